This is an optimization exercise on Yosys and OpenROAD, whose aim is small area, not a production implementation.
At most, simulation tests tie the RTL to the original design; equivalence was not proved.
Runs are listed by start time; runs that overlapped did not see each other's results, and the first one shown may already differ from the original design.
Not every run is shown, and edits may drop behaviour that the tests do not exercise.
For runs 10 to 13, 20 to 23, 25 and 30 to 35, only the layout was checked, not whether the RTL still works.

==> flow/design.v <==
`timescale 1ns / 1ps
module FPGA_ScoreBoard_TOP( 
				input CLK_50MHZ,  
				input BTN_WEST,  
				input RS232_DCE_RXD,  
				output RS232_DCE_TXD,  
				output [21:0] NF_A,
				input [7:0] NF_D_I,  
				output [7:0] NF_D_O,  
				output NF_D_OE,  
				output NF_CE, NF_BYTE, NF_OE, NF_RP, NF_WE, NF_WP
    );
wire RS_TRG_WRITE, RS_DONE;
wire [7:0] RS_DATAIN, RS_DATAOUT;
wire FL_FLOW, FL_STATUS, FL_TRG;
wire [7:0] fl_data_in, fl_data_out, FL_ADDR;
assign NF_A[21:8] = 0;
UART uart( 	.RST(BTN_WEST), .CLK_50MHZ(CLK_50MHZ), .TX(RS232_DCE_TXD), .RX(RS232_DCE_RXD),
				.DATA_IN(RS_DATAIN), .DATA_OUT(RS_DATAOUT),
				.TRG_WRITE(RS_TRG_WRITE), .DONE(RS_DONE)
	);
Flash fl( 	.CLK_50MHZ(CLK_50MHZ), .RST(BTN_WEST),
				.addr(FL_ADDR), .data_in(fl_data_out), .data_out(fl_data_in),
				.fb_start(FL_TRG),.fb_done(FL_STATUS), .direction_rw(FL_FLOW),
				.NF_A(NF_A[7:0]), .NF_D_I(NF_D_I), .NF_D_O(NF_D_O), .NF_D_OE(NF_D_OE),
				.NF_CE(NF_CE), .NF_BYTE(NF_BYTE), .NF_OE(NF_OE), .NF_RP(NF_RP), .NF_WE(NF_WE), .NF_WP(NF_WP)
			);
MANAGER mgr( 	.CLK_50MHZ(CLK_50MHZ), .RST(BTN_WEST), .RS_DATAIN(RS_DATAIN),
					.RS_DATAOUT(RS_DATAOUT), .RS_TRG_WRITE(RS_TRG_WRITE),
					.RS_DONE(RS_DONE),
					.fl_data_in(fl_data_in), .fl_data_out(fl_data_out),
					.FL_TRG(FL_TRG), .FL_STATUS(FL_STATUS),
					.FL_FLOW(FL_FLOW), .FL_ADDR(FL_ADDR)
				);
endmodule
`timescale 1ns / 1ps
module UART(
				input RST,
				input CLK_50MHZ,
				output TX,
				input RX,
				input [7:0] DATA_IN,
				output [7:0] DATA_OUT,
				input TRG_WRITE,
				output DONE
				);
wire MOD_RST;				 
wire TICK_RX, TICK_TX;		 
UART_CLOCK #(.K(2416),.N(16)) clk(.CLK(CLK_50MHZ),.RST(RST),.TICK_RX(TICK_RX),.TICK_TX(TICK_TX));
SERIAL_RX_FIFO #(.DEPTH(2))
					mod_rx( 	.CLK(CLK_50MHZ),
							.TICK_RX(TICK_RX),
							.RST(~MOD_RST),
							.RD_EN(DONE),
							.RX(RX),
							.DATA_RDY(DONE),
							.DATA(DATA_OUT)
						);
SERIAL_TX_FIFO #(.DEPTH(2))
					mod_tx( 	.CLK(CLK_50MHZ),
							.TICK_TX(TICK_TX),
							.RST(~MOD_RST),
							.WR_EN(TRG_WRITE),							
							.TX(TX),
							.DATA(DATA_IN)
						);
uart_rst_fsm fsm(	.MOD_RST(MOD_RST),
						.RST(RST),
						.CLK(CLK_50MHZ)
						);
endmodule
`timescale 1ns / 1ps
module UART_CLOCK #(parameter K=1, N=1)
	(
   input CLK,
   input RST,
   output reg TICK_RX,	 
   output reg TICK_TX	 
   );
reg [N-1:0] acc;
reg [3:0] cnt;
reg clk_1_16;
wire [N-1:0] acc_next = acc + K;
always @(posedge CLK)  
 if(RST) begin acc<=0; TICK_RX<=0; end
 else begin acc<=acc_next; TICK_RX<=~acc[N-1] & acc_next[N-1]; end
always @(posedge CLK)  
 if(RST) begin cnt<=0; clk_1_16<=0; TICK_TX<=0; end
 else
 begin
  TICK_TX<=0;
  if(TICK_RX)
   if(cnt<4'd7) cnt<=cnt+1;
   else
   begin cnt<=0; clk_1_16<=~clk_1_16; TICK_TX<=~clk_1_16; end
 end
endmodule
module SERIAL_RX_FIFO
       #(parameter DEPTH=5)
       (input CLK,TICK_RX,RST,RX,RD_EN,
        output reg DATA_RDY,
        output  [7:0] DATA);
localparam N=2**DEPTH;
reg [7:0] FIFO [0:N-1];
reg [DEPTH-1:0] rd_cnt, wr_cnt,wr_cnt_sync,wr_cnt_sync1;						  
wire [7:0] rx_data;
reg rd_ack;
wire rx_rdy;
reg [1:0] st;
reg WR_EN;
SERIAL_RX uart_rx
         (.CLK(CLK),.TICK(TICK_RX),.RX(RX),.RD_ACK(rd_ack),
          .RST(RST),.DATA(rx_data),.RDY(rx_rdy));
always @(posedge CLK)
if(~RST) wr_cnt<=0;
else
 if(TICK_RX & WR_EN) wr_cnt<=wr_cnt+1;
always @(posedge CLK)
 if (TICK_RX & WR_EN) FIFO[wr_cnt]<=rx_data;
assign DATA=FIFO[rd_cnt];
always @(posedge CLK)  
if(~RST) begin rd_cnt<=0;DATA_RDY<=0; end
else
if (RD_EN) 
begin
  rd_cnt<=rd_cnt+1; DATA_RDY<=0;
end
else
begin
 if(wr_cnt_sync!=rd_cnt) DATA_RDY<=1;
  else DATA_RDY<=0;
end
always @(posedge CLK) 
begin
 wr_cnt_sync1<=wr_cnt;
 wr_cnt_sync<=wr_cnt_sync1;
end
always @(posedge CLK)  
 if(~RST) begin st<=0; WR_EN<=0; rd_ack<=0; end
 else if(TICK_RX)
   case (st)
    0: begin WR_EN<=0; rd_ack<=0; if(rx_rdy) st<=1; end
    1: begin WR_EN<=1; rd_ack<=1; st<=2; end
    2: begin WR_EN<=0; if(~rx_rdy) st<=0; end
   endcase
endmodule
module SERIAL_RX(input CLK,TICK,RST,RX,RD_ACK,
                 output [7:0] DATA,
		  output RDY);
reg [7:0] rxdata;
reg [3:0] cnt;
reg r1,r2,r3,start,rxbit,rxdone;
reg rx_sync1,rx_sync2,rx_m,rd_ack_sync1,rd_ack_sync2;
reg [3:0] bcnt;
assign DATA=rxdata;
assign RDY=rxdone;
always @(*)  
 case ({r1,r2,r3})
  3'b000: rxbit=0;
  3'b001: rxbit=0;
  3'b010: rxbit=0;
  3'b011: rxbit=1;
  3'b100: rxbit=0;
  3'b101: rxbit=1;
  3'b110: rxbit=1;
  3'b111: rxbit=1;
 endcase 
always @(posedge CLK)  
if(TICK)
begin 
 rx_sync1<=RX;
 rx_sync2<=rx_sync1;
 rx_m<=rx_sync2;
 rd_ack_sync1<=RD_ACK;
 rd_ack_sync2<=rd_ack_sync1;
end
always @(posedge CLK)
begin
  if(~RST)
  begin
   start<=1'b0; rxdone<=1'b0; rxdata<=8'd0;
  end
  else if(TICK)
  begin
    if(rxdone)
     if (rd_ack_sync2) rxdone<=1'b0;
     if(rx_m&~rx_sync2&~start)  
     begin start<=1'b1; cnt<=4'd15; bcnt<=4'd0; end
     if(start)
     begin
      if(cnt==5'd11)  r3<=rx_sync2;  
      if(cnt==5'd8)   r2<=rx_sync2;  
      if(cnt==5'd4)   r1<=rx_sync2;  
      if(cnt) cnt<=cnt-1; else
	 begin
	   cnt<=4'd15;
	   rxdata<={rxbit,rxdata[7:1]};  
	   if (bcnt<8) bcnt<=bcnt+1;
	   else begin start<=1'b0; rxdone<=1'b1; end
	 end
     end
  end
end
endmodule
module SERIAL_TX_FIFO
       #(parameter DEPTH=5)
       (input CLK,TICK_TX,RST,WR_EN,
        output TX,
        input [7:0] DATA);
localparam N=2**DEPTH;
reg [7:0] FIFO [0:N-1];
reg [DEPTH-1:0] rd_cnt, wr_cnt;
wire [7:0] DATA_OUT;
reg [3:0] st;
reg tx_send;
wire tx_done;
rs232_tx uart_tx( .CLK(CLK),.TICK(TICK_TX),.RST(RST),.WR_EN(tx_send), .TX(TX),.DONE(tx_done),.DATA(DATA_OUT));
always @(posedge CLK)
if(~RST) wr_cnt<=0;
else
 if(WR_EN) wr_cnt<=wr_cnt+1;
always @(posedge CLK)
 if (WR_EN) FIFO[wr_cnt]<=DATA;
assign DATA_OUT=FIFO[rd_cnt];								
always @(posedge CLK)  
 if(~RST) st<=0;
 else
   case (st)
    0: begin tx_send<=0; rd_cnt<=0; st<=1; end
    1: if(wr_cnt!=rd_cnt) st<=2;else st<=1;
    2: begin tx_send<=1; if(~tx_done) st<=3; end
    3: begin tx_send<=0; if(tx_done) st<=4; end
    4: begin rd_cnt<=rd_cnt+1; st<=1; end
   endcase
endmodule
`timescale 1ns / 1ps
module rs232_tx( CLK, TICK, RST, TX, DATA, WR_EN, DONE
    );
input CLK;
input TICK;
input RST;
output TX;
input [7:0]DATA;
input WR_EN;
output reg DONE;
reg tx_;
assign TX = tx_;
reg [7:0] data_buf;
reg [3:0] data_left;
localparam [2:0]	IDLE = 0,
						WAITING_TRG = 1,
						SEND_START = 2,
						WAITING_WRITE = 3,
						DONE_WRITING = 4;
reg [2:0] state, next;
always @(posedge CLK) begin
	if( ~RST ) state <= IDLE;
	else if( TICK ) state <= next;
end
always @* begin
	if( ~RST )
		next = IDLE;
	else begin
		next = IDLE;
		case( state )
			IDLE: begin 
								next = WAITING_TRG;
			end
			WAITING_TRG: begin 
				if( WR_EN )	next = SEND_START;
				else			next = WAITING_TRG;
			end
			SEND_START: begin
								next = WAITING_WRITE;
			end
			WAITING_WRITE: begin 
				if( data_left > 0 )
								next = WAITING_WRITE;
				else			next = DONE_WRITING;
			end
			DONE_WRITING: begin 
								next = IDLE;
			end
		endcase
	end
end
always @(posedge CLK) begin
	if( ~RST ) begin
		DONE <= 1;
		tx_ <= 1;
	end else if( TICK ) begin
		case( state )
			IDLE: begin end
			WAITING_TRG: begin 
				data_left <= 7;
				data_buf <= DATA;
				tx_ <= 1;
			end
			SEND_START: begin
				tx_ <= 0;
				DONE <= 0;
			end
			WAITING_WRITE: begin 
				data_left <= data_left - 1;
				tx_ <= ~data_buf[0];
				data_buf[7:0] <= {1'b0, data_buf[7:1]};
			end
			DONE_WRITING: begin 			
				DONE <= 1;
			end
		endcase
	end
end
endmodule
`timescale 1ns / 1ps
module uart_rst_fsm( MOD_RST, RST, CLK);
output reg MOD_RST;
input RST, CLK;
parameter [2:0]  
						IDLE = 3'd0,
				        S1 = 3'd1,
						  S2 = 3'd2,
						STOP = 3'd3,
					  ERROR = 3'd4;
reg [2:0]  
				state, next;
reg [7:0] mod_cnt;
always @(posedge CLK) begin
	if( RST ) state <= IDLE;
	else begin 
		state <= next;
		if ( state == S1 ) mod_cnt <= 255;
		else if( mod_cnt ) 	mod_cnt <= mod_cnt - 1;
	end
end
always @* begin
	next = IDLE;
	MOD_RST = 0;
	case( state ) 
		IDLE: begin  
							next = S1;
			MOD_RST = 1;
		end
		S1: begin  
							next = S2;
			MOD_RST = 1;
		end
		S2: begin  
			if( mod_cnt > 3'd0 ) next = S2;
			else 			next = STOP;
			MOD_RST = 1;
		end
		STOP: begin  
							next = STOP;
		end
		ERROR: begin
							next = ERROR;
		end		
	endcase
end
endmodule
`timescale 1ns / 1ps
module MANAGER( CLK_50MHZ, RST, RS_DATAIN, RS_DATAOUT, RS_TRG_WRITE,
						RS_DONE, fl_data_in, fl_data_out, FL_ADDR, FL_TRG, FL_STATUS, FL_FLOW );
input CLK_50MHZ;
input RST;
output [7:0] RS_DATAIN;
input [7:0] RS_DATAOUT;
output RS_TRG_WRITE;
input RS_DONE;
input [7:0] fl_data_in;
output [7:0] fl_data_out;
output [7:0] FL_ADDR; 
output FL_TRG;
input FL_STATUS;
output FL_FLOW;
wire cmd_rx;
wire [7:0] addr_rx;
wire [7:0] data_rx, data_tx;
wire fl_rx_trg, tx_trig;
Manager_RX_FSM m_rx_fsm(
	CLK_50MHZ,
	RST,
	RS_DATAOUT,
	RS_DONE,
	fl_rx_trg,
	cmd_rx,
	addr_rx,
	data_rx
);
Manager_Flash_FSM m_flash_fsm(
	.CLK_50MHZ(CLK_50MHZ),
	.RST(RST),
	.cmd_rx(cmd_rx),
	.FL_FLOW(FL_FLOW),
	.FL_ADDR(FL_ADDR),
	.fl_data_in(fl_data_in),
	.fl_data_out(fl_data_out),
	.addr_rx(addr_rx),
	.data_rx(data_rx),
	.data_tx(data_tx),
	.fb_start(FL_TRG),
	.fb_done(FL_STATUS),
	.fl_trg(fl_rx_trg),
	.tx_trig(tx_trig)
);
Manager_TX_FSM m_tx_fsm(
	.CLK_50MHZ(CLK_50MHZ),
	.RST(RST),
	.tx_trig(tx_trig),
	.data_tx(data_tx),
	.RS_DATAIN(RS_DATAIN),
	.RS_TRG_WRITE(RS_TRG_WRITE)
);
endmodule
`timescale 1ns / 1ps
module Manager_RX_FSM(
	input CLK_50MHZ,
	input RST,
	input [7:0] RS_DATAOUT,
	input RS_DONE,
	output reg fl_trg,
	output reg cmd_rx,
	output reg [7:0] addr_rx,
	output reg [7:0] data_rx
   );
	reg cmd_rx_buf;
	reg [2:0] state_rx;
	localparam [2:0]	IDLE = 3'd0,
							RX_WAITING_CMD = 3'd1,
							RX_READING_CMD = 3'd2,
							RX_WAITING_ADDR = 3'd3,
							RX_READING_ADDR = 3'd4,
							RX_WAITING_DATA = 3'd5,
							RX_READING_DATA = 3'd6,
							RX_DONE = 3'd7;
	always @(posedge CLK_50MHZ) begin
		if(RST) state_rx <= IDLE;
		else begin
			case (state_rx)
				IDLE: begin
					state_rx <= RX_WAITING_CMD;
				end
				RX_WAITING_CMD: begin
					if( RS_DONE ) begin
						state_rx <= RX_READING_CMD;
					end
				end
				RX_READING_CMD: begin
					state_rx <= RX_WAITING_ADDR;
				end
				RX_WAITING_ADDR: begin
					if( RS_DONE ) begin
						state_rx <= RX_READING_ADDR;
					end
				end
				RX_READING_ADDR: begin
					state_rx <= RX_WAITING_DATA;
				end
				RX_WAITING_DATA: begin
					if( RS_DONE ) begin
						state_rx <= RX_READING_DATA;
					end
				end
				RX_READING_DATA: begin
					state_rx <= RX_DONE;
				end
				RX_DONE: begin
					state_rx <= RX_WAITING_CMD;
				end
			endcase
		end
	end
	always @(posedge CLK_50MHZ) begin
		fl_trg <= 1'b0;
		case( state_rx )
			RX_WAITING_CMD: begin
				cmd_rx_buf <= RS_DATAOUT;
			end
			RX_WAITING_ADDR: begin
				cmd_rx <= cmd_rx_buf;
				addr_rx <= RS_DATAOUT;
			end
			RX_WAITING_DATA: begin
				data_rx <= RS_DATAOUT;
			end
			RX_DONE:
				fl_trg <= 1'b1;				
		endcase
	end
endmodule
`timescale 1ns / 1ps
module Manager_Flash_FSM(
	input CLK_50MHZ,
	input RST,
	input cmd_rx,
	output reg FL_FLOW,
	output reg [7:0] FL_ADDR,
	input [7:0] fl_data_in,
	output reg [7:0] fl_data_out,
	input [7:0] addr_rx,
	input [7:0] data_rx,
	output reg [7:0] data_tx,
	output reg fb_start,
	input fb_done,
	input fl_trg,
	output reg tx_trig
   );
	reg [7:0] data_tx_buf;
	reg [2:0] state_fl;  
	localparam [2:0]	IDLE = 3'd0,
							FL_WAITING_TRIG = 3'd1,
							FL_RW = 3'd2,
							FL_WAITING_RW = 3'd3,
							TX_TRG = 3'd4,
							TX_TRG_DONE = 3'd5;							
	always @(posedge CLK_50MHZ) begin
		if(RST) state_fl <= IDLE;
		else begin
			case (state_fl)
				IDLE:
					state_fl <= FL_WAITING_TRIG;
				FL_WAITING_TRIG:
					if(fl_trg) state_fl <= FL_RW;
				FL_RW:
					state_fl <= FL_WAITING_RW;
				FL_WAITING_RW:
					if(fb_done) state_fl <= TX_TRG_DONE;
				TX_TRG_DONE:
					state_fl <= FL_WAITING_TRIG;
			endcase
		end
	end
	always @(posedge CLK_50MHZ) begin	
		FL_FLOW <= 1'b0;
		fb_start <= 0;
		tx_trig <= 0;
		data_tx <= data_tx_buf;
		case( state_fl )
			IDLE: begin
			end
			FL_RW: begin
				FL_FLOW <= cmd_rx;
				FL_ADDR <= addr_rx;
				fl_data_out <= data_rx;
				fb_start <= 1;
			end
			FL_WAITING_RW: begin
				FL_FLOW <= cmd_rx;
				FL_ADDR <= addr_rx;	
			end
			TX_TRG_DONE: begin
				tx_trig <= 1'b1;				
			end
		endcase
	end
always @(posedge CLK_50MHZ) begin
	if(state_fl == TX_TRG_DONE) data_tx_buf <= fl_data_in;
end
endmodule
`timescale 1ns / 1ps
module Manager_TX_FSM(
	input CLK_50MHZ,
	input RST,
	input tx_trig,
	input [7:0] data_tx,
	output reg [7:0] RS_DATAIN,
	output reg RS_TRG_WRITE
   );
	reg [2:0] state_tx;  
	localparam [2:0]	IDLE = 3'd0,
							TX_WAITING_TRIG = 3'd1,
							TX_WRITING_DATA = 3'd2;
	always @(posedge CLK_50MHZ) begin
		if(RST) state_tx <= IDLE;  
		else begin
			case (state_tx)
				IDLE: begin
					state_tx <= TX_WAITING_TRIG;
				end
				TX_WAITING_TRIG:
					if( tx_trig )
						state_tx <= TX_WRITING_DATA;
				TX_WRITING_DATA:
					state_tx <= IDLE;
			endcase
		end
	end
	always @* begin
		RS_DATAIN = data_tx;
		RS_TRG_WRITE = 1'b0;
		case( state_tx )
			IDLE:
				RS_TRG_WRITE = 1'b0;
			TX_WRITING_DATA: begin
				RS_TRG_WRITE = 1'b1;
			end
		endcase
	end
endmodule
`timescale 1ns / 1ps
module Flash(  
	input RST,  
	input CLK_50MHZ,
	output reg NF_CE, NF_BYTE, NF_OE, NF_RP, NF_WE, NF_WP,
	output [7:0] NF_A,
	input [7:0] NF_D_I,	 
	output [7:0] NF_D_O,	 
	output NF_D_OE,	 
	input [7:0] addr,  
	input [7:0] data_in,  
	output reg [7:0] data_out,
	input direction_rw,  
	input fb_start,  
	output reg fb_done
	);
		assign NF_A[7:0] = addr[7:0];
		reg [7:0] flash_data_buf;
		reg czy_czytamy_flash;
		assign NF_D_O = flash_data_buf;
		assign NF_D_OE = ~czy_czytamy_flash;
	reg ft_start;
	wire ft_done;
	FlashTimer fl_timer(.CLK_50MHZ(CLK_50MHZ), .RST(RST), .start(ft_start), .done(ft_done));
	localparam 	IDLE = 3'd0,
			RW = 3'd1,
			WAITING = 3'd2,
			DONE = 3'd3;
	reg [2:0] state;
	always @(posedge CLK_50MHZ)
	begin
		if(RST) begin
			NF_BYTE<=1'b0;  
			NF_WP<=1'b0;  
			NF_RP<=1;
		end
		else
			NF_RP<=0;
	end
	always @(posedge CLK_50MHZ)
		begin
			if(RST) 
				state <= IDLE;
			else begin			
				case(state)
					IDLE:
						if(fb_start == 1'b1)  
							state <= RW;
						else
							state <= IDLE;
					RW: 			
						state <= WAITING;
					WAITING:
						if(ft_done)
							state <= DONE;
						else
							state <= WAITING;
					DONE:
						state <= IDLE;
				endcase
			end
	end
	always @(posedge CLK_50MHZ)
	begin
		NF_CE <= 1'b1;  
		NF_WE <= 1'b1;  
		NF_OE <= 1'b1;  
		ft_start <= 1'b0;
		fb_done <= 1'b0;
		czy_czytamy_flash <= 1;
		data_out <= flash_data_buf;
		case(state)
			IDLE: begin
			end
			RW: begin
				NF_CE <= 1'b0;
				if(direction_rw) begin
					NF_OE <= 1'b0;
				end else begin
					NF_WE <= 1'b0;
					flash_data_buf <= data_in;
					czy_czytamy_flash <= 0;
				end
				ft_start <= 1'b1;
			end
			WAITING: begin
				NF_CE <= 1'b0;
				if(direction_rw) begin
					NF_OE <= 1'b0;
				end else begin
					NF_WE <= 1'b0;
					czy_czytamy_flash <= 0;
				end
			end
			DONE: begin			
				if(direction_rw) 
					flash_data_buf <= NF_D_I;
				fb_done <= 1;
			end
		endcase
	end
endmodule
`timescale 1ns / 1ps
module FlashTimer  
	(input CLK_50MHZ,
	 input RST,
	 input start,
	 output reg done
	);
localparam [1:0]  IDLE = 3'd0,
						COUNTING = 3'd1,
						STOP = 3'd2;
reg [1:0] state, next;	
	reg [2:0] cnt, next_cnt;  
	always @(posedge CLK_50MHZ) begin
		if(RST) begin
			state <= IDLE;
		end else begin
			state <= next;
			cnt <= next_cnt;
		end
	end
	always @* begin	
		done = 0;
		next_cnt = 0;
		next = IDLE;
		case(state) 
			IDLE: begin
				done = 0;
				if(start)	next = COUNTING;
				else 			next = IDLE;			
			end
			COUNTING: begin
				if(cnt > 4'd5) next = STOP;
				else begin				
						next = COUNTING;
						next_cnt = cnt + 1;
				end
			end
			STOP: begin
								next = IDLE;
				done = 1;
			end
		endcase
	end
endmodule
==> flow/run.sh <==
#!/bin/bash
# synth_recipe.tcl (not shown) runs the flow's synth.tcl, then flattens the netlist and writes it again
# the make line also repeats each setting of config.mk as NAME=value (left out here)
make -C /OpenROAD-flow-scripts/flow DESIGN_CONFIG=/design/flow/config.mk WORK_HOME=/design/flow/orfs CLKGATE_MAP_FILE= SYNTH_SCRIPT=/design/flow/synth_recipe.tcl finish
==> flow/config.mk <==
export PLATFORM = sky130hd
export DESIGN_NAME = FPGA_ScoreBoard_TOP
export DESIGN_NICKNAME = FPGA_ScoreBoard_TOP
export VERILOG_FILES = /design/flow/design.v
export SDC_FILE = /design/flow/constraint.sdc
export NUM_CORES = 4
export LEC_CHECK = 0
export CAP_MARGIN = 20
export CORE_MARGIN = 2
export CORE_UTILIZATION = 40
export SLEW_MARGIN = 20
==> flow/constraint.sdc <==
create_clock -name core_clock -period 20.0 [get_ports {CLK_50MHZ}]
set_input_delay 4.0000 -clock core_clock [delete_from_list [all_inputs] [get_ports {CLK_50MHZ}]]
set_output_delay 4.0000 -clock core_clock [all_outputs]
set_load 0.01 [all_outputs]
==> results of run 1 <==
cell families after synthesis:
| family | after synthesis | share of synthesized area [%] |
|---|---|---|
| other | 1 | 0.0387 |
| multiplexers | 42 | 6.54 |
| buffers and inverters | 67 | 3.29 |
| flip-flops | 253 | 68.3 |
| AND/OR/NAND/NOR | 212 | 11.2 |
| XOR/XNOR | 21 | 1.90 |
| adder cells (fa/ha/maj) | 34 | 4.39 |
| AO/OA/AOI/OAI | 67 | 4.31 |
how the worst max path moves through the flow:
stage / startpoint / to / depth (start not counted)
floorplan: BTN_WEST / uart.fsm.mod_cnt[0]$_SDFFCE_PN1P_ / 3
global placement: BTN_WEST / uart.fsm.mod_cnt[2]$_SDFFCE_PN1P_ / 3
detailed placement: BTN_WEST / uart.fsm.mod_cnt[4]$_SDFFCE_PN1P_ / 3
CTS: fl.flash_data_buf[0]$_DFFE_PP_ / NF_D_O[0] / 1
global route: fl.flash_data_buf[0]$_DFFE_PP_ / NF_D_O[0] / 1
finish: fl.flash_data_buf[0]$_DFFE_PP_ / NF_D_O[0] / 1
layout by cell type (no fill, tap or decap), types with 8 or more instances in the layout:
master and n:
a21oi_1 28, and2_1 9, and3_1 11, clkbuf_16 25, clkdlybuf4s50_1 32, conb_1 16
dfxtp_1 97, edfxtp_1 156, ha_1 34, inv_1 32, mux2_2 11, mux2i_1 15
mux4_2 16, nand2_1 67, nand2b_1 8, nor2_1 50, nor2b_1 14, nor3_1 14
o21ai_0 12, xnor2_1 17
area by class of cell:
class	count	share of cell area, %
Clock buffer	36	6.50
Clock inverter	9	1.28
Inverter	32	1.07
Multi-Input combinational cell	392	25.2
Sequential cell	253	59.3
Tap cell	319	3.57
Timing Repair Buffer	36	3.13
per-layer routing:
metal	share of wire (%)	global-route usage [%]	vias to the layer above
li1	-	-	2553
met1	42	13.5	2548
met2	53	22.5	65
met3	2.8	2.08	27
met4	2.1	2.77	0
met5	0	0	-
through the flow:
stage                     instances  util (%)  setup slack, ns  hold WS, ns
after CTS                      1077      47.3            14.54        0.328
after detailed placement       1032      43.7            14.33        0.313
after floorplan                 712         -            14.79        0.310
final                          1077      47.4            14.56        0.328
after global routing           1077      47.4            14.52        0.331
after global placement         1032      43.7            14.40        0.314
flip-flops by register name, summed over array words and instances, names as in the netlist, 4 cells and up, named ones only:
register	count
uart.mod_tx.FIFO	32
mgr.m_flash_fsm.data_tx	8
uart.mod_rx.FIFO	32
fl.flash_data_buf	8
uart.mod_tx.uart_tx.data_buf	8
uart.mod_rx.uart_rx.rxdata	8
fl.data_out	8
uart.fsm.mod_cnt	8
mgr.m_rx_fsm.data_rx	8
uart.mod_rx.uart_rx.cnt	4
mgr.m_flash_fsm.fl_data_out	8
mgr.m_flash_fsm.data_tx_buf	8
uart.mod_rx.uart_rx.bcnt	4
uart.clk.cnt	4
mgr.m_rx_fsm.addr_rx	8
mgr.m_flash_fsm.FL_ADDR	8
uart.clk.acc	12
uart.mod_tx.uart_tx.data_left	4
==> notes.md, run 1 <==
outcome timing/DRC/antenna clean; first-pass GRT wire length 25,000 microns; Least-Margin Pin Slew 0.746 ns; final hold viol count 0; row cnt 56; Post-CTS Hold Buffers 0; reg2reg end uart.mod_rx.uart_rx.rxdata[3]$_SDFFE_PP0P_; DP Area 10,300 sq um; Skew-Pair Late Insertion Delay 0.50 ns; asr flop ratio synth 0%; flops & latches, synth 253; EDFF count, synth 156; final worst path period share 27.2%; P&R area growth vs syn 15.3%; GRT Util Overall 11.7%; Pins Over Slew Limit 0; GR Overflow Total 0; CTS sink cnt 253; drt pass-1 iters 4; via count 5,193; Worst Hold Class flop to flop; Fillers 2,059; area of the multi-input gates 2820 sq um; area share of the largest cell type after synthesis 48.3%; max frequency 0.184 GHz; post-route setup TNS 0 ns; post-synthesis sequential area ratio 68.3%; synthesized area 9700 sq um; Mean Syn Cell Area 13.9 sq um; CORE AREA 23,600 sq um; DP HPWL 10,300 microns; initial antenna violation count 0; worst path arrival time 1.44 ns; slowest cell on the critical path clkdlybuf4s50_1; layout cells sized above 1 10.7%; worst rel slew slack 50.1%; Crit. End Element primary output; crit-path leading delay family buffers and inverters; Final nets 785; worst r2r src uart.mod_rx.uart_rx.cnt[0]$_SDFFCE_PN1P_; Boundary Pins 49; YS warnings 11; post-route ant nets 0; average wire per cell in the routed design 13.9 microns; WP data required 16.00 ns; Crit Path Category flop to primary output; maximum root-to-sink buffer count 3; vias in the first global route 5,343; most numerous cell in the Yosys netlist edfxtp_1; hold endpoint uart.mod_rx.wr_cnt_sync[0]$_DFF_P_; routability-driven placement congestion ratio 0.749; Initial Utilization 41.1%; final instance area 11,200 sq um; Final Critical Period 5.44 ns; clock-pin slew on the worst setup and hold paths 0.06 ns; crit-path max cell delay 0.61 ns; skew final 0.0173 ns; largest net degree at the start of global routing 37; I/O Buffers 32; TritonCTS clock tree yes; Synth area leaders edfxtp_1 (48%), dfxtp_1 (20%), ha_1 (4.4%); Max FO, Critical Path 2; die area 25,500 sq um; post-CTS setup repair buffer count 0; RSZ-0062 raised after global routing false; CTS resizes 0; post-synthesis cell count 697; DR iter-0 viols 258; # DRC 0; most common library cells after synthesis edfxtp_1 (156), dfxtp_1 (97), nand2_1 (67); hold path startpoint uart.mod_rx.wr_cnt_sync1[0]$_DFF_P_; crit-path cells clkdlybuf4s50_1; final setup fails 0; DRT Wirelength 15,000 microns; crit start category flop; die width 160 microns; Seq. cell area 6630 sq um; Max Cap Viol 0; reg-to-reg slack, setup 17.80 ns; area leader, netlist edfxtp_1; Yosys cell types 57; die height 160 microns; Clock H-tree levels 1; via density per instance 4.82; Worst Path Buf+Inv 1; n_diodes 0; r2r worst-path depth 6; hold depth 0; Clk Tree Root Cell clkbuf_16; Top FF cell, synth edfxtp_1; CTS Buf Count 25
Power of run 1 is not shown: the default activity estimate is doubtful for this run.
==> inputs of run 2 (changes only) <==
==> flow/design.v (replaced) <==
module FPGA_ScoreBoard_TOP(
	input CLK_50MHZ,
	input BTN_WEST,
	input RS232_DCE_RXD,
	output RS232_DCE_TXD,
	output [21:0] NF_A,
	input [7:0] NF_D_I,
	output [7:0] NF_D_O,
	output NF_D_OE,
	output reg NF_CE, NF_BYTE, NF_OE, NF_RP, NF_WE, NF_WP
);
wire clk = CLK_50MHZ;
wire rst = BTN_WEST;
reg [11:0] acc;
reg tick_rx, tick_tx;
reg [3:0] tdiv;                
wire [12:0] acc_sum = {1'b0, acc} + 13'd151;
always @(posedge clk)
	if (rst) begin acc <= 0; tick_rx <= 0; end
	else begin acc <= acc_sum[11:0]; tick_rx <= ~acc[11] & acc_sum[11]; end
always @(posedge clk)
	if (rst) begin tdiv <= 0; tick_tx <= 0; end
	else begin
		tick_tx <= tick_rx & (tdiv == 4'd7);
		if (tick_rx) tdiv <= tdiv + 1'b1;
	end
reg mdone;
wire mrst = ~mdone;
always @(posedge clk)
	if (rst) mdone <= 0;
	else if (acc == 12'd1943) mdone <= 1;
reg rx_s1, rx_s2, rx_m, ack_s1, ack_s2;
reg start, rxdone, r2, r3;
reg [3:0] cnt, bcnt;
reg [7:0] rxdata;
wire maj = (r3 & r2) | (r3 & rx_s2) | (r2 & rx_s2);
reg [1:0] st;
reg wr_en, rd_ack;
reg wr_t, wr_t1, wr_t2, rd_t, data_rdy;
always @(posedge clk)
	if (tick_rx) begin
		rx_s1 <= RS232_DCE_RXD; rx_s2 <= rx_s1; rx_m <= rx_s2;
		ack_s1 <= rd_ack; ack_s2 <= ack_s1;
	end
always @(posedge clk)
	if (mrst) begin start <= 0; rxdone <= 0; end
	else if (tick_rx) begin
		if (rxdone & ack_s2) rxdone <= 0;
		if (rx_m & ~rx_s2 & ~start) begin start <= 1; cnt <= 15; bcnt <= 0; end
		if (start) begin
			if (cnt == 4'd11) r3 <= rx_s2;
			if (cnt == 4'd8) r2 <= rx_s2;
			if (cnt == 4'd4) rxdata <= {maj, rxdata[7:1]};
			if (cnt != 0) cnt <= cnt - 1'b1;
			else begin
				cnt <= 15;
				if (bcnt < 8) bcnt <= bcnt + 1'b1;
				else begin start <= 0; rxdone <= 1; end
			end
		end
	end
always @(posedge clk)
	if (mrst) begin st <= 0; wr_en <= 0; rd_ack <= 0; end
	else if (tick_rx)
		case (st)
		0: begin wr_en <= 0; rd_ack <= 0; if (rxdone) st <= 1; end
		1: begin wr_en <= 1; rd_ack <= 1; st <= 2; end
		2: begin wr_en <= 0; if (~rxdone) st <= 0; end
		default: ;
		endcase
always @(posedge clk)
	if (mrst) wr_t <= 0;
	else if (tick_rx & wr_en) wr_t <= ~wr_t;
always @(posedge clk) begin wr_t1 <= wr_t; wr_t2 <= wr_t1; end
always @(posedge clk)
	if (mrst) begin rd_t <= 0; data_rdy <= 0; end
	else if (data_rdy) begin rd_t <= ~rd_t; data_rdy <= 0; end
	else data_rdy <= wr_t2 ^ rd_t;
localparam RX_IDLE = 3'd0, RX_WCMD = 3'd1, RX_RCMD = 3'd2, RX_WADDR = 3'd3,
           RX_RADDR = 3'd4, RX_WDATA = 3'd5, RX_RDATA = 3'd6, RX_DONE = 3'd7;
reg [2:0] state_rx;
reg fl_trg, cmd_q;
always @(posedge clk)
	if (rst) state_rx <= RX_IDLE;
	else case (state_rx)
		RX_IDLE: state_rx <= RX_WCMD;
		RX_WCMD: if (data_rdy) state_rx <= RX_RCMD;
		RX_RCMD: state_rx <= RX_WADDR;
		RX_WADDR: if (data_rdy) state_rx <= RX_RADDR;
		RX_RADDR: state_rx <= RX_WDATA;
		RX_WDATA: if (data_rdy) state_rx <= RX_RDATA;
		RX_RDATA: state_rx <= RX_DONE;
		RX_DONE: state_rx <= RX_WCMD;
	endcase
always @(posedge clk) begin
	fl_trg <= (state_rx == RX_DONE);
	if (state_rx == RX_WCMD & data_rdy) cmd_q <= rxdata[0];
end
localparam FS_IDLE = 3'd0, FS_WTRIG = 3'd1, FS_RW = 3'd2, FS_WRW = 3'd3, FS_TXD = 3'd5;
reg [2:0] state_fl;
reg fl_flow, fb_start, tx_trig;
always @(posedge clk)
	if (rst) state_fl <= FS_IDLE;
	else case (state_fl)
		FS_IDLE: state_fl <= FS_WTRIG;
		FS_WTRIG: if (fl_trg) state_fl <= FS_RW;
		FS_RW: state_fl <= FS_WRW;
		FS_WRW: if (fb_done) state_fl <= FS_TXD;
		FS_TXD: state_fl <= FS_WTRIG;
		default: ;
	endcase
always @(posedge clk) begin
	fl_flow <= (state_fl == FS_RW | state_fl == FS_WRW) & cmd_q;
	fb_start <= (state_fl == FS_RW);
	tx_trig <= (state_fl == FS_TXD);
end
reg [1:0] state_tx;
always @(posedge clk)
	if (rst) state_tx <= 0;
	else case (state_tx)
		0: state_tx <= 1;
		1: if (tx_trig) state_tx <= 2;
		2: state_tx <= 0;
		default: ;
	endcase
wire trg_write = (state_tx == 2);
localparam F_IDLE = 2'd0, F_RW = 2'd1, F_WAIT = 2'd2, F_DONE = 2'd3;
reg [1:0] fstate;
reg ft_start, fb_done, czy;
reg [1:0] ftstate;
reg [2:0] ftcnt;
wire ft_done = (ftstate == 2'd2);
always @(posedge clk) begin
	if (rst) begin NF_BYTE <= 0; NF_WP <= 0; NF_RP <= 1; end
	else NF_RP <= 0;
end
always @(posedge clk)
	if (rst) fstate <= F_IDLE;
	else case (fstate)
		F_IDLE: if (fb_start) fstate <= F_RW;
		F_RW: fstate <= F_WAIT;
		F_WAIT: if (ft_done) fstate <= F_DONE;
		F_DONE: fstate <= F_IDLE;
	endcase
wire active = (fstate == F_RW) | (fstate == F_WAIT);
always @(posedge clk) begin
	NF_CE <= ~active;
	NF_OE <= ~(active & fl_flow);
	NF_WE <= ~(active & ~fl_flow);
	czy <= ~(active & ~fl_flow);
	ft_start <= (fstate == F_RW);
	fb_done <= (fstate == F_DONE);
end
always @(posedge clk)
	if (rst) ftstate <= 0;
	else case (ftstate)
		2'd0: begin ftcnt <= 0; if (ft_start) ftstate <= 2'd1; end
		2'd1: if (ftcnt > 3'd5) begin ftstate <= 2'd2; ftcnt <= 0; end else ftcnt <= ftcnt + 1'b1;
		default: begin ftstate <= 2'd0; ftcnt <= 0; end
	endcase
reg [7:0] R;
reg tw_t, tr_t;         
reg [2:0] tst;
reg tx_send;
reg [2:0] txs;
reg [3:0] data_left;
reg tx_, tdone;
assign RS232_DCE_TXD = tx_;
always @(posedge clk)
	if (mrst) tw_t <= 0;
	else if (trg_write) tw_t <= ~tw_t;
always @(posedge clk)
	if (mrst) tst <= 0;
	else case (tst)
		0: begin tx_send <= 0; tr_t <= 0; tst <= 1; end
		1: if (tw_t != tr_t) tst <= 2;
		2: begin tx_send <= 1; if (~tdone) tst <= 3; end
		3: begin tx_send <= 0; if (tdone) tst <= 4; end
		4: begin tr_t <= ~tr_t; tst <= 1; end
		default: ;
	endcase
localparam T_IDLE = 3'd0, T_WAIT = 3'd1, T_START = 3'd2, T_WRITE = 3'd3, T_DONE = 3'd4;
always @(posedge clk)
	if (mrst) txs <= T_IDLE;
	else if (tick_tx) case (txs)
		T_IDLE: txs <= T_WAIT;
		T_WAIT: if (tx_send) txs <= T_START;
		T_START: txs <= T_WRITE;
		T_WRITE: if (data_left == 0) txs <= T_DONE;
		default: txs <= T_IDLE;
	endcase
always @(posedge clk)
	if (mrst) begin tdone <= 1; tx_ <= 1; end
	else if (tick_tx) case (txs)
		T_WAIT: begin data_left <= 7; tx_ <= 1; end
		T_START: begin tx_ <= 0; tdone <= 0; end
		T_WRITE: begin data_left <= data_left - 1'b1; tx_ <= ~R[0]; end
		T_DONE: tdone <= 1;
		default: ;
	endcase
always @(posedge clk)
	if (state_rx == RX_WADDR & data_rdy) R <= rxdata;
	else if (fstate == F_DONE) R <= fl_flow ? NF_D_I : rxdata;
	else if (~mrst & tick_tx & txs == T_WRITE) R <= {1'b0, R[7:1]};
assign NF_A[21:8] = 14'd0;
assign NF_A[7:0] = R;
assign NF_D_O = rxdata;
assign NF_D_OE = ~czy;
endmodule
==> run 2 against run 1 <==
Compared with the run above:
- die area decreased by 52%
- critical path depth stayed put
- fmax up 3.0%
- final cell count is 43% lower
- utilization shrank 0.58 points
- area after synthesis shrank 53%
- sequential share of layout area down 13 points
- setup slack better by 0.16 ns
- non-clock buffer count decreased by 2
- clock skew fell by 0.012 ns
- design area decreased by 53%
- still clean on timing, DRC and antenna
==> notes.md, run 2 <==
EDFF count, synth 41 (-74%); via count 3,014 (-42%); CTS resizes 0 (unchanged); Top Metal Used met4; layout cells sized above 1 6.41% (-4.3 points); hold depth 0 (unchanged); routed wl met3 285 microns (-32%); P&R area growth vs syn 15.5%; vias in the first global route 2,891 (-46%); crit-path max cell delay 0.57 ns (-0.04 ns); initial antenna violation count 0 (unchanged); most common cell after layout, fill and taps aside dfxtp_1; post-route ant nets 0 (unchanged); Clock H-tree levels 3 (+2); post-synthesis sequential area ratio 53.7% (-15 points); crit-path leading delay family buffers and inverters; post-synthesis cell count 431 (-38%); Mean Syn Cell Area 10.6 sq um (-24%); Final nets 498 (-37%); maximum root-to-sink buffer count 2 (-1); most frequent cells in the layout dfxtp_1 (61), nand2_1 (43), edfxtp_1 (41); Skew-Pair Late Insertion Delay 0.34 ns (-0.16 ns); first-pass GRT wire length 13,200 microns (-47%); I/O Buffers 32 (unchanged); WP data required 16.00 ns (about the same); GRT Util Overall 13.0% (+1.3 points); r2r worst-path depth 3 (-3); final setup fails 0 (unchanged); Biggest register acc; Crit Path Category flop to primary output; biggest regs acc (12), R (8), rxdata (8); clock-pin slew on the worst setup and hold paths 0.07 ns (about the same); flops & latches, synth 102 (-60%); reg2reg end rxdata[3]$_DFFE_PP_; CTS sink cnt 102 (-60%); Final Critical Period 5.28 ns (-0.157 ns); hold endpoint wr_t2$_DFF_P_; worst path arrival time 1.28 ns (-0.16 ns); area leader, netlist edfxtp_1; area share of the largest cell type after synthesis 27.0% (-21 points); worst r2r src tick_rx$_SDFF_PP0_; synthesized area 4570 sq um (-53%); final worst path period share 26.4% (-0.78 points); DR iter-0 viols 156 (-40%); skew final 0.00481 ns (-0.0125 ns); post-CTS setup repair buffer count 0 (unchanged); reg-to-reg slack, setup 18.06 ns (+0.26 ns); drt pass-1 iters 4 (unchanged); crit-path cells clkdlybuf4s50_1; RSZ-0062 raised after global routing false; largest net degree at the start of global routing 35 (-5.4%); GR Overflow Total 0 (unchanged); M1 WL 3650 microns (-42%); routability-driven placement congestion ratio 0.748 (-0.16%); outcome timing/DRC/antenna clean; row cnt 39 (-30%); n_diodes 0 (unchanged); Synth area leaders edfxtp_1 (27%), dfxtp_1 (27%), ha_1 (6.6%); final hold viol count 0 (unchanged); # DRC 0 (unchanged); Clk Tree Root Cell clkbuf_16; Post-CTS Hold Buffers 0 (unchanged); max reg flops 12; CORE AREA 11,300 sq um (-52%); Fillers 1,049 (-49%); wire length on met2 3350 microns (-58%); CTS Buf Count 9 (-64%); DRT Wirelength 7440 microns (-50%); DP HPWL 5260 microns (-49%); crit start category flop; Pins Over Slew Limit 0 (unchanged); Max FO, Critical Path 3 (+1); Worst Hold Class flop to flop; average wire per cell in the routed design 12.2 microns (-13%); slowest cell on the critical path clkdlybuf4s50_1; hold path startpoint wr_t1$_DFF_P_; die height 111 microns (-31%); worst rel slew slack 44.9% (-5.2 points); most common library cells after synthesis dfxtp_1 (61), nand2_1 (43), edfxtp_1 (41); Crit. End Element primary output; die area 12,300 sq um (-52%); max frequency 0.189 GHz (+3.0%); Yosys cell types 57 (unchanged); post-route setup TNS 0 ns (unchanged); asr flop ratio synth 0% (unchanged); Top FF cell, synth dfxtp_1; Max Cap Viol 0 (unchanged); die width 111 microns (-31%); most numerous cell in the Yosys netlist dfxtp_1; Least-Margin Pin Slew 0.825 ns (+0.0786 ns); TritonCTS clock tree yes; Worst Path Buf+Inv 1 (unchanged); YS warnings 1 (-10); Boundary Pins 49 (unchanged); via density per instance 4.93 (+2.3%); Initial Utilization 40.5% (-0.57 points)
==> run 2: cell types whose count changed after synthesis, moves of 4 or more <==
cell / before / now
edfxtp_1: 156 / 41
dfxtp_1: 97 / 61
nand2_1: 67 / 43
nor2_1: 51 / 32
mux4_2: 16 / 0
mux2_2: 11 / 0
ha_1: 34 / 24
clkbuf_1: 13 / 4
xnor2_1: 17 / 8
inv_1: 32 / 25
and3_1: 11 / 5
and2_1: 9 / 4
a21oi_1: 29 / 25
==> run 2: cell type report <==
class | instances | area (sq um) | share of cell area (%)
clock buffers | 14 | 305 | 5.79
clock inverters | 2 | 10.0 | 0.190
inverters | 25 | 93.8 | 1.78
multi-input cells | 291 | 1900 | 36.0
flip-flops and latches | 102 | 2450 | 46.5
well taps | 143 | 179 | 3.39
repair buffers | 34 | 335 | 6.36
==> run 2: layer usage <==
metal  GRT usage [%]  vias to the layer above
met5               0                        -
met4            5.50                        0
met3            3.39                        9
met2            20.7                       47
met1            16.8                     1425
li1                -                     1533
==> run 2: cell families after synthesis <==
logic type | after synthesis | share of synthesized area (%)
muxes | 18 | 4.06
AOI/OAI and AO/OA | 63 | 8.47
xor gates and xnor gates | 13 | 2.49
DFF | 102 | 53.7
buffers and inverters | 53 | 5.97
adders and majority gates | 25 | 6.80
and+or+nand+nor | 156 | 18.4
other | 1 | 0.0821
==> run 2: worst max path at each step <==
stage | endpoint | start | cells past startpoint | slack, ns
after global routing | NF_D_O[5] | rxdata[5]$_DFFE_PP_ | 1 | 14.64
after detailed placement | acc[6]$_SDFF_PP0_ | BTN_WEST | 6 | 14.59
after floorplan | acc[9]$_SDFF_PP0_ | BTN_WEST | 3 | 15.37
after global placement | acc[6]$_SDFF_PP0_ | BTN_WEST | 6 | 14.61
after CTS | NF_D_O[5] | rxdata[5]$_DFFE_PP_ | 1 | 14.68
final | NF_D_O[7] | rxdata[7]$_DFFE_PP_ | 1 | 14.72
==> run 2: stage by stage <==
| step | instances | utilization, % | worst slack [ns] | hold slack, ns | area [sq um] |
|---|---|---|---|---|---|
| final | 611 | 46.8 | 14.72 | 0.322 | 5270 |
| after global routing | 611 | 46.8 | 14.64 | 0.338 | 5270 |
| after CTS | 611 | 46.8 | 14.68 | 0.323 | 5270 |
| after detailed placement | 595 | 44.0 | 14.59 | 0.314 | 4960 |
| after global placement | 595 | 44.0 | 14.61 | 0.311 | 4960 |
| after floorplan | 446 | - | 15.37 | 0.310 | 4620 |
Power of run 2 is not shown: the default activity estimate is doubtful for this run.
==> inputs of run 3 (changes only) <==
==> flow/design.v (replaced) <==
module FPGA_ScoreBoard_TOP(
	input CLK_50MHZ,
	input BTN_WEST,
	input RS232_DCE_RXD,
	output RS232_DCE_TXD,
	output [21:0] NF_A,
	input [7:0] NF_D_I,
	output [7:0] NF_D_O,
	output NF_D_OE,
	output NF_CE, NF_BYTE, NF_OE,
	output reg NF_RP,
	output NF_WE, NF_WP
);
wire clk = CLK_50MHZ;
wire rst = BTN_WEST;
reg [11:0] acc;
reg tick_rx, tick_tx;
reg [3:0] tdiv;                
wire [12:0] acc_sum = {1'b0, acc} + 13'd151;
always @(posedge clk)
	if (rst) begin acc <= 0; tick_rx <= 0; end
	else begin acc <= acc_sum[11:0]; tick_rx <= ~acc[11] & acc_sum[11]; end
always @(posedge clk)
	if (rst) begin tdiv <= 0; tick_tx <= 0; end
	else begin
		tick_tx <= tick_rx & (tdiv == 4'd7);
		if (tick_rx) tdiv <= tdiv + 1'b1;
	end
reg mdone;
wire mrst = ~mdone;
always @(posedge clk)
	if (rst) mdone <= 0;
	else if (acc == 12'd1943) mdone <= 1;
always @(posedge clk) NF_RP <= rst;
reg rx_s1, rx_s2, rx_m;
reg start, r2, r3;
reg [3:0] cnt, bcnt;
reg [7:0] rxdata;
wire maj = (r3 & r2) | (r3 & rx_s2) | (r2 & rx_s2);
wire bytedone = ~mrst & tick_rx & start & (cnt == 0) & (bcnt == 4'd8);
always @(posedge clk)
	if (tick_rx) begin rx_s1 <= RS232_DCE_RXD; rx_s2 <= rx_s1; rx_m <= rx_s2; end
always @(posedge clk)
	if (mrst) start <= 0;
	else if (tick_rx) begin
		if (rx_m & ~rx_s2 & ~start) begin start <= 1; cnt <= 15; bcnt <= 0; end
		if (start) begin
			if (cnt == 4'd11) r3 <= rx_s2;
			if (cnt == 4'd8) r2 <= rx_s2;
			if (cnt == 4'd4) rxdata <= {maj, rxdata[7:1]};
			if (cnt != 0) cnt <= cnt - 1'b1;
			else begin
				cnt <= 15;
				if (bcnt != 4'd8) bcnt <= bcnt + 1'b1;
				else start <= 0;
			end
		end
	end
reg [4:0] ps;
reg [1:0] bc;
reg cmd_q, act_q;
reg [7:0] R;
reg [3:0] ts;
wire tx_wait = (ts == 4'd12) | (ts == 4'd13);
wire pickup = tick_tx & tx_wait;
always @(posedge clk)
	if (rst) ps <= (ps == 5'd11) ? 5'd12 : 5'd0;
	else if (bytedone) ps <= 5'd1;
	else if (ps == 5'd0) ps <= 5'd0;
	else if (ps <= 5'd3) begin if (tick_rx) ps <= ps + 1'b1; end
	else if (ps == 5'd7 & bc != 2'd2) ps <= 5'd0;
	else if (ps == 5'd29) ps <= 5'd30;
	else if (ps == 5'd30) begin if (mrst | pickup) ps <= 5'd0; end
	else ps <= ps + 1'b1;
always @(posedge clk)
	if (rst) bc <= 0;
	else if (ps == 5'd7) bc <= (bc == 2'd2) ? 2'd0 : bc + 1'b1;
always @(posedge clk)
	if (rst) begin if (ps == 5'd11) cmd_q <= 0; end
	else if (ps == 5'd7 & bc == 2'd0) cmd_q <= rxdata[0];
always @(posedge clk) act_q <= (ps >= 5'd13) & (ps <= 5'd22);
always @(posedge clk)
	if (mrst) ts <= 4'd11;
	else if (tick_tx) begin
		if (tx_wait) ts <= (ps == 5'd30) ? 4'd15 : 4'd12;
		else if (ts == 4'd15) ts <= 4'd0;
		else if (ts == 4'd9) ts <= 4'd13;
		else if (ts == 4'd11) ts <= 4'd12;
		else ts <= ts + 1'b1;
	end
assign RS232_DCE_TXD = (ts == 4'd0) ? 1'b0 : (ts == 4'd11 | ts == 4'd12 | ts == 4'd15) ? 1'b1 : ~R[0];
always @(posedge clk)
	if (ps == 5'd7 & bc == 2'd1) R <= rxdata;
	else if (ps == 5'd23) R <= cmd_q ? NF_D_I : rxdata;
	else if (~mrst & tick_tx & ts >= 4'd1 & ts <= 4'd7) R <= {1'b0, R[7:1]};
assign NF_A[21:8] = 14'd0;
assign NF_A[7:0] = R;
assign NF_D_O = rxdata;
assign NF_CE = ~act_q;
assign NF_OE = ~(act_q & cmd_q);
assign NF_WE = ~(act_q & ~cmd_q);
assign NF_D_OE = act_q & ~cmd_q;
assign NF_BYTE = 1'b0;
assign NF_WP = 1'b0;
endmodule
==> run 3 against run 2 <==
Compared with the run above:
- synthesized cell count down 23%
- clock-buffer cell count fell by 4
- non-clock buffer count stayed put
- critical path depth rose by 5
- fmax decreased by 13%
- still clean
- final cell count is 23% lower
- highest routed layer unchanged
- worst hold slack better by 0.10 ns
- utilization grew 0.78 points
- global-route usage is 1.6 points higher
==> notes.md, run 3 <==
Least-Margin Pin Slew 0.527 ns (-0.298 ns); synthesized area 3370 sq um (-26%); final setup fails 0 (unchanged); P&R area growth vs syn 15.5% (about the same); Skew-Pair Late Insertion Delay 0.33 ns (about the same); die width 95.7 microns (-14%); drt pass-1 iters 4 (unchanged); post-synthesis sequential area ratio 47.9% (-5.9 points); largest family of logic cells by synthesized area compound AO/OA/AOI/OAI gates; Fillers 790 (-25%); Post-CTS Hold Buffers 0 (unchanged); Crit. End Element primary output; Post-Synth Adder-Cell Area 6.61% (-0.18 points); Pins Over Slew Limit 0 (unchanged); most frequent cells in the layout edfxtp_1 (35), clkdlybuf4s50_1 (32), dfxtp_1 (28); WP data required 16.00 ns (about the same); Max FO, Critical Path 8 (+5); Top FF cell, synth edfxtp_1; post-route setup TNS 0 ns (unchanged); I/O Buffers 32 (unchanged); asr flop ratio synth 0% (unchanged); worst path arrival time 2.08 ns (+0.80 ns); layout cells sized above 1 6.27% (-0.14 points); GRT Util Overall 14.5% (+1.6 points); Biggest register acc; post-CTS setup repair buffer count 0 (unchanged); die height 95.7 microns (-14%); routability-driven placement congestion ratio 0.845 (+13%); GR Overflow Total 0 (unchanged); via density per instance 5.23 (+6.1%); CORE AREA 8180 sq um (-27%); biggest regs acc (12), R (8), rxdata (8); Clk Tree Root Cell clkbuf_8; area of the multi-input gates 1530 sq um (-19%); area share of the largest cell type after synthesis 31.2% (+4.2 points); Initial Utilization 41.2% (+0.68 points); CTS Buf Count 9 (unchanged); TritonCTS clock tree yes; crit start category flop; r2r worst-path depth 5 (+2); initial antenna violation count 0 (unchanged); largest net degree at the start of global routing 24 (-31%); Final nets 390 (-22%); post-synthesis cell count 333 (-23%); Post-Synth Simple-Gate Area 17.1% (-1.3 points); vias in the first global route 2,248 (-22%); outcome timing/DRC/antenna clean; RSZ-0062 raised after global routing false; CTS resizes 0 (unchanged); flops & latches, synth 63 (-38%); Final Critical Period 6.08 ns (+0.795 ns); DRT Wirelength 6280 microns (-16%); clock-pin slew on the worst setup and hold paths 0.07 ns (about the same); maximum root-to-sink buffer count 2 (unchanged); DR iter-0 viols 83 (-47%); skew final 0.0106 ns (+0.00581 ns); Crit Path Category flop to primary output; area leader, netlist edfxtp_1; Synth Area in XOR/XNOR 1.56% (-0.93 points); max frequency 0.165 GHz (-13%); via count 2,470 (-18%); worst rel slew slack 64.8% (+20 points); hold depth 0 (unchanged); most common library cells after synthesis edfxtp_1 (35), dfxtp_1 (28), nor2_1 (24); YS warnings 1 (unchanged); complex-gate fraction of the synthesized area 17.9% (+9.4 points); final worst path period share 30.4% (+4.0 points); most common cell after layout, fill and taps aside edfxtp_1; Clock H-tree levels 3 (unchanged); Max Cap Viol 0 (unchanged); average wire per cell in the routed design 13.3 microns (+9.3%); post-route ant nets 0 (unchanged); first-pass GRT wire length 10,400 microns (-21%); n_diodes 0 (unchanged); Synth area leaders edfxtp_1 (31%), dfxtp_1 (17%), ha_1 (6.3%); final hold viol count 0 (unchanged); most numerous cell in the Yosys netlist edfxtp_1; Worst Hold Class flop to flop; Mean Syn Cell Area 10.1 sq um (-4.6%); EDFF count, synth 35 (-15%); mux share of post-synthesis cell area 0.632% (-3.4 points); DP HPWL 4520 microns (-14%); Yosys cell types 62 (+8.8%); # DRC 0 (unchanged); Boundary Pins 49 (unchanged); CTS sink cnt 63 (-38%); max reg flops 12 (unchanged); row cnt 33 (-15%); die area 9170 sq um (-25%); Seq. cell area 1610 sq um (-34%)
[run 3: cell families (layout without fill, tap and decap cells)]
kind of cell               count (synthesis)  after routing
xor gates and xnor gates                   6              6
other                                      1             16
DFF                                       63             63
muxes                                      2              2
adders and majority gates                 18             18
and+or+nand+nor                          103            103
buffers and inverters                     54             73
AOI/OAI and AO/OA                         86             86
[run 3: area by class of cell]
type / instances / area share (%)
clock buffers: 10 / 3.28
flip-flops and latches: 63 / 41.5
repair buffers: 34 / 8.63
well taps: 105 / 3.38
inverters: 23 / 2.22
multi-input cells: 231 / 39.5
clock inverters: 6 / 1.58
[run 3: layer usage]
metal / vias to the layer above / global-route usage (%) / share of wire [%]
met1: 1155 / 20.1 / 49
li1: 1261 / - / -
met5: - / 0 / 0
met2: 48 / 22.3 / 46
met3: 6 / 3.76 / 3.8
met4: 0 / 4.88 / 1.1
[run 3: metrics by stage]
step           instances  util (%)  area (sq um)  setup slack [ns]  hold WS, ns
2_1_floorplan        348         -          3420             14.81        0.400
3_3_place_gp         456      45.2          3700             14.34        0.406
3_5_place_dp         456      45.2          3700             14.27        0.408
4_1_cts              472      47.6          3890             13.90        0.425
5_1_grt              472      47.6          3890             13.76        0.447
6_report             472      47.6          3890             13.92        0.424
[run 3: worst max-delay path, cell delays in order, from the launching register on]
cell and delay [ns]:
dfxtp_1 0.46, inv_1 0.08, ha_1 0.28, inv_1 0.10, o22ai_1 0.08, a22oi_1 0.20
clkdlybuf4s50_1 0.56
[run 3: final timing paths]
kind                                     startpoint              end  slack (ns)
worst min register to register      rx_s1$_DFFE_PP_  rx_s2$_DFFE_PP_        0.42
worst max register to register  ps[1]$_SDFFCE_PP0P_   R[6]$_DFFE_PP_       17.90
worst min-delay path                rx_s1$_DFFE_PP_  rx_s2$_DFFE_PP_        0.42
worst max-delay path             ts[0]$_SDFFE_PN1P_    RS232_DCE_TXD       13.92
Power of run 3 is not shown: the default activity estimate is doubtful for this run.
==> inputs of run 4 (changes only) <==
==> flow/design.v (replaced) <==
module FPGA_ScoreBoard_TOP(
	input CLK_50MHZ,
	input BTN_WEST,
	input RS232_DCE_RXD,
	output RS232_DCE_TXD,
	output [21:0] NF_A,
	input [7:0] NF_D_I,
	output [7:0] NF_D_O,
	output NF_D_OE,
	output NF_CE, NF_BYTE, NF_OE,
	output reg NF_RP,
	output NF_WE, NF_WP
);
wire clk = CLK_50MHZ;
wire rst = BTN_WEST;
reg [1:0] bc;                  
reg [11:0] acc;
reg tick_rx, tick_tx;
reg [3:0] tdiv;                
wire [12:0] acc_sum = {1'b0, acc} + 13'd151;
always @(posedge clk)
	if (rst) begin acc <= 0; tick_rx <= 0; end
	else begin acc <= acc_sum[11:0]; tick_rx <= ~acc[11] & acc_sum[11]; end
always @(posedge clk)
	if (rst) begin tdiv <= 0; tick_tx <= 0; end
	else begin
		tick_tx <= tick_rx & (tdiv == 4'd7);
		if (tick_rx) tdiv <= tdiv + 1'b1;
	end
reg mdone;
wire mrst = ~mdone;
always @(posedge clk)
	if (rst) mdone <= 0;
	else if (acc == 12'd1943) mdone <= 1;
always @(posedge clk) NF_RP <= rst;
reg rx_s1, rx_s2, rx_m;
reg r2, r3;
reg [7:0] rc;
reg [7:0] rxdata;              
wire maj = (r3 & r2) | (r3 & rx_s2) | (r2 & rx_s2);
wire rx_idle = (rc == 8'd255);
wire bytedone = ~mrst & tick_rx & (rc == 8'd0);
wire rx_shift = ~mrst & tick_rx & ~rx_idle & (rc[3:0] == 4'd4);
always @(posedge clk)
	if (tick_rx) begin rx_s1 <= RS232_DCE_RXD; rx_s2 <= rx_s1; rx_m <= rx_s2; end
always @(posedge clk)
	if (mrst) rc <= 8'd255;
	else if (tick_rx) begin
		if (rx_idle) begin if (rx_m & ~rx_s2) rc <= 8'd143; end
		else begin
			rc <= rc - 1'b1;
			if (rc[3:0] == 4'd11) r3 <= rx_s2;
			if (rc[3:0] == 4'd8) r2 <= rx_s2;
		end
	end
always @(posedge clk)
	if (rx_shift & bc != 2'd2) rxdata <= {maj, rxdata[7:1]};
reg [4:0] ps;
reg cmd_q;
reg [7:0] R;                   
reg [3:0] ts;
wire tx_wait = (ts == 4'd12) | (ts == 4'd13);
wire pickup = tick_tx & tx_wait;
always @(posedge clk)
	if (rst) ps <= (ps == 5'd11) ? 5'd12 : (ps >= 5'd13 & ps <= 5'd22) ? 5'd31 : 5'd0;
	else if (bytedone) ps <= 5'd1;
	else if (ps == 5'd0) ps <= 5'd0;
	else if (ps <= 5'd3) begin if (tick_rx) ps <= ps + 1'b1; end
	else if (ps == 5'd7 & bc != 2'd2) ps <= 5'd0;
	else if (ps == 5'd29) ps <= 5'd30;
	else if (ps == 5'd30) begin if (mrst | pickup) ps <= 5'd0; end
	else if (ps == 5'd31) ps <= 5'd0;
	else ps <= ps + 1'b1;
always @(posedge clk)
	if (rst) bc <= 0;
	else if (ps == 5'd7) bc <= (bc == 2'd2) ? 2'd0 : bc + 1'b1;
always @(posedge clk)
	if (rst) begin if (ps == 5'd11) cmd_q <= 0; end
	else if (ps == 5'd7 & bc == 2'd0) cmd_q <= rxdata[0];
wire act = (ps >= 5'd14 & ps <= 5'd23) | (ps == 5'd31);
always @(posedge clk)
	if (mrst) ts <= 4'd11;
	else if (tick_tx) begin
		if (tx_wait) ts <= (ps == 5'd30) ? 4'd15 : 4'd12;
		else if (ts == 4'd15) ts <= 4'd0;
		else if (ts == 4'd9) ts <= 4'd13;
		else if (ts == 4'd11) ts <= 4'd12;
		else ts <= ts + 1'b1;
	end
assign RS232_DCE_TXD = (ts == 4'd0) ? 1'b0 : (ts == 4'd11 | ts == 4'd12 | ts == 4'd15) ? 1'b1 : ~R[0];
always @(posedge clk)
	if (ps == 5'd23 & cmd_q) R <= NF_D_I;
	else if ((rx_shift & bc == 2'd2) | (~mrst & tick_tx & ts >= 4'd1 & ts <= 4'd7)) R <= {maj, R[7:1]};
assign NF_A[21:8] = 14'd0;
assign NF_A[7:0] = rxdata;
assign NF_D_O = R;
assign NF_CE = ~act;
assign NF_OE = ~(act & cmd_q);
assign NF_WE = ~(act & ~cmd_q);
assign NF_D_OE = act & ~cmd_q;
assign NF_BYTE = 1'b0;
assign NF_WP = 1'b0;
endmodule
==> run 4 against run 3 <==
Compared with the run above:
- non-clock buffer count is 1 higher
- setup slack worse by 0.53 ns
- final cell count is 1.9% lower
- via count fell by 1.8%
- worst hold slack barely moved
- global-route usage barely moved
==> notes.md, run 4 <==
die area 8740 sq um (-4.6%); Pins Over Slew Limit 0 (unchanged); slowest cell on the critical path clkdlybuf4s50_1; Top Metal Used met4; hold path startpoint rx_s1$_DFFE_PP_; Max FO, Critical Path 8 (unchanged); Post-CTS Hold Buffers 0 (unchanged); CTS sink cnt 61 (-3.2%); drt pass-1 iters 4 (unchanged); Least-Margin Pin Slew 0.740 ns (+0.213 ns); outcome timing/DRC/antenna clean; post-route setup TNS 0 ns (unchanged); skew final 0.00900 ns (-0.00162 ns); final setup fails 0 (unchanged); average wire per cell in the routed design 13.1 microns (-1.6%); n_diodes 0 (unchanged); max reg flops 12 (unchanged); CTS resizes 0 (unchanged); die width 93.5 microns (-2.3%); wire length on met2 2780 microns (-3.6%); flops & latches, synth 61 (-3.2%); worst path arrival time 2.61 ns (+0.53 ns); mux share of post-synthesis cell area 3.48% (+2.8 points); Yosys cell types 60 (-3.2%); Initial Utilization 41.5% (+0.28 points); Final nets 382 (-2.1%); WP data required 16.00 ns (about the same); largest family of logic cells by synthesized area simple AND/OR/NAND/NOR gates; I/O Buffers 32 (unchanged); post-CTS setup repair buffer count 0 (unchanged); Post-Synth Adder-Cell Area 6.17% (-0.45 points); final worst path period share 33.0% (+2.6 points); # DRC 0 (unchanged); complex-gate fraction of the synthesized area 13.7% (-4.2 points); asr flop ratio synth 0% (unchanged); most common cell after layout, fill and taps aside dfxtp_1; DR iter-0 viols 89 (+7.2%); Synth Area in XOR/XNOR 2.46% (+0.90 points); Max Cap Viol 0 (unchanged); TritonCTS clock tree yes; M1 WL 2870 microns (-6.9%); hold depth 0 (unchanged); most frequent cells in the layout dfxtp_1 (34), nor2_1 (32), clkdlybuf4s50_1 (32); max frequency 0.151 GHz (-8.0%); area share of the largest cell type after synthesis 25.3% (-5.9 points); post-route ant nets 0 (unchanged); Biggest register acc; Boundary Pins 49 (unchanged); cell mode on critical path ha_1; routability-driven placement congestion ratio 0.844 (-0.13%); reg-to-reg slack, setup 17.55 ns (-0.35 ns); Clock H-tree levels 3 (unchanged); reg2reg end ps[4]$_DFFE_PP_; P&R area growth vs syn 17.1%; crit-path max cell delay 0.52 ns (-0.04 ns); Worst Hold Class flop to flop; initial antenna violation count 0 (unchanged); first-pass GRT wire length 9980 microns (-4.4%); DP HPWL 4360 microns (-3.6%); Crit Path Category flop to primary output; layout cells sized above 1 9.70% (+3.4 points); via density per instance 5.24 (+0.13%); r2r worst-path depth 5 (unchanged); Clk Tree Root Cell clkbuf_8; crit-path cells ha_1 > and3_1 > ha_1 > a211oi_1 > or2_2 > clkdlybuf4s50_1; EDFF count, synth 27 (-23%); vias in the first global route 2,079 (-7.5%); CTS Buf Count 9 (unchanged); CORE AREA 7730 sq um (-5.5%); GRT Util Overall 14.5% (-0.027 points); area leader, netlist edfxtp_1; GR Overflow Total 0 (unchanged); worst r2r src ps[0]$_DFFE_PP_; clock-pin slew on the worst setup and hold paths 0.07 ns (about the same); maximum root-to-sink buffer count 2 (unchanged); Final Critical Period 6.61 ns (+0.528 ns); via count 2,426 (-1.8%); row cnt 32 (-3.0%); synthesized area 3200 sq um (-4.8%); Mean Syn Cell Area 9.89 sq um (-2.2%); die height 93.5 microns (-2.3%); RSZ-0062 raised after global routing false; Crit. End Element primary output; post-synthesis cell count 324 (-2.7%); largest net degree at the start of global routing 32 (+33%); Synth area leaders edfxtp_1 (25%), dfxtp_1 (21%), ha_1 (5.9%); Skew-Pair Late Insertion Delay 0.34 ns (about the same); DRT Wirelength 6060 microns (-3.5%); final hold viol count 0 (unchanged); YS warnings 1 (unchanged); most common library cells after synthesis dfxtp_1 (34), nor2_1 (32), edfxtp_1 (27); most numerous cell in the Yosys netlist dfxtp_1; hold endpoint rx_s2$_DFFE_PP_; post-synthesis sequential area ratio 46.5% (-1.3 points); Top FF cell, synth dfxtp_1; crit start category flop; Post-Synth Simple-Gate Area 20.0% (+2.9 points); routed wl met3 321 microns (+33%); worst rel slew slack 50.2% (-15 points)
-- run 4: changes by cell type after synthesis, moves of 6 or more --
cell | previous run | this run
mux2_2 | 0 | 9
nor2_1 | 24 | 32
o211ai_1 | 2 | 9
nand2_1 | 20 | 14
edfxtp_1 | 35 | 27
o22ai_1 | 11 | 1
o21ai_1 | 9 | 1
dfxtp_1 | 28 | 34
o21ai_0 | 3 | 15
a2bb2oi_1 | 7 | 1
-- run 4: worst max-delay path: cells and delay by family (launching register included) --
| family | cells | cell delay [ns] |
|---|---|---|
| buf+inv | 1 | 0.52 |
| fa+ha+maj | 2 | 0.54 |
| simple gates | 2 | 0.38 |
| flops | 1 | 0.50 |
| compound gates | 1 | 0.32 |
-- run 4: worst max path at each step --
stage	startpoint	endpoint	slack, ns	cells past startpoint
after global placement	ps[0]$_DFFE_PP_	NF_WE	13.77	6
after CTS	ps[0]$_DFFE_PP_	NF_WE	13.37	6
after detailed placement	ps[0]$_DFFE_PP_	NF_WE	13.75	6
after floorplan	ps[0]$_DFFE_PP_	NF_WE	14.19	5
final	ps[0]$_DFFE_PP_	NF_WE	13.39	6
after global routing	ps[0]$_DFFE_PP_	NF_WE	13.18	6
-- run 4: cell families (layout without fill, tap and decap cells) --
family	after synthesis	in the layout
xor+xnor	9	9
compound gates	66	66
fa+ha+maj	16	16
buf+inv	47	69
other cells	1	16
simple gates	114	114
flops	61	61
mux	10	10
-- run 4: final cells by class --
type | count | area, sq um
Inverter | 18 | 67.6
Timing Repair Buffer | 35 | 343
Clock inverter | 7 | 72.6
Tap cell | 102 | 128
Clock buffer | 9 | 124
Fill cell | 725 | 3970
Multi-Input combinational cell | 231 | 1530
Sequential cell | 61 | 1490
-- run 4: routing by layer --
metal | track usage (%) | up-vias
met5 | 0 | -
met4 | 5.76 | 0
met3 | 4.83 | 7
met2 | 20.3 | 62
met1 | 20.5 | 1142
li1 | - | 1215
-- run 4: through the flow --
stage | std cells | setup WS [ns] | hold WS, ns | area [sq um] | util, %
floorplan | 339 | 14.19 | 0.400 | 3260 | -
global placement | 447 | 13.77 | 0.404 | 3560 | 46.0
detailed placement | 447 | 13.75 | 0.406 | 3560 | 46.0
CTS | 463 | 13.37 | 0.424 | 3750 | 48.6
global route | 463 | 13.18 | 0.432 | 3750 | 48.6
finish | 463 | 13.39 | 0.424 | 3750 | 48.6
Power of run 4 is not shown: the default activity estimate is doubtful for this run.
==> inputs of run 5 (changes only) <==
--- a/flow/config.mk
+++ b/flow/config.mk
@@ -8,4 +8,6 @@
 export CAP_MARGIN = 20
 export CORE_MARGIN = 2
 export CORE_UTILIZATION = 40
+export CTS_BUF_LIST = sky130_fd_sc_hd__clkbuf_4
+export CTS_CLUSTER_SIZE = 30
 export SLEW_MARGIN = 20
==> run 5 against run 4 <==
Compared with the run above:
- setup slack lost 0.063 ns
- flip-flop and latch count is the same
- via count shrank 0.45%
- clock-buffer cell count unchanged
- sequential share of layout area grew 0.61 points
- global-route usage grew 0.051 points
- non-clock buffer count is the same
- utilization shrank 0.73 points
- critical path depth did not move
- design area shrank 1.5%
- clock skew grew 0.0067 ns
==> notes.md, run 5 <==
maximum root-to-sink buffer count 2 (unchanged); vias in the first global route 2,084 (+0.24%); WP data required 16.00 ns (about the same); CTS sink cnt 61 (unchanged); n_diodes 0 (unchanged); synthesized area 3200 sq um (unchanged); area share of the largest cell type after synthesis 25.3% (unchanged); most common cell after layout, fill and taps aside dfxtp_1; first-pass GRT wire length 9990 microns (about the same); Crit Path Category flop to primary output; CP startpoint ps[0]$_DFFE_PP_; Worst Hold Class flop to flop; layout cells sized above 1 9.70% (unchanged); YS warnings 1 (unchanged); Final nets 382 (unchanged); max frequency 0.150 GHz (-0.95%); most frequent cells in the layout dfxtp_1 (34), nor2_1 (32), clkdlybuf4s50_1 (32); Crit. End Element primary output; DP HPWL 4360 microns (unchanged); Post-CTS Hold Buffers 0 (unchanged); TritonCTS clock tree yes; GR Overflow Total 0 (unchanged); max reg flops 12 (unchanged); worst rel slew slack 50.5% (+0.30 points); Max Cap Viol 0 (unchanged); final setup fails 0 (unchanged); post-synthesis cell count 324 (unchanged); CTS resizes 0 (unchanged); drt pass-1 iters 4 (unchanged); asr flop ratio synth 0% (unchanged); CP Capture Point NF_WE; via density per instance 5.22 (-0.45%); CTS Buf Count 9 (unchanged); final hold viol count 0 (unchanged); post-route ant nets 0 (unchanged); Initial Utilization 41.5% (unchanged); die width 93.5 microns (unchanged); clock-pin slew on the worst setup and hold paths 0.11 ns (+0.04 ns); area leader, netlist edfxtp_1; skew final 0.0157 ns (+0.00670 ns); EDFF count, synth 27 (unchanged); Least-Margin Pin Slew 0.735 ns (-0.00451 ns); DR iter-0 viols 89 (unchanged); post-route setup TNS 0 ns (unchanged); Pins Over Slew Limit 0 (unchanged); Final Critical Period 6.67 ns (+0.0633 ns); Clock H-tree levels 3 (unchanged); CORE AREA 7730 sq um (unchanged); flops & latches, synth 61 (unchanged); die height 93.5 microns (unchanged); via count 2,415 (-0.45%); Yosys cell types 60 (unchanged); initial antenna violation count 0 (unchanged); routability-driven placement congestion ratio 0.844 (unchanged); post-CTS setup repair buffer count 0 (unchanged); Skew-Pair Late Insertion Delay 0.40 ns (+0.06 ns); # DRC 0 (unchanged); Boundary Pins 49 (unchanged); die area 8740 sq um (unchanged); reg2reg end ps[3]$_DFFE_PP_; reg-to-reg slack, setup 17.53 ns (-0.02 ns); final worst path period share 33.3% (+0.32 points); largest net degree at the start of global routing 32 (unchanged); I/O Buffers 32 (unchanged); most common library cells after synthesis dfxtp_1 (34), nor2_1 (32), edfxtp_1 (27); Max FO, Critical Path 8 (unchanged); Biggest register acc; GRT Util Overall 14.6% (+0.051 points); row cnt 32 (unchanged); crit start category flop; Clk Tree Root Cell clkbuf_4; average wire per cell in the routed design 13.1 microns (+0.35%); P&R area growth vs syn 15.4%; Synth area leaders edfxtp_1 (25%), dfxtp_1 (21%), ha_1 (5.9%); post-synthesis sequential area ratio 46.5% (unchanged); Top FF cell, synth dfxtp_1; Mean Syn Cell Area 9.89 sq um (unchanged); r2r worst-path depth 5 (unchanged); RSZ-0062 raised after global routing false; worst path arrival time 2.67 ns (+0.06 ns); outcome timing/DRC/antenna clean; DRT Wirelength 6080 microns (+0.35%); worst r2r src ps[1]$_DFFE_PP_; most numerous cell in the Yosys netlist dfxtp_1
==> run 5: worst min path at each step <==
stage / startpoint / end / slack (ns) / depth (start not counted)
floorplan: rx_s1$_DFFE_PP_ / rx_s2$_DFFE_PP_ / 0.40 / 0
global placement: rx_s1$_DFFE_PP_ / rx_s2$_DFFE_PP_ / 0.40 / 0
detailed placement: rx_s1$_DFFE_PP_ / rx_s2$_DFFE_PP_ / 0.41 / 0
CTS: rx_s1$_DFFE_PP_ / rx_s2$_DFFE_PP_ / 0.43 / 0
global route: rx_s1$_DFFE_PP_ / rx_s2$_DFFE_PP_ / 0.44 / 0
finish: rx_s1$_DFFE_PP_ / rx_s2$_DFFE_PP_ / 0.43 / 0
==> run 5: cell families after synthesis <==
logic type      Yosys count  synth area share, %
mux                      10                 3.48
other cells               1                0.117
buf+inv                  47                 7.54
compound gates           66                 13.7
fa+ha+maj                16                 6.17
xor+xnor                  9                 2.46
simple gates            114                 20.0
flops                    61                 46.5
==> run 5: metrics by stage <==
step                util (%)  area [sq um]  std cells  setup slack [ns]  hold slack [ns]
floorplan                  -          3260        339             14.19            0.400
global placement        46.0          3560        447             13.77            0.404
detailed placement      46.0          3560        447             13.75            0.406
CTS                     47.8          3700        463             13.28            0.434
global route            47.8          3700        463             13.09            0.443
finish                  47.8          3700        463             13.33            0.433
==> run 5: worst max-delay path, cell delays in order, from the launching register on <==
cell and delay, ns:
edfxtp_1 0.51, ha_1 0.33, and3_1 0.21, ha_1 0.21, a211oi_1 0.32, or2_2 0.17
clkdlybuf4s50_1 0.52
==> run 5: cell type report <==
class | count | area (sq um)
clock buffers | 9 | 67.6
clock inverters | 7 | 72.6
fillers | 739 | 4030
inverters | 18 | 67.6
multi-input cells | 231 | 1530
flip-flops and latches | 61 | 1490
well taps | 102 | 128
repair buffers | 35 | 343
==> run 5: layer usage <==
metal	share of wire, %	global-route usage [%]	wire length [microns]
met5	0	0	0
met4	0.63	6.50	38
met3	4.7	4.11	288
met2	46	20.7	2770
met1	49	20.5	2980
Power of run 5 is not shown: the default activity estimate is doubtful for this run.
==> inputs of run 6 (changes only) <==
--- a/flow/config.mk
+++ b/flow/config.mk
@@ -5,9 +5,8 @@
 export SDC_FILE = /design/flow/constraint.sdc
 export NUM_CORES = 4
 export LEC_CHECK = 0
+export ABC_AREA = 1
 export CAP_MARGIN = 20
 export CORE_MARGIN = 2
 export CORE_UTILIZATION = 40
-export CTS_BUF_LIST = sky130_fd_sc_hd__clkbuf_4
-export CTS_CLUSTER_SIZE = 30
 export SLEW_MARGIN = 20
==> run 6 against run 5 <==
Compared with the run above:
- critical path depth grew 2
- highest routed layer unchanged
- global-route usage grew 0.74 points
- critical path type unchanged
- flip-flop and latch count is the same
- fmax grew 7.1%
- design area grew 2.9%
==> notes.md, run 6 <==
CTS sink cnt 61 (unchanged); maximum root-to-sink buffer count 2 (unchanged); WP data required 16.00 ns (about the same); first-pass GRT wire length 10,700 microns (+6.8%); Least-Margin Pin Slew 0.722 ns (-0.0136 ns); flops & latches, synth 61 (unchanged); CTS resizes 0 (unchanged); most numerous cell in the Yosys netlist nand2_1; row cnt 32 (unchanged); skew final 0.00907 ns (-0.00663 ns); Max FO, Critical Path 5 (-3); average wire per cell in the routed design 11.7 microns (-11%); initial antenna violation count 0 (unchanged); EDFF count, synth 27 (unchanged); max reg flops 12 (unchanged); I/O Buffers 32 (unchanged); Fillers 761 (+3.0%); cell mode on critical path nor2_1; die width 93.6 microns (+0.14%); most common cell after layout, fill and taps aside nand2_1; Max Cap Viol 0 (unchanged); Top FF cell, synth dfxtp_1; P&R area growth vs syn 18.3%; CTS Buf Count 9 (unchanged); worst rel slew slack 51.7% (+1.2 points); die area 8770 sq um (+0.29%); Final nets 449 (+18%); Synth Area in XOR/XNOR 1.91% (-0.55 points); Clk Tree Root Cell clkbuf_8; largest net degree at the start of global routing 17 (-47%); Boundary Pins 49 (unchanged); Skew-Pair Late Insertion Delay 0.33 ns (-0.07 ns); DRT Wirelength 6230 microns (+2.4%); Crit Path Category flop to primary output; complex-gate fraction of the synthesized area 8.95% (-4.7 points); final worst path period share 31.1% (-2.2 points); post-synthesis cell count 387 (+19%); GR Overflow Total 0 (unchanged); post-synthesis sequential area ratio 46.4% (-0.14 points); Worst Hold Class flop to flop; synthesized area 3210 sq um (+0.31%); clock-pin slew on the worst setup and hold paths 0.06 ns (-0.05 ns); hold depth 0 (unchanged); most frequent cells in the layout nand2_1 (75), inv_1 (53), dfxtp_1 (34), nand3_1 (34), clkdlybuf4s50_1 (32); outcome timing/DRC/antenna clean; CORE AREA 7770 sq um (+0.52%); post-route setup TNS 0 ns (unchanged); # DRC 0 (unchanged); Synth area leaders edfxtp_1 (25%), dfxtp_1 (21%), nand2_1 (8.8%); die height 93.6 microns (+0.14%); area leader, netlist edfxtp_1; crit-path max cell delay 0.52 ns (about the same); DP HPWL 4680 microns (+7.3%); post-CTS setup repair buffer count 0 (unchanged); reg-to-reg slack, setup 17.85 ns (+0.32 ns); Pins Over Slew Limit 0 (unchanged); Crit. End Element primary output; most common library cells after synthesis nand2_1 (75), inv_1 (53), dfxtp_1 (34), nand3_1 (34), nor2_1 (31); crit start category flop; routability-driven placement congestion ratio 0.910 (+7.9%); DR iter-0 viols 98 (+10%); RSZ-0062 raised after global routing false; vias in the first global route 2,399 (+15%); final hold viol count 0 (unchanged); slowest cell on the critical path clkdlybuf4s50_1; GRT Util Overall 15.3% (+0.74 points); final setup fails 0 (unchanged); TritonCTS clock tree yes; Post-CTS Hold Buffers 0 (unchanged); post-route ant nets 0 (unchanged); Post-Synth Simple-Gate Area 22.7% (+2.7 points); YS warnings 1 (unchanged); largest family of logic cells by synthesized area simple AND/OR/NAND/NOR gates; asr flop ratio synth 0% (unchanged); crit-path cells ha_1 > inv_1 > nor2_1 > ha_1 > nor2_1 > nor2_1 > inv_1 > clkdlybuf4s50_1; n_diodes 0 (unchanged); Biggest register acc; max frequency 0.161 GHz (+7.1%); Clock H-tree levels 3 (unchanged); via density per instance 4.91 (-5.8%); Post-Synth Adder-Cell Area 6.15% (-0.019 points); Yosys cell types 37 (-38%); area share of the largest cell type after synthesis 25.2% (-0.079 points); worst path arrival time 2.22 ns (-0.45 ns); Mean Syn Cell Area 8.31 sq um (-16%); layout cells sized above 1 7.48% (-2.2 points); via count 2,604 (+7.8%); mux share of post-synthesis cell area 2.80% (-0.67 points); r2r worst-path depth 5 (unchanged); Final Critical Period 6.22 ns (-0.445 ns); drt pass-1 iters 5 (+1); Initial Utilization 41.4% (-0.085 points)
-- run 6: cell count changes after synthesis, moves of 6 or more --
cell	previous run	this run
nor2b_1	6	0
nand3_1	10	34
a21oi_1	14	20
nand2_1	14	75
o211ai_1	9	2
inv_1	18	53
-- run 6: critical path, delay by kind of cell, from the launching register on --
kind	cells	cell delay (ns)
AND/OR/NAND/NOR	3	0.26
adder cells (fa/ha/maj)	2	0.52
flip-flops	1	0.45
buffers and inverters	3	0.67
-- run 6: path summary, 6_finish.rpt --
kind / start / endpoint
hold reg to reg: rx_s1$_DFFE_PP_ / rx_s2$_DFFE_PP_
setup reg to reg: mdone$_SDFFE_PP0N_ / R[5]$_DFFE_PP_
hold / removal: rx_s1$_DFFE_PP_ / rx_s2$_DFFE_PP_
setup / recovery: ps[0]$_DFFE_PP_ / NF_WE
-- run 6: cell families after synthesis --
family          count (synthesis)
simple gates                  165
buf+inv                        77
flops                          61
compound gates                 52
fa+ha+maj                      16
mux                             8
xor+xnor                        7
other cells                     1
-- run 6: final cells by class --
cell class	instances	area, sq um	area share (%)
Clock buffer	11	131	3.45
Sequential cell	61	1490	39.2
Tap cell	102	128	3.36
Timing Repair Buffer	32	320	8.42
Inverter	55	206	5.43
Clock inverter	5	98.8	2.60
Multi-Input combinational cell	264	1430	37.5
-- run 6: through the flow --
| step | utilization [%] | cells | area [sq um] | hold WS, ns | setup WS (ns) |
|---|---|---|---|---|---|
| 2_1_floorplan | - | 402 | 3270 | 0.400 | 14.53 |
| 3_3_place_gp | 46.0 | 514 | 3570 | 0.404 | 14.15 |
| 3_5_place_dp | 46.0 | 514 | 3570 | 0.419 | 14.07 |
| 4_1_cts | 49.0 | 530 | 3800 | 0.438 | 13.77 |
| 5_1_grt | 49.0 | 530 | 3800 | 0.456 | 13.58 |
| 6_report | 49.0 | 530 | 3800 | 0.433 | 13.78 |
-- run 6: routing by layer --
| layer | vias up | global-route usage (%) | part of all wire, % |
|---|---|---|---|
| li1 | 1326 | - | - |
| met1 | 1177 | 20.4 | 48 |
| met2 | 87 | 23.2 | 43 |
| met3 | 14 | 4.03 | 6.3 |
| met4 | 0 | 7.13 | 2.5 |
| met5 | - | 0 | 0 |
Power of run 6 is not shown: the default activity estimate is doubtful for this run.
==> inputs of run 7 (changes only) <==
--- a/flow/config.mk
+++ b/flow/config.mk
@@ -9,4 +9,6 @@
 export CAP_MARGIN = 20
 export CORE_MARGIN = 2
 export CORE_UTILIZATION = 40
+export CTS_BUF_LIST = sky130_fd_sc_hd__clkbuf_4
+export CTS_CLUSTER_SIZE = 20
 export SLEW_MARGIN = 20
==> run 7 against run 6 <==
Compared with the run above:
- still clean
- global-route usage stayed put
- first-iteration DRC count is 1.0% higher
- wire length down 0.77%
- setup slack got worse by 0.054 ns
- register-to-register slack worse by 0.03 ns
- highest routed layer unchanged
==> notes.md, run 7 <==
post-route ant nets 0 (unchanged); Clock H-tree levels 3 (unchanged); Max FO, Critical Path 5 (unchanged); Skew-Pair Late Insertion Delay 0.39 ns (+0.06 ns); first-pass GRT wire length 10,600 microns (-0.26%); area leader, netlist edfxtp_1; final setup fails 0 (unchanged); worst r2r src mdone$_SDFFE_PP0N_; final worst path period share 31.4% (+0.27 points); GRT Util Overall 15.3% (unchanged); skew final 0.0145 ns (+0.00544 ns); Biggest register acc; final instance area 3750 sq um (-1.3%); die area 8770 sq um (unchanged); largest net degree at the start of global routing 17 (unchanged); P&R area growth vs syn 16.8%; GR Overflow Total 0 (unchanged); CTS Buf Count 9 (unchanged); post-route setup TNS 0 ns (unchanged); max frequency 0.159 GHz (-0.86%); Yosys cell types 37 (unchanged); reg2reg end R[5]$_DFFE_PP_; Max Cap Viol 0 (unchanged); WP data required 16.00 ns (about the same); die height 93.6 microns (unchanged); worst path arrival time 2.28 ns (+0.06 ns); I/O Buffers 32 (unchanged); post-synthesis cell count 387 (unchanged); area share of the largest cell type after synthesis 25.2% (unchanged); routability-driven placement congestion ratio 0.910 (unchanged); Boundary Pins 49 (unchanged); die width 93.6 microns (unchanged); Final nets 449 (unchanged); GR Layer Usage met3 4.51% (+0.48 points); Initial Utilization 41.4% (unchanged); Crit Path Category flop to primary output; flops & latches, synth 61 (unchanged); hold endpoint acc[0]$_SDFF_PP0_; maximum root-to-sink buffer count 2 (unchanged); post-CTS setup repair buffer count 0 (unchanged); initial antenna violation count 0 (unchanged); CORE AREA 7770 sq um (unchanged); layout cells sized above 1 7.94% (+0.47 points); Top FF cell, synth dfxtp_1; synthesized area 3210 sq um (unchanged); hold depth 1 (+1); Pins Over Slew Limit 0 (unchanged); CTS sink cnt 61 (unchanged); max reg flops 12 (unchanged); Least-Margin Pin Slew 0.735 ns (+0.0133 ns); DRT Wirelength 6180 microns (-0.77%); clock-pin slew on the worst setup and hold paths 0.09 ns (+0.03 ns); Seq. cell area 1490 sq um (unchanged); r2r worst-path depth 5 (unchanged); average wire per cell in the routed design 11.7 microns (-0.77%); DR iter-0 viols 99 (+1.0%); row cnt 32 (unchanged); most common cell after layout, fill and taps aside nand2_1; DP Area 3570 sq um (unchanged); most frequent cells in the layout nand2_1 (75), inv_1 (53), dfxtp_1 (34), nand3_1 (34), clkdlybuf4s50_1 (32); EDFF count, synth 27 (unchanged); M2 GR Usage 23.1% (-0.12 points); n_diodes 0 (unchanged); reg-to-reg slack, setup 17.82 ns (-0.03 ns); # DRC 0 (unchanged); CTS resizes 0 (unchanged); vias in the first global route 2,402 (+0.13%); area of the multi-input gates 1430 sq um (unchanged); RSZ-0062 raised after global routing false; via count 2,615 (+0.42%); asr flop ratio synth 0% (unchanged); post-synthesis sequential area ratio 46.4% (unchanged); TritonCTS clock tree yes; routing usage on met1 20.4% (-0.051 points); most numerous cell in the Yosys netlist nand2_1; Clk Tree Root Cell clkbuf_4; Fillers 766 (+0.66%); drt pass-1 iters 4 (-1); worst rel slew slack 50.8% (-0.89 points); most common library cells after synthesis nand2_1 (75), inv_1 (53), dfxtp_1 (34), nand3_1 (34), nor2_1 (31); DP HPWL 4680 microns (unchanged); Mean Syn Cell Area 8.31 sq um (unchanged); hold path startpoint acc[0]$_SDFF_PP0_; Worst Hold Class flop to flop; crit start category flop; YS warnings 1 (unchanged); Synth area leaders edfxtp_1 (25%), dfxtp_1 (21%), nand2_1 (8.8%); GR peak layer met2; Crit. End Element primary output; via density per instance 4.93 (+0.42%); Post-CTS Hold Buffers 0 (unchanged); outcome timing/DRC/antenna clean; Final Critical Period 6.28 ns (+0.0538 ns); final hold viol count 0 (unchanged)
## run 7: cell counts after synthesis
Identical to the previous run, type by type.
## run 7: stage by stage
stage	setup WS [ns]	hold slack, ns	cells	utilization (%)
5_1_grt	13.49	0.464	530	48.3
4_1_cts	13.69	0.446	530	48.3
2_1_floorplan	14.53	0.400	402	-
3_3_place_gp	14.15	0.404	514	46.0
6_report	13.72	0.442	530	48.3
3_5_place_dp	14.07	0.419	514	46.0
## run 7: area by class of cell
type                       count  share of cell area (%)
clock inverter                 5                    2.63
sequential                    61                    39.7
timing repair buffer          32                    8.53
clock buffer                  11                    2.20
tap                          102                    3.40
multi-input combinational    264                    38.0
inverter                      55                    5.50
## run 7: metal layers
metal / up-vias / wire length, microns
met5: - / 0
met4: 0 / 157
met3: 14 / 400
met2: 81 / 2630
met1: 1194 / 2990
li1: 1326 / -
## run 7: worst max path at each step
stage / start / end / slack (ns) / cells past startpoint
global route: ps[0]$_DFFE_PP_ / NF_D_OE / 13.49 / 7
floorplan: ps[0]$_DFFE_PP_ / NF_WE / 14.53 / 7
detailed placement: BTN_WEST / ps[2]$_DFFE_PP_ / 14.07 / 5
global placement: BTN_WEST / ps[2]$_DFFE_PP_ / 14.15 / 5
finish: ps[0]$_DFFE_PP_ / NF_WE / 13.72 / 8
CTS: ps[0]$_DFFE_PP_ / NF_WE / 13.69 / 8
## run 7: worst max-delay path, cell delays in order (launching register included)
cell and delay (ns):
edfxtp_1 0.46, ha_1 0.30, inv_1 0.09, nor2_1 0.05, ha_1 0.22, nor2_1 0.14, nor2_1 0.07, inv_1 0.05
clkdlybuf4s50_1 0.52
## run 7: logic make-up after synthesis
group | Yosys count | share of synthesized area (%)
and+or+nand+nor | 165 | 22.7
other | 1 | 0.117
adders and majority gates | 16 | 6.15
muxes | 8 | 2.80
AOI/OAI and AO/OA | 52 | 8.95
buffers and inverters | 77 | 10.9
xor gates and xnor gates | 7 | 1.91
DFF | 61 | 46.4
Power of run 7 is not shown: the default activity estimate is doubtful for this run.
==> inputs of run 8 (changes only) <==
==> flow/flow/run.sh (new file) <==
#!/bin/bash
# Layout flow: the standard flow (standard.sh) with three synthesis/placement settings changed:
#  - adders are left to ABC instead of being mapped to half/full-adder cells (ADDER_MAP_FILE empty),
#  - ABC maps with Yosys's default area-oriented script instead of ORFS's speed script,
#  - ports are buffered with sky130_fd_sc_hd__buf_1.
# The synthesis script is synth_recipe.tcl with only its source line pointed at the edited copy of
# ORFS's synth.tcl, so synth still runs with -nofsm -noshare and the netlist is flattened and
# renamed as synth_recipe.tcl does. Each tool's output goes to the logs ORFS writes under orfs/logs;
# make's own output goes to flow_make.log.
set -euo pipefail
W=$(pwd)
sed 's|log_cmd abc {\*}\$abc_args|abc {*}[lrange $abc_args 2 end-2]|' \
  "$FLOW_HOME/scripts/synth.tcl" > "$W/flow_synth.tcl"
grep -q 'abc {\*}\[lrange \$abc_args 2 end-2\]' "$W/flow_synth.tcl"
sed "s|source \$::env(SCRIPTS_DIR)/synth.tcl|source $W/flow_synth.tcl|" \
  "$W/synth_recipe.tcl" > "$W/flow_synth_recipe.tcl"
grep -q "source $W/flow_synth.tcl" "$W/flow_synth_recipe.tcl"
sed "s|SYNTH_SCRIPT=[^ ]*|SYNTH_SCRIPT=$W/flow_synth_recipe.tcl|" "$W/standard.sh" > "$W/flow_standard.sh"
grep -q "SYNTH_SCRIPT=$W/flow_synth_recipe.tcl" "$W/flow_standard.sh"
bash "$W/flow_standard.sh" ADDER_MAP_FILE= "BUFFER_PORTS_ARGS=-buffer_cell sky130_fd_sc_hd__buf_1" finish \
  > "$W/flow_make.log" 2>&1
==> flow/standard.sh (new file) <==
#!/bin/bash
# synth_recipe.tcl (not shown) runs the flow's synth.tcl, then flattens the netlist and writes it again
# the make line also repeats each setting of config.mk as NAME=value (left out here)
make -C /OpenROAD-flow-scripts/flow DESIGN_CONFIG=/design/flow/config.mk WORK_HOME=/design/flow/orfs CLKGATE_MAP_FILE= SYNTH_SCRIPT=/design/flow/synth_recipe.tcl "${@:-finish}"
==> flow/config.mk (replaced) <==
export PLATFORM = sky130hd
export DESIGN_NAME = FPGA_ScoreBoard_TOP
export DESIGN_NICKNAME = FPGA_ScoreBoard_TOP
export VERILOG_FILES = /design/flow/design.v
export SDC_FILE = /design/flow/constraint.sdc
export NUM_CORES = 4
export LEC_CHECK = 0
export CAP_MARGIN = 20
export CORE_MARGIN = 2
export CORE_UTILIZATION = 40
export SLEW_MARGIN = 20
removed: flow/run.sh
==> run 8 against run 7 <==
Compared with the run above:
- highest routed layer unchanged
- utilization is 3.0 points lower
- flip-flop and latch count stayed put
- clock skew is 0.0048 ns lower
- die area is 15% lower
- wire length is 27% lower
- fmax is 11% higher
- design area is 19% lower
- via count is 26% lower
==> notes.md, run 8 <==
TritonCTS clock tree yes; Clock H-tree levels 3 (unchanged); n_diodes 0 (unchanged); GR Overflow Total 0 (unchanged); worst path arrival time 1.64 ns (-0.64 ns); Worst Hold Class flop to flop; die area 7470 sq um (-15%); average wire per cell in the routed design 11.7 microns (+0.61%); largest net degree at the start of global routing 27 (+10); most frequent cells in the layout dfxtp_1 (34), buf_1 (32), edfxtp_1 (27); CTS sink cnt 61 (unchanged); first-pass GRT wire length 7490 microns (-30%); RSZ-0062 raised after global routing false; crit start category flop; row cnt 30 (-6.3%); Final Util 45.4% (-3.0 points); maximum root-to-sink buffer count 2 (unchanged); Crit Path Category flop to primary output; post-synthesis sequential area ratio 54.9% (+8.5 points); Biggest register acc; Pins Over Slew Limit 0 (unchanged); DR iter-0 viols 83 (-16%); DRT Wirelength 4530 microns (-27%); most common library cells after synthesis dfxtp_1 (34), edfxtp_1 (27), nand2_1 (24); max reg flops 12 (unchanged); initial antenna violation count 0 (unchanged); drt pass-1 iters 4 (unchanged); # DRC 0 (unchanged); Least-Margin Pin Slew 0.901 ns (+0.166 ns); YS warnings 1 (unchanged); max frequency 0.177 GHz (+11%); CTS Buf Count 9 (unchanged); final setup fails 0 (unchanged); post-route ant nets 0 (unchanged); Crit. End Element primary output; crit-path cells nand3_1 > a31oi_1 > nand2b_1 > inv_1 > buf_1; layout cells sized above 1 9.48% (+1.5 points); synthesized area 2720 sq um (-15%); EDFF count, synth 27 (unchanged); final worst path period share 28.2% (-3.2 points); Final Critical Period 5.64 ns (-0.640 ns); Max FO, Critical Path 11 (+6); slowest cell on the critical path edfxtp_1; Clk Tree Root Cell clkbuf_8; post-CTS setup repair buffer count 0 (unchanged); WP data required 16.00 ns (about the same); DP Cell Count 370 (-28%); Initial Utilization 40.7% (-0.73 points); asr flop ratio synth 0% (unchanged); Final nets 312 (-31%); DP HPWL 3250 microns (-30%); crit-path leading delay family flip-flops; post-synthesis cell count 268 (-31%); flops & latches, synth 61 (unchanged); clock-pin slew on the worst setup and hold paths 0.07 ns (-0.02 ns); Worst Path Buf+Inv 2 (-1); Max Cap Viol 0 (unchanged); I/O Buffers 32 (unchanged); via count 1,942 (-26%); P&R area growth vs syn 11.6%; CORE AREA 6680 sq um (-14%); crit-path max cell delay 0.53 ns (about the same); Synth area leaders edfxtp_1 (30%), dfxtp_1 (25%), buf_4 (4.4%); most numerous cell in the Yosys netlist dfxtp_1; CTS resizes 0 (unchanged); final hold viol count 0 (unchanged); GRT Util Overall 12.8% (-2.5 points); Top FF cell, synth dfxtp_1; routability-driven placement congestion ratio 0.803 (-12%); outcome timing/DRC/antenna clean; die width 86.4 microns (-7.7%); skew final 0.00966 ns (-0.00485 ns); Final Non-Filler Cells 386 (-27%); most common cell after layout, fill and taps aside dfxtp_1; Boundary Pins 49 (unchanged); Post-CTS Hold Buffers 0 (unchanged); area leader, netlist edfxtp_1; Mean Syn Cell Area 10.1 sq um (+22%); Skew-Pair Late Insertion Delay 0.33 ns (-0.06 ns); vias in the first global route 1,687 (-30%); area share of the largest cell type after synthesis 29.8% (+4.6 points); Yosys cell types 41 (+11%); worst rel slew slack 39.2% (-12 points); post-route setup TNS 0 ns (unchanged); via density per instance 5.03 (+2.0%); die height 86.4 microns (-7.7%)
-- run 8: cell types whose count changed after synthesis, moves of 5 or more --
cell	previous run	this run
inv_1	53	7
nand3_1	34	7
o211ai_1	2	7
ha_1	15	0
nor2_1	31	17
nand2_1	75	24
a21oi_1	20	14
nor3_1	6	11
or3_1	0	5
o21a_1	0	5
nor2b_1	0	8
-- run 8: worst register-to-register path, cell delays in order, from the launching register on --
cell and delay (ns):
dfxtp_1 0.66, nand2_1 0.21, nor4b_1 0.49, nor2b_1 0.62
-- run 8: final timing paths --
path	start	end	slack [ns]	depth (start not counted)
setup / recovery	ps[0]$_DFFE_PP_	NF_D_OE	14.36	5
hold / removal	rx_s1$_DFFE_PP_	rx_s2$_DFFE_PP_	0.42	0
setup reg to reg	mdone$_SDFFE_PP0N_	rxdata[3]$_DFFE_PP_	17.66	3
hold reg to reg	rx_s1$_DFFE_PP_	rx_s2$_DFFE_PP_	0.42	0
-- run 8: cell type report --
class | count | area [sq um]
repair buffers | 33 | 128
clock buffers | 10 | 128
inverters | 7 | 26.3
fillers | 636 | 3650
multi-input cells | 189 | 1090
well taps | 80 | 100
flip-flops and latches | 61 | 1490
clock inverters | 6 | 63.8
-- run 8: cells by family (layout without fill, tap and decap cells) --
logic type      count (synthesis)  in the layout  synth area share [%]
fa+ha+maj                       1              1                 0.369
buf+inv                        33             56                  7.09
mux                             8              8                  3.32
xor+xnor                        8              8                  2.58
compound gates                 55             55                  12.7
simple gates                  101            101                  18.9
other cells                     1             16                 0.138
flops                          61             61                  54.9
-- run 8: per-layer routing --
layer  wire length (microns)  GRT usage [%]
met1                    2230           16.3
met3                     196           4.95
met5                       0              0
met4                      31           6.53
met2                    2070           19.0
-- run 8: stage by stage --
step	cell area [sq um]	hold WS, ns	setup slack [ns]
floorplan	2770	0.400	14.76
global placement	2830	0.402	14.73
detailed placement	2840	0.405	14.71
CTS	3030	0.421	14.34
global route	3030	0.429	14.19
finish	3030	0.421	14.36
Power of run 8 is not shown: the default activity estimate is doubtful for this run.
==> inputs of run 9 (changes only) <==
--- a/flow/config.mk
+++ b/flow/config.mk
@@ -8,4 +8,6 @@
 export CAP_MARGIN = 20
 export CORE_MARGIN = 2
 export CORE_UTILIZATION = 40
+export CTS_BUF_LIST = sky130_fd_sc_hd__clkbuf_4
+export CTS_CLUSTER_SIZE = 20
 export SLEW_MARGIN = 20
==> run 9 against run 8 <==
Compared with the run above:
- still clean on timing, DRC and antenna
- critical endpoint unchanged
- via count increased by 0.31%
- worst hold slack improved by 0.0090 ns
- non-clock buffer count unchanged
- register-to-register slack improved by 0.02 ns
- critical path depth unchanged
- wire length increased by 0.44%
==> notes.md, run 9 <==
die height 86.4 microns (unchanged); largest net degree at the start of global routing 27 (unchanged); average wire per cell in the routed design 11.8 microns (+0.44%); post-synthesis sequential area ratio 54.9% (unchanged); CTS resizes 0 (unchanged); P&R area growth vs syn 9.63%; Skew-Pair Late Insertion Delay 0.39 ns (+0.06 ns); Initial Utilization 40.7% (unchanged); die area 7470 sq um (unchanged); WP data required 16.00 ns (about the same); maximum root-to-sink buffer count 2 (unchanged); Top FF cell, synth dfxtp_1; # DRC 0 (unchanged); CTS Buf Count 9 (unchanged); final hold viol count 0 (unchanged); Max Cap Viol 0 (unchanged); Max FO, Critical Path 11 (unchanged); most common cell after layout, fill and taps aside dfxtp_1; drt pass-1 iters 4 (unchanged); post-synthesis cell count 268 (unchanged); most numerous cell in the Yosys netlist dfxtp_1; asr flop ratio synth 0% (unchanged); CORE AREA 6680 sq um (unchanged); outcome timing/DRC/antenna clean; clock-pin slew on the worst setup and hold paths 0.10 ns (+0.03 ns); max frequency 0.175 GHz (-1.2%); via density per instance 5.05 (+0.31%); layout cells sized above 1 9.80% (+0.33 points); synthesized area 2720 sq um (unchanged); initial antenna violation count 0 (unchanged); worst r2r src mdone$_SDFFE_PP0N_; DRT Wirelength 4550 microns (+0.44%); Mean Syn Cell Area 10.1 sq um (unchanged); area leader, netlist edfxtp_1; worst rel slew slack 38.9% (-0.26 points); Clock H-tree levels 3 (unchanged); most frequent cells in the layout dfxtp_1 (34), buf_1 (32), edfxtp_1 (27); post-CTS setup repair buffer count 0 (unchanged); max reg flops 12 (unchanged); hold path startpoint rx_s1$_DFFE_PP_; final setup fails 0 (unchanged); DP Area 2840 sq um (unchanged); crit start category flop; Boundary Pins 49 (unchanged); area share of the largest cell type after synthesis 29.8% (unchanged); DP HPWL 3250 microns (unchanged); RSZ-0062 raised after global routing false; Biggest register acc; EDFF count, synth 27 (unchanged); GR Overflow Total 0 (unchanged); GRT Util Overall 12.9% (+0.060 points); Final Critical Period 5.71 ns (+0.0663 ns); final instance area 2980 sq um (-1.7%); post-route setup TNS 0 ns (unchanged); DR iter-0 viols 91 (+9.6%); DP Worst Slack 14.71 ns (unchanged); Pins Over Slew Limit 0 (unchanged); flops & latches, synth 61 (unchanged); Crit Path Category flop to primary output; Yosys cell types 41 (unchanged); Final nets 312 (unchanged); first-pass GRT wire length 7510 microns (+0.19%); worst path arrival time 1.71 ns (+0.07 ns); TritonCTS clock tree yes; post-route ant nets 0 (unchanged); Least-Margin Pin Slew 0.905 ns (+0.00388 ns); Post-CTS Hold Buffers 0 (unchanged); skew final 0.00814 ns (-0.00152 ns); Synth area leaders edfxtp_1 (30%), dfxtp_1 (25%), buf_4 (4.4%); I/O Buffers 32 (unchanged); YS warnings 1 (unchanged); Worst Hold Class flop to flop; final worst slack 14.29 ns (-0.0663 ns); routability-driven placement congestion ratio 0.803 (unchanged); Clk Tree Root Cell clkbuf_4; CP startpoint ps[0]$_DFFE_PP_; CTS sink cnt 61 (unchanged); n_diodes 0 (unchanged); most common library cells after synthesis dfxtp_1 (34), edfxtp_1 (27), nand2_1 (24); final worst path period share 28.5% (+0.33 points); row cnt 30 (unchanged); Crit. End Element primary output; vias in the first global route 1,697 (+0.59%); die width 86.4 microns (unchanged); via count 1,948 (+0.31%)
==> run 9: cell count changes in the layout (fill, tap and decap cells not counted) <==
cell / delta
clkbuf_1: -1
clkbuf_8: -9
clkbuf_4: +10
==> run 9: layer usage <==
metal / global-route usage (%) / vias up / share of wire (%)
met1: 16.5 / 882 / 49
li1: - / 1016 / -
met5: 0 / - / 0
met2: 19.0 / 46 / 45
met4: 8.24 / 0 / 1.1
met3: 3.81 / 4 / 4.4
==> run 9: final cells by class <==
class,count,area [sq um]
Fill cell,646,3700
Sequential cell,61,1490
Multi-Input combinational cell,189,1090
Timing Repair Buffer,33,128
Tap cell,80,100
Clock buffer,10,75.1
Clock inverter,6,63.8
Inverter,7,26.3
==> run 9: cells by family (layout without fill, tap and decap cells) <==
logic type	count (synthesis)	in the layout	share of synthesized area, %
adder cells (fa/ha/maj)	1	1	0.369
XOR/XNOR	8	8	2.58
multiplexers	8	8	3.32
buffers and inverters	33	56	7.09
flip-flops	61	61	54.9
AND/OR/NAND/NOR	101	101	18.9
other	1	16	0.138
AO/OA/AOI/OAI	55	55	12.7
==> run 9: through the flow <==
step | cells | util [%] | hold slack (ns)
final | 386 | 44.6 | 0.430
after global routing | 386 | 44.6 | 0.440
after CTS | 386 | 44.6 | 0.429
after detailed placement | 370 | 42.5 | 0.405
after global placement | 370 | 42.4 | 0.402
after floorplan | 283 | - | 0.400
==> run 9: worst paths after layout <==
path,to,slack (ns),cells past startpoint
setup / recovery,NF_D_OE,14.29,5
hold / removal,rx_s2$_DFFE_PP_,0.43,0
setup reg to reg,rxdata[3]$_DFFE_PP_,17.68,3
hold reg to reg,rx_s2$_DFFE_PP_,0.43,0
==> run 9: worst max-delay path: stages, from the launching register on <==
cell and delay, ns:
edfxtp_1 0.54, nand3_1 0.19, a31oi_1 0.28, nand2b_1 0.11
inv_1 0.06, buf_1 0.14
Power of run 9 is not shown: the default activity estimate is doubtful for this run.
==> inputs of run 10 (changes only) <==
--- a/flow/design.v
+++ b/flow/design.v
@@ -14,24 +14,21 @@
 wire clk = CLK_50MHZ;
 wire rst = BTN_WEST;
 reg [1:0] bc;                  
-reg [11:0] acc;
+reg [15:0] acc;
 reg tick_rx, tick_tx;
-reg [3:0] tdiv;                
-wire [12:0] acc_sum = {1'b0, acc} + 13'd151;
+wire [15:0] acc_next = acc + 16'd151;
 always @(posedge clk)
-	if (rst) begin acc <= 0; tick_rx <= 0; end
-	else begin acc <= acc_sum[11:0]; tick_rx <= ~acc[11] & acc_sum[11]; end
-always @(posedge clk)
-	if (rst) begin tdiv <= 0; tick_tx <= 0; end
+	if (rst) begin acc <= 16'h0800; tick_rx <= 0; tick_tx <= 0; end
 	else begin
-		tick_tx <= tick_rx & (tdiv == 4'd7);
-		if (tick_rx) tdiv <= tdiv + 1'b1;
+		acc <= acc_next;
+		tick_rx <= acc[11] & ~acc_next[11];
+		tick_tx <= tick_rx & (acc[15:12] == 4'd8);
 	end
 reg mdone;
 wire mrst = ~mdone;
 always @(posedge clk)
 	if (rst) mdone <= 0;
-	else if (acc == 12'd1943) mdone <= 1;
+	else if (acc[11:0] == 12'd3991) mdone <= 1;
 always @(posedge clk) NF_RP <= rst;
 reg rx_s1, rx_s2, rx_m;
 reg r2, r3;
@@ -59,7 +56,7 @@
 reg cmd_q;
 reg [7:0] R;                   
 reg [3:0] ts;
-wire tx_wait = (ts == 4'd12) | (ts == 4'd13);
+wire tx_wait = (ts == 4'd0) | (ts == 4'd15);
 wire pickup = tick_tx & tx_wait;
 always @(posedge clk)
 	if (rst) ps <= (ps == 5'd11) ? 5'd12 : (ps >= 5'd13 & ps <= 5'd22) ? 5'd31 : 5'd0;
@@ -79,18 +76,16 @@
 	else if (ps == 5'd7 & bc == 2'd0) cmd_q <= rxdata[0];
 wire act = (ps >= 5'd14 & ps <= 5'd23) | (ps == 5'd31);
 always @(posedge clk)
-	if (mrst) ts <= 4'd11;
+	if (mrst) ts <= 4'd1;
 	else if (tick_tx) begin
-		if (tx_wait) ts <= (ps == 5'd30) ? 4'd15 : 4'd12;
-		else if (ts == 4'd15) ts <= 4'd0;
-		else if (ts == 4'd9) ts <= 4'd13;
-		else if (ts == 4'd11) ts <= 4'd12;
+		if (tx_wait) ts <= (ps == 5'd30) ? 4'd4 : 4'd0;
+		else if (ts[3:2] == 2'b00) ts <= 4'd0;
 		else ts <= ts + 1'b1;
 	end
-assign RS232_DCE_TXD = (ts == 4'd0) ? 1'b0 : (ts == 4'd11 | ts == 4'd12 | ts == 4'd15) ? 1'b1 : ~R[0];
+assign RS232_DCE_TXD = (ts <= 4'd4) | ((ts >= 4'd6) & ~R[0]);
 always @(posedge clk)
 	if (ps == 5'd23 & cmd_q) R <= NF_D_I;
-	else if ((rx_shift & bc == 2'd2) | (~mrst & tick_tx & ts >= 4'd1 & ts <= 4'd7)) R <= {maj, R[7:1]};
+	else if ((rx_shift & bc == 2'd2) | (~mrst & tick_tx & ts >= 4'd6 & ts <= 4'd12)) R <= {maj, R[7:1]};
 assign NF_A[21:8] = 14'd0;
 assign NF_A[7:0] = rxdata;
 assign NF_D_O = R;
--- a/flow/config.mk
+++ b/flow/config.mk
@@ -8,6 +8,4 @@
 export CAP_MARGIN = 20
 export CORE_MARGIN = 2
 export CORE_UTILIZATION = 40
-export CTS_BUF_LIST = sky130_fd_sc_hd__clkbuf_4
-export CTS_CLUSTER_SIZE = 20
 export SLEW_MARGIN = 20
==> run 10 against run 9 <==
Compared with the run above:
- design area rose by 2.6%
- worst hold slack got worse by 0.0057 ns
- via count rose by 0.46%
- still clean
==> notes.md, run 10 <==
outcome timing/DRC/antenna clean; DR iter-0 viols 82 (-9.9%); worst path arrival time 1.69 ns (-0.02 ns); CORE AREA 6680 sq um (unchanged); crit start category flop; drt pass-1 iters 4 (unchanged); Crit. End Element primary output; post-synthesis cell count 264 (-1.5%); most frequent cells in the layout dfxtp_1 (34), buf_1 (32), edfxtp_1 (27), nor2_1 (27), nand2_1 (22); Clk Tree Root Cell clkbuf_8; GRT Util Overall 13.4% (+0.48 points); flops & latches, synth 61 (unchanged); Biggest register acc; Final nets 313 (+0.32%); most numerous cell in the Yosys netlist dfxtp_1; hold endpoint rx_s2$_DFFE_PP_; r2r worst-path depth 5 (+2); area leader, netlist edfxtp_1; average wire per cell in the routed design 12.2 microns (+3.4%); GR Overflow Total 0 (unchanged); layout cells sized above 1 10.7% (+0.95 points); post-route setup TNS 0 ns (unchanged); die area 7480 sq um (+0.17%); DRT Wirelength 4710 microns (+3.7%); Top FF cell, synth dfxtp_1; Least-Margin Pin Slew 0.746 ns (-0.159 ns); Worst Hold Class flop to flop; via count 1,957 (+0.46%); Skew-Pair Late Insertion Delay 0.34 ns (-0.05 ns); YS warnings 1 (unchanged); post-CTS setup repair buffer count 0 (unchanged); skew final 0.0104 ns (+0.00228 ns); Max FO, Critical Path 6 (-5); Boundary Pins 49 (unchanged); EDFF count, synth 27 (unchanged); first-pass GRT wire length 7690 microns (+2.5%); vias in the first global route 1,670 (-1.6%); die height 86.5 microns (about the same); most common cell after layout, fill and taps aside dfxtp_1; Yosys cell types 50 (+22%); Crit Path Category flop to primary output; Max Cap Viol 0 (unchanged); via density per instance 5.06 (+0.20%); largest net degree at the start of global routing 29 (+7.4%); Final Critical Period 5.69 ns (-0.0154 ns); final setup fails 0 (unchanged); die width 86.5 microns (about the same); Pins Over Slew Limit 0 (unchanged); most common library cells after synthesis dfxtp_1 (34), edfxtp_1 (27), nor2_1 (27); reg2reg end R[7]$_DFFE_PP_; CTS Buf Count 9 (unchanged); final hold viol count 0 (unchanged); maximum root-to-sink buffer count 2 (unchanged); WP data required 16.00 ns (about the same); I/O Buffers 32 (unchanged); post-route ant nets 0 (unchanged); hold path startpoint rx_s1$_DFFE_PP_; asr flop ratio synth 0% (unchanged); Mean Syn Cell Area 10.3 sq um (+1.7%); Initial Utilization 40.7% (+0.075 points); worst rel slew slack 50.0% (+11 points); # DRC 0 (unchanged); Fillers 648 (+0.31%); final worst path period share 28.4% (-0.077 points); reg-to-reg slack, setup 17.78 ns (+0.10 ns); area share of the largest cell type after synthesis 29.8% (-0.055 points); initial antenna violation count 0 (unchanged); RSZ-0062 raised after global routing false; DP HPWL 3230 microns (-0.73%); CTS resizes 0 (unchanged); Clock H-tree levels 3 (unchanged); hold depth 0 (unchanged); n_diodes 0 (unchanged); routability-driven placement congestion ratio 0.758 (-5.5%); TritonCTS clock tree yes; max reg flops 16 (+4); row cnt 30 (unchanged); synthesized area 2720 sq um (+0.18%); worst r2r src ps[0]$_DFFE_PP_; clock-pin slew on the worst setup and hold paths 0.07 ns (-0.03 ns); Post-CTS Hold Buffers 0 (unchanged); P&R area growth vs syn 12.3%; Synth area leaders edfxtp_1 (30%), dfxtp_1 (25%), buf_4 (4.4%); CTS sink cnt 61 (unchanged); post-synthesis sequential area ratio 54.8% (-0.10 points); max frequency 0.176 GHz (+0.27%)
==> run 10: final cells by class <==
class	count	area (sq um)	share of cell area (%)
well taps	80	100	3.27
clock inverters	7	66.3	2.17
inverters	5	18.8	0.614
multi-input cells	192	1130	36.9
repair buffers	33	128	4.18
flip-flops and latches	61	1490	48.8
clock buffers	9	124	4.05
==> run 10: worst max path at each step <==
stage	from	endpoint	cells after the start
floorplan	BTN_WEST	ps[0]$_DFFE_PP_	3
global placement	BTN_WEST	ps[2]$_DFFE_PP_	4
detailed placement	BTN_WEST	ps[3]$_DFFE_PP_	4
CTS	ps[0]$_DFFE_PP_	NF_D_OE	6
global route	ps[0]$_DFFE_PP_	NF_D_OE	6
finish	ps[0]$_DFFE_PP_	NF_D_OE	6
==> run 10: worst max-delay path, stage by stage, from the launching register on <==
cell	delay, ns
edfxtp_1	0.42
and2_1	0.23
nand2_1	0.12
a31oi_1	0.28
nand2b_1	0.10
inv_1	0.06
buf_1	0.14
==> run 10: through the flow <==
stage               worst slack, ns  hold WS (ns)  util [%]  instances  area, sq um
finish                        14.31         0.424      45.7        387         3060
CTS                           14.30         0.427      45.7        387         3060
global route                  14.10         0.430      45.7        387         3060
detailed placement            14.50         0.410      42.9        371         2870
global placement              14.53         0.404      42.9        371         2870
floorplan                     14.71         0.400         -        279         2780
==> run 10: routing by layer <==
metal / track usage (%) / routed length [microns]
met1: 17.3 / 2430
met2: 19.3 / 2020
met3: 4.67 / 180
met4: 7.67 / 79
met5: 0 / 0
==> run 10: kinds of logic (layout without fill, tap and decap cells) <==
group | count (synthesis) | after routing | synth area share (%)
buf+inv | 26 | 54 | 5.79
mux | 8 | 8 | 3.31
xor+xnor | 8 | 8 | 2.57
fa+ha+maj | 1 | 1 | 0.368
other cells | 1 | 16 | 0.138
flops | 61 | 61 | 54.8
simple gates | 111 | 111 | 21.2
compound gates | 48 | 48 | 11.8
Power of run 10 is not shown: the default activity estimate is doubtful for this run.
==> inputs of run 11 (changes only) <==
--- a/flow/config.mk
+++ b/flow/config.mk
@@ -8,4 +8,6 @@
 export CAP_MARGIN = 20
 export CORE_MARGIN = 2
 export CORE_UTILIZATION = 40
+export CTS_BUF_LIST = sky130_fd_sc_hd__clkbuf_4
+export CTS_CLUSTER_SIZE = 20
 export SLEW_MARGIN = 20
==> run 11 against run 10 <==
Compared with the run above:
- still clean
- critical path depth did not move
- fmax fell by 1.5%
- area after synthesis did not move
- critical path type unchanged
- largest cell class unchanged
==> notes.md, run 11 <==
outcome timing/DRC/antenna clean; TritonCTS clock tree yes; max frequency 0.173 GHz (-1.5%); maximum root-to-sink buffer count 2 (unchanged); CORE AREA 6680 sq um (unchanged); YS warnings 1 (unchanged); final worst path period share 28.9% (+0.44 points); Worst Hold Class flop to flop; die height 86.5 microns (unchanged); DP Area 2870 sq um (unchanged); Initial Utilization 40.7% (unchanged); Mean Syn Cell Area 10.3 sq um (unchanged); DRT Wirelength 4690 microns (-0.51%); CP Capture Point NF_D_OE; Max Cap Viol 0 (unchanged); vias in the first global route 1,678 (+0.48%); Final Util 44.9% (-0.84 points); r2r worst-path depth 5 (unchanged); die area 7480 sq um (unchanged); via density per instance 5.06 (about the same); Least-Margin Pin Slew 0.750 ns (+0.00380 ns); Max FO, Critical Path 6 (unchanged); I/O Buffers 32 (unchanged); Boundary Pins 49 (unchanged); post-CTS setup repair buffer count 0 (unchanged); Biggest register acc; row cnt 30 (unchanged); initial antenna violation count 0 (unchanged); slowest cell on the critical path edfxtp_1; synthesized area 2720 sq um (unchanged); Pins Over Slew Limit 0 (unchanged); post-route setup TNS 0 ns (unchanged); final setup fails 0 (unchanged); Top FF cell, synth dfxtp_1; CTS Buf Count 9 (unchanged); most common library cells after synthesis dfxtp_1 (34), edfxtp_1 (27), nor2_1 (27); max reg flops 16 (unchanged); routability-driven placement congestion ratio 0.758 (unchanged); Synth area leaders edfxtp_1 (30%), dfxtp_1 (25%), buf_4 (4.4%); GRT Util Overall 13.1% (-0.22 points); most frequent cells in the layout dfxtp_1 (34), buf_1 (32), edfxtp_1 (27), nor2_1 (27), nand2_1 (22); crit-path max cell delay 0.44 ns (+0.02 ns); via count 1,958 (+0.051%); CTS resizes 0 (unchanged); # DRC 0 (unchanged); Fillers 652 (+0.62%); flops & latches, synth 61 (unchanged); EDFF count, synth 27 (unchanged); layout cells sized above 1 10.7% (unchanged); reg2reg end R[7]$_DFFE_PP_; post-synthesis sequential area ratio 54.8% (unchanged); Crit Path Category flop to primary output; n_diodes 0 (unchanged); first-pass GRT wire length 7630 microns (-0.81%); DR iter-0 viols 147 (+79%); most numerous cell in the Yosys netlist dfxtp_1; crit start category flop; P&R area growth vs syn 10.3%; worst path arrival time 1.78 ns (+0.09 ns); Yosys cell types 50 (unchanged); GR Overflow Total 0 (unchanged); area leader, netlist edfxtp_1; clock-pin slew on the worst setup and hold paths 0.11 ns (+0.04 ns); CTS sink cnt 61 (unchanged); Post-CTS Hold Buffers 0 (unchanged); CP startpoint ps[0]$_DFFE_PP_; area share of the largest cell type after synthesis 29.8% (unchanged); die width 86.5 microns (unchanged); largest net degree at the start of global routing 29 (unchanged); post-synthesis cell count 264 (unchanged); asr flop ratio synth 0% (unchanged); Clock H-tree levels 3 (unchanged); DP HPWL 3230 microns (unchanged); post-route ant nets 0 (unchanged); final hold viol count 0 (unchanged); crit-path cells and2_1 > nand2_1 > a31oi_1 > nand2b_1 > inv_1 > buf_1; reg-to-reg slack, setup 17.78 ns (about the same); RSZ-0062 raised after global routing false; final instance area 3000 sq um (-1.8%); average wire per cell in the routed design 12.1 microns (-0.51%); most common cell after layout, fill and taps aside dfxtp_1; WP data required 16.00 ns (about the same); worst rel slew slack 49.7% (-0.25 points); Final nets 313 (unchanged); skew final 0.0215 ns (+0.0111 ns); drt pass-1 iters 4 (unchanged); Skew-Pair Late Insertion Delay 0.41 ns (+0.07 ns); area of the multi-input gates 1130 sq um (unchanged); Crit. End Element primary output; worst r2r src ps[0]$_DFFE_PP_; Final Critical Period 5.78 ns (+0.0879 ns); Clk Tree Root Cell clkbuf_4; Seq. cell area 1490 sq um (unchanged)
## run 11: cell counts after synthesis
Identical to the previous run, type by type.
## run 11: critical path, delay by kind of cell (launching register included)
family / cells / cell delay [ns]
and+or+nand+nor: 3 / 0.45
DFF: 1 / 0.44
buffers and inverters: 2 / 0.20
AOI/OAI and AO/OA: 1 / 0.28
## run 11: how the worst min path moves through the flow
stage / start / to / slack, ns / cells past startpoint
final: rx_s1$_DFFE_PP_ / rx_s2$_DFFE_PP_ / 0.44 / 0
after global routing: rx_s1$_DFFE_PP_ / rx_s2$_DFFE_PP_ / 0.44 / 0
after CTS: rx_s1$_DFFE_PP_ / rx_s2$_DFFE_PP_ / 0.44 / 0
after detailed placement: rx_s1$_DFFE_PP_ / rx_s2$_DFFE_PP_ / 0.41 / 0
after global placement: rx_s1$_DFFE_PP_ / rx_s2$_DFFE_PP_ / 0.40 / 0
after floorplan: rx_s1$_DFFE_PP_ / rx_s2$_DFFE_PP_ / 0.40 / 0
## run 11: final cells by class
cell class	count	share of cell area (%)
Sequential cell	61	49.7
Multi-Input combinational cell	192	37.6
Clock inverter	7	2.21
Clock buffer	9	2.25
Tap cell	80	3.34
Inverter	5	0.626
Timing Repair Buffer	33	4.25
## run 11: metal layers
metal	track usage [%]	vias up	wire (microns)
met5	0	-	0
met4	6.39	0	111
li1	-	1009	-
met3	4.95	9	183
met2	19.0	44	1940
met1	17.3	896	2450
## run 11: per-stage QoR
step	worst slack, ns	std cells	hold slack (ns)
5_1_grt	14.01	387	0.440
4_1_cts	14.22	387	0.436
3_3_place_gp	14.53	371	0.404
2_1_floorplan	14.71	279	0.400
3_5_place_dp	14.50	371	0.410
6_report	14.22	387	0.438
## run 11: kinds of logic after synthesis
family                     count (synthesis)  share of synthesized area [%]
other                                      1                          0.138
buffers and inverters                     26                           5.79
xor gates and xnor gates                   8                           2.57
adders and majority gates                  1                          0.368
muxes                                      8                           3.31
AOI/OAI and AO/OA                         48                           11.8
DFF                                       61                           54.8
and+or+nand+nor                          111                           21.2
Power of run 11 is not shown: the default activity estimate is doubtful for this run.
==> inputs of run 12 (changes only) <==
--- a/flow/config.mk
+++ b/flow/config.mk
@@ -8,6 +8,6 @@
 export CAP_MARGIN = 20
 export CORE_MARGIN = 2
 export CORE_UTILIZATION = 40
-export CTS_BUF_LIST = sky130_fd_sc_hd__clkbuf_4
-export CTS_CLUSTER_SIZE = 20
+export CTS_BUF_LIST = sky130_fd_sc_hd__clkbuf_8
+export CTS_CLUSTER_SIZE = 30
 export SLEW_MARGIN = 20
==> run 12 against run 11 <==
Compared with the run above:
- clock-buffer cell count did not move
- register-to-register slack is essentially flat
- non-clock buffer count did not move
- wire length up 0.51%
- worst hold slack got worse by 0.014 ns
- global-route usage up 0.22 points
- critical path type unchanged
==> notes.md, run 12 <==
synthesized area 2720 sq um (unchanged); via density per instance 5.06 (about the same); WP data required 16.00 ns (about the same); die height 86.5 microns (unchanged); TritonCTS clock tree yes; via count 1,957 (-0.051%); EDFF count, synth 27 (unchanged); Yosys cell types 50 (unchanged); Post-CTS Hold Buffers 0 (unchanged); Clock H-tree levels 3 (unchanged); Final Non-Filler Cells 387 (unchanged); post-CTS setup repair buffer count 0 (unchanged); Synth area leaders edfxtp_1 (30%), dfxtp_1 (25%), buf_4 (4.4%); Biggest register acc; I/O Buffers 32 (unchanged); Final Util 45.7% (+0.84 points); area share of the largest cell type after synthesis 29.8% (unchanged); most frequent cells in the layout dfxtp_1 (34), buf_1 (32), edfxtp_1 (27), nor2_1 (27), nand2_1 (22); die width 86.5 microns (unchanged); Top FF cell, synth dfxtp_1; average wire per cell in the routed design 12.2 microns (+0.51%); Clk Tree Root Cell clkbuf_8; DP Cell Count 371 (unchanged); Boundary Pins 49 (unchanged); max reg flops 16 (unchanged); CTS sink cnt 61 (unchanged); CTS Buf Count 9 (unchanged); Initial Utilization 40.7% (unchanged); Crit Path Category flop to primary output; routed wl met3 180 microns (-1.6%); most common library cells after synthesis dfxtp_1 (34), edfxtp_1 (27), nor2_1 (27); post-route setup TNS 0 ns (unchanged); Max Cap Viol 0 (unchanged); post-synthesis cell count 264 (unchanged); largest net degree at the start of global routing 29 (unchanged); asr flop ratio synth 0% (unchanged); area leader, netlist edfxtp_1; Skew-Pair Late Insertion Delay 0.34 ns (-0.07 ns); clock-pin slew on the worst setup and hold paths 0.07 ns (-0.04 ns); wire length on met2 2020 microns (+4.2%); drt pass-1 iters 4 (unchanged); Least-Margin Pin Slew 0.746 ns (-0.00380 ns); DRT Wirelength 4710 microns (+0.51%); GRT Util Overall 13.4% (+0.22 points); max frequency 0.176 GHz (+1.5%); final hold viol count 0 (unchanged); Mean Syn Cell Area 10.3 sq um (unchanged); final setup fails 0 (unchanged); DP HPWL 3230 microns (unchanged); Final Critical Period 5.69 ns (-0.0879 ns); worst rel slew slack 50.0% (+0.25 points); GR Overflow Total 0 (unchanged); crit start category flop; final worst path period share 28.4% (-0.44 points); first-pass GRT wire length 7690 microns (+0.81%); YS warnings 1 (unchanged); vias in the first global route 1,670 (-0.48%); post-synthesis sequential area ratio 54.8% (unchanged); Min Hold Slack 0.424 ns (-0.0139 ns); reg-to-reg slack, setup 17.78 ns (about the same); most common cell after layout, fill and taps aside dfxtp_1; worst path arrival time 1.69 ns (-0.09 ns); Worst Hold Class flop to flop; die area 7480 sq um (unchanged); Pins Over Slew Limit 0 (unchanged); CORE AREA 6680 sq um (unchanged); Max FO, Critical Path 6 (unchanged); Top Metal Used met4; routability-driven placement congestion ratio 0.758 (unchanged); flops & latches, synth 61 (unchanged); CTS resizes 0 (unchanged); RSZ-0062 raised after global routing false; # DRC 0 (unchanged); M1 WL 2430 microns (-0.94%); skew final 0.0104 ns (-0.0111 ns); Crit. End Element primary output; post-route ant nets 0 (unchanged); initial antenna violation count 0 (unchanged); Final nets 313 (unchanged); P&R area growth vs syn 12.3%; row cnt 30 (unchanged); outcome timing/DRC/antenna clean; DR iter-0 viols 82 (-44%); n_diodes 0 (unchanged); maximum root-to-sink buffer count 2 (unchanged); most numerous cell in the Yosys netlist dfxtp_1; layout cells sized above 1 10.7% (unchanged)
==> run 12: worst paths after layout <==
kind,from,depth (start not counted),to
max reg2reg,ps[0]$_DFFE_PP_,5,R[7]$_DFFE_PP_
max,ps[0]$_DFFE_PP_,6,NF_D_OE
min,rx_s1$_DFFE_PP_,0,rx_s2$_DFFE_PP_
min reg2reg,rx_s1$_DFFE_PP_,0,rx_s2$_DFFE_PP_
==> run 12: cell families (layout without fill, tap and decap cells) <==
logic type | count (synthesis) | count (layout) | share of synthesized area [%]
multiplexers | 8 | 8 | 3.31
AO/OA/AOI/OAI | 48 | 48 | 11.8
adder cells (fa/ha/maj) | 1 | 1 | 0.368
buffers and inverters | 26 | 54 | 5.79
flip-flops | 61 | 61 | 54.8
other | 1 | 16 | 0.138
AND/OR/NAND/NOR | 111 | 111 | 21.2
XOR/XNOR | 8 | 8 | 2.57
==> run 12: critical path: stages, from the launching register on <==
cell and delay, ns:
edfxtp_1 0.42, and2_1 0.23, nand2_1 0.12, a31oi_1 0.28, nand2b_1 0.10, inv_1 0.06
buf_1 0.14
==> run 12: layout make-up <==
| type | count | area [sq um] |
|---|---|---|
| fillers | 648 | 3620 |
| flip-flops and latches | 61 | 1490 |
| multi-input cells | 192 | 1130 |
| repair buffers | 33 | 128 |
| clock buffers | 9 | 124 |
| well taps | 80 | 100 |
| clock inverters | 7 | 66.3 |
| inverters | 5 | 18.8 |
==> run 12: per-layer routing <==
| layer | vias to the layer above | track usage [%] |
|---|---|---|
| met5 | - | 0 |
| met4 | 0 | 7.67 |
| met3 | 7 | 4.67 |
| met2 | 43 | 19.3 |
| met1 | 892 | 17.3 |
| li1 | 1015 | - |
==> run 12: metrics by stage <==
step	setup slack, ns	area (sq um)
final	14.31	3060
after global routing	14.10	3060
after CTS	14.30	3060
after detailed placement	14.50	2870
after global placement	14.53	2870
after floorplan	14.71	2780
Power of run 12 is not shown: the default activity estimate is doubtful for this run.
==> inputs of run 13 (changes only) <==
--- a/flow/config.mk
+++ b/flow/config.mk
@@ -7,7 +7,7 @@
 export LEC_CHECK = 0
 export CAP_MARGIN = 20
 export CORE_MARGIN = 2
-export CORE_UTILIZATION = 40
-export CTS_BUF_LIST = sky130_fd_sc_hd__clkbuf_8
-export CTS_CLUSTER_SIZE = 30
+export CORE_UTILIZATION = 70
+export CTS_BUF_LIST = sky130_fd_sc_hd__clkbuf_4
+export CTS_CLUSTER_SIZE = 20
 export SLEW_MARGIN = 20
==> run 13 against run 12 <==
Compared with the run above:
- still clean
- final cell count shrank 8.5%
- synthesized cell count is the same
- worst hold slack gained 0.025 ns
- utilization grew 35 points
- design area shrank 2.6%
- setup slack lost 0.11 ns
- flip-flop and latch count is the same
- area after synthesis is the same
- first-iteration DRC count grew to 2.5 times the previous value
- largest cell class unchanged
==> notes.md, run 13 <==
outcome timing/DRC/antenna clean; final worst path period share 29.0% (+0.54 points); max reg flops 16 (unchanged); n_diodes 0 (unchanged); Boundary Pins 49 (unchanged); Top FF cell, synth dfxtp_1; skew final 0.0138 ns (+0.00338 ns); YS warnings 1 (unchanged); most frequent cells in the layout dfxtp_1 (34), buf_1 (31), edfxtp_1 (27), nor2_1 (27), nand2_1 (22); die height 66.4 microns (-23%); Pins Over Slew Limit 0 (unchanged); area share of the largest cell type after synthesis 29.8% (unchanged); post-CTS setup repair buffer count 0 (unchanged); wire length on met2 2340 microns (+15%); most common library cells after synthesis dfxtp_1 (34), edfxtp_1 (27), nor2_1 (27); Biggest register acc; Skew-Pair Late Insertion Delay 0.40 ns (+0.06 ns); initial antenna violation count 0 (unchanged); Final Non-Filler Cells 354 (-8.5%); via density per instance 5.73 (+13%); row cnt 22 (-27%); TritonCTS clock tree yes; max frequency 0.172 GHz (-1.9%); flops & latches, synth 61 (unchanged); drt pass-1 iters 4 (unchanged); final instance area 2980 sq um (-2.6%); Final Critical Period 5.80 ns (+0.108 ns); die width 66.4 microns (-23%); crit start category flop; DR iter-0 viols 207 (+150%); Fillers 246 (-62%); M1 WL 2230 microns (-8.1%); DP Area 2820 sq um (-1.7%); Max Cap Viol 0 (unchanged); DP HPWL 3360 microns (+3.9%); CTS resizes 0 (unchanged); Top Metal Used met4; I/O Buffers 32 (unchanged); post-synthesis sequential area ratio 54.8% (unchanged); die area 4400 sq um (-41%); Worst Hold Class flop to flop; most common cell after layout, fill and taps aside dfxtp_1; EDFF count, synth 27 (unchanged); RSZ-0062 raised after global routing false; WP data required 16.00 ns (about the same); post-synthesis cell count 264 (unchanged); maximum root-to-sink buffer count 2 (unchanged); Final nets 312 (-0.32%); area leader, netlist edfxtp_1; post-route setup TNS 0 ns (unchanged); routability-driven placement congestion ratio 0.846 (+12%); Synth area leaders edfxtp_1 (30%), dfxtp_1 (25%), buf_4 (4.4%); final setup fails 0 (unchanged); Post-CTS Hold Buffers 0 (unchanged); post-route ant nets 0 (unchanged); largest net degree at the start of global routing 29 (unchanged); Mean Syn Cell Area 10.3 sq um (unchanged); P&R area growth vs syn 9.43%; synthesized area 2720 sq um (unchanged); GR Overflow Total 0 (unchanged); Crit. End Element primary output; Max FO, Critical Path 6 (unchanged); DRT Wirelength 4950 microns (+5.1%); DP Cell Count 338 (-8.9%); worst rel slew slack 54.5% (+4.5 points); clock-pin slew on the worst setup and hold paths 0.10 ns (+0.03 ns); Clock H-tree levels 3 (unchanged); CTS Buf Count 9 (unchanged); most numerous cell in the Yosys netlist dfxtp_1; Yosys cell types 50 (unchanged); worst path arrival time 1.80 ns (+0.11 ns); vias in the first global route 1,879 (+13%); routed wl met3 304 microns (+69%); Crit Path Category flop to primary output; Least-Margin Pin Slew 0.679 ns (-0.0673 ns); CORE AREA 3690 sq um (-45%); # DRC 0 (unchanged); Clk Tree Root Cell clkbuf_4; average wire per cell in the routed design 14.0 microns (+15%); via count 2,027 (+3.6%); layout cells sized above 1 11.4% (+0.69 points); asr flop ratio synth 0% (unchanged); Initial Utilization 73.8% (+33 points); first-pass GRT wire length 8490 microns (+10%); final hold viol count 0 (unchanged); GRT Util Overall 26.1% (+13 points); CTS sink cnt 61 (unchanged)
[run 13: stage by stage]
stage                     utilization, %  hold WS, ns  setup slack, ns
after floorplan                        -        0.400            14.71
after global routing                80.7        0.465            14.05
after detailed placement            76.4        0.427            14.25
final                               80.7        0.450            14.20
after CTS                           80.7        0.456            14.17
after global placement              76.4        0.400            14.26
[run 13: path summary, 6_finish.rpt]
path,from,end,slack (ns),cells after the start
max reg2reg,ps[0]$_DFFE_PP_,R[7]$_DFFE_PP_,17.79,5
min,acc[14]$_SDFF_PP0_,tick_tx$_SDFF_PP0_,0.45,1
min reg2reg,acc[14]$_SDFF_PP0_,tick_tx$_SDFF_PP0_,0.45,1
max,ps[0]$_DFFE_PP_,NF_D_OE,14.20,6
[run 13: metal layers]
layer / vias to the layer above / track usage [%]
li1: 1004 / -
met1: 941 / 33.3
met2: 74 / 41.5
met3: 8 / 7.50
met4: 0 / 11.0
met5: - / 0
[run 13: final cells by class]
cell class	instances	area, sq um	share of cell area [%]
flip-flops and latches	61	1490	50.1
multi-input cells	192	1130	37.9
repair buffers	32	121	4.08
clock buffers	11	82.6	2.77
clock inverters	5	75.1	2.52
well taps	48	60.1	2.02
inverters	5	18.8	0.630
[run 13: critical path, stage by stage (launching register included)]
cell and delay, ns:
edfxtp_1 0.44, and2_1 0.26, nand2_1 0.13, a31oi_1 0.27
nand2b_1 0.10, inv_1 0.06, buf_1 0.14
[run 13: kinds of logic after synthesis]
| family | share of synthesized area, % |
|---|---|
| xor gates and xnor gates | 2.57 |
| AOI/OAI and AO/OA | 11.8 |
| adders and majority gates | 0.368 |
| buffers and inverters | 5.79 |
| and+or+nand+nor | 21.2 |
| DFF | 54.8 |
| muxes | 3.31 |
| other | 0.138 |
Power of run 13 is not shown: the default activity estimate is doubtful for this run.
==> inputs of run 14 (changes only) <==
--- a/flow/design.v
+++ b/flow/design.v
@@ -14,21 +14,24 @@
 wire clk = CLK_50MHZ;
 wire rst = BTN_WEST;
 reg [1:0] bc;                  
-reg [15:0] acc;
+reg [11:0] acc;
 reg tick_rx, tick_tx;
-wire [15:0] acc_next = acc + 16'd151;
+reg [3:0] tdiv;                
+wire [12:0] acc_sum = {1'b0, acc} + 13'd151;
 always @(posedge clk)
-	if (rst) begin acc <= 16'h0800; tick_rx <= 0; tick_tx <= 0; end
+	if (rst) begin acc <= 0; tick_rx <= 0; end
+	else begin acc <= acc_sum[11:0]; tick_rx <= ~acc[11] & acc_sum[11]; end
+always @(posedge clk)
+	if (rst) begin tdiv <= 0; tick_tx <= 0; end
 	else begin
-		acc <= acc_next;
-		tick_rx <= acc[11] & ~acc_next[11];
-		tick_tx <= tick_rx & (acc[15:12] == 4'd8);
+		tick_tx <= tick_rx & (tdiv == 4'd7);
+		if (tick_rx) tdiv <= tdiv + 1'b1;
 	end
 reg mdone;
 wire mrst = ~mdone;
 always @(posedge clk)
 	if (rst) mdone <= 0;
-	else if (acc[11:0] == 12'd3991) mdone <= 1;
+	else if (acc == 12'd1943) mdone <= 1;
 always @(posedge clk) NF_RP <= rst;
 reg rx_s1, rx_s2, rx_m;
 reg r2, r3;
@@ -56,7 +59,7 @@
 reg cmd_q;
 reg [7:0] R;                   
 reg [3:0] ts;
-wire tx_wait = (ts == 4'd0) | (ts == 4'd15);
+wire tx_wait = (ts == 4'd12) | (ts == 4'd13);
 wire pickup = tick_tx & tx_wait;
 always @(posedge clk)
 	if (rst) ps <= (ps == 5'd11) ? 5'd12 : (ps >= 5'd13 & ps <= 5'd22) ? 5'd31 : 5'd0;
@@ -76,16 +79,18 @@
 	else if (ps == 5'd7 & bc == 2'd0) cmd_q <= rxdata[0];
 wire act = (ps >= 5'd14 & ps <= 5'd23) | (ps == 5'd31);
 always @(posedge clk)
-	if (mrst) ts <= 4'd1;
+	if (mrst) ts <= 4'd11;
 	else if (tick_tx) begin
-		if (tx_wait) ts <= (ps == 5'd30) ? 4'd4 : 4'd0;
-		else if (ts[3:2] == 2'b00) ts <= 4'd0;
+		if (tx_wait) ts <= (ps == 5'd30) ? 4'd15 : 4'd12;
+		else if (ts == 4'd15) ts <= 4'd0;
+		else if (ts == 4'd9) ts <= 4'd13;
+		else if (ts == 4'd11) ts <= 4'd12;
 		else ts <= ts + 1'b1;
 	end
-assign RS232_DCE_TXD = (ts <= 4'd4) | ((ts >= 4'd6) & ~R[0]);
+assign RS232_DCE_TXD = (ts == 4'd0) ? 1'b0 : (ts == 4'd11 | ts == 4'd12 | ts == 4'd15) ? 1'b1 : ~R[0];
 always @(posedge clk)
 	if (ps == 5'd23 & cmd_q) R <= NF_D_I;
-	else if ((rx_shift & bc == 2'd2) | (~mrst & tick_tx & ts >= 4'd6 & ts <= 4'd12)) R <= {maj, R[7:1]};
+	else if ((rx_shift & bc == 2'd2) | (~mrst & tick_tx & ts >= 4'd1 & ts <= 4'd7)) R <= {maj, R[7:1]};
 assign NF_A[21:8] = 14'd0;
 assign NF_A[7:0] = rxdata;
 assign NF_D_O = R;
--- a/flow/flow/run.sh
+++ b/flow/flow/run.sh
@@ -18,4 +18,4 @@
 sed "s|SYNTH_SCRIPT=[^ ]*|SYNTH_SCRIPT=$W/flow_synth_recipe.tcl|" "$W/standard.sh" > "$W/flow_standard.sh"
 grep -q "SYNTH_SCRIPT=$W/flow_synth_recipe.tcl" "$W/flow_standard.sh"
 bash "$W/flow_standard.sh" ADDER_MAP_FILE= "BUFFER_PORTS_ARGS=-buffer_cell sky130_fd_sc_hd__buf_1" finish \
-  > "$W/flow_make.log" 2>&1
+  "CTS_ARGS=-sink_clustering_enable -repair_clock_nets -dont_use_dummy_load -buf_list sky130_fd_sc_hd__clkbuf_4 -sink_clustering_size 20" > "$W/flow_make.log" 2>&1
--- a/flow/config.mk
+++ b/flow/config.mk
@@ -7,7 +7,5 @@
 export LEC_CHECK = 0
 export CAP_MARGIN = 20
 export CORE_MARGIN = 2
-export CORE_UTILIZATION = 70
-export CTS_BUF_LIST = sky130_fd_sc_hd__clkbuf_4
-export CTS_CLUSTER_SIZE = 20
+export CORE_UTILIZATION = 40
 export SLEW_MARGIN = 20
==> run 14 against run 13 <==
Compared with the run above:
- setup slack improved by 0.13 ns
- clock skew rose by 0.015 ns
- area after synthesis shrank 0.18%
- sequential share of layout area is 1.2 points higher
- still clean
- register-to-register slack got worse by 0.08 ns
- via count is 3.7% lower
- non-clock buffer count rose by 1
- die area grew 70%
- critical path depth decreased by 1
==> notes.md, run 14 <==
reg2reg end rxdata[3]$_DFFE_PP_; Clock H-tree levels 3 (unchanged); Clk Tree Root Cell clkbuf_4; layout cells sized above 1 7.69% (-3.7 points); clock-pin slew on the worst setup and hold paths 0.08 ns (-0.02 ns); crit start category flop; worst path arrival time 1.67 ns (-0.13 ns); CTS Buf Count 9 (unchanged); P&R area growth vs syn 7.00%; Worst Hold Class flop to flop; asr flop ratio synth 0% (unchanged); routability-driven placement congestion ratio 0.803 (-5.2%); vias in the first global route 1,674 (-11%); die height 86.4 microns (+30%); critical path depth 5 (-1); average wire per cell in the routed design 11.9 microns (-15%); synthesized area 2720 sq um (-0.18%); Mean Syn Cell Area 10.1 sq um (-1.7%); Max FO, Critical Path 11 (+5); CTS sink cnt 61 (unchanged); Final nets 312 (unchanged); max frequency 0.176 GHz (+2.2%); reg-to-reg slack, setup 17.71 ns (-0.08 ns); post-route setup TNS 0 ns (unchanged); initial antenna violation count 0 (unchanged); I/O Buffers 32 (unchanged); die width 86.4 microns (+30%); # DRC 0 (unchanged); RSZ-0062 raised after global routing false; most numerous cell in the Yosys netlist dfxtp_1; GRT Util Overall 13.1% (-13 points); Max Cap Viol 0 (unchanged); outcome timing/DRC/antenna clean; GR Overflow Total 0 (unchanged); max reg flops 12 (-4); DRT Wirelength 4530 microns (-8.6%); TritonCTS clock tree yes; Biggest register acc; CTS resizes 0 (unchanged); DP HPWL 3250 microns (-3.0%); r2r worst-path depth 3 (-2); post-route ant nets 0 (unchanged); via density per instance 5.15 (-10%); WP data required 16.00 ns (about the same); crit-path leading delay family flip-flops; final hold viol count 0 (unchanged); DR iter-0 viols 104 (-50%); die area 7470 sq um (+70%); via count 1,951 (-3.7%); first-pass GRT wire length 7480 microns (-12%); worst rel slew slack 36.2% (-18 points); Boundary Pins 49 (unchanged); most common library cells after synthesis dfxtp_1 (34), edfxtp_1 (27), nand2_1 (24); crit-path cells nand3_1 > a31oi_1 > nand2b_1 > inv_1 > buf_1; drt pass-1 iters 4 (unchanged); maximum root-to-sink buffer count 2 (unchanged); Synth area leaders edfxtp_1 (30%), dfxtp_1 (25%), buf_4 (4.4%); CORE AREA 6680 sq um (+81%); post-synthesis sequential area ratio 54.9% (+0.10 points); row cnt 30 (+36%); final setup fails 0 (unchanged); worst r2r src mdone$_SDFFE_PP0N_; Crit Path Category flop to primary output; Final Critical Period 5.67 ns (-0.125 ns); most frequent cells in the layout dfxtp_1 (34), buf_1 (32), edfxtp_1 (27); post-synthesis cell count 268 (+1.5%); area leader, netlist edfxtp_1; Crit. End Element primary output; Initial Utilization 40.7% (-33 points); crit-path max cell delay 0.53 ns (+0.09 ns); YS warnings 1 (unchanged); slowest cell on the critical path edfxtp_1; most common cell after layout, fill and taps aside dfxtp_1; Skew-Pair Late Insertion Delay 0.39 ns (about the same); n_diodes 0 (unchanged); Post-CTS Hold Buffers 0 (unchanged); Yosys cell types 41 (-18%); post-CTS setup repair buffer count 0 (unchanged); Top FF cell, synth dfxtp_1; area share of the largest cell type after synthesis 29.8% (+0.055 points); skew final 0.0286 ns (+0.0148 ns); CP startpoint ps[0]$_DFFE_PP_; EDFF count, synth 27 (unchanged); CP Capture Point NF_D_OE; final worst path period share 28.4% (-0.63 points); largest net degree at the start of global routing 27 (-6.9%); flops & latches, synth 61 (unchanged); Pins Over Slew Limit 0 (unchanged); Worst Path Buf+Inv 2 (unchanged); Least-Margin Pin Slew 0.946 ns (+0.267 ns)
==> run 14: cell families (layout without fill, tap and decap cells) <==
kind of cell / after synthesis / count (layout) / synth area share [%]
AND/OR/NAND/NOR: 101 / 101 / 18.9
flip-flops: 61 / 61 / 54.9
AO/OA/AOI/OAI: 55 / 55 / 12.7
buffers and inverters: 33 / 49 / 7.09
XOR/XNOR: 8 / 8 / 2.58
multiplexers: 8 / 8 / 3.32
adder cells (fa/ha/maj): 1 / 1 / 0.369
other: 1 / 16 / 0.138
==> run 14: routing by layer <==
layer | GRT usage [%] | part of all wire, %
met5 | 0 | 0
met4 | 6.53 | 0.84
met3 | 6.38 | 4.7
met2 | 18.5 | 46
met1 | 16.5 | 48
==> run 14: layout make-up <==
cell class | count | area, sq um
timing repair buffer | 33 | 128
sequential | 61 | 1490
multi-input combinational | 189 | 1090
fill | 652 | 3770
clock buffer | 9 | 67.6
inverter | 7 | 26.3
tap | 80 | 100
==> run 14: worst min-delay path by stage <==
stage | cells past startpoint | start | endpoint | slack, ns
4_1_cts | 0 | rx_s1$_DFFE_PP_ | rx_s2$_DFFE_PP_ | 0.43
3_5_place_dp | 0 | rx_s1$_DFFE_PP_ | rx_s2$_DFFE_PP_ | 0.40
2_1_floorplan | 0 | rx_s1$_DFFE_PP_ | rx_s2$_DFFE_PP_ | 0.40
6_report | 0 | rx_s1$_DFFE_PP_ | rx_s2$_DFFE_PP_ | 0.43
3_3_place_gp | 0 | rx_s1$_DFFE_PP_ | rx_s2$_DFFE_PP_ | 0.40
5_1_grt | 0 | rx_s1$_DFFE_PP_ | rx_s2$_DFFE_PP_ | 0.44
==> run 14: through the flow <==
stage                     hold slack [ns]  area, sq um  setup slack, ns  util [%]  std cells
after floorplan                     0.400         2770            14.76         -        283
after global placement              0.402         2830            14.73      42.4        370
after detailed placement            0.405         2840            14.71      42.5        370
after CTS                           0.426         2910            14.29      43.5        379
after global routing                0.436         2910            14.12      43.5        379
final                               0.427         2910            14.33      43.5        379
Power of run 14 is not shown: the default activity estimate is doubtful for this run.
==> inputs of run 15 (changes only) <==
--- a/flow/flow/run.sh
+++ b/flow/flow/run.sh
@@ -18,4 +18,4 @@
 sed "s|SYNTH_SCRIPT=[^ ]*|SYNTH_SCRIPT=$W/flow_synth_recipe.tcl|" "$W/standard.sh" > "$W/flow_standard.sh"
 grep -q "SYNTH_SCRIPT=$W/flow_synth_recipe.tcl" "$W/flow_standard.sh"
 bash "$W/flow_standard.sh" ADDER_MAP_FILE= "BUFFER_PORTS_ARGS=-buffer_cell sky130_fd_sc_hd__buf_1" finish \
-  "CTS_ARGS=-sink_clustering_enable -repair_clock_nets -dont_use_dummy_load -buf_list sky130_fd_sc_hd__clkbuf_4 -sink_clustering_size 20" > "$W/flow_make.log" 2>&1
+  "CTS_ARGS=-sink_clustering_enable -repair_clock_nets -dont_use_dummy_load -buf_list sky130_fd_sc_hd__clkbuf_8" > "$W/flow_make.log" 2>&1
==> run 15 against run 14 <==
Compared with the run above:
- critical path type unchanged
- still clean
- final cell count did not move
- die area is the same
- synthesized cell count unchanged
- critical endpoint unchanged
==> notes.md, run 15 <==
outcome timing/DRC/antenna clean; via count 1,921 (-1.5%); max frequency 0.178 GHz (+0.94%); WP data required 16.00 ns (about the same); crit-path cells nand3_1 > a31oi_1 > nand2b_1 > inv_1 > buf_1; row cnt 30 (unchanged); worst rel slew slack 37.4% (+1.2 points); YS warnings 1 (unchanged); area leader, netlist edfxtp_1; area share of the largest cell type after synthesis 29.8% (unchanged); Crit. End Element primary output; DRT Wirelength 4530 microns (about the same); clock-pin slew on the worst setup and hold paths 0.06 ns (-0.02 ns); first-pass GRT wire length 7470 microns (-0.19%); crit start category flop; TritonCTS clock tree yes; Final nets 312 (unchanged); DP Cell Count 370 (unchanged); final worst path period share 28.1% (-0.26 points); drt pass-1 iters 4 (unchanged); Synth area leaders edfxtp_1 (30%), dfxtp_1 (25%), buf_4 (4.4%); post-synthesis sequential area ratio 54.9% (unchanged); # DRC 0 (unchanged); die width 86.4 microns (unchanged); CORE AREA 6680 sq um (unchanged); max reg flops 12 (unchanged); asr flop ratio synth 0% (unchanged); post-route setup TNS 0 ns (unchanged); Yosys cell types 41 (unchanged); die height 86.4 microns (unchanged); Worst Path Buf+Inv 2 (unchanged); Final Non-Filler Cells 379 (unchanged); vias in the first global route 1,666 (-0.48%); slowest cell on the critical path edfxtp_1; Top FF cell, synth dfxtp_1; P&R area growth vs syn 9.07%; routability-driven placement congestion ratio 0.803 (unchanged); Least-Margin Pin Slew 0.927 ns (-0.0185 ns); Fillers 642 (-1.5%); maximum root-to-sink buffer count 2 (unchanged); most numerous cell in the Yosys netlist dfxtp_1; DP HPWL 3250 microns (unchanged); Boundary Pins 49 (unchanged); largest net degree at the start of global routing 27 (unchanged); die area 7470 sq um (unchanged); post-synthesis cell count 268 (unchanged); EDFF count, synth 27 (unchanged); Biggest register acc; final hold viol count 0 (unchanged); Skew-Pair Late Insertion Delay 0.33 ns (-0.06 ns); GRT Util Overall 13.0% (-0.060 points); CTS Buf Count 9 (unchanged); Clk Tree Root Cell clkbuf_8; average wire per cell in the routed design 12.0 microns (about the same); I/O Buffers 32 (unchanged); Final Util 44.3% (+0.84 points); RSZ-0062 raised after global routing false; CTS sink cnt 61 (unchanged); Clock H-tree levels 3 (unchanged); Max Cap Viol 0 (unchanged); Post-CTS Hold Buffers 0 (unchanged); DR iter-0 viols 101 (-2.9%); Mean Syn Cell Area 10.1 sq um (unchanged); GR Overflow Total 0 (unchanged); final setup fails 0 (unchanged); Crit Path Category flop to primary output; Worst Hold Class flop to flop; most common cell after layout, fill and taps aside dfxtp_1; initial antenna violation count 0 (unchanged); post-CTS setup repair buffer count 0 (unchanged); skew final 0.0190 ns (-0.00961 ns); most frequent cells in the layout dfxtp_1 (34), buf_1 (32), edfxtp_1 (27); crit-path max cell delay 0.52 ns (about the same); crit-path leading delay family flip-flops; Pins Over Slew Limit 0 (unchanged); flops & latches, synth 61 (unchanged); post-route ant nets 0 (unchanged); most common library cells after synthesis dfxtp_1 (34), edfxtp_1 (27), nand2_1 (24); layout cells sized above 1 7.69% (unchanged); Final Critical Period 5.62 ns (-0.0530 ns); n_diodes 0 (unchanged); Initial Utilization 40.7% (unchanged); CTS resizes 0 (unchanged); Max FO, Critical Path 11 (unchanged); synthesized area 2720 sq um (unchanged); worst path arrival time 1.62 ns (-0.05 ns); via density per instance 5.07 (-1.5%)
## run 15: worst paths after layout
path | slack [ns] | to | start | cells after the start
setup / recovery | 14.38 | NF_D_OE | ps[0]$_DFFE_PP_ | 5
hold / removal | 0.42 | rx_s2$_DFFE_PP_ | rx_s1$_DFFE_PP_ | 0
setup reg to reg | 17.71 | rxdata[3]$_DFFE_PP_ | mdone$_SDFFE_PP0N_ | 3
hold reg to reg | 0.42 | rx_s2$_DFFE_PP_ | rx_s1$_DFFE_PP_ | 0
## run 15: worst reg2reg max path, cell delays in order (launching register included)
cell     delay, ns
dfxtp_1       0.65
nand2_1       0.21
nor4b_1       0.46
nor2b_1       0.62
## run 15: cell families (layout without fill, tap and decap cells)
logic type / count (synthesis) / count (layout) / synth area share (%)
AOI/OAI and AO/OA: 55 / 55 / 12.7
buffers and inverters: 33 / 49 / 7.09
adders and majority gates: 1 / 1 / 0.369
other: 1 / 16 / 0.138
xor gates and xnor gates: 8 / 8 / 2.58
DFF: 61 / 61 / 54.9
muxes: 8 / 8 / 3.32
and+or+nand+nor: 101 / 101 / 18.9
## run 15: layout make-up
| class | count | area [sq um] | share of cell area, % |
|---|---|---|---|
| Timing Repair Buffer | 33 | 128 | 4.31 |
| Clock buffer | 9 | 124 | 4.18 |
| Inverter | 7 | 26.3 | 0.887 |
| Multi-Input combinational cell | 189 | 1090 | 36.9 |
| Tap cell | 80 | 100 | 3.38 |
| Sequential cell | 61 | 1490 | 50.3 |
## run 15: routing by layer
layer  global-route usage (%)  share of wire [%]
met1                     16.5                 49
met4                     6.53               0.68
met5                        0                  0
met2                     18.5                 46
met3                     6.10                4.4
## run 15: metrics by stage
stage,hold slack (ns),area (sq um),worst slack [ns]
5_1_grt,0.427,2960,14.20
3_5_place_dp,0.405,2840,14.71
3_3_place_gp,0.402,2830,14.73
2_1_floorplan,0.400,2770,14.76
4_1_cts,0.419,2960,14.35
6_report,0.420,2960,14.38
Power of run 15 is not shown: the default activity estimate is doubtful for this run.
==> inputs of run 16 (changes only) <==
--- a/flow/flow/run.sh
+++ b/flow/flow/run.sh
@@ -18,4 +18,4 @@
 sed "s|SYNTH_SCRIPT=[^ ]*|SYNTH_SCRIPT=$W/flow_synth_recipe.tcl|" "$W/standard.sh" > "$W/flow_standard.sh"
 grep -q "SYNTH_SCRIPT=$W/flow_synth_recipe.tcl" "$W/flow_standard.sh"
 bash "$W/flow_standard.sh" ADDER_MAP_FILE= "BUFFER_PORTS_ARGS=-buffer_cell sky130_fd_sc_hd__buf_1" finish \
-  "CTS_ARGS=-sink_clustering_enable -repair_clock_nets -dont_use_dummy_load -buf_list sky130_fd_sc_hd__clkbuf_8" > "$W/flow_make.log" 2>&1
+  "CTS_ARGS=-sink_clustering_enable -repair_clock_nets -dont_use_dummy_load -buf_list sky130_fd_sc_hd__clkbuf_8 -sink_clustering_size 30" > "$W/flow_make.log" 2>&1
==> run 16 against run 15 <==
Compared with the run above:
- still clean
- final cell count did not move
- wire length stayed put
- register-to-register slack about the same
- global-route usage unchanged
- clock skew did not move
- area after synthesis did not move
- flip-flop and latch count did not move
- first-iteration DRC count stayed put
- via count is the same
- design area is the same
- critical path depth unchanged
- fmax unchanged
==> notes.md, run 16 <==
outcome timing/DRC/antenna clean; worst path arrival time 1.62 ns (about the same); max reg flops 12 (unchanged); routability-driven placement congestion ratio 0.803 (unchanged); r2r worst-path depth 3 (unchanged); via density per instance 5.07 (unchanged); post-CTS setup repair buffer count 0 (unchanged); vias in the first global route 1,666 (unchanged); RSZ-0062 raised after global routing false; row cnt 30 (unchanged); I/O Buffers 32 (unchanged); initial antenna violation count 0 (unchanged); most numerous cell in the Yosys netlist dfxtp_1; Initial Utilization 40.7% (unchanged); average wire per cell in the routed design 12.0 microns (unchanged); maximum root-to-sink buffer count 2 (unchanged); EDFF count, synth 27 (unchanged); M2 GR Usage 18.5% (unchanged); most common library cells after synthesis dfxtp_1 (34), edfxtp_1 (27), nand2_1 (24); n_diodes 0 (unchanged); post-route setup TNS 0 ns (unchanged); routing usage on met1 16.5% (unchanged); synthesized area 2720 sq um (unchanged); crit start category flop; YS warnings 1 (unchanged); Synth area leaders edfxtp_1 (30%), dfxtp_1 (25%), buf_4 (4.4%); most frequent cells in the layout dfxtp_1 (34), buf_1 (32), edfxtp_1 (27); post-synthesis sequential area ratio 54.9% (unchanged); DP HPWL 3250 microns (unchanged); post-route ant nets 0 (unchanged); DP Cell Count 370 (unchanged); CTS resizes 0 (unchanged); Top FF cell, synth dfxtp_1; asr flop ratio synth 0% (unchanged); Boundary Pins 49 (unchanged); DP Area 2840 sq um (unchanged); die width 86.4 microns (unchanged); first-pass GRT wire length 7470 microns (unchanged); skew final 0.0190 ns (unchanged); die area 7470 sq um (unchanged); Yosys cell types 41 (unchanged); GR Overflow Total 0 (unchanged); area share of the largest cell type after synthesis 29.8% (unchanged); post-synthesis cell count 268 (unchanged); final setup fails 0 (unchanged); CORE AREA 6680 sq um (unchanged); Final Critical Period 5.62 ns (unchanged); via count 1,921 (unchanged); Skew-Pair Late Insertion Delay 0.33 ns (about the same); TritonCTS clock tree yes; Max FO, Critical Path 11 (unchanged); worst rel slew slack 37.4% (unchanged); Clock H-tree levels 3 (unchanged); GR peak layer met2; Final Util 44.3% (unchanged); Worst Hold Class flop to flop; DRT Wirelength 4530 microns (unchanged); flops & latches, synth 61 (unchanged); Max Cap Viol 0 (unchanged); Crit Path Category flop to primary output; final hold viol count 0 (unchanged); DR iter-0 viols 101 (unchanged); Least-Margin Pin Slew 0.927 ns (unchanged); P&R area growth vs syn 9.07% (unchanged); Final nets 312 (unchanged); CTS Buf Count 9 (unchanged); GRT Util Overall 13.0% (unchanged); Clk Tree Root Cell clkbuf_8; max frequency 0.178 GHz (unchanged); Pins Over Slew Limit 0 (unchanged); Crit. End Element primary output; die height 86.4 microns (unchanged); # DRC 0 (unchanged); final instance area 2960 sq um (unchanged); layout cells sized above 1 7.69% (unchanged); CTS sink cnt 61 (unchanged); clock-pin slew on the worst setup and hold paths 0.06 ns (about the same); drt pass-1 iters 4 (unchanged); area leader, netlist edfxtp_1; GR Layer Usage met3 6.10% (unchanged); Final Non-Filler Cells 379 (unchanged); Mean Syn Cell Area 10.1 sq um (unchanged); most common cell after layout, fill and taps aside dfxtp_1; Biggest register acc; Post-CTS Hold Buffers 0 (unchanged); hold depth 0 (unchanged); final worst path period share 28.1% (unchanged); largest net degree at the start of global routing 27 (unchanged); WP data required 16.00 ns (about the same)
## run 16: cell counts in the layout (fill, tap and decap cells not counted)
No cell type changed its count.
## run 16: logic make-up (layout without fill, tap and decap cells)
kind of cell	after synthesis	in the layout	share of synthesized area [%]
AOI/OAI and AO/OA	55	55	12.7
other	1	16	0.138
buffers and inverters	33	49	7.09
muxes	8	8	3.32
adders and majority gates	1	1	0.369
and+or+nand+nor	101	101	18.9
xor gates and xnor gates	8	8	2.58
DFF	61	61	54.9
## run 16: final cells by class
cell class | instances | area (sq um)
timing repair buffer | 33 | 128
clock buffer | 9 | 124
multi-input combinational | 189 | 1090
inverter | 7 | 26.3
tap | 80 | 100
sequential | 61 | 1490
fill | 642 | 3720
## run 16: layer usage
metal	routed length (microns)	up-vias	share of wire, %
met5	0	-	0
met1	2230	875	49
met3	200	2	4.4
met4	31	0	0.68
li1	-	1005	-
met2	2070	39	46
## run 16: stage by stage
stage          setup WS, ns  hold WS, ns
6_report              14.38        0.420
2_1_floorplan         14.76        0.400
5_1_grt               14.20        0.427
3_5_place_dp          14.71        0.405
3_3_place_gp          14.73        0.402
4_1_cts               14.35        0.419
## run 16: worst paths after layout
check                           slack, ns                  end               start
worst max register to register      17.71  rxdata[3]$_DFFE_PP_  mdone$_SDFFE_PP0N_
worst min-delay path                 0.42      rx_s2$_DFFE_PP_     rx_s1$_DFFE_PP_
worst max-delay path                14.38              NF_D_OE     ps[0]$_DFFE_PP_
worst min register to register       0.42      rx_s2$_DFFE_PP_     rx_s1$_DFFE_PP_
## run 16: critical path, cell delays in order, from the launching register on
cell	delay, ns
edfxtp_1	0.52
nand3_1	0.19
a31oi_1	0.28
nand2b_1	0.11
inv_1	0.06
buf_1	0.14
Power of run 16 is not shown: the default activity estimate is doubtful for this run.
==> inputs of run 17 (changes only) <==
--- a/flow/flow/run.sh
+++ b/flow/flow/run.sh
@@ -18,4 +18,4 @@
 sed "s|SYNTH_SCRIPT=[^ ]*|SYNTH_SCRIPT=$W/flow_synth_recipe.tcl|" "$W/standard.sh" > "$W/flow_standard.sh"
 grep -q "SYNTH_SCRIPT=$W/flow_synth_recipe.tcl" "$W/flow_standard.sh"
 bash "$W/flow_standard.sh" ADDER_MAP_FILE= "BUFFER_PORTS_ARGS=-buffer_cell sky130_fd_sc_hd__buf_1" finish \
-  "CTS_ARGS=-sink_clustering_enable -repair_clock_nets -dont_use_dummy_load -buf_list sky130_fd_sc_hd__clkbuf_8 -sink_clustering_size 30" > "$W/flow_make.log" 2>&1
+  "CTS_ARGS=-sink_clustering_enable -repair_clock_nets -dont_use_dummy_load -buf_list sky130_fd_sc_hd__clkbuf_16 -sink_clustering_size 64" > "$W/flow_make.log" 2>&1
==> run 17 against run 16 <==
Compared with the run above:
- highest routed layer unchanged
- largest cell class unchanged
- register-to-register slack barely moved
- critical endpoint unchanged
- area after synthesis unchanged
- still clean on timing, DRC and antenna
- final cell count is the same
- setup slack improved by 0.0058 ns
==> notes.md, run 17 <==
outcome timing/DRC/antenna clean; area share of the largest cell type after synthesis 29.8% (unchanged); crit-path max cell delay 0.52 ns (about the same); P&R area growth vs syn 12.8%; WP data required 16.00 ns (about the same); routability-driven placement congestion ratio 0.803 (unchanged); Fillers 630 (-1.9%); clock-pin slew on the worst setup and hold paths 0.05 ns (about the same); crit start category flop; DR iter-0 viols 99 (-2.0%); layout cells sized above 1 7.69% (unchanged); maximum root-to-sink buffer count 2 (unchanged); YS warnings 1 (unchanged); Final Critical Period 5.61 ns (-0.00580 ns); most numerous cell in the Yosys netlist dfxtp_1; most common library cells after synthesis dfxtp_1 (34), edfxtp_1 (27), nand2_1 (24); Worst Hold Class flop to flop; first-pass GRT wire length 7540 microns (+1.0%); Crit. End Element primary output; flops & latches, synth 61 (unchanged); CTS Buf Count 9 (unchanged); EDFF count, synth 27 (unchanged); final hold viol count 0 (unchanged); Max FO, Critical Path 11 (unchanged); area leader, netlist edfxtp_1; slowest cell on the critical path edfxtp_1; Initial Utilization 40.7% (unchanged); row cnt 30 (unchanged); Synth area leaders edfxtp_1 (30%), dfxtp_1 (25%), buf_4 (4.4%); die height 86.4 microns (unchanged); initial antenna violation count 0 (unchanged); GRT Util Overall 13.1% (+0.098 points); final setup fails 0 (unchanged); Yosys cell types 41 (unchanged); Final nets 312 (unchanged); most frequent cells in the layout dfxtp_1 (34), buf_1 (32), edfxtp_1 (27); Post-CTS Hold Buffers 0 (unchanged); Max Cap Viol 0 (unchanged); RSZ-0062 raised after global routing false; Mean Syn Cell Area 10.1 sq um (unchanged); asr flop ratio synth 0% (unchanged); n_diodes 0 (unchanged); Biggest register acc; Skew-Pair Late Insertion Delay 0.32 ns (about the same); die area 7470 sq um (unchanged); worst path arrival time 1.61 ns (about the same); skew final 0.0131 ns (-0.00591 ns); DRT Wirelength 4530 microns (about the same); worst rel slew slack 37.6% (+0.15 points); Pins Over Slew Limit 0 (unchanged); CORE AREA 6680 sq um (unchanged); Clk Tree Root Cell clkbuf_16; via density per instance 5.09 (+0.52%); # DRC 0 (unchanged); average wire per cell in the routed design 12.0 microns (about the same); Crit Path Category flop to primary output; final worst path period share 28.1% (-0.029 points); via count 1,931 (+0.52%); post-CTS setup repair buffer count 0 (unchanged); max frequency 0.178 GHz (+0.10%); die width 86.4 microns (unchanged); post-route ant nets 0 (unchanged); Clock H-tree levels 3 (unchanged); Boundary Pins 49 (unchanged); most common cell after layout, fill and taps aside dfxtp_1; synthesized area 2720 sq um (unchanged); TritonCTS clock tree yes; largest net degree at the start of global routing 27 (unchanged); max reg flops 12 (unchanged); I/O Buffers 32 (unchanged); area of the multi-input gates 1090 sq um (unchanged); CTS resizes 0 (unchanged); Top FF cell, synth dfxtp_1; post-synthesis cell count 268 (unchanged); GR Overflow Total 0 (unchanged); vias in the first global route 1,676 (+0.60%); Seq. cell area 1490 sq um (unchanged); DP HPWL 3250 microns (unchanged); Least-Margin Pin Slew 0.925 ns (-0.00229 ns); post-route setup TNS 0 ns (unchanged); crit-path cells nand3_1 > a31oi_1 > nand2b_1 > inv_1 > buf_1; drt pass-1 iters 4 (unchanged); CTS sink cnt 61 (unchanged); post-synthesis sequential area ratio 54.9% (unchanged)
-- run 17: cell counts after synthesis --
No cell type changed its count.
-- run 17: layer usage --
| layer | GRT usage [%] | wire [microns] |
|---|---|---|
| met1 | 16.7 | 2220 |
| met2 | 18.6 | 2030 |
| met3 | 6.38 | 216 |
| met4 | 6.11 | 65 |
| met5 | 0 | 0 |
-- run 17: worst paths after layout --
check	depth (start not counted)	endpoint	from	slack, ns
min	0	rx_s2$_DFFE_PP_	rx_s1$_DFFE_PP_	0.42
min reg2reg	0	rx_s2$_DFFE_PP_	rx_s1$_DFFE_PP_	0.42
max	5	NF_D_OE	ps[0]$_DFFE_PP_	14.39
max reg2reg	3	rxdata[3]$_DFFE_PP_	mdone$_SDFFE_PP0N_	17.72
-- run 17: layout make-up --
type                    count  area share, %
clock buffers               9           7.35
inverters                   7          0.857
multi-input cells         189           35.7
flip-flops and latches     61           48.7
well taps                  80           3.27
repair buffers             33           4.16
-- run 17: worst max-delay path, delay by kind of cell, from the launching register on --
family / cells / cell delay (ns)
flops: 1 / 0.52
simple gates: 2 / 0.30
compound gates: 1 / 0.28
buf+inv: 2 / 0.20
-- run 17: cell families after synthesis --
logic type | share of synthesized area (%)
fa+ha+maj | 0.369
xor+xnor | 2.58
buf+inv | 7.09
simple gates | 18.9
mux | 3.32
flops | 54.9
compound gates | 12.7
other cells | 0.138
-- run 17: metrics by stage --
stage                     std cells  setup slack, ns  utilization (%)  hold slack [ns]  cell area (sq um)
after floorplan                 283            14.76                -            0.400               2770
after global placement          370            14.73             42.4            0.402               2830
after detailed placement        370            14.71             42.5            0.405               2840
after CTS                       379            14.37             45.9            0.416               3060
after global routing            379            14.22             45.9            0.423               3060
final                           379            14.39             45.9            0.416               3060
Power of run 17 is not shown: the default activity estimate is doubtful for this run.
==> inputs of run 18 (changes only) <==
--- a/flow/flow/run.sh
+++ b/flow/flow/run.sh
@@ -18,4 +18,4 @@
 sed "s|SYNTH_SCRIPT=[^ ]*|SYNTH_SCRIPT=$W/flow_synth_recipe.tcl|" "$W/standard.sh" > "$W/flow_standard.sh"
 grep -q "SYNTH_SCRIPT=$W/flow_synth_recipe.tcl" "$W/flow_standard.sh"
 bash "$W/flow_standard.sh" ADDER_MAP_FILE= "BUFFER_PORTS_ARGS=-buffer_cell sky130_fd_sc_hd__buf_1" finish \
-  "CTS_ARGS=-sink_clustering_enable -repair_clock_nets -dont_use_dummy_load -buf_list sky130_fd_sc_hd__clkbuf_16 -sink_clustering_size 64" > "$W/flow_make.log" 2>&1
+  "CTS_ARGS=-sink_clustering_enable -repair_clock_nets -dont_use_dummy_load -buf_list sky130_fd_sc_hd__clkbuf_8 -sink_clustering_size 64 -sink_clustering_max_diameter 500 -sink_clustering_levels 1" > "$W/flow_make.log" 2>&1
==> run 18 against run 17 <==
Compared with the run above:
- still clean on timing, DRC and antenna
- design area shrank 3.3%
- synthesized cell count stayed put
- non-clock buffer count stayed put
- utilization down 1.5 points
- clock-buffer cell count is the same
- sequential share of layout area is 1.7 points higher
- final cell count unchanged
- clock skew up 0.0059 ns
- global-route usage fell by 0.098 points
- fmax down 0.10%
- area after synthesis unchanged
- largest cell class unchanged
==> notes.md, run 18 <==
final setup fails 0 (unchanged); Synth area leaders edfxtp_1 (30%), dfxtp_1 (25%), buf_4 (4.4%); crit-path cells nand3_1 > a31oi_1 > nand2b_1 > inv_1 > buf_1; P&R area growth vs syn 9.07%; Fillers 642 (+1.9%); average wire per cell in the routed design 12.0 microns (about the same); Post-CTS Hold Buffers 0 (unchanged); Worst Hold Class flop to flop; post-route ant nets 0 (unchanged); most frequent cells in the layout dfxtp_1 (34), buf_1 (32), edfxtp_1 (27); Yosys cell types 41 (unchanged); RSZ-0062 raised after global routing false; Least-Margin Pin Slew 0.927 ns (+0.00229 ns); via count 1,921 (-0.52%); hold depth 0 (unchanged); most common cell after layout, fill and taps aside dfxtp_1; DRT Wirelength 4530 microns (about the same); GR Overflow Total 0 (unchanged); max reg flops 12 (unchanged); drt pass-1 iters 4 (unchanged); Mean Syn Cell Area 10.1 sq um (unchanged); routability-driven placement congestion ratio 0.803 (unchanged); CTS sink cnt 61 (unchanged); die area 7470 sq um (unchanged); asr flop ratio synth 0% (unchanged); Pins Over Slew Limit 0 (unchanged); Biggest register acc; Boundary Pins 49 (unchanged); first-pass GRT wire length 7470 microns (-1.0%); area of the multi-input gates 1090 sq um (unchanged); layout cells sized above 1 7.69% (unchanged); WP data required 16.00 ns (about the same); post-synthesis cell count 268 (unchanged); Max Cap Viol 0 (unchanged); max frequency 0.178 GHz (-0.10%); final worst path period share 28.1% (+0.029 points); flops & latches, synth 61 (unchanged); Skew-Pair Late Insertion Delay 0.33 ns (about the same); YS warnings 1 (unchanged); via density per instance 5.07 (-0.52%); Crit Path Category flop to primary output; synthesized area 2720 sq um (unchanged); CTS Buf Count 9 (unchanged); Top FF cell, synth dfxtp_1; Final Critical Period 5.62 ns (+0.00580 ns); Seq. cell area 1490 sq um (unchanged); die width 86.4 microns (unchanged); n_diodes 0 (unchanged); area share of the largest cell type after synthesis 29.8% (unchanged); clock-pin slew on the worst setup and hold paths 0.06 ns (about the same); I/O Buffers 32 (unchanged); slowest cell on the critical path edfxtp_1; most numerous cell in the Yosys netlist dfxtp_1; DP HPWL 3250 microns (unchanged); crit-path max cell delay 0.52 ns (about the same); final hold viol count 0 (unchanged); EDFF count, synth 27 (unchanged); most common library cells after synthesis dfxtp_1 (34), edfxtp_1 (27), nand2_1 (24); post-route setup TNS 0 ns (unchanged); CORE AREA 6680 sq um (unchanged); Clk Tree Root Cell clkbuf_8; post-CTS setup repair buffer count 0 (unchanged); row cnt 30 (unchanged); crit start category flop; area leader, netlist edfxtp_1; skew final 0.0190 ns (+0.00591 ns); initial antenna violation count 0 (unchanged); Clock H-tree levels 3 (unchanged); largest net degree at the start of global routing 27 (unchanged); die height 86.4 microns (unchanged); Final nets 312 (unchanged); TritonCTS clock tree yes; DP Area 2840 sq um (unchanged); worst path arrival time 1.62 ns (about the same); Crit. End Element primary output; GRT Util Overall 13.0% (-0.098 points); maximum root-to-sink buffer count 2 (unchanged); r2r worst-path depth 3 (unchanged); reg-to-reg slack, setup 17.71 ns (about the same); worst rel slew slack 37.4% (-0.15 points); CTS resizes 0 (unchanged); DR iter-0 viols 101 (+2.0%); outcome timing/DRC/antenna clean; final instance area 2960 sq um (-3.3%); post-synthesis sequential area ratio 54.9% (unchanged); Initial Utilization 40.7% (unchanged); vias in the first global route 1,666 (-0.60%); Max FO, Critical Path 11 (unchanged); # DRC 0 (unchanged)
## run 18: cell counts after synthesis
No cell type changed its count.
## run 18: per-stage QoR
| stage | instances | setup slack, ns | hold slack, ns | util [%] |
|---|---|---|---|---|
| global route | 379 | 14.20 | 0.427 | 44.3 |
| floorplan | 283 | 14.76 | 0.400 | - |
| detailed placement | 370 | 14.71 | 0.405 | 42.5 |
| global placement | 370 | 14.73 | 0.402 | 42.4 |
| CTS | 379 | 14.35 | 0.419 | 44.3 |
| finish | 379 | 14.38 | 0.420 | 44.3 |
## run 18: kinds of logic (layout without fill, tap and decap cells)
| family | count (synthesis) | count (layout) | share of synthesized area (%) |
|---|---|---|---|
| multiplexers | 8 | 8 | 3.32 |
| XOR/XNOR | 8 | 8 | 2.58 |
| AND/OR/NAND/NOR | 101 | 101 | 18.9 |
| adder cells (fa/ha/maj) | 1 | 1 | 0.369 |
| AO/OA/AOI/OAI | 55 | 55 | 12.7 |
| buffers and inverters | 33 | 49 | 7.09 |
| flip-flops | 61 | 61 | 54.9 |
| other | 1 | 16 | 0.138 |
## run 18: final timing paths
check,from,to
hold / removal,rx_s1$_DFFE_PP_,rx_s2$_DFFE_PP_
setup / recovery,ps[0]$_DFFE_PP_,NF_D_OE
setup reg to reg,mdone$_SDFFE_PP0N_,rxdata[3]$_DFFE_PP_
hold reg to reg,rx_s1$_DFFE_PP_,rx_s2$_DFFE_PP_
## run 18: cell type report
cell class | instances | share of cell area, %
repair buffers | 33 | 4.31
well taps | 80 | 3.38
multi-input cells | 189 | 36.9
inverters | 7 | 0.887
clock buffers | 9 | 4.18
flip-flops and latches | 61 | 50.3
## run 18: routing by layer
| metal | up-vias | track usage, % | routed length, microns |
|---|---|---|---|
| met5 | - | 0 | 0 |
| met4 | 0 | 6.53 | 31 |
| met3 | 2 | 6.10 | 200 |
| met2 | 39 | 18.5 | 2070 |
| met1 | 875 | 16.5 | 2230 |
| li1 | 1005 | - | - |
## run 18: critical path: cells and delay by family, from the launching register on
kind / cells / cell delay [ns]
buffers and inverters: 2 / 0.20
flip-flops: 1 / 0.52
AO/OA/AOI/OAI: 1 / 0.28
AND/OR/NAND/NOR: 2 / 0.30
Power of run 18 is not shown: the default activity estimate is doubtful for this run.
==> inputs of run 19 (changes only) <==
--- a/flow/flow/run.sh
+++ b/flow/flow/run.sh
@@ -18,4 +18,4 @@
 sed "s|SYNTH_SCRIPT=[^ ]*|SYNTH_SCRIPT=$W/flow_synth_recipe.tcl|" "$W/standard.sh" > "$W/flow_standard.sh"
 grep -q "SYNTH_SCRIPT=$W/flow_synth_recipe.tcl" "$W/flow_standard.sh"
 bash "$W/flow_standard.sh" ADDER_MAP_FILE= "BUFFER_PORTS_ARGS=-buffer_cell sky130_fd_sc_hd__buf_1" finish \
-  "CTS_ARGS=-sink_clustering_enable -repair_clock_nets -dont_use_dummy_load -buf_list sky130_fd_sc_hd__clkbuf_8 -sink_clustering_size 64 -sink_clustering_max_diameter 500 -sink_clustering_levels 1" > "$W/flow_make.log" 2>&1
+  "CTS_ARGS=-repair_clock_nets -dont_use_dummy_load -buf_list sky130_fd_sc_hd__clkbuf_4" > "$W/flow_make.log" 2>&1
==> run 19 against run 18 <==
Compared with the run above:
- synthesized cell count unchanged
- non-clock buffer count unchanged
- worst hold slack better by 0.0066 ns
- design area down 1.9%
- utilization down 0.84 points
- sequential share of layout area up 0.98 points
- final cell count unchanged
- register-to-register slack about the same
- critical endpoint unchanged
==> notes.md, run 19 <==
max reg flops 12 (unchanged); initial antenna violation count 0 (unchanged); synthesized area 2720 sq um (unchanged); final hold viol count 0 (unchanged); Synth area leaders edfxtp_1 (30%), dfxtp_1 (25%), buf_4 (4.4%); Skew-Pair Late Insertion Delay 0.39 ns (+0.06 ns); DR iter-0 viols 104 (+3.0%); average wire per cell in the routed design 11.9 microns (about the same); crit start category flop; CTS sink cnt 61 (unchanged); DP HPWL 3250 microns (unchanged); post-synthesis sequential area ratio 54.9% (unchanged); die height 86.4 microns (unchanged); final worst path period share 28.4% (+0.26 points); area of the multi-input gates 1090 sq um (unchanged); Crit. End Element primary output; clock-pin slew on the worst setup and hold paths 0.08 ns (+0.02 ns); Worst Hold Class flop to flop; GR Overflow Total 0 (unchanged); flops & latches, synth 61 (unchanged); I/O Buffers 32 (unchanged); largest family of logic cells by synthesized area simple AND/OR/NAND/NOR gates; P&R area growth vs syn 7.00%; Pins Over Slew Limit 0 (unchanged); CP Capture Point NF_D_OE; most common cell after layout, fill and taps aside dfxtp_1; Fillers 652 (+1.6%); Post-Synth Adder-Cell Area 0.368% (unchanged); most frequent cells in the layout dfxtp_1 (34), buf_1 (32), edfxtp_1 (27); drt pass-1 iters 4 (unchanged); routability-driven placement congestion ratio 0.803 (unchanged); Synth Area in XOR/XNOR 2.58% (unchanged); n_diodes 0 (unchanged); post-CTS setup repair buffer count 0 (unchanged); RSZ-0062 raised after global routing false; outcome timing/DRC/antenna clean; CP startpoint ps[0]$_DFFE_PP_; Least-Margin Pin Slew 0.946 ns (+0.0185 ns); # DRC 0 (unchanged); Clock H-tree levels 3 (unchanged); Post-CTS Hold Buffers 0 (unchanged); CTS Buf Count 9 (unchanged); Boundary Pins 49 (unchanged); Mean Syn Cell Area 10.1 sq um (unchanged); reg2reg end rxdata[3]$_DFFE_PP_; Seq. cell area 1490 sq um (unchanged); mux share of post-synthesis cell area 3.32% (unchanged); worst rel slew slack 36.2% (-1.2 points); Clk Tree Root Cell clkbuf_4; TritonCTS clock tree yes; Max Cap Viol 0 (unchanged); die area 7470 sq um (unchanged); most numerous cell in the Yosys netlist dfxtp_1; Final nets 312 (unchanged); DRT Wirelength 4530 microns (about the same); final setup fails 0 (unchanged); Max FO, Critical Path 11 (unchanged); Biggest register acc; Final Critical Period 5.67 ns (+0.0530 ns); Initial Utilization 40.7% (unchanged); complex-gate fraction of the synthesized area 12.7% (unchanged); worst path arrival time 1.67 ns (+0.05 ns); GRT Util Overall 13.1% (+0.060 points); largest net degree at the start of global routing 27 (unchanged); YS warnings 1 (unchanged); max frequency 0.176 GHz (-0.94%); EDFF count, synth 27 (unchanged); Crit Path Category flop to primary output; post-route ant nets 0 (unchanged); Yosys cell types 41 (unchanged); first-pass GRT wire length 7480 microns (+0.19%); r2r worst-path depth 3 (unchanged); row cnt 30 (unchanged); area leader, netlist edfxtp_1; reg-to-reg slack, setup 17.71 ns (about the same); Post-Synth Simple-Gate Area 18.9% (unchanged); CORE AREA 6680 sq um (unchanged); area share of the largest cell type after synthesis 29.8% (unchanged); die width 86.4 microns (unchanged); worst r2r src mdone$_SDFFE_PP0N_; asr flop ratio synth 0% (unchanged); vias in the first global route 1,674 (+0.48%); CTS resizes 0 (unchanged); skew final 0.0286 ns (+0.00961 ns); layout cells sized above 1 7.69% (unchanged); post-synthesis cell count 268 (unchanged); via density per instance 5.15 (+1.6%); via count 1,951 (+1.6%); final instance area 2910 sq um (-1.9%); WP data required 16.00 ns (about the same); maximum root-to-sink buffer count 2 (unchanged); DP Area 2840 sq um (unchanged); post-route setup TNS 0 ns (unchanged); most common library cells after synthesis dfxtp_1 (34), edfxtp_1 (27), nand2_1 (24); Top FF cell, synth dfxtp_1
[run 19: cell counts after synthesis]
Identical to the previous run, type by type.
[run 19: through the flow]
stage / worst slack (ns) / utilization, % / cells / hold slack [ns]
after floorplan: 14.76 / - / 283 / 0.400
after CTS: 14.29 / 43.5 / 379 / 0.426
after global routing: 14.12 / 43.5 / 379 / 0.436
final: 14.33 / 43.5 / 379 / 0.427
after detailed placement: 14.71 / 42.5 / 370 / 0.405
after global placement: 14.73 / 42.4 / 370 / 0.402
[run 19: cell type report]
class,instances,share of cell area (%)
Timing Repair Buffer,33,4.39
Tap cell,80,3.44
Multi-Input combinational cell,189,37.6
Clock buffer,9,2.32
Inverter,7,0.904
Sequential cell,61,51.3
[run 19: cell families after synthesis]
group / count (synthesis)
simple gates: 101
flops: 61
compound gates: 55
buf+inv: 33
xor+xnor: 8
mux: 8
fa+ha+maj: 1
other cells: 1
[run 19: routing by layer]
metal,global-route usage (%),up-vias,share of wire [%]
met5,0,-,0
met1,16.5,887,48
li1,-,1011,-
met2,18.5,51,46
met3,6.38,2,4.7
met4,6.53,0,0.84
[run 19: critical path, cell delays in order, from the launching register on]
cell and delay [ns]:
edfxtp_1 0.53, nand3_1 0.19, a31oi_1 0.28, nand2b_1 0.11, inv_1 0.06, buf_1 0.14
[run 19: worst min path at each step]
stage / start / end / cells after the start
2_1_floorplan: rx_s1$_DFFE_PP_ / rx_s2$_DFFE_PP_ / 0
5_1_grt: rx_s1$_DFFE_PP_ / rx_s2$_DFFE_PP_ / 0
3_3_place_gp: rx_s1$_DFFE_PP_ / rx_s2$_DFFE_PP_ / 0
3_5_place_dp: rx_s1$_DFFE_PP_ / rx_s2$_DFFE_PP_ / 0
6_report: rx_s1$_DFFE_PP_ / rx_s2$_DFFE_PP_ / 0
4_1_cts: rx_s1$_DFFE_PP_ / rx_s2$_DFFE_PP_ / 0
Power of run 19 is not shown: the default activity estimate is doubtful for this run.
==> inputs of run 20 (changes only) <==
==> flow/design.v (replaced) <==
module FPGA_ScoreBoard_TOP(
	input CLK_50MHZ,
	input BTN_WEST,
	input RS232_DCE_RXD,
	output RS232_DCE_TXD,
	output [21:0] NF_A,
	input [7:0] NF_D_I,
	output [7:0] NF_D_O,
	output NF_D_OE,
	output NF_CE, NF_BYTE, NF_OE,
	output reg NF_RP,
	output NF_WE, NF_WP
);
wire clk = CLK_50MHZ;
wire rst = BTN_WEST;
reg [1:0] bc;                  
reg [15:0] acc;
reg tick_rx, tick_tx;
wire [15:0] acc_next = acc + 16'd151;
always @(posedge clk)
	if (rst) begin acc <= 16'h0800; tick_rx <= 0; tick_tx <= 0; end
	else begin
		acc <= acc_next;
		tick_rx <= acc[11] & ~acc_next[11];
		tick_tx <= tick_rx & (acc[15:12] == 4'd8);
	end
reg mdone;
wire mrst = ~mdone;
always @(posedge clk)
	if (rst) mdone <= 0;
	else if (acc[11:0] == 12'd3991) mdone <= 1;
always @(posedge clk) NF_RP <= rst;
reg rx_s1, rx_s2, m3, r2;
reg [7:0] rc;
reg [7:0] rxdata;              
wire maj = (m3 & r2) | (m3 & rx_s2) | (r2 & rx_s2);
wire rx_idle = (rc == 8'd255);
wire bytedone = ~mrst & tick_rx & (rc == 8'd0);
wire rx_shift = ~mrst & tick_rx & ~rx_idle & (rc[3:0] == 4'd4);
wire r3_hold = ~rx_idle & (rc[3:0] >= 4'd5) & (rc[3:0] <= 4'd10);
always @(posedge clk)
	if (tick_rx) begin
		rx_s1 <= RS232_DCE_RXD; rx_s2 <= rx_s1;
		if (~r3_hold) m3 <= rx_s2;
	end
always @(posedge clk)
	if (mrst) rc <= 8'd255;
	else if (tick_rx) begin
		if (rx_idle) begin if (m3 & ~rx_s2) rc <= 8'd143; end
		else begin
			rc <= rc - 1'b1;
			if (rc[3:0] == 4'd8) r2 <= rx_s2;
		end
	end
always @(posedge clk)
	if (rx_shift & bc != 2'd2) rxdata <= {maj, rxdata[7:1]};
reg [4:0] ps;
reg cmd_q;
reg [7:0] R;                   
reg [3:0] ts;
wire tx_wait = (ts == 4'd12) | (ts == 4'd13);
wire pickup = tick_tx & tx_wait;
always @(posedge clk)
	if (rst) ps <= (ps == 5'd11) ? 5'd12 : (ps >= 5'd13 & ps <= 5'd22) ? 5'd31 : 5'd0;
	else if (bytedone) ps <= 5'd1;
	else if (ps == 5'd0) ps <= 5'd0;
	else if (ps <= 5'd3) begin if (tick_rx) ps <= ps + 1'b1; end
	else if (ps == 5'd7 & bc != 2'd2) ps <= 5'd0;
	else if (ps == 5'd30) begin if (mrst | pickup) ps <= 5'd0; end
	else if (ps == 5'd31) ps <= 5'd0;
	else ps <= ps + 1'b1;
always @(posedge clk)
	if (rst) bc <= 0;
	else if (ps == 5'd7) bc <= (bc == 2'd2) ? 2'd0 : bc + 1'b1;
always @(posedge clk)
	if (rst) begin if (ps == 5'd11) cmd_q <= 0; end
	else if (ps == 5'd7 & bc == 2'd0) cmd_q <= rxdata[0];
wire act = (ps >= 5'd14 & ps <= 5'd23) | (ps == 5'd31);
always @(posedge clk)
	if (mrst) ts <= 4'd12;
	else if (tick_tx) begin
		if (tx_wait) ts <= (ps == 5'd30) ? 4'd15 : 4'd12;
		else if (ts == 4'd15) ts <= 4'd0;
		else if (ts == 4'd9) ts <= 4'd13;
		else ts <= ts + 1'b1;
	end
assign RS232_DCE_TXD = (ts == 4'd0) ? 1'b0 : (ts == 4'd12 | ts == 4'd15) ? 1'b1 : ~R[0];
always @(posedge clk)
	if (ps == 5'd23 & cmd_q) R <= NF_D_I;
	else if ((rx_shift & bc == 2'd2) | (tick_tx & ts >= 4'd1 & ts <= 4'd7)) R <= {maj, R[7:1]};
assign NF_A[21:8] = 14'd0;
assign NF_A[7:0] = rxdata;
assign NF_D_O = R;
assign NF_CE = ~act;
assign NF_OE = ~(act & cmd_q);
assign NF_WE = ~(act & ~cmd_q);
assign NF_D_OE = act & ~cmd_q;
assign NF_BYTE = 1'b0;
assign NF_WP = 1'b0;
endmodule
--- a/flow/flow/run.sh
+++ b/flow/flow/run.sh
@@ -18,4 +18,4 @@
 sed "s|SYNTH_SCRIPT=[^ ]*|SYNTH_SCRIPT=$W/flow_synth_recipe.tcl|" "$W/standard.sh" > "$W/flow_standard.sh"
 grep -q "SYNTH_SCRIPT=$W/flow_synth_recipe.tcl" "$W/flow_standard.sh"
 bash "$W/flow_standard.sh" ADDER_MAP_FILE= "BUFFER_PORTS_ARGS=-buffer_cell sky130_fd_sc_hd__buf_1" finish \
-  "CTS_ARGS=-repair_clock_nets -dont_use_dummy_load -buf_list sky130_fd_sc_hd__clkbuf_4" > "$W/flow_make.log" 2>&1
+  "CTS_ARGS=-sink_clustering_enable -repair_clock_nets -dont_use_dummy_load -buf_list sky130_fd_sc_hd__clkbuf_4 -sink_clustering_size 20" > "$W/flow_make.log" 2>&1
==> run 20 against run 19 <==
Compared with the run above:
- still clean on timing, DRC and antenna
- clock-buffer cell count unchanged
- wire length up 4.8%
- area after synthesis up 0.97%
- worst hold slack worse by 0.0016 ns
- final cell count up 1.1%
- utilization up 0.41 points
==> notes.md, run 20 <==
flops & latches, synth 60 (-1.6%); via count 2,028 (+3.9%); final instance area 2950 sq um (+1.5%); initial antenna violation count 0 (unchanged); row cnt 30 (unchanged); Initial Utilization 40.8% (+0.16 points); most frequent cells in the layout dfxtp_1 (34), buf_1 (32), edfxtp_1 (26), nand2_1 (26), nor2_1 (21); Clk Tree Root Cell clkbuf_4; area leader, netlist edfxtp_1; TritonCTS clock tree yes; RSZ-0062 raised after global routing false; skew final 0.0233 ns (-0.00533 ns); GR Overflow Total 0 (unchanged); area share of the largest cell type after synthesis 28.5% (-1.4 points); crit start category flop; DR iter-0 viols 76 (-27%); most numerous cell in the Yosys netlist dfxtp_1; # DRC 0 (unchanged); die height 86.8 microns (+0.46%); CTS resizes 0 (unchanged); die area 7540 sq um (+0.93%); Biggest register acc; post-synthesis cell count 269 (+0.37%); Max FO, Critical Path 9 (-2); Crit Path Category flop to primary output; drt pass-1 iters 4 (unchanged); Final nets 316 (+1.3%); DRT Wirelength 4750 microns (+4.8%); P&R area growth vs syn 7.57%; worst path arrival time 1.64 ns (-0.03 ns); routability-driven placement congestion ratio 0.796 (-0.76%); Mean Syn Cell Area 10.2 sq um (+0.59%); synthesized area 2740 sq um (+0.97%); Crit. End Element primary output; Least-Margin Pin Slew 0.734 ns (-0.211 ns); max frequency 0.177 GHz (+0.54%); Yosys cell types 50 (+22%); final setup fails 0 (unchanged); most common library cells after synthesis dfxtp_1 (34), edfxtp_1 (26), nand2_1 (26); post-synthesis sequential area ratio 53.3% (-1.6 points); Clock H-tree levels 3 (unchanged); Min Hold Slack 0.425 ns (-0.00162 ns); post-route setup TNS 0 ns (unchanged); Final Non-Filler Cells 383 (+1.1%); final worst path period share 28.2% (-0.15 points); n_diodes 0 (unchanged); CTS Buf Count 9 (unchanged); die width 86.8 microns (+0.46%); most common cell after layout, fill and taps aside dfxtp_1; Max Cap Viol 0 (unchanged); GRT Util Overall 13.5% (+0.40 points); EDFF count, synth 26 (-3.7%); I/O Buffers 32 (unchanged); via density per instance 5.30 (+2.9%); first-pass GRT wire length 7850 microns (+4.9%); post-route ant nets 0 (unchanged); worst rel slew slack 50.8% (+15 points); CTS sink cnt 60 (-1.6%); average wire per cell in the routed design 12.4 microns (+3.7%); Skew-Pair Late Insertion Delay 0.39 ns (about the same); DP Cell Count 374 (+1.1%); Final Critical Period 5.64 ns (-0.0305 ns); CORE AREA 6720 sq um (+0.56%); max reg flops 16 (+4); Boundary Pins 49 (unchanged); Post-CTS Hold Buffers 0 (unchanged); layout cells sized above 1 9.57% (+1.9 points); WP data required 16.00 ns (about the same); Worst Hold Class flop to flop; final hold viol count 0 (unchanged); largest net degree at the start of global routing 29 (+7.4%); asr flop ratio synth 0% (unchanged); Synth area leaders edfxtp_1 (28%), dfxtp_1 (25%), buf_4 (4.4%); YS warnings 1 (unchanged); post-CTS setup repair buffer count 0 (unchanged); outcome timing/DRC/antenna clean; DP Area 2880 sq um (+1.5%); Top FF cell, synth dfxtp_1; vias in the first global route 1,734 (+3.6%); clock-pin slew on the worst setup and hold paths 0.09 ns (about the same); Pins Over Slew Limit 0 (unchanged); maximum root-to-sink buffer count 2 (unchanged); DP HPWL 3320 microns (+2.1%)
==> run 20: metrics by stage <==
step | utilization [%] | worst slack [ns]
6_report | 43.9 | 14.36
2_1_floorplan | - | 14.78
3_5_place_dp | 42.9 | 14.76
3_3_place_gp | 42.8 | 14.81
5_1_grt | 43.9 | 14.22
4_1_cts | 43.9 | 14.33
==> run 20: path summary, 6_finish.rpt <==
| check | start | to | cells after the start | slack, ns |
|---|---|---|---|---|
| worst max-delay path | ps[0]$_DFFE_PP_ | NF_D_OE | 5 | 14.36 |
| worst min-delay path | rx_s1$_DFFE_PP_ | rx_s2$_DFFE_PP_ | 0 | 0.42 |
| worst max register to register | mdone$_SDFFE_PP0N_ | rxdata[0]$_DFFE_PP_ | 3 | 17.74 |
| worst min register to register | rx_s1$_DFFE_PP_ | rx_s2$_DFFE_PP_ | 0 | 0.42 |
==> run 20: cell type report <==
type	instances	area [sq um]
Fill cell	654	3770
Inverter	5	18.8
Sequential cell	60	1460
Multi-Input combinational cell	196	1170
Clock buffer	9	67.6
Timing Repair Buffer	33	128
Tap cell	80	100
==> run 20: worst max-delay path, cell delays in order (launching register included) <==
cell and delay (ns):
edfxtp_1 0.50, nand3_1 0.18, a31oi_1 0.28, nand2b_1 0.10
inv_1 0.06, buf_1 0.14
==> run 20: cells by family (layout without fill, tap and decap cells) <==
kind of cell | count (synthesis) | in the layout | share of synthesized area, %
compound gates | 58 | 58 | 15.1
xor+xnor | 7 | 7 | 2.24
fa+ha+maj | 1 | 1 | 0.365
buf+inv | 28 | 47 | 6.11
flops | 60 | 60 | 53.3
mux | 8 | 8 | 3.28
other cells | 1 | 16 | 0.137
simple gates | 106 | 106 | 19.5
==> run 20: per-layer routing <==
metal | vias up | part of all wire (%) | GRT usage, %
met5 | - | 0 | 0
met4 | 0 | 1.3 | 5.54
met3 | 5 | 4.8 | 5.14
met2 | 54 | 46 | 20.2
met1 | 939 | 48 | 17.4
li1 | 1030 | - | -
Power of run 20 is not shown: the default activity estimate is doubtful for this run.
==> inputs of run 21 (changes only) <==
--- a/flow/flow/run.sh
+++ b/flow/flow/run.sh
@@ -17,5 +17,5 @@
 grep -q "source $W/flow_synth.tcl" "$W/flow_synth_recipe.tcl"
 sed "s|SYNTH_SCRIPT=[^ ]*|SYNTH_SCRIPT=$W/flow_synth_recipe.tcl|" "$W/standard.sh" > "$W/flow_standard.sh"
 grep -q "SYNTH_SCRIPT=$W/flow_synth_recipe.tcl" "$W/flow_standard.sh"
-bash "$W/flow_standard.sh" ADDER_MAP_FILE= "BUFFER_PORTS_ARGS=-buffer_cell sky130_fd_sc_hd__buf_1" finish \
+bash "$W/flow_standard.sh" ADDER_MAP_FILE= SKIP_REPAIR_TIE_FANOUT=1 "BUFFER_PORTS_ARGS=-buffer_cell sky130_fd_sc_hd__buf_1" finish \
   "CTS_ARGS=-sink_clustering_enable -repair_clock_nets -dont_use_dummy_load -buf_list sky130_fd_sc_hd__clkbuf_4 -sink_clustering_size 20" > "$W/flow_make.log" 2>&1
==> run 21 against run 20 <==
Compared with the run above:
- still clean
- sequential share of layout area is 0.96 points higher
- setup slack worse by 0.019 ns
- non-clock buffer count stayed put
- critical path depth stayed put
- first-iteration DRC count is 14% higher
- global-route usage is 0.20 points higher
- wire length is 1.6% higher
- critical endpoint unchanged
==> notes.md, run 21 <==
worst rel slew slack 52.1% (+1.3 points); post-synthesis cell count 269 (unchanged); Yosys cell types 50 (unchanged); Pins Over Slew Limit 0 (unchanged); final setup fails 0 (unchanged); Final Critical Period 5.66 ns (+0.0192 ns); CTS Buf Count 9 (unchanged); crit-path leading delay family flip-flops; Crit Path Category flop to primary output; largest net degree at the start of global routing 29 (unchanged); post-route setup TNS 0 ns (unchanged); Max Cap Viol 0 (unchanged); area share of the largest cell type after synthesis 28.5% (unchanged); Final nets 301 (-4.7%); post-route ant nets 0 (unchanged); GRT Util Overall 13.7% (+0.20 points); complex-gate fraction of the synthesized area 15.1% (unchanged); I/O Buffers 32 (unchanged); skew final 0.0198 ns (-0.00344 ns); mux share of post-synthesis cell area 3.28% (unchanged); crit start category flop; crit-path cells a31oi_1 > a31oi_1 > nand2b_1 > inv_1 > buf_1; Worst Path Buf+Inv 2 (unchanged); TritonCTS clock tree yes; P&R area growth vs syn 5.52%; die width 86.8 microns (unchanged); first-pass GRT wire length 7980 microns (+1.8%); cell mode on critical path a31oi_1; post-CTS setup repair buffer count 0 (unchanged); Top FF cell, synth dfxtp_1; post-synthesis sequential area ratio 53.3% (unchanged); Skew-Pair Late Insertion Delay 0.39 ns (about the same); RSZ-0062 raised after global routing false; initial antenna violation count 0 (unchanged); YS warnings 1 (unchanged); CORE AREA 6720 sq um (unchanged); Clock H-tree levels 3 (unchanged); largest family of logic cells by synthesized area simple AND/OR/NAND/NOR gates; clock-pin slew on the worst setup and hold paths 0.08 ns (about the same); area leader, netlist edfxtp_1; Mean Syn Cell Area 10.2 sq um (unchanged); maximum root-to-sink buffer count 2 (unchanged); r2r worst-path depth 3 (unchanged); # DRC 0 (unchanged); worst path arrival time 1.66 ns (+0.02 ns); n_diodes 0 (unchanged); most frequent cells in the layout dfxtp_1 (34), buf_1 (32), edfxtp_1 (26), nand2_1 (26), nor2_1 (21); via density per instance 5.40 (+1.9%); Boundary Pins 49 (unchanged); Least-Margin Pin Slew 0.715 ns (-0.0196 ns); WP data required 16.00 ns (about the same); Post-Synth Simple-Gate Area 19.5% (unchanged); Clk Tree Root Cell clkbuf_4; Biggest register acc; critical path depth 5 (unchanged); CTS sink cnt 60 (unchanged); average wire per cell in the routed design 13.1 microns (+5.7%); vias in the first global route 1,759 (+1.4%); via count 1,986 (-2.1%); Crit. End Element primary output; layout cells sized above 1 10.1% (+0.50 points); slowest cell on the critical path edfxtp_1; Synth Area in XOR/XNOR 2.24% (unchanged); Max FO, Critical Path 12 (+3); Initial Utilization 40.8% (unchanged); DRT Wirelength 4820 microns (+1.6%); GR Overflow Total 0 (unchanged); flops & latches, synth 60 (unchanged); asr flop ratio synth 0% (unchanged); CTS resizes 0 (unchanged); row cnt 30 (unchanged); reg-to-reg slack, setup 17.76 ns (+0.02 ns); max reg flops 16 (unchanged); final hold viol count 0 (unchanged); most common library cells after synthesis dfxtp_1 (34), edfxtp_1 (26), nand2_1 (26); hold depth 0 (unchanged); most numerous cell in the Yosys netlist dfxtp_1; die height 86.8 microns (unchanged); Fillers 660 (+0.92%); die area 7540 sq um (unchanged); DR iter-0 viols 87 (+14%); routability-driven placement congestion ratio 0.760 (-4.6%); final worst path period share 28.3% (+0.096 points); drt pass-1 iters 4 (unchanged); Post-Synth Adder-Cell Area 0.365% (unchanged); Post-CTS Hold Buffers 0 (unchanged); Worst Hold Class flop to flop; crit-path max cell delay 0.55 ns (+0.05 ns); max frequency 0.177 GHz (-0.34%); synthesized area 2740 sq um (unchanged); EDFF count, synth 26 (unchanged); DP HPWL 3390 microns (+2.0%); outcome timing/DRC/antenna clean; Synth area leaders edfxtp_1 (28%), dfxtp_1 (25%), buf_4 (4.4%); most common cell after layout, fill and taps aside dfxtp_1
## run 21: cell count changes in the layout (fill, tap and decap cells not counted)
| cell | delta |
|---|---|
| conb_1 | -15 |
## run 21: path summary, 6_finish.rpt
kind,end,start
worst max-delay path,NF_D_OE,ps[3]$_DFFE_PP_
worst min-delay path,rx_s2$_DFFE_PP_,rx_s1$_DFFE_PP_
worst max register to register,rxdata[6]$_DFFE_PP_,mdone$_SDFFE_PP0N_
worst min register to register,rx_s2$_DFFE_PP_,rx_s1$_DFFE_PP_
## run 21: worst reg2reg max path, cell delays in order (launching register included)
cell and delay [ns]:
dfxtp_1 0.73, nand2_1 0.15, nor4_1 0.42, nor2b_1 0.60
## run 21: through the flow
stage               std cells  area, sq um  utilization, %  setup WS, ns  hold WS, ns
finish                    368         2890            43.1         14.34        0.426
global placement          359         2820            42.0         14.80        0.409
CTS                       368         2890            43.1         14.30        0.430
detailed placement        359         2830            42.1         14.73        0.408
floorplan                 269         2740               -         14.78        0.400
global route              368         2890            43.1         14.16        0.445
## run 21: layout make-up
type                       count  area, sq um  area share, %
sequential                    60         1460           50.5
inverter                       5         18.8          0.649
tap                           80          100           3.46
timing repair buffer          33          128           4.41
clock buffer                   9         67.6           2.33
multi-input combinational    181         1120           38.7
## run 21: kinds of logic (layout without fill, tap and decap cells)
logic type / Yosys count / in the layout
other: 1 / 1
muxes: 8 / 8
and+or+nand+nor: 106 / 106
DFF: 60 / 60
buffers and inverters: 28 / 47
AOI/OAI and AO/OA: 58 / 58
xor gates and xnor gates: 7 / 7
adders and majority gates: 1 / 1
## run 21: layer usage
layer  GRT usage (%)  share of wire [%]
met4            8.10                2.5
met2            20.5                 44
met1            17.7                 50
met5               0                  0
met3            3.43                3.2
Power of run 21 is not shown: the default activity estimate is doubtful for this run.
==> inputs of run 22 (changes only) <==
--- a/flow/design.v
+++ b/flow/design.v
@@ -14,21 +14,24 @@
 wire clk = CLK_50MHZ;
 wire rst = BTN_WEST;
 reg [1:0] bc;                  
-reg [15:0] acc;
+reg [11:0] acc;
 reg tick_rx, tick_tx;
-wire [15:0] acc_next = acc + 16'd151;
+reg [3:0] tdiv;                
+wire [12:0] acc_sum = {1'b0, acc} + 13'd151;
 always @(posedge clk)
-	if (rst) begin acc <= 16'h0800; tick_rx <= 0; tick_tx <= 0; end
+	if (rst) begin acc <= 0; tick_rx <= 0; end
+	else begin acc <= acc_sum[11:0]; tick_rx <= ~acc[11] & acc_sum[11]; end
+always @(posedge clk)
+	if (rst) begin tdiv <= 0; tick_tx <= 0; end
 	else begin
-		acc <= acc_next;
-		tick_rx <= acc[11] & ~acc_next[11];
-		tick_tx <= tick_rx & (acc[15:12] == 4'd8);
+		tick_tx <= tick_rx & (tdiv == 4'd7);
+		if (tick_rx) tdiv <= tdiv + 1'b1;
 	end
 reg mdone;
 wire mrst = ~mdone;
 always @(posedge clk)
 	if (rst) mdone <= 0;
-	else if (acc[11:0] == 12'd3991) mdone <= 1;
+	else if (acc == 12'd1943) mdone <= 1;
 always @(posedge clk) NF_RP <= rst;
 reg rx_s1, rx_s2, m3, r2;
 reg [7:0] rc;
@@ -66,6 +69,7 @@
 	else if (ps == 5'd0) ps <= 5'd0;
 	else if (ps <= 5'd3) begin if (tick_rx) ps <= ps + 1'b1; end
 	else if (ps == 5'd7 & bc != 2'd2) ps <= 5'd0;
+	else if (ps == 5'd29) ps <= 5'd30;
 	else if (ps == 5'd30) begin if (mrst | pickup) ps <= 5'd0; end
 	else if (ps == 5'd31) ps <= 5'd0;
 	else ps <= ps + 1'b1;
@@ -77,17 +81,18 @@
 	else if (ps == 5'd7 & bc == 2'd0) cmd_q <= rxdata[0];
 wire act = (ps >= 5'd14 & ps <= 5'd23) | (ps == 5'd31);
 always @(posedge clk)
-	if (mrst) ts <= 4'd12;
+	if (mrst) ts <= 4'd11;
 	else if (tick_tx) begin
 		if (tx_wait) ts <= (ps == 5'd30) ? 4'd15 : 4'd12;
 		else if (ts == 4'd15) ts <= 4'd0;
 		else if (ts == 4'd9) ts <= 4'd13;
+		else if (ts == 4'd11) ts <= 4'd12;
 		else ts <= ts + 1'b1;
 	end
-assign RS232_DCE_TXD = (ts == 4'd0) ? 1'b0 : (ts == 4'd12 | ts == 4'd15) ? 1'b1 : ~R[0];
+assign RS232_DCE_TXD = (ts == 4'd0) ? 1'b0 : (ts == 4'd11 | ts == 4'd12 | ts == 4'd15) ? 1'b1 : ~R[0];
 always @(posedge clk)
 	if (ps == 5'd23 & cmd_q) R <= NF_D_I;
-	else if ((rx_shift & bc == 2'd2) | (tick_tx & ts >= 4'd1 & ts <= 4'd7)) R <= {maj, R[7:1]};
+	else if ((rx_shift & bc == 2'd2) | (~mrst & tick_tx & ts >= 4'd1 & ts <= 4'd7)) R <= {maj, R[7:1]};
 assign NF_A[21:8] = 14'd0;
 assign NF_A[7:0] = rxdata;
 assign NF_D_O = R;
--- a/flow/flow/run.sh
+++ b/flow/flow/run.sh
@@ -17,5 +17,5 @@
 grep -q "source $W/flow_synth.tcl" "$W/flow_synth_recipe.tcl"
 sed "s|SYNTH_SCRIPT=[^ ]*|SYNTH_SCRIPT=$W/flow_synth_recipe.tcl|" "$W/standard.sh" > "$W/flow_standard.sh"
 grep -q "SYNTH_SCRIPT=$W/flow_synth_recipe.tcl" "$W/flow_standard.sh"
-bash "$W/flow_standard.sh" ADDER_MAP_FILE= SKIP_REPAIR_TIE_FANOUT=1 "BUFFER_PORTS_ARGS=-buffer_cell sky130_fd_sc_hd__buf_1" finish \
+bash "$W/flow_standard.sh" ADDER_MAP_FILE= "BUFFER_PORTS_ARGS=-buffer_cell sky130_fd_sc_hd__buf_1" finish \
   "CTS_ARGS=-sink_clustering_enable -repair_clock_nets -dont_use_dummy_load -buf_list sky130_fd_sc_hd__clkbuf_4 -sink_clustering_size 20" > "$W/flow_make.log" 2>&1
==> run 22 against run 21 <==
Compared with the run above:
- clock skew rose by 0.0096 ns
- worst hold slack got worse by 0.0029 ns
- final cell count rose by 1.4%
- clock-buffer cell count did not move
- utilization rose by 2.1 points
- die area fell by 1.5%
- synthesized cell count fell by 2.6%
- via count fell by 3.0%
- flip-flop and latch count did not move
- non-clock buffer count rose by 1
- critical endpoint unchanged
- highest routed layer unchanged
==> notes.md, run 22 <==
layout cells sized above 1 9.46% (-0.61 points); via count 1,927 (-3.0%); average wire per cell in the routed design 12.7 microns (-3.3%); worst path arrival time 1.69 ns (+0.03 ns); post-route setup TNS 0 ns (unchanged); Worst Path Buf+Inv 2 (unchanged); die width 86.2 microns (-0.74%); largest net degree at the start of global routing 29 (unchanged); flops & latches, synth 60 (unchanged); Yosys cell types 46 (-8.0%); final hold viol count 0 (unchanged); most common library cells after synthesis dfxtp_1 (34), nand2_1 (27), edfxtp_1 (26); skew final 0.0294 ns (+0.00960 ns); Worst Hold Class flop to flop; final worst path period share 28.4% (+0.13 points); max frequency 0.176 GHz (-0.47%); DP Cell Count 364 (+1.4%); Crit. End Element primary output; routability-driven placement congestion ratio 0.821 (+8.0%); post-synthesis sequential area ratio 54.1% (+0.84 points); slowest cell on the critical path edfxtp_1; n_diodes 0 (unchanged); die area 7420 sq um (-1.5%); initial antenna violation count 0 (unchanged); Initial Utilization 42.0% (+1.2 points); Clock H-tree levels 3 (unchanged); r2r worst-path depth 4 (+1); post-CTS setup repair buffer count 0 (unchanged); max reg flops 12 (-4); most common cell after layout, fill and taps aside dfxtp_1; final setup fails 0 (unchanged); TritonCTS clock tree yes; GR Overflow Total 0 (unchanged); Max Cap Viol 0 (unchanged); via density per instance 5.17 (-4.3%); Final Util 45.2% (+2.1 points); Pins Over Slew Limit 0 (unchanged); area leader, netlist edfxtp_1; Boundary Pins 49 (unchanged); post-synthesis cell count 262 (-2.6%); row cnt 29 (-3.3%); hold depth 0 (unchanged); synthesized area 2700 sq um (-1.6%); Top FF cell, synth dfxtp_1; crit-path max cell delay 0.48 ns (-0.07 ns); GRT Util Overall 14.0% (+0.34 points); clock-pin slew on the worst setup and hold paths 0.08 ns (about the same); EDFF count, synth 26 (unchanged); vias in the first global route 1,763 (+0.23%); maximum root-to-sink buffer count 2 (unchanged); RSZ-0062 raised after global routing false; YS warnings 1 (unchanged); critical path depth 5 (unchanged); worst rel slew slack 59.7% (+7.7 points); Max FO, Critical Path 8 (-4); first-pass GRT wire length 8080 microns (+1.2%); Least-Margin Pin Slew 0.603 ns (-0.112 ns); P&R area growth vs syn 7.55%; Synth area leaders edfxtp_1 (29%), dfxtp_1 (25%), buf_4 (4.4%); I/O Buffers 32 (unchanged); crit-path cells nand3_1 > a31oi_1 > nand2b_1 > inv_1 > buf_1; area share of the largest cell type after synthesis 28.9% (+0.45 points); CTS resizes 0 (unchanged); most numerous cell in the Yosys netlist dfxtp_1; DP HPWL 3310 microns (-2.4%); Mean Syn Cell Area 10.3 sq um (+1.1%); CTS Buf Count 9 (unchanged); outcome timing/DRC/antenna clean; Final Critical Period 5.69 ns (+0.0267 ns); Final nets 309 (+2.7%); drt pass-1 iters 4 (unchanged); WP data required 16.00 ns (about the same); CTS sink cnt 60 (unchanged); post-route ant nets 0 (unchanged); Post-CTS Hold Buffers 0 (unchanged); Final Non-Filler Cells 373 (+1.4%); Biggest register acc; asr flop ratio synth 0% (unchanged); Clk Tree Root Cell clkbuf_4; Skew-Pair Late Insertion Delay 0.39 ns (about the same); DRT Wirelength 4720 microns (-2.0%); # DRC 0 (unchanged); die height 86.2 microns (-0.74%); Crit Path Category flop to primary output; crit start category flop; CORE AREA 6420 sq um (-4.4%); most frequent cells in the layout dfxtp_1 (34), buf_1 (32), nand2_1 (27); DR iter-0 viols 105 (+21%); crit-path leading delay family flip-flops
## run 22: cell type report
class                           instances  area [sq um]
Multi-Input combinational cell        188          1120
Fill cell                             633          3520
Timing Repair Buffer                   34           135
Clock buffer                            9          67.6
Inverter                                5          18.8
Tap cell                               77          96.3
Sequential cell                        60          1460
## run 22: through the flow
stage | hold slack (ns) | cell area (sq um) | setup slack [ns]
after floorplan | 0.400 | 2760 | 14.84
after global routing | 0.439 | 2900 | 14.10
after global placement | 0.407 | 2840 | 14.79
after CTS | 0.426 | 2900 | 14.28
after detailed placement | 0.407 | 2840 | 14.73
final | 0.423 | 2900 | 14.31
## run 22: worst reg2reg max path, delay by kind of cell (launching register included)
| family | cells | cell delay [ns] |
|---|---|---|
| AOI/OAI and AO/OA | 1 | 0.36 |
| DFF | 1 | 0.48 |
| and+or+nand+nor | 3 | 0.82 |
## run 22: cell families (layout without fill, tap and decap cells)
logic type                 Yosys count  count (layout)  synth area share, %
and+or+nand+nor                     99              99                 19.2
DFF                                 60              60                 54.1
AOI/OAI and AO/OA                   58              58                 14.6
buffers and inverters               29              48                 6.30
adders and majority gates            1               1                0.371
muxes                                8               8                 3.34
other                                1              16                0.139
xor gates and xnor gates             6               6                 1.95
## run 22: per-layer routing
layer	vias to the layer above	GRT usage (%)	share of wire, %	wire length, microns
met5	-	0	0	0
met4	0	5.63	0.80	38
met3	2	5.49	5.0	236
met2	54	21.4	45	2150
met1	869	17.7	49	2310
li1	1002	-	-	-
## run 22: final timing paths
| path | start | to | slack (ns) |
|---|---|---|---|
| worst max register to register | ps[0]$_DFFE_PP_ | R[7]$_DFFE_PP_ | 18.01 |
| worst max-delay path | ps[0]$_DFFE_PP_ | NF_D_OE | 14.31 |
| worst min register to register | rx_s1$_DFFE_PP_ | rx_s2$_DFFE_PP_ | 0.42 |
| worst min-delay path | rx_s1$_DFFE_PP_ | rx_s2$_DFFE_PP_ | 0.42 |
Power of run 22 is not shown: the default activity estimate is doubtful for this run.
==> inputs of run 23 (changes only) <==
--- a/flow/design.v
+++ b/flow/design.v
@@ -33,25 +33,23 @@
 	if (rst) mdone <= 0;
 	else if (acc == 12'd1943) mdone <= 1;
 always @(posedge clk) NF_RP <= rst;
-reg rx_s1, rx_s2, m3, r2;
+reg rx_s1, rx_s2, rx_m;
+reg r2, r3;
 reg [7:0] rc;
 reg [7:0] rxdata;              
-wire maj = (m3 & r2) | (m3 & rx_s2) | (r2 & rx_s2);
+wire maj = (r3 & r2) | (r3 & rx_s2) | (r2 & rx_s2);
 wire rx_idle = (rc == 8'd255);
 wire bytedone = ~mrst & tick_rx & (rc == 8'd0);
 wire rx_shift = ~mrst & tick_rx & ~rx_idle & (rc[3:0] == 4'd4);
-wire r3_hold = ~rx_idle & (rc[3:0] >= 4'd5) & (rc[3:0] <= 4'd10);
 always @(posedge clk)
-	if (tick_rx) begin
-		rx_s1 <= RS232_DCE_RXD; rx_s2 <= rx_s1;
-		if (~r3_hold) m3 <= rx_s2;
-	end
+	if (tick_rx) begin rx_s1 <= RS232_DCE_RXD; rx_s2 <= rx_s1; rx_m <= rx_s2; end
 always @(posedge clk)
 	if (mrst) rc <= 8'd255;
 	else if (tick_rx) begin
-		if (rx_idle) begin if (m3 & ~rx_s2) rc <= 8'd143; end
+		if (rx_idle) begin if (rx_m & ~rx_s2) rc <= 8'd143; end
 		else begin
 			rc <= rc - 1'b1;
+			if (rc[3:0] == 4'd11) r3 <= rx_s2;
 			if (rc[3:0] == 4'd8) r2 <= rx_s2;
 		end
 	end
@@ -81,18 +79,17 @@
 	else if (ps == 5'd7 & bc == 2'd0) cmd_q <= rxdata[0];
 wire act = (ps >= 5'd14 & ps <= 5'd23) | (ps == 5'd31);
 always @(posedge clk)
-	if (mrst) ts <= 4'd11;
+	if (mrst) ts <= 4'd12;
 	else if (tick_tx) begin
 		if (tx_wait) ts <= (ps == 5'd30) ? 4'd15 : 4'd12;
 		else if (ts == 4'd15) ts <= 4'd0;
 		else if (ts == 4'd9) ts <= 4'd13;
-		else if (ts == 4'd11) ts <= 4'd12;
 		else ts <= ts + 1'b1;
 	end
-assign RS232_DCE_TXD = (ts == 4'd0) ? 1'b0 : (ts == 4'd11 | ts == 4'd12 | ts == 4'd15) ? 1'b1 : ~R[0];
+assign RS232_DCE_TXD = (ts == 4'd0) ? 1'b0 : (ts == 4'd12 | ts == 4'd15) ? 1'b1 : ~R[0];
 always @(posedge clk)
 	if (ps == 5'd23 & cmd_q) R <= NF_D_I;
-	else if ((rx_shift & bc == 2'd2) | (~mrst & tick_tx & ts >= 4'd1 & ts <= 4'd7)) R <= {maj, R[7:1]};
+	else if ((rx_shift & bc == 2'd2) | (tick_tx & ts >= 4'd1 & ts <= 4'd7)) R <= {maj, R[7:1]};
 assign NF_A[21:8] = 14'd0;
 assign NF_A[7:0] = rxdata;
 assign NF_D_O = R;
==> run 23 against run 22 <==
Compared with the run above:
- fmax down 1.2%
- die area increased by 0.30%
- setup slack got worse by 0.068 ns
- clock-buffer cell count stayed put
- critical path type unchanged
==> notes.md, run 23 <==
via density per instance 5.26 (+1.9%); post-CTS setup repair buffer count 0 (unchanged); Max FO, Critical Path 9 (+1); CORE AREA 6460 sq um (+0.56%); I/O Buffers 32 (unchanged); Max Cap Viol 0 (unchanged); Fillers 607 (-4.1%); r2r worst-path depth 4 (unchanged); routability-driven placement congestion ratio 0.831 (+1.2%); Initial Utilization 41.9% (-0.10 points); post-route ant nets 0 (unchanged); die height 86.3 microns (+0.15%); Top FF cell, synth dfxtp_1; Final nets 304 (-1.6%); most frequent cells in the layout dfxtp_1 (34), buf_1 (32), edfxtp_1 (27); Pins Over Slew Limit 0 (unchanged); final hold viol count 0 (unchanged); EDFF count, synth 27 (+3.8%); CTS Buf Count 9 (unchanged); via count 1,937 (+0.52%); die area 7450 sq um (+0.30%); worst path arrival time 1.76 ns (+0.07 ns); n_diodes 0 (unchanged); row cnt 29 (unchanged); Mean Syn Cell Area 10.5 sq um (+1.9%); vias in the first global route 1,726 (-2.1%); RSZ-0062 raised after global routing false; critical path depth 6 (+1); GRT Util Overall 14.1% (+0.082 points); flops & latches, synth 61 (+1.7%); post-synthesis sequential area ratio 55.1% (+0.93 points); drt pass-1 iters 4 (unchanged); most common cell after layout, fill and taps aside dfxtp_1; Yosys cell types 44 (-4.3%); GR Overflow Total 0 (unchanged); first-pass GRT wire length 8100 microns (+0.26%); DP HPWL 3480 microns (+5.0%); Clock H-tree levels 3 (unchanged); largest net degree at the start of global routing 27 (-6.9%); asr flop ratio synth 0% (unchanged); layout cells sized above 1 8.93% (-0.52 points); CP Capture Point NF_D_OE; P&R area growth vs syn 7.34%; post-route setup TNS 0 ns (unchanged); maximum root-to-sink buffer count 2 (unchanged); post-synthesis cell count 258 (-1.5%); Least-Margin Pin Slew 0.769 ns (+0.166 ns); # DRC 0 (unchanged); CTS resizes 0 (unchanged); die width 86.3 microns (+0.15%); final worst path period share 28.8% (+0.34 points); Worst Path Buf+Inv 2 (unchanged); initial antenna violation count 0 (unchanged); worst rel slew slack 48.4% (-11 points); most common library cells after synthesis dfxtp_1 (34), edfxtp_1 (27), nand2_1 (21); TritonCTS clock tree yes; max reg flops 12 (unchanged); Synth area leaders edfxtp_1 (30%), dfxtp_1 (25%), buf_4 (4.7%); average wire per cell in the routed design 13.1 microns (+3.6%); area leader, netlist edfxtp_1; outcome timing/DRC/antenna clean; slowest cell on the critical path edfxtp_1; area share of the largest cell type after synthesis 29.9% (+1.0 points); Crit Path Category flop to primary output; worst r2r src ps[0]$_DFFE_PP_; most numerous cell in the Yosys netlist dfxtp_1; Skew-Pair Late Insertion Delay 0.39 ns (about the same); max frequency 0.174 GHz (-1.2%); final setup fails 0 (unchanged); Final Critical Period 5.76 ns (+0.0683 ns); crit-path max cell delay 0.50 ns (+0.02 ns); WP data required 16.00 ns (about the same); Clk Tree Root Cell clkbuf_4; DR iter-0 viols 117 (+11%); YS warnings 1 (unchanged); CTS sink cnt 61 (+1.7%); synthesized area 2710 sq um (+0.32%); skew final 0.0209 ns (-0.00849 ns); Post-CTS Hold Buffers 0 (unchanged); Biggest register acc; Worst Hold Class flop to flop; reg2reg end R[4]$_DFFE_PP_; crit start category flop; Crit. End Element primary output; crit-path leading delay family flip-flops; CP startpoint ps[3]$_DFFE_PP_; Boundary Pins 49 (unchanged); crit-path cells and3_1 > nor2_1 > a31oi_1 > nand2b_1 > inv_1 > buf_1; reg-to-reg slack, setup 17.84 ns (-0.17 ns); clock-pin slew on the worst setup and hold paths 0.08 ns (about the same); DRT Wirelength 4830 microns (+2.2%)
==> run 23: worst min-delay path by stage <==
| stage | startpoint | end | slack [ns] | cells past startpoint |
|---|---|---|---|---|
| 2_1_floorplan | rx_s1$_DFFE_PP_ | rx_s2$_DFFE_PP_ | 0.40 | 0 |
| 3_3_place_gp | rx_s1$_DFFE_PP_ | rx_s2$_DFFE_PP_ | 0.41 | 0 |
| 3_5_place_dp | rx_s1$_DFFE_PP_ | rx_s2$_DFFE_PP_ | 0.41 | 0 |
| 4_1_cts | rx_s1$_DFFE_PP_ | rx_s2$_DFFE_PP_ | 0.42 | 0 |
| 5_1_grt | rx_s1$_DFFE_PP_ | rx_s2$_DFFE_PP_ | 0.44 | 0 |
| 6_report | rx_s1$_DFFE_PP_ | rx_s2$_DFFE_PP_ | 0.42 | 0 |
==> run 23: cell families after synthesis <==
logic type | share of synthesized area (%)
simple gates | 17.7
flops | 55.1
compound gates | 13.9
buf+inv | 6.51
xor+xnor | 2.91
mux | 3.33
fa+ha+maj | 0.370
other cells | 0.138
==> run 23: layer usage <==
metal	wire length [microns]	up-vias	GRT usage, %	part of all wire, %
met3	313	5	6.19	6.5
li1	-	992	-	-
met1	2410	896	19.5	50
met5	0	-	0	0
met4	63	0	4.97	1.3
met2	2040	44	19.5	42
==> run 23: worst register-to-register path, stage by stage, from the launching register on <==
cell,delay (ns)
edfxtp_1,0.54
nand3_1,0.19
nor3_2,0.65
a41oi_1,0.16
o31ai_2,0.26
==> run 23: stage by stage <==
| step | hold slack, ns | setup WS (ns) | instance area (sq um) | std cells | util [%] |
|---|---|---|---|---|---|
| final | 0.420 | 14.24 | 2910 | 368 | 45.0 |
| after global routing | 0.435 | 14.05 | 2910 | 368 | 45.0 |
| after CTS | 0.423 | 14.22 | 2910 | 368 | 45.0 |
| after detailed placement | 0.406 | 14.62 | 2840 | 359 | 44.0 |
| after global placement | 0.406 | 14.63 | 2840 | 359 | 43.9 |
| after floorplan | 0.400 | 14.70 | 2770 | 273 | - |
==> run 23: layout make-up <==
cell class	instances	area, sq um	share of cell area [%]
sequential	61	1490	51.3
timing repair buffer	33	128	4.39
inverter	6	22.5	0.775
clock buffer	9	67.6	2.32
tap	77	96.3	3.31
multi-input combinational	182	1100	37.9
Power of run 23 is not shown: the default activity estimate is doubtful for this run.
==> inputs of run 24 (changes only) <==
--- a/flow/design.v
+++ b/flow/design.v
@@ -33,23 +33,25 @@
 	if (rst) mdone <= 0;
 	else if (acc == 12'd1943) mdone <= 1;
 always @(posedge clk) NF_RP <= rst;
-reg rx_s1, rx_s2, rx_m;
-reg r2, r3;
+reg rx_s1, rx_s2, m3, r2;
 reg [7:0] rc;
 reg [7:0] rxdata;              
-wire maj = (r3 & r2) | (r3 & rx_s2) | (r2 & rx_s2);
+wire maj = (m3 & r2) | (m3 & rx_s2) | (r2 & rx_s2);
 wire rx_idle = (rc == 8'd255);
 wire bytedone = ~mrst & tick_rx & (rc == 8'd0);
 wire rx_shift = ~mrst & tick_rx & ~rx_idle & (rc[3:0] == 4'd4);
+wire r3_hold = ~rx_idle & (rc[3:0] >= 4'd5) & (rc[3:0] <= 4'd10);
 always @(posedge clk)
-	if (tick_rx) begin rx_s1 <= RS232_DCE_RXD; rx_s2 <= rx_s1; rx_m <= rx_s2; end
+	if (tick_rx) begin
+		rx_s1 <= RS232_DCE_RXD; rx_s2 <= rx_s1;
+		if (~r3_hold) m3 <= rx_s2;
+	end
 always @(posedge clk)
 	if (mrst) rc <= 8'd255;
 	else if (tick_rx) begin
-		if (rx_idle) begin if (rx_m & ~rx_s2) rc <= 8'd143; end
+		if (rx_idle) begin if (m3 & ~rx_s2) rc <= 8'd143; end
 		else begin
 			rc <= rc - 1'b1;
-			if (rc[3:0] == 4'd11) r3 <= rx_s2;
 			if (rc[3:0] == 4'd8) r2 <= rx_s2;
 		end
 	end
@@ -67,7 +69,6 @@
 	else if (ps == 5'd0) ps <= 5'd0;
 	else if (ps <= 5'd3) begin if (tick_rx) ps <= ps + 1'b1; end
 	else if (ps == 5'd7 & bc != 2'd2) ps <= 5'd0;
-	else if (ps == 5'd29) ps <= 5'd30;
 	else if (ps == 5'd30) begin if (mrst | pickup) ps <= 5'd0; end
 	else if (ps == 5'd31) ps <= 5'd0;
 	else ps <= ps + 1'b1;
--- a/flow/flow/run.sh
+++ b/flow/flow/run.sh
@@ -17,5 +17,5 @@
 grep -q "source $W/flow_synth.tcl" "$W/flow_synth_recipe.tcl"
 sed "s|SYNTH_SCRIPT=[^ ]*|SYNTH_SCRIPT=$W/flow_synth_recipe.tcl|" "$W/standard.sh" > "$W/flow_standard.sh"
 grep -q "SYNTH_SCRIPT=$W/flow_synth_recipe.tcl" "$W/flow_standard.sh"
-bash "$W/flow_standard.sh" ADDER_MAP_FILE= "BUFFER_PORTS_ARGS=-buffer_cell sky130_fd_sc_hd__buf_1" finish \
+bash "$W/flow_standard.sh" ADDER_MAP_FILE= SKIP_REPAIR_TIE_FANOUT=1 "BUFFER_PORTS_ARGS=-buffer_cell sky130_fd_sc_hd__buf_1" finish \
   "CTS_ARGS=-sink_clustering_enable -repair_clock_nets -dont_use_dummy_load -buf_list sky130_fd_sc_hd__clkbuf_4 -sink_clustering_size 20" > "$W/flow_make.log" 2>&1
==> run 24 against run 23 <==
Compared with the run above:
- still clean
- clock-buffer cell count is the same
- flip-flop and latch count shrank 1
- sequential share of layout area grew 0.34 points
- utilization down 0.95 points
- final cell count shrank 2.7%
- setup slack better by 0.078 ns
- first-iteration DRC count shrank 9.4%
- global-route usage fell by 0.46 points
- die area down 0.74%
==> notes.md, run 24 <==
row cnt 29 (unchanged); post-synthesis sequential area ratio 54.4% (-0.68 points); worst path arrival time 1.68 ns (-0.08 ns); Yosys cell types 47 (+6.8%); slowest cell on the critical path edfxtp_1; Clock H-tree levels 3 (unchanged); mux share of post-synthesis cell area 3.35% (+0.026 points); Post-Synth Simple-Gate Area 20.0% (+2.2 points); first-pass GRT wire length 7890 microns (-2.6%); area leader, netlist edfxtp_1; largest net degree at the start of global routing 28 (+3.7%); Final nets 294 (-3.3%); Synth area leaders edfxtp_1 (29%), dfxtp_1 (25%), buf_4 (4.5%); Least-Margin Pin Slew 0.757 ns (-0.0126 ns); largest family of logic cells by synthesized area simple AND/OR/NAND/NOR gates; DRT Wirelength 4670 microns (-3.4%); die height 86.0 microns (-0.37%); crit-path cells nand3_1 > a31oi_1 > nand2b_1 > inv_1 > buf_1; via count 1,894 (-2.2%); Post-Synth Adder-Cell Area 0.372% (+0.0029 points); Skew-Pair Late Insertion Delay 0.39 ns (about the same); die area 7390 sq um (-0.74%); most frequent cells in the layout dfxtp_1 (34), buf_1 (32), edfxtp_1 (26); Post-CTS Hold Buffers 0 (unchanged); Crit. End Element primary output; CORE AREA 6420 sq um (-0.56%); Crit Path Category flop to primary output; YS warnings 1 (unchanged); Final Critical Period 5.68 ns (-0.0779 ns); I/O Buffers 32 (unchanged); # DRC 0 (unchanged); area share of the largest cell type after synthesis 29.1% (-0.88 points); Final Non-Filler Cells 358 (-2.7%); worst r2r src rc[0]$_SDFFE_PN1P_; RSZ-0062 raised after global routing false; post-CTS setup repair buffer count 0 (unchanged); via density per instance 5.29 (+0.51%); max reg flops 12 (unchanged); most numerous cell in the Yosys netlist dfxtp_1; Max Cap Viol 0 (unchanged); EDFF count, synth 26 (-3.7%); final hold viol count 0 (unchanged); routability-driven placement congestion ratio 0.826 (-0.57%); flops & latches, synth 60 (-1.6%); post-synthesis cell count 264 (+2.3%); post-route setup TNS 0 ns (unchanged); DP Cell Count 349 (-2.8%); Biggest register acc; clock-pin slew on the worst setup and hold paths 0.09 ns (about the same); initial antenna violation count 0 (unchanged); CTS Buf Count 9 (unchanged); DR iter-0 viols 106 (-9.4%); skew final 0.0296 ns (+0.00866 ns); Max FO, Critical Path 10 (+1); layout cells sized above 1 10.3% (+1.4 points); vias in the first global route 1,740 (+0.81%); asr flop ratio synth 0% (unchanged); max frequency 0.176 GHz (+1.4%); CTS sink cnt 60 (-1.6%); Initial Utilization 41.8% (-0.094 points); n_diodes 0 (unchanged); hold endpoint tick_tx$_SDFF_PP0_; final setup fails 0 (unchanged); average wire per cell in the routed design 13.0 microns (-0.66%); worst rel slew slack 49.3% (+0.84 points); most common cell after layout, fill and taps aside dfxtp_1; synthesized area 2690 sq um (-0.79%); reg-to-reg slack, setup 17.84 ns (about the same); Top FF cell, synth dfxtp_1; P&R area growth vs syn 5.31%; die width 86.0 microns (-0.37%); crit-path max cell delay 0.52 ns (+0.02 ns); post-route ant nets 0 (unchanged); reg2reg end ps[0]$_DFFE_PP_; most common library cells after synthesis dfxtp_1 (34), edfxtp_1 (26), nand2_1 (22); DP HPWL 3240 microns (-6.7%); outcome timing/DRC/antenna clean; Worst Hold Class flop to flop; Pins Over Slew Limit 0 (unchanged); hold depth 1 (+1); Boundary Pins 49 (unchanged); Clk Tree Root Cell clkbuf_4; drt pass-1 iters 4 (unchanged); GRT Util Overall 13.6% (-0.46 points); Synth Area in XOR/XNOR 1.96% (-0.95 points); CTS resizes 0 (unchanged); hold path startpoint tdiv[3]$_SDFFE_PP0P_; crit start category flop; maximum root-to-sink buffer count 2 (unchanged); TritonCTS clock tree yes; WP data required 16.00 ns (about the same); Mean Syn Cell Area 10.2 sq um (-3.0%); complex-gate fraction of the synthesized area 13.3% (-0.68 points); r2r worst-path depth 4 (unchanged); final worst path period share 28.4% (-0.39 points); GR Overflow Total 0 (unchanged)
## run 24: worst max-delay path, delay by kind of cell, from the launching register on
kind / cells / cell delay, ns
AO/OA/AOI/OAI: 1 / 0.29
flip-flops: 1 / 0.52
buffers and inverters: 2 / 0.20
AND/OR/NAND/NOR: 2 / 0.27
## run 24: how the worst max path moves through the flow
stage / to / start / depth (start not counted)
CTS: NF_D_OE / ps[2]$_DFFE_PP_ / 5
finish: NF_D_OE / ps[2]$_DFFE_PP_ / 5
detailed placement: NF_D_OE / ps[2]$_DFFE_PP_ / 5
global placement: NF_D_OE / ps[2]$_DFFE_PP_ / 5
global route: NF_D_OE / ps[2]$_DFFE_PP_ / 5
floorplan: NF_D_OE / ps[2]$_DFFE_PP_ / 5
## run 24: cell families after synthesis
group                    count (synthesis)
adder cells (fa/ha/maj)                  1
AND/OR/NAND/NOR                        100
XOR/XNOR                                 6
multiplexers                             8
buffers and inverters                   31
flip-flops                              60
other                                    1
AO/OA/AOI/OAI                           57
## run 24: through the flow
step / cell area, sq um / utilization, % / hold WS (ns) / setup WS, ns
finish: 2830 / 44.1 / 0.404 / 14.32
global route: 2830 / 44.1 / 0.441 / 14.16
CTS: 2830 / 44.0 / 0.406 / 14.31
detailed placement: 2760 / 42.9 / 0.405 / 14.75
global placement: 2760 / 42.9 / 0.405 / 14.82
floorplan: 2690 / - / 0.400 / 14.79
## run 24: cell type report
class	instances	area, sq um
clock buffers	9	67.6
well taps	77	96.3
flip-flops and latches	60	1460
repair buffers	33	128
inverters	6	22.5
multi-input cells	173	1050
fillers	629	3590
## run 24: per-layer routing
metal	track usage (%)	share of wire, %	up-vias	wire, microns
met2	20.9	44	56	2070
met3	3.85	5.5	6	256
met5	0	0	-	0
li1	-	-	978	-
met1	17.3	49	854	2270
met4	7.36	1.6	0	76
Power of run 24 is not shown: the default activity estimate is doubtful for this run.
==> inputs of run 25 (changes only) <==
--- a/flow/design.v
+++ b/flow/design.v
@@ -64,13 +64,12 @@
 wire tx_wait = (ts == 4'd12) | (ts == 4'd13);
 wire pickup = tick_tx & tx_wait;
 always @(posedge clk)
-	if (rst) ps <= (ps == 5'd11) ? 5'd12 : (ps >= 5'd13 & ps <= 5'd22) ? 5'd31 : 5'd0;
+	if (rst) ps <= (ps == 5'd11) ? 5'd12 : 5'd0;
 	else if (bytedone) ps <= 5'd1;
 	else if (ps == 5'd0) ps <= 5'd0;
 	else if (ps <= 5'd3) begin if (tick_rx) ps <= ps + 1'b1; end
 	else if (ps == 5'd7 & bc != 2'd2) ps <= 5'd0;
 	else if (ps == 5'd30) begin if (mrst | pickup) ps <= 5'd0; end
-	else if (ps == 5'd31) ps <= 5'd0;
 	else ps <= ps + 1'b1;
 always @(posedge clk)
 	if (rst) bc <= 0;
@@ -78,7 +77,8 @@
 always @(posedge clk)
 	if (rst) begin if (ps == 5'd11) cmd_q <= 0; end
 	else if (ps == 5'd7 & bc == 2'd0) cmd_q <= rxdata[0];
-wire act = (ps >= 5'd14 & ps <= 5'd23) | (ps == 5'd31);
+reg act;                       
+always @(posedge clk) act <= (ps >= 5'd13) & (ps <= 5'd22);
 always @(posedge clk)
 	if (mrst) ts <= 4'd12;
 	else if (tick_tx) begin
==> run 25 against run 24 <==
Compared with the run above:
- via count decreased by 1.4%
- critical path depth decreased by 1
- first-iteration DRC count decreased by 50%
- fmax increased by 5.1%
- sequential share of layout area increased by 0.57 points
- utilization increased by 0.12 points
- area after synthesis increased by 0.33%
- final cell count unchanged
- setup slack improved by 0.27 ns
==> notes.md, run 25 <==
GRT Util Overall 13.4% (-0.21 points); CP startpoint ts[1]$_SDFFE_PN0P_; Worst Hold Class flop to flop; DR iter-0 viols 53 (-50%); post-route setup TNS 0 ns (unchanged); die width 86.1 microns (+0.15%); Skew-Pair Late Insertion Delay 0.40 ns (about the same); synthesized area 2700 sq um (+0.33%); I/O Buffers 32 (unchanged); P&R area growth vs syn 5.24% (about the same); clock-pin slew on the worst setup and hold paths 0.09 ns (about the same); Max Cap Viol 0 (unchanged); die area 7410 sq um (+0.30%); TritonCTS clock tree yes; GR Overflow Total 0 (unchanged); crit-path max cell delay 0.44 ns (-0.08 ns); Top FF cell, synth dfxtp_1; area of the multi-input gates 1050 sq um (-0.47%); DRT Wirelength 4520 microns (-3.1%); via density per instance 5.22 (-1.4%); most common cell after layout, fill and taps aside dfxtp_1; Worst Path Buf+Inv 1 (-1); max frequency 0.185 GHz (+5.1%); Final nets 294 (unchanged); average wire per cell in the routed design 12.6 microns (-3.1%); CTS Buf Count 9 (unchanged); routability-driven placement congestion ratio 0.800 (-3.2%); final worst path period share 27.0% (-1.4 points); skew final 0.0349 ns (+0.00526 ns); post-route ant nets 0 (unchanged); max reg flops 12 (unchanged); Post-CTS Hold Buffers 0 (unchanged); area leader, netlist edfxtp_1; critical path depth 4 (-1); reg2reg end rxdata[0]$_DFFE_PP_; row cnt 29 (unchanged); WP data required 16.00 ns (about the same); CTS resizes 0 (unchanged); CTS sink cnt 61 (+1.7%); Initial Utilization 42.0% (+0.14 points); crit start category flop; RSZ-0062 raised after global routing false; slowest cell on the critical path dfxtp_1; Seq. cell area 1480 sq um (+1.4%); Mean Syn Cell Area 10.3 sq um (+1.5%); most numerous cell in the Yosys netlist dfxtp_1; CORE AREA 6420 sq um (unchanged); Fillers 632 (+0.48%); crit-path leading delay family flip-flops; Synth area leaders edfxtp_1 (29%), dfxtp_1 (26%), buf_4 (4.5%); DP Area 2770 sq um (+0.45%); vias in the first global route 1,718 (-1.3%); post-synthesis sequential area ratio 54.9% (+0.57 points); worst path arrival time 1.40 ns (-0.28 ns); Least-Margin Pin Slew 0.689 ns (-0.0677 ns); first-pass GRT wire length 7780 microns (-1.5%); worst rel slew slack 53.9% (+4.6 points); flops & latches, synth 61 (+1.7%); CP Capture Point RS232_DCE_TXD; post-CTS setup repair buffer count 0 (unchanged); outcome timing/DRC/antenna clean; maximum root-to-sink buffer count 2 (unchanged); final hold viol count 0 (unchanged); worst r2r src tick_rx$_SDFF_PP0_; initial antenna violation count 0 (unchanged); Crit. End Element primary output; YS warnings 1 (unchanged); Final Util 44.2% (+0.12 points); Clock H-tree levels 3 (unchanged); most common library cells after synthesis dfxtp_1 (35), nand2_1 (29), edfxtp_1 (26); via count 1,867 (-1.4%); largest net degree at the start of global routing 28 (unchanged); die height 86.1 microns (+0.15%); Crit Path Category flop to primary output; area share of the largest cell type after synthesis 29.0% (-0.094 points); Boundary Pins 49 (unchanged); Clk Tree Root Cell clkbuf_4; final instance area 2840 sq um (+0.27%); reg-to-reg slack, setup 17.82 ns (-0.02 ns); layout cells sized above 1 10.7% (+0.36 points); r2r worst-path depth 3 (-1); Yosys cell types 48 (+2.1%); final setup fails 0 (unchanged); most frequent cells in the layout dfxtp_1 (35), buf_1 (32), nand2_1 (29); EDFF count, synth 26 (unchanged); # DRC 0 (unchanged); Biggest register acc; Pins Over Slew Limit 0 (unchanged); n_diodes 0 (unchanged); Max FO, Critical Path 6 (-4); asr flop ratio synth 0% (unchanged); post-synthesis cell count 261 (-1.1%); Final Critical Period 5.40 ns (-0.274 ns); drt pass-1 iters 4 (unchanged); DP HPWL 3170 microns (-2.3%); crit-path cells xnor2_1 > nand3_1 > a21oi_1 > buf_1
==> run 25: metal layers <==
metal	track usage [%]	vias to the layer above	routed length, microns
li1	-	970	-
met1	17.1	860	2220
met2	20.6	29	2040
met3	2.60	8	165
met4	8.66	0	97
met5	0	-	0
==> run 25: metrics by stage <==
step / hold slack [ns] / std cells / setup WS, ns
after floorplan: 0.400 / 261 / 15.07
after detailed placement: 0.411 / 349 / 14.69
after global routing: 0.451 / 358 / 14.49
final: 0.430 / 358 / 14.60
after CTS: 0.434 / 358 / 14.56
after global placement: 0.417 / 349 / 14.73
==> run 25: worst min path at each step <==
stage	cells past startpoint	to	slack, ns	from
final	0	rx_s2$_DFFE_PP_	0.43	rx_s1$_DFFE_PP_
after CTS	0	rx_s2$_DFFE_PP_	0.43	rx_s1$_DFFE_PP_
after detailed placement	0	rx_s2$_DFFE_PP_	0.41	rx_s1$_DFFE_PP_
after global placement	0	rx_s2$_DFFE_PP_	0.42	rx_s1$_DFFE_PP_
after floorplan	0	rx_s2$_DFFE_PP_	0.40	rx_s1$_DFFE_PP_
after global routing	0	rx_s2$_DFFE_PP_	0.45	rx_s1$_DFFE_PP_
==> run 25: cells by family after synthesis <==
group	synth area share [%]
muxes	3.76
adders and majority gates	0.371
AOI/OAI and AO/OA	9.93
xor gates and xnor gates	2.60
buffers and inverters	6.13
other	0.139
and+or+nand+nor	22.1
DFF	54.9
==> run 25: worst register-to-register path, cell delays in order, from the launching register on <==
cell     delay [ns]
dfxtp_1        0.65
nand2_1        0.20
or3_1          0.42
nor2_1         0.56
==> run 25: cell type report <==
class | instances | share of cell area (%)
repair buffers | 33 | 4.50
multi-input cells | 174 | 37.0
inverters | 4 | 0.529
flip-flops and latches | 61 | 52.2
clock buffers | 9 | 2.38
well taps | 77 | 3.40
Power of run 25 is not shown: the default activity estimate is doubtful for this run.
==> inputs of run 26 (changes only) <==
--- a/flow/design.v
+++ b/flow/design.v
@@ -64,12 +64,13 @@
 wire tx_wait = (ts == 4'd12) | (ts == 4'd13);
 wire pickup = tick_tx & tx_wait;
 always @(posedge clk)
-	if (rst) ps <= (ps == 5'd11) ? 5'd12 : 5'd0;
+	if (rst) ps <= (ps == 5'd11) ? 5'd12 : (ps >= 5'd13 & ps <= 5'd22) ? 5'd31 : 5'd0;
 	else if (bytedone) ps <= 5'd1;
 	else if (ps == 5'd0) ps <= 5'd0;
 	else if (ps <= 5'd3) begin if (tick_rx) ps <= ps + 1'b1; end
 	else if (ps == 5'd7 & bc != 2'd2) ps <= 5'd0;
 	else if (ps == 5'd30) begin if (mrst | pickup) ps <= 5'd0; end
+	else if (ps == 5'd31) ps <= 5'd0;
 	else ps <= ps + 1'b1;
 always @(posedge clk)
 	if (rst) bc <= 0;
@@ -77,8 +78,7 @@
 always @(posedge clk)
 	if (rst) begin if (ps == 5'd11) cmd_q <= 0; end
 	else if (ps == 5'd7 & bc == 2'd0) cmd_q <= rxdata[0];
-reg act;                       
-always @(posedge clk) act <= (ps >= 5'd13) & (ps <= 5'd22);
+wire act = (ps >= 5'd14 & ps <= 5'd23) | (ps == 5'd31);
 always @(posedge clk)
 	if (mrst) ts <= 4'd12;
 	else if (tick_tx) begin
--- a/flow/flow/run.sh
+++ b/flow/flow/run.sh
@@ -17,5 +17,5 @@
 grep -q "source $W/flow_synth.tcl" "$W/flow_synth_recipe.tcl"
 sed "s|SYNTH_SCRIPT=[^ ]*|SYNTH_SCRIPT=$W/flow_synth_recipe.tcl|" "$W/standard.sh" > "$W/flow_standard.sh"
 grep -q "SYNTH_SCRIPT=$W/flow_synth_recipe.tcl" "$W/flow_standard.sh"
-bash "$W/flow_standard.sh" ADDER_MAP_FILE= SKIP_REPAIR_TIE_FANOUT=1 "BUFFER_PORTS_ARGS=-buffer_cell sky130_fd_sc_hd__buf_1" finish \
+bash "$W/flow_standard.sh" ADDER_MAP_FILE= SKIP_REPAIR_TIE_FANOUT=1 RECOVER_POWER=100 "BUFFER_PORTS_ARGS=-buffer_cell sky130_fd_sc_hd__buf_1" finish \
   "CTS_ARGS=-sink_clustering_enable -repair_clock_nets -dont_use_dummy_load -buf_list sky130_fd_sc_hd__clkbuf_4 -sink_clustering_size 20" > "$W/flow_make.log" 2>&1
==> run 26 against run 25 <==
Compared with the run above:
- clock-buffer cell count is the same
- sequential share of layout area fell by 0.15 points
- worst hold slack got worse by 0.025 ns
- synthesized cell count up 1.1%
- critical endpoint is now NF_D_OE
- largest cell class unchanged
- highest routed layer unchanged
==> notes.md, run 26 <==
CTS Buf Count 9 (unchanged); DP Worst Slack 14.75 ns (+0.0568 ns); first-pass GRT wire length 7890 microns (+1.5%); worst r2r src ps[2]$_DFFE_PP_; Top FF cell, synth dfxtp_1; Crit. End Element primary output; # DRC 0 (unchanged); P&R area growth vs syn 4.47%; CTS sink cnt 60 (-1.6%); die area 7390 sq um (-0.30%); Max FO, Critical Path 10 (+4); crit start category flop; skew final 0.0304 ns (-0.00444 ns); worst path arrival time 1.65 ns (+0.25 ns); final instance area 2810 sq um (-1.1%); max reg flops 12 (unchanged); Post-CTS Hold Buffers 0 (unchanged); Yosys cell types 47 (-2.1%); DRT Wirelength 4700 microns (+3.9%); YS warnings 1 (unchanged); hold path startpoint tdiv[3]$_SDFFE_PP0P_; DP Area 2760 sq um (-0.45%); worst rel slew slack 16.6% (-37 points); vias in the first global route 1,740 (+1.3%); Clock H-tree levels 3 (unchanged); via density per instance 5.30 (+1.6%); outcome timing/DRC/antenna clean; post-route ant nets 0 (unchanged); post-synthesis cell count 264 (+1.1%); final setup fails 0 (unchanged); GRT Util Overall 13.6% (+0.21 points); synthesized area 2690 sq um (-0.32%); clock-pin slew on the worst setup and hold paths 0.09 ns (about the same); CORE AREA 6420 sq um (unchanged); row cnt 29 (unchanged); Skew-Pair Late Insertion Delay 0.39 ns (about the same); post-synthesis sequential area ratio 54.4% (-0.57 points); WP data required 16.00 ns (about the same); n_diodes 0 (unchanged); layout cells sized above 1 8.54% (-2.1 points); final worst path period share 28.3% (+1.2 points); flops & latches, synth 60 (-1.6%); hold endpoint tick_tx$_SDFF_PP0_; Synth area leaders edfxtp_1 (29%), dfxtp_1 (25%), buf_4 (4.5%); Crit Path Category flop to primary output; reg-to-reg slack, setup 17.54 ns (-0.28 ns); Fillers 631 (-0.16%); Least-Margin Pin Slew 1.24 ns (+0.552 ns); die height 86.0 microns (-0.15%); routability-driven placement congestion ratio 0.826 (+3.3%); final hold viol count 0 (unchanged); post-CTS setup repair buffer count 0 (unchanged); Final Util 43.7% (-0.47 points); drt pass-1 iters 4 (unchanged); average wire per cell in the routed design 13.1 microns (+3.9%); r2r worst-path depth 4 (+1); Max Cap Viol 0 (unchanged); Initial Utilization 41.8% (-0.14 points); via count 1,896 (+1.6%); area leader, netlist edfxtp_1; Boundary Pins 49 (unchanged); area share of the largest cell type after synthesis 29.1% (+0.094 points); Worst Hold Class flop to flop; RSZ-0062 raised after global routing false; max frequency 0.177 GHz (-4.4%); reg2reg end R[7]$_DFFE_PP_; most common library cells after synthesis dfxtp_1 (34), edfxtp_1 (26), nand2_1 (22); CTS resizes 0 (unchanged); Final nets 294 (unchanged); GR Overflow Total 0 (unchanged); Clk Tree Root Cell clkbuf_4; asr flop ratio synth 0% (unchanged); largest net degree at the start of global routing 28 (unchanged); initial antenna violation count 0 (unchanged); post-route setup TNS 0 ns (unchanged); Pins Over Slew Limit 0 (unchanged); TritonCTS clock tree yes; Biggest register acc; most frequent cells in the layout dfxtp_1 (34), buf_1 (32), edfxtp_1 (26); final worst slack 14.35 ns (-0.250 ns); most numerous cell in the Yosys netlist dfxtp_1; I/O Buffers 32 (unchanged); maximum root-to-sink buffer count 2 (unchanged); EDFF count, synth 26 (unchanged); hold depth 1 (+1); Mean Syn Cell Area 10.2 sq um (-1.5%); Final Critical Period 5.65 ns (+0.250 ns); DR iter-0 viols 95 (+79%); most common cell after layout, fill and taps aside dfxtp_1; die width 86.0 microns (-0.15%); DP HPWL 3240 microns (+2.4%)
run 26: cell types whose count changed after synthesis, sizes merged, moves of 4 or more:
cell and change:
o211ai +4, nand2 -7, nor3 -5, clkbuf +4, nand3 -4, a21oi +5
run 26: per-stage QoR:
| stage | instances | hold slack (ns) |
|---|---|---|
| 5_1_grt | 358 | 0.441 |
| 3_5_place_dp | 349 | 0.405 |
| 6_report | 358 | 0.404 |
| 4_1_cts | 358 | 0.406 |
| 3_3_place_gp | 349 | 0.405 |
| 2_1_floorplan | 264 | 0.400 |
run 26: kinds of logic after synthesis:
logic type / Yosys count / share of synthesized area (%)
muxes: 8 / 3.35
xor gates and xnor gates: 6 / 1.96
buffers and inverters: 31 / 6.56
adders and majority gates: 1 / 0.372
other: 1 / 0.140
AOI/OAI and AO/OA: 57 / 13.3
and+or+nand+nor: 100 / 20.0
DFF: 60 / 54.4
run 26: worst max-delay path by stage:
stage / startpoint / end / slack, ns / cells after the start
floorplan: ps[2]$_DFFE_PP_ / NF_D_OE / 14.79 / 5
global placement: ps[2]$_DFFE_PP_ / NF_D_OE / 14.82 / 5
detailed placement: ps[2]$_DFFE_PP_ / NF_D_OE / 14.75 / 5
CTS: ps[2]$_DFFE_PP_ / NF_D_OE / 14.31 / 5
global route: ps[2]$_DFFE_PP_ / NF_D_OE / 14.18 / 5
finish: ps[2]$_DFFE_PP_ / NF_D_OE / 14.35 / 5
run 26: worst max-delay path, stage by stage, from the launching register on:
cell and delay, ns:
edfxtp_1 0.52, nand3_1 0.16, a31oi_1 0.29, nand2b_1 0.10, inv_1 0.06, buf_1 0.14
run 26: final cells by class:
type	count	area [sq um]	area share, %
sequential	60	1460	52.0
multi-input combinational	173	1040	36.9
timing repair buffer	33	124	4.41
tap	77	96.3	3.43
clock buffer	9	67.6	2.41
inverter	6	22.5	0.802
run 26: per-layer routing:
layer / track usage [%] / wire (microns)
met1: 17.3 / 2310
met2: 20.9 / 2070
met3: 3.85 / 219
met4: 7.36 / 96
met5: 0 / 0
Power of run 26 is not shown: the default activity estimate is doubtful for this run.
==> inputs of run 27 (changes only) <==
==> flow/flow/run.sh (replaced) <==
#!/bin/bash
# Layout flow: the standard flow (standard.sh) with these settings changed:
#  - synthesis: adders are left to ABC instead of being mapped to half/full-adder cells
#    (ADDER_MAP_FILE empty), and ABC maps with Yosys's default area script, given only the
#    liberty file and don't-use list (flow/abc_args.tcl) instead of ORFS's speed script;
#  - ports are buffered with sky130_fd_sc_hd__buf_1;
#  - the constant outputs share the one tie cell synthesis makes (SKIP_REPAIR_TIE_FANOUT);
#  - CTS builds its tree from sky130_fd_sc_hd__clkbuf_4 without dummy loads.
# The synthesis script is synth_recipe.tcl with only its source line pointed at the edited copy of
# ORFS's synth.tcl, so synth still runs with -nofsm -noshare and the netlist is flattened and
# renamed as synth_recipe.tcl does. Each tool's output goes to the logs ORFS writes under
# orfs/logs; make's own output goes to flow_make.log.
set -euo pipefail
W=$(pwd)
{ cat "$W/flow/abc_args.tcl"
  sed 's|log_cmd abc {\*}\$abc_args|log_cmd abc {*}[flow_abc_args $abc_args]|' "$FLOW_HOME/scripts/synth.tcl"
} > "$W/flow_synth.tcl"
grep -q 'log_cmd abc {\*}\[flow_abc_args \$abc_args\]' "$W/flow_synth.tcl"
sed "s|source \$::env(SCRIPTS_DIR)/synth.tcl|source $W/flow_synth.tcl|" \
  "$W/synth_recipe.tcl" > "$W/flow_synth_recipe.tcl"
grep -q "source $W/flow_synth.tcl" "$W/flow_synth_recipe.tcl"
sed "s|SYNTH_SCRIPT=[^ ]*|SYNTH_SCRIPT=$W/flow_synth_recipe.tcl|" "$W/standard.sh" > "$W/flow_standard.sh"
grep -q "SYNTH_SCRIPT=$W/flow_synth_recipe.tcl" "$W/flow_standard.sh"
bash "$W/flow_standard.sh" ADDER_MAP_FILE= SKIP_REPAIR_TIE_FANOUT=1 \
  "BUFFER_PORTS_ARGS=-buffer_cell sky130_fd_sc_hd__buf_1" \
  "CTS_ARGS=-sink_clustering_enable -repair_clock_nets -dont_use_dummy_load -buf_list sky130_fd_sc_hd__clkbuf_4 -sink_clustering_size 20" \
  finish > "$W/flow_make.log" 2>&1
==> flow/flow/abc_args.tcl (new file) <==
# The arguments of ORFS's abc call without its -script, -constr and -D options: Yosys's default
# ABC script then maps for area with the liberty file and don't-use list alone.
proc flow_abc_args { args_in } {
  set out {}
  set skip 0
  foreach a $args_in {
    if { $skip } {
      set skip 0
      continue
    }
    if { $a in {-script -constr -D} } {
      set skip 1
      continue
    }
    lappend out $a
  }
  return $out
}
==> run 27 against run 26 <==
Compared with the run above:
- highest routed layer unchanged
- global-route usage grew 0.37 points
- sequential share of layout area is essentially flat
- non-clock buffer count grew 1
- clock skew grew 0.012 ns
- utilization grew 0.52 points
==> notes.md, run 27 <==
post-route ant nets 0 (unchanged); average wire per cell in the routed design 12.9 microns (-1.8%); r2r worst-path depth 5 (+1); Least-Margin Pin Slew 0.996 ns (-0.244 ns); P&R area growth vs syn 7.01%; Max Cap Viol 0 (unchanged); DR iter-0 viols 69 (-27%); area share of the largest cell type after synthesis 29.7% (+0.69 points); GRT Util Overall 14.0% (+0.37 points); crit start category flop; via density per instance 5.28 (-0.28%); first-pass GRT wire length 7880 microns (-0.18%); CTS Buf Count 9 (unchanged); Biggest register acc; post-synthesis cell count 255 (-3.4%); row cnt 29 (unchanged); Fillers 610 (-3.3%); Clk Tree Root Cell clkbuf_4; n_diodes 0 (unchanged); post-route setup TNS 0 ns (unchanged); post-synthesis sequential area ratio 55.7% (+1.3 points); die width 85.0 microns (-1.1%); final hold viol count 0 (unchanged); WP data required 16.00 ns (about the same); # DRC 0 (unchanged); asr flop ratio synth 0% (unchanged); largest net degree at the start of global routing 28 (unchanged); CTS sink cnt 60 (unchanged); layout cells sized above 1 4.26% (-4.3 points); clock-pin slew on the worst setup and hold paths 0.09 ns (about the same); Mean Syn Cell Area 10.3 sq um (+1.1%); Worst Hold Class flop to flop; maximum root-to-sink buffer count 2 (unchanged); final setup fails 0 (unchanged); area leader, netlist edfxtp_1; Yosys cell types 39 (-17%); synthesized area 2630 sq um (-2.3%); Final Critical Period 5.69 ns (+0.0383 ns); flops & latches, synth 60 (unchanged); Final nets 295 (+0.34%); worst path arrival time 1.69 ns (+0.04 ns); worst rel slew slack 33.0% (+16 points); skew final 0.0425 ns (+0.0121 ns); GR Overflow Total 0 (unchanged); Synth area leaders edfxtp_1 (30%), dfxtp_1 (26%), buf_4 (4.6%); RSZ-0062 raised after global routing false; final worst path period share 28.5% (+0.19 points); most frequent cells in the layout dfxtp_1 (34), buf_1 (32), edfxtp_1 (26); max frequency 0.176 GHz (-0.67%); die area 7230 sq um (-2.2%); drt pass-1 iters 4 (unchanged); die height 85.0 microns (-1.1%); Max FO, Critical Path 10 (unchanged); hold depth 0 (-1); EDFF count, synth 26 (unchanged); max reg flops 12 (unchanged); Initial Utilization 41.3% (-0.51 points); initial antenna violation count 0 (unchanged); Boundary Pins 49 (unchanged); Clock H-tree levels 3 (unchanged); vias in the first global route 1,727 (-0.75%); routability-driven placement congestion ratio 0.900 (+9.0%); via count 1,896 (unchanged); I/O Buffers 32 (unchanged); outcome timing/DRC/antenna clean; CORE AREA 6350 sq um (-1.1%); Skew-Pair Late Insertion Delay 0.41 ns (+0.02 ns); TritonCTS clock tree yes; most numerous cell in the Yosys netlist dfxtp_1; Top FF cell, synth dfxtp_1; Post-CTS Hold Buffers 0 (unchanged); Crit. End Element primary output; YS warnings 1 (unchanged); most common library cells after synthesis dfxtp_1 (34), edfxtp_1 (26), nand2_1 (22); CTS resizes 0 (unchanged); DP HPWL 3160 microns (-2.5%); post-CTS setup repair buffer count 0 (unchanged); DRT Wirelength 4630 microns (-1.5%); most common cell after layout, fill and taps aside dfxtp_1; Pins Over Slew Limit 0 (unchanged); Crit Path Category flop to primary output
-- run 27: per-layer routing --
metal / track usage (%) / part of all wire (%) / wire [microns]
met1: 16.6 / 48 / 2230
met2: 21.3 / 44 / 2030
met3: 6.23 / 6.3 / 290
met4: 7.50 / 1.7 / 78
met5: 0 / 0 / 0
-- run 27: critical path, stage by stage, from the launching register on --
cell,delay [ns]
edfxtp_1,0.53
nand3_1,0.17
a31oi_1,0.29
nand2b_1,0.11
clkinv_1,0.05
buf_1,0.14
-- run 27: cells by family (layout without fill, tap and decap cells) --
group,after synthesis,in the layout,synth area share [%]
muxes,8,8,3.43
adders and majority gates,1,1,0.381
AOI/OAI and AO/OA,57,57,13.4
xor gates and xnor gates,6,6,2.00
buffers and inverters,22,49,5.43
other,1,1,0.143
and+or+nand+nor,100,100,19.5
DFF,60,60,55.7
-- run 27: stage by stage --
step | hold WS (ns) | cells | util (%) | cell area, sq um | worst slack (ns)
detailed placement | 0.423 | 350 | 43.1 | 2740 | 14.75
floorplan | 0.400 | 255 | - | 2630 | 14.92
global route | 0.477 | 359 | 44.2 | 2810 | 14.13
global placement | 0.403 | 350 | 43.1 | 2740 | 14.82
CTS | 0.460 | 359 | 44.2 | 2800 | 14.28
finish | 0.452 | 359 | 44.2 | 2810 | 14.31
-- run 27: final timing paths --
check | startpoint | end | slack [ns]
worst max-delay path | ps[2]$_DFFE_PP_ | NF_D_OE | 14.31
worst min-delay path | rxdata[6]$_DFFE_PP_ | rxdata[5]$_DFFE_PP_ | 0.45
worst max register to register | rc[3]$_SDFFE_PN1P_ | rc[6]$_SDFFE_PN1P_ | 17.80
worst min register to register | rxdata[6]$_DFFE_PP_ | rxdata[5]$_DFFE_PP_ | 0.45
-- run 27: area by class of cell --
class | instances | area [sq um] | area share, %
Sequential cell | 60 | 1460 | 52.0
Multi-Input combinational cell | 173 | 1030 | 36.5
Timing Repair Buffer | 34 | 135 | 4.81
Tap cell | 77 | 96.3 | 3.43
Clock buffer | 9 | 67.6 | 2.41
Inverter | 6 | 22.5 | 0.802
Power of run 27 is not shown: the default activity estimate is doubtful for this run.
==> inputs of run 28 (changes only) <==
--- a/flow/flow/run.sh
+++ b/flow/flow/run.sh
@@ -5,7 +5,8 @@
 #    liberty file and don't-use list (flow/abc_args.tcl) instead of ORFS's speed script;
 #  - ports are buffered with sky130_fd_sc_hd__buf_1;
 #  - the constant outputs share the one tie cell synthesis makes (SKIP_REPAIR_TIE_FANOUT);
-#  - CTS builds its tree from sky130_fd_sc_hd__clkbuf_4 without dummy loads.
+#  - CTS builds its tree from sky130_fd_sc_hd__clkbuf_4 without dummy loads;
+#  - after global routing, repair_timing downsizes gates off the critical paths (RECOVER_POWER).
 # The synthesis script is synth_recipe.tcl with only its source line pointed at the edited copy of
 # ORFS's synth.tcl, so synth still runs with -nofsm -noshare and the netlist is flattened and
 # renamed as synth_recipe.tcl does. Each tool's output goes to the logs ORFS writes under
@@ -21,7 +22,7 @@
 grep -q "source $W/flow_synth.tcl" "$W/flow_synth_recipe.tcl"
 sed "s|SYNTH_SCRIPT=[^ ]*|SYNTH_SCRIPT=$W/flow_synth_recipe.tcl|" "$W/standard.sh" > "$W/flow_standard.sh"
 grep -q "SYNTH_SCRIPT=$W/flow_synth_recipe.tcl" "$W/flow_standard.sh"
-bash "$W/flow_standard.sh" ADDER_MAP_FILE= SKIP_REPAIR_TIE_FANOUT=1 \
+bash "$W/flow_standard.sh" ADDER_MAP_FILE= SKIP_REPAIR_TIE_FANOUT=1 RECOVER_POWER=100 \
   "BUFFER_PORTS_ARGS=-buffer_cell sky130_fd_sc_hd__buf_1" \
   "CTS_ARGS=-sink_clustering_enable -repair_clock_nets -dont_use_dummy_load -buf_list sky130_fd_sc_hd__clkbuf_4 -sink_clustering_size 20" \
   finish > "$W/flow_make.log" 2>&1
--- a/flow/config.mk
+++ b/flow/config.mk
@@ -8,4 +8,5 @@
 export CAP_MARGIN = 20
 export CORE_MARGIN = 2
 export CORE_UTILIZATION = 40
+export GPL_TIMING_DRIVEN = 0
 export SLEW_MARGIN = 20
==> run 28 against run 27 <==
Compared with the run above:
- final cell count is 3.9% higher
- wire length grew 3.4%
- critical path type unchanged
- design area is 3.6% higher
- synthesized cell count unchanged
- via count is 5.4% higher
- setup slack got worse by 0.0092 ns
- first-iteration DRC count rose by 20%
- flip-flop and latch count stayed put
==> notes.md, run 28 <==
RSZ-0062 raised after global routing false; TritonCTS clock tree yes; Initial Utilization 41.3% (unchanged); Pins Over Slew Limit 0 (unchanged); clock-pin slew on the worst setup and hold paths 0.11 ns (+0.02 ns); initial antenna violation count 0 (unchanged); Least-Margin Pin Slew 1.19 ns (+0.192 ns); die height 85.0 microns (unchanged); Biggest register acc; crit-path max cell delay 0.53 ns (about the same); max reg flops 12 (unchanged); skew final 0.0369 ns (-0.00556 ns); post-route setup TNS 0 ns (unchanged); vias in the first global route 1,709 (-1.0%); DR iter-0 viols 83 (+20%); flops & latches, synth 60 (unchanged); first-pass GRT wire length 7800 microns (-0.96%); outcome timing/DRC/antenna clean; drt pass-1 iters 6 (+2); # DRC 0 (unchanged); worst path arrival time 1.70 ns (about the same); via density per instance 5.36 (+1.5%); GR Overflow Total 0 (unchanged); post-synthesis cell count 255 (unchanged); slowest cell on the critical path edfxtp_1; GRT Util Overall 13.5% (-0.48 points); Final nets 309 (+4.7%); max frequency 0.175 GHz (-0.16%); Clk Tree Root Cell clkbuf_4; crit start category flop; DP HPWL 3270 microns (+3.6%); area leader, netlist edfxtp_1; CORE AREA 6350 sq um (unchanged); WP data required 16.00 ns (about the same); area share of the largest cell type after synthesis 29.7% (unchanged); n_diodes 0 (unchanged); Crit. End Element primary output; crit-path leading delay family flip-flops; Top FF cell, synth dfxtp_1; die area 7230 sq um (unchanged); Mean Syn Cell Area 10.3 sq um (unchanged); post-route ant nets 0 (unchanged); Worst Path Buf+Inv 2 (unchanged); Max FO, Critical Path 10 (unchanged); Clock H-tree levels 3 (unchanged); most numerous cell in the Yosys netlist dfxtp_1; P&R area growth vs syn 10.8%; post-CTS setup repair buffer count 0 (unchanged); maximum root-to-sink buffer count 2 (unchanged); CTS resizes 0 (unchanged); I/O Buffers 32 (unchanged); via count 1,999 (+5.4%); die width 85.0 microns (unchanged); DP Area 2850 sq um (+4.0%); final hold viol count 0 (unchanged); Synth area leaders edfxtp_1 (30%), dfxtp_1 (26%), buf_4 (4.6%); most common cell after layout, fill and taps aside dfxtp_1; Final Critical Period 5.70 ns (+0.00920 ns); layout cells sized above 1 8.45% (+4.2 points); crit-path cells nand3_1 > a31oi_1 > nand2b_1 > clkinv_1 > buf_1; Worst Hold Class flop to flop; Yosys cell types 39 (unchanged); row cnt 29 (unchanged); Skew-Pair Late Insertion Delay 0.40 ns (about the same); Crit Path Category flop to primary output; average wire per cell in the routed design 12.8 microns (-0.51%); EDFF count, synth 26 (unchanged); most common library cells after synthesis dfxtp_1 (34), edfxtp_1 (26), nand2_1 (22); synthesized area 2630 sq um (unchanged); worst rel slew slack 20.2% (-13 points); CTS Buf Count 9 (unchanged); largest net degree at the start of global routing 28 (unchanged); DRT Wirelength 4780 microns (+3.4%); Post-CTS Hold Buffers 0 (unchanged); final setup fails 0 (unchanged); CTS sink cnt 60 (unchanged); YS warnings 1 (unchanged); Max Cap Viol 0 (unchanged); post-synthesis sequential area ratio 55.7% (unchanged); final instance area 2910 sq um (+3.6%); routability-driven placement congestion ratio 0.819 (-9.1%); final worst path period share 28.5% (+0.046 points); asr flop ratio synth 0% (unchanged); most frequent cells in the layout dfxtp_1 (34), buf_1 (31), edfxtp_1 (26); Boundary Pins 49 (unchanged)
[run 28: final cells by class]
| cell class | instances | area [sq um] |
|---|---|---|
| Sequential cell | 60 | 1460 |
| Tap cell | 77 | 96.3 |
| Multi-Input combinational cell | 173 | 1020 |
| Buffer | 16 | 120 |
| Inverter | 6 | 22.5 |
| Timing Repair Buffer | 32 | 120 |
| Fill cell | 617 | 3440 |
| Clock buffer | 9 | 67.6 |
[run 28: metal layers]
layer / track usage [%] / up-vias / share of wire, %
met2: 19.7 / 47 / 42
met4: 7.07 / 0 / 1.7
met1: 18.1 / 925 / 51
met5: 0 / - / 0
met3: 3.99 / 9 / 5.3
li1: - / 1018 / -
[run 28: logic make-up after synthesis]
| family | Yosys count | share of synthesized area (%) |
|---|---|---|
| compound gates | 57 | 13.4 |
| xor+xnor | 6 | 2.00 |
| fa+ha+maj | 1 | 0.381 |
| buf+inv | 22 | 5.43 |
| flops | 60 | 55.7 |
| mux | 8 | 3.43 |
| other cells | 1 | 0.143 |
| simple gates | 100 | 19.5 |
[run 28: through the flow]
step	setup slack (ns)	instances	utilization, %	hold slack [ns]
final	14.30	373	45.8	0.434
after global routing	14.12	373	45.8	0.454
after CTS	14.26	373	45.9	0.434
after detailed placement	14.17	364	44.8	0.406
after global placement	14.17	364	44.7	0.401
after floorplan	14.92	255	-	0.400
[run 28: path summary, 6_finish.rpt]
check / startpoint / endpoint / slack (ns) / depth (start not counted)
hold reg to reg: rx_s1$_DFFE_PP_ / rx_s2$_DFFE_PP_ / 0.43 / 0
setup / recovery: ps[2]$_DFFE_PP_ / NF_D_OE / 14.30 / 5
hold / removal: rx_s1$_DFFE_PP_ / rx_s2$_DFFE_PP_ / 0.43 / 0
setup reg to reg: ps[2]$_DFFE_PP_ / R[6]$_DFFE_PP_ / 17.49 / 4
Power of run 28 is not shown: the default activity estimate is doubtful for this run.
==> inputs of run 29 (changes only) <==
--- a/flow/config.mk
+++ b/flow/config.mk
@@ -8,5 +8,4 @@
 export CAP_MARGIN = 20
 export CORE_MARGIN = 2
 export CORE_UTILIZATION = 40
-export GPL_TIMING_DRIVEN = 0
 export SLEW_MARGIN = 20
==> run 29 against run 28 <==
Compared with the run above:
- clock skew is 0.0057 ns higher
- sequential share of layout area rose by 2.0 points
- clock-buffer cell count did not move
- global-route usage rose by 0.48 points
- critical path depth did not move
- via count down 5.1%
- synthesized cell count unchanged
- non-clock buffer count down 14
==> notes.md, run 29 <==
die height 85.0 microns (unchanged); max reg flops 12 (unchanged); GR Overflow Total 0 (unchanged); I/O Buffers 32 (unchanged); final hold viol count 0 (unchanged); Pins Over Slew Limit 0 (unchanged); DRT Wirelength 4600 microns (-3.7%); GRT Util Overall 14.0% (+0.48 points); worst rel slew slack 23.5% (+3.4 points); die width 85.0 microns (unchanged); most frequent cells in the layout dfxtp_1 (34), buf_1 (32), edfxtp_1 (26); TritonCTS clock tree yes; most common library cells after synthesis dfxtp_1 (34), edfxtp_1 (26), nand2_1 (22); reg-to-reg slack, setup 17.80 ns (+0.31 ns); post-CTS setup repair buffer count 0 (unchanged); routability-driven placement congestion ratio 0.900 (+10%); EDFF count, synth 26 (unchanged); asr flop ratio synth 0% (unchanged); Crit. End Element primary output; outcome timing/DRC/antenna clean; Boundary Pins 49 (unchanged); Clock H-tree levels 3 (unchanged); Biggest register acc; row cnt 29 (unchanged); n_diodes 0 (unchanged); post-synthesis cell count 255 (unchanged); max frequency 0.176 GHz (+0.48%); P&R area growth vs syn 6.67%; r2r worst-path depth 5 (+1); area leader, netlist edfxtp_1; reg2reg end rc[6]$_SDFFE_PN1P_; CTS Buf Count 9 (unchanged); largest net degree at the start of global routing 28 (unchanged); first-pass GRT wire length 7880 microns (+0.97%); via count 1,898 (-5.1%); DP HPWL 3160 microns (-3.5%); synthesized area 2630 sq um (unchanged); Synth area leaders edfxtp_1 (30%), dfxtp_1 (26%), buf_4 (4.6%); Mean Syn Cell Area 10.3 sq um (unchanged); Worst Hold Class flop to flop; die area 7230 sq um (unchanged); most common cell after layout, fill and taps aside dfxtp_1; Post-CTS Hold Buffers 0 (unchanged); DR iter-0 viols 70 (-16%); Max FO, Critical Path 10 (unchanged); YS warnings 1 (unchanged); clock-pin slew on the worst setup and hold paths 0.09 ns (-0.02 ns); Min Hold Slack 0.453 ns (+0.0187 ns); Clk Tree Root Cell clkbuf_4; Top FF cell, synth dfxtp_1; final worst path period share 28.4% (-0.13 points); hold depth 0 (unchanged); CTS resizes 0 (unchanged); most numerous cell in the Yosys netlist dfxtp_1; Least-Margin Pin Slew 1.15 ns (-0.0416 ns); average wire per cell in the routed design 12.8 microns (about the same); Final nets 295 (-4.5%); crit start category flop; worst path arrival time 1.67 ns (-0.03 ns); Yosys cell types 39 (unchanged); hold path startpoint rxdata[6]$_DFFE_PP_; vias in the first global route 1,727 (+1.1%); WP data required 16.00 ns (about the same); initial antenna violation count 0 (unchanged); CORE AREA 6350 sq um (unchanged); post-synthesis sequential area ratio 55.7% (unchanged); Final Critical Period 5.67 ns (-0.0270 ns); area share of the largest cell type after synthesis 29.7% (unchanged); flops & latches, synth 60 (unchanged); worst r2r src rc[3]$_SDFFE_PN1P_; post-route setup TNS 0 ns (unchanged); CTS sink cnt 60 (unchanged); # DRC 0 (unchanged); maximum root-to-sink buffer count 2 (unchanged); drt pass-1 iters 4 (-2); Skew-Pair Late Insertion Delay 0.39 ns (about the same); Max Cap Viol 0 (unchanged); Crit Path Category flop to primary output; via density per instance 5.29 (-1.3%); layout cells sized above 1 3.55% (-4.9 points); Final Util 44.1% (-1.7 points); Initial Utilization 41.3% (unchanged); hold endpoint rxdata[5]$_DFFE_PP_; skew final 0.0427 ns (+0.00574 ns); RSZ-0062 raised after global routing false; post-route ant nets 0 (unchanged); final setup fails 0 (unchanged)
## run 29: routing by layer
metal	vias up	track usage, %	share of wire (%)
li1	990	-	-
met1	838	16.6	48
met2	64	21.3	44
met3	6	6.23	6.7
met4	0	7.50	1.4
met5	-	0	0
## run 29: area by class of cell
type                    count  area, sq um
multi-input cells         173         1020
inverters                   6         22.5
clock buffers               9         67.6
flip-flops and latches     60         1460
well taps                  77         96.3
fillers                   612         3550
repair buffers             34          131
## run 29: worst max path at each step
| stage | start | end | slack (ns) |
|---|---|---|---|
| after global placement | BTN_WEST | ps[3]$_DFFE_PP_ | 14.82 |
| after floorplan | ps[2]$_DFFE_PP_ | NF_D_OE | 14.92 |
| final | ps[2]$_DFFE_PP_ | NF_D_OE | 14.33 |
| after detailed placement | ps[2]$_DFFE_PP_ | NF_D_OE | 14.75 |
| after global routing | ps[2]$_DFFE_PP_ | NF_D_OE | 14.13 |
| after CTS | ps[2]$_DFFE_PP_ | NF_D_OE | 14.28 |
## run 29: per-stage QoR
stage	instance area [sq um]	std cells	worst slack, ns
6_report	2800	359	14.33
4_1_cts	2800	359	14.28
2_1_floorplan	2630	255	14.92
3_3_place_gp	2740	350	14.82
3_5_place_dp	2740	350	14.75
5_1_grt	2800	359	14.13
## run 29: kinds of logic (layout without fill, tap and decap cells)
logic type      after synthesis  after routing  synth area share (%)
compound gates               57             57                  13.4
xor+xnor                      6              6                  2.00
fa+ha+maj                     1              1                 0.381
buf+inv                      22             49                  5.43
flops                        60             60                  55.7
mux                           8              8                  3.43
other cells                   1              1                 0.143
simple gates                100            100                  19.5
## run 29: critical path, cell delays in order (launching register included)
cell and delay (ns):
edfxtp_1 0.53, nand3_1 0.17, a31oi_1 0.29, nand2b_1 0.11
clkinv_1 0.05, buf_1 0.14
Power of run 29 is not shown: the default activity estimate is doubtful for this run.
==> inputs of run 30 (changes only) <==
--- a/flow/design.v
+++ b/flow/design.v
@@ -64,32 +64,33 @@
 wire tx_wait = (ts == 4'd12) | (ts == 4'd13);
 wire pickup = tick_tx & tx_wait;
 always @(posedge clk)
-	if (rst) ps <= (ps == 5'd11) ? 5'd12 : (ps >= 5'd13 & ps <= 5'd22) ? 5'd31 : 5'd0;
+	if (rst) ps <= (ps == 5'd19) ? 5'd20 : (ps >= 5'd21 & ps <= 5'd30) ? 5'd31 : 5'd0;
 	else if (bytedone) ps <= 5'd1;
 	else if (ps == 5'd0) ps <= 5'd0;
-	else if (ps <= 5'd3) begin if (tick_rx) ps <= ps + 1'b1; end
-	else if (ps == 5'd7 & bc != 2'd2) ps <= 5'd0;
-	else if (ps == 5'd30) begin if (mrst | pickup) ps <= 5'd0; end
-	else if (ps == 5'd31) ps <= 5'd0;
+	else if (ps <= 5'd3) begin if (tick_rx) ps <= (ps == 5'd3) ? 5'd12 : ps + 1'b1; end
+	else if (ps == 5'd4) begin if (tick_rx) ps <= mrst ? 5'd0 : 5'd5; end
+	else if (ps == 5'd5) begin if (mrst | pickup) ps <= 5'd0; end
+	else if (ps == 5'd15 & bc != 2'd2) ps <= 5'd0;
+	else if (ps == 5'd31) ps <= 5'd4;
 	else ps <= ps + 1'b1;
 always @(posedge clk)
 	if (rst) bc <= 0;
-	else if (ps == 5'd7) bc <= (bc == 2'd2) ? 2'd0 : bc + 1'b1;
+	else if (ps == 5'd15) bc <= (bc == 2'd2) ? 2'd0 : bc + 1'b1;
 always @(posedge clk)
-	if (rst) begin if (ps == 5'd11) cmd_q <= 0; end
-	else if (ps == 5'd7 & bc == 2'd0) cmd_q <= rxdata[0];
-wire act = (ps >= 5'd14 & ps <= 5'd23) | (ps == 5'd31);
+	if (rst) begin if (ps == 5'd19) cmd_q <= 0; end
+	else if (ps == 5'd15 & bc == 2'd0) cmd_q <= rxdata[0];
+wire act = (ps >= 5'd22);
 always @(posedge clk)
 	if (mrst) ts <= 4'd12;
 	else if (tick_tx) begin
-		if (tx_wait) ts <= (ps == 5'd30) ? 4'd15 : 4'd12;
+		if (tx_wait) ts <= (ps == 5'd5) ? 4'd15 : 4'd12;
 		else if (ts == 4'd15) ts <= 4'd0;
 		else if (ts == 4'd9) ts <= 4'd13;
 		else ts <= ts + 1'b1;
 	end
 assign RS232_DCE_TXD = (ts == 4'd0) ? 1'b0 : (ts == 4'd12 | ts == 4'd15) ? 1'b1 : ~R[0];
 always @(posedge clk)
-	if (ps == 5'd23 & cmd_q) R <= NF_D_I;
+	if (ps == 5'd31 & cmd_q) R <= NF_D_I;
 	else if ((rx_shift & bc == 2'd2) | (tick_tx & ts >= 4'd1 & ts <= 4'd7)) R <= {maj, R[7:1]};
 assign NF_A[21:8] = 14'd0;
 assign NF_A[7:0] = rxdata;
==> run 30 against run 29 <==
Compared with the run above:
- global-route usage is 0.14 points higher
- first-iteration DRC count is 73% higher
- sequential share of layout area is 1.1 points lower
- flip-flop and latch count stayed put
- design area is 2.1% higher
- non-clock buffer count is 2 higher
- largest cell class unchanged
- highest routed layer unchanged
==> notes.md, run 30 <==
r2r worst-path depth 4 (-1); Mean Syn Cell Area 10.3 sq um (-0.20%); routed wl met3 229 microns (-25%); final worst path period share 28.4% (about the same); most common library cells after synthesis dfxtp_1 (34), edfxtp_1 (26), nand2_1 (24); post-synthesis sequential area ratio 54.5% (-1.2 points); hold depth 1 (+1); P&R area growth vs syn 6.67% (about the same); Yosys cell types 43 (+10%); via density per instance 5.50 (+4.0%); Top Metal Used met4; CORE AREA 6420 sq um (+1.1%); maximum root-to-sink buffer count 2 (unchanged); Fillers 638 (+4.2%); wire length on met2 2160 microns (+6.4%); CTS resizes 0 (unchanged); average wire per cell in the routed design 13.4 microns (+4.3%); via count 2,018 (+6.3%); Top FF cell, synth dfxtp_1; reg2reg end R[0]$_DFFE_PP_; area leader, netlist edfxtp_1; Synth area leaders edfxtp_1 (29%), dfxtp_1 (25%), buf_4 (4.5%); final hold viol count 0 (unchanged); Post-CTS Hold Buffers 0 (unchanged); Max Cap Viol 0 (unchanged); max frequency 0.176 GHz (about the same); skew final 0.0255 ns (-0.0171 ns); max reg flops 12 (unchanged); worst rel slew slack 27.0% (+3.5 points); hold endpoint tick_tx$_SDFF_PP0_; most frequent cells in the layout dfxtp_1 (34), buf_1 (32), edfxtp_1 (26); clock-pin slew on the worst setup and hold paths 0.09 ns (about the same); Worst Hold Class flop to flop; DRT Wirelength 4910 microns (+6.6%); GR Overflow Total 0 (unchanged); most numerous cell in the Yosys netlist dfxtp_1; Final Critical Period 5.68 ns (+0.00230 ns); DP Worst Slack 14.68 ns (-0.0720 ns); Initial Utilization 41.7% (+0.41 points); asr flop ratio synth 0% (unchanged); M1 WL 2440 microns (+11%); WP data required 16.00 ns (about the same); die height 85.9 microns (+1.0%); drt pass-1 iters 16 (+12); hold path startpoint tdiv[3]$_SDFFE_PP0P_; Least-Margin Pin Slew 1.09 ns (-0.0524 ns); die area 7370 sq um (+2.0%); slowest cell on the critical path edfxtp_1; die width 85.9 microns (+1.0%); Max FO, Critical Path 12 (+2); RSZ-0062 raised after global routing false; TritonCTS clock tree yes; post-synthesis cell count 261 (+2.4%); Biggest register acc; GRT Util Overall 14.1% (+0.14 points); vias in the first global route 1,778 (+3.0%); YS warnings 1 (unchanged); CTS Buf Count 9 (unchanged); most common cell after layout, fill and taps aside dfxtp_1; row cnt 29 (unchanged); crit-path max cell delay 0.59 ns (+0.06 ns); Boundary Pins 49 (unchanged); n_diodes 0 (unchanged); layout cells sized above 1 3.10% (-0.44 points); Skew-Pair Late Insertion Delay 0.39 ns (about the same); final worst slack 14.32 ns (-0.00230 ns); # DRC 0 (unchanged); Crit. End Element primary output; crit-path cells a21o_1 > nand2_1 > or2_0 > clkinv_1 > buf_1; post-CTS setup repair buffer count 0 (unchanged); routability-driven placement congestion ratio 0.842 (-6.4%); flops & latches, synth 60 (unchanged); synthesized area 2680 sq um (+2.1%); area share of the largest cell type after synthesis 29.1% (-0.62 points); largest net degree at the start of global routing 29 (+3.6%); final setup fails 0 (unchanged); I/O Buffers 32 (unchanged); EDFF count, synth 26 (unchanged); crit start category flop; reg-to-reg slack, setup 17.73 ns (-0.07 ns); Clk Tree Root Cell clkbuf_4; worst r2r src ps[2]$_DFFE_PP_; Final Util 44.5% (+0.44 points); worst path arrival time 1.68 ns (about the same); Crit Path Category flop to primary output; first-pass GRT wire length 8110 microns (+2.9%); CTS sink cnt 60 (unchanged); DR iter-0 viols 121 (+73%); Pins Over Slew Limit 0 (unchanged); Clock H-tree levels 3 (unchanged); outcome timing/DRC/antenna clean; initial antenna violation count 0 (unchanged); Final nets 303 (+2.7%); DP HPWL 3420 microns (+8.1%); post-route setup TNS 0 ns (unchanged); post-route ant nets 0 (unchanged)
==> run 30: how the worst max path moves through the flow <==
stage,slack [ns],to,from
CTS,14.30,NF_D_OE,ps[2]$_DFFE_PP_
floorplan,14.78,NF_D_OE,ps[2]$_DFFE_PP_
finish,14.32,NF_D_OE,ps[2]$_DFFE_PP_
global route,14.19,NF_D_OE,ps[2]$_DFFE_PP_
global placement,14.73,ps[2]$_DFFE_PP_,BTN_WEST
detailed placement,14.68,ps[2]$_DFFE_PP_,BTN_WEST
==> run 30: metal layers <==
metal | global-route usage [%] | vias to the layer above
met5 | 0 | -
met4 | 6.93 | 0
met3 | 4.91 | 7
met2 | 21.0 | 66
met1 | 18.3 | 924
li1 | - | 1021
==> run 30: area by class of cell <==
cell class / instances / area, sq um / area share [%]
flip-flops and latches: 60 / 1460 / 51.1
multi-input cells: 181 / 1080 / 37.9
repair buffers: 36 / 135 / 4.72
well taps: 77 / 96.3 / 3.37
clock buffers: 9 / 67.6 / 2.36
inverters: 4 / 15.0 / 0.525
==> run 30: worst max-delay path, delay by kind of cell (launching register included) <==
family | cells | cell delay (ns)
DFF | 1 | 0.59
AOI/OAI and AO/OA | 1 | 0.19
and+or+nand+nor | 2 | 0.31
buffers and inverters | 2 | 0.19
==> run 30: through the flow <==
step / cell area [sq um] / hold WS [ns] / instances
after floorplan: 2680 / 0.400 / 261
after global placement: 2810 / 0.403 / 358
after detailed placement: 2810 / 0.423 / 358
after CTS: 2880 / 0.445 / 367
after global routing: 2860 / 0.465 / 367
final: 2860 / 0.437 / 367
==> run 30: kinds of logic (layout without fill, tap and decap cells) <==
logic type | count (synthesis) | after routing | synth area share, %
AO/OA/AOI/OAI | 60 | 60 | 14.0
adder cells (fa/ha/maj) | 1 | 1 | 0.373
multiplexers | 8 | 8 | 3.36
buffers and inverters | 20 | 49 | 5.04
other | 1 | 1 | 0.140
flip-flops | 60 | 60 | 54.5
XOR/XNOR | 6 | 6 | 1.96
AND/OR/NAND/NOR | 105 | 105 | 20.6
Power of run 30 is not shown: the default activity estimate is doubtful for this run.
==> inputs of run 31 (changes only) <==
--- a/flow/design.v
+++ b/flow/design.v
@@ -64,33 +64,31 @@
 wire tx_wait = (ts == 4'd12) | (ts == 4'd13);
 wire pickup = tick_tx & tx_wait;
 always @(posedge clk)
-	if (rst) ps <= (ps == 5'd19) ? 5'd20 : (ps >= 5'd21 & ps <= 5'd30) ? 5'd31 : 5'd0;
-	else if (bytedone) ps <= 5'd1;
+	if (rst) ps <= (ps == 5'd11) ? 5'd12 : (ps >= 5'd13 & ps <= 5'd22) ? 5'd31 : 5'd0;
+	else if (bytedone & bc == 2'd2) ps <= 5'd1;
 	else if (ps == 5'd0) ps <= 5'd0;
-	else if (ps <= 5'd3) begin if (tick_rx) ps <= (ps == 5'd3) ? 5'd12 : ps + 1'b1; end
-	else if (ps == 5'd4) begin if (tick_rx) ps <= mrst ? 5'd0 : 5'd5; end
-	else if (ps == 5'd5) begin if (mrst | pickup) ps <= 5'd0; end
-	else if (ps == 5'd15 & bc != 2'd2) ps <= 5'd0;
-	else if (ps == 5'd31) ps <= 5'd4;
+	else if (ps <= 5'd3) begin if (tick_rx) ps <= ps + 1'b1; end
+	else if (ps == 5'd30) begin if (mrst | pickup) ps <= 5'd0; end
+	else if (ps == 5'd31) ps <= 5'd0;
 	else ps <= ps + 1'b1;
 always @(posedge clk)
 	if (rst) bc <= 0;
-	else if (ps == 5'd15) bc <= (bc == 2'd2) ? 2'd0 : bc + 1'b1;
+	else if (bytedone) bc <= (bc == 2'd2) ? 2'd0 : bc + 1'b1;
 always @(posedge clk)
-	if (rst) begin if (ps == 5'd19) cmd_q <= 0; end
-	else if (ps == 5'd15 & bc == 2'd0) cmd_q <= rxdata[0];
-wire act = (ps >= 5'd22);
+	if (rst) begin if (ps == 5'd11) cmd_q <= 0; end
+	else if (bytedone & bc == 2'd0) cmd_q <= rxdata[0];
+wire act = (ps >= 5'd14 & ps <= 5'd23) | (ps == 5'd31);
 always @(posedge clk)
 	if (mrst) ts <= 4'd12;
 	else if (tick_tx) begin
-		if (tx_wait) ts <= (ps == 5'd5) ? 4'd15 : 4'd12;
+		if (tx_wait) ts <= (ps == 5'd30) ? 4'd15 : 4'd12;
 		else if (ts == 4'd15) ts <= 4'd0;
 		else if (ts == 4'd9) ts <= 4'd13;
 		else ts <= ts + 1'b1;
 	end
 assign RS232_DCE_TXD = (ts == 4'd0) ? 1'b0 : (ts == 4'd12 | ts == 4'd15) ? 1'b1 : ~R[0];
 always @(posedge clk)
-	if (ps == 5'd31 & cmd_q) R <= NF_D_I;
+	if (ps == 5'd23 & cmd_q) R <= NF_D_I;
 	else if ((rx_shift & bc == 2'd2) | (tick_tx & ts >= 4'd1 & ts <= 4'd7)) R <= {maj, R[7:1]};
 assign NF_A[21:8] = 14'd0;
 assign NF_A[7:0] = rxdata;
==> run 31 against run 30 <==
Compared with the run above:
- die area shrank 1.6%
- still clean
- highest routed layer unchanged
- critical path depth is the same
- wire length shrank 6.6%
- non-clock buffer count shrank 2
- via count shrank 6.7%
==> notes.md, run 31 <==
first-pass GRT wire length 7640 microns (-5.8%); Final nets 292 (-3.6%); most frequent cells in the layout dfxtp_1 (34), buf_1 (32), edfxtp_1 (26); reg2reg end ps[1]$_DFFE_PP_; via count 1,882 (-6.7%); r2r worst-path depth 4 (unchanged); Synth area leaders edfxtp_1 (30%), dfxtp_1 (26%), buf_4 (4.6%); area share of the largest cell type after synthesis 29.6% (+0.50 points); EDFF count, synth 26 (unchanged); final setup fails 0 (unchanged); CP Capture Point NF_D_OE; post-CTS setup repair buffer count 0 (unchanged); crit-path cells nand3_1 > a31o_1 > or2_0 > clkinv_1 > buf_1; post-synthesis cell count 252 (-3.4%); post-route ant nets 0 (unchanged); asr flop ratio synth 0% (unchanged); max frequency 0.174 GHz (-1.2%); Clk Tree Root Cell clkbuf_4; P&R area growth vs syn 6.64% (about the same); YS warnings 1 (unchanged); Clock H-tree levels 3 (unchanged); final hold viol count 0 (unchanged); post-synthesis sequential area ratio 55.4% (+0.93 points); Crit Path Category flop to primary output; outcome timing/DRC/antenna clean; CTS resizes 0 (unchanged); Top FF cell, synth dfxtp_1; crit-path max cell delay 0.54 ns (-0.05 ns); crit start category flop; CP startpoint ps[0]$_DFFE_PP_; Post-CTS Hold Buffers 0 (unchanged); Fillers 639 (+0.16%); Mean Syn Cell Area 10.5 sq um (+1.8%); largest net degree at the start of global routing 27 (-6.9%); WP data required 16.00 ns (about the same); post-route setup TNS 0 ns (unchanged); via density per instance 5.29 (-3.9%); die area 7260 sq um (-1.6%); TritonCTS clock tree yes; worst r2r src rc[4]$_SDFFE_PN1P_; average wire per cell in the routed design 12.9 microns (-3.7%); Min Hold Slack 0.425 ns (-0.0119 ns); most common cell after layout, fill and taps aside dfxtp_1; worst rel slew slack 25.4% (-1.6 points); # DRC 0 (unchanged); die height 85.2 microns (-0.80%); reg-to-reg slack, setup 17.73 ns (about the same); Initial Utilization 41.5% (-0.23 points); Seq. cell area 1460 sq um (unchanged); most numerous cell in the Yosys netlist dfxtp_1; routability-driven placement congestion ratio 0.803 (-4.7%); initial antenna violation count 0 (unchanged); DRT Wirelength 4580 microns (-6.6%); crit-path leading delay family flip-flops; vias in the first global route 1,727 (-2.9%); Skew-Pair Late Insertion Delay 0.39 ns (about the same); GR Overflow Total 0 (unchanged); maximum root-to-sink buffer count 2 (unchanged); CORE AREA 6350 sq um (-1.1%); Max FO, Critical Path 11 (-1); n_diodes 0 (unchanged); final instance area 2810 sq um (-1.7%); skew final 0.0229 ns (-0.00265 ns); Least-Margin Pin Slew 1.11 ns (+0.0152 ns); most common library cells after synthesis dfxtp_1 (34), edfxtp_1 (26), nand2_1 (20); DP HPWL 3200 microns (-6.4%); Yosys cell types 44 (+2.3%); synthesized area 2640 sq um (-1.7%); Final Critical Period 5.75 ns (+0.0719 ns); Worst Path Buf+Inv 2 (unchanged); Crit. End Element primary output; max reg flops 12 (unchanged); area leader, netlist edfxtp_1; drt pass-1 iters 4 (-12); die width 85.2 microns (-0.80%); CTS Buf Count 9 (unchanged); Worst Hold Class flop to flop; slowest cell on the critical path edfxtp_1; flops & latches, synth 60 (unchanged); RSZ-0062 raised after global routing false; row cnt 29 (unchanged); Boundary Pins 49 (unchanged); worst path arrival time 1.75 ns (+0.07 ns); DR iter-0 viols 84 (-31%); final worst path period share 28.7% (+0.36 points); layout cells sized above 1 3.58% (+0.48 points); Max Cap Viol 0 (unchanged); Final Non-Filler Cells 356 (-3.0%); area of the multi-input gates 1030 sq um (-4.8%); Pins Over Slew Limit 0 (unchanged); CTS sink cnt 60 (unchanged); I/O Buffers 32 (unchanged); critical path depth 5 (unchanged); clock-pin slew on the worst setup and hold paths 0.09 ns (about the same); GRT Util Overall 13.3% (-0.83 points); DP Area 2750 sq um (-2.1%); DP Cell Count 347 (-3.1%); Biggest register acc
run 31: changes by cell type in the layout (fill, tap and decap cells not counted), moves of 3 or more:
cell and delta:
nor2_1 +6, nor3_1 -6, nand2_1 -4, clkbuf_1 -3, nand3b_1 -3, nor4_1 -3, or2_0 -3
run 31: worst min-delay path by stage:
stage                     cells past startpoint             endpoint                start
after floorplan                               0      rx_s2$_DFFE_PP_      rx_s1$_DFFE_PP_
after global placement                        0      rx_s2$_DFFE_PP_      rx_s1$_DFFE_PP_
after detailed placement                      0      rx_s2$_DFFE_PP_      rx_s1$_DFFE_PP_
after CTS                                     0      rx_s2$_DFFE_PP_      rx_s1$_DFFE_PP_
after global routing                          0  rxdata[5]$_DFFE_PP_  rxdata[6]$_DFFE_PP_
final                                         0      rx_s2$_DFFE_PP_      rx_s1$_DFFE_PP_
run 31: logic make-up (layout without fill, tap and decap cells):
family          count (synthesis)  in the layout  synth area share (%)
mux                             9              9                  3.80
simple gates                   95             95                  19.0
other cells                     1              1                 0.142
xor+xnor                        9              9                  2.99
compound gates                 55             55                  12.8
flops                          60             60                  55.4
buf+inv                        22             49                  5.41
fa+ha+maj                       1              1                 0.380
run 31: layout make-up:
cell class / instances / area share [%]
repair buffers: 34 / 4.67
clock buffers: 9 / 2.40
multi-input cells: 170 / 36.7
inverters: 6 / 0.801
well taps: 77 / 3.43
flip-flops and latches: 60 / 52.0
run 31: stage by stage:
step / utilization, % / setup slack (ns)
after CTS: 44.3 / 14.22
final: 44.3 / 14.25
after global placement: 43.3 / 14.69
after detailed placement: 43.3 / 14.66
after global routing: 44.3 / 14.12
after floorplan: - / 14.75
run 31: worst register-to-register path, delay by kind of cell, from the launching register on:
family          cells  cell delay, ns
compound gates      2            0.54
flops               1            0.37
simple gates        2            1.03
run 31: layer usage:
metal | wire length [microns] | vias to the layer above | track usage, %
met1 | 2260 | 860 | 17.2
met5 | 0 | - | 0
li1 | - | 966 | -
met3 | 285 | 7 | 3.89
met2 | 1980 | 49 | 20.8
met4 | 62 | 0 | 5.63
Power of run 31 is not shown: the default activity estimate is doubtful for this run.
==> inputs of run 32 (changes only) <==
==> flow/design.v (replaced) <==
module FPGA_ScoreBoard_TOP(
	input CLK_50MHZ,
	input BTN_WEST,
	input RS232_DCE_RXD,
	output RS232_DCE_TXD,
	output [21:0] NF_A,
	input [7:0] NF_D_I,
	output [7:0] NF_D_O,
	output NF_D_OE,
	output NF_CE, NF_BYTE, NF_OE,
	output reg NF_RP,
	output NF_WE, NF_WP
);
wire clk = CLK_50MHZ;
wire rst = BTN_WEST;
reg [1:0] bc;                  
wire bc0 = ~bc[1] & ~bc[0];
wire bc2 = bc[1];
reg [11:0] acc;
reg tick_rx, tick_tx;
reg [3:0] tdiv;                
wire [12:0] acc_sum = {1'b0, acc} + 13'd151;
always @(posedge clk)
	if (rst) begin acc <= 0; tick_rx <= 0; end
	else begin acc <= acc_sum[11:0]; tick_rx <= ~acc[11] & acc_sum[11]; end
always @(posedge clk)
	if (rst) begin tdiv <= 0; tick_tx <= 0; end
	else begin
		tick_tx <= tick_rx & (tdiv == 4'd7);
		if (tick_rx) tdiv <= tdiv + 1'b1;
	end
reg mdone;
wire mrst = ~mdone;
always @(posedge clk)
	if (rst) mdone <= 0;
	else if ({acc[10], acc[7], acc[5], acc[4], acc[2], acc[1]} == 6'b110111) mdone <= 1;
always @(posedge clk) NF_RP <= rst;
reg rx_s1, rx_s2, m3, r2;
reg [7:0] rc;
reg [7:0] rxdata;              
wire maj = (m3 & r2) | (m3 & rx_s2) | (r2 & rx_s2);
wire rx_idle = rc[7] & rc[6];    
wire bytedone = ~mrst & tick_rx & (rc == 8'd0);
wire rx_shift = ~mrst & tick_rx & (rc[3:0] == 4'd4);
wire r3_hold = (rc[3:0] >= 4'd5) & (rc[3:0] <= 4'd10);
always @(posedge clk)
	if (tick_rx) begin
		rx_s1 <= RS232_DCE_RXD; rx_s2 <= rx_s1;
		if (~r3_hold) m3 <= rx_s2;
	end
always @(posedge clk)
	if (mrst) rc <= 8'd255;
	else if (tick_rx) begin
		if (rx_idle) begin if (m3 & ~rx_s2) rc <= 8'd143; end
		else rc <= rc - 1'b1;
		if (rc[3:0] == 4'd8) r2 <= rx_s2;
	end
always @(posedge clk)
	if (rx_shift & ~bc2) rxdata <= {maj, rxdata[7:1]};
reg [4:0] ps;
reg cmd_q;
reg [7:0] R;                   
reg [3:0] ts;
wire tx_wait = ts[3] & ts[2] & ~ts[1];      
wire pickup = tick_tx & tx_wait;
always @(posedge clk)
	if (rst) ps <= (ps == 5'd11) ? 5'd12 : (ps >= 5'd13 & ps <= 5'd22) ? 5'd31 : 5'd0;
	else if (bytedone & bc2) ps <= 5'd1;
	else if (ps == 5'd0) ps <= 5'd0;
	else if (ps <= 5'd3) begin if (tick_rx) ps <= ps + 1'b1; end
	else if (ps == 5'd30) begin if (mrst | pickup) ps <= 5'd0; end
	else if (ps == 5'd31) ps <= 5'd0;
	else ps <= ps + 1'b1;
always @(posedge clk)
	if (rst) bc <= 0;
	else if (bytedone) bc <= {bc[0], bc0};
always @(posedge clk)
	if (rst) begin if (ps == 5'd11) cmd_q <= 0; end
	else if (bytedone & bc0) cmd_q <= rxdata[0];
wire act = (ps >= 5'd14 & ps <= 5'd23) | (ps == 5'd31);
always @(posedge clk)
	if (mrst) ts <= 4'd12;
	else if (tick_tx) begin
		if (tx_wait) ts <= (ps == 5'd30) ? 4'd15 : 4'd12;
		else if (ts[3] & ts[1]) ts <= 4'd0;       
		else if (ts[3] & ts[0]) ts <= 4'd13;      
		else ts <= ts + 1'b1;
	end
assign RS232_DCE_TXD = (ts == 4'd0) ? 1'b0 : (ts[3] & ts[2] & (ts[1] | ~ts[0])) ? 1'b1 : ~R[0];
always @(posedge clk)
	if (ps == 5'd23 & cmd_q) R <= NF_D_I;
	else if ((rx_shift & bc2) | (tick_tx & ~ts[3] & (ts[2:0] != 3'd0))) R <= {maj, R[7:1]};
assign NF_A[21:8] = 14'd0;
assign NF_A[7:0] = rxdata;
assign NF_D_O = R;
assign NF_CE = ~act;
assign NF_OE = ~(act & cmd_q);
assign NF_WE = ~(act & ~cmd_q);
assign NF_D_OE = act & ~cmd_q;
assign NF_BYTE = 1'b0;
assign NF_WP = 1'b0;
endmodule
==> run 32 against run 31 <==
Compared with the run above:
- still clean on timing, DRC and antenna
- global-route usage shrank 0.37 points
- clock skew is 0.019 ns higher
- critical path depth unchanged
- synthesized cell count increased by 0.40%
- non-clock buffer count shrank 1
==> notes.md, run 32 <==
DRT Wirelength 4380 microns (-4.4%); maximum root-to-sink buffer count 2 (unchanged); die width 85.0 microns (-0.23%); outcome timing/DRC/antenna clean; routability-driven placement congestion ratio 0.822 (+2.4%); Least-Margin Pin Slew 0.802 ns (-0.308 ns); Clock H-tree levels 3 (unchanged); post-synthesis cell count 253 (+0.40%); Crit. End Element flop; post-synthesis sequential area ratio 55.7% (+0.26 points); Skew-Pair Late Insertion Delay 0.40 ns (about the same); Boundary Pins 49 (unchanged); Biggest register acc; final worst path period share 28.6% (-0.16 points); Max FO, Critical Path 20 (+9); asr flop ratio synth 0% (unchanged); DP Area 2730 sq um (-0.73%); via density per instance 5.17 (-2.3%); most common library cells after synthesis dfxtp_1 (34), edfxtp_1 (26), nand2_1 (26); post-route ant nets 0 (unchanged); DP HPWL 3140 microns (-1.7%); die area 7220 sq um (-0.46%); CORE AREA 6350 sq um (unchanged); final instance area 2790 sq um (-0.71%); Synth area leaders edfxtp_1 (30%), dfxtp_1 (26%), buf_4 (4.6%); Max Cap Viol 0 (unchanged); first-pass GRT wire length 7390 microns (-3.3%); crit start category input port; die height 85.0 microns (-0.23%); via count 1,839 (-2.3%); n_diodes 0 (unchanged); TritonCTS clock tree yes; DP Cell Count 347 (unchanged); RSZ-0062 raised after global routing false; Final Non-Filler Cells 356 (unchanged); Clk Tree Root Cell clkbuf_4; final hold viol count 0 (unchanged); Initial Utilization 41.3% (-0.20 points); worst path arrival time 5.76 ns (+4.01 ns); Final Critical Period 5.72 ns (-0.0328 ns); CTS Buf Count 9 (unchanged); Mean Syn Cell Area 10.4 sq um (-0.87%); area share of the largest cell type after synthesis 29.8% (+0.14 points); row cnt 29 (unchanged); max frequency 0.175 GHz (+0.57%); drt pass-1 iters 4 (unchanged); max reg flops 12 (unchanged); post-route setup TNS 0 ns (unchanged); DR iter-0 viols 84 (unchanged); CTS resizes 0 (unchanged); Crit Path Category input port to flop; average wire per cell in the routed design 12.3 microns (-4.4%); layout cells sized above 1 3.23% (-0.36 points); clock-pin slew on the worst setup and hold paths 0.11 ns (+0.02 ns); Pins Over Slew Limit 0 (unchanged); post-CTS setup repair buffer count 0 (unchanged); Post-CTS Hold Buffers 0 (unchanged); area leader, netlist edfxtp_1; CTS sink cnt 60 (unchanged); largest net degree at the start of global routing 21 (-22%); P&R area growth vs syn 6.39%; GRT Util Overall 12.9% (-0.37 points); Top FF cell, synth dfxtp_1; final setup fails 0 (unchanged); worst rel slew slack 46.0% (+21 points); Worst Hold Class flop to flop; Yosys cell types 43 (-2.3%); skew final 0.0417 ns (+0.0189 ns); most numerous cell in the Yosys netlist dfxtp_1; flops & latches, synth 60 (unchanged); synthesized area 2620 sq um (-0.47%); most common cell after layout, fill and taps aside dfxtp_1; WP data required 20.05 ns (+4.05 ns); YS warnings 1 (unchanged); GR Overflow Total 0 (unchanged); most frequent cells in the layout dfxtp_1 (34), buf_1 (32), edfxtp_1 (26), nand2_1 (26), a21oi_1 (18); I/O Buffers 32 (unchanged); Final nets 292 (unchanged); # DRC 0 (unchanged); initial antenna violation count 0 (unchanged); EDFF count, synth 26 (unchanged); vias in the first global route 1,643 (-4.9%)
==> run 32: path summary, 6_finish.rpt <==
kind                 startpoint                  end  slack, ns  cells past startpoint
max                    BTN_WEST  cmd_q$_SDFFCE_PP0P_      14.28                      5
min             rx_s1$_DFFE_PP_      rx_s2$_DFFE_PP_       0.44                      0
max reg2reg  rc[0]$_SDFFE_PN1P_      ps[3]$_DFFE_PP_      17.31                      4
min reg2reg     rx_s1$_DFFE_PP_      rx_s2$_DFFE_PP_       0.44                      0
==> run 32: through the flow <==
step	hold WS, ns	utilization (%)	worst slack [ns]
after floorplan	0.400	-	14.65
after global placement	0.405	43.0	14.55
after detailed placement	0.412	43.0	14.52
after CTS	0.442	44.0	14.31
after global routing	0.448	44.0	14.05
final	0.440	44.0	14.28
==> run 32: logic make-up after synthesis <==
| family | count (synthesis) | share of synthesized area [%] |
|---|---|---|
| mux | 8 | 3.43 |
| fa+ha+maj | 1 | 0.382 |
| simple gates | 96 | 19.0 |
| flops | 60 | 55.7 |
| buf+inv | 22 | 5.44 |
| other cells | 1 | 0.143 |
| compound gates | 59 | 13.9 |
| xor+xnor | 6 | 2.00 |
==> run 32: metal layers <==
layer	global-route usage, %	part of all wire [%]
met2	19.2	45
met1	16.6	50
met3	4.57	4.6
met5	0	0
met4	6.64	1.1
==> run 32: final cells by class <==
class	count	area, sq um
clock buffers	9	67.6
fillers	603	3560
inverters	6	22.5
multi-input cells	171	1020
flip-flops and latches	60	1460
well taps	77	96.3
repair buffers	33	124
==> run 32: critical path: stages <==
cell,delay (ns)
buf_1,0.06
clkbuf_1,0.61
clkinv_1,0.41
or4_1,0.58
o31ai_1,0.09
Power of run 32 is not shown: the default activity estimate is doubtful for this run.
==> inputs of run 33 (changes only) <==
--- a/flow/design.v
+++ b/flow/design.v
@@ -57,39 +57,41 @@
 	end
 always @(posedge clk)
 	if (rx_shift & ~bc2) rxdata <= {maj, rxdata[7:1]};
-reg [4:0] ps;
+localparam [5:0] WAIT = 6'd12, PEND = 6'd15;
+reg [5:0] S;
 reg cmd_q;
 reg [7:0] R;                   
-reg [3:0] ts;
-wire tx_wait = ts[3] & ts[2] & ~ts[1];      
-wire pickup = tick_tx & tx_wait;
+wire seq = S[5];
+wire [4:0] ps = S[4:0];
+wire [3:0] ts = S[3:0];
 always @(posedge clk)
-	if (rst) ps <= (ps == 5'd11) ? 5'd12 : (ps >= 5'd13 & ps <= 5'd22) ? 5'd31 : 5'd0;
-	else if (bytedone & bc2) ps <= 5'd1;
-	else if (ps == 5'd0) ps <= 5'd0;
-	else if (ps <= 5'd3) begin if (tick_rx) ps <= ps + 1'b1; end
-	else if (ps == 5'd30) begin if (mrst | pickup) ps <= 5'd0; end
-	else if (ps == 5'd31) ps <= 5'd0;
-	else ps <= ps + 1'b1;
+	if (seq) begin
+		if (rst) S <= (ps == 5'd11) ? {1'b1, 5'd12} : (ps >= 5'd13 & ps <= 5'd22) ? {1'b1, 5'd31} : WAIT;
+		else if (ps[4:2] == 3'd0) begin if (tick_rx) S <= S + 1'b1; end    
+		else if (ps == 5'd30) begin if (mrst) S <= WAIT; else if (tick_tx) S <= PEND; end
+		else if (ps == 5'd31) S <= WAIT;
+		else S <= S + 1'b1;
+	end else begin
+		if (mrst) S <= WAIT;
+		else if (bytedone & bc2 & ~rst) S <= {1'b1, 5'd1};
+		else if (tick_tx) begin
+			if (ts[3] & ts[2] & ~ts[1]) S <= WAIT;           
+			else if (ts[3] & ts[1]) S <= 6'd0;                
+			else if (ts[3] & ts[0]) S <= 6'd13;               
+			else S <= S + 1'b1;
+		end
+	end
 always @(posedge clk)
 	if (rst) bc <= 0;
 	else if (bytedone) bc <= {bc[0], bc0};
 always @(posedge clk)
-	if (rst) begin if (ps == 5'd11) cmd_q <= 0; end
+	if (rst) begin if (seq & ps == 5'd11) cmd_q <= 0; end
 	else if (bytedone & bc0) cmd_q <= rxdata[0];
-wire act = (ps >= 5'd14 & ps <= 5'd23) | (ps == 5'd31);
+wire act = seq & ((ps >= 5'd14 & ps <= 5'd23) | (ps == 5'd31));
+assign RS232_DCE_TXD = seq ? 1'b1 : (ts == 4'd0) ? 1'b0 : (ts[3] & ts[2] & (ts[1] | ~ts[0])) ? 1'b1 : ~R[0];
 always @(posedge clk)
-	if (mrst) ts <= 4'd12;
-	else if (tick_tx) begin
-		if (tx_wait) ts <= (ps == 5'd30) ? 4'd15 : 4'd12;
-		else if (ts[3] & ts[1]) ts <= 4'd0;       
-		else if (ts[3] & ts[0]) ts <= 4'd13;      
-		else ts <= ts + 1'b1;
-	end
-assign RS232_DCE_TXD = (ts == 4'd0) ? 1'b0 : (ts[3] & ts[2] & (ts[1] | ~ts[0])) ? 1'b1 : ~R[0];
-always @(posedge clk)
-	if (ps == 5'd23 & cmd_q) R <= NF_D_I;
-	else if ((rx_shift & bc2) | (tick_tx & ~ts[3] & (ts[2:0] != 3'd0))) R <= {maj, R[7:1]};
+	if (seq & ps == 5'd23 & cmd_q) R <= NF_D_I;
+	else if ((rx_shift & bc2) | (~seq & tick_tx & ~ts[3] & (ts[2:0] != 3'd0))) R <= {maj, R[7:1]};
 assign NF_A[21:8] = 14'd0;
 assign NF_A[7:0] = rxdata;
 assign NF_D_O = R;
==> run 33 against run 32 <==
Compared with the run above:
- non-clock buffer count increased by 1
- still clean
- fmax fell by 7.8%
- area after synthesis decreased by 0.38%
- sequential share of layout area is 2.0 points lower
- final cell count is 3.1% higher
- via count is 9.4% higher
- clock-buffer cell count did not move
==> notes.md, run 33 <==
outcome timing/DRC/antenna clean; reg-to-reg slack, setup 17.12 ns (-0.19 ns); most common library cells after synthesis dfxtp_1 (31), nand2_1 (30), nor2_1 (28); CORE AREA 6350 sq um (unchanged); Clk Tree Root Cell clkbuf_4; die width 84.8 microns (-0.18%); synthesized area 2610 sq um (-0.38%); Post-CTS Hold Buffers 0 (unchanged); YS warnings 1 (unchanged); via density per instance 5.48 (+6.1%); largest net degree at the start of global routing 29 (+38%); post-synthesis cell count 263 (+4.0%); WP data required 16.00 ns (-4.05 ns); P&R area growth vs syn 6.56%; CTS resizes 0 (unchanged); Mean Syn Cell Area 9.94 sq um (-4.2%); Yosys cell types 44 (+2.3%); final worst path period share 31.0% (+2.4 points); maximum root-to-sink buffer count 2 (unchanged); post-route ant nets 0 (unchanged); CTS Buf Count 9 (unchanged); initial antenna violation count 0 (unchanged); asr flop ratio synth 0% (unchanged); Biggest register acc; Clock H-tree levels 3 (unchanged); drt pass-1 iters 4 (unchanged); reg2reg end S[1]$_DFFE_PP_; final setup fails 0 (unchanged); routed wl met3 197 microns (-2.0%); final worst slack 13.80 ns (-0.486 ns); n_diodes 0 (unchanged); CP startpoint S[3]$_DFFE_PP_; first-pass GRT wire length 8540 microns (+16%); routability-driven placement congestion ratio 0.894 (+8.8%); Max Cap Viol 0 (unchanged); Worst Hold Class flop to flop; GR Overflow Total 0 (unchanged); flops & latches, synth 57 (-5.0%); Boundary Pins 49 (unchanged); worst rel slew slack 28.4% (-18 points); row cnt 29 (unchanged); wire length on met2 2330 microns (+19%); I/O Buffers 32 (unchanged); Min Hold Slack 0.425 ns (-0.0155 ns); skew final 0.0219 ns (-0.0198 ns); Post-Synth Simple-Gate Area 23.0% (+4.0 points); max frequency 0.161 GHz (-7.8%); Crit Path Category flop to primary output; post-CTS setup repair buffer count 0 (unchanged); most frequent cells in the layout buf_1 (32), dfxtp_1 (31), nand2_1 (30); DR iter-0 viols 93 (+11%); DP Worst Slack 13.86 ns (-0.668 ns); Top FF cell, synth dfxtp_1; Pins Over Slew Limit 0 (unchanged); final hold viol count 0 (unchanged); Initial Utilization 41.2% (-0.16 points); DRT Wirelength 5230 microns (+19%); largest family of logic cells by synthesized area simple AND/OR/NAND/NOR gates; crit start category flop; vias in the first global route 1,806 (+9.9%); area share of the largest cell type after synthesis 29.9% (+0.11 points); Final Critical Period 6.20 ns (+0.486 ns); complex-gate fraction of the synthesized area 12.2% (-1.7 points); clock-pin slew on the worst setup and hold paths 0.09 ns (-0.02 ns); Max FO, Critical Path 14 (-30%); TritonCTS clock tree yes; CP Capture Point NF_WE; most common cell after layout, fill and taps aside buf_1; max reg flops 12 (unchanged); GRT Util Overall 15.1% (+2.2 points); # DRC 0 (unchanged); Top Metal Used met4; Synth Area in XOR/XNOR 2.01% (+0.0077 points); mux share of post-synthesis cell area 3.45% (+0.013 points); die area 7200 sq um (-0.36%); post-synthesis sequential area ratio 53.6% (-2.1 points); worst path arrival time 2.20 ns (-3.56 ns); area leader, netlist edfxtp_1; Fillers 631 (+4.6%); M1 WL 2610 microns (+20%); layout cells sized above 1 3.10% (-0.12 points); DP HPWL 3670 microns (+17%); via count 2,011 (+9.4%); most numerous cell in the Yosys netlist dfxtp_1; CTS sink cnt 57 (-5.0%); worst r2r src rc[3]$_SDFFE_PN1P_; Crit. End Element primary output; die height 84.8 microns (-0.18%); RSZ-0062 raised after global routing false; Post-Synth Adder-Cell Area 0.383% (+0.0015 points); Skew-Pair Late Insertion Delay 0.40 ns (about the same); Synth area leaders edfxtp_1 (30%), dfxtp_1 (24%), buf_4 (4.6%); Least-Margin Pin Slew 1.06 ns (+0.262 ns); r2r worst-path depth 4 (unchanged); average wire per cell in the routed design 14.3 microns (+16%); post-route setup TNS 0 ns (unchanged); EDFF count, synth 26 (unchanged); Final nets 303 (+3.8%)
run 33: cell types whose count changed after synthesis, moves of 4 or more:
cell and change:
nand3_1 +5, nor2_1 +14, a21oi_1 -9, nand2_1 +4, nor3_1 +6, o21ai_0 -5
run 33: cells by family (layout without fill, tap and decap cells):
family	after synthesis	after routing
simple gates	123	123
buf+inv	20	47
xor+xnor	6	6
flops	57	57
compound gates	47	47
mux	8	8
fa+ha+maj	1	1
other cells	1	1
run 33: worst min-delay path by stage:
| stage | startpoint | end | slack, ns | cells after the start |
|---|---|---|---|---|
| 2_1_floorplan | rx_s1$_DFFE_PP_ | rx_s2$_DFFE_PP_ | 0.40 | 0 |
| 3_3_place_gp | rx_s1$_DFFE_PP_ | rx_s2$_DFFE_PP_ | 0.41 | 0 |
| 3_5_place_dp | rx_s1$_DFFE_PP_ | rx_s2$_DFFE_PP_ | 0.41 | 0 |
| 4_1_cts | rx_s1$_DFFE_PP_ | rx_s2$_DFFE_PP_ | 0.43 | 0 |
| 5_1_grt | rx_s1$_DFFE_PP_ | rx_s2$_DFFE_PP_ | 0.44 | 0 |
| 6_report | rx_s1$_DFFE_PP_ | rx_s2$_DFFE_PP_ | 0.42 | 0 |
run 33: critical path: stages, from the launching register on:
cell and delay (ns):
edfxtp_1 0.60, nand2_1 0.26, nor2_1 0.30, nand2_1 0.09, nand3_1 0.11, nand2_1 0.09, or2_0 0.23, buf_1 0.13
run 33: metrics by stage:
stage | utilization [%] | instances | instance area [sq um]
2_1_floorplan | - | 263 | 2610
3_3_place_gp | 42.9 | 358 | 2730
3_5_place_dp | 42.9 | 358 | 2730
4_1_cts | 44.0 | 367 | 2790
5_1_grt | 43.9 | 367 | 2790
6_report | 43.9 | 367 | 2790
run 33: per-layer routing:
metal  track usage, %  up-vias
met4             6.64        0
met3             4.96       11
li1                 -     1002
met1             20.9      949
met2             21.7       49
met5                0        -
run 33: area by class of cell:
class                           instances  area (sq um)  share of cell area, %
Inverter                                4          15.0                  0.539
Multi-Input combinational cell        186          1080                   38.7
Sequential cell                        57          1400                   50.3
Clock buffer                            9          67.6                   2.43
Timing Repair Buffer                   34           128                   4.58
Tap cell                               77          96.3                   3.46
Power of run 33 is not shown: the default activity estimate is doubtful for this run.
==> inputs of run 34 (changes only) <==
--- a/flow/design.v
+++ b/flow/design.v
@@ -29,31 +29,33 @@
 		tick_tx <= tick_rx & (tdiv == 4'd7);
 		if (tick_rx) tdiv <= tdiv + 1'b1;
 	end
-reg mdone;
-wire mrst = ~mdone;
-always @(posedge clk)
-	if (rst) mdone <= 0;
-	else if ({acc[10], acc[7], acc[5], acc[4], acc[2], acc[1]} == 6'b110111) mdone <= 1;
+wire mrst;
 always @(posedge clk) NF_RP <= rst;
 reg rx_s1, rx_s2, m3, r2;
 reg [7:0] rc;
 reg [7:0] rxdata;              
 wire maj = (m3 & r2) | (m3 & rx_s2) | (r2 & rx_s2);
-wire rx_idle = rc[7] & rc[6];    
-wire bytedone = ~mrst & tick_rx & (rc == 8'd0);
-wire rx_shift = ~mrst & tick_rx & (rc[3:0] == 4'd4);
-wire r3_hold = (rc[3:0] >= 4'd5) & (rc[3:0] <= 4'd10);
+wire rx_idle = (rc == 8'd255);
+assign mrst = (rc == 8'd254);
+wire bytedone = tick_rx & (rc == 8'd0);
+wire rx_shift = tick_rx & ~rx_idle & ~mrst & (rc[3:0] == 4'd4);
+wire r3_hold = ~rx_idle & ~mrst & (rc[3:0] >= 4'd5) & (rc[3:0] <= 4'd10);
 always @(posedge clk)
 	if (tick_rx) begin
 		rx_s1 <= RS232_DCE_RXD; rx_s2 <= rx_s1;
 		if (~r3_hold) m3 <= rx_s2;
 	end
 always @(posedge clk)
-	if (mrst) rc <= 8'd255;
+	if (rst) rc <= 8'd254;
+	else if (mrst) begin
+		if ({acc[10], acc[7], acc[5], acc[4], acc[2], acc[1]} == 6'b110111) rc <= 8'd255;
+	end
 	else if (tick_rx) begin
 		if (rx_idle) begin if (m3 & ~rx_s2) rc <= 8'd143; end
-		else rc <= rc - 1'b1;
-		if (rc[3:0] == 4'd8) r2 <= rx_s2;
+		else begin
+			rc <= rc - 1'b1;
+			if (rc[3:0] == 4'd8) r2 <= rx_s2;
+		end
 	end
 always @(posedge clk)
 	if (rx_shift & ~bc2) rxdata <= {maj, rxdata[7:1]};
@@ -67,7 +69,7 @@
 always @(posedge clk)
 	if (seq) begin
 		if (rst) S <= (ps == 5'd11) ? {1'b1, 5'd12} : (ps >= 5'd13 & ps <= 5'd22) ? {1'b1, 5'd31} : WAIT;
-		else if (ps[4:2] == 3'd0) begin if (tick_rx) S <= S + 1'b1; end    
+		else if (ps <= 5'd3) begin if (tick_rx) S <= S + 1'b1; end
 		else if (ps == 5'd30) begin if (mrst) S <= WAIT; else if (tick_tx) S <= PEND; end
 		else if (ps == 5'd31) S <= WAIT;
 		else S <= S + 1'b1;
@@ -75,9 +77,9 @@
 		if (mrst) S <= WAIT;
 		else if (bytedone & bc2 & ~rst) S <= {1'b1, 5'd1};
 		else if (tick_tx) begin
-			if (ts[3] & ts[2] & ~ts[1]) S <= WAIT;           
-			else if (ts[3] & ts[1]) S <= 6'd0;                
-			else if (ts[3] & ts[0]) S <= 6'd13;               
+			if (ts == 4'd12 | ts == 4'd13) S <= WAIT;
+			else if (ts == 4'd15) S <= 6'd0;
+			else if (ts == 4'd9) S <= 6'd13;
 			else S <= S + 1'b1;
 		end
 	end
@@ -88,10 +90,10 @@
 	if (rst) begin if (seq & ps == 5'd11) cmd_q <= 0; end
 	else if (bytedone & bc0) cmd_q <= rxdata[0];
 wire act = seq & ((ps >= 5'd14 & ps <= 5'd23) | (ps == 5'd31));
-assign RS232_DCE_TXD = seq ? 1'b1 : (ts == 4'd0) ? 1'b0 : (ts[3] & ts[2] & (ts[1] | ~ts[0])) ? 1'b1 : ~R[0];
+assign RS232_DCE_TXD = seq ? 1'b1 : (ts == 4'd0) ? 1'b0 : (ts == 4'd12 | ts == 4'd15) ? 1'b1 : ~R[0];
 always @(posedge clk)
 	if (seq & ps == 5'd23 & cmd_q) R <= NF_D_I;
-	else if ((rx_shift & bc2) | (~seq & tick_tx & ~ts[3] & (ts[2:0] != 3'd0))) R <= {maj, R[7:1]};
+	else if ((rx_shift & bc2) | (~seq & tick_tx & ts >= 4'd1 & ts <= 4'd7)) R <= {maj, R[7:1]};
 assign NF_A[21:8] = 14'd0;
 assign NF_A[7:0] = rxdata;
 assign NF_D_O = R;
--- a/flow/flow/run.sh
+++ b/flow/flow/run.sh
@@ -5,7 +5,7 @@
 #    liberty file and don't-use list (flow/abc_args.tcl) instead of ORFS's speed script;
 #  - ports are buffered with sky130_fd_sc_hd__buf_1;
 #  - the constant outputs share the one tie cell synthesis makes (SKIP_REPAIR_TIE_FANOUT);
-#  - CTS builds its tree from sky130_fd_sc_hd__clkbuf_4 without dummy loads;
+#  - CTS builds its tree from sky130_fd_sc_hd__clkbuf_8 without dummy loads;
 #  - after global routing, repair_timing downsizes gates off the critical paths (RECOVER_POWER).
 # The synthesis script is synth_recipe.tcl with only its source line pointed at the edited copy of
 # ORFS's synth.tcl, so synth still runs with -nofsm -noshare and the netlist is flattened and
@@ -24,5 +24,5 @@
 grep -q "SYNTH_SCRIPT=$W/flow_synth_recipe.tcl" "$W/flow_standard.sh"
 bash "$W/flow_standard.sh" ADDER_MAP_FILE= SKIP_REPAIR_TIE_FANOUT=1 RECOVER_POWER=100 \
   "BUFFER_PORTS_ARGS=-buffer_cell sky130_fd_sc_hd__buf_1" \
-  "CTS_ARGS=-sink_clustering_enable -repair_clock_nets -dont_use_dummy_load -buf_list sky130_fd_sc_hd__clkbuf_4 -sink_clustering_size 20" \
+  "CTS_ARGS=-sink_clustering_enable -repair_clock_nets -dont_use_dummy_load -buf_list sky130_fd_sc_hd__clkbuf_8 -sink_clustering_size 20" \
   finish > "$W/flow_make.log" 2>&1
==> run 34 against run 33 <==
Compared with the run above:
- now fails the layout checks on capacitance limit, slew limit
- first-iteration DRC count up 11%
- wire length decreased by 6.3%
- final cell count is 3.3% lower
- register-to-register slack got worse by 0.43 ns
- setup slack better by 0.014 ns
- area after synthesis grew 0.34%
- design area is 0.22% higher
- fmax rose by 0.22%
- global-route usage shrank 1.1 points
- worst hold slack improved by 0.0022 ns
- sequential share of layout area down 0.83 points
- die area grew 0.32%
- highest routed layer unchanged
==> notes.md, run 34 <==
synthesized area 2620 sq um (+0.34%); first-pass GRT wire length 8220 microns (-3.8%); Max FO, Critical Path 23 (+9); Final nets 291 (-4.0%); Post-Synth Adder-Cell Area 0.382% (-0.0013 points); CTS sink cnt 56 (-1.8%); worst rel slew slack -25.3% (-54 points); area of the multi-input gates 1110 sq um (+3.0%); YS warnings 1 (unchanged); max reg flops 12 (unchanged); crit start category input port; skew final 0.0176 ns (-0.00436 ns); CORE AREA 6350 sq um (unchanged); Final Critical Period 6.19 ns (-0.0137 ns); Clk Tree Root Cell clkbuf_8; mux share of post-synthesis cell area 4.20% (+0.75 points); Clock H-tree levels 2 (-1); routability-driven placement congestion ratio 0.891 (-0.31%); Fillers 611 (-3.2%); Synth area leaders edfxtp_1 (30%), dfxtp_1 (23%), buf_4 (4.6%); Post-CTS Hold Buffers 0 (unchanged); GR Overflow Total 0 (unchanged); DP HPWL 3520 microns (-4.1%); I/O Buffers 32 (unchanged); vias in the first global route 1,807 (+0.055%); slowest cell on the critical path clkbuf_1; Synth Area in XOR/XNOR 2.00% (-0.0067 points); via count 1,944 (-3.3%); Biggest register acc; final worst path period share 30.9% (-0.068 points); Worst Path Buf+Inv 3 (+2); crit-path max cell delay 0.80 ns (+0.20 ns); Top FF cell, synth dfxtp_1; Max Cap Viol 1 (+1); outcome failed layout checks; post-synthesis cell count 256 (-2.7%); post-route setup TNS 0 ns (unchanged); Worst Hold Class flop to flop; die width 85.0 microns (+0.16%); worst path arrival time 6.22 ns (+4.02 ns); asr flop ratio synth 0% (unchanged); complex-gate fraction of the synthesized area 13.2% (+1.0 points); crit-path cells buf_1 > clkbuf_1 > clkinv_1 > nand3_1 > nand2_1 > o21a_1; most numerous cell in the Yosys netlist dfxtp_1; DRT Wirelength 4910 microns (-6.3%); EDFF count, synth 26 (unchanged); area share of the largest cell type after synthesis 29.8% (-0.10 points); drt pass-1 iters 4 (unchanged); P&R area growth vs syn 6.44%; final setup fails 0 (unchanged); via density per instance 5.48 (about the same); WP data required 20.03 ns (+4.03 ns); post-CTS setup repair buffer count 0 (unchanged); largest family of logic cells by synthesized area simple AND/OR/NAND/NOR gates; maximum root-to-sink buffer count 2 (unchanged); average wire per cell in the routed design 13.8 microns (-3.1%); Post-Synth Simple-Gate Area 22.4% (-0.65 points); die height 85.0 microns (+0.16%); TritonCTS clock tree yes; largest net degree at the start of global routing 24 (-17%); most frequent cells in the layout buf_1 (32), dfxtp_1 (30), edfxtp_1 (26); crit-path leading delay family buffers and inverters; initial antenna violation count 0 (unchanged); die area 7220 sq um (+0.32%); clock-pin slew on the worst setup and hold paths 0.09 ns (about the same); DR iter-0 viols 103 (+11%); layout cells sized above 1 1.80% (-1.3 points); Initial Utilization 41.3% (+0.14 points); CTS Buf Count 5 (-4); flops & latches, synth 56 (-1.8%); # DRC 0 (unchanged); Crit Path Category input port to flop; Least-Margin Pin Slew 1.85 ns (+0.789 ns); row cnt 29 (unchanged); most common library cells after synthesis dfxtp_1 (30), edfxtp_1 (26), nor2_1 (24); RSZ-0062 raised after global routing false; Seq. cell area 1380 sq um (-1.4%); Skew-Pair Late Insertion Delay 0.30 ns (-0.10 ns); most common cell after layout, fill and taps aside buf_1; final hold viol count 0 (unchanged); Crit. End Element flop; Yosys cell types 49 (+11%); Boundary Pins 49 (unchanged); max frequency 0.162 GHz (+0.22%); area leader, netlist edfxtp_1; Pins Over Slew Limit 10 (+10); CTS resizes 0 (unchanged); Blocking Checks capacitance limit, slew limit; post-synthesis sequential area ratio 52.7% (-0.94 points); n_diodes 0 (unchanged); Mean Syn Cell Area 10.2 sq um (+3.1%); GRT Util Overall 14.0% (-1.1 points); post-route ant nets 0 (unchanged)
## run 34: logic make-up (layout without fill, tap and decap cells)
logic type | Yosys count | after routing
AND/OR/NAND/NOR | 107 | 107
AO/OA/AOI/OAI | 56 | 56
flip-flops | 56 | 56
buffers and inverters | 19 | 41
multiplexers | 10 | 10
XOR/XNOR | 6 | 6
adder cells (fa/ha/maj) | 1 | 1
other | 1 | 1
## run 34: worst register-to-register path: cells and delay by family (launching register included)
kind	cells	cell delay, ns
AO/OA/AOI/OAI	2	0.68
flip-flops	1	0.54
AND/OR/NAND/NOR	2	1.72
## run 34: routing by layer
metal	GRT usage (%)	vias up	wire (microns)
li1	-	986	-
met1	17.5	897	2300
met2	22.7	57	2250
met3	3.89	4	313
met4	6.20	0	42
met5	0	-	0
## run 34: final timing paths
kind / from / endpoint / slack, ns / depth (start not counted)
worst min register to register: acc[11]$_SDFF_PP0_ / tick_rx$_SDFF_PP0_ / 0.43 / 1
worst min-delay path: acc[11]$_SDFF_PP0_ / tick_rx$_SDFF_PP0_ / 0.43 / 1
worst max register to register: S[2]$_DFFE_PP_ / R[6]$_DFFE_PP_ / 16.69 / 4
worst max-delay path: BTN_WEST / S[4]$_DFFE_PP_ / 13.81 / 6
## run 34: final cells by class
class | count | share of cell area, %
clock buffers | 5 | 2.47
repair buffers | 33 | 4.44
multi-input cells | 181 | 39.8
inverters | 3 | 0.403
flip-flops and latches | 56 | 49.5
well taps | 77 | 3.45
## run 34: per-stage QoR
| stage | hold WS [ns] | cell area [sq um] | instances | setup slack (ns) | utilization, % |
|---|---|---|---|---|---|
| detailed placement | 0.419 | 2730 | 350 | 14.35 | 43.0 |
| floorplan | 0.400 | 2620 | 256 | 14.45 | - |
| finish | 0.427 | 2790 | 355 | 13.81 | 44.0 |
| global placement | 0.410 | 2730 | 350 | 14.39 | 43.0 |
| CTS | 0.434 | 2800 | 355 | 14.02 | 44.1 |
| global route | 0.450 | 2790 | 355 | 13.60 | 44.0 |
Power of run 34 is not shown: the default activity estimate is doubtful for this run.
==> inputs of run 35 (changes only) <==
--- a/flow/config.mk
+++ b/flow/config.mk
@@ -5,7 +5,7 @@
 export SDC_FILE = /design/flow/constraint.sdc
 export NUM_CORES = 4
 export LEC_CHECK = 0
-export CAP_MARGIN = 20
+export CAP_MARGIN = 60
 export CORE_MARGIN = 2
 export CORE_UTILIZATION = 40
-export SLEW_MARGIN = 20
+export SLEW_MARGIN = 60
==> run 35 against run 34 <==
Compared with the run above:
- sequential share of layout area down 0.42 points
- synthesized cell count unchanged
- utilization up 0.37 points
- first-iteration DRC count up 61%
- clock-buffer cell count unchanged
- now clean on timing, DRC and antenna
- area after synthesis unchanged
- wire length down 1.2%
- design area up 0.85%
- clock skew about the same
==> notes.md, run 35 <==
outcome timing/DRC/antenna clean; YS warnings 1 (unchanged); Final Critical Period 6.16 ns (-0.0324 ns); asr flop ratio synth 0% (unchanged); vias in the first global route 1,816 (+0.50%); Mean Syn Cell Area 10.2 sq um (unchanged); largest net degree at the start of global routing 24 (unchanged); most numerous cell in the Yosys netlist dfxtp_1; Boundary Pins 49 (unchanged); GRT Util Overall 14.0% (about the same); post-synthesis cell count 256 (unchanged); maximum root-to-sink buffer count 2 (unchanged); post-route setup TNS 0 ns (unchanged); first-pass GRT wire length 8200 microns (-0.16%); DP HPWL 3580 microns (+1.7%); DP Worst Slack 14.32 ns (-0.0330 ns); CTS resizes 0 (unchanged); routability-driven placement congestion ratio 0.891 (unchanged); Crit. End Element flop; RSZ-0062 raised after global routing false; DRT Wirelength 4850 microns (-1.2%); post-CTS setup repair buffer count 0 (unchanged); Final nets 293 (+0.69%); TritonCTS clock tree yes; area leader, netlist edfxtp_1; final hold viol count 0 (unchanged); Yosys cell types 49 (unchanged); worst path arrival time 6.18 ns (-0.04 ns); Crit Path Category input port to flop; Skew-Pair Late Insertion Delay 0.30 ns (about the same); post-route ant nets 0 (unchanged); final setup fails 0 (unchanged); Post-CTS Hold Buffers 0 (unchanged); Max FO, Critical Path 23 (unchanged); DR iter-0 viols 166 (+61%); Least-Margin Pin Slew 1.12 ns (-0.729 ns); via count 1,972 (+1.4%); CORE AREA 6350 sq um (unchanged); most common library cells after synthesis dfxtp_1 (30), edfxtp_1 (26), nor2_1 (24); max frequency 0.162 GHz (+0.53%); synthesized area 2620 sq um (unchanged); final worst slack 13.84 ns (+0.0324 ns); skew final 0.0177 ns (+0.000161 ns); initial antenna violation count 0 (unchanged); GR Overflow Total 0 (unchanged); P&R area growth vs syn 7.35%; die height 85.0 microns (unchanged); layout cells sized above 1 2.50% (+0.70 points); Pins Over Slew Limit 0 (-10); worst rel slew slack 24.3% (+50 points); Initial Utilization 41.3% (unchanged); # DRC 0 (unchanged); average wire per cell in the routed design 13.6 microns (-1.7%); row cnt 29 (unchanged); Worst Hold Class flop to flop; Synth area leaders edfxtp_1 (30%), dfxtp_1 (23%), buf_4 (4.6%); Biggest register acc; Top FF cell, synth dfxtp_1; clock-pin slew on the worst setup and hold paths 0.09 ns (about the same); Max Cap Viol 0 (-1); flops & latches, synth 56 (unchanged); CTS sink cnt 56 (unchanged); drt pass-1 iters 4 (unchanged); WP data required 20.02 ns (about the same); Clk Tree Root Cell clkbuf_8; I/O Buffers 32 (unchanged); crit start category input port; die area 7220 sq um (unchanged); EDFF count, synth 26 (unchanged); max reg flops 12 (unchanged); final worst path period share 30.8% (-0.16 points); via density per instance 5.52 (+0.87%); Fillers 594 (-2.8%); most common cell after layout, fill and taps aside buf_1; most frequent cells in the layout buf_1 (32), dfxtp_1 (30), edfxtp_1 (26); Clock H-tree levels 2 (unchanged); post-synthesis sequential area ratio 52.7% (unchanged); area share of the largest cell type after synthesis 29.8% (unchanged); die width 85.0 microns (unchanged); CTS Buf Count 5 (unchanged); n_diodes 0 (unchanged)
[run 35: layer usage]
layer / wire length [microns] / up-vias / GRT usage [%]
met4: 51 / 0 / 4.91
li1: - / 988 / -
met5: 0 / - / 0
met1: 2270 / 936 / 18.2
met2: 2270 / 43 / 23.0
met3: 259 / 5 / 3.21
[run 35: cell type report]
cell class	count	area (sq um)	share of cell area, %
Clock buffer	5	68.8	2.44
Tap cell	77	96.3	3.42
Sequential cell	56	1380	49.1
Timing Repair Buffer	35	133	4.71
Inverter	3	11.3	0.400
Multi-Input combinational cell	181	1120	40.0
[run 35: cells by family (layout without fill, tap and decap cells)]
group	Yosys count	in the layout	synth area share (%)
and+or+nand+nor	107	107	22.4
AOI/OAI and AO/OA	56	56	13.2
DFF	56	56	52.7
buffers and inverters	19	43	5.01
muxes	10	10	4.20
xor gates and xnor gates	6	6	2.00
adders and majority gates	1	1	0.382
other	1	1	0.143
[run 35: path summary, 6_finish.rpt]
path                                         start                 end  slack (ns)  cells after the start
worst max register to register  tick_rx$_SDFF_PP0_  rc[6]$_SDFFE_PP1P_       17.76                      5
worst min register to register  acc[11]$_SDFF_PP0_  tick_rx$_SDFF_PP0_        0.43                      1
worst min-delay path            acc[11]$_SDFF_PP0_  tick_rx$_SDFF_PP0_        0.43                      1
worst max-delay path                      BTN_WEST      S[0]$_DFFE_PP_       13.84                      6
[run 35: worst max-delay path, stage by stage]
cell and delay, ns:
buf_1 0.06, clkbuf_1 0.78, clkinv_1 0.64, nand3_1 0.35
nand2_1 0.08, o21a_1 0.25
[run 35: metrics by stage]
| stage | area, sq um | hold slack (ns) | utilization (%) | std cells |
|---|---|---|---|---|
| detailed placement | 2760 | 0.419 | 43.5 | 352 |
| floorplan | 2620 | 0.400 | - | 256 |
| global placement | 2730 | 0.410 | 43.0 | 350 |
| CTS | 2830 | 0.434 | 44.6 | 357 |
| finish | 2820 | 0.428 | 44.3 | 357 |
| global route | 2820 | 0.450 | 44.3 | 357 |
Power of run 35 is not shown: the default activity estimate is doubtful for this run.
==> inputs of run 36 (changes only) <==
==> flow/design.v (replaced) <==
module FPGA_ScoreBoard_TOP(
	input CLK_50MHZ,
	input BTN_WEST,
	input RS232_DCE_RXD,
	output RS232_DCE_TXD,
	output [21:0] NF_A,
	input [7:0] NF_D_I,
	output [7:0] NF_D_O,
	output NF_D_OE,
	output NF_CE, NF_BYTE, NF_OE,
	output reg NF_RP,
	output NF_WE, NF_WP
);
wire clk = CLK_50MHZ;
wire rst = BTN_WEST;
reg [1:0] bc;                  
reg [11:0] acc;
reg tick_rx, tick_tx;
reg [3:0] tdiv;                
wire [12:0] acc_sum = {1'b0, acc} + 13'd151;
always @(posedge clk)
	if (rst) begin acc <= 0; tick_rx <= 0; end
	else begin acc <= acc_sum[11:0]; tick_rx <= ~acc[11] & acc_sum[11]; end
always @(posedge clk)
	if (rst) begin tdiv <= 0; tick_tx <= 0; end
	else begin
		tick_tx <= tick_rx & (tdiv == 4'd7);
		if (tick_rx) tdiv <= tdiv + 1'b1;
	end
reg mdone;
wire mrst = ~mdone;
always @(posedge clk)
	if (rst) mdone <= 0;
	else if ({acc[10], acc[7], acc[5], acc[4], acc[2], acc[1]} == 6'b110111) mdone <= 1;
always @(posedge clk) NF_RP <= rst;
reg rx_s1, rx_s2, m3, r2;
reg [7:0] rc;
reg [7:0] rxdata;              
wire maj = (m3 & r2) | (m3 & rx_s2) | (r2 & rx_s2);
wire rx_idle = rc[7] & rc[6];    
wire bytedone = ~mrst & tick_rx & (rc == 8'd0);
wire rx_shift = ~mrst & tick_rx & ~rx_idle & (rc[3:0] == 4'd4);
wire r3_hold = ~rx_idle & (rc[3:0] >= 4'd5) & (rc[3:0] <= 4'd10);
always @(posedge clk)
	if (tick_rx) begin
		rx_s1 <= RS232_DCE_RXD; rx_s2 <= rx_s1;
		if (~r3_hold) m3 <= rx_s2;
	end
always @(posedge clk)
	if (mrst) rc <= 8'd255;
	else if (tick_rx) begin
		if (rx_idle) begin if (m3 & ~rx_s2) rc <= 8'd143; end
		else begin
			rc <= rc - 1'b1;
			if (rc[3:0] == 4'd8) r2 <= rx_s2;
		end
	end
always @(posedge clk)
	if (rx_shift & bc != 2'd2) rxdata <= {maj, rxdata[7:1]};
reg [4:0] ps;
reg cmd_q;
reg [7:0] R;                   
reg [3:0] ts;
wire tx_wait = (ts == 4'd12) | (ts == 4'd13);
wire pickup = tick_tx & tx_wait;
always @(posedge clk)
	if (rst) ps <= (ps == 5'd11) ? 5'd12 : (ps >= 5'd13 & ps <= 5'd22) ? 5'd31 : 5'd0;
	else if (bytedone & bc == 2'd2) ps <= 5'd1;
	else if (ps == 5'd0) ps <= 5'd0;
	else if (ps <= 5'd3) begin if (tick_rx) ps <= ps + 1'b1; end
	else if (ps == 5'd30) begin if (mrst | pickup) ps <= 5'd0; end
	else if (ps == 5'd31) ps <= 5'd0;
	else ps <= ps + 1'b1;
always @(posedge clk)
	if (rst) bc <= 0;
	else if (bytedone) bc <= (bc == 2'd2) ? 2'd0 : bc + 1'b1;
always @(posedge clk)
	if (rst) begin if (ps == 5'd11) cmd_q <= 0; end
	else if (bytedone & bc == 2'd0) cmd_q <= rxdata[0];
wire act = (ps >= 5'd14 & ps <= 5'd23) | (ps == 5'd31);
always @(posedge clk)
	if (mrst) ts <= 4'd12;
	else if (tick_tx) begin
		if (tx_wait) ts <= (ps == 5'd30) ? 4'd15 : 4'd12;
		else if (ts == 4'd15) ts <= 4'd0;
		else if (ts == 4'd9) ts <= 4'd13;
		else ts <= ts + 1'b1;
	end
assign RS232_DCE_TXD = (ts == 4'd0) ? 1'b0 : (ts == 4'd12 | ts == 4'd15) ? 1'b1 : ~R[0];
always @(posedge clk)
	if (ps == 5'd23 & cmd_q) R <= NF_D_I;
	else if ((rx_shift & bc == 2'd2) | (tick_tx & ts >= 4'd1 & ts <= 4'd7)) R <= {maj, R[7:1]};
assign NF_A[21:8] = 14'd0;
assign NF_A[7:0] = rxdata;
assign NF_D_O = R;
assign NF_CE = ~act;
assign NF_OE = ~(act & cmd_q);
assign NF_WE = ~(act & ~cmd_q);
assign NF_D_OE = act & ~cmd_q;
assign NF_BYTE = 1'b0;
assign NF_WP = 1'b0;
endmodule
--- a/flow/flow/run.sh
+++ b/flow/flow/run.sh
@@ -5,7 +5,7 @@
 #    liberty file and don't-use list (flow/abc_args.tcl) instead of ORFS's speed script;
 #  - ports are buffered with sky130_fd_sc_hd__buf_1;
 #  - the constant outputs share the one tie cell synthesis makes (SKIP_REPAIR_TIE_FANOUT);
-#  - CTS builds its tree from sky130_fd_sc_hd__clkbuf_8 without dummy loads;
+#  - CTS builds its tree from sky130_fd_sc_hd__clkbuf_4 without dummy loads;
 #  - after global routing, repair_timing downsizes gates off the critical paths (RECOVER_POWER).
 # The synthesis script is synth_recipe.tcl with only its source line pointed at the edited copy of
 # ORFS's synth.tcl, so synth still runs with -nofsm -noshare and the netlist is flattened and
@@ -24,5 +24,5 @@
 grep -q "SYNTH_SCRIPT=$W/flow_synth_recipe.tcl" "$W/flow_standard.sh"
 bash "$W/flow_standard.sh" ADDER_MAP_FILE= SKIP_REPAIR_TIE_FANOUT=1 RECOVER_POWER=100 \
   "BUFFER_PORTS_ARGS=-buffer_cell sky130_fd_sc_hd__buf_1" \
-  "CTS_ARGS=-sink_clustering_enable -repair_clock_nets -dont_use_dummy_load -buf_list sky130_fd_sc_hd__clkbuf_8 -sink_clustering_size 20" \
+  "CTS_ARGS=-sink_clustering_enable -repair_clock_nets -dont_use_dummy_load -buf_list sky130_fd_sc_hd__clkbuf_4 -sink_clustering_size 20" \
   finish > "$W/flow_make.log" 2>&1
--- a/flow/config.mk
+++ b/flow/config.mk
@@ -5,7 +5,7 @@
 export SDC_FILE = /design/flow/constraint.sdc
 export NUM_CORES = 4
 export LEC_CHECK = 0
-export CAP_MARGIN = 60
+export CAP_MARGIN = 20
 export CORE_MARGIN = 2
 export CORE_UTILIZATION = 40
-export SLEW_MARGIN = 60
+export SLEW_MARGIN = 20
==> run 36 against run 35 <==
Compared with the run above:
- clock skew increased by 0.011 ns
- utilization decreased by 0.53 points
- global-route usage decreased by 0.23 points
- design area decreased by 1.2%
- register-to-register slack got worse by 0.31 ns
- sequential share of layout area increased by 3.5 points
- synthesized cell count decreased by 2.3%
- final cell count decreased by 1.1%
- wire length decreased by 4.7%
- largest cell class unchanged
- first-iteration DRC count decreased by 31%
==> notes.md, run 36 <==
die height 84.8 microns (-0.16%); most common cell after layout, fill and taps aside dfxtp_1; EDFF count, synth 26 (unchanged); most common library cells after synthesis dfxtp_1 (34), edfxtp_1 (26), nand2_1 (24); CTS resizes 0 (unchanged); outcome timing/DRC/antenna clean; Clk Tree Root Cell clkbuf_4; Least-Margin Pin Slew 1.15 ns (+0.0294 ns); first-pass GRT wire length 7820 microns (-4.7%); n_diodes 0 (unchanged); RSZ-0062 raised after global routing false; Post-Synth Simple-Gate Area 21.7% (-0.69 points); worst path arrival time 1.67 ns (-4.51 ns); via density per instance 5.30 (-4.0%); GRT Util Overall 13.8% (-0.23 points); CTS sink cnt 60 (+7.1%); CORE AREA 6350 sq um (unchanged); Skew-Pair Late Insertion Delay 0.39 ns (+0.09 ns); post-CTS setup repair buffer count 0 (unchanged); clock-pin slew on the worst setup and hold paths 0.09 ns (about the same); final setup fails 0 (unchanged); worst rel slew slack 22.3% (-2.0 points); YS warnings 1 (unchanged); mux share of post-synthesis cell area 3.45% (-0.75 points); Worst Hold Class flop to flop; Pins Over Slew Limit 0 (unchanged); final hold viol count 0 (unchanged); largest net degree at the start of global routing 27 (+13%); Initial Utilization 41.2% (-0.14 points); DP Area 2720 sq um (-1.5%); Synth area leaders edfxtp_1 (30%), dfxtp_1 (26%), buf_4 (4.6%); die area 7200 sq um (-0.32%); GR Overflow Total 0 (unchanged); DP HPWL 3180 microns (-11%); area share of the largest cell type after synthesis 29.9% (+0.10 points); Crit. End Element primary output; row cnt 29 (unchanged); layout cells sized above 1 3.26% (+0.76 points); crit start category flop; Yosys cell types 39 (-20%); Clock H-tree levels 3 (+1); Top FF cell, synth dfxtp_1; max frequency 0.176 GHz (+8.6%); synthesized area 2610 sq um (-0.33%); area leader, netlist edfxtp_1; Final Critical Period 5.67 ns (-0.485 ns); complex-gate fraction of the synthesized area 11.7% (-1.5 points); most frequent cells in the layout dfxtp_1 (34), buf_1 (32), edfxtp_1 (26); # DRC 0 (unchanged); initial antenna violation count 0 (unchanged); Boundary Pins 49 (unchanged); Post-Synth Adder-Cell Area 0.383% (+0.0013 points); maximum root-to-sink buffer count 2 (unchanged); asr flop ratio synth 0% (unchanged); drt pass-1 iters 4 (unchanged); post-synthesis cell count 250 (-2.3%); Synth Area in XOR/XNOR 2.01% (+0.0067 points); post-synthesis sequential area ratio 55.9% (+3.2 points); Final nets 289 (-1.4%); max reg flops 12 (unchanged); via count 1,872 (-5.1%); vias in the first global route 1,660 (-8.6%); DR iter-0 viols 114 (-31%); TritonCTS clock tree yes; CTS Buf Count 9 (+4); skew final 0.0292 ns (+0.0114 ns); Max FO, Critical Path 9 (-61%); final instance area 2780 sq um (-1.2%); Biggest register acc; final worst path period share 28.4% (-2.4 points); most numerous cell in the Yosys netlist dfxtp_1; average wire per cell in the routed design 13.1 microns (-3.6%); post-route ant nets 0 (unchanged); Mean Syn Cell Area 10.5 sq um (+2.1%); die width 84.8 microns (-0.16%); Crit Path Category flop to primary output; Post-CTS Hold Buffers 0 (unchanged); flops & latches, synth 60 (+7.1%); I/O Buffers 32 (unchanged); post-route setup TNS 0 ns (unchanged); P&R area growth vs syn 6.41%; Max Cap Viol 0 (unchanged); DRT Wirelength 4620 microns (-4.7%); routability-driven placement congestion ratio 0.803 (-9.8%); WP data required 16.00 ns (-4.02 ns); largest family of logic cells by synthesized area simple AND/OR/NAND/NOR gates
-- run 36: cell types whose count changed after synthesis, moves of 4 or more --
cell	change
a21oi_1	-7
nor2_1	-4
nand2_1	+9
nand3_1	+6
dfxtp_1	+4
o21ai_0	-6
-- run 36: cells by family (layout without fill, tap and decap cells) --
logic type               count (synthesis)  count (layout)
flip-flops                              60              60
adder cells (fa/ha/maj)                  1               1
multiplexers                             8               8
XOR/XNOR                                 6               6
AND/OR/NAND/NOR                        110             110
AO/OA/AOI/OAI                           47              47
buffers and inverters                   17              43
other                                    1               1
-- run 36: metal layers --
layer	up-vias	wire length [microns]	track usage, %
met3	5	189	4.38
met1	865	2340	19.0
met5	-	0	0
li1	955	-	-
met4	0	52	6.49
met2	47	2040	19.8
-- run 36: stage by stage --
step	hold WS (ns)	util (%)	cells	setup WS (ns)
finish	0.435	43.8	353	14.33
global route	0.444	43.8	353	14.14
CTS	0.430	43.9	353	14.29
detailed placement	0.412	42.8	344	14.73
global placement	0.403	42.8	344	14.76
floorplan	0.400	-	250	14.64
-- run 36: worst paths after layout --
check	startpoint	endpoint	slack, ns	cells past startpoint
min reg2reg	rx_s1$_DFFE_PP_	rx_s2$_DFFE_PP_	0.44	0
max reg2reg	rc[0]$_SDFFE_PN1P_	ps[4]$_DFFE_PP_	17.45	5
max	ps[3]$_DFFE_PP_	NF_D_OE	14.33	5
min	rx_s1$_DFFE_PP_	rx_s2$_DFFE_PP_	0.44	0
-- run 36: worst max-delay path: stages (launching register included) --
cell      delay [ns]
edfxtp_1        0.52
and3_1          0.25
a21oi_1         0.17
or2_0           0.16
clkinv_1        0.07
buf_1           0.12
-- run 36: cell type report --
class	count	area, sq um
multi-input combinational	173	1030
sequential	60	1460
timing repair buffer	33	124
inverter	1	3.75
clock buffer	9	67.6
fill	614	3570
tap	77	96.3
Power of run 36 is not shown: the default activity estimate is doubtful for this run.
==> inputs of run 37 (changes only) <==
--- a/flow/design.v
+++ b/flow/design.v
@@ -14,6 +14,8 @@
 wire clk = CLK_50MHZ;
 wire rst = BTN_WEST;
 reg [1:0] bc;                  
+wire bc0 = ~bc[1] & ~bc[0];
+wire bc2 = bc[1];
 reg [11:0] acc;
 reg tick_rx, tick_tx;
 reg [3:0] tdiv;                
@@ -56,40 +58,42 @@
 		end
 	end
 always @(posedge clk)
-	if (rx_shift & bc != 2'd2) rxdata <= {maj, rxdata[7:1]};
-reg [4:0] ps;
+	if (rx_shift & ~bc2) rxdata <= {maj, rxdata[7:1]};
+localparam [5:0] WAIT = 6'd12, PEND = 6'd15;
+reg [5:0] S;
 reg cmd_q;
 reg [7:0] R;                   
-reg [3:0] ts;
-wire tx_wait = (ts == 4'd12) | (ts == 4'd13);
-wire pickup = tick_tx & tx_wait;
+wire seq = S[5];
+wire [4:0] ps = S[4:0];
+wire [3:0] ts = S[3:0];
 always @(posedge clk)
-	if (rst) ps <= (ps == 5'd11) ? 5'd12 : (ps >= 5'd13 & ps <= 5'd22) ? 5'd31 : 5'd0;
-	else if (bytedone & bc == 2'd2) ps <= 5'd1;
-	else if (ps == 5'd0) ps <= 5'd0;
-	else if (ps <= 5'd3) begin if (tick_rx) ps <= ps + 1'b1; end
-	else if (ps == 5'd30) begin if (mrst | pickup) ps <= 5'd0; end
-	else if (ps == 5'd31) ps <= 5'd0;
-	else ps <= ps + 1'b1;
+	if (seq) begin
+		if (rst) S <= (ps == 5'd11) ? {1'b1, 5'd12} : (ps >= 5'd13 & ps <= 5'd22) ? {1'b1, 5'd31} : WAIT;
+		else if (ps <= 5'd3) begin if (tick_rx) S <= S + 1'b1; end
+		else if (ps == 5'd30) begin if (mrst) S <= WAIT; else if (tick_tx) S <= PEND; end
+		else if (ps == 5'd31) S <= WAIT;
+		else S <= S + 1'b1;
+	end else begin
+		if (mrst) S <= WAIT;
+		else if (bytedone & bc2 & ~rst) S <= {1'b1, 5'd1};
+		else if (tick_tx) begin
+			if (ts == 4'd12 | ts == 4'd13) S <= WAIT;
+			else if (ts == 4'd15) S <= 6'd0;
+			else if (ts == 4'd9) S <= 6'd13;
+			else S <= S + 1'b1;
+		end
+	end
 always @(posedge clk)
 	if (rst) bc <= 0;
-	else if (bytedone) bc <= (bc == 2'd2) ? 2'd0 : bc + 1'b1;
+	else if (bytedone) bc <= {bc[0], bc0};
 always @(posedge clk)
-	if (rst) begin if (ps == 5'd11) cmd_q <= 0; end
-	else if (bytedone & bc == 2'd0) cmd_q <= rxdata[0];
-wire act = (ps >= 5'd14 & ps <= 5'd23) | (ps == 5'd31);
+	if (rst) begin if (seq & ps == 5'd11) cmd_q <= 0; end
+	else if (bytedone & bc0) cmd_q <= rxdata[0];
+wire act = seq & ((ps >= 5'd14 & ps <= 5'd23) | (ps == 5'd31));
+assign RS232_DCE_TXD = seq ? 1'b1 : (ts == 4'd0) ? 1'b0 : (ts == 4'd12 | ts == 4'd15) ? 1'b1 : ~R[0];
 always @(posedge clk)
-	if (mrst) ts <= 4'd12;
-	else if (tick_tx) begin
-		if (tx_wait) ts <= (ps == 5'd30) ? 4'd15 : 4'd12;
-		else if (ts == 4'd15) ts <= 4'd0;
-		else if (ts == 4'd9) ts <= 4'd13;
-		else ts <= ts + 1'b1;
-	end
-assign RS232_DCE_TXD = (ts == 4'd0) ? 1'b0 : (ts == 4'd12 | ts == 4'd15) ? 1'b1 : ~R[0];
-always @(posedge clk)
-	if (ps == 5'd23 & cmd_q) R <= NF_D_I;
-	else if ((rx_shift & bc == 2'd2) | (tick_tx & ts >= 4'd1 & ts <= 4'd7)) R <= {maj, R[7:1]};
+	if (seq & ps == 5'd23 & cmd_q) R <= NF_D_I;
+	else if ((rx_shift & bc2) | (~seq & tick_tx & ts >= 4'd1 & ts <= 4'd7)) R <= {maj, R[7:1]};
 assign NF_A[21:8] = 14'd0;
 assign NF_A[7:0] = rxdata;
 assign NF_D_O = R;
==> run 37 against run 36 <==
Compared with the run above:
- still clean
- design area hardly changed
- first-iteration DRC count is 43% lower
- critical path depth is 1 higher
- via count is 2.7% higher
- area after synthesis is 0.34% lower
- global-route usage is 0.50 points higher
- worst hold slack worse by 0.0099 ns
- critical path type unchanged
==> notes.md, run 37 <==
TritonCTS clock tree yes; Top FF cell, synth dfxtp_1; routed wl met3 249 microns (+32%); layout cells sized above 1 3.58% (+0.32 points); Least-Margin Pin Slew 1.07 ns (-0.0835 ns); area share of the largest cell type after synthesis 30.0% (+0.10 points); CTS resizes 0 (unchanged); CORE AREA 6310 sq um (-0.57%); die width 84.7 microns (-0.16%); YS warnings 1 (unchanged); Final Non-Filler Cells 356 (+0.85%); post-synthesis cell count 251 (+0.40%); Initial Utilization 41.3% (+0.098 points); most numerous cell in the Yosys netlist dfxtp_1; die height 84.7 microns (-0.16%); n_diodes 0 (unchanged); crit start category flop; via count 1,923 (+2.7%); DP HPWL 3460 microns (+8.8%); max reg flops 12 (unchanged); I/O Buffers 32 (unchanged); Crit. End Element primary output; post-route setup TNS 0 ns (unchanged); Crit Path Category flop to primary output; post-synthesis sequential area ratio 53.8% (-2.1 points); Final Critical Period 5.79 ns (+0.123 ns); RSZ-0062 raised after global routing false; GRT Util Overall 14.3% (+0.50 points); Mean Syn Cell Area 10.4 sq um (-0.73%); area leader, netlist edfxtp_1; max frequency 0.173 GHz (-2.1%); P&R area growth vs syn 6.87%; clock-pin slew on the worst setup and hold paths 0.08 ns (about the same); maximum root-to-sink buffer count 2 (unchanged); most common library cells after synthesis dfxtp_1 (31), edfxtp_1 (26), nand2_1 (23); Biggest register acc; Fillers 612 (-0.33%); Clock H-tree levels 3 (unchanged); DR iter-0 viols 65 (-43%); most common cell after layout, fill and taps aside buf_1; final setup fails 0 (unchanged); worst rel slew slack 28.2% (+5.8 points); asr flop ratio synth 0% (unchanged); post-CTS setup repair buffer count 0 (unchanged); largest net degree at the start of global routing 23 (-15%); area of the multi-input gates 1070 sq um (+3.9%); via density per instance 5.40 (+1.9%); wire length on met2 2130 microns (+4.5%); EDFF count, synth 26 (unchanged); flops & latches, synth 57 (-5.0%); Pins Over Slew Limit 0 (unchanged); CTS Buf Count 9 (unchanged); final worst path period share 29.0% (+0.61 points); Boundary Pins 49 (unchanged); GR Overflow Total 0 (unchanged); # DRC 0 (unchanged); Synth area leaders edfxtp_1 (30%), dfxtp_1 (24%), buf_4 (4.6%); row cnt 29 (unchanged); Top Metal Used met4; Skew-Pair Late Insertion Delay 0.39 ns (about the same); Clk Tree Root Cell clkbuf_4; WP data required 16.00 ns (about the same); Final nets 292 (+1.0%); M1 WL 2440 microns (+4.1%); CTS sink cnt 57 (-5.0%); drt pass-1 iters 4 (unchanged); die area 7170 sq um (-0.32%); worst path arrival time 1.79 ns (+0.12 ns); outcome timing/DRC/antenna clean; final hold viol count 0 (unchanged); first-pass GRT wire length 8060 microns (+3.1%); DRT Wirelength 4910 microns (+6.3%); routability-driven placement congestion ratio 0.897 (+12%); synthesized area 2600 sq um (-0.34%); Post-CTS Hold Buffers 0 (unchanged); vias in the first global route 1,726 (+4.0%); most frequent cells in the layout buf_1 (32), dfxtp_1 (31), edfxtp_1 (26); DP Cell Count 347 (+0.87%); Worst Hold Class flop to flop; skew final 0.0276 ns (-0.00156 ns); Max Cap Viol 0 (unchanged); Seq. cell area 1400 sq um (-4.1%); Yosys cell types 47 (+21%); post-route ant nets 0 (unchanged); initial antenna violation count 0 (unchanged); average wire per cell in the routed design 13.8 microns (+5.4%); Max FO, Critical Path 10 (+1)
[run 37: cell count changes after synthesis, moves of 3 or more]
cell      before  now
nand2b_1       5    2
o21ai_0       14   11
clkinv_1       1    4
nor3_1        12    9
nand3b_1       0    4
o21bai_1       0    3
dfxtp_1       34   31
[run 37: kinds of logic after synthesis]
| logic type | after synthesis | synth area share (%) |
|---|---|---|
| DFF | 57 | 53.8 |
| adders and majority gates | 1 | 0.384 |
| xor gates and xnor gates | 5 | 1.68 |
| AOI/OAI and AO/OA | 55 | 14.3 |
| and+or+nand+nor | 104 | 21.1 |
| buffers and inverters | 20 | 5.19 |
| other | 1 | 0.144 |
| muxes | 8 | 3.46 |
[run 37: critical path, stage by stage (launching register included)]
cell	delay, ns
edfxtp_1	0.54
nand3_1	0.19
nand3_1	0.15
nand3_1	0.11
or2_0	0.24
clkinv_1	0.05
buf_1	0.14
[run 37: final timing paths]
check / from / end / slack [ns] / depth (start not counted)
worst max-delay path: S[1]$_DFFE_PP_ / NF_D_OE / 14.21 / 6
worst min register to register: rx_s1$_DFFE_PP_ / rx_s2$_DFFE_PP_ / 0.43 / 0
worst max register to register: rc[0]$_SDFFE_PN1P_ / S[4]$_DFFE_PP_ / 17.41 / 5
worst min-delay path: rx_s1$_DFFE_PP_ / rx_s2$_DFFE_PP_ / 0.43 / 0
[run 37: per-stage QoR]
step / instance area (sq um) / worst slack [ns] / utilization, % / hold slack, ns
floorplan: 2610 / 14.69 / - / 0.400
global route: 2780 / 13.98 / 44.1 / 0.441
global placement: 2720 / 14.54 / 43.1 / 0.401
detailed placement: 2720 / 14.50 / 43.1 / 0.406
CTS: 2790 / 14.19 / 44.2 / 0.428
finish: 2780 / 14.21 / 44.1 / 0.426
[run 37: final cells by class]
type,count,area share [%]
timing repair buffer,35,4.85
tap,77,3.46
clock buffer,9,2.43
multi-input combinational,174,38.4
sequential,57,50.3
inverter,4,0.539
[run 37: layer usage]
layer	track usage, %	vias up
li1	-	981
met5	0	-
met3	5.21	11
met2	21.0	35
met1	18.7	896
met4	6.64	0
Power of run 37 is not shown: the default activity estimate is doubtful for this run.
==> inputs of run 38 (changes only) <==
--- a/flow/design.v
+++ b/flow/design.v
@@ -14,8 +14,6 @@
 wire clk = CLK_50MHZ;
 wire rst = BTN_WEST;
 reg [1:0] bc;                  
-wire bc0 = ~bc[1] & ~bc[0];
-wire bc2 = bc[1];
 reg [11:0] acc;
 reg tick_rx, tick_tx;
 reg [3:0] tdiv;                
@@ -58,42 +56,44 @@
 		end
 	end
 always @(posedge clk)
-	if (rx_shift & ~bc2) rxdata <= {maj, rxdata[7:1]};
-localparam [5:0] WAIT = 6'd12, PEND = 6'd15;
-reg [5:0] S;
+	if (rx_shift & bc != 2'd2) rxdata <= {maj, rxdata[7:1]};
+reg [4:0] ps;
 reg cmd_q;
 reg [7:0] R;                   
-wire seq = S[5];
-wire [4:0] ps = S[4:0];
-wire [3:0] ts = S[3:0];
+reg [3:0] ts;
+wire tx_wait = (ts == 4'd12) | (ts == 4'd13);
+wire pickup = tick_tx & tx_wait;
 always @(posedge clk)
-	if (seq) begin
-		if (rst) S <= (ps == 5'd11) ? {1'b1, 5'd12} : (ps >= 5'd13 & ps <= 5'd22) ? {1'b1, 5'd31} : WAIT;
-		else if (ps <= 5'd3) begin if (tick_rx) S <= S + 1'b1; end
-		else if (ps == 5'd30) begin if (mrst) S <= WAIT; else if (tick_tx) S <= PEND; end
-		else if (ps == 5'd31) S <= WAIT;
-		else S <= S + 1'b1;
-	end else begin
-		if (mrst) S <= WAIT;
-		else if (bytedone & bc2 & ~rst) S <= {1'b1, 5'd1};
-		else if (tick_tx) begin
-			if (ts == 4'd12 | ts == 4'd13) S <= WAIT;
-			else if (ts == 4'd15) S <= 6'd0;
-			else if (ts == 4'd9) S <= 6'd13;
-			else S <= S + 1'b1;
-		end
+	if (rst) begin
+		if (~NF_RP & ps == 5'd11) ps <= 5'd12;
+		else if (~NF_RP & ps >= 5'd13 & ps <= 5'd22) ps <= 5'd31;
+		else ps <= 5'd0;
 	end
+	else if (bytedone & bc == 2'd2) ps <= 5'd1;
+	else if (ps == 5'd0) ps <= 5'd0;
+	else if (ps <= 5'd3) begin if (tick_rx) ps <= ps + 1'b1; end
+	else if (ps == 5'd30) begin if (mrst | pickup) ps <= 5'd0; end
+	else if (ps == 5'd31) ps <= 5'd0;
+	else ps <= ps + 1'b1;
 always @(posedge clk)
 	if (rst) bc <= 0;
-	else if (bytedone) bc <= {bc[0], bc0};
+	else if (bytedone) bc <= (bc == 2'd2) ? 2'd0 : bc + 1'b1;
 always @(posedge clk)
-	if (rst) begin if (seq & ps == 5'd11) cmd_q <= 0; end
-	else if (bytedone & bc0) cmd_q <= rxdata[0];
-wire act = seq & ((ps >= 5'd14 & ps <= 5'd23) | (ps == 5'd31));
-assign RS232_DCE_TXD = seq ? 1'b1 : (ts == 4'd0) ? 1'b0 : (ts == 4'd12 | ts == 4'd15) ? 1'b1 : ~R[0];
+	if (rst) begin if (~NF_RP & ps == 5'd11) cmd_q <= 0; end
+	else if (bytedone & bc == 2'd0) cmd_q <= rxdata[0];
+wire act = (ps >= 5'd14 & ps <= 5'd23) | (ps == 5'd31);
 always @(posedge clk)
-	if (seq & ps == 5'd23 & cmd_q) R <= NF_D_I;
-	else if ((rx_shift & bc2) | (~seq & tick_tx & ts >= 4'd1 & ts <= 4'd7)) R <= {maj, R[7:1]};
+	if (mrst) ts <= 4'd12;
+	else if (tick_tx) begin
+		if (tx_wait) ts <= (ps == 5'd30) ? 4'd15 : 4'd12;
+		else if (ts == 4'd15) ts <= 4'd0;
+		else if (ts == 4'd9) ts <= 4'd13;
+		else ts <= ts + 1'b1;
+	end
+assign RS232_DCE_TXD = (ts == 4'd0) ? 1'b0 : (ts == 4'd12 | ts == 4'd15) ? 1'b1 : ~R[0];
+always @(posedge clk)
+	if (ps == 5'd23 & cmd_q) R <= NF_D_I;
+	else if ((rx_shift & bc == 2'd2) | (tick_tx & ts >= 4'd1 & ts <= 4'd7)) R <= {maj, R[7:1]};
 assign NF_A[21:8] = 14'd0;
 assign NF_A[7:0] = rxdata;
 assign NF_D_O = R;
==> run 38 against run 37 <==
Compared with the run above:
- design area grew 0.67%
- first-iteration DRC count increased by 9.2%
- non-clock buffer count shrank 2
- final cell count fell by 0.56%
- utilization about the same
- area after synthesis grew 1.2%
- via count grew 0.21%
- clock skew hardly changed
- synthesized cell count is the same
- critical path type unchanged
- largest cell class unchanged
==> notes.md, run 38 <==
outcome timing/DRC/antenna clean; asr flop ratio synth 0% (unchanged); most numerous cell in the Yosys netlist dfxtp_1; Pins Over Slew Limit 0 (unchanged); TritonCTS clock tree yes; Max Cap Viol 0 (unchanged); DRT Wirelength 4650 microns (-5.4%); YS warnings 1 (unchanged); average wire per cell in the routed design 13.1 microns (-4.9%); row cnt 29 (unchanged); worst path arrival time 1.72 ns (-0.07 ns); post-route ant nets 0 (unchanged); layout cells sized above 1 3.25% (-0.34 points); DP HPWL 3350 microns (-3.1%); final hold viol count 0 (unchanged); area share of the largest cell type after synthesis 29.6% (-0.34 points); worst rel slew slack 31.6% (+3.4 points); I/O Buffers 32 (unchanged); CORE AREA 6350 sq um (+0.57%); largest net degree at the start of global routing 28 (+22%); # DRC 0 (unchanged); skew final 0.0278 ns (+0.000246 ns); first-pass GRT wire length 7870 microns (-2.4%); Mean Syn Cell Area 10.5 sq um (+1.2%); max reg flops 12 (unchanged); die area 7250 sq um (+1.1%); n_diodes 0 (unchanged); most common cell after layout, fill and taps aside dfxtp_1; DR iter-0 viols 71 (+9.2%); Clock H-tree levels 3 (unchanged); Least-Margin Pin Slew 1.03 ns (-0.0428 ns); post-synthesis cell count 251 (unchanged); GR Overflow Total 0 (unchanged); max frequency 0.175 GHz (+1.3%); crit-path max cell delay 0.48 ns (-0.06 ns); initial antenna violation count 0 (unchanged); CTS resizes 0 (unchanged); clock-pin slew on the worst setup and hold paths 0.09 ns (about the same); Boundary Pins 49 (unchanged); most frequent cells in the layout dfxtp_1 (34), buf_1 (32), nand2_1 (29); synthesized area 2640 sq um (+1.2%); most common library cells after synthesis dfxtp_1 (34), nand2_1 (29), edfxtp_1 (26); area leader, netlist edfxtp_1; post-route setup TNS 0 ns (unchanged); final worst path period share 28.6% (-0.37 points); crit-path leading delay family flip-flops; via count 1,927 (+0.21%); flops & latches, synth 60 (+5.3%); crit start category flop; CTS sink cnt 60 (+5.3%); Biggest register acc; GRT Util Overall 13.9% (-0.34 points); Crit. End Element primary output; Skew-Pair Late Insertion Delay 0.39 ns (about the same); Final Critical Period 5.72 ns (-0.0731 ns); post-synthesis sequential area ratio 55.5% (+1.7 points); die height 85.2 microns (+0.55%); maximum root-to-sink buffer count 2 (unchanged); final setup fails 0 (unchanged); Post-CTS Hold Buffers 0 (unchanged); vias in the first global route 1,729 (+0.17%); routability-driven placement congestion ratio 0.818 (-8.8%); WP data required 16.00 ns (about the same); CTS Buf Count 9 (unchanged); Initial Utilization 41.5% (+0.24 points); Max FO, Critical Path 7 (-3); EDFF count, synth 26 (unchanged); RSZ-0062 raised after global routing false; Final Util 44.1% (about the same); Crit Path Category flop to primary output; Final nets 290 (-0.68%); slowest cell on the critical path edfxtp_1; Worst Hold Class flop to flop; drt pass-1 iters 4 (unchanged); Worst Path Buf+Inv 2 (unchanged); crit-path cells and3_1 > o22ai_1 > or2_0 > clkinv_1 > buf_1; Yosys cell types 43 (-8.5%); P&R area growth vs syn 6.36%; post-CTS setup repair buffer count 0 (unchanged); via density per instance 5.44 (+0.77%); Top FF cell, synth dfxtp_1; Synth area leaders edfxtp_1 (30%), dfxtp_1 (26%), buf_4 (4.6%); Clk Tree Root Cell clkbuf_4; die width 85.2 microns (+0.55%)
==> run 38: cell count changes after synthesis, moves of 3 or more <==
cell,previous run,this run
nand2_1,23,29
nor2_1,22,18
nor3_1,9,13
dfxtp_1,31,34
or3_1,5,2
a31oi_1,6,2
o41ai_1,0,3
==> run 38: logic make-up (layout without fill, tap and decap cells) <==
family	count (synthesis)	count (layout)	synth area share, %
simple gates	105	105	20.7
flops	60	60	55.5
compound gates	52	52	13.3
buf+inv	19	45	4.99
mux	8	8	3.42
xor+xnor	5	5	1.66
fa+ha+maj	1	1	0.380
other cells	1	1	0.142
==> run 38: worst reg2reg max path, cell delays in order, from the launching register on <==
cell      delay (ns)
dfxtp_1         0.66
and2_0          0.25
nand4_1         0.20
nand3b_1        0.26
nand2b_1        0.19
a21o_1          0.26
==> run 38: through the flow <==
step | setup WS (ns) | std cells | hold WS (ns) | instance area [sq um]
5_1_grt | 14.09 | 354 | 0.440 | 2800
3_3_place_gp | 14.73 | 345 | 0.403 | 2740
6_report | 14.28 | 354 | 0.420 | 2800
3_5_place_dp | 14.70 | 345 | 0.407 | 2740
4_1_cts | 14.24 | 354 | 0.422 | 2810
2_1_floorplan | 14.61 | 251 | 0.400 | 2640
==> run 38: cell type report <==
| class | instances | area [sq um] |
|---|---|---|
| Tap cell | 77 | 96.3 |
| Inverter | 3 | 11.3 |
| Clock buffer | 9 | 67.6 |
| Multi-Input combinational cell | 172 | 1040 |
| Timing Repair Buffer | 33 | 124 |
| Fill cell | 627 | 3550 |
| Sequential cell | 60 | 1460 |
==> run 38: path summary, 6_finish.rpt <==
check,start,to,slack [ns],cells past startpoint
worst min register to register,rx_s1$_DFFE_PP_,rx_s2$_DFFE_PP_,0.42,0
worst min-delay path,rx_s1$_DFFE_PP_,rx_s2$_DFFE_PP_,0.42,0
worst max register to register,mdone$_SDFFE_PP0N_,ps[2]$_DFFE_PP_,17.86,5
worst max-delay path,ps[0]$_DFFE_PP_,NF_D_OE,14.28,5
==> run 38: per-layer routing <==
| layer | vias to the layer above | share of wire [%] | track usage (%) |
|---|---|---|---|
| met2 | 40 | 47 | 22.2 |
| met1 | 903 | 47 | 16.7 |
| met3 | 4 | 5.2 | 5.35 |
| li1 | 980 | - | - |
| met4 | 0 | 0.86 | 6.49 |
| met5 | - | 0 | 0 |
Power of run 38 is not shown: the default activity estimate is doubtful for this run.
==> inputs of run 39 (changes only) <==
--- a/flow/design.v
+++ b/flow/design.v
@@ -14,6 +14,8 @@
 wire clk = CLK_50MHZ;
 wire rst = BTN_WEST;
 reg [1:0] bc;                  
+wire bc0 = ~bc[1] & ~bc[0];
+wire bc2 = bc[1];
 reg [11:0] acc;
 reg tick_rx, tick_tx;
 reg [3:0] tdiv;                
@@ -56,44 +58,47 @@
 		end
 	end
 always @(posedge clk)
-	if (rx_shift & bc != 2'd2) rxdata <= {maj, rxdata[7:1]};
-reg [4:0] ps;
+	if (rx_shift & ~bc2) rxdata <= {maj, rxdata[7:1]};
+localparam [5:0] WAIT = 6'd12, PEND = 6'd15;
+reg [5:0] S;
 reg cmd_q;
 reg [7:0] R;                   
-reg [3:0] ts;
-wire tx_wait = (ts == 4'd12) | (ts == 4'd13);
-wire pickup = tick_tx & tx_wait;
+wire seq = S[5];
+wire [4:0] ps = S[4:0];
+wire [3:0] ts = S[3:0];
 always @(posedge clk)
-	if (rst) begin
-		if (~NF_RP & ps == 5'd11) ps <= 5'd12;
-		else if (~NF_RP & ps >= 5'd13 & ps <= 5'd22) ps <= 5'd31;
-		else ps <= 5'd0;
+	if (rst & NF_RP) S <= WAIT;
+	else if (seq) begin
+		if (rst) begin
+			if (ps == 5'd11) S <= {1'b1, 5'd12};
+			else if (ps >= 5'd13 & ps <= 5'd22) S <= {1'b1, 5'd31};
+			else S <= WAIT;
+		end
+		else if (ps <= 5'd3) begin if (tick_rx) S <= S + 1'b1; end
+		else if (ps == 5'd30) begin if (mrst) S <= WAIT; else if (tick_tx) S <= PEND; end
+		else if (ps == 5'd31) S <= WAIT;
+		else S <= S + 1'b1;
+	end else begin
+		if (mrst) S <= WAIT;
+		else if (bytedone & bc2 & ~rst) S <= {1'b1, 5'd1};
+		else if (tick_tx) begin
+			if (ts == 4'd12 | ts == 4'd13) S <= WAIT;
+			else if (ts == 4'd15) S <= 6'd0;
+			else if (ts == 4'd9) S <= 6'd13;
+			else S <= S + 1'b1;
+		end
 	end
-	else if (bytedone & bc == 2'd2) ps <= 5'd1;
-	else if (ps == 5'd0) ps <= 5'd0;
-	else if (ps <= 5'd3) begin if (tick_rx) ps <= ps + 1'b1; end
-	else if (ps == 5'd30) begin if (mrst | pickup) ps <= 5'd0; end
-	else if (ps == 5'd31) ps <= 5'd0;
-	else ps <= ps + 1'b1;
 always @(posedge clk)
 	if (rst) bc <= 0;
-	else if (bytedone) bc <= (bc == 2'd2) ? 2'd0 : bc + 1'b1;
+	else if (bytedone) bc <= {bc[0], bc0};
 always @(posedge clk)
-	if (rst) begin if (~NF_RP & ps == 5'd11) cmd_q <= 0; end
-	else if (bytedone & bc == 2'd0) cmd_q <= rxdata[0];
-wire act = (ps >= 5'd14 & ps <= 5'd23) | (ps == 5'd31);
+	if (rst) begin if (~NF_RP & seq & ps == 5'd11) cmd_q <= 0; end
+	else if (bytedone & bc0) cmd_q <= rxdata[0];
+wire act = seq & ((ps >= 5'd14 & ps <= 5'd23) | (ps == 5'd31));
+assign RS232_DCE_TXD = seq ? 1'b1 : (ts == 4'd0) ? 1'b0 : (ts == 4'd12 | ts == 4'd15) ? 1'b1 : ~R[0];
 always @(posedge clk)
-	if (mrst) ts <= 4'd12;
-	else if (tick_tx) begin
-		if (tx_wait) ts <= (ps == 5'd30) ? 4'd15 : 4'd12;
-		else if (ts == 4'd15) ts <= 4'd0;
-		else if (ts == 4'd9) ts <= 4'd13;
-		else ts <= ts + 1'b1;
-	end
-assign RS232_DCE_TXD = (ts == 4'd0) ? 1'b0 : (ts == 4'd12 | ts == 4'd15) ? 1'b1 : ~R[0];
-always @(posedge clk)
-	if (ps == 5'd23 & cmd_q) R <= NF_D_I;
-	else if ((rx_shift & bc == 2'd2) | (tick_tx & ts >= 4'd1 & ts <= 4'd7)) R <= {maj, R[7:1]};
+	if (seq & ps == 5'd23 & cmd_q) R <= NF_D_I;
+	else if ((rx_shift & bc2) | (~seq & tick_tx & ts >= 4'd1 & ts <= 4'd7)) R <= {maj, R[7:1]};
 assign NF_A[21:8] = 14'd0;
 assign NF_A[7:0] = rxdata;
 assign NF_D_O = R;
==> run 39 against run 38 <==
Compared with the run above:
- clock skew is 0.016 ns higher
- fmax is 7.0% lower
- sequential share of layout area is 4.1 points lower
- via count is 7.5% higher
- wire length is 7.9% higher
- critical path type is now input port to flop
- register-to-register slack worse by 0.34 ns
- die area hardly changed
- non-clock buffer count is 2 higher
- still clean on timing, DRC and antenna
==> notes.md, run 39 <==
EDFF count, synth 21 (-19%); via density per instance 5.60 (+2.9%); area share of the largest cell type after synthesis 27.3% (-2.3 points); CTS resizes 0 (unchanged); most common cell after layout, fill and taps aside dfxtp_1; Skew-Pair Late Insertion Delay 0.39 ns (about the same); Top FF cell, synth dfxtp_1; post-route ant nets 0 (unchanged); initial antenna violation count 0 (unchanged); Post-CTS Hold Buffers 0 (unchanged); average wire per cell in the routed design 13.5 microns (+3.2%); Least-Margin Pin Slew 1.20 ns (+0.170 ns); skew final 0.0442 ns (+0.0164 ns); die area 7260 sq um (about the same); area leader, netlist dfxtp_1; worst path arrival time 6.42 ns (+4.70 ns); die width 85.2 microns (about the same); # DRC 0 (unchanged); final setup fails 0 (unchanged); final worst path period share 30.8% (+2.2 points); most numerous cell in the Yosys netlist dfxtp_1; GRT Util Overall 14.3% (+0.34 points); Crit Path Category input port to flop; asr flop ratio synth 0% (unchanged); YS warnings 1 (unchanged); P&R area growth vs syn 6.79%; DR iter-0 viols 170 (+140%); most common library cells after synthesis dfxtp_1 (36), nand2_1 (24), o21ai_0 (23); Final Critical Period 6.15 ns (+0.433 ns); Biggest register acc; I/O Buffers 32 (unchanged); Initial Utilization 41.5% (about the same); most frequent cells in the layout dfxtp_1 (36), buf_1 (32), nand2_1 (24); CTS sink cnt 57 (-5.0%); crit start category input port; Max FO, Critical Path 30 (+23); n_diodes 0 (unchanged); via count 2,072 (+7.5%); flops & latches, synth 57 (-5.0%); CTS Buf Count 9 (unchanged); Clk Tree Root Cell clkbuf_4; vias in the first global route 1,831 (+5.9%); row cnt 29 (unchanged); final hold viol count 0 (unchanged); Pins Over Slew Limit 0 (unchanged); maximum root-to-sink buffer count 2 (unchanged); Worst Hold Class flop to flop; Crit. End Element flop; CORE AREA 6350 sq um (unchanged); post-synthesis sequential area ratio 51.3% (-4.2 points); largest net degree at the start of global routing 31 (+11%); GR Overflow Total 0 (unchanged); Synth area leaders dfxtp_1 (27%), edfxtp_1 (24%), buf_4 (4.6%); WP data required 20.26 ns (+4.26 ns); clock-pin slew on the worst setup and hold paths 0.12 ns (+0.03 ns); drt pass-1 iters 5 (+1); Clock H-tree levels 3 (unchanged); Max Cap Viol 0 (unchanged); worst rel slew slack 20.2% (-11 points); synthesized area 2640 sq um (about the same); Boundary Pins 49 (unchanged); post-route setup TNS 0 ns (unchanged); max frequency 0.163 GHz (-7.0%); first-pass GRT wire length 8200 microns (+4.2%); max reg flops 12 (unchanged); Final nets 306 (+5.5%); RSZ-0062 raised after global routing false; outcome timing/DRC/antenna clean; DRT Wirelength 5010 microns (+7.9%); post-synthesis cell count 265 (+5.6%); Mean Syn Cell Area 9.95 sq um (-5.2%); post-CTS setup repair buffer count 0 (unchanged); routability-driven placement congestion ratio 0.851 (+4.1%); layout cells sized above 1 3.41% (+0.16 points); die height 85.2 microns (about the same); Yosys cell types 49 (+14%); DP HPWL 3510 microns (+4.6%); TritonCTS clock tree yes
## run 39: changes by cell type in the layout (fill, tap and decap cells not counted), sizes merged, moves of 3 or more
cell / previous run / this run
a21oi: 8 / 14
a41oi: 0 / 3
edfxtp: 26 / 21
nand2: 29 / 24
o21ai: 13 / 23
o41ai: 3 / 0
or4: 3 / 6
## run 39: final timing paths
| path | slack (ns) | startpoint | cells past startpoint | to |
|---|---|---|---|---|
| max reg2reg | 17.52 | mdone$_SDFFE_PP0N_ | 5 | S[2]$_SDFFE_PP1P_ |
| min | 0.42 | rxdata[5]$_DFFE_PP_ | 0 | rxdata[4]$_DFFE_PP_ |
| max | 13.85 | BTN_WEST | 6 | S[0]$_SDFFE_PP0P_ |
| min reg2reg | 0.42 | rxdata[5]$_DFFE_PP_ | 0 | rxdata[4]$_DFFE_PP_ |
## run 39: cells by family (layout without fill, tap and decap cells)
family / count (synthesis) / after routing / synth area share [%]
muxes: 8 / 8 / 3.42
and+or+nand+nor: 99 / 99 / 20.1
AOI/OAI and AO/OA: 73 / 73 / 17.8
DFF: 57 / 57 / 51.3
adders and majority gates: 1 / 1 / 0.380
buffers and inverters: 21 / 49 / 5.27
xor gates and xnor gates: 5 / 5 / 1.66
other: 1 / 1 / 0.142
## run 39: cell type report
class                      count  area (sq um)
timing repair buffer          35           135
multi-input combinational    187          1150
tap                           77          96.3
fill                         613          3530
sequential                    57          1350
inverter                       5          18.8
clock buffer                   9          67.6
## run 39: worst max-delay path, stage by stage
cell and delay (ns):
buf_1 0.06, clkbuf_1 0.87, nor2_1 0.15, a2111oi_0 0.88, o21ai_0 0.21, a41oi_1 0.23
## run 39: metrics by stage
stage	utilization (%)	cell area [sq um]	setup slack (ns)	hold WS, ns	instances
after floorplan	-	2640	14.63	0.400	265
after global placement	43.4	2760	14.12	0.405	361
after detailed placement	43.4	2760	14.18	0.406	361
after CTS	44.5	2820	14.11	0.421	370
after global routing	44.3	2820	13.39	0.432	370
final	44.3	2820	13.85	0.422	370
## run 39: per-layer routing
layer	GRT usage [%]	vias up	wire length, microns
li1	-	1039	-
met2	21.3	78	2170
met5	0	-	0
met1	18.7	945	2400
met4	7.65	0	82
met3	4.18	10	364
Power of run 39 is not shown: the default activity estimate is doubtful for this run.

separate check: timing with driven ports:
How much do the figures lean on ideal ports? The routed layouts below were timed once more, with nothing changed but the port constraints. Step 1: set_driving_cell puts a clkbuf_16 on CLK_50MHZ and a buf_2 on each other input, an assumption about the parent block. Step 2 moves the port delays by t, midway between the first and last clock arrival at a register: inputs arrive t later, outputs are due t later. That takes back most of the time a late clock gives input paths. Slacks: ideal ports / drivers / drivers and shift; pairs: ideal ports / drivers.
| run | t (ns) | setup WS [ns] | worst setup path at the end | pins driven straight from the clock port |
|---|---|---|---|---|
| run 1 | 0.534 | 14.560 / 14.521 / 14.361 | input to register | 1 |
| run 2 | 0.374 | 14.716 / 14.677 / 14.576 | input to register | 1 |
| run 3 | 0.353 | 13.921 / 13.892 / 14.245 | register to output | 1 |
| run 4 | 0.365 | 13.393 / 13.363 / 13.729 | register to output | 1 |
| run 5 | 0.417 | 13.330 / 13.301 / 13.718 | register to output | 1 |
| run 6 | 0.356 | 13.775 / 13.744 / 14.069 | input to register | 1 |
| run 7 | 0.410 | 13.721 / 13.693 / 14.071 | input to register | 1 |
| run 8 | 0.352 | 14.361 / 14.332 / 14.684 | register to output | 1 |
| run 9 | 0.408 | 14.295 / 14.268 / 14.676 | register to output | 1 |
| run 10 | 0.363 | 14.310 / 14.283 / 14.491 | input to register | 1 |
| run 11 | 0.431 | 14.222 / 14.195 / 14.499 | input to register | 1 |
| run 12 | 0.363 | 14.310 / 14.283 / 14.491 | input to register | 1 |
| run 13 | 0.418 | 14.202 / 14.177 / 14.408 | input to register | 1 |
| run 14 | 0.400 | 14.327 / 14.301 / 14.701 | register to output | 1 |
| run 15 | 0.348 | 14.380 / 14.352 / 14.700 | register to output | 1 |
| run 16 | 0.348 | 14.380 / 14.352 / 14.700 | register to output | 1 |
| run 17 | 0.343 | 14.386 / 14.355 / 14.698 | register to output | 1 |
| run 18 | 0.348 | 14.380 / 14.352 / 14.700 | register to output | 1 |
| run 19 | 0.400 | 14.327 / 14.301 / 14.701 | register to output | 1 |
| run 20 | 0.406 | 14.358 / 14.332 / 14.738 | register to output | 1 |
| run 21 | 0.408 | 14.339 / 14.313 / 14.721 | register to output | 1 |
| run 22 | 0.403 | 14.312 / 14.286 / 14.689 | register to output | 1 |
| run 23 | 0.405 | 14.244 / 14.217 / 14.596 | input to register | 1 |
| run 24 | 0.400 | 14.322 / 14.295 / 14.695 | register to output | 1 |
| run 25 | 0.406 | 14.596 / 14.571 / 14.684 | input to register | 1 |
| run 26 | 0.404 | 14.346 / 14.320 / 14.173 | input to register | 1 |
| run 27 | 0.410 | 14.308 / 14.284 / 14.694 | register to output | 1 |
| run 28 | 0.403 | 14.299 / 14.273 / 14.178 | input to register | 1 |
| run 29 | 0.396 | 14.326 / 14.301 / 14.051 | input to register | 1 |
| run 30 | 0.411 | 14.323 / 14.297 / 14.030 | input to register | 1 |
| run 31 | 0.399 | 14.252 / 14.227 / 14.187 | input to register | 1 |
| run 32 | 0.399 | 14.284 / 14.287 / 13.888 | input to register | 1 |
| run 33 | 0.413 | 13.798 / 13.774 / 13.531 | input to register | 1 |
| run 34 | 0.322 | 13.812 / 13.819 / 13.497 | input to register | 1 |
| run 35 | 0.316 | 13.844 / 13.852 / 13.536 | input to register | 1 |
| run 36 | 0.398 | 14.329 / 14.304 / 14.164 | input to register | 1 |
| run 37 | 0.402 | 14.207 / 14.181 / 13.882 | input to register | 1 |
| run 38 | 0.399 | 14.280 / 14.256 / 14.191 | input to register | 1 |
| run 39 | 0.389 | 13.847 / 13.849 / 13.460 | input to register | 1 |
The setup slack of run 32, which loses most, moves by +0.003 ns with the drivers and by -0.396 ns with both steps.
